From an optimization exercise on the open Yosys and OpenROAD flow, aimed at small area; shortcuts taken in it are not production practice.
At most, simulation tests tie the RTL to the original design; equivalence was not proved.
The runs stand in the order in which they began. Some may have run side by side, so a run need not build on the results above it, and the first need not be the original design.
Some runs may be left out. An edit can pass the tests and still lose a function that they never use.
The RTL of runs 3, 5 to 8 and 10 was laid out without a check of its function.
Power and IR drop assume default switching activity.

File: config.mk
export PLATFORM = sky130hd
export DESIGN_NAME = Core
export DESIGN_NICKNAME = Core
export VERILOG_FILES = /design/flow/design.v
export SDC_FILE = /design/flow/constraint.sdc
export NUM_CORES = 8
export LEC_CHECK = 0
export CAP_MARGIN = 20
export CORE_MARGIN = 2
export CORE_UTILIZATION = 40
export SLEW_MARGIN = 20
File: constraint.sdc
create_clock -name core_clock -period 10.0 [get_ports {clk}]
set_input_delay 2.0000 -clock core_clock [delete_from_list [all_inputs] [get_ports {clk}]]
set_output_delay 2.0000 -clock core_clock [all_outputs]
set_load 0.01 [all_outputs]
File: run.sh
#!/bin/bash
# synth_recipe.tcl (not shown) runs the flow's synth.tcl, then flattens the netlist and writes it again
# the make line also repeats each setting of config.mk as NAME=value (left out here)
make -C /OpenROAD-flow-scripts/flow DESIGN_CONFIG=/design/flow/config.mk WORK_HOME=/design/flow/orfs CLKGATE_MAP_FILE= SYNTH_SCRIPT=/design/flow/synth_recipe.tcl finish
File: design.v
module config_cell(clk, config_en, config_reset, config_in, config_out, config_sig);
    parameter size = 1;
    input clk, config_en, config_reset, config_in;
    output config_out;
    output [size-1:0] config_sig;
    reg [size-1:0] temp;
    always @(posedge clk, posedge config_reset)
        if (config_reset)
            temp <= 0;
        else if (config_en)
            temp <= {config_in, temp} >> 1;
    assign config_sig = temp;
    assign config_out = temp[0];
endmodule
module FULLYCONN_1X1(clk, config_en, config_reset, config_in, config_out, in0, out0);
	parameter size = 16;
	input clk, config_en, config_reset, config_in;
	output config_out;
	input [size-1:0] in0;
	output reg [size-1:0] out0;
	wire mux_sel_0;
	config_cell #(1) config_cell_0(
		.clk(clk),
		.config_en(config_en),
		.config_reset(config_reset),
		.config_in(config_in),
		.config_out(config_out),
		.config_sig(mux_sel_0)
	);
	always @(*)
		case (mux_sel_0)
			0: out0 = in0;
			default: out0 = 0;
		endcase
endmodule
module FULLYCONN_2X1(clk, config_en, config_reset, config_in, config_out, in0, in1, out0);
	parameter size = 16;
	input clk, config_en, config_reset, config_in;
	output config_out;
	input [size-1:0] in0, in1;
	output reg [size-1:0] out0;
	wire mux_sel_0;
	config_cell #(1) config_cell_0(
		.clk(clk),
		.config_en(config_en),
		.config_reset(config_reset),
		.config_in(config_in),
		.config_out(config_out),
		.config_sig(mux_sel_0)
	);
	always @(*)
		case (mux_sel_0)
			0: out0 = in0;
			1: out0 = in1;
			default: out0 = 0;
		endcase
endmodule
module FULLYCONN_4X1(clk, config_en, config_reset, config_in, config_out, in0, in1, in2, in3, out0);
	parameter size = 16;
	input clk, config_en, config_reset, config_in;
	output config_out;
	input [size-1:0] in0, in1, in2, in3;
	output reg [size-1:0] out0;
	wire [1:0] mux_sel_0;
	config_cell #(2) config_cell_0(
		.clk(clk),
		.config_en(config_en),
		.config_reset(config_reset),
		.config_in(config_in),
		.config_out(config_out),
		.config_sig(mux_sel_0)
	);
	always @(*)
		case (mux_sel_0)
			0: out0 = in0;
			1: out0 = in1;
			2: out0 = in2;
			3: out0 = in3;
			default: out0 = 0;
		endcase
endmodule
module FULLYCONN_4X4(clk, config_en, config_reset, config_in, config_out, in0, in1, in2, in3, out0, out1, out2, out3);
	parameter size = 16;
	input clk, config_en, config_reset, config_in;
	output config_out;
	input [size-1:0] in0, in1, in2, in3;
	output reg [size-1:0] out0, out1, out2, out3;
	wire [1:0] mux_sel_0;
	wire [1:0] mux_sel_1;
	wire [1:0] mux_sel_2;
	wire [1:0] mux_sel_3;
	wire config_wire_1;
	wire config_wire_2;
	wire config_wire_3;
	config_cell #(2) config_cell_0(
		.clk(clk),
		.config_en(config_en),
		.config_reset(config_reset),
		.config_in(config_in),
		.config_out(config_wire_1),
		.config_sig(mux_sel_0)
	);
	config_cell #(2) config_cell_1(
		.clk(clk),
		.config_en(config_en),
		.config_reset(config_reset),
		.config_in(config_wire_1),
		.config_out(config_wire_2),
		.config_sig(mux_sel_1)
	);
	config_cell #(2) config_cell_2(
		.clk(clk),
		.config_en(config_en),
		.config_reset(config_reset),
		.config_in(config_wire_2),
		.config_out(config_wire_3),
		.config_sig(mux_sel_2)
	);
	config_cell #(2) config_cell_3(
		.clk(clk),
		.config_en(config_en),
		.config_reset(config_reset),
		.config_in(config_wire_3),
		.config_out(config_out),
		.config_sig(mux_sel_3)
	);
	always @(*)
		case (mux_sel_0)
			0: out0 = in0;
			1: out0 = in1;
			2: out0 = in2;
			3: out0 = in3;
			default: out0 = 0;
		endcase
	always @(*)
		case (mux_sel_1)
			0: out1 = in0;
			1: out1 = in1;
			2: out1 = in2;
			3: out1 = in3;
			default: out1 = 0;
		endcase
	always @(*)
		case (mux_sel_2)
			0: out2 = in0;
			1: out2 = in1;
			2: out2 = in2;
			3: out2 = in3;
			default: out2 = 0;
		endcase
	always @(*)
		case (mux_sel_3)
			0: out3 = in0;
			1: out3 = in1;
			2: out3 = in2;
			3: out3 = in3;
			default: out3 = 0;
		endcase
endmodule
module FULLYCONN_5X1(clk, config_en, config_reset, config_in, config_out, in0, in1, in2, in3, in4, out0);
	parameter size = 16;
	input clk, config_en, config_reset, config_in;
	output config_out;
	input [size-1:0] in0, in1, in2, in3, in4;
	output reg [size-1:0] out0;
	wire [2:0] mux_sel_0;
	config_cell #(3) config_cell_0(
		.clk(clk),
		.config_en(config_en),
		.config_reset(config_reset),
		.config_in(config_in),
		.config_out(config_out),
		.config_sig(mux_sel_0)
	);
	always @(*)
		case (mux_sel_0)
			0: out0 = in0;
			1: out0 = in1;
			2: out0 = in2;
			3: out0 = in3;
			4: out0 = in4;
			default: out0 = 0;
		endcase
endmodule
module FULLYCONN_6X1(clk, config_en, config_reset, config_in, config_out, in0, in1, in2, in3, in4, in5, out0);
	parameter size = 16;
	input clk, config_en, config_reset, config_in;
	output config_out;
	input [size-1:0] in0, in1, in2, in3, in4, in5;
	output reg [size-1:0] out0;
	wire [2:0] mux_sel_0;
	config_cell #(3) config_cell_0(
		.clk(clk),
		.config_en(config_en),
		.config_reset(config_reset),
		.config_in(config_in),
		.config_out(config_out),
		.config_sig(mux_sel_0)
	);
	always @(*)
		case (mux_sel_0)
			0: out0 = in0;
			1: out0 = in1;
			2: out0 = in2;
			3: out0 = in3;
			4: out0 = in4;
			5: out0 = in5;
			default: out0 = 0;
		endcase
endmodule
module MEM(clk, reset, config_sig, in0, in1, out0);
    parameter size = 16;
    input clk, reset, config_sig;
    input [size-1:0] in0, in1;
    output reg [size-1:0] out0;
    always @(posedge clk, posedge reset)
        if (reset == 1)
            out0 <= 0;
        else if (config_sig == 0)
            out0 <= in0;
        else
            out0 <= in1;
endmodule
module ALU(clk, reset, config_sig, in0, in1, out0);
    parameter size = 16;
    input clk, reset;
    input [size-1:0] in0;
    input [size-1:0] in1;
    output reg [size-1:0] out0;
    input [3:0] config_sig;
    wire [size-1:0] add_sel;
    wire [size-1:0] sub_sel;
    wire [size-1:0] mul_sel;
    wire [size-1:0] and_sel;
    wire [size-1:0] or_sel;
    wire [size-1:0] xor_sel;
    wire [size-1:0] shl_sel;
    wire [size-1:0] shr_sel;
    assign add_sel = in0 + in1;
    assign sub_sel = in0 - in1;
    assign mul_sel = in0 * in1;
    assign and_sel = in0 & in1;
    assign or_sel = in0 | in1;
    assign xor_sel = in0 ^ in1;
    assign shl_sel = in0 << in1;
    assign shr_sel = in0 >> in1;
    always @(posedge clk, posedge reset)
        if (reset == 1)
            out0 <= 0;
        else
        case (config_sig)
            0: out0 <= add_sel;
            1: out0 <= sub_sel;
            2: out0 <= mul_sel;
            3: out0 <= and_sel;
            4: out0 <= or_sel;
            5: out0 <= xor_sel;
            6: out0 <= shl_sel;
            7: out0 <= shr_sel;
            8: out0 <= in0;
            9: out0 <= in1;
            default: out0 <= 0;
        endcase
endmodule
module BlockIO(clk, reset, config_en, config_reset, config_in, config_out, in0, in1, out0);
    parameter size = 16;
    input clk, reset, config_en, config_reset, config_in;
    output config_out;
    input [size-1:0] in0, in1;
    output reg [size-1:0] out0;
    wire mux_sel;
    reg [size-1:0] in;
    config_cell #(1) config_cell_1(
        .clk(clk),
        .config_en(config_en), 
        .config_reset(config_reset), 
        .config_in(config_in), 
        .config_out(config_out), 
        .config_sig(mux_sel)
    );
    always @*
        case (mux_sel)
            0 : in = in0;
            1 : in = in1;
        endcase
    always @(posedge clk, posedge reset)
        if (reset == 1)
            out0 <= 0;
        else
            out0 <= in;
endmodule
module BlockMEM(config_en, config_reset, config_out, config_in, reset, clk, in0, in1, out0);
	parameter size = 16;
	input config_en, config_reset, config_in, reset, clk;
	output config_out;
	input [size-1:0] in0, in1;
	output [size-1:0] out0;
	wire config_sig_0;
	wire [size-1:0] in0;
	wire [size-1:0] in1;
	wire [size-1:0] MEM0_out0;
	config_cell #(1) config_cell_0(
		.clk(clk),
		.config_en(config_en),
		.config_reset(config_reset),
		.config_in(config_in),
		.config_out(config_out),
		.config_sig(config_sig_0)
	);
	MEM MEM0(
		.clk(clk),
		.reset(reset),
		.config_sig(config_sig_0),
		.in0(in0),
		.in1(in1),
		.out0(MEM0_out0)
	);
	assign out0 = MEM0_out0;
endmodule
module BlockPE(reset, config_en, config_reset, config_out, config_in, clk, in0, in1, out0);
	parameter size = 16;
	input reset, config_en, config_reset, config_in, clk;
	output config_out;
	input [size-1:0] in0, in1;
	output [size-1:0] out0;
	wire [3:0] config_sig_0;
	wire config_sig_1;
	wire config_wire_0;
	wire config_wire_1;
	wire config_wire_2;
	wire [size-1:0] SW_INPORT_FU_out2;
	wire [size-1:0] SW_INPORT_FU_out1;
	wire [size-1:0] in0;
	wire [size-1:0] ALU0_out0;
	wire [size-1:0] in1;
	wire [size-1:0] SW_INPORT_FU_out0;
	wire [size-1:0] SW_INPORT_FU_out3;
	wire [size-1:0] MEM0_out0;
	wire [size-1:0] SW_FU_OUTPORT_out0;
	config_cell #(4) config_cell_0(
		.clk(clk),
		.config_en(config_en),
		.config_reset(config_reset),
		.config_in(config_in),
		.config_out(config_wire_0),
		.config_sig(config_sig_0)
	);
	config_cell #(1) config_cell_1(
		.clk(clk),
		.config_en(config_en),
		.config_reset(config_reset),
		.config_in(config_wire_0),
		.config_out(config_wire_1),
		.config_sig(config_sig_1)
	);
	ALU ALU0(
		.clk(clk),
		.reset(reset),
		.config_sig(config_sig_0),
		.in0(SW_INPORT_FU_out0),
		.in1(SW_INPORT_FU_out1),
		.out0(ALU0_out0)
	);
	MEM MEM0(
		.clk(clk),
		.reset(reset),
		.config_sig(config_sig_1),
		.in0(SW_INPORT_FU_out2),
		.in1(SW_INPORT_FU_out3),
		.out0(MEM0_out0)
	);
	FULLYCONN_2X1 SW_FU_OUTPORT(
		.clk(clk),
		.config_en(config_en),
		.config_reset(config_reset),
		.config_in(config_wire_1),
		.config_out(config_wire_2),
		.in0(ALU0_out0),
		.in1(MEM0_out0),
		.out0(SW_FU_OUTPORT_out0)
	);
	FULLYCONN_4X4 SW_INPORT_FU(
		.clk(clk),
		.config_en(config_en),
		.config_reset(config_reset),
		.config_in(config_wire_2),
		.config_out(config_out),
		.in0(in0),
		.in1(in1),
		.in2(ALU0_out0),
		.in3(MEM0_out0),
		.out0(SW_INPORT_FU_out0),
		.out1(SW_INPORT_FU_out1),
		.out2(SW_INPORT_FU_out2),
		.out3(SW_INPORT_FU_out3)
	);
	assign out0 = SW_FU_OUTPORT_out0;
endmodule
module Core(clk, reset, config_en, config_in, config_out, in0, in1, in2, in3, in4, in5, in6, in7, out0, out1, out2, out3, out4, out5, out6, out7);
	parameter size = 16;
	input clk, reset, config_en, config_in;
	output config_out;
	input [size-1:0] in0, in1, in2, in3, in4, in5, in6, in7;
	output [size-1:0] out0, out1, out2, out3, out4, out5, out6, out7;
	wire config_reset;
	wire config_wire_0;
	wire config_wire_1;
	wire config_wire_2;
	wire config_wire_3;
	wire config_wire_4;
	wire config_wire_5;
	wire config_wire_6;
	wire config_wire_7;
	wire config_wire_8;
	wire config_wire_9;
	wire config_wire_10;
	wire config_wire_11;
	wire config_wire_12;
	wire config_wire_13;
	wire config_wire_14;
	wire config_wire_15;
	wire config_wire_16;
	wire config_wire_17;
	wire config_wire_18;
	wire config_wire_19;
	wire config_wire_20;
	wire config_wire_21;
	wire config_wire_22;
	wire config_wire_23;
	wire config_wire_24;
	wire config_wire_25;
	wire config_wire_26;
	wire config_wire_27;
	wire config_wire_28;
	wire config_wire_29;
	wire config_wire_30;
	wire config_wire_31;
	wire config_wire_32;
	wire config_wire_33;
	wire config_wire_34;
	wire config_wire_35;
	wire config_wire_36;
	wire config_wire_37;
	wire config_wire_38;
	wire config_wire_39;
	wire config_wire_40;
	wire config_wire_41;
	wire config_wire_42;
	wire config_wire_43;
	wire config_wire_44;
	wire config_wire_45;
	wire config_wire_46;
	wire config_wire_47;
	wire config_wire_48;
	wire config_wire_49;
	wire config_wire_50;
	wire config_wire_51;
	wire config_wire_52;
	wire config_wire_53;
	wire config_wire_54;
	wire config_wire_55;
	wire config_wire_56;
	wire config_wire_57;
	wire config_wire_58;
	wire config_wire_59;
	wire config_wire_60;
	wire config_wire_61;
	wire config_wire_62;
	wire config_wire_63;
	wire config_wire_64;
	wire config_wire_65;
	wire config_wire_66;
	wire config_wire_67;
	wire config_wire_68;
	wire config_wire_69;
	wire config_wire_70;
	wire config_wire_71;
	wire config_wire_72;
	wire config_wire_73;
	wire config_wire_74;
	wire config_wire_75;
	wire config_wire_76;
	wire config_wire_77;
	wire config_wire_78;
	wire config_wire_79;
	wire config_wire_80;
	wire config_wire_81;
	wire config_wire_82;
	wire config_wire_83;
	wire config_wire_84;
	wire config_wire_85;
	wire config_wire_86;
	wire config_wire_87;
	wire config_wire_88;
	wire config_wire_89;
	wire config_wire_90;
	wire config_wire_91;
	wire config_wire_92;
	wire config_wire_93;
	wire config_wire_94;
	wire config_wire_95;
	wire config_wire_96;
	wire config_wire_97;
	wire config_wire_98;
	wire config_wire_99;
	wire config_wire_100;
	wire config_wire_101;
	wire config_wire_102;
	wire [size-1:0] SW5X1_BlockPE7_in0_CONNECT_out0;
	wire [size-1:0] BlockMEM7_out0;
	wire [size-1:0] in3;
	wire [size-1:0] SW5X1_BlockPE14_in1_CONNECT_out0;
	wire [size-1:0] in4;
	wire [size-1:0] SW5X1_BlockPE4_in1_CONNECT_out0;
	wire [size-1:0] BlockMEM1_out0;
	wire [size-1:0] SW4X1_BlockPE10_in1_CONNECT_out0;
	wire [size-1:0] SW4X1_BlockPE6_in1_CONNECT_out0;
	wire [size-1:0] SW5X1_BlockPE2_in0_CONNECT_out0;
	wire [size-1:0] SW5X1_BlockPE4_in0_CONNECT_out0;
	wire [size-1:0] SW1X1_BlockMEM2_in1_CONNECT_out0;
	wire [size-1:0] BlockPE10_out0;
	wire [size-1:0] SW6X1_BlockPE12_in0_CONNECT_out0;
	wire [size-1:0] SW5X1_BlockPE8_in1_CONNECT_out0;
	wire [size-1:0] SW6X1_BlockPE3_in1_CONNECT_out0;
	wire [size-1:0] BlockMEM3_out0;
	wire [size-1:0] BlockMEM6_out0;
	wire [size-1:0] SW5X1_BlockPE13_in0_CONNECT_out0;
	wire [size-1:0] SW5X1_BlockPE11_in0_CONNECT_out0;
	wire [size-1:0] SW6X1_BlockPE15_in1_CONNECT_out0;
	wire [size-1:0] BlockMEM2_out0;
	wire [size-1:0] SW6X1_BlockPE12_in1_CONNECT_out0;
	wire [size-1:0] SW5X1_BlockPE14_in0_CONNECT_out0;
	wire [size-1:0] SW1X1_BlockIO3_in1_CONNECT_out0;
	wire [size-1:0] BlockMEM4_out0;
	wire [size-1:0] BlockPE5_out0;
	wire [size-1:0] SW5X1_BlockPE1_in1_CONNECT_out0;
	wire [size-1:0] BlockPE13_out0;
	wire [size-1:0] SW6X1_BlockPE0_in1_CONNECT_out0;
	wire [size-1:0] SW4X1_BlockPE6_in0_CONNECT_out0;
	wire [size-1:0] SW6X1_BlockPE3_in0_CONNECT_out0;
	wire [size-1:0] SW5X1_BlockPE13_in1_CONNECT_out0;
	wire [size-1:0] SW4X1_BlockPE5_in0_CONNECT_out0;
	wire [size-1:0] SW4X1_BlockPE5_in1_CONNECT_out0;
	wire [size-1:0] SW6X1_BlockPE0_in0_CONNECT_out0;
	wire [size-1:0] BlockIO4_out0;
	wire [size-1:0] in2;
	wire [size-1:0] SW1X1_out3_CONNECT_out0;
	wire [size-1:0] BlockPE1_out0;
	wire [size-1:0] BlockIO6_out0;
	wire [size-1:0] SW6X1_BlockPE15_in0_CONNECT_out0;
	wire [size-1:0] in7;
	wire [size-1:0] SW5X1_BlockPE2_in1_CONNECT_out0;
	wire [size-1:0] BlockIO7_out0;
	wire [size-1:0] BlockPE11_out0;
	wire [size-1:0] BlockPE3_out0;
	wire [size-1:0] SW1X1_BlockMEM0_in0_CONNECT_out0;
	wire [size-1:0] BlockPE6_out0;
	wire [size-1:0] BlockPE9_out0;
	wire [size-1:0] SW1X1_BlockMEM3_in1_CONNECT_out0;
	wire [size-1:0] SW1X1_BlockMEM4_in0_CONNECT_out0;
	wire [size-1:0] BlockPE0_out0;
	wire [size-1:0] in5;
	wire [size-1:0] SW1X1_BlockMEM4_in1_CONNECT_out0;
	wire [size-1:0] SW2X1_BlockIO6_in0_CONNECT_out0;
	wire [size-1:0] BlockPE4_out0;
	wire [size-1:0] SW1X1_BlockIO7_in1_CONNECT_out0;
	wire [size-1:0] SW1X1_out5_CONNECT_out0;
	wire [size-1:0] BlockIO3_out0;
	wire [size-1:0] SW1X1_out4_CONNECT_out0;
	wire [size-1:0] SW1X1_out2_CONNECT_out0;
	wire [size-1:0] SW4X1_BlockPE9_in0_CONNECT_out0;
	wire [size-1:0] SW1X1_BlockMEM5_in0_CONNECT_out0;
	wire [size-1:0] SW1X1_BlockMEM3_in0_CONNECT_out0;
	wire [size-1:0] SW1X1_BlockMEM6_in1_CONNECT_out0;
	wire [size-1:0] BlockPE7_out0;
	wire [size-1:0] SW4X1_BlockPE10_in0_CONNECT_out0;
	wire [size-1:0] in0;
	wire [size-1:0] SW1X1_BlockMEM1_in1_CONNECT_out0;
	wire [size-1:0] SW1X1_BlockIO6_in1_CONNECT_out0;
	wire [size-1:0] SW1X1_BlockIO4_in1_CONNECT_out0;
	wire [size-1:0] SW2X1_BlockIO4_in0_CONNECT_out0;
	wire [size-1:0] SW5X1_BlockPE1_in0_CONNECT_out0;
	wire [size-1:0] BlockIO5_out0;
	wire [size-1:0] SW5X1_BlockPE7_in1_CONNECT_out0;
	wire [size-1:0] SW1X1_BlockMEM7_in0_CONNECT_out0;
	wire [size-1:0] SW2X1_BlockIO2_in0_CONNECT_out0;
	wire [size-1:0] BlockMEM5_out0;
	wire [size-1:0] SW1X1_BlockMEM2_in0_CONNECT_out0;
	wire [size-1:0] BlockPE8_out0;
	wire [size-1:0] SW2X1_BlockIO1_in0_CONNECT_out0;
	wire [size-1:0] SW2X1_BlockIO7_in0_CONNECT_out0;
	wire [size-1:0] SW1X1_BlockMEM1_in0_CONNECT_out0;
	wire [size-1:0] SW1X1_out1_CONNECT_out0;
	wire [size-1:0] SW1X1_BlockIO1_in1_CONNECT_out0;
	wire [size-1:0] SW1X1_BlockMEM6_in0_CONNECT_out0;
	wire [size-1:0] SW1X1_BlockMEM7_in1_CONNECT_out0;
	wire [size-1:0] BlockPE14_out0;
	wire [size-1:0] BlockIO1_out0;
	wire [size-1:0] SW1X1_BlockIO0_in1_CONNECT_out0;
	wire [size-1:0] BlockPE2_out0;
	wire [size-1:0] BlockMEM0_out0;
	wire [size-1:0] in1;
	wire [size-1:0] BlockIO0_out0;
	wire [size-1:0] SW1X1_out7_CONNECT_out0;
	wire [size-1:0] BlockPE12_out0;
	wire [size-1:0] BlockPE15_out0;
	wire [size-1:0] SW1X1_BlockMEM5_in1_CONNECT_out0;
	wire [size-1:0] SW2X1_BlockIO3_in0_CONNECT_out0;
	wire [size-1:0] SW1X1_out0_CONNECT_out0;
	wire [size-1:0] BlockIO2_out0;
	wire [size-1:0] SW1X1_out6_CONNECT_out0;
	wire [size-1:0] in6;
	wire [size-1:0] SW5X1_BlockPE8_in0_CONNECT_out0;
	wire [size-1:0] SW4X1_BlockPE9_in1_CONNECT_out0;
	wire [size-1:0] SW1X1_BlockIO2_in1_CONNECT_out0;
	wire [size-1:0] SW1X1_BlockIO5_in1_CONNECT_out0;
	wire [size-1:0] SW2X1_BlockIO5_in0_CONNECT_out0;
	wire [size-1:0] SW5X1_BlockPE11_in1_CONNECT_out0;
	wire [size-1:0] SW1X1_BlockMEM0_in1_CONNECT_out0;
	wire [size-1:0] SW2X1_BlockIO0_in0_CONNECT_out0;
	BlockIO BlockIO0(
		.clk(clk),
		.reset(reset),
		.config_en(config_en),
		.config_reset(config_reset),
		.config_in(config_in),
		.config_out(config_wire_0),
		.in0(SW2X1_BlockIO0_in0_CONNECT_out0),
		.in1(SW1X1_BlockIO0_in1_CONNECT_out0),
		.out0(BlockIO0_out0)
	);
	BlockIO BlockIO1(
		.clk(clk),
		.reset(reset),
		.config_en(config_en),
		.config_reset(config_reset),
		.config_in(config_wire_0),
		.config_out(config_wire_1),
		.in0(SW2X1_BlockIO1_in0_CONNECT_out0),
		.in1(SW1X1_BlockIO1_in1_CONNECT_out0),
		.out0(BlockIO1_out0)
	);
	BlockIO BlockIO2(
		.clk(clk),
		.reset(reset),
		.config_en(config_en),
		.config_reset(config_reset),
		.config_in(config_wire_1),
		.config_out(config_wire_2),
		.in0(SW2X1_BlockIO2_in0_CONNECT_out0),
		.in1(SW1X1_BlockIO2_in1_CONNECT_out0),
		.out0(BlockIO2_out0)
	);
	BlockIO BlockIO3(
		.clk(clk),
		.reset(reset),
		.config_en(config_en),
		.config_reset(config_reset),
		.config_in(config_wire_2),
		.config_out(config_wire_3),
		.in0(SW2X1_BlockIO3_in0_CONNECT_out0),
		.in1(SW1X1_BlockIO3_in1_CONNECT_out0),
		.out0(BlockIO3_out0)
	);
	BlockIO BlockIO4(
		.clk(clk),
		.reset(reset),
		.config_en(config_en),
		.config_reset(config_reset),
		.config_in(config_wire_3),
		.config_out(config_wire_4),
		.in0(SW2X1_BlockIO4_in0_CONNECT_out0),
		.in1(SW1X1_BlockIO4_in1_CONNECT_out0),
		.out0(BlockIO4_out0)
	);
	BlockIO BlockIO5(
		.clk(clk),
		.reset(reset),
		.config_en(config_en),
		.config_reset(config_reset),
		.config_in(config_wire_4),
		.config_out(config_wire_5),
		.in0(SW2X1_BlockIO5_in0_CONNECT_out0),
		.in1(SW1X1_BlockIO5_in1_CONNECT_out0),
		.out0(BlockIO5_out0)
	);
	BlockIO BlockIO6(
		.clk(clk),
		.reset(reset),
		.config_en(config_en),
		.config_reset(config_reset),
		.config_in(config_wire_5),
		.config_out(config_wire_6),
		.in0(SW2X1_BlockIO6_in0_CONNECT_out0),
		.in1(SW1X1_BlockIO6_in1_CONNECT_out0),
		.out0(BlockIO6_out0)
	);
	BlockIO BlockIO7(
		.clk(clk),
		.reset(reset),
		.config_en(config_en),
		.config_reset(config_reset),
		.config_in(config_wire_6),
		.config_out(config_wire_7),
		.in0(SW2X1_BlockIO7_in0_CONNECT_out0),
		.in1(SW1X1_BlockIO7_in1_CONNECT_out0),
		.out0(BlockIO7_out0)
	);
	BlockMEM BlockMEM0(
		.config_en(config_en),
		.config_reset(config_reset),
		.config_out(config_wire_8),
		.config_in(config_wire_7),
		.reset(reset),
		.clk(clk),
		.in0(SW1X1_BlockMEM0_in0_CONNECT_out0),
		.in1(SW1X1_BlockMEM0_in1_CONNECT_out0),
		.out0(BlockMEM0_out0)
	);
	BlockMEM BlockMEM1(
		.config_en(config_en),
		.config_reset(config_reset),
		.config_out(config_wire_9),
		.config_in(config_wire_8),
		.reset(reset),
		.clk(clk),
		.in0(SW1X1_BlockMEM1_in0_CONNECT_out0),
		.in1(SW1X1_BlockMEM1_in1_CONNECT_out0),
		.out0(BlockMEM1_out0)
	);
	BlockMEM BlockMEM2(
		.config_en(config_en),
		.config_reset(config_reset),
		.config_out(config_wire_10),
		.config_in(config_wire_9),
		.reset(reset),
		.clk(clk),
		.in0(SW1X1_BlockMEM2_in0_CONNECT_out0),
		.in1(SW1X1_BlockMEM2_in1_CONNECT_out0),
		.out0(BlockMEM2_out0)
	);
	BlockMEM BlockMEM3(
		.config_en(config_en),
		.config_reset(config_reset),
		.config_out(config_wire_11),
		.config_in(config_wire_10),
		.reset(reset),
		.clk(clk),
		.in0(SW1X1_BlockMEM3_in0_CONNECT_out0),
		.in1(SW1X1_BlockMEM3_in1_CONNECT_out0),
		.out0(BlockMEM3_out0)
	);
	BlockMEM BlockMEM4(
		.config_en(config_en),
		.config_reset(config_reset),
		.config_out(config_wire_12),
		.config_in(config_wire_11),
		.reset(reset),
		.clk(clk),
		.in0(SW1X1_BlockMEM4_in0_CONNECT_out0),
		.in1(SW1X1_BlockMEM4_in1_CONNECT_out0),
		.out0(BlockMEM4_out0)
	);
	BlockMEM BlockMEM5(
		.config_en(config_en),
		.config_reset(config_reset),
		.config_out(config_wire_13),
		.config_in(config_wire_12),
		.reset(reset),
		.clk(clk),
		.in0(SW1X1_BlockMEM5_in0_CONNECT_out0),
		.in1(SW1X1_BlockMEM5_in1_CONNECT_out0),
		.out0(BlockMEM5_out0)
	);
	BlockMEM BlockMEM6(
		.config_en(config_en),
		.config_reset(config_reset),
		.config_out(config_wire_14),
		.config_in(config_wire_13),
		.reset(reset),
		.clk(clk),
		.in0(SW1X1_BlockMEM6_in0_CONNECT_out0),
		.in1(SW1X1_BlockMEM6_in1_CONNECT_out0),
		.out0(BlockMEM6_out0)
	);
	BlockMEM BlockMEM7(
		.config_en(config_en),
		.config_reset(config_reset),
		.config_out(config_wire_15),
		.config_in(config_wire_14),
		.reset(reset),
		.clk(clk),
		.in0(SW1X1_BlockMEM7_in0_CONNECT_out0),
		.in1(SW1X1_BlockMEM7_in1_CONNECT_out0),
		.out0(BlockMEM7_out0)
	);
	BlockPE BlockPE0(
		.reset(reset),
		.config_en(config_en),
		.config_reset(config_reset),
		.config_out(config_wire_16),
		.config_in(config_wire_15),
		.clk(clk),
		.in0(SW6X1_BlockPE0_in0_CONNECT_out0),
		.in1(SW6X1_BlockPE0_in1_CONNECT_out0),
		.out0(BlockPE0_out0)
	);
	BlockPE BlockPE1(
		.reset(reset),
		.config_en(config_en),
		.config_reset(config_reset),
		.config_out(config_wire_17),
		.config_in(config_wire_16),
		.clk(clk),
		.in0(SW5X1_BlockPE1_in0_CONNECT_out0),
		.in1(SW5X1_BlockPE1_in1_CONNECT_out0),
		.out0(BlockPE1_out0)
	);
	BlockPE BlockPE10(
		.reset(reset),
		.config_en(config_en),
		.config_reset(config_reset),
		.config_out(config_wire_18),
		.config_in(config_wire_17),
		.clk(clk),
		.in0(SW4X1_BlockPE10_in0_CONNECT_out0),
		.in1(SW4X1_BlockPE10_in1_CONNECT_out0),
		.out0(BlockPE10_out0)
	);
	BlockPE BlockPE11(
		.reset(reset),
		.config_en(config_en),
		.config_reset(config_reset),
		.config_out(config_wire_19),
		.config_in(config_wire_18),
		.clk(clk),
		.in0(SW5X1_BlockPE11_in0_CONNECT_out0),
		.in1(SW5X1_BlockPE11_in1_CONNECT_out0),
		.out0(BlockPE11_out0)
	);
	BlockPE BlockPE12(
		.reset(reset),
		.config_en(config_en),
		.config_reset(config_reset),
		.config_out(config_wire_20),
		.config_in(config_wire_19),
		.clk(clk),
		.in0(SW6X1_BlockPE12_in0_CONNECT_out0),
		.in1(SW6X1_BlockPE12_in1_CONNECT_out0),
		.out0(BlockPE12_out0)
	);
	BlockPE BlockPE13(
		.reset(reset),
		.config_en(config_en),
		.config_reset(config_reset),
		.config_out(config_wire_21),
		.config_in(config_wire_20),
		.clk(clk),
		.in0(SW5X1_BlockPE13_in0_CONNECT_out0),
		.in1(SW5X1_BlockPE13_in1_CONNECT_out0),
		.out0(BlockPE13_out0)
	);
	BlockPE BlockPE14(
		.reset(reset),
		.config_en(config_en),
		.config_reset(config_reset),
		.config_out(config_wire_22),
		.config_in(config_wire_21),
		.clk(clk),
		.in0(SW5X1_BlockPE14_in0_CONNECT_out0),
		.in1(SW5X1_BlockPE14_in1_CONNECT_out0),
		.out0(BlockPE14_out0)
	);
	BlockPE BlockPE15(
		.reset(reset),
		.config_en(config_en),
		.config_reset(config_reset),
		.config_out(config_wire_23),
		.config_in(config_wire_22),
		.clk(clk),
		.in0(SW6X1_BlockPE15_in0_CONNECT_out0),
		.in1(SW6X1_BlockPE15_in1_CONNECT_out0),
		.out0(BlockPE15_out0)
	);
	BlockPE BlockPE2(
		.reset(reset),
		.config_en(config_en),
		.config_reset(config_reset),
		.config_out(config_wire_24),
		.config_in(config_wire_23),
		.clk(clk),
		.in0(SW5X1_BlockPE2_in0_CONNECT_out0),
		.in1(SW5X1_BlockPE2_in1_CONNECT_out0),
		.out0(BlockPE2_out0)
	);
	BlockPE BlockPE3(
		.reset(reset),
		.config_en(config_en),
		.config_reset(config_reset),
		.config_out(config_wire_25),
		.config_in(config_wire_24),
		.clk(clk),
		.in0(SW6X1_BlockPE3_in0_CONNECT_out0),
		.in1(SW6X1_BlockPE3_in1_CONNECT_out0),
		.out0(BlockPE3_out0)
	);
	BlockPE BlockPE4(
		.reset(reset),
		.config_en(config_en),
		.config_reset(config_reset),
		.config_out(config_wire_26),
		.config_in(config_wire_25),
		.clk(clk),
		.in0(SW5X1_BlockPE4_in0_CONNECT_out0),
		.in1(SW5X1_BlockPE4_in1_CONNECT_out0),
		.out0(BlockPE4_out0)
	);
	BlockPE BlockPE5(
		.reset(reset),
		.config_en(config_en),
		.config_reset(config_reset),
		.config_out(config_wire_27),
		.config_in(config_wire_26),
		.clk(clk),
		.in0(SW4X1_BlockPE5_in0_CONNECT_out0),
		.in1(SW4X1_BlockPE5_in1_CONNECT_out0),
		.out0(BlockPE5_out0)
	);
	BlockPE BlockPE6(
		.reset(reset),
		.config_en(config_en),
		.config_reset(config_reset),
		.config_out(config_wire_28),
		.config_in(config_wire_27),
		.clk(clk),
		.in0(SW4X1_BlockPE6_in0_CONNECT_out0),
		.in1(SW4X1_BlockPE6_in1_CONNECT_out0),
		.out0(BlockPE6_out0)
	);
	BlockPE BlockPE7(
		.reset(reset),
		.config_en(config_en),
		.config_reset(config_reset),
		.config_out(config_wire_29),
		.config_in(config_wire_28),
		.clk(clk),
		.in0(SW5X1_BlockPE7_in0_CONNECT_out0),
		.in1(SW5X1_BlockPE7_in1_CONNECT_out0),
		.out0(BlockPE7_out0)
	);
	BlockPE BlockPE8(
		.reset(reset),
		.config_en(config_en),
		.config_reset(config_reset),
		.config_out(config_wire_30),
		.config_in(config_wire_29),
		.clk(clk),
		.in0(SW5X1_BlockPE8_in0_CONNECT_out0),
		.in1(SW5X1_BlockPE8_in1_CONNECT_out0),
		.out0(BlockPE8_out0)
	);
	BlockPE BlockPE9(
		.reset(reset),
		.config_en(config_en),
		.config_reset(config_reset),
		.config_out(config_wire_31),
		.config_in(config_wire_30),
		.clk(clk),
		.in0(SW4X1_BlockPE9_in0_CONNECT_out0),
		.in1(SW4X1_BlockPE9_in1_CONNECT_out0),
		.out0(BlockPE9_out0)
	);
	FULLYCONN_1X1 SW1X1_BlockIO0_in1_CONNECT(
		.clk(clk),
		.config_en(config_en),
		.config_reset(config_reset),
		.config_in(config_wire_31),
		.config_out(config_wire_32),
		.in0(BlockPE0_out0),
		.out0(SW1X1_BlockIO0_in1_CONNECT_out0)
	);
	FULLYCONN_1X1 SW1X1_BlockIO1_in1_CONNECT(
		.clk(clk),
		.config_en(config_en),
		.config_reset(config_reset),
		.config_in(config_wire_32),
		.config_out(config_wire_33),
		.in0(BlockPE1_out0),
		.out0(SW1X1_BlockIO1_in1_CONNECT_out0)
	);
	FULLYCONN_1X1 SW1X1_BlockIO2_in1_CONNECT(
		.clk(clk),
		.config_en(config_en),
		.config_reset(config_reset),
		.config_in(config_wire_33),
		.config_out(config_wire_34),
		.in0(BlockPE2_out0),
		.out0(SW1X1_BlockIO2_in1_CONNECT_out0)
	);
	FULLYCONN_1X1 SW1X1_BlockIO3_in1_CONNECT(
		.clk(clk),
		.config_en(config_en),
		.config_reset(config_reset),
		.config_in(config_wire_34),
		.config_out(config_wire_35),
		.in0(BlockPE3_out0),
		.out0(SW1X1_BlockIO3_in1_CONNECT_out0)
	);
	FULLYCONN_1X1 SW1X1_BlockIO4_in1_CONNECT(
		.clk(clk),
		.config_en(config_en),
		.config_reset(config_reset),
		.config_in(config_wire_35),
		.config_out(config_wire_36),
		.in0(BlockPE12_out0),
		.out0(SW1X1_BlockIO4_in1_CONNECT_out0)
	);
	FULLYCONN_1X1 SW1X1_BlockIO5_in1_CONNECT(
		.clk(clk),
		.config_en(config_en),
		.config_reset(config_reset),
		.config_in(config_wire_36),
		.config_out(config_wire_37),
		.in0(BlockPE13_out0),
		.out0(SW1X1_BlockIO5_in1_CONNECT_out0)
	);
	FULLYCONN_1X1 SW1X1_BlockIO6_in1_CONNECT(
		.clk(clk),
		.config_en(config_en),
		.config_reset(config_reset),
		.config_in(config_wire_37),
		.config_out(config_wire_38),
		.in0(BlockPE14_out0),
		.out0(SW1X1_BlockIO6_in1_CONNECT_out0)
	);
	FULLYCONN_1X1 SW1X1_BlockIO7_in1_CONNECT(
		.clk(clk),
		.config_en(config_en),
		.config_reset(config_reset),
		.config_in(config_wire_38),
		.config_out(config_wire_39),
		.in0(BlockPE15_out0),
		.out0(SW1X1_BlockIO7_in1_CONNECT_out0)
	);
	FULLYCONN_1X1 SW1X1_BlockMEM0_in0_CONNECT(
		.clk(clk),
		.config_en(config_en),
		.config_reset(config_reset),
		.config_in(config_wire_39),
		.config_out(config_wire_40),
		.in0(BlockPE0_out0),
		.out0(SW1X1_BlockMEM0_in0_CONNECT_out0)
	);
	FULLYCONN_1X1 SW1X1_BlockMEM0_in1_CONNECT(
		.clk(clk),
		.config_en(config_en),
		.config_reset(config_reset),
		.config_in(config_wire_40),
		.config_out(config_wire_41),
		.in0(BlockPE0_out0),
		.out0(SW1X1_BlockMEM0_in1_CONNECT_out0)
	);
	FULLYCONN_1X1 SW1X1_BlockMEM1_in0_CONNECT(
		.clk(clk),
		.config_en(config_en),
		.config_reset(config_reset),
		.config_in(config_wire_41),
		.config_out(config_wire_42),
		.in0(BlockPE4_out0),
		.out0(SW1X1_BlockMEM1_in0_CONNECT_out0)
	);
	FULLYCONN_1X1 SW1X1_BlockMEM1_in1_CONNECT(
		.clk(clk),
		.config_en(config_en),
		.config_reset(config_reset),
		.config_in(config_wire_42),
		.config_out(config_wire_43),
		.in0(BlockPE4_out0),
		.out0(SW1X1_BlockMEM1_in1_CONNECT_out0)
	);
	FULLYCONN_1X1 SW1X1_BlockMEM2_in0_CONNECT(
		.clk(clk),
		.config_en(config_en),
		.config_reset(config_reset),
		.config_in(config_wire_43),
		.config_out(config_wire_44),
		.in0(BlockPE8_out0),
		.out0(SW1X1_BlockMEM2_in0_CONNECT_out0)
	);
	FULLYCONN_1X1 SW1X1_BlockMEM2_in1_CONNECT(
		.clk(clk),
		.config_en(config_en),
		.config_reset(config_reset),
		.config_in(config_wire_44),
		.config_out(config_wire_45),
		.in0(BlockPE8_out0),
		.out0(SW1X1_BlockMEM2_in1_CONNECT_out0)
	);
	FULLYCONN_1X1 SW1X1_BlockMEM3_in0_CONNECT(
		.clk(clk),
		.config_en(config_en),
		.config_reset(config_reset),
		.config_in(config_wire_45),
		.config_out(config_wire_46),
		.in0(BlockPE12_out0),
		.out0(SW1X1_BlockMEM3_in0_CONNECT_out0)
	);
	FULLYCONN_1X1 SW1X1_BlockMEM3_in1_CONNECT(
		.clk(clk),
		.config_en(config_en),
		.config_reset(config_reset),
		.config_in(config_wire_46),
		.config_out(config_wire_47),
		.in0(BlockPE12_out0),
		.out0(SW1X1_BlockMEM3_in1_CONNECT_out0)
	);
	FULLYCONN_1X1 SW1X1_BlockMEM4_in0_CONNECT(
		.clk(clk),
		.config_en(config_en),
		.config_reset(config_reset),
		.config_in(config_wire_47),
		.config_out(config_wire_48),
		.in0(BlockPE3_out0),
		.out0(SW1X1_BlockMEM4_in0_CONNECT_out0)
	);
	FULLYCONN_1X1 SW1X1_BlockMEM4_in1_CONNECT(
		.clk(clk),
		.config_en(config_en),
		.config_reset(config_reset),
		.config_in(config_wire_48),
		.config_out(config_wire_49),
		.in0(BlockPE3_out0),
		.out0(SW1X1_BlockMEM4_in1_CONNECT_out0)
	);
	FULLYCONN_1X1 SW1X1_BlockMEM5_in0_CONNECT(
		.clk(clk),
		.config_en(config_en),
		.config_reset(config_reset),
		.config_in(config_wire_49),
		.config_out(config_wire_50),
		.in0(BlockPE7_out0),
		.out0(SW1X1_BlockMEM5_in0_CONNECT_out0)
	);
	FULLYCONN_1X1 SW1X1_BlockMEM5_in1_CONNECT(
		.clk(clk),
		.config_en(config_en),
		.config_reset(config_reset),
		.config_in(config_wire_50),
		.config_out(config_wire_51),
		.in0(BlockPE7_out0),
		.out0(SW1X1_BlockMEM5_in1_CONNECT_out0)
	);
	FULLYCONN_1X1 SW1X1_BlockMEM6_in0_CONNECT(
		.clk(clk),
		.config_en(config_en),
		.config_reset(config_reset),
		.config_in(config_wire_51),
		.config_out(config_wire_52),
		.in0(BlockPE11_out0),
		.out0(SW1X1_BlockMEM6_in0_CONNECT_out0)
	);
	FULLYCONN_1X1 SW1X1_BlockMEM6_in1_CONNECT(
		.clk(clk),
		.config_en(config_en),
		.config_reset(config_reset),
		.config_in(config_wire_52),
		.config_out(config_wire_53),
		.in0(BlockPE11_out0),
		.out0(SW1X1_BlockMEM6_in1_CONNECT_out0)
	);
	FULLYCONN_1X1 SW1X1_BlockMEM7_in0_CONNECT(
		.clk(clk),
		.config_en(config_en),
		.config_reset(config_reset),
		.config_in(config_wire_53),
		.config_out(config_wire_54),
		.in0(BlockPE15_out0),
		.out0(SW1X1_BlockMEM7_in0_CONNECT_out0)
	);
	FULLYCONN_1X1 SW1X1_BlockMEM7_in1_CONNECT(
		.clk(clk),
		.config_en(config_en),
		.config_reset(config_reset),
		.config_in(config_wire_54),
		.config_out(config_wire_55),
		.in0(BlockPE15_out0),
		.out0(SW1X1_BlockMEM7_in1_CONNECT_out0)
	);
	FULLYCONN_1X1 SW1X1_out0_CONNECT(
		.clk(clk),
		.config_en(config_en),
		.config_reset(config_reset),
		.config_in(config_wire_55),
		.config_out(config_wire_56),
		.in0(BlockIO0_out0),
		.out0(SW1X1_out0_CONNECT_out0)
	);
	FULLYCONN_1X1 SW1X1_out1_CONNECT(
		.clk(clk),
		.config_en(config_en),
		.config_reset(config_reset),
		.config_in(config_wire_56),
		.config_out(config_wire_57),
		.in0(BlockIO1_out0),
		.out0(SW1X1_out1_CONNECT_out0)
	);
	FULLYCONN_1X1 SW1X1_out2_CONNECT(
		.clk(clk),
		.config_en(config_en),
		.config_reset(config_reset),
		.config_in(config_wire_57),
		.config_out(config_wire_58),
		.in0(BlockIO2_out0),
		.out0(SW1X1_out2_CONNECT_out0)
	);
	FULLYCONN_1X1 SW1X1_out3_CONNECT(
		.clk(clk),
		.config_en(config_en),
		.config_reset(config_reset),
		.config_in(config_wire_58),
		.config_out(config_wire_59),
		.in0(BlockIO3_out0),
		.out0(SW1X1_out3_CONNECT_out0)
	);
	FULLYCONN_1X1 SW1X1_out4_CONNECT(
		.clk(clk),
		.config_en(config_en),
		.config_reset(config_reset),
		.config_in(config_wire_59),
		.config_out(config_wire_60),
		.in0(BlockIO4_out0),
		.out0(SW1X1_out4_CONNECT_out0)
	);
	FULLYCONN_1X1 SW1X1_out5_CONNECT(
		.clk(clk),
		.config_en(config_en),
		.config_reset(config_reset),
		.config_in(config_wire_60),
		.config_out(config_wire_61),
		.in0(BlockIO5_out0),
		.out0(SW1X1_out5_CONNECT_out0)
	);
	FULLYCONN_1X1 SW1X1_out6_CONNECT(
		.clk(clk),
		.config_en(config_en),
		.config_reset(config_reset),
		.config_in(config_wire_61),
		.config_out(config_wire_62),
		.in0(BlockIO6_out0),
		.out0(SW1X1_out6_CONNECT_out0)
	);
	FULLYCONN_1X1 SW1X1_out7_CONNECT(
		.clk(clk),
		.config_en(config_en),
		.config_reset(config_reset),
		.config_in(config_wire_62),
		.config_out(config_wire_63),
		.in0(BlockIO7_out0),
		.out0(SW1X1_out7_CONNECT_out0)
	);
	FULLYCONN_2X1 SW2X1_BlockIO0_in0_CONNECT(
		.clk(clk),
		.config_en(config_en),
		.config_reset(config_reset),
		.config_in(config_wire_63),
		.config_out(config_wire_64),
		.in0(BlockPE0_out0),
		.in1(in0),
		.out0(SW2X1_BlockIO0_in0_CONNECT_out0)
	);
	FULLYCONN_2X1 SW2X1_BlockIO1_in0_CONNECT(
		.clk(clk),
		.config_en(config_en),
		.config_reset(config_reset),
		.config_in(config_wire_64),
		.config_out(config_wire_65),
		.in0(BlockPE1_out0),
		.in1(in1),
		.out0(SW2X1_BlockIO1_in0_CONNECT_out0)
	);
	FULLYCONN_2X1 SW2X1_BlockIO2_in0_CONNECT(
		.clk(clk),
		.config_en(config_en),
		.config_reset(config_reset),
		.config_in(config_wire_65),
		.config_out(config_wire_66),
		.in0(BlockPE2_out0),
		.in1(in2),
		.out0(SW2X1_BlockIO2_in0_CONNECT_out0)
	);
	FULLYCONN_2X1 SW2X1_BlockIO3_in0_CONNECT(
		.clk(clk),
		.config_en(config_en),
		.config_reset(config_reset),
		.config_in(config_wire_66),
		.config_out(config_wire_67),
		.in0(BlockPE3_out0),
		.in1(in3),
		.out0(SW2X1_BlockIO3_in0_CONNECT_out0)
	);
	FULLYCONN_2X1 SW2X1_BlockIO4_in0_CONNECT(
		.clk(clk),
		.config_en(config_en),
		.config_reset(config_reset),
		.config_in(config_wire_67),
		.config_out(config_wire_68),
		.in0(BlockPE12_out0),
		.in1(in4),
		.out0(SW2X1_BlockIO4_in0_CONNECT_out0)
	);
	FULLYCONN_2X1 SW2X1_BlockIO5_in0_CONNECT(
		.clk(clk),
		.config_en(config_en),
		.config_reset(config_reset),
		.config_in(config_wire_68),
		.config_out(config_wire_69),
		.in0(BlockPE13_out0),
		.in1(in5),
		.out0(SW2X1_BlockIO5_in0_CONNECT_out0)
	);
	FULLYCONN_2X1 SW2X1_BlockIO6_in0_CONNECT(
		.clk(clk),
		.config_en(config_en),
		.config_reset(config_reset),
		.config_in(config_wire_69),
		.config_out(config_wire_70),
		.in0(BlockPE14_out0),
		.in1(in6),
		.out0(SW2X1_BlockIO6_in0_CONNECT_out0)
	);
	FULLYCONN_2X1 SW2X1_BlockIO7_in0_CONNECT(
		.clk(clk),
		.config_en(config_en),
		.config_reset(config_reset),
		.config_in(config_wire_70),
		.config_out(config_wire_71),
		.in0(BlockPE15_out0),
		.in1(in7),
		.out0(SW2X1_BlockIO7_in0_CONNECT_out0)
	);
	FULLYCONN_4X1 SW4X1_BlockPE10_in0_CONNECT(
		.clk(clk),
		.config_en(config_en),
		.config_reset(config_reset),
		.config_in(config_wire_71),
		.config_out(config_wire_72),
		.in0(BlockPE6_out0),
		.in1(BlockPE9_out0),
		.in2(BlockPE11_out0),
		.in3(BlockPE14_out0),
		.out0(SW4X1_BlockPE10_in0_CONNECT_out0)
	);
	FULLYCONN_4X1 SW4X1_BlockPE10_in1_CONNECT(
		.clk(clk),
		.config_en(config_en),
		.config_reset(config_reset),
		.config_in(config_wire_72),
		.config_out(config_wire_73),
		.in0(BlockPE6_out0),
		.in1(BlockPE9_out0),
		.in2(BlockPE11_out0),
		.in3(BlockPE14_out0),
		.out0(SW4X1_BlockPE10_in1_CONNECT_out0)
	);
	FULLYCONN_4X1 SW4X1_BlockPE5_in0_CONNECT(
		.clk(clk),
		.config_en(config_en),
		.config_reset(config_reset),
		.config_in(config_wire_73),
		.config_out(config_wire_74),
		.in0(BlockPE1_out0),
		.in1(BlockPE4_out0),
		.in2(BlockPE6_out0),
		.in3(BlockPE9_out0),
		.out0(SW4X1_BlockPE5_in0_CONNECT_out0)
	);
	FULLYCONN_4X1 SW4X1_BlockPE5_in1_CONNECT(
		.clk(clk),
		.config_en(config_en),
		.config_reset(config_reset),
		.config_in(config_wire_74),
		.config_out(config_wire_75),
		.in0(BlockPE1_out0),
		.in1(BlockPE4_out0),
		.in2(BlockPE6_out0),
		.in3(BlockPE9_out0),
		.out0(SW4X1_BlockPE5_in1_CONNECT_out0)
	);
	FULLYCONN_4X1 SW4X1_BlockPE6_in0_CONNECT(
		.clk(clk),
		.config_en(config_en),
		.config_reset(config_reset),
		.config_in(config_wire_75),
		.config_out(config_wire_76),
		.in0(BlockPE2_out0),
		.in1(BlockPE5_out0),
		.in2(BlockPE7_out0),
		.in3(BlockPE10_out0),
		.out0(SW4X1_BlockPE6_in0_CONNECT_out0)
	);
	FULLYCONN_4X1 SW4X1_BlockPE6_in1_CONNECT(
		.clk(clk),
		.config_en(config_en),
		.config_reset(config_reset),
		.config_in(config_wire_76),
		.config_out(config_wire_77),
		.in0(BlockPE2_out0),
		.in1(BlockPE5_out0),
		.in2(BlockPE7_out0),
		.in3(BlockPE10_out0),
		.out0(SW4X1_BlockPE6_in1_CONNECT_out0)
	);
	FULLYCONN_4X1 SW4X1_BlockPE9_in0_CONNECT(
		.clk(clk),
		.config_en(config_en),
		.config_reset(config_reset),
		.config_in(config_wire_77),
		.config_out(config_wire_78),
		.in0(BlockPE5_out0),
		.in1(BlockPE8_out0),
		.in2(BlockPE10_out0),
		.in3(BlockPE13_out0),
		.out0(SW4X1_BlockPE9_in0_CONNECT_out0)
	);
	FULLYCONN_4X1 SW4X1_BlockPE9_in1_CONNECT(
		.clk(clk),
		.config_en(config_en),
		.config_reset(config_reset),
		.config_in(config_wire_78),
		.config_out(config_wire_79),
		.in0(BlockPE5_out0),
		.in1(BlockPE8_out0),
		.in2(BlockPE10_out0),
		.in3(BlockPE13_out0),
		.out0(SW4X1_BlockPE9_in1_CONNECT_out0)
	);
	FULLYCONN_5X1 SW5X1_BlockPE11_in0_CONNECT(
		.clk(clk),
		.config_en(config_en),
		.config_reset(config_reset),
		.config_in(config_wire_79),
		.config_out(config_wire_80),
		.in0(BlockPE7_out0),
		.in1(BlockPE8_out0),
		.in2(BlockPE10_out0),
		.in3(BlockPE15_out0),
		.in4(BlockMEM6_out0),
		.out0(SW5X1_BlockPE11_in0_CONNECT_out0)
	);
	FULLYCONN_5X1 SW5X1_BlockPE11_in1_CONNECT(
		.clk(clk),
		.config_en(config_en),
		.config_reset(config_reset),
		.config_in(config_wire_80),
		.config_out(config_wire_81),
		.in0(BlockPE7_out0),
		.in1(BlockPE8_out0),
		.in2(BlockPE10_out0),
		.in3(BlockPE15_out0),
		.in4(BlockMEM6_out0),
		.out0(SW5X1_BlockPE11_in1_CONNECT_out0)
	);
	FULLYCONN_5X1 SW5X1_BlockPE13_in0_CONNECT(
		.clk(clk),
		.config_en(config_en),
		.config_reset(config_reset),
		.config_in(config_wire_81),
		.config_out(config_wire_82),
		.in0(BlockPE1_out0),
		.in1(BlockPE9_out0),
		.in2(BlockPE12_out0),
		.in3(BlockPE14_out0),
		.in4(BlockIO5_out0),
		.out0(SW5X1_BlockPE13_in0_CONNECT_out0)
	);
	FULLYCONN_5X1 SW5X1_BlockPE13_in1_CONNECT(
		.clk(clk),
		.config_en(config_en),
		.config_reset(config_reset),
		.config_in(config_wire_82),
		.config_out(config_wire_83),
		.in0(BlockPE1_out0),
		.in1(BlockPE9_out0),
		.in2(BlockPE12_out0),
		.in3(BlockPE14_out0),
		.in4(BlockIO5_out0),
		.out0(SW5X1_BlockPE13_in1_CONNECT_out0)
	);
	FULLYCONN_5X1 SW5X1_BlockPE14_in0_CONNECT(
		.clk(clk),
		.config_en(config_en),
		.config_reset(config_reset),
		.config_in(config_wire_83),
		.config_out(config_wire_84),
		.in0(BlockPE2_out0),
		.in1(BlockPE10_out0),
		.in2(BlockPE13_out0),
		.in3(BlockPE15_out0),
		.in4(BlockIO6_out0),
		.out0(SW5X1_BlockPE14_in0_CONNECT_out0)
	);
	FULLYCONN_5X1 SW5X1_BlockPE14_in1_CONNECT(
		.clk(clk),
		.config_en(config_en),
		.config_reset(config_reset),
		.config_in(config_wire_84),
		.config_out(config_wire_85),
		.in0(BlockPE2_out0),
		.in1(BlockPE10_out0),
		.in2(BlockPE13_out0),
		.in3(BlockPE15_out0),
		.in4(BlockIO6_out0),
		.out0(SW5X1_BlockPE14_in1_CONNECT_out0)
	);
	FULLYCONN_5X1 SW5X1_BlockPE1_in0_CONNECT(
		.clk(clk),
		.config_en(config_en),
		.config_reset(config_reset),
		.config_in(config_wire_85),
		.config_out(config_wire_86),
		.in0(BlockPE0_out0),
		.in1(BlockPE2_out0),
		.in2(BlockPE5_out0),
		.in3(BlockPE13_out0),
		.in4(BlockIO1_out0),
		.out0(SW5X1_BlockPE1_in0_CONNECT_out0)
	);
	FULLYCONN_5X1 SW5X1_BlockPE1_in1_CONNECT(
		.clk(clk),
		.config_en(config_en),
		.config_reset(config_reset),
		.config_in(config_wire_86),
		.config_out(config_wire_87),
		.in0(BlockPE0_out0),
		.in1(BlockPE2_out0),
		.in2(BlockPE5_out0),
		.in3(BlockPE13_out0),
		.in4(BlockIO1_out0),
		.out0(SW5X1_BlockPE1_in1_CONNECT_out0)
	);
	FULLYCONN_5X1 SW5X1_BlockPE2_in0_CONNECT(
		.clk(clk),
		.config_en(config_en),
		.config_reset(config_reset),
		.config_in(config_wire_87),
		.config_out(config_wire_88),
		.in0(BlockPE1_out0),
		.in1(BlockPE3_out0),
		.in2(BlockPE6_out0),
		.in3(BlockPE14_out0),
		.in4(BlockIO2_out0),
		.out0(SW5X1_BlockPE2_in0_CONNECT_out0)
	);
	FULLYCONN_5X1 SW5X1_BlockPE2_in1_CONNECT(
		.clk(clk),
		.config_en(config_en),
		.config_reset(config_reset),
		.config_in(config_wire_88),
		.config_out(config_wire_89),
		.in0(BlockPE1_out0),
		.in1(BlockPE3_out0),
		.in2(BlockPE6_out0),
		.in3(BlockPE14_out0),
		.in4(BlockIO2_out0),
		.out0(SW5X1_BlockPE2_in1_CONNECT_out0)
	);
	FULLYCONN_5X1 SW5X1_BlockPE4_in0_CONNECT(
		.clk(clk),
		.config_en(config_en),
		.config_reset(config_reset),
		.config_in(config_wire_89),
		.config_out(config_wire_90),
		.in0(BlockPE0_out0),
		.in1(BlockPE5_out0),
		.in2(BlockPE7_out0),
		.in3(BlockPE8_out0),
		.in4(BlockMEM1_out0),
		.out0(SW5X1_BlockPE4_in0_CONNECT_out0)
	);
	FULLYCONN_5X1 SW5X1_BlockPE4_in1_CONNECT(
		.clk(clk),
		.config_en(config_en),
		.config_reset(config_reset),
		.config_in(config_wire_90),
		.config_out(config_wire_91),
		.in0(BlockPE0_out0),
		.in1(BlockPE5_out0),
		.in2(BlockPE7_out0),
		.in3(BlockPE8_out0),
		.in4(BlockMEM1_out0),
		.out0(SW5X1_BlockPE4_in1_CONNECT_out0)
	);
	FULLYCONN_5X1 SW5X1_BlockPE7_in0_CONNECT(
		.clk(clk),
		.config_en(config_en),
		.config_reset(config_reset),
		.config_in(config_wire_91),
		.config_out(config_wire_92),
		.in0(BlockPE3_out0),
		.in1(BlockPE4_out0),
		.in2(BlockPE6_out0),
		.in3(BlockPE11_out0),
		.in4(BlockMEM5_out0),
		.out0(SW5X1_BlockPE7_in0_CONNECT_out0)
	);
	FULLYCONN_5X1 SW5X1_BlockPE7_in1_CONNECT(
		.clk(clk),
		.config_en(config_en),
		.config_reset(config_reset),
		.config_in(config_wire_92),
		.config_out(config_wire_93),
		.in0(BlockPE3_out0),
		.in1(BlockPE4_out0),
		.in2(BlockPE6_out0),
		.in3(BlockPE11_out0),
		.in4(BlockMEM5_out0),
		.out0(SW5X1_BlockPE7_in1_CONNECT_out0)
	);
	FULLYCONN_5X1 SW5X1_BlockPE8_in0_CONNECT(
		.clk(clk),
		.config_en(config_en),
		.config_reset(config_reset),
		.config_in(config_wire_93),
		.config_out(config_wire_94),
		.in0(BlockPE4_out0),
		.in1(BlockPE9_out0),
		.in2(BlockPE11_out0),
		.in3(BlockPE12_out0),
		.in4(BlockMEM2_out0),
		.out0(SW5X1_BlockPE8_in0_CONNECT_out0)
	);
	FULLYCONN_5X1 SW5X1_BlockPE8_in1_CONNECT(
		.clk(clk),
		.config_en(config_en),
		.config_reset(config_reset),
		.config_in(config_wire_94),
		.config_out(config_wire_95),
		.in0(BlockPE4_out0),
		.in1(BlockPE9_out0),
		.in2(BlockPE11_out0),
		.in3(BlockPE12_out0),
		.in4(BlockMEM2_out0),
		.out0(SW5X1_BlockPE8_in1_CONNECT_out0)
	);
	FULLYCONN_6X1 SW6X1_BlockPE0_in0_CONNECT(
		.clk(clk),
		.config_en(config_en),
		.config_reset(config_reset),
		.config_in(config_wire_95),
		.config_out(config_wire_96),
		.in0(BlockPE1_out0),
		.in1(BlockPE3_out0),
		.in2(BlockPE4_out0),
		.in3(BlockPE12_out0),
		.in4(BlockIO0_out0),
		.in5(BlockMEM0_out0),
		.out0(SW6X1_BlockPE0_in0_CONNECT_out0)
	);
	FULLYCONN_6X1 SW6X1_BlockPE0_in1_CONNECT(
		.clk(clk),
		.config_en(config_en),
		.config_reset(config_reset),
		.config_in(config_wire_96),
		.config_out(config_wire_97),
		.in0(BlockPE1_out0),
		.in1(BlockPE3_out0),
		.in2(BlockPE4_out0),
		.in3(BlockPE12_out0),
		.in4(BlockIO0_out0),
		.in5(BlockMEM0_out0),
		.out0(SW6X1_BlockPE0_in1_CONNECT_out0)
	);
	FULLYCONN_6X1 SW6X1_BlockPE12_in0_CONNECT(
		.clk(clk),
		.config_en(config_en),
		.config_reset(config_reset),
		.config_in(config_wire_97),
		.config_out(config_wire_98),
		.in0(BlockPE0_out0),
		.in1(BlockPE8_out0),
		.in2(BlockPE13_out0),
		.in3(BlockPE15_out0),
		.in4(BlockIO4_out0),
		.in5(BlockMEM3_out0),
		.out0(SW6X1_BlockPE12_in0_CONNECT_out0)
	);
	FULLYCONN_6X1 SW6X1_BlockPE12_in1_CONNECT(
		.clk(clk),
		.config_en(config_en),
		.config_reset(config_reset),
		.config_in(config_wire_98),
		.config_out(config_wire_99),
		.in0(BlockPE0_out0),
		.in1(BlockPE8_out0),
		.in2(BlockPE13_out0),
		.in3(BlockPE15_out0),
		.in4(BlockIO4_out0),
		.in5(BlockMEM3_out0),
		.out0(SW6X1_BlockPE12_in1_CONNECT_out0)
	);
	FULLYCONN_6X1 SW6X1_BlockPE15_in0_CONNECT(
		.clk(clk),
		.config_en(config_en),
		.config_reset(config_reset),
		.config_in(config_wire_99),
		.config_out(config_wire_100),
		.in0(BlockPE3_out0),
		.in1(BlockPE11_out0),
		.in2(BlockPE12_out0),
		.in3(BlockPE14_out0),
		.in4(BlockIO7_out0),
		.in5(BlockMEM7_out0),
		.out0(SW6X1_BlockPE15_in0_CONNECT_out0)
	);
	FULLYCONN_6X1 SW6X1_BlockPE15_in1_CONNECT(
		.clk(clk),
		.config_en(config_en),
		.config_reset(config_reset),
		.config_in(config_wire_100),
		.config_out(config_wire_101),
		.in0(BlockPE3_out0),
		.in1(BlockPE11_out0),
		.in2(BlockPE12_out0),
		.in3(BlockPE14_out0),
		.in4(BlockIO7_out0),
		.in5(BlockMEM7_out0),
		.out0(SW6X1_BlockPE15_in1_CONNECT_out0)
	);
	FULLYCONN_6X1 SW6X1_BlockPE3_in0_CONNECT(
		.clk(clk),
		.config_en(config_en),
		.config_reset(config_reset),
		.config_in(config_wire_101),
		.config_out(config_wire_102),
		.in0(BlockPE0_out0),
		.in1(BlockPE2_out0),
		.in2(BlockPE7_out0),
		.in3(BlockPE15_out0),
		.in4(BlockIO3_out0),
		.in5(BlockMEM4_out0),
		.out0(SW6X1_BlockPE3_in0_CONNECT_out0)
	);
	FULLYCONN_6X1 SW6X1_BlockPE3_in1_CONNECT(
		.clk(clk),
		.config_en(config_en),
		.config_reset(config_reset),
		.config_in(config_wire_102),
		.config_out(config_out),
		.in0(BlockPE0_out0),
		.in1(BlockPE2_out0),
		.in2(BlockPE7_out0),
		.in3(BlockPE15_out0),
		.in4(BlockIO3_out0),
		.in5(BlockMEM4_out0),
		.out0(SW6X1_BlockPE3_in1_CONNECT_out0)
	);
	assign config_reset = reset;
	assign out0 = SW1X1_out0_CONNECT_out0;
	assign out1 = SW1X1_out1_CONNECT_out0;
	assign out2 = SW1X1_out2_CONNECT_out0;
	assign out3 = SW1X1_out3_CONNECT_out0;
	assign out4 = SW1X1_out4_CONNECT_out0;
	assign out5 = SW1X1_out5_CONNECT_out0;
	assign out6 = SW1X1_out6_CONNECT_out0;
	assign out7 = SW1X1_out7_CONNECT_out0;
endmodule
==> results of run 1 <==
through the flow:
step | setup slack, ns | util, % | hold slack, ns | TNS, ns | cell area (um^2)
6_report | 0.385 | 43.6 | 0.512 | 0 | 217000
5_1_grt | 0.264 | 43.5 | 0.538 | 0 | 217000
4_1_cts | 0.622 | 43.5 | 0.509 | 0 | 217000
3_5_place_dp | 0.669 | 42.3 | 0.497 | 0 | 211000
3_3_place_gp | 0.745 | 42.3 | 0.494 | 0 | 211000
2_1_floorplan | -7.68 | - | 0.488 | -8725.09 | 200000
cell type report:
type | count | share of cell area [%]
antenna | 126 | 0.145
clock buffer | 224 | 2.17
clock inverter | 71 | 0.433
inverter | 2721 | 4.71
multi-input combinational | 19412 | 71.6
sequential | 1136 | 13.1
tap | 6655 | 3.84
timing repair buffer | 1067 | 4.05
logic make-up (layout without fill, tap and decap cells):
logic type,count (synthesis),count (layout),synth area share (%)
compound gates,6496,6496,22.0
xor+xnor,1017,1017,4.70
fa+ha+maj,2944,2944,23.2
buf+inv,4543,4083,8.64
flops,1136,1136,14.2
mux,1732,1732,11.4
other cells,0,126,0
simple gates,7223,7223,15.8
path summary, 6_finish.rpt:
path	startpoint	to	cells after the start
max in group asynchronous	reset	BlockPE11.ALU0.out0[11]	4
max reg2reg	BlockPE15.SW_FU_OUTPORT.config_cell_0.temp	BlockPE14.ALU0.out0[15]	25
max	BlockPE15.SW_FU_OUTPORT.config_cell_0.temp	BlockPE14.ALU0.out0[15]	25
min	BlockPE0.config_cell_1.temp	BlockPE0.config_cell_1.temp	1
min in group asynchronous	reset	BlockPE4.SW_INPORT_FU.config_cell_0.temp[1]	3
min reg2reg	BlockPE0.config_cell_1.temp	BlockPE0.config_cell_1.temp	1
layout by cell type, fill, tap and decap left out, types with 115 or more instances in the layout:
cell	instances
a21o_1	166
fa_1	1296
o21ai_0	1242
xnor2_1	784
nor2_1	2792
a22oi_1	603
inv_1	2576
clkdlybuf4s50_1	259
diode_2	126
a221oi_1	619
clkbuf_16	166
a31oi_1	173
nor2b_1	284
mux2i_1	679
nand2_1	2564
o211ai_1	285
o22ai_1	159
mux2_2	591
buf_4	791
a211oi_1	263
dfrtp_1	1134
ha_1	1643
a21oi_1	1580
and2_1	122
a211o_1	128
nand2b_1	141
nor3_1	274
mux4_2	386
clkinv_1	115
nand3_1	341
o221ai_1	181
xor2_1	196
layer usage:
| metal | vias to the layer above | GRT usage [%] | share of wire (%) |
|---|---|---|---|
| met5 | - | 0.462 | 0.072 |
| met1 | 103501 | 54.9 | 39 |
| met4 | 73 | 26.0 | 7.5 |
| met2 | 14822 | 59.8 | 41 |
| met3 | 3105 | 12.5 | 12 |
| li1 | 87274 | - | - |
worst max-delay path, cell delays in order, from the launching register on:
cell and delay (ns):
dfrtp_1 1.09, buf_4 0.34, mux2_2 0.63, a221oi_1 0.67, nand3b_1 0.16, a32oi_2 0.57, clkinv_1 0.48, nand2_1 0.22
fa_1 0.47, fa_1 0.52, inv_1 0.06, fa_1 0.52, fa_1 0.51, inv_1 0.05, fa_1 0.46, fa_1 0.40
xor2_1 0.17, xnor2_1 0.19, xnor2_1 0.16, xnor2_1 0.16, xnor2_1 0.15, xnor3_1 0.29, xnor3_1 0.39, xnor3_1 0.36
xnor2_1 0.19, o221ai_1 0.15
==> impl_metrics.tcl, run 1 <==
set metrics [dict create \
    status "timing/DRC/antenna clean" \
    finClkSkew_ns 0.0821 \
    multi_input_area_um2 155000 \
    cp-end-kind "register" \
    cts_setup_buffers 0 \
    fp.dieW_um 712 \
    grt_overflow 0 \
    synthTopCellsByArea "dfrtp_1 14%, fa_1 13%, ha_1 10%" \
    yosys.cell_types.count 111 \
    clock_path_buffers 4 \
    yosys.area.top_type "dfrtp_1" \
    hold_viol_final 0 \
    start_util_pct 40.2 \
    synth-main-ff-cell "dfrtp_1" \
    ios 261 \
    antenna_found_initial 160 \
    r2r_slack_ns 0.39 \
    core-area_um2 498000 \
    grt_max_degree 141 \
    cap_viol_max_count 0 \
    synth_enable_flop_cells 0 \
    grt_pass1_wl_mm 1540 \
    timing.final.crit_period_ns 9.61 \
    setup_viol 0 \
    syn_area_per_cell_um2 7.99 \
    worstPathArrival_ns 10.40 \
    syn_to_final_growth_pct 8.30 \
    num-fill-cells 50546 \
    yosysMostFrequentCell "nor2_1" \
    drive_gt1_share_pct 9.89 \
    cp.required_ns 10.79 \
    critical_path_class "register to register" \
    drt_iter0_markers 31649 \
    gp_routability_congestion 1.06 \
    drt-wirelength-per-cell_um 35.0 \
    cts_buffers 164 \
    fp.dieH_um 712 \
    relSlewSlack_pct 10.1 \
    synth_commonest_cells "2799 x nor2_1, 2577 x inv_1, 2564 x nand2_1" \
    hold_class "register to register" \
    track_usage_pct 41.8 \
    postCtsHoldBufs 0 \
    drv_slew 0 \
    max_freq_mhz 104 \
    route.detailed.drc 0 \
    clockRootBuffer "clkbuf_16" \
    async_flop_share_pct 100 \
    grt_pass1_vias 196876 \
    seq_area_um2 28400 \
    first_pass_iters 10 \
    cts_tree "done" \
    dpl.cell_count 30989 \
    critPathMaxFanout 19 \
    syn_area_um2 200000 \
    die_area_um2 507000 \
    h-tree-depth 4 \
    min_period_over_period_pct 96.1 \
    port_buffers 260 \
    clk_pin_slew_ns 0.07 \
    viasPerCell 6.65 \
    ant_nets 0 \
    cp-start-kind "register" \
    cts_resized 0 \
    vias 208775 \
    yosysTopAreaCellShare_pct 14.2 \
    drt-total-wl_mm 1100 \
    nNetsFinal 27578 \
    tightestPinTransition_ns 1.35 \
    syn-num-nets 28167 \
    finalNonFillerCells 31412 \
    clkSinkCount 1136 \
    rsz0062_at_grt "no" \
    place_hpwl_mm 852 \
    synth-warning-count 13 \
    synth_cells 25091 \
    clock_latency_ns 1.02 \
    synth_seq_cells 1136 \
    seq_area_frac_synth_pct 14.2 \
    rows 259 \
]
Power of run 1 is not shown: default switching activity piles up to over one toggle a cycle in this logic, so the estimate is an artifact.
==> inputs of run 2 (changes only) <==
==> design.v (replaced) <==
module FA(a, b, c, s, co);
	input a, b, c;
	output s, co;
	assign s = a ^ b ^ c;
	assign co = (a & b) | (a & c) | (b & c);
endmodule
module XNOR2(a, b, y);
	input a, b;
	output y;
	assign y = ~(a ^ b);
endmodule
module OR2(a, b, y);
	input a, b;
	output y;
	assign y = a | b;
endmodule
module ALU(op, a, b, y);
	input [3:0] op;
	input [15:0] a, b;
	output [15:0] y;
	wire o_add = (op == 4'd0);
	wire o_sub = (op == 4'd1);
	wire o_mul = (op == 4'd2);
	wire o_and = (op == 4'd3);
	wire o_or  = (op == 4'd4);
	wire o_xor = (op == 4'd5);
	wire o_shl = (op == 4'd6);
	wire o_shr = (op == 4'd7);
	wire o_pa  = (op == 4'd8);
	wire o_pb  = (op == 4'd9);
	wire o_sh = o_shl | o_shr;
	wire o_one = o_add | o_sub;
	wire big = |b[15:4];
	wire t0 = o_sub;                            
	wire t1 = o_add | o_or | o_xor | o_pb;      
	wire t2 = o_or | o_xor | o_pa | o_sub;      
	wire t3 = o_add | o_and | o_or | o_pb | o_pa;  
	wire [3:0] lo = {b[1:0] == 2'd3, b[1:0] == 2'd2, b[1:0] == 2'd1, b[1:0] == 2'd0};
	wire [3:0] hi = {4{o_sh & ~big}} & {b[3:2] == 2'd3, b[3:2] == 2'd2, b[3:2] == 2'd1, b[3:2] == 2'd0};
	wire cinn = ~o_sub;
	wire [15:0] x, yv, wn, r;
	genvar i;
	generate for (i = 0; i < 16; i = i + 1) begin : g
		assign x[i] = o_shr ? a[15 - i] : a[i];
		assign yv[i] = (o_mul & b[i]) | (lo[i % 4] & hi[i / 4]) | ((i == 0) & o_one);
		assign wn[i] = ~(a[i] ? (b[i] ? t3 : t2) : (b[i] ? t1 : t0));
		assign y[i] = o_shr ? r[15 - i] : r[i];
	end endgenerate
	wire [15:0] ppn0;
	wire [14:0] ppn1;
	wire [13:0] ppn2;
	wire [12:0] ppn3;
	wire [11:0] ppn4;
	wire [10:0] ppn5;
	wire [9:0] ppn6;
	wire [8:0] ppn7;
	wire [7:0] ppn8;
	wire [6:0] ppn9;
	wire [5:0] ppn10;
	wire [4:0] ppn11;
	wire [3:0] ppn12;
	wire [2:0] ppn13;
	wire [1:0] ppn14;
	wire [0:0] ppn15;
	assign ppn0[0] = ~(x[0] & yv[0]);
	assign ppn0[1] = ~(x[1] & yv[0]);
	assign ppn0[2] = ~(x[2] & yv[0]);
	assign ppn0[3] = ~(x[3] & yv[0]);
	assign ppn0[4] = ~(x[4] & yv[0]);
	assign ppn0[5] = ~(x[5] & yv[0]);
	assign ppn0[6] = ~(x[6] & yv[0]);
	assign ppn0[7] = ~(x[7] & yv[0]);
	assign ppn0[8] = ~(x[8] & yv[0]);
	assign ppn0[9] = ~(x[9] & yv[0]);
	assign ppn0[10] = ~(x[10] & yv[0]);
	assign ppn0[11] = ~(x[11] & yv[0]);
	assign ppn0[12] = ~(x[12] & yv[0]);
	assign ppn0[13] = ~(x[13] & yv[0]);
	assign ppn0[14] = ~(x[14] & yv[0]);
	assign ppn0[15] = ~(x[15] & yv[0]);
	assign ppn1[0] = ~((x[0] & yv[1]) | ~wn[1]);
	assign ppn1[1] = ~((x[1] & yv[1]) | ~wn[2]);
	assign ppn1[2] = ~((x[2] & yv[1]) | ~wn[3]);
	assign ppn1[3] = ~((x[3] & yv[1]) | ~wn[4]);
	assign ppn1[4] = ~((x[4] & yv[1]) | ~wn[5]);
	assign ppn1[5] = ~((x[5] & yv[1]) | ~wn[6]);
	assign ppn1[6] = ~((x[6] & yv[1]) | ~wn[7]);
	assign ppn1[7] = ~((x[7] & yv[1]) | ~wn[8]);
	assign ppn1[8] = ~((x[8] & yv[1]) | ~wn[9]);
	assign ppn1[9] = ~((x[9] & yv[1]) | ~wn[10]);
	assign ppn1[10] = ~((x[10] & yv[1]) | ~wn[11]);
	assign ppn1[11] = ~((x[11] & yv[1]) | ~wn[12]);
	assign ppn1[12] = ~((x[12] & yv[1]) | ~wn[13]);
	assign ppn1[13] = ~((x[13] & yv[1]) | ~wn[14]);
	assign ppn1[14] = ~((x[14] & yv[1]) | ~wn[15]);
	assign ppn2[0] = ~(x[0] & yv[2]);
	assign ppn2[1] = ~(x[1] & yv[2]);
	assign ppn2[2] = ~(x[2] & yv[2]);
	assign ppn2[3] = ~(x[3] & yv[2]);
	assign ppn2[4] = ~(x[4] & yv[2]);
	assign ppn2[5] = ~(x[5] & yv[2]);
	assign ppn2[6] = ~(x[6] & yv[2]);
	assign ppn2[7] = ~(x[7] & yv[2]);
	assign ppn2[8] = ~(x[8] & yv[2]);
	assign ppn2[9] = ~(x[9] & yv[2]);
	assign ppn2[10] = ~(x[10] & yv[2]);
	assign ppn2[11] = ~(x[11] & yv[2]);
	assign ppn2[12] = ~(x[12] & yv[2]);
	assign ppn2[13] = ~(x[13] & yv[2]);
	assign ppn3[0] = ~(x[0] & yv[3]);
	assign ppn3[1] = ~(x[1] & yv[3]);
	assign ppn3[2] = ~(x[2] & yv[3]);
	assign ppn3[3] = ~(x[3] & yv[3]);
	assign ppn3[4] = ~(x[4] & yv[3]);
	assign ppn3[5] = ~(x[5] & yv[3]);
	assign ppn3[6] = ~(x[6] & yv[3]);
	assign ppn3[7] = ~(x[7] & yv[3]);
	assign ppn3[8] = ~(x[8] & yv[3]);
	assign ppn3[9] = ~(x[9] & yv[3]);
	assign ppn3[10] = ~(x[10] & yv[3]);
	assign ppn3[11] = ~(x[11] & yv[3]);
	assign ppn3[12] = ~(x[12] & yv[3]);
	assign ppn4[0] = ~(x[0] & yv[4]);
	assign ppn4[1] = ~(x[1] & yv[4]);
	assign ppn4[2] = ~(x[2] & yv[4]);
	assign ppn4[3] = ~(x[3] & yv[4]);
	assign ppn4[4] = ~(x[4] & yv[4]);
	assign ppn4[5] = ~(x[5] & yv[4]);
	assign ppn4[6] = ~(x[6] & yv[4]);
	assign ppn4[7] = ~(x[7] & yv[4]);
	assign ppn4[8] = ~(x[8] & yv[4]);
	assign ppn4[9] = ~(x[9] & yv[4]);
	assign ppn4[10] = ~(x[10] & yv[4]);
	assign ppn4[11] = ~(x[11] & yv[4]);
	assign ppn5[0] = ~(x[0] & yv[5]);
	assign ppn5[1] = ~(x[1] & yv[5]);
	assign ppn5[2] = ~(x[2] & yv[5]);
	assign ppn5[3] = ~(x[3] & yv[5]);
	assign ppn5[4] = ~(x[4] & yv[5]);
	assign ppn5[5] = ~(x[5] & yv[5]);
	assign ppn5[6] = ~(x[6] & yv[5]);
	assign ppn5[7] = ~(x[7] & yv[5]);
	assign ppn5[8] = ~(x[8] & yv[5]);
	assign ppn5[9] = ~(x[9] & yv[5]);
	assign ppn5[10] = ~(x[10] & yv[5]);
	assign ppn6[0] = ~(x[0] & yv[6]);
	assign ppn6[1] = ~(x[1] & yv[6]);
	assign ppn6[2] = ~(x[2] & yv[6]);
	assign ppn6[3] = ~(x[3] & yv[6]);
	assign ppn6[4] = ~(x[4] & yv[6]);
	assign ppn6[5] = ~(x[5] & yv[6]);
	assign ppn6[6] = ~(x[6] & yv[6]);
	assign ppn6[7] = ~(x[7] & yv[6]);
	assign ppn6[8] = ~(x[8] & yv[6]);
	assign ppn6[9] = ~(x[9] & yv[6]);
	assign ppn7[0] = ~(x[0] & yv[7]);
	assign ppn7[1] = ~(x[1] & yv[7]);
	assign ppn7[2] = ~(x[2] & yv[7]);
	assign ppn7[3] = ~(x[3] & yv[7]);
	assign ppn7[4] = ~(x[4] & yv[7]);
	assign ppn7[5] = ~(x[5] & yv[7]);
	assign ppn7[6] = ~(x[6] & yv[7]);
	assign ppn7[7] = ~(x[7] & yv[7]);
	assign ppn7[8] = ~(x[8] & yv[7]);
	assign ppn8[0] = ~(x[0] & yv[8]);
	assign ppn8[1] = ~(x[1] & yv[8]);
	assign ppn8[2] = ~(x[2] & yv[8]);
	assign ppn8[3] = ~(x[3] & yv[8]);
	assign ppn8[4] = ~(x[4] & yv[8]);
	assign ppn8[5] = ~(x[5] & yv[8]);
	assign ppn8[6] = ~(x[6] & yv[8]);
	assign ppn8[7] = ~(x[7] & yv[8]);
	assign ppn9[0] = ~(x[0] & yv[9]);
	assign ppn9[1] = ~(x[1] & yv[9]);
	assign ppn9[2] = ~(x[2] & yv[9]);
	assign ppn9[3] = ~(x[3] & yv[9]);
	assign ppn9[4] = ~(x[4] & yv[9]);
	assign ppn9[5] = ~(x[5] & yv[9]);
	assign ppn9[6] = ~(x[6] & yv[9]);
	assign ppn10[0] = ~(x[0] & yv[10]);
	assign ppn10[1] = ~(x[1] & yv[10]);
	assign ppn10[2] = ~(x[2] & yv[10]);
	assign ppn10[3] = ~(x[3] & yv[10]);
	assign ppn10[4] = ~(x[4] & yv[10]);
	assign ppn10[5] = ~(x[5] & yv[10]);
	assign ppn11[0] = ~(x[0] & yv[11]);
	assign ppn11[1] = ~(x[1] & yv[11]);
	assign ppn11[2] = ~(x[2] & yv[11]);
	assign ppn11[3] = ~(x[3] & yv[11]);
	assign ppn11[4] = ~(x[4] & yv[11]);
	assign ppn12[0] = ~(x[0] & yv[12]);
	assign ppn12[1] = ~(x[1] & yv[12]);
	assign ppn12[2] = ~(x[2] & yv[12]);
	assign ppn12[3] = ~(x[3] & yv[12]);
	assign ppn13[0] = ~(x[0] & yv[13]);
	assign ppn13[1] = ~(x[1] & yv[13]);
	assign ppn13[2] = ~(x[2] & yv[13]);
	assign ppn14[0] = ~(x[0] & yv[14]);
	assign ppn14[1] = ~(x[1] & yv[14]);
	assign ppn15[0] = ~(x[0] & yv[15]);
	wire n1;
	wire n2;
	FA fa2(.a(wn[0]), .b(cinn), .c(ppn0[0]), .s(n1), .co(n2));
	wire n3;
	wire n4;
	FA fa4(.a(ppn0[1]), .b(ppn1[0]), .c(n2), .s(n3), .co(n4));
	wire n5;
	wire n6;
	FA fa6(.a(ppn0[2]), .b(ppn1[1]), .c(ppn2[0]), .s(n5), .co(n6));
	wire n7;
	wire n8;
	XNOR2 hx8(.a(n5), .b(n4), .y(n7));
	OR2 ho8(.a(n5), .b(n4), .y(n8));
	wire n9;
	wire n10;
	FA fa10(.a(ppn0[3]), .b(ppn1[2]), .c(ppn2[1]), .s(n9), .co(n10));
	wire n11;
	wire n12;
	FA fa12(.a(ppn3[0]), .b(n6), .c(n9), .s(n11), .co(n12));
	wire n13;
	wire n14;
	XNOR2 hx14(.a(n11), .b(n8), .y(n13));
	OR2 ho14(.a(n11), .b(n8), .y(n14));
	wire n15;
	wire n16;
	FA fa16(.a(ppn0[4]), .b(ppn1[3]), .c(ppn2[2]), .s(n15), .co(n16));
	wire n17;
	wire n18;
	FA fa18(.a(ppn3[1]), .b(ppn4[0]), .c(n10), .s(n17), .co(n18));
	wire n19;
	wire n20;
	FA fa20(.a(n15), .b(n12), .c(n17), .s(n19), .co(n20));
	wire n21;
	wire n22;
	XNOR2 hx22(.a(n14), .b(n19), .y(n21));
	OR2 ho22(.a(n14), .b(n19), .y(n22));
	wire n23;
	wire n24;
	FA fa24(.a(ppn0[5]), .b(ppn1[4]), .c(ppn2[3]), .s(n23), .co(n24));
	wire n25;
	wire n26;
	FA fa26(.a(ppn3[2]), .b(ppn4[1]), .c(ppn5[0]), .s(n25), .co(n26));
	wire n27;
	wire n28;
	FA fa28(.a(n16), .b(n23), .c(n25), .s(n27), .co(n28));
	wire n29;
	wire n30;
	FA fa30(.a(n18), .b(n27), .c(n20), .s(n29), .co(n30));
	wire n31;
	wire n32;
	XNOR2 hx32(.a(n22), .b(n29), .y(n31));
	OR2 ho32(.a(n22), .b(n29), .y(n32));
	wire n33;
	wire n34;
	FA fa34(.a(ppn0[6]), .b(ppn1[5]), .c(ppn2[4]), .s(n33), .co(n34));
	wire n35;
	wire n36;
	FA fa36(.a(ppn3[3]), .b(ppn4[2]), .c(ppn5[1]), .s(n35), .co(n36));
	wire n37;
	wire n38;
	FA fa38(.a(ppn6[0]), .b(n24), .c(n26), .s(n37), .co(n38));
	wire n39;
	wire n40;
	FA fa40(.a(n33), .b(n35), .c(n28), .s(n39), .co(n40));
	wire n41;
	wire n42;
	FA fa42(.a(n37), .b(n39), .c(n30), .s(n41), .co(n42));
	wire n43;
	wire n44;
	XNOR2 hx44(.a(n32), .b(n41), .y(n43));
	OR2 ho44(.a(n32), .b(n41), .y(n44));
	wire n45;
	wire n46;
	FA fa46(.a(ppn0[7]), .b(ppn1[6]), .c(ppn2[5]), .s(n45), .co(n46));
	wire n47;
	wire n48;
	FA fa48(.a(ppn3[4]), .b(ppn4[3]), .c(ppn5[2]), .s(n47), .co(n48));
	wire n49;
	wire n50;
	FA fa50(.a(ppn6[1]), .b(ppn7[0]), .c(n34), .s(n49), .co(n50));
	wire n51;
	wire n52;
	FA fa52(.a(n36), .b(n45), .c(n47), .s(n51), .co(n52));
	wire n53;
	wire n54;
	FA fa54(.a(n38), .b(n49), .c(n51), .s(n53), .co(n54));
	wire n55;
	wire n56;
	FA fa56(.a(n40), .b(n53), .c(n42), .s(n55), .co(n56));
	wire n57;
	wire n58;
	XNOR2 hx58(.a(n44), .b(n55), .y(n57));
	OR2 ho58(.a(n44), .b(n55), .y(n58));
	wire n59;
	wire n60;
	FA fa60(.a(ppn0[8]), .b(ppn1[7]), .c(ppn2[6]), .s(n59), .co(n60));
	wire n61;
	wire n62;
	FA fa62(.a(ppn3[5]), .b(ppn4[4]), .c(ppn5[3]), .s(n61), .co(n62));
	wire n63;
	wire n64;
	FA fa64(.a(ppn6[2]), .b(ppn7[1]), .c(ppn8[0]), .s(n63), .co(n64));
	wire n65;
	wire n66;
	FA fa66(.a(n46), .b(n48), .c(n59), .s(n65), .co(n66));
	wire n67;
	wire n68;
	FA fa68(.a(n61), .b(n63), .c(n50), .s(n67), .co(n68));
	wire n69;
	wire n70;
	FA fa70(.a(n52), .b(n65), .c(n54), .s(n69), .co(n70));
	wire n71;
	wire n72;
	FA fa72(.a(n67), .b(n69), .c(n56), .s(n71), .co(n72));
	wire n73;
	wire n74;
	XNOR2 hx74(.a(n58), .b(n71), .y(n73));
	OR2 ho74(.a(n58), .b(n71), .y(n74));
	wire n75;
	wire n76;
	FA fa76(.a(ppn0[9]), .b(ppn1[8]), .c(ppn2[7]), .s(n75), .co(n76));
	wire n77;
	wire n78;
	FA fa78(.a(ppn3[6]), .b(ppn4[5]), .c(ppn5[4]), .s(n77), .co(n78));
	wire n79;
	wire n80;
	FA fa80(.a(ppn6[3]), .b(ppn7[2]), .c(ppn8[1]), .s(n79), .co(n80));
	wire n81;
	wire n82;
	FA fa82(.a(ppn9[0]), .b(n60), .c(n62), .s(n81), .co(n82));
	wire n83;
	wire n84;
	FA fa84(.a(n64), .b(n75), .c(n77), .s(n83), .co(n84));
	wire n85;
	wire n86;
	FA fa86(.a(n79), .b(n66), .c(n81), .s(n85), .co(n86));
	wire n87;
	wire n88;
	FA fa88(.a(n83), .b(n68), .c(n85), .s(n87), .co(n88));
	wire n89;
	wire n90;
	FA fa90(.a(n70), .b(n87), .c(n72), .s(n89), .co(n90));
	wire n91;
	wire n92;
	XNOR2 hx92(.a(n74), .b(n89), .y(n91));
	OR2 ho92(.a(n74), .b(n89), .y(n92));
	wire n93;
	wire n94;
	FA fa94(.a(ppn0[10]), .b(ppn1[9]), .c(ppn2[8]), .s(n93), .co(n94));
	wire n95;
	wire n96;
	FA fa96(.a(ppn3[7]), .b(ppn4[6]), .c(ppn5[5]), .s(n95), .co(n96));
	wire n97;
	wire n98;
	FA fa98(.a(ppn6[4]), .b(ppn7[3]), .c(ppn8[2]), .s(n97), .co(n98));
	wire n99;
	wire n100;
	FA fa100(.a(ppn9[1]), .b(ppn10[0]), .c(n76), .s(n99), .co(n100));
	wire n101;
	wire n102;
	FA fa102(.a(n78), .b(n80), .c(n93), .s(n101), .co(n102));
	wire n103;
	wire n104;
	FA fa104(.a(n95), .b(n97), .c(n82), .s(n103), .co(n104));
	wire n105;
	wire n106;
	FA fa106(.a(n84), .b(n99), .c(n101), .s(n105), .co(n106));
	wire n107;
	wire n108;
	FA fa108(.a(n86), .b(n103), .c(n105), .s(n107), .co(n108));
	wire n109;
	wire n110;
	FA fa110(.a(n88), .b(n107), .c(n90), .s(n109), .co(n110));
	wire n111;
	wire n112;
	XNOR2 hx112(.a(n92), .b(n109), .y(n111));
	OR2 ho112(.a(n92), .b(n109), .y(n112));
	wire n113;
	wire n114;
	FA fa114(.a(ppn0[11]), .b(ppn1[10]), .c(ppn2[9]), .s(n113), .co(n114));
	wire n115;
	wire n116;
	FA fa116(.a(ppn3[8]), .b(ppn4[7]), .c(ppn5[6]), .s(n115), .co(n116));
	wire n117;
	wire n118;
	FA fa118(.a(ppn6[5]), .b(ppn7[4]), .c(ppn8[3]), .s(n117), .co(n118));
	wire n119;
	wire n120;
	FA fa120(.a(ppn9[2]), .b(ppn10[1]), .c(ppn11[0]), .s(n119), .co(n120));
	wire n121;
	wire n122;
	FA fa122(.a(n94), .b(n96), .c(n98), .s(n121), .co(n122));
	wire n123;
	wire n124;
	FA fa124(.a(n113), .b(n115), .c(n117), .s(n123), .co(n124));
	wire n125;
	wire n126;
	FA fa126(.a(n119), .b(n100), .c(n102), .s(n125), .co(n126));
	wire n127;
	wire n128;
	FA fa128(.a(n121), .b(n123), .c(n104), .s(n127), .co(n128));
	wire n129;
	wire n130;
	FA fa130(.a(n106), .b(n125), .c(n108), .s(n129), .co(n130));
	wire n131;
	wire n132;
	FA fa132(.a(n127), .b(n129), .c(n110), .s(n131), .co(n132));
	wire n133;
	wire n134;
	XNOR2 hx134(.a(n112), .b(n131), .y(n133));
	OR2 ho134(.a(n112), .b(n131), .y(n134));
	wire n135;
	wire n136;
	FA fa136(.a(ppn0[12]), .b(ppn1[11]), .c(ppn2[10]), .s(n135), .co(n136));
	wire n137;
	wire n138;
	FA fa138(.a(ppn3[9]), .b(ppn4[8]), .c(ppn5[7]), .s(n137), .co(n138));
	wire n139;
	wire n140;
	FA fa140(.a(ppn6[6]), .b(ppn7[5]), .c(ppn8[4]), .s(n139), .co(n140));
	wire n141;
	wire n142;
	FA fa142(.a(ppn9[3]), .b(ppn10[2]), .c(ppn11[1]), .s(n141), .co(n142));
	wire n143;
	wire n144;
	FA fa144(.a(ppn12[0]), .b(n114), .c(n116), .s(n143), .co(n144));
	wire n145;
	wire n146;
	FA fa146(.a(n118), .b(n120), .c(n135), .s(n145), .co(n146));
	wire n147;
	wire n148;
	FA fa148(.a(n137), .b(n139), .c(n141), .s(n147), .co(n148));
	wire n149;
	wire n150;
	FA fa150(.a(n122), .b(n124), .c(n143), .s(n149), .co(n150));
	wire n151;
	wire n152;
	FA fa152(.a(n145), .b(n147), .c(n126), .s(n151), .co(n152));
	wire n153;
	wire n154;
	FA fa154(.a(n149), .b(n128), .c(n151), .s(n153), .co(n154));
	wire n155;
	wire n156;
	FA fa156(.a(n130), .b(n153), .c(n132), .s(n155), .co(n156));
	wire n157;
	wire n158;
	XNOR2 hx158(.a(n134), .b(n155), .y(n157));
	OR2 ho158(.a(n134), .b(n155), .y(n158));
	wire n159;
	wire n160;
	FA fa160(.a(ppn0[13]), .b(ppn1[12]), .c(ppn2[11]), .s(n159), .co(n160));
	wire n161;
	wire n162;
	FA fa162(.a(ppn3[10]), .b(ppn4[9]), .c(ppn5[8]), .s(n161), .co(n162));
	wire n163;
	wire n164;
	FA fa164(.a(ppn6[7]), .b(ppn7[6]), .c(ppn8[5]), .s(n163), .co(n164));
	wire n165;
	wire n166;
	FA fa166(.a(ppn9[4]), .b(ppn10[3]), .c(ppn11[2]), .s(n165), .co(n166));
	wire n167;
	wire n168;
	FA fa168(.a(ppn12[1]), .b(ppn13[0]), .c(n136), .s(n167), .co(n168));
	wire n169;
	wire n170;
	FA fa170(.a(n138), .b(n140), .c(n142), .s(n169), .co(n170));
	wire n171;
	wire n172;
	FA fa172(.a(n159), .b(n161), .c(n163), .s(n171), .co(n172));
	wire n173;
	wire n174;
	FA fa174(.a(n165), .b(n144), .c(n146), .s(n173), .co(n174));
	wire n175;
	wire n176;
	FA fa176(.a(n148), .b(n167), .c(n169), .s(n175), .co(n176));
	wire n177;
	wire n178;
	FA fa178(.a(n171), .b(n150), .c(n173), .s(n177), .co(n178));
	wire n179;
	wire n180;
	FA fa180(.a(n175), .b(n152), .c(n177), .s(n179), .co(n180));
	wire n181;
	wire n182;
	FA fa182(.a(n154), .b(n179), .c(n156), .s(n181), .co(n182));
	wire n183;
	wire n184;
	XNOR2 hx184(.a(n158), .b(n181), .y(n183));
	OR2 ho184(.a(n158), .b(n181), .y(n184));
	wire n185;
	wire n186;
	FA fa186(.a(ppn0[14]), .b(ppn1[13]), .c(ppn2[12]), .s(n185), .co(n186));
	wire n187;
	wire n188;
	FA fa188(.a(ppn3[11]), .b(ppn4[10]), .c(ppn5[9]), .s(n187), .co(n188));
	wire n189;
	wire n190;
	FA fa190(.a(ppn6[8]), .b(ppn7[7]), .c(ppn8[6]), .s(n189), .co(n190));
	wire n191;
	wire n192;
	FA fa192(.a(ppn9[5]), .b(ppn10[4]), .c(ppn11[3]), .s(n191), .co(n192));
	wire n193;
	wire n194;
	FA fa194(.a(ppn12[2]), .b(ppn13[1]), .c(ppn14[0]), .s(n193), .co(n194));
	wire n195;
	wire n196;
	FA fa196(.a(n160), .b(n162), .c(n164), .s(n195), .co(n196));
	wire n197;
	wire n198;
	FA fa198(.a(n166), .b(n185), .c(n187), .s(n197), .co(n198));
	wire n199;
	wire n200;
	FA fa200(.a(n189), .b(n191), .c(n193), .s(n199), .co(n200));
	wire n201;
	wire n202;
	FA fa202(.a(n168), .b(n170), .c(n172), .s(n201), .co(n202));
	wire n203;
	wire n204;
	FA fa204(.a(n195), .b(n197), .c(n199), .s(n203), .co(n204));
	wire n205;
	wire n206;
	FA fa206(.a(n174), .b(n176), .c(n201), .s(n205), .co(n206));
	wire n207;
	wire n208;
	FA fa208(.a(n203), .b(n178), .c(n205), .s(n207), .co(n208));
	wire n209;
	wire n210;
	FA fa210(.a(n180), .b(n207), .c(n182), .s(n209), .co(n210));
	wire n211;
	wire n212;
	XNOR2 hx212(.a(n184), .b(n209), .y(n211));
	OR2 ho212(.a(n184), .b(n209), .y(n212));
	wire n213;
	assign n213 = ppn0[15] ^ ppn1[14];
	wire n214;
	assign n214 = ppn2[13] ^ ppn3[12];
	wire n215;
	assign n215 = ppn4[11] ^ ppn5[10];
	wire n216;
	assign n216 = ppn6[9] ^ ppn7[8];
	wire n217;
	assign n217 = ppn8[7] ^ ppn9[6];
	wire n218;
	assign n218 = ppn10[5] ^ ppn11[4];
	wire n219;
	assign n219 = ppn12[3] ^ ppn13[2];
	wire n220;
	assign n220 = ppn14[1] ^ ppn15[0];
	wire n221;
	assign n221 = n213 ^ n214;
	wire n222;
	assign n222 = n215 ^ n216;
	wire n223;
	assign n223 = n217 ^ n218;
	wire n224;
	assign n224 = n219 ^ n220;
	wire n225;
	assign n225 = n186 ^ n188;
	wire n226;
	assign n226 = n190 ^ n192;
	wire n227;
	assign n227 = n194 ^ n221;
	wire n228;
	assign n228 = n222 ^ n223;
	wire n229;
	assign n229 = n224 ^ n225;
	wire n230;
	assign n230 = n226 ^ n227;
	wire n231;
	assign n231 = n228 ^ n196;
	wire n232;
	assign n232 = n198 ^ n200;
	wire n233;
	assign n233 = n229 ^ n230;
	wire n234;
	assign n234 = n231 ^ n232;
	wire n235;
	assign n235 = n233 ^ n202;
	wire n236;
	assign n236 = n204 ^ n234;
	wire n237;
	assign n237 = n235 ^ n236;
	wire n238;
	assign n238 = n206 ^ n237;
	wire n239;
	assign n239 = n238 ^ n208;
	wire n240;
	assign n240 = n239 ^ n210;
	wire n241;
	assign n241 = n212 ^ n240;
	assign r[0] = ~n1;
	assign r[1] = ~n3;
	assign r[2] = ~n7;
	assign r[3] = ~n13;
	assign r[4] = ~n21;
	assign r[5] = ~n31;
	assign r[6] = ~n43;
	assign r[7] = ~n57;
	assign r[8] = ~n73;
	assign r[9] = ~n91;
	assign r[10] = ~n111;
	assign r[11] = ~n133;
	assign r[12] = ~n157;
	assign r[13] = ~n183;
	assign r[14] = ~n211;
	assign r[15] = n241;
endmodule
module Core(clk, reset, config_en, config_in, config_out, in0, in1, in2, in3, in4, in5, in6, in7, out0, out1, out2, out3, out4, out5, out6, out7);
	parameter size = 16;
	input clk, reset, config_en, config_in;
	output config_out;
	input [size-1:0] in0, in1, in2, in3, in4, in5, in6, in7;
	output [size-1:0] out0, out1, out2, out3, out4, out5, out6, out7;
	reg [367:0] cfg;
	always @(posedge clk, posedge reset)
		if (reset) cfg <= 0;
		else if (config_en) cfg <= {cfg[366:0], config_in};
	assign config_out = cfg[367];
	reg [size-1:0] io_q0, io_q1, io_q2, io_q3, io_q4, io_q5, io_q6, io_q7, bm_q0, bm_q1, bm_q2, bm_q3, bm_q4, bm_q5, bm_q6, bm_q7, alu_q0, mem_q0, alu_q1, mem_q1, alu_q10, mem_q10, alu_q11, mem_q11, alu_q12, mem_q12, alu_q13, mem_q13, alu_q14, mem_q14, alu_q15, mem_q15, alu_q2, mem_q2, alu_q3, mem_q3, alu_q4, mem_q4, alu_q5, mem_q5, alu_q6, mem_q6, alu_q7, mem_q7, alu_q8, mem_q8, alu_q9, mem_q9;
	wire [size-1:0] pe_out0, pe_out1, pe_out10, pe_out11, pe_out12, pe_out13, pe_out14, pe_out15, pe_out2, pe_out3, pe_out4, pe_out5, pe_out6, pe_out7, pe_out8, pe_out9, sw_SW1X1_BlockIO0_in1, sw_SW1X1_BlockIO1_in1, sw_SW1X1_BlockIO2_in1, sw_SW1X1_BlockIO3_in1, sw_SW1X1_BlockIO4_in1, sw_SW1X1_BlockIO5_in1, sw_SW1X1_BlockIO6_in1, sw_SW1X1_BlockIO7_in1, sw_SW1X1_BlockMEM0_in0, sw_SW1X1_BlockMEM0_in1, sw_SW1X1_BlockMEM1_in0, sw_SW1X1_BlockMEM1_in1, sw_SW1X1_BlockMEM2_in0, sw_SW1X1_BlockMEM2_in1, sw_SW1X1_BlockMEM3_in0, sw_SW1X1_BlockMEM3_in1, sw_SW1X1_BlockMEM4_in0, sw_SW1X1_BlockMEM4_in1, sw_SW1X1_BlockMEM5_in0, sw_SW1X1_BlockMEM5_in1, sw_SW1X1_BlockMEM6_in0, sw_SW1X1_BlockMEM6_in1, sw_SW1X1_BlockMEM7_in0, sw_SW1X1_BlockMEM7_in1, sw_SW1X1_out0, sw_SW1X1_out1, sw_SW1X1_out2, sw_SW1X1_out3, sw_SW1X1_out4, sw_SW1X1_out5, sw_SW1X1_out6, sw_SW1X1_out7, sw_SW2X1_BlockIO0_in0, sw_SW2X1_BlockIO1_in0, sw_SW2X1_BlockIO2_in0, sw_SW2X1_BlockIO3_in0, sw_SW2X1_BlockIO4_in0, sw_SW2X1_BlockIO5_in0, sw_SW2X1_BlockIO6_in0, sw_SW2X1_BlockIO7_in0, sw_SW4X1_BlockPE10_in0, sw_SW4X1_BlockPE10_in1, sw_SW4X1_BlockPE5_in0, sw_SW4X1_BlockPE5_in1, sw_SW4X1_BlockPE6_in0, sw_SW4X1_BlockPE6_in1, sw_SW4X1_BlockPE9_in0, sw_SW4X1_BlockPE9_in1, sw_SW5X1_BlockPE11_in0, sw_SW5X1_BlockPE11_in1, sw_SW5X1_BlockPE13_in0, sw_SW5X1_BlockPE13_in1, sw_SW5X1_BlockPE14_in0, sw_SW5X1_BlockPE14_in1, sw_SW5X1_BlockPE1_in0, sw_SW5X1_BlockPE1_in1, sw_SW5X1_BlockPE2_in0, sw_SW5X1_BlockPE2_in1, sw_SW5X1_BlockPE4_in0, sw_SW5X1_BlockPE4_in1, sw_SW5X1_BlockPE7_in0, sw_SW5X1_BlockPE7_in1, sw_SW5X1_BlockPE8_in0, sw_SW5X1_BlockPE8_in1, sw_SW6X1_BlockPE0_in0, sw_SW6X1_BlockPE0_in1, sw_SW6X1_BlockPE12_in0, sw_SW6X1_BlockPE12_in1, sw_SW6X1_BlockPE15_in0, sw_SW6X1_BlockPE15_in1, sw_SW6X1_BlockPE3_in0, sw_SW6X1_BlockPE3_in1;
	assign sw_SW1X1_BlockIO0_in1 = cfg[240] ? {size{1'b0}} : pe_out0;
	assign sw_SW1X1_BlockIO1_in1 = cfg[241] ? {size{1'b0}} : pe_out1;
	assign sw_SW1X1_BlockIO2_in1 = cfg[242] ? {size{1'b0}} : pe_out2;
	assign sw_SW1X1_BlockIO3_in1 = cfg[243] ? {size{1'b0}} : pe_out3;
	assign sw_SW1X1_BlockIO4_in1 = cfg[244] ? {size{1'b0}} : pe_out12;
	assign sw_SW1X1_BlockIO5_in1 = cfg[245] ? {size{1'b0}} : pe_out13;
	assign sw_SW1X1_BlockIO6_in1 = cfg[246] ? {size{1'b0}} : pe_out14;
	assign sw_SW1X1_BlockIO7_in1 = cfg[247] ? {size{1'b0}} : pe_out15;
	assign sw_SW1X1_BlockMEM0_in0 = cfg[248] ? {size{1'b0}} : pe_out0;
	assign sw_SW1X1_BlockMEM0_in1 = cfg[249] ? {size{1'b0}} : pe_out0;
	assign sw_SW1X1_BlockMEM1_in0 = cfg[250] ? {size{1'b0}} : pe_out4;
	assign sw_SW1X1_BlockMEM1_in1 = cfg[251] ? {size{1'b0}} : pe_out4;
	assign sw_SW1X1_BlockMEM2_in0 = cfg[252] ? {size{1'b0}} : pe_out8;
	assign sw_SW1X1_BlockMEM2_in1 = cfg[253] ? {size{1'b0}} : pe_out8;
	assign sw_SW1X1_BlockMEM3_in0 = cfg[254] ? {size{1'b0}} : pe_out12;
	assign sw_SW1X1_BlockMEM3_in1 = cfg[255] ? {size{1'b0}} : pe_out12;
	assign sw_SW1X1_BlockMEM4_in0 = cfg[256] ? {size{1'b0}} : pe_out3;
	assign sw_SW1X1_BlockMEM4_in1 = cfg[257] ? {size{1'b0}} : pe_out3;
	assign sw_SW1X1_BlockMEM5_in0 = cfg[258] ? {size{1'b0}} : pe_out7;
	assign sw_SW1X1_BlockMEM5_in1 = cfg[259] ? {size{1'b0}} : pe_out7;
	assign sw_SW1X1_BlockMEM6_in0 = cfg[260] ? {size{1'b0}} : pe_out11;
	assign sw_SW1X1_BlockMEM6_in1 = cfg[261] ? {size{1'b0}} : pe_out11;
	assign sw_SW1X1_BlockMEM7_in0 = cfg[262] ? {size{1'b0}} : pe_out15;
	assign sw_SW1X1_BlockMEM7_in1 = cfg[263] ? {size{1'b0}} : pe_out15;
	assign sw_SW1X1_out0 = cfg[264] ? {size{1'b0}} : io_q0;
	assign sw_SW1X1_out1 = cfg[265] ? {size{1'b0}} : io_q1;
	assign sw_SW1X1_out2 = cfg[266] ? {size{1'b0}} : io_q2;
	assign sw_SW1X1_out3 = cfg[267] ? {size{1'b0}} : io_q3;
	assign sw_SW1X1_out4 = cfg[268] ? {size{1'b0}} : io_q4;
	assign sw_SW1X1_out5 = cfg[269] ? {size{1'b0}} : io_q5;
	assign sw_SW1X1_out6 = cfg[270] ? {size{1'b0}} : io_q6;
	assign sw_SW1X1_out7 = cfg[271] ? {size{1'b0}} : io_q7;
	assign sw_SW2X1_BlockIO0_in0 = cfg[272] ? in0 : pe_out0;
	assign sw_SW2X1_BlockIO1_in0 = cfg[273] ? in1 : pe_out1;
	assign sw_SW2X1_BlockIO2_in0 = cfg[274] ? in2 : pe_out2;
	assign sw_SW2X1_BlockIO3_in0 = cfg[275] ? in3 : pe_out3;
	assign sw_SW2X1_BlockIO4_in0 = cfg[276] ? in4 : pe_out12;
	assign sw_SW2X1_BlockIO5_in0 = cfg[277] ? in5 : pe_out13;
	assign sw_SW2X1_BlockIO6_in0 = cfg[278] ? in6 : pe_out14;
	assign sw_SW2X1_BlockIO7_in0 = cfg[279] ? in7 : pe_out15;
	wire [1:0] sw_SW4X1_BlockPE10_in0_s = {cfg[280], cfg[281]};
	assign sw_SW4X1_BlockPE10_in0 = ({size{sw_SW4X1_BlockPE10_in0_s == 0}} & pe_out6) | ({size{sw_SW4X1_BlockPE10_in0_s == 1}} & pe_out9) | ({size{sw_SW4X1_BlockPE10_in0_s == 2}} & pe_out11) | ({size{sw_SW4X1_BlockPE10_in0_s == 3}} & pe_out14);
	wire [1:0] sw_SW4X1_BlockPE10_in1_s = {cfg[282], cfg[283]};
	assign sw_SW4X1_BlockPE10_in1 = ({size{sw_SW4X1_BlockPE10_in1_s == 0}} & pe_out6) | ({size{sw_SW4X1_BlockPE10_in1_s == 1}} & pe_out9) | ({size{sw_SW4X1_BlockPE10_in1_s == 2}} & pe_out11) | ({size{sw_SW4X1_BlockPE10_in1_s == 3}} & pe_out14);
	wire [1:0] sw_SW4X1_BlockPE5_in0_s = {cfg[284], cfg[285]};
	assign sw_SW4X1_BlockPE5_in0 = ({size{sw_SW4X1_BlockPE5_in0_s == 0}} & pe_out1) | ({size{sw_SW4X1_BlockPE5_in0_s == 1}} & pe_out4) | ({size{sw_SW4X1_BlockPE5_in0_s == 2}} & pe_out6) | ({size{sw_SW4X1_BlockPE5_in0_s == 3}} & pe_out9);
	wire [1:0] sw_SW4X1_BlockPE5_in1_s = {cfg[286], cfg[287]};
	assign sw_SW4X1_BlockPE5_in1 = ({size{sw_SW4X1_BlockPE5_in1_s == 0}} & pe_out1) | ({size{sw_SW4X1_BlockPE5_in1_s == 1}} & pe_out4) | ({size{sw_SW4X1_BlockPE5_in1_s == 2}} & pe_out6) | ({size{sw_SW4X1_BlockPE5_in1_s == 3}} & pe_out9);
	wire [1:0] sw_SW4X1_BlockPE6_in0_s = {cfg[288], cfg[289]};
	assign sw_SW4X1_BlockPE6_in0 = ({size{sw_SW4X1_BlockPE6_in0_s == 0}} & pe_out2) | ({size{sw_SW4X1_BlockPE6_in0_s == 1}} & pe_out5) | ({size{sw_SW4X1_BlockPE6_in0_s == 2}} & pe_out7) | ({size{sw_SW4X1_BlockPE6_in0_s == 3}} & pe_out10);
	wire [1:0] sw_SW4X1_BlockPE6_in1_s = {cfg[290], cfg[291]};
	assign sw_SW4X1_BlockPE6_in1 = ({size{sw_SW4X1_BlockPE6_in1_s == 0}} & pe_out2) | ({size{sw_SW4X1_BlockPE6_in1_s == 1}} & pe_out5) | ({size{sw_SW4X1_BlockPE6_in1_s == 2}} & pe_out7) | ({size{sw_SW4X1_BlockPE6_in1_s == 3}} & pe_out10);
	wire [1:0] sw_SW4X1_BlockPE9_in0_s = {cfg[292], cfg[293]};
	assign sw_SW4X1_BlockPE9_in0 = ({size{sw_SW4X1_BlockPE9_in0_s == 0}} & pe_out5) | ({size{sw_SW4X1_BlockPE9_in0_s == 1}} & pe_out8) | ({size{sw_SW4X1_BlockPE9_in0_s == 2}} & pe_out10) | ({size{sw_SW4X1_BlockPE9_in0_s == 3}} & pe_out13);
	wire [1:0] sw_SW4X1_BlockPE9_in1_s = {cfg[294], cfg[295]};
	assign sw_SW4X1_BlockPE9_in1 = ({size{sw_SW4X1_BlockPE9_in1_s == 0}} & pe_out5) | ({size{sw_SW4X1_BlockPE9_in1_s == 1}} & pe_out8) | ({size{sw_SW4X1_BlockPE9_in1_s == 2}} & pe_out10) | ({size{sw_SW4X1_BlockPE9_in1_s == 3}} & pe_out13);
	wire [2:0] sw_SW5X1_BlockPE11_in0_s = {cfg[296], cfg[297], cfg[298]};
	assign sw_SW5X1_BlockPE11_in0 = ({size{sw_SW5X1_BlockPE11_in0_s == 0}} & pe_out7) | ({size{sw_SW5X1_BlockPE11_in0_s == 1}} & pe_out8) | ({size{sw_SW5X1_BlockPE11_in0_s == 2}} & pe_out10) | ({size{sw_SW5X1_BlockPE11_in0_s == 3}} & pe_out15) | ({size{sw_SW5X1_BlockPE11_in0_s == 4}} & bm_q6);
	wire [2:0] sw_SW5X1_BlockPE11_in1_s = {cfg[299], cfg[300], cfg[301]};
	assign sw_SW5X1_BlockPE11_in1 = ({size{sw_SW5X1_BlockPE11_in1_s == 0}} & pe_out7) | ({size{sw_SW5X1_BlockPE11_in1_s == 1}} & pe_out8) | ({size{sw_SW5X1_BlockPE11_in1_s == 2}} & pe_out10) | ({size{sw_SW5X1_BlockPE11_in1_s == 3}} & pe_out15) | ({size{sw_SW5X1_BlockPE11_in1_s == 4}} & bm_q6);
	wire [2:0] sw_SW5X1_BlockPE13_in0_s = {cfg[302], cfg[303], cfg[304]};
	assign sw_SW5X1_BlockPE13_in0 = ({size{sw_SW5X1_BlockPE13_in0_s == 0}} & pe_out1) | ({size{sw_SW5X1_BlockPE13_in0_s == 1}} & pe_out9) | ({size{sw_SW5X1_BlockPE13_in0_s == 2}} & pe_out12) | ({size{sw_SW5X1_BlockPE13_in0_s == 3}} & pe_out14) | ({size{sw_SW5X1_BlockPE13_in0_s == 4}} & io_q5);
	wire [2:0] sw_SW5X1_BlockPE13_in1_s = {cfg[305], cfg[306], cfg[307]};
	assign sw_SW5X1_BlockPE13_in1 = ({size{sw_SW5X1_BlockPE13_in1_s == 0}} & pe_out1) | ({size{sw_SW5X1_BlockPE13_in1_s == 1}} & pe_out9) | ({size{sw_SW5X1_BlockPE13_in1_s == 2}} & pe_out12) | ({size{sw_SW5X1_BlockPE13_in1_s == 3}} & pe_out14) | ({size{sw_SW5X1_BlockPE13_in1_s == 4}} & io_q5);
	wire [2:0] sw_SW5X1_BlockPE14_in0_s = {cfg[308], cfg[309], cfg[310]};
	assign sw_SW5X1_BlockPE14_in0 = ({size{sw_SW5X1_BlockPE14_in0_s == 0}} & pe_out2) | ({size{sw_SW5X1_BlockPE14_in0_s == 1}} & pe_out10) | ({size{sw_SW5X1_BlockPE14_in0_s == 2}} & pe_out13) | ({size{sw_SW5X1_BlockPE14_in0_s == 3}} & pe_out15) | ({size{sw_SW5X1_BlockPE14_in0_s == 4}} & io_q6);
	wire [2:0] sw_SW5X1_BlockPE14_in1_s = {cfg[311], cfg[312], cfg[313]};
	assign sw_SW5X1_BlockPE14_in1 = ({size{sw_SW5X1_BlockPE14_in1_s == 0}} & pe_out2) | ({size{sw_SW5X1_BlockPE14_in1_s == 1}} & pe_out10) | ({size{sw_SW5X1_BlockPE14_in1_s == 2}} & pe_out13) | ({size{sw_SW5X1_BlockPE14_in1_s == 3}} & pe_out15) | ({size{sw_SW5X1_BlockPE14_in1_s == 4}} & io_q6);
	wire [2:0] sw_SW5X1_BlockPE1_in0_s = {cfg[314], cfg[315], cfg[316]};
	assign sw_SW5X1_BlockPE1_in0 = ({size{sw_SW5X1_BlockPE1_in0_s == 0}} & pe_out0) | ({size{sw_SW5X1_BlockPE1_in0_s == 1}} & pe_out2) | ({size{sw_SW5X1_BlockPE1_in0_s == 2}} & pe_out5) | ({size{sw_SW5X1_BlockPE1_in0_s == 3}} & pe_out13) | ({size{sw_SW5X1_BlockPE1_in0_s == 4}} & io_q1);
	wire [2:0] sw_SW5X1_BlockPE1_in1_s = {cfg[317], cfg[318], cfg[319]};
	assign sw_SW5X1_BlockPE1_in1 = ({size{sw_SW5X1_BlockPE1_in1_s == 0}} & pe_out0) | ({size{sw_SW5X1_BlockPE1_in1_s == 1}} & pe_out2) | ({size{sw_SW5X1_BlockPE1_in1_s == 2}} & pe_out5) | ({size{sw_SW5X1_BlockPE1_in1_s == 3}} & pe_out13) | ({size{sw_SW5X1_BlockPE1_in1_s == 4}} & io_q1);
	wire [2:0] sw_SW5X1_BlockPE2_in0_s = {cfg[320], cfg[321], cfg[322]};
	assign sw_SW5X1_BlockPE2_in0 = ({size{sw_SW5X1_BlockPE2_in0_s == 0}} & pe_out1) | ({size{sw_SW5X1_BlockPE2_in0_s == 1}} & pe_out3) | ({size{sw_SW5X1_BlockPE2_in0_s == 2}} & pe_out6) | ({size{sw_SW5X1_BlockPE2_in0_s == 3}} & pe_out14) | ({size{sw_SW5X1_BlockPE2_in0_s == 4}} & io_q2);
	wire [2:0] sw_SW5X1_BlockPE2_in1_s = {cfg[323], cfg[324], cfg[325]};
	assign sw_SW5X1_BlockPE2_in1 = ({size{sw_SW5X1_BlockPE2_in1_s == 0}} & pe_out1) | ({size{sw_SW5X1_BlockPE2_in1_s == 1}} & pe_out3) | ({size{sw_SW5X1_BlockPE2_in1_s == 2}} & pe_out6) | ({size{sw_SW5X1_BlockPE2_in1_s == 3}} & pe_out14) | ({size{sw_SW5X1_BlockPE2_in1_s == 4}} & io_q2);
	wire [2:0] sw_SW5X1_BlockPE4_in0_s = {cfg[326], cfg[327], cfg[328]};
	assign sw_SW5X1_BlockPE4_in0 = ({size{sw_SW5X1_BlockPE4_in0_s == 0}} & pe_out0) | ({size{sw_SW5X1_BlockPE4_in0_s == 1}} & pe_out5) | ({size{sw_SW5X1_BlockPE4_in0_s == 2}} & pe_out7) | ({size{sw_SW5X1_BlockPE4_in0_s == 3}} & pe_out8) | ({size{sw_SW5X1_BlockPE4_in0_s == 4}} & bm_q1);
	wire [2:0] sw_SW5X1_BlockPE4_in1_s = {cfg[329], cfg[330], cfg[331]};
	assign sw_SW5X1_BlockPE4_in1 = ({size{sw_SW5X1_BlockPE4_in1_s == 0}} & pe_out0) | ({size{sw_SW5X1_BlockPE4_in1_s == 1}} & pe_out5) | ({size{sw_SW5X1_BlockPE4_in1_s == 2}} & pe_out7) | ({size{sw_SW5X1_BlockPE4_in1_s == 3}} & pe_out8) | ({size{sw_SW5X1_BlockPE4_in1_s == 4}} & bm_q1);
	wire [2:0] sw_SW5X1_BlockPE7_in0_s = {cfg[332], cfg[333], cfg[334]};
	assign sw_SW5X1_BlockPE7_in0 = ({size{sw_SW5X1_BlockPE7_in0_s == 0}} & pe_out3) | ({size{sw_SW5X1_BlockPE7_in0_s == 1}} & pe_out4) | ({size{sw_SW5X1_BlockPE7_in0_s == 2}} & pe_out6) | ({size{sw_SW5X1_BlockPE7_in0_s == 3}} & pe_out11) | ({size{sw_SW5X1_BlockPE7_in0_s == 4}} & bm_q5);
	wire [2:0] sw_SW5X1_BlockPE7_in1_s = {cfg[335], cfg[336], cfg[337]};
	assign sw_SW5X1_BlockPE7_in1 = ({size{sw_SW5X1_BlockPE7_in1_s == 0}} & pe_out3) | ({size{sw_SW5X1_BlockPE7_in1_s == 1}} & pe_out4) | ({size{sw_SW5X1_BlockPE7_in1_s == 2}} & pe_out6) | ({size{sw_SW5X1_BlockPE7_in1_s == 3}} & pe_out11) | ({size{sw_SW5X1_BlockPE7_in1_s == 4}} & bm_q5);
	wire [2:0] sw_SW5X1_BlockPE8_in0_s = {cfg[338], cfg[339], cfg[340]};
	assign sw_SW5X1_BlockPE8_in0 = ({size{sw_SW5X1_BlockPE8_in0_s == 0}} & pe_out4) | ({size{sw_SW5X1_BlockPE8_in0_s == 1}} & pe_out9) | ({size{sw_SW5X1_BlockPE8_in0_s == 2}} & pe_out11) | ({size{sw_SW5X1_BlockPE8_in0_s == 3}} & pe_out12) | ({size{sw_SW5X1_BlockPE8_in0_s == 4}} & bm_q2);
	wire [2:0] sw_SW5X1_BlockPE8_in1_s = {cfg[341], cfg[342], cfg[343]};
	assign sw_SW5X1_BlockPE8_in1 = ({size{sw_SW5X1_BlockPE8_in1_s == 0}} & pe_out4) | ({size{sw_SW5X1_BlockPE8_in1_s == 1}} & pe_out9) | ({size{sw_SW5X1_BlockPE8_in1_s == 2}} & pe_out11) | ({size{sw_SW5X1_BlockPE8_in1_s == 3}} & pe_out12) | ({size{sw_SW5X1_BlockPE8_in1_s == 4}} & bm_q2);
	wire [2:0] sw_SW6X1_BlockPE0_in0_s = {cfg[344], cfg[345], cfg[346]};
	assign sw_SW6X1_BlockPE0_in0 = ({size{sw_SW6X1_BlockPE0_in0_s == 0}} & pe_out1) | ({size{sw_SW6X1_BlockPE0_in0_s == 1}} & pe_out3) | ({size{sw_SW6X1_BlockPE0_in0_s == 2}} & pe_out4) | ({size{sw_SW6X1_BlockPE0_in0_s == 3}} & pe_out12) | ({size{sw_SW6X1_BlockPE0_in0_s == 4}} & io_q0) | ({size{sw_SW6X1_BlockPE0_in0_s == 5}} & bm_q0);
	wire [2:0] sw_SW6X1_BlockPE0_in1_s = {cfg[347], cfg[348], cfg[349]};
	assign sw_SW6X1_BlockPE0_in1 = ({size{sw_SW6X1_BlockPE0_in1_s == 0}} & pe_out1) | ({size{sw_SW6X1_BlockPE0_in1_s == 1}} & pe_out3) | ({size{sw_SW6X1_BlockPE0_in1_s == 2}} & pe_out4) | ({size{sw_SW6X1_BlockPE0_in1_s == 3}} & pe_out12) | ({size{sw_SW6X1_BlockPE0_in1_s == 4}} & io_q0) | ({size{sw_SW6X1_BlockPE0_in1_s == 5}} & bm_q0);
	wire [2:0] sw_SW6X1_BlockPE12_in0_s = {cfg[350], cfg[351], cfg[352]};
	assign sw_SW6X1_BlockPE12_in0 = ({size{sw_SW6X1_BlockPE12_in0_s == 0}} & pe_out0) | ({size{sw_SW6X1_BlockPE12_in0_s == 1}} & pe_out8) | ({size{sw_SW6X1_BlockPE12_in0_s == 2}} & pe_out13) | ({size{sw_SW6X1_BlockPE12_in0_s == 3}} & pe_out15) | ({size{sw_SW6X1_BlockPE12_in0_s == 4}} & io_q4) | ({size{sw_SW6X1_BlockPE12_in0_s == 5}} & bm_q3);
	wire [2:0] sw_SW6X1_BlockPE12_in1_s = {cfg[353], cfg[354], cfg[355]};
	assign sw_SW6X1_BlockPE12_in1 = ({size{sw_SW6X1_BlockPE12_in1_s == 0}} & pe_out0) | ({size{sw_SW6X1_BlockPE12_in1_s == 1}} & pe_out8) | ({size{sw_SW6X1_BlockPE12_in1_s == 2}} & pe_out13) | ({size{sw_SW6X1_BlockPE12_in1_s == 3}} & pe_out15) | ({size{sw_SW6X1_BlockPE12_in1_s == 4}} & io_q4) | ({size{sw_SW6X1_BlockPE12_in1_s == 5}} & bm_q3);
	wire [2:0] sw_SW6X1_BlockPE15_in0_s = {cfg[356], cfg[357], cfg[358]};
	assign sw_SW6X1_BlockPE15_in0 = ({size{sw_SW6X1_BlockPE15_in0_s == 0}} & pe_out3) | ({size{sw_SW6X1_BlockPE15_in0_s == 1}} & pe_out11) | ({size{sw_SW6X1_BlockPE15_in0_s == 2}} & pe_out12) | ({size{sw_SW6X1_BlockPE15_in0_s == 3}} & pe_out14) | ({size{sw_SW6X1_BlockPE15_in0_s == 4}} & io_q7) | ({size{sw_SW6X1_BlockPE15_in0_s == 5}} & bm_q7);
	wire [2:0] sw_SW6X1_BlockPE15_in1_s = {cfg[359], cfg[360], cfg[361]};
	assign sw_SW6X1_BlockPE15_in1 = ({size{sw_SW6X1_BlockPE15_in1_s == 0}} & pe_out3) | ({size{sw_SW6X1_BlockPE15_in1_s == 1}} & pe_out11) | ({size{sw_SW6X1_BlockPE15_in1_s == 2}} & pe_out12) | ({size{sw_SW6X1_BlockPE15_in1_s == 3}} & pe_out14) | ({size{sw_SW6X1_BlockPE15_in1_s == 4}} & io_q7) | ({size{sw_SW6X1_BlockPE15_in1_s == 5}} & bm_q7);
	wire [2:0] sw_SW6X1_BlockPE3_in0_s = {cfg[362], cfg[363], cfg[364]};
	assign sw_SW6X1_BlockPE3_in0 = ({size{sw_SW6X1_BlockPE3_in0_s == 0}} & pe_out0) | ({size{sw_SW6X1_BlockPE3_in0_s == 1}} & pe_out2) | ({size{sw_SW6X1_BlockPE3_in0_s == 2}} & pe_out7) | ({size{sw_SW6X1_BlockPE3_in0_s == 3}} & pe_out15) | ({size{sw_SW6X1_BlockPE3_in0_s == 4}} & io_q3) | ({size{sw_SW6X1_BlockPE3_in0_s == 5}} & bm_q4);
	wire [2:0] sw_SW6X1_BlockPE3_in1_s = {cfg[365], cfg[366], cfg[367]};
	assign sw_SW6X1_BlockPE3_in1 = ({size{sw_SW6X1_BlockPE3_in1_s == 0}} & pe_out0) | ({size{sw_SW6X1_BlockPE3_in1_s == 1}} & pe_out2) | ({size{sw_SW6X1_BlockPE3_in1_s == 2}} & pe_out7) | ({size{sw_SW6X1_BlockPE3_in1_s == 3}} & pe_out15) | ({size{sw_SW6X1_BlockPE3_in1_s == 4}} & io_q3) | ({size{sw_SW6X1_BlockPE3_in1_s == 5}} & bm_q4);
	wire [size-1:0] io_d0 = cfg[0] ? sw_SW1X1_BlockIO0_in1 : sw_SW2X1_BlockIO0_in0;
	always @(posedge clk, posedge reset)
		if (reset) io_q0 <= 0;
		else io_q0 <= io_d0;
	wire [size-1:0] io_d1 = cfg[1] ? sw_SW1X1_BlockIO1_in1 : sw_SW2X1_BlockIO1_in0;
	always @(posedge clk, posedge reset)
		if (reset) io_q1 <= 0;
		else io_q1 <= io_d1;
	wire [size-1:0] io_d2 = cfg[2] ? sw_SW1X1_BlockIO2_in1 : sw_SW2X1_BlockIO2_in0;
	always @(posedge clk, posedge reset)
		if (reset) io_q2 <= 0;
		else io_q2 <= io_d2;
	wire [size-1:0] io_d3 = cfg[3] ? sw_SW1X1_BlockIO3_in1 : sw_SW2X1_BlockIO3_in0;
	always @(posedge clk, posedge reset)
		if (reset) io_q3 <= 0;
		else io_q3 <= io_d3;
	wire [size-1:0] io_d4 = cfg[4] ? sw_SW1X1_BlockIO4_in1 : sw_SW2X1_BlockIO4_in0;
	always @(posedge clk, posedge reset)
		if (reset) io_q4 <= 0;
		else io_q4 <= io_d4;
	wire [size-1:0] io_d5 = cfg[5] ? sw_SW1X1_BlockIO5_in1 : sw_SW2X1_BlockIO5_in0;
	always @(posedge clk, posedge reset)
		if (reset) io_q5 <= 0;
		else io_q5 <= io_d5;
	wire [size-1:0] io_d6 = cfg[6] ? sw_SW1X1_BlockIO6_in1 : sw_SW2X1_BlockIO6_in0;
	always @(posedge clk, posedge reset)
		if (reset) io_q6 <= 0;
		else io_q6 <= io_d6;
	wire [size-1:0] io_d7 = cfg[7] ? sw_SW1X1_BlockIO7_in1 : sw_SW2X1_BlockIO7_in0;
	always @(posedge clk, posedge reset)
		if (reset) io_q7 <= 0;
		else io_q7 <= io_d7;
	wire [size-1:0] bm_d0 = cfg[8] ? sw_SW1X1_BlockMEM0_in1 : sw_SW1X1_BlockMEM0_in0;
	always @(posedge clk, posedge reset)
		if (reset) bm_q0 <= 0;
		else bm_q0 <= bm_d0;
	wire [size-1:0] bm_d1 = cfg[9] ? sw_SW1X1_BlockMEM1_in1 : sw_SW1X1_BlockMEM1_in0;
	always @(posedge clk, posedge reset)
		if (reset) bm_q1 <= 0;
		else bm_q1 <= bm_d1;
	wire [size-1:0] bm_d2 = cfg[10] ? sw_SW1X1_BlockMEM2_in1 : sw_SW1X1_BlockMEM2_in0;
	always @(posedge clk, posedge reset)
		if (reset) bm_q2 <= 0;
		else bm_q2 <= bm_d2;
	wire [size-1:0] bm_d3 = cfg[11] ? sw_SW1X1_BlockMEM3_in1 : sw_SW1X1_BlockMEM3_in0;
	always @(posedge clk, posedge reset)
		if (reset) bm_q3 <= 0;
		else bm_q3 <= bm_d3;
	wire [size-1:0] bm_d4 = cfg[12] ? sw_SW1X1_BlockMEM4_in1 : sw_SW1X1_BlockMEM4_in0;
	always @(posedge clk, posedge reset)
		if (reset) bm_q4 <= 0;
		else bm_q4 <= bm_d4;
	wire [size-1:0] bm_d5 = cfg[13] ? sw_SW1X1_BlockMEM5_in1 : sw_SW1X1_BlockMEM5_in0;
	always @(posedge clk, posedge reset)
		if (reset) bm_q5 <= 0;
		else bm_q5 <= bm_d5;
	wire [size-1:0] bm_d6 = cfg[14] ? sw_SW1X1_BlockMEM6_in1 : sw_SW1X1_BlockMEM6_in0;
	always @(posedge clk, posedge reset)
		if (reset) bm_q6 <= 0;
		else bm_q6 <= bm_d6;
	wire [size-1:0] bm_d7 = cfg[15] ? sw_SW1X1_BlockMEM7_in1 : sw_SW1X1_BlockMEM7_in0;
	always @(posedge clk, posedge reset)
		if (reset) bm_q7 <= 0;
		else bm_q7 <= bm_d7;
	assign pe_out0 = cfg[21] ? mem_q0 : alu_q0;
	wire [1:0] pa0_s = {cfg[22], cfg[23]};
	wire [size-1:0] pa0 = ({size{pa0_s == 0}} & sw_SW6X1_BlockPE0_in0) | ({size{pa0_s == 1}} & sw_SW6X1_BlockPE0_in1) | ({size{pa0_s == 2}} & alu_q0) | ({size{pa0_s == 3}} & mem_q0);
	wire [1:0] pb0_s = {cfg[24], cfg[25]};
	wire [size-1:0] pb0 = ({size{pb0_s == 0}} & sw_SW6X1_BlockPE0_in0) | ({size{pb0_s == 1}} & sw_SW6X1_BlockPE0_in1) | ({size{pb0_s == 2}} & alu_q0) | ({size{pb0_s == 3}} & mem_q0);
	wire [1:0] ms0 = cfg[20] ? {cfg[28], cfg[29]} : {cfg[26], cfg[27]};
	wire [size-1:0] md0 = ({size{ms0 == 0}} & sw_SW6X1_BlockPE0_in0) | ({size{ms0 == 1}} & sw_SW6X1_BlockPE0_in1) | ({size{ms0 == 2}} & alu_q0) | ({size{ms0 == 3}} & mem_q0);
	wire [size-1:0] alu_d0;
	ALU ALU0(.op({cfg[16], cfg[17], cfg[18], cfg[19]}), .a(pa0), .b(pb0), .y(alu_d0));
	always @(posedge clk, posedge reset)
		if (reset) begin alu_q0 <= 0; mem_q0 <= 0; end
		else begin alu_q0 <= alu_d0; mem_q0 <= md0; end
	assign pe_out1 = cfg[35] ? mem_q1 : alu_q1;
	wire [1:0] pa1_s = {cfg[36], cfg[37]};
	wire [size-1:0] pa1 = ({size{pa1_s == 0}} & sw_SW5X1_BlockPE1_in0) | ({size{pa1_s == 1}} & sw_SW5X1_BlockPE1_in1) | ({size{pa1_s == 2}} & alu_q1) | ({size{pa1_s == 3}} & mem_q1);
	wire [1:0] pb1_s = {cfg[38], cfg[39]};
	wire [size-1:0] pb1 = ({size{pb1_s == 0}} & sw_SW5X1_BlockPE1_in0) | ({size{pb1_s == 1}} & sw_SW5X1_BlockPE1_in1) | ({size{pb1_s == 2}} & alu_q1) | ({size{pb1_s == 3}} & mem_q1);
	wire [1:0] ms1 = cfg[34] ? {cfg[42], cfg[43]} : {cfg[40], cfg[41]};
	wire [size-1:0] md1 = ({size{ms1 == 0}} & sw_SW5X1_BlockPE1_in0) | ({size{ms1 == 1}} & sw_SW5X1_BlockPE1_in1) | ({size{ms1 == 2}} & alu_q1) | ({size{ms1 == 3}} & mem_q1);
	wire [size-1:0] alu_d1;
	ALU ALU1(.op({cfg[30], cfg[31], cfg[32], cfg[33]}), .a(pa1), .b(pb1), .y(alu_d1));
	always @(posedge clk, posedge reset)
		if (reset) begin alu_q1 <= 0; mem_q1 <= 0; end
		else begin alu_q1 <= alu_d1; mem_q1 <= md1; end
	assign pe_out10 = cfg[49] ? mem_q10 : alu_q10;
	wire [1:0] pa10_s = {cfg[50], cfg[51]};
	wire [size-1:0] pa10 = ({size{pa10_s == 0}} & sw_SW4X1_BlockPE10_in0) | ({size{pa10_s == 1}} & sw_SW4X1_BlockPE10_in1) | ({size{pa10_s == 2}} & alu_q10) | ({size{pa10_s == 3}} & mem_q10);
	wire [1:0] pb10_s = {cfg[52], cfg[53]};
	wire [size-1:0] pb10 = ({size{pb10_s == 0}} & sw_SW4X1_BlockPE10_in0) | ({size{pb10_s == 1}} & sw_SW4X1_BlockPE10_in1) | ({size{pb10_s == 2}} & alu_q10) | ({size{pb10_s == 3}} & mem_q10);
	wire [1:0] ms10 = cfg[48] ? {cfg[56], cfg[57]} : {cfg[54], cfg[55]};
	wire [size-1:0] md10 = ({size{ms10 == 0}} & sw_SW4X1_BlockPE10_in0) | ({size{ms10 == 1}} & sw_SW4X1_BlockPE10_in1) | ({size{ms10 == 2}} & alu_q10) | ({size{ms10 == 3}} & mem_q10);
	wire [size-1:0] alu_d10;
	ALU ALU10(.op({cfg[44], cfg[45], cfg[46], cfg[47]}), .a(pa10), .b(pb10), .y(alu_d10));
	always @(posedge clk, posedge reset)
		if (reset) begin alu_q10 <= 0; mem_q10 <= 0; end
		else begin alu_q10 <= alu_d10; mem_q10 <= md10; end
	assign pe_out11 = cfg[63] ? mem_q11 : alu_q11;
	wire [1:0] pa11_s = {cfg[64], cfg[65]};
	wire [size-1:0] pa11 = ({size{pa11_s == 0}} & sw_SW5X1_BlockPE11_in0) | ({size{pa11_s == 1}} & sw_SW5X1_BlockPE11_in1) | ({size{pa11_s == 2}} & alu_q11) | ({size{pa11_s == 3}} & mem_q11);
	wire [1:0] pb11_s = {cfg[66], cfg[67]};
	wire [size-1:0] pb11 = ({size{pb11_s == 0}} & sw_SW5X1_BlockPE11_in0) | ({size{pb11_s == 1}} & sw_SW5X1_BlockPE11_in1) | ({size{pb11_s == 2}} & alu_q11) | ({size{pb11_s == 3}} & mem_q11);
	wire [1:0] ms11 = cfg[62] ? {cfg[70], cfg[71]} : {cfg[68], cfg[69]};
	wire [size-1:0] md11 = ({size{ms11 == 0}} & sw_SW5X1_BlockPE11_in0) | ({size{ms11 == 1}} & sw_SW5X1_BlockPE11_in1) | ({size{ms11 == 2}} & alu_q11) | ({size{ms11 == 3}} & mem_q11);
	wire [size-1:0] alu_d11;
	ALU ALU11(.op({cfg[58], cfg[59], cfg[60], cfg[61]}), .a(pa11), .b(pb11), .y(alu_d11));
	always @(posedge clk, posedge reset)
		if (reset) begin alu_q11 <= 0; mem_q11 <= 0; end
		else begin alu_q11 <= alu_d11; mem_q11 <= md11; end
	assign pe_out12 = cfg[77] ? mem_q12 : alu_q12;
	wire [1:0] pa12_s = {cfg[78], cfg[79]};
	wire [size-1:0] pa12 = ({size{pa12_s == 0}} & sw_SW6X1_BlockPE12_in0) | ({size{pa12_s == 1}} & sw_SW6X1_BlockPE12_in1) | ({size{pa12_s == 2}} & alu_q12) | ({size{pa12_s == 3}} & mem_q12);
	wire [1:0] pb12_s = {cfg[80], cfg[81]};
	wire [size-1:0] pb12 = ({size{pb12_s == 0}} & sw_SW6X1_BlockPE12_in0) | ({size{pb12_s == 1}} & sw_SW6X1_BlockPE12_in1) | ({size{pb12_s == 2}} & alu_q12) | ({size{pb12_s == 3}} & mem_q12);
	wire [1:0] ms12 = cfg[76] ? {cfg[84], cfg[85]} : {cfg[82], cfg[83]};
	wire [size-1:0] md12 = ({size{ms12 == 0}} & sw_SW6X1_BlockPE12_in0) | ({size{ms12 == 1}} & sw_SW6X1_BlockPE12_in1) | ({size{ms12 == 2}} & alu_q12) | ({size{ms12 == 3}} & mem_q12);
	wire [size-1:0] alu_d12;
	ALU ALU12(.op({cfg[72], cfg[73], cfg[74], cfg[75]}), .a(pa12), .b(pb12), .y(alu_d12));
	always @(posedge clk, posedge reset)
		if (reset) begin alu_q12 <= 0; mem_q12 <= 0; end
		else begin alu_q12 <= alu_d12; mem_q12 <= md12; end
	assign pe_out13 = cfg[91] ? mem_q13 : alu_q13;
	wire [1:0] pa13_s = {cfg[92], cfg[93]};
	wire [size-1:0] pa13 = ({size{pa13_s == 0}} & sw_SW5X1_BlockPE13_in0) | ({size{pa13_s == 1}} & sw_SW5X1_BlockPE13_in1) | ({size{pa13_s == 2}} & alu_q13) | ({size{pa13_s == 3}} & mem_q13);
	wire [1:0] pb13_s = {cfg[94], cfg[95]};
	wire [size-1:0] pb13 = ({size{pb13_s == 0}} & sw_SW5X1_BlockPE13_in0) | ({size{pb13_s == 1}} & sw_SW5X1_BlockPE13_in1) | ({size{pb13_s == 2}} & alu_q13) | ({size{pb13_s == 3}} & mem_q13);
	wire [1:0] ms13 = cfg[90] ? {cfg[98], cfg[99]} : {cfg[96], cfg[97]};
	wire [size-1:0] md13 = ({size{ms13 == 0}} & sw_SW5X1_BlockPE13_in0) | ({size{ms13 == 1}} & sw_SW5X1_BlockPE13_in1) | ({size{ms13 == 2}} & alu_q13) | ({size{ms13 == 3}} & mem_q13);
	wire [size-1:0] alu_d13;
	ALU ALU13(.op({cfg[86], cfg[87], cfg[88], cfg[89]}), .a(pa13), .b(pb13), .y(alu_d13));
	always @(posedge clk, posedge reset)
		if (reset) begin alu_q13 <= 0; mem_q13 <= 0; end
		else begin alu_q13 <= alu_d13; mem_q13 <= md13; end
	assign pe_out14 = cfg[105] ? mem_q14 : alu_q14;
	wire [1:0] pa14_s = {cfg[106], cfg[107]};
	wire [size-1:0] pa14 = ({size{pa14_s == 0}} & sw_SW5X1_BlockPE14_in0) | ({size{pa14_s == 1}} & sw_SW5X1_BlockPE14_in1) | ({size{pa14_s == 2}} & alu_q14) | ({size{pa14_s == 3}} & mem_q14);
	wire [1:0] pb14_s = {cfg[108], cfg[109]};
	wire [size-1:0] pb14 = ({size{pb14_s == 0}} & sw_SW5X1_BlockPE14_in0) | ({size{pb14_s == 1}} & sw_SW5X1_BlockPE14_in1) | ({size{pb14_s == 2}} & alu_q14) | ({size{pb14_s == 3}} & mem_q14);
	wire [1:0] ms14 = cfg[104] ? {cfg[112], cfg[113]} : {cfg[110], cfg[111]};
	wire [size-1:0] md14 = ({size{ms14 == 0}} & sw_SW5X1_BlockPE14_in0) | ({size{ms14 == 1}} & sw_SW5X1_BlockPE14_in1) | ({size{ms14 == 2}} & alu_q14) | ({size{ms14 == 3}} & mem_q14);
	wire [size-1:0] alu_d14;
	ALU ALU14(.op({cfg[100], cfg[101], cfg[102], cfg[103]}), .a(pa14), .b(pb14), .y(alu_d14));
	always @(posedge clk, posedge reset)
		if (reset) begin alu_q14 <= 0; mem_q14 <= 0; end
		else begin alu_q14 <= alu_d14; mem_q14 <= md14; end
	assign pe_out15 = cfg[119] ? mem_q15 : alu_q15;
	wire [1:0] pa15_s = {cfg[120], cfg[121]};
	wire [size-1:0] pa15 = ({size{pa15_s == 0}} & sw_SW6X1_BlockPE15_in0) | ({size{pa15_s == 1}} & sw_SW6X1_BlockPE15_in1) | ({size{pa15_s == 2}} & alu_q15) | ({size{pa15_s == 3}} & mem_q15);
	wire [1:0] pb15_s = {cfg[122], cfg[123]};
	wire [size-1:0] pb15 = ({size{pb15_s == 0}} & sw_SW6X1_BlockPE15_in0) | ({size{pb15_s == 1}} & sw_SW6X1_BlockPE15_in1) | ({size{pb15_s == 2}} & alu_q15) | ({size{pb15_s == 3}} & mem_q15);
	wire [1:0] ms15 = cfg[118] ? {cfg[126], cfg[127]} : {cfg[124], cfg[125]};
	wire [size-1:0] md15 = ({size{ms15 == 0}} & sw_SW6X1_BlockPE15_in0) | ({size{ms15 == 1}} & sw_SW6X1_BlockPE15_in1) | ({size{ms15 == 2}} & alu_q15) | ({size{ms15 == 3}} & mem_q15);
	wire [size-1:0] alu_d15;
	ALU ALU15(.op({cfg[114], cfg[115], cfg[116], cfg[117]}), .a(pa15), .b(pb15), .y(alu_d15));
	always @(posedge clk, posedge reset)
		if (reset) begin alu_q15 <= 0; mem_q15 <= 0; end
		else begin alu_q15 <= alu_d15; mem_q15 <= md15; end
	assign pe_out2 = cfg[133] ? mem_q2 : alu_q2;
	wire [1:0] pa2_s = {cfg[134], cfg[135]};
	wire [size-1:0] pa2 = ({size{pa2_s == 0}} & sw_SW5X1_BlockPE2_in0) | ({size{pa2_s == 1}} & sw_SW5X1_BlockPE2_in1) | ({size{pa2_s == 2}} & alu_q2) | ({size{pa2_s == 3}} & mem_q2);
	wire [1:0] pb2_s = {cfg[136], cfg[137]};
	wire [size-1:0] pb2 = ({size{pb2_s == 0}} & sw_SW5X1_BlockPE2_in0) | ({size{pb2_s == 1}} & sw_SW5X1_BlockPE2_in1) | ({size{pb2_s == 2}} & alu_q2) | ({size{pb2_s == 3}} & mem_q2);
	wire [1:0] ms2 = cfg[132] ? {cfg[140], cfg[141]} : {cfg[138], cfg[139]};
	wire [size-1:0] md2 = ({size{ms2 == 0}} & sw_SW5X1_BlockPE2_in0) | ({size{ms2 == 1}} & sw_SW5X1_BlockPE2_in1) | ({size{ms2 == 2}} & alu_q2) | ({size{ms2 == 3}} & mem_q2);
	wire [size-1:0] alu_d2;
	ALU ALU2(.op({cfg[128], cfg[129], cfg[130], cfg[131]}), .a(pa2), .b(pb2), .y(alu_d2));
	always @(posedge clk, posedge reset)
		if (reset) begin alu_q2 <= 0; mem_q2 <= 0; end
		else begin alu_q2 <= alu_d2; mem_q2 <= md2; end
	assign pe_out3 = cfg[147] ? mem_q3 : alu_q3;
	wire [1:0] pa3_s = {cfg[148], cfg[149]};
	wire [size-1:0] pa3 = ({size{pa3_s == 0}} & sw_SW6X1_BlockPE3_in0) | ({size{pa3_s == 1}} & sw_SW6X1_BlockPE3_in1) | ({size{pa3_s == 2}} & alu_q3) | ({size{pa3_s == 3}} & mem_q3);
	wire [1:0] pb3_s = {cfg[150], cfg[151]};
	wire [size-1:0] pb3 = ({size{pb3_s == 0}} & sw_SW6X1_BlockPE3_in0) | ({size{pb3_s == 1}} & sw_SW6X1_BlockPE3_in1) | ({size{pb3_s == 2}} & alu_q3) | ({size{pb3_s == 3}} & mem_q3);
	wire [1:0] ms3 = cfg[146] ? {cfg[154], cfg[155]} : {cfg[152], cfg[153]};
	wire [size-1:0] md3 = ({size{ms3 == 0}} & sw_SW6X1_BlockPE3_in0) | ({size{ms3 == 1}} & sw_SW6X1_BlockPE3_in1) | ({size{ms3 == 2}} & alu_q3) | ({size{ms3 == 3}} & mem_q3);
	wire [size-1:0] alu_d3;
	ALU ALU3(.op({cfg[142], cfg[143], cfg[144], cfg[145]}), .a(pa3), .b(pb3), .y(alu_d3));
	always @(posedge clk, posedge reset)
		if (reset) begin alu_q3 <= 0; mem_q3 <= 0; end
		else begin alu_q3 <= alu_d3; mem_q3 <= md3; end
	assign pe_out4 = cfg[161] ? mem_q4 : alu_q4;
	wire [1:0] pa4_s = {cfg[162], cfg[163]};
	wire [size-1:0] pa4 = ({size{pa4_s == 0}} & sw_SW5X1_BlockPE4_in0) | ({size{pa4_s == 1}} & sw_SW5X1_BlockPE4_in1) | ({size{pa4_s == 2}} & alu_q4) | ({size{pa4_s == 3}} & mem_q4);
	wire [1:0] pb4_s = {cfg[164], cfg[165]};
	wire [size-1:0] pb4 = ({size{pb4_s == 0}} & sw_SW5X1_BlockPE4_in0) | ({size{pb4_s == 1}} & sw_SW5X1_BlockPE4_in1) | ({size{pb4_s == 2}} & alu_q4) | ({size{pb4_s == 3}} & mem_q4);
	wire [1:0] ms4 = cfg[160] ? {cfg[168], cfg[169]} : {cfg[166], cfg[167]};
	wire [size-1:0] md4 = ({size{ms4 == 0}} & sw_SW5X1_BlockPE4_in0) | ({size{ms4 == 1}} & sw_SW5X1_BlockPE4_in1) | ({size{ms4 == 2}} & alu_q4) | ({size{ms4 == 3}} & mem_q4);
	wire [size-1:0] alu_d4;
	ALU ALU4(.op({cfg[156], cfg[157], cfg[158], cfg[159]}), .a(pa4), .b(pb4), .y(alu_d4));
	always @(posedge clk, posedge reset)
		if (reset) begin alu_q4 <= 0; mem_q4 <= 0; end
		else begin alu_q4 <= alu_d4; mem_q4 <= md4; end
	assign pe_out5 = cfg[175] ? mem_q5 : alu_q5;
	wire [1:0] pa5_s = {cfg[176], cfg[177]};
	wire [size-1:0] pa5 = ({size{pa5_s == 0}} & sw_SW4X1_BlockPE5_in0) | ({size{pa5_s == 1}} & sw_SW4X1_BlockPE5_in1) | ({size{pa5_s == 2}} & alu_q5) | ({size{pa5_s == 3}} & mem_q5);
	wire [1:0] pb5_s = {cfg[178], cfg[179]};
	wire [size-1:0] pb5 = ({size{pb5_s == 0}} & sw_SW4X1_BlockPE5_in0) | ({size{pb5_s == 1}} & sw_SW4X1_BlockPE5_in1) | ({size{pb5_s == 2}} & alu_q5) | ({size{pb5_s == 3}} & mem_q5);
	wire [1:0] ms5 = cfg[174] ? {cfg[182], cfg[183]} : {cfg[180], cfg[181]};
	wire [size-1:0] md5 = ({size{ms5 == 0}} & sw_SW4X1_BlockPE5_in0) | ({size{ms5 == 1}} & sw_SW4X1_BlockPE5_in1) | ({size{ms5 == 2}} & alu_q5) | ({size{ms5 == 3}} & mem_q5);
	wire [size-1:0] alu_d5;
	ALU ALU5(.op({cfg[170], cfg[171], cfg[172], cfg[173]}), .a(pa5), .b(pb5), .y(alu_d5));
	always @(posedge clk, posedge reset)
		if (reset) begin alu_q5 <= 0; mem_q5 <= 0; end
		else begin alu_q5 <= alu_d5; mem_q5 <= md5; end
	assign pe_out6 = cfg[189] ? mem_q6 : alu_q6;
	wire [1:0] pa6_s = {cfg[190], cfg[191]};
	wire [size-1:0] pa6 = ({size{pa6_s == 0}} & sw_SW4X1_BlockPE6_in0) | ({size{pa6_s == 1}} & sw_SW4X1_BlockPE6_in1) | ({size{pa6_s == 2}} & alu_q6) | ({size{pa6_s == 3}} & mem_q6);
	wire [1:0] pb6_s = {cfg[192], cfg[193]};
	wire [size-1:0] pb6 = ({size{pb6_s == 0}} & sw_SW4X1_BlockPE6_in0) | ({size{pb6_s == 1}} & sw_SW4X1_BlockPE6_in1) | ({size{pb6_s == 2}} & alu_q6) | ({size{pb6_s == 3}} & mem_q6);
	wire [1:0] ms6 = cfg[188] ? {cfg[196], cfg[197]} : {cfg[194], cfg[195]};
	wire [size-1:0] md6 = ({size{ms6 == 0}} & sw_SW4X1_BlockPE6_in0) | ({size{ms6 == 1}} & sw_SW4X1_BlockPE6_in1) | ({size{ms6 == 2}} & alu_q6) | ({size{ms6 == 3}} & mem_q6);
	wire [size-1:0] alu_d6;
	ALU ALU6(.op({cfg[184], cfg[185], cfg[186], cfg[187]}), .a(pa6), .b(pb6), .y(alu_d6));
	always @(posedge clk, posedge reset)
		if (reset) begin alu_q6 <= 0; mem_q6 <= 0; end
		else begin alu_q6 <= alu_d6; mem_q6 <= md6; end
	assign pe_out7 = cfg[203] ? mem_q7 : alu_q7;
	wire [1:0] pa7_s = {cfg[204], cfg[205]};
	wire [size-1:0] pa7 = ({size{pa7_s == 0}} & sw_SW5X1_BlockPE7_in0) | ({size{pa7_s == 1}} & sw_SW5X1_BlockPE7_in1) | ({size{pa7_s == 2}} & alu_q7) | ({size{pa7_s == 3}} & mem_q7);
	wire [1:0] pb7_s = {cfg[206], cfg[207]};
	wire [size-1:0] pb7 = ({size{pb7_s == 0}} & sw_SW5X1_BlockPE7_in0) | ({size{pb7_s == 1}} & sw_SW5X1_BlockPE7_in1) | ({size{pb7_s == 2}} & alu_q7) | ({size{pb7_s == 3}} & mem_q7);
	wire [1:0] ms7 = cfg[202] ? {cfg[210], cfg[211]} : {cfg[208], cfg[209]};
	wire [size-1:0] md7 = ({size{ms7 == 0}} & sw_SW5X1_BlockPE7_in0) | ({size{ms7 == 1}} & sw_SW5X1_BlockPE7_in1) | ({size{ms7 == 2}} & alu_q7) | ({size{ms7 == 3}} & mem_q7);
	wire [size-1:0] alu_d7;
	ALU ALU7(.op({cfg[198], cfg[199], cfg[200], cfg[201]}), .a(pa7), .b(pb7), .y(alu_d7));
	always @(posedge clk, posedge reset)
		if (reset) begin alu_q7 <= 0; mem_q7 <= 0; end
		else begin alu_q7 <= alu_d7; mem_q7 <= md7; end
	assign pe_out8 = cfg[217] ? mem_q8 : alu_q8;
	wire [1:0] pa8_s = {cfg[218], cfg[219]};
	wire [size-1:0] pa8 = ({size{pa8_s == 0}} & sw_SW5X1_BlockPE8_in0) | ({size{pa8_s == 1}} & sw_SW5X1_BlockPE8_in1) | ({size{pa8_s == 2}} & alu_q8) | ({size{pa8_s == 3}} & mem_q8);
	wire [1:0] pb8_s = {cfg[220], cfg[221]};
	wire [size-1:0] pb8 = ({size{pb8_s == 0}} & sw_SW5X1_BlockPE8_in0) | ({size{pb8_s == 1}} & sw_SW5X1_BlockPE8_in1) | ({size{pb8_s == 2}} & alu_q8) | ({size{pb8_s == 3}} & mem_q8);
	wire [1:0] ms8 = cfg[216] ? {cfg[224], cfg[225]} : {cfg[222], cfg[223]};
	wire [size-1:0] md8 = ({size{ms8 == 0}} & sw_SW5X1_BlockPE8_in0) | ({size{ms8 == 1}} & sw_SW5X1_BlockPE8_in1) | ({size{ms8 == 2}} & alu_q8) | ({size{ms8 == 3}} & mem_q8);
	wire [size-1:0] alu_d8;
	ALU ALU8(.op({cfg[212], cfg[213], cfg[214], cfg[215]}), .a(pa8), .b(pb8), .y(alu_d8));
	always @(posedge clk, posedge reset)
		if (reset) begin alu_q8 <= 0; mem_q8 <= 0; end
		else begin alu_q8 <= alu_d8; mem_q8 <= md8; end
	assign pe_out9 = cfg[231] ? mem_q9 : alu_q9;
	wire [1:0] pa9_s = {cfg[232], cfg[233]};
	wire [size-1:0] pa9 = ({size{pa9_s == 0}} & sw_SW4X1_BlockPE9_in0) | ({size{pa9_s == 1}} & sw_SW4X1_BlockPE9_in1) | ({size{pa9_s == 2}} & alu_q9) | ({size{pa9_s == 3}} & mem_q9);
	wire [1:0] pb9_s = {cfg[234], cfg[235]};
	wire [size-1:0] pb9 = ({size{pb9_s == 0}} & sw_SW4X1_BlockPE9_in0) | ({size{pb9_s == 1}} & sw_SW4X1_BlockPE9_in1) | ({size{pb9_s == 2}} & alu_q9) | ({size{pb9_s == 3}} & mem_q9);
	wire [1:0] ms9 = cfg[230] ? {cfg[238], cfg[239]} : {cfg[236], cfg[237]};
	wire [size-1:0] md9 = ({size{ms9 == 0}} & sw_SW4X1_BlockPE9_in0) | ({size{ms9 == 1}} & sw_SW4X1_BlockPE9_in1) | ({size{ms9 == 2}} & alu_q9) | ({size{ms9 == 3}} & mem_q9);
	wire [size-1:0] alu_d9;
	ALU ALU9(.op({cfg[226], cfg[227], cfg[228], cfg[229]}), .a(pa9), .b(pb9), .y(alu_d9));
	always @(posedge clk, posedge reset)
		if (reset) begin alu_q9 <= 0; mem_q9 <= 0; end
		else begin alu_q9 <= alu_d9; mem_q9 <= md9; end
	assign out0 = sw_SW1X1_out0;
	assign out1 = sw_SW1X1_out1;
	assign out2 = sw_SW1X1_out2;
	assign out3 = sw_SW1X1_out3;
	assign out4 = sw_SW1X1_out4;
	assign out5 = sw_SW1X1_out5;
	assign out6 = sw_SW1X1_out6;
	assign out7 = sw_SW1X1_out7;
endmodule
--- a/config.mk
+++ b/config.mk
@@ -9,3 +9,4 @@
 export CORE_MARGIN = 2
 export CORE_UTILIZATION = 40
 export SLEW_MARGIN = 20
+export SYNTH_HIERARCHICAL = 1
==> run 2 against run 1 <==
  * The layout now fails its checks (setup timing)
  * Non-clock buffer count up 3580
  * Synthesized cell count fell by 35%
  * Sequential cell count did not move
  * Final cell count fell by 20%
  * Critical path type unchanged
  * Largest cell class unchanged
  * Highest routed layer unchanged
==> impl_metrics.tcl, run 2 <==
set metrics [dict create \
    ant_nets 0 \
    dpl.cell_count 24227 \
    rows 231 \
    cp-start-kind "register" \
    finClkSkew_ns 0.0504 \
    max_freq_mhz 94.9 \
    clock_path_buffers 4 \
    grt_overflow 0 \
    drv_slew 0 \
    seq_area_frac_synth_pct 17.9 \
    yosysMostFrequentCell "nand2_1" \
    place_hpwl_mm 660 \
    async_flop_share_pct 100 \
    cp-end-kind "register" \
    yosys.cell_types.count 84 \
    worstPathArrival_ns 11.35 \
    hold_viol_final 0 \
    grt_pass1_wl_mm 1160 \
    drt-wirelength-per-cell_um 33.2 \
    clockRootBuffer "clkbuf_16" \
    port_buffers 260 \
    fp.dieH_um 633 \
    top_register "cfg" \
    cap_viol_max_count 0 \
    cts_tree "done" \
    yosysTopAreaCellShare_pct 18.8 \
    timing.final.crit_period_ns 10.54 \
    route.detailed.drc 0 \
    syn_area_per_cell_um2 9.71 \
    synthTopCellsByArea "fa_1 19%, dfrtp_1 18%, mux4_2 6.6%" \
    nNetsFinal 21150 \
    drive_gt1_share_pct 36.1 \
    relSlewSlack_pct 14.1 \
    min_period_over_period_pct 105 \
    fin_ws_ns -0.540 \
    hold_class "register to register" \
    cp.required_ns 10.81 \
    track_usage_pct 40.3 \
    drt_iter0_markers 22669 \
    critical_path_class "register to register" \
    drt-total-wl_mm 830 \
    cp_slowest_cell "mux4_2" \
    dpl_cell_area_um2 194000 \
    critPathMaxStageDelay_ns 0.59 \
    core-area_um2 395000 \
    grt_max_degree 160 \
    first_pass_iters 14 \
    critPathMaxFanout 10 \
    yosys.area.top_type "fa_1" \
    syn_area_um2 158000 \
    ios 261 \
    synth_seq_cells 1136 \
    grt_pass1_vias 154175 \
    syn-num-nets 17938 \
    final_cell_mix "3872 x buf_4, 2564 x nand2_1, 1254 x fa_1" \
    tightestPinTransition_ns 1.29 \
    cts_buffers 161 \
    clock_latency_ns 0.93 \
    setup_viol 31 \
    crit_top_cell "fa_2" \
    violations "setup timing" \
    fp.dieW_um 633 \
    rsz0062_at_grt "yes" \
    die_area_um2 401000 \
    clk_pin_slew_ns 0.06 \
    syn_to_final_growth_pct 30.0 \
    antenna_found_initial 102 \
    synth_cells 16318 \
    status "finished with violations" \
    finalNonFillerCells 24973 \
    postLayoutCellArea_um2 206000 \
    synth_commonest_cells "2594 x nand2_1, 1488 x fa_1, 1136 x dfrtp_1" \
    largest_reg_flops 368 \
    synth-warning-count 7 \
    whs_ns 0.529 \
    vias 159901 \
    gp_routability_congestion 1.09 \
    start_util_pct 40.1 \
    synth_enable_flop_cells 0 \
    final_common_cell "buf_4" \
    viasPerCell 6.40 \
    synth-main-ff-cell "dfrtp_1" \
    h-tree-depth 4 \
    clkSinkCount 1136 \
]
==> run 2: cell count changes in the layout (fill, tap and decap cells not counted), sizes merged, moves of 272 or more <==
cell | previous run | this run
a21oi | 1587 | 311
a221oi | 631 | 52
buf | 806 | 4386
ha | 1648 | 0
inv | 2618 | 309
mux2 | 600 | 920
nor2 | 2807 | 635
o21ai | 1254 | 333
o22ai | 159 | 613
xnor2 | 784 | 512
==> run 2: area by class of cell <==
class | count | area (um^2)
Inverter | 295 | 1110
Tap cell | 5242 | 6560
Antenna cell | 74 | 185
Sequential cell | 1136 | 28500
Multi-Input combinational cell | 13289 | 123000
Fill cell | 35942 | 189000
Timing Repair Buffer | 4647 | 40900
Clock buffer | 207 | 4370
Clock inverter | 83 | 1110
==> run 2: kinds of logic (layout without fill, tap and decap cells) <==
kind of cell	after synthesis	in the layout	synth area share, %
simple gates	5196	5196	16.7
compound gates	3737	3737	17.5
mux	2259	2260	18.8
buf+inv	1894	5232	6.18
fa+ha+maj	1488	1488	18.8
flops	1136	1136	17.9
xor+xnor	608	608	4.01
other cells	0	74	0
==> run 2: path summary, 6_finish.rpt <==
check                      slack [ns]   endpoint  cells past startpoint      from
max                             -0.54  alu_q0[0]                     38   cfg[77]
min                              0.53   cfg[261]                      1  cfg[260]
max reg2reg                     -0.54  alu_q0[0]                     38   cfg[77]
min reg2reg                      0.53   cfg[261]                      1  cfg[260]
max in group asynchronous        6.29    cfg[19]                      4     reset
min in group asynchronous        1.54  alu_q9[6]                      2     reset
==> run 2: metrics by stage <==
stage | TNS, ns | setup WS, ns | utilization, %
2_1_floorplan | -8738.30 | -7.68 | -
3_3_place_gp | -27.25 | -1.02 | 49.0
3_5_place_dp | -28.62 | -1.07 | 49.0
4_1_cts | -8.81 | -0.632 | 51.4
5_1_grt | -15.92 | -0.723 | 52.1
6_report | -7.59 | -0.540 | 52.1
==> run 2: worst max-delay path, delay by kind of cell, from the launching register on <==
family | cells | cell delay (ns)
AND/OR/NAND/NOR | 6 | 1.36
multiplexers | 3 | 1.00
buffers and inverters | 7 | 1.03
flip-flops | 1 | 0.42
XOR/XNOR | 7 | 1.36
AO/OA/AOI/OAI | 2 | 0.39
adder cells (fa/ha/maj) | 13 | 4.84
==> run 2: routing by layer <==
metal | wire, um | vias up | track usage, %
li1 | - | 66348 | -
met1 | 317000 | 81240 | 51.9
met2 | 346000 | 10061 | 58.1
met3 | 95800 | 2212 | 11.8
met4 | 71500 | 40 | 27.8
met5 | 275 | - | 0
==> run 2: per-module statistics from Yosys, one instance, submodules excluded <==
module | cells inside | copies in the design | flip-flops and latches | cell area [um^2]
ALU | 458 | 16 | 0 | 3000
OR2 | 1 | 208 | 0 | 6.26
Core | 7086 | 1 | 1136 | 77500
FA | 1 | 1488 | 0 | 20.0
XNOR2 | 1 | 208 | 0 | 8.76
==> run 2: what timing repair did <==
item,in CTS,in global routing
buffers inserted,245,138
pin swaps,281,274
resized for setup,563,289
hold buffers,0,0
hold endpoints to repair,0,0
endpoints found under the setup margin,32,32
gates cloned,1,3
Power of run 2 is not shown: the default activity estimate is doubtful for this run.
==> inputs of run 3 (changes only) <==
--- a/design.v
+++ b/design.v
@@ -9,14 +9,34 @@
 	output y;
 	assign y = ~(a ^ b);
 endmodule
+module XOR2(a, b, y);
+	input a, b;
+	output y;
+	assign y = a ^ b;
+endmodule
+module INV(a, y);
+	input a;
+	output y;
+	assign y = ~a;
+endmodule
+module GI(gh, th, gl, y);
+	input gh, th, gl;
+	output y;
+	assign y = ~(gh | (th & gl));
+endmodule
+module GP(gh, th, gl, y);
+	input gh, th, gl;
+	output y;
+	assign y = ~(gh & (th | gl));
+endmodule
 module OR2(a, b, y);
 	input a, b;
 	output y;
 	assign y = a | b;
 endmodule
-module ALU(op, a, b, y);
+module ALU(op, an, bn, y);
 	input [3:0] op;
-	input [15:0] a, b;
+	input [15:0] an, bn;
 	output [15:0] y;
 	wire o_add = (op == 4'd0);
 	wire o_sub = (op == 4'd1);
@@ -30,22 +50,23 @@
 	wire o_pb  = (op == 4'd9);
 	wire o_sh = o_shl | o_shr;
 	wire o_one = o_add | o_sub;
-	wire big = |b[15:4];
-	wire t0 = o_sub;                            
-	wire t1 = o_add | o_or | o_xor | o_pb;      
-	wire t2 = o_or | o_xor | o_pa | o_sub;      
-	wire t3 = o_add | o_and | o_or | o_pb | o_pa;  
-	wire [3:0] lo = {b[1:0] == 2'd3, b[1:0] == 2'd2, b[1:0] == 2'd1, b[1:0] == 2'd0};
-	wire [3:0] hi = {4{o_sh & ~big}} & {b[3:2] == 2'd3, b[3:2] == 2'd2, b[3:2] == 2'd1, b[3:2] == 2'd0};
+	wire big = ~&bn[15:4];
+	wire t00 = o_sub;                               
+	wire t01 = o_add | o_or | o_xor | o_pb;         
+	wire t10 = o_or | o_xor | o_pa | o_sub;         
+	wire t11 = o_add | o_and | o_or | o_pb | o_pa;  
+	wire [3:0] lo = {bn[1:0] == 2'd0, bn[1:0] == 2'd1, bn[1:0] == 2'd2, bn[1:0] == 2'd3};
+	wire [3:0] hi = {4{o_sh & ~big}} & {bn[3:2] == 2'd0, bn[3:2] == 2'd1, bn[3:2] == 2'd2, bn[3:2] == 2'd3};
 	wire cinn = ~o_sub;
-	wire [15:0] x, yv, wn, r;
+	wire [15:0] x, yv, w, rn;
 	genvar i;
 	generate for (i = 0; i < 16; i = i + 1) begin : g
-		assign x[i] = o_shr ? a[15 - i] : a[i];
-		assign yv[i] = (o_mul & b[i]) | (lo[i % 4] & hi[i / 4]) | ((i == 0) & o_one);
-		assign wn[i] = ~(a[i] ? (b[i] ? t3 : t2) : (b[i] ? t1 : t0));
-		assign y[i] = o_shr ? r[15 - i] : r[i];
+		assign x[i] = o_shr ? ~an[15 - i] : ~an[i];
+		assign yv[i] = (o_mul & ~bn[i]) | (lo[i % 4] & hi[i / 4]) | ((i == 0) & o_one);
+		assign w[i] = an[i] ? (bn[i] ? t00 : t01) : (bn[i] ? t10 : t11);
+		assign y[i] = o_shr ? ~rn[15 - i] : ~rn[i];
 	end endgenerate
+	wire wn0 = ~w[0];
 	wire [15:0] ppn0;
 	wire [14:0] ppn1;
 	wire [13:0] ppn2;
@@ -78,21 +99,21 @@
 	assign ppn0[13] = ~(x[13] & yv[0]);
 	assign ppn0[14] = ~(x[14] & yv[0]);
 	assign ppn0[15] = ~(x[15] & yv[0]);
-	assign ppn1[0] = ~((x[0] & yv[1]) | ~wn[1]);
-	assign ppn1[1] = ~((x[1] & yv[1]) | ~wn[2]);
-	assign ppn1[2] = ~((x[2] & yv[1]) | ~wn[3]);
-	assign ppn1[3] = ~((x[3] & yv[1]) | ~wn[4]);
-	assign ppn1[4] = ~((x[4] & yv[1]) | ~wn[5]);
-	assign ppn1[5] = ~((x[5] & yv[1]) | ~wn[6]);
-	assign ppn1[6] = ~((x[6] & yv[1]) | ~wn[7]);
-	assign ppn1[7] = ~((x[7] & yv[1]) | ~wn[8]);
-	assign ppn1[8] = ~((x[8] & yv[1]) | ~wn[9]);
-	assign ppn1[9] = ~((x[9] & yv[1]) | ~wn[10]);
-	assign ppn1[10] = ~((x[10] & yv[1]) | ~wn[11]);
-	assign ppn1[11] = ~((x[11] & yv[1]) | ~wn[12]);
-	assign ppn1[12] = ~((x[12] & yv[1]) | ~wn[13]);
-	assign ppn1[13] = ~((x[13] & yv[1]) | ~wn[14]);
-	assign ppn1[14] = ~((x[14] & yv[1]) | ~wn[15]);
+	assign ppn1[0] = ~((x[0] & yv[1]) | w[1]);
+	assign ppn1[1] = ~((x[1] & yv[1]) | w[2]);
+	assign ppn1[2] = ~((x[2] & yv[1]) | w[3]);
+	assign ppn1[3] = ~((x[3] & yv[1]) | w[4]);
+	assign ppn1[4] = ~((x[4] & yv[1]) | w[5]);
+	assign ppn1[5] = ~((x[5] & yv[1]) | w[6]);
+	assign ppn1[6] = ~((x[6] & yv[1]) | w[7]);
+	assign ppn1[7] = ~((x[7] & yv[1]) | w[8]);
+	assign ppn1[8] = ~((x[8] & yv[1]) | w[9]);
+	assign ppn1[9] = ~((x[9] & yv[1]) | w[10]);
+	assign ppn1[10] = ~((x[10] & yv[1]) | w[11]);
+	assign ppn1[11] = ~((x[11] & yv[1]) | w[12]);
+	assign ppn1[12] = ~((x[12] & yv[1]) | w[13]);
+	assign ppn1[13] = ~((x[13] & yv[1]) | w[14]);
+	assign ppn1[14] = ~((x[14] & yv[1]) | w[15]);
 	assign ppn2[0] = ~(x[0] & yv[2]);
 	assign ppn2[1] = ~(x[1] & yv[2]);
 	assign ppn2[2] = ~(x[2] & yv[2]);
@@ -200,409 +221,469 @@
 	assign ppn15[0] = ~(x[0] & yv[15]);
 	wire n1;
 	wire n2;
-	FA fa2(.a(wn[0]), .b(cinn), .c(ppn0[0]), .s(n1), .co(n2));
+	XNOR2 hx2(.a(ppn0[13]), .b(ppn10[3]), .y(n1));
+	OR2 ho2(.a(ppn0[13]), .b(ppn10[3]), .y(n2));
 	wire n3;
 	wire n4;
-	FA fa4(.a(ppn0[1]), .b(ppn1[0]), .c(n2), .s(n3), .co(n4));
+	FA fa4(.a(ppn0[14]), .b(ppn10[4]), .c(ppn11[3]), .s(n3), .co(n4));
 	wire n5;
 	wire n6;
-	FA fa6(.a(ppn0[2]), .b(ppn1[1]), .c(ppn2[0]), .s(n5), .co(n6));
+	XNOR2 hx6(.a(ppn12[2]), .b(ppn13[1]), .y(n5));
+	OR2 ho6(.a(ppn12[2]), .b(ppn13[1]), .y(n6));
 	wire n7;
 	wire n8;
-	XNOR2 hx8(.a(n5), .b(n4), .y(n7));
-	OR2 ho8(.a(n5), .b(n4), .y(n8));
+	XNOR2 hx8(.a(ppn0[9]), .b(ppn2[7]), .y(n7));
+	OR2 ho8(.a(ppn0[9]), .b(ppn2[7]), .y(n8));
 	wire n9;
 	wire n10;
-	FA fa10(.a(ppn0[3]), .b(ppn1[2]), .c(ppn2[1]), .s(n9), .co(n10));
+	FA fa10(.a(ppn0[10]), .b(ppn10[0]), .c(ppn2[8]), .s(n9), .co(n10));
 	wire n11;
 	wire n12;
-	FA fa12(.a(ppn3[0]), .b(n6), .c(n9), .s(n11), .co(n12));
+	XNOR2 hx12(.a(ppn3[7]), .b(ppn4[6]), .y(n11));
+	OR2 ho12(.a(ppn3[7]), .b(ppn4[6]), .y(n12));
 	wire n13;
 	wire n14;
-	XNOR2 hx14(.a(n11), .b(n8), .y(n13));
-	OR2 ho14(.a(n11), .b(n8), .y(n14));
+	FA fa14(.a(ppn0[11]), .b(ppn10[1]), .c(ppn11[0]), .s(n13), .co(n14));
 	wire n15;
 	wire n16;
-	FA fa16(.a(ppn0[4]), .b(ppn1[3]), .c(ppn2[2]), .s(n15), .co(n16));
+	FA fa16(.a(ppn2[9]), .b(ppn3[8]), .c(ppn4[7]), .s(n15), .co(n16));
 	wire n17;
 	wire n18;
-	FA fa18(.a(ppn3[1]), .b(ppn4[0]), .c(n10), .s(n17), .co(n18));
+	XNOR2 hx18(.a(ppn5[6]), .b(ppn6[5]), .y(n17));
+	OR2 ho18(.a(ppn5[6]), .b(ppn6[5]), .y(n18));
 	wire n19;
 	wire n20;
-	FA fa20(.a(n15), .b(n12), .c(n17), .s(n19), .co(n20));
+	FA fa20(.a(ppn0[12]), .b(ppn10[2]), .c(ppn11[1]), .s(n19), .co(n20));
 	wire n21;
 	wire n22;
-	XNOR2 hx22(.a(n14), .b(n19), .y(n21));
-	OR2 ho22(.a(n14), .b(n19), .y(n22));
+	FA fa22(.a(ppn12[0]), .b(ppn2[10]), .c(ppn3[9]), .s(n21), .co(n22));
 	wire n23;
 	wire n24;
-	FA fa24(.a(ppn0[5]), .b(ppn1[4]), .c(ppn2[3]), .s(n23), .co(n24));
+	FA fa24(.a(ppn4[8]), .b(ppn5[7]), .c(ppn6[6]), .s(n23), .co(n24));
 	wire n25;
 	wire n26;
-	FA fa26(.a(ppn3[2]), .b(ppn4[1]), .c(ppn5[0]), .s(n25), .co(n26));
+	XNOR2 hx26(.a(ppn7[5]), .b(ppn8[4]), .y(n25));
+	OR2 ho26(.a(ppn7[5]), .b(ppn8[4]), .y(n26));
 	wire n27;
 	wire n28;
-	FA fa28(.a(n16), .b(n23), .c(n25), .s(n27), .co(n28));
+	FA fa28(.a(ppn11[2]), .b(ppn12[1]), .c(ppn13[0]), .s(n27), .co(n28));
 	wire n29;
 	wire n30;
-	FA fa30(.a(n18), .b(n27), .c(n20), .s(n29), .co(n30));
+	FA fa30(.a(ppn2[11]), .b(ppn3[10]), .c(ppn4[9]), .s(n29), .co(n30));
 	wire n31;
 	wire n32;
-	XNOR2 hx32(.a(n22), .b(n29), .y(n31));
-	OR2 ho32(.a(n22), .b(n29), .y(n32));
+	FA fa32(.a(ppn5[8]), .b(ppn6[7]), .c(ppn7[6]), .s(n31), .co(n32));
 	wire n33;
 	wire n34;
-	FA fa34(.a(ppn0[6]), .b(ppn1[5]), .c(ppn2[4]), .s(n33), .co(n34));
+	FA fa34(.a(ppn8[5]), .b(ppn9[4]), .c(ppn1[12]), .s(n33), .co(n34));
 	wire n35;
 	wire n36;
-	FA fa36(.a(ppn3[3]), .b(ppn4[2]), .c(ppn5[1]), .s(n35), .co(n36));
+	FA fa36(.a(ppn14[0]), .b(ppn2[12]), .c(ppn3[11]), .s(n35), .co(n36));
 	wire n37;
 	wire n38;
-	FA fa38(.a(ppn6[0]), .b(n24), .c(n26), .s(n37), .co(n38));
+	FA fa38(.a(ppn4[10]), .b(ppn5[9]), .c(ppn6[8]), .s(n37), .co(n38));
 	wire n39;
 	wire n40;
-	FA fa40(.a(n33), .b(n35), .c(n28), .s(n39), .co(n40));
+	FA fa40(.a(ppn7[7]), .b(ppn8[6]), .c(ppn9[5]), .s(n39), .co(n40));
 	wire n41;
 	wire n42;
-	FA fa42(.a(n37), .b(n39), .c(n30), .s(n41), .co(n42));
+	FA fa42(.a(ppn1[13]), .b(n2), .c(n5), .s(n41), .co(n42));
 	wire n43;
 	wire n44;
-	XNOR2 hx44(.a(n32), .b(n41), .y(n43));
-	OR2 ho44(.a(n32), .b(n41), .y(n44));
+	XNOR2 hx44(.a(ppn0[6]), .b(ppn2[4]), .y(n43));
+	OR2 ho44(.a(ppn0[6]), .b(ppn2[4]), .y(n44));
 	wire n45;
 	wire n46;
-	FA fa46(.a(ppn0[7]), .b(ppn1[6]), .c(ppn2[5]), .s(n45), .co(n46));
+	FA fa46(.a(ppn0[7]), .b(ppn2[5]), .c(ppn3[4]), .s(n45), .co(n46));
 	wire n47;
 	wire n48;
-	FA fa48(.a(ppn3[4]), .b(ppn4[3]), .c(ppn5[2]), .s(n47), .co(n48));
+	XNOR2 hx48(.a(ppn4[3]), .b(ppn5[2]), .y(n47));
+	OR2 ho48(.a(ppn4[3]), .b(ppn5[2]), .y(n48));
 	wire n49;
 	wire n50;
-	FA fa50(.a(ppn6[1]), .b(ppn7[0]), .c(n34), .s(n49), .co(n50));
+	FA fa50(.a(ppn0[8]), .b(ppn2[6]), .c(ppn3[5]), .s(n49), .co(n50));
 	wire n51;
 	wire n52;
-	FA fa52(.a(n36), .b(n45), .c(n47), .s(n51), .co(n52));
+	FA fa52(.a(ppn4[4]), .b(ppn5[3]), .c(ppn6[2]), .s(n51), .co(n52));
 	wire n53;
 	wire n54;
-	FA fa54(.a(n38), .b(n49), .c(n51), .s(n53), .co(n54));
+	XNOR2 hx54(.a(ppn7[1]), .b(ppn8[0]), .y(n53));
+	OR2 ho54(.a(ppn7[1]), .b(ppn8[0]), .y(n54));
 	wire n55;
 	wire n56;
-	FA fa56(.a(n40), .b(n53), .c(n42), .s(n55), .co(n56));
+	FA fa56(.a(ppn3[6]), .b(ppn4[5]), .c(ppn5[4]), .s(n55), .co(n56));
 	wire n57;
 	wire n58;
-	XNOR2 hx58(.a(n44), .b(n55), .y(n57));
-	OR2 ho58(.a(n44), .b(n55), .y(n58));
+	FA fa58(.a(ppn6[3]), .b(ppn7[2]), .c(ppn8[1]), .s(n57), .co(n58));
 	wire n59;
 	wire n60;
-	FA fa60(.a(ppn0[8]), .b(ppn1[7]), .c(ppn2[6]), .s(n59), .co(n60));
+	FA fa60(.a(ppn9[0]), .b(ppn1[8]), .c(n7), .s(n59), .co(n60));
 	wire n61;
 	wire n62;
-	FA fa62(.a(ppn3[5]), .b(ppn4[4]), .c(ppn5[3]), .s(n61), .co(n62));
+	FA fa62(.a(ppn5[5]), .b(ppn6[4]), .c(ppn7[3]), .s(n61), .co(n62));
 	wire n63;
 	wire n64;
-	FA fa64(.a(ppn6[2]), .b(ppn7[1]), .c(ppn8[0]), .s(n63), .co(n64));
+	FA fa64(.a(ppn8[2]), .b(ppn9[1]), .c(ppn1[9]), .s(n63), .co(n64));
 	wire n65;
 	wire n66;
-	FA fa66(.a(n46), .b(n48), .c(n59), .s(n65), .co(n66));
+	FA fa66(.a(n8), .b(n11), .c(n9), .s(n65), .co(n66));
 	wire n67;
 	wire n68;
-	FA fa68(.a(n61), .b(n63), .c(n50), .s(n67), .co(n68));
+	FA fa68(.a(ppn7[4]), .b(ppn8[3]), .c(ppn9[2]), .s(n67), .co(n68));
 	wire n69;
 	wire n70;
-	FA fa70(.a(n52), .b(n65), .c(n54), .s(n69), .co(n70));
+	FA fa70(.a(ppn1[10]), .b(n12), .c(n17), .s(n69), .co(n70));
 	wire n71;
 	wire n72;
-	FA fa72(.a(n67), .b(n69), .c(n56), .s(n71), .co(n72));
+	FA fa72(.a(n10), .b(n13), .c(n15), .s(n71), .co(n72));
 	wire n73;
 	wire n74;
-	XNOR2 hx74(.a(n58), .b(n71), .y(n73));
-	OR2 ho74(.a(n58), .b(n71), .y(n74));
+	FA fa74(.a(ppn9[3]), .b(ppn1[11]), .c(n18), .s(n73), .co(n74));
 	wire n75;
 	wire n76;
-	FA fa76(.a(ppn0[9]), .b(ppn1[8]), .c(ppn2[7]), .s(n75), .co(n76));
+	FA fa76(.a(n25), .b(n14), .c(n16), .s(n75), .co(n76));
 	wire n77;
 	wire n78;
-	FA fa78(.a(ppn3[6]), .b(ppn4[5]), .c(ppn5[4]), .s(n77), .co(n78));
+	FA fa78(.a(n19), .b(n21), .c(n23), .s(n77), .co(n78));
 	wire n79;
 	wire n80;
-	FA fa80(.a(ppn6[3]), .b(ppn7[2]), .c(ppn8[1]), .s(n79), .co(n80));
+	FA fa80(.a(n26), .b(n1), .c(n20), .s(n79), .co(n80));
 	wire n81;
 	wire n82;
-	FA fa82(.a(ppn9[0]), .b(n60), .c(n62), .s(n81), .co(n82));
+	FA fa82(.a(n22), .b(n24), .c(n27), .s(n81), .co(n82));
 	wire n83;
 	wire n84;
-	FA fa84(.a(n64), .b(n75), .c(n77), .s(n83), .co(n84));
+	FA fa84(.a(n29), .b(n31), .c(n33), .s(n83), .co(n84));
 	wire n85;
 	wire n86;
-	FA fa86(.a(n79), .b(n66), .c(n81), .s(n85), .co(n86));
+	FA fa86(.a(n28), .b(n30), .c(n32), .s(n85), .co(n86));
 	wire n87;
 	wire n88;
-	FA fa88(.a(n83), .b(n68), .c(n85), .s(n87), .co(n88));
+	FA fa88(.a(n3), .b(n35), .c(n37), .s(n87), .co(n88));
 	wire n89;
 	wire n90;
-	FA fa90(.a(n70), .b(n87), .c(n72), .s(n89), .co(n90));
+	FA fa90(.a(n39), .b(n34), .c(n41), .s(n89), .co(n90));
 	wire n91;
 	wire n92;
-	XNOR2 hx92(.a(n74), .b(n89), .y(n91));
-	OR2 ho92(.a(n74), .b(n89), .y(n92));
+	XNOR2 hx92(.a(ppn0[4]), .b(ppn2[2]), .y(n91));
+	OR2 ho92(.a(ppn0[4]), .b(ppn2[2]), .y(n92));
 	wire n93;
 	wire n94;
-	FA fa94(.a(ppn0[10]), .b(ppn1[9]), .c(ppn2[8]), .s(n93), .co(n94));
+	FA fa94(.a(ppn0[5]), .b(ppn2[3]), .c(ppn3[2]), .s(n93), .co(n94));
 	wire n95;
 	wire n96;
-	FA fa96(.a(ppn3[7]), .b(ppn4[6]), .c(ppn5[5]), .s(n95), .co(n96));
+	XNOR2 hx96(.a(ppn4[1]), .b(ppn5[0]), .y(n95));
+	OR2 ho96(.a(ppn4[1]), .b(ppn5[0]), .y(n96));
 	wire n97;
 	wire n98;
-	FA fa98(.a(ppn6[4]), .b(ppn7[3]), .c(ppn8[2]), .s(n97), .co(n98));
+	FA fa98(.a(ppn3[3]), .b(ppn4[2]), .c(ppn5[1]), .s(n97), .co(n98));
 	wire n99;
 	wire n100;
-	FA fa100(.a(ppn9[1]), .b(ppn10[0]), .c(n76), .s(n99), .co(n100));
+	FA fa100(.a(ppn6[0]), .b(ppn1[5]), .c(n43), .s(n99), .co(n100));
 	wire n101;
 	wire n102;
-	FA fa102(.a(n78), .b(n80), .c(n93), .s(n101), .co(n102));
+	FA fa102(.a(ppn6[1]), .b(ppn7[0]), .c(ppn1[6]), .s(n101), .co(n102));
 	wire n103;
 	wire n104;
-	FA fa104(.a(n95), .b(n97), .c(n82), .s(n103), .co(n104));
+	FA fa104(.a(n44), .b(n47), .c(n45), .s(n103), .co(n104));
 	wire n105;
 	wire n106;
-	FA fa106(.a(n84), .b(n99), .c(n101), .s(n105), .co(n106));
+	FA fa106(.a(ppn1[7]), .b(n48), .c(n53), .s(n105), .co(n106));
 	wire n107;
 	wire n108;
-	FA fa108(.a(n86), .b(n103), .c(n105), .s(n107), .co(n108));
+	FA fa108(.a(n46), .b(n49), .c(n51), .s(n107), .co(n108));
 	wire n109;
 	wire n110;
-	FA fa110(.a(n88), .b(n107), .c(n90), .s(n109), .co(n110));
+	FA fa110(.a(n54), .b(n50), .c(n52), .s(n109), .co(n110));
 	wire n111;
 	wire n112;
-	XNOR2 hx112(.a(n92), .b(n109), .y(n111));
-	OR2 ho112(.a(n92), .b(n109), .y(n112));
+	FA fa112(.a(n55), .b(n57), .c(n59), .s(n111), .co(n112));
 	wire n113;
 	wire n114;
-	FA fa114(.a(ppn0[11]), .b(ppn1[10]), .c(ppn2[9]), .s(n113), .co(n114));
+	FA fa114(.a(n56), .b(n58), .c(n61), .s(n113), .co(n114));
 	wire n115;
 	wire n116;
-	FA fa116(.a(ppn3[8]), .b(ppn4[7]), .c(ppn5[6]), .s(n115), .co(n116));
+	FA fa116(.a(n63), .b(n60), .c(n65), .s(n115), .co(n116));
 	wire n117;
 	wire n118;
-	FA fa118(.a(ppn6[5]), .b(ppn7[4]), .c(ppn8[3]), .s(n117), .co(n118));
+	FA fa118(.a(n62), .b(n67), .c(n64), .s(n117), .co(n118));
 	wire n119;
 	wire n120;
-	FA fa120(.a(ppn9[2]), .b(ppn10[1]), .c(ppn11[0]), .s(n119), .co(n120));
+	FA fa120(.a(n69), .b(n66), .c(n71), .s(n119), .co(n120));
 	wire n121;
 	wire n122;
-	FA fa122(.a(n94), .b(n96), .c(n98), .s(n121), .co(n122));
+	FA fa122(.a(n68), .b(n70), .c(n73), .s(n121), .co(n122));
 	wire n123;
 	wire n124;
-	FA fa124(.a(n113), .b(n115), .c(n117), .s(n123), .co(n124));
+	FA fa124(.a(n72), .b(n75), .c(n77), .s(n123), .co(n124));
 	wire n125;
 	wire n126;
-	FA fa126(.a(n119), .b(n100), .c(n102), .s(n125), .co(n126));
+	FA fa126(.a(n74), .b(n76), .c(n78), .s(n125), .co(n126));
 	wire n127;
 	wire n128;
-	FA fa128(.a(n121), .b(n123), .c(n104), .s(n127), .co(n128));
+	FA fa128(.a(n79), .b(n81), .c(n83), .s(n127), .co(n128));
 	wire n129;
 	wire n130;
-	FA fa130(.a(n106), .b(n125), .c(n108), .s(n129), .co(n130));
+	FA fa130(.a(n80), .b(n82), .c(n85), .s(n129), .co(n130));
 	wire n131;
 	wire n132;
-	FA fa132(.a(n127), .b(n129), .c(n110), .s(n131), .co(n132));
+	FA fa132(.a(n84), .b(n87), .c(n89), .s(n131), .co(n132));
 	wire n133;
 	wire n134;
-	XNOR2 hx134(.a(n112), .b(n131), .y(n133));
-	OR2 ho134(.a(n112), .b(n131), .y(n134));
+	XNOR2 hx134(.a(ppn0[3]), .b(ppn2[1]), .y(n133));
+	OR2 ho134(.a(ppn0[3]), .b(ppn2[1]), .y(n134));
 	wire n135;
 	wire n136;
-	FA fa136(.a(ppn0[12]), .b(ppn1[11]), .c(ppn2[10]), .s(n135), .co(n136));
+	FA fa136(.a(ppn3[1]), .b(ppn4[0]), .c(ppn1[3]), .s(n135), .co(n136));
 	wire n137;
 	wire n138;
-	FA fa138(.a(ppn3[9]), .b(ppn4[8]), .c(ppn5[7]), .s(n137), .co(n138));
+	FA fa138(.a(ppn1[4]), .b(n92), .c(n95), .s(n137), .co(n138));
 	wire n139;
 	wire n140;
-	FA fa140(.a(ppn6[6]), .b(ppn7[5]), .c(ppn8[4]), .s(n139), .co(n140));
+	FA fa140(.a(n96), .b(n94), .c(n97), .s(n139), .co(n140));
 	wire n141;
 	wire n142;
-	FA fa142(.a(ppn9[3]), .b(ppn10[2]), .c(ppn11[1]), .s(n141), .co(n142));
+	FA fa142(.a(n98), .b(n101), .c(n100), .s(n141), .co(n142));
 	wire n143;
 	wire n144;
-	FA fa144(.a(ppn12[0]), .b(n114), .c(n116), .s(n143), .co(n144));
+	FA fa144(.a(n102), .b(n105), .c(n104), .s(n143), .co(n144));
 	wire n145;
 	wire n146;
-	FA fa146(.a(n118), .b(n120), .c(n135), .s(n145), .co(n146));
+	FA fa146(.a(n106), .b(n108), .c(n109), .s(n145), .co(n146));
 	wire n147;
 	wire n148;
-	FA fa148(.a(n137), .b(n139), .c(n141), .s(n147), .co(n148));
+	FA fa148(.a(n110), .b(n113), .c(n112), .s(n147), .co(n148));
 	wire n149;
 	wire n150;
-	FA fa150(.a(n122), .b(n124), .c(n143), .s(n149), .co(n150));
+	FA fa150(.a(n114), .b(n117), .c(n116), .s(n149), .co(n150));
 	wire n151;
 	wire n152;
-	FA fa152(.a(n145), .b(n147), .c(n126), .s(n151), .co(n152));
+	FA fa152(.a(n118), .b(n121), .c(n120), .s(n151), .co(n152));
 	wire n153;
 	wire n154;
-	FA fa154(.a(n149), .b(n128), .c(n151), .s(n153), .co(n154));
+	FA fa154(.a(n122), .b(n124), .c(n125), .s(n153), .co(n154));
 	wire n155;
 	wire n156;
-	FA fa156(.a(n130), .b(n153), .c(n132), .s(n155), .co(n156));
+	FA fa156(.a(n126), .b(n129), .c(n128), .s(n155), .co(n156));
 	wire n157;
 	wire n158;
-	XNOR2 hx158(.a(n134), .b(n155), .y(n157));
-	OR2 ho158(.a(n134), .b(n155), .y(n158));
+	XNOR2 hx158(.a(cinn), .b(ppn0[0]), .y(n157));
+	OR2 ho158(.a(cinn), .b(ppn0[0]), .y(n158));
 	wire n159;
 	wire n160;
-	FA fa160(.a(ppn0[13]), .b(ppn1[12]), .c(ppn2[11]), .s(n159), .co(n160));
+	XNOR2 hx160(.a(ppn0[1]), .b(ppn1[0]), .y(n159));
+	OR2 ho160(.a(ppn0[1]), .b(ppn1[0]), .y(n160));
 	wire n161;
 	wire n162;
-	FA fa162(.a(ppn3[10]), .b(ppn4[9]), .c(ppn5[8]), .s(n161), .co(n162));
+	FA fa162(.a(ppn0[2]), .b(ppn2[0]), .c(ppn1[1]), .s(n161), .co(n162));
 	wire n163;
 	wire n164;
-	FA fa164(.a(ppn6[7]), .b(ppn7[6]), .c(ppn8[5]), .s(n163), .co(n164));
+	FA fa164(.a(ppn3[0]), .b(ppn1[2]), .c(n133), .s(n163), .co(n164));
 	wire n165;
 	wire n166;
-	FA fa166(.a(ppn9[4]), .b(ppn10[3]), .c(ppn11[2]), .s(n165), .co(n166));
+	FA fa166(.a(n134), .b(n91), .c(n135), .s(n165), .co(n166));
 	wire n167;
 	wire n168;
-	FA fa168(.a(ppn12[1]), .b(ppn13[0]), .c(n136), .s(n167), .co(n168));
+	FA fa168(.a(n93), .b(n136), .c(n137), .s(n167), .co(n168));
 	wire n169;
 	wire n170;
-	FA fa170(.a(n138), .b(n140), .c(n142), .s(n169), .co(n170));
+	FA fa170(.a(n138), .b(n99), .c(n139), .s(n169), .co(n170));
 	wire n171;
 	wire n172;
-	FA fa172(.a(n159), .b(n161), .c(n163), .s(n171), .co(n172));
+	FA fa172(.a(n140), .b(n103), .c(n141), .s(n171), .co(n172));
 	wire n173;
 	wire n174;
-	FA fa174(.a(n165), .b(n144), .c(n146), .s(n173), .co(n174));
+	FA fa174(.a(n107), .b(n142), .c(n143), .s(n173), .co(n174));
 	wire n175;
 	wire n176;
-	FA fa176(.a(n148), .b(n167), .c(n169), .s(n175), .co(n176));
+	FA fa176(.a(n111), .b(n144), .c(n145), .s(n175), .co(n176));
 	wire n177;
 	wire n178;
-	FA fa178(.a(n171), .b(n150), .c(n173), .s(n177), .co(n178));
+	FA fa178(.a(n146), .b(n115), .c(n147), .s(n177), .co(n178));
 	wire n179;
 	wire n180;
-	FA fa180(.a(n175), .b(n152), .c(n177), .s(n179), .co(n180));
+	FA fa180(.a(n119), .b(n148), .c(n149), .s(n179), .co(n180));
 	wire n181;
 	wire n182;
-	FA fa182(.a(n154), .b(n179), .c(n156), .s(n181), .co(n182));
+	FA fa182(.a(n123), .b(n150), .c(n151), .s(n181), .co(n182));
 	wire n183;
 	wire n184;
-	XNOR2 hx184(.a(n158), .b(n181), .y(n183));
-	OR2 ho184(.a(n158), .b(n181), .y(n184));
+	FA fa184(.a(n127), .b(n152), .c(n153), .s(n183), .co(n184));
 	wire n185;
 	wire n186;
-	FA fa186(.a(ppn0[14]), .b(ppn1[13]), .c(ppn2[12]), .s(n185), .co(n186));
+	FA fa186(.a(n131), .b(n154), .c(n155), .s(n185), .co(n186));
 	wire n187;
 	wire n188;
-	FA fa188(.a(ppn3[11]), .b(ppn4[10]), .c(ppn5[9]), .s(n187), .co(n188));
+	XNOR2 hx188(.a(wn0), .b(n157), .y(n187));
+	OR2 ho188(.a(wn0), .b(n157), .y(n188));
 	wire n189;
 	wire n190;
-	FA fa190(.a(ppn6[8]), .b(ppn7[7]), .c(ppn8[6]), .s(n189), .co(n190));
+	FA fa190(.a(n158), .b(n159), .c(n188), .s(n189), .co(n190));
 	wire n191;
 	wire n192;
-	FA fa192(.a(ppn9[5]), .b(ppn10[4]), .c(ppn11[3]), .s(n191), .co(n192));
+	FA fa192(.a(n160), .b(n161), .c(n190), .s(n191), .co(n192));
 	wire n193;
 	wire n194;
-	FA fa194(.a(ppn12[2]), .b(ppn13[1]), .c(ppn14[0]), .s(n193), .co(n194));
+	FA fa194(.a(n162), .b(n163), .c(n192), .s(n193), .co(n194));
 	wire n195;
 	wire n196;
-	FA fa196(.a(n160), .b(n162), .c(n164), .s(n195), .co(n196));
+	FA fa196(.a(n164), .b(n165), .c(n194), .s(n195), .co(n196));
 	wire n197;
 	wire n198;
-	FA fa198(.a(n166), .b(n185), .c(n187), .s(n197), .co(n198));
+	FA fa198(.a(n166), .b(n167), .c(n196), .s(n197), .co(n198));
+	wire g6 = ~(n168 | n169);
+	wire tp6 = ~(n168 & n169);
+	wire h6 = n168 ^ n169;
+	wire g7 = ~(n170 | n171);
+	wire tp7 = ~(n170 & n171);
+	wire h7 = n170 ^ n171;
+	wire g8 = ~(n172 | n173);
+	wire tp8 = ~(n172 & n173);
+	wire h8 = n172 ^ n173;
+	wire g9 = ~(n174 | n175);
+	wire tp9 = ~(n174 & n175);
+	wire h9 = n174 ^ n175;
+	wire g10 = ~(n176 | n177);
+	wire tp10 = ~(n176 & n177);
+	wire h10 = n176 ^ n177;
+	wire g11 = ~(n178 | n179);
+	wire tp11 = ~(n178 & n179);
+	wire h11 = n178 ^ n179;
+	wire g12 = ~(n180 | n181);
+	wire tp12 = ~(n180 & n181);
+	wire h12 = n180 ^ n181;
+	wire g13 = ~(n182 | n183);
+	wire tp13 = ~(n182 & n183);
+	wire h13 = n182 ^ n183;
+	wire g14 = ~(n184 | n185);
+	wire tp14 = ~(n184 & n185);
+	wire h14 = n184 ^ n185;
 	wire n199;
+	INV iv199(.a(n198), .y(n199));
 	wire n200;
-	FA fa200(.a(n189), .b(n191), .c(n193), .s(n199), .co(n200));
+	GI gi200(.gh(g6), .th(tp6), .gl(n199), .y(n200));
 	wire n201;
+	GI gi201(.gh(g8), .th(tp8), .gl(g7), .y(n201));
 	wire n202;
-	FA fa202(.a(n168), .b(n170), .c(n172), .s(n201), .co(n202));
+	assign n202 = ~(tp8 & tp7);
 	wire n203;
+	GI gi203(.gh(g10), .th(tp10), .gl(g9), .y(n203));
 	wire n204;
-	FA fa204(.a(n195), .b(n197), .c(n199), .s(n203), .co(n204));
+	assign n204 = ~(tp10 & tp9);
 	wire n205;
+	GI gi205(.gh(g12), .th(tp12), .gl(g11), .y(n205));
 	wire n206;
-	FA fa206(.a(n174), .b(n176), .c(n201), .s(n205), .co(n206));
+	assign n206 = ~(tp12 & tp11);
 	wire n207;
+	GI gi207(.gh(g14), .th(tp14), .gl(g13), .y(n207));
 	wire n208;
-	FA fa208(.a(n203), .b(n178), .c(n205), .s(n207), .co(n208));
+	assign n208 = ~(tp14 & tp13);
 	wire n209;
+	INV iv209(.a(n200), .y(n209));
 	wire n210;
-	FA fa210(.a(n180), .b(n207), .c(n182), .s(n209), .co(n210));
+	GI gi210(.gh(g7), .th(tp7), .gl(n209), .y(n210));
 	wire n211;
+	GP gp211(.gh(n201), .th(n202), .gl(n200), .y(n211));
 	wire n212;
-	XNOR2 hx212(.a(n184), .b(n209), .y(n211));
-	OR2 ho212(.a(n184), .b(n209), .y(n212));
+	INV iv212(.a(n203), .y(n212));
 	wire n213;
-	assign n213 = ppn0[15] ^ ppn1[14];
+	INV iv213(.a(n204), .y(n213));
 	wire n214;
-	assign n214 = ppn2[13] ^ ppn3[12];
+	GI gi214(.gh(g11), .th(tp11), .gl(n212), .y(n214));
 	wire n215;
-	assign n215 = ppn4[11] ^ ppn5[10];
+	assign n215 = ~(tp11 & n213);
 	wire n216;
-	assign n216 = ppn6[9] ^ ppn7[8];
+	GP gp216(.gh(n205), .th(n206), .gl(n203), .y(n216));
 	wire n217;
-	assign n217 = ppn8[7] ^ ppn9[6];
+	assign n217 = ~(n206 | n204);
 	wire n218;
-	assign n218 = ppn10[5] ^ ppn11[4];
+	GI gi218(.gh(g9), .th(tp9), .gl(n211), .y(n218));
 	wire n219;
-	assign n219 = ppn12[3] ^ ppn13[2];
+	INV iv219(.a(n211), .y(n219));
 	wire n220;
-	assign n220 = ppn14[1] ^ ppn15[0];
+	GP gp220(.gh(n203), .th(n204), .gl(n219), .y(n220));
 	wire n221;
-	assign n221 = n213 ^ n214;
+	GP gp221(.gh(n214), .th(n215), .gl(n219), .y(n221));
 	wire n222;
-	assign n222 = n215 ^ n216;
+	GI gi222(.gh(n216), .th(n217), .gl(n211), .y(n222));
 	wire n223;
-	assign n223 = n217 ^ n218;
+	INV iv223(.a(n222), .y(n223));
 	wire n224;
-	assign n224 = n219 ^ n220;
+	GI gi224(.gh(g13), .th(tp13), .gl(n223), .y(n224));
 	wire n225;
-	assign n225 = n186 ^ n188;
+	GP gp225(.gh(n207), .th(n208), .gl(n222), .y(n225));
 	wire n226;
-	assign n226 = n190 ^ n192;
+	XOR2 xo226(.a(ppn0[15]), .b(ppn10[5]), .y(n226));
 	wire n227;
-	assign n227 = n194 ^ n221;
+	XOR2 xo227(.a(ppn11[4]), .b(ppn12[3]), .y(n227));
 	wire n228;
-	assign n228 = n222 ^ n223;
+	XOR2 xo228(.a(ppn13[2]), .b(ppn14[1]), .y(n228));
 	wire n229;
-	assign n229 = n224 ^ n225;
+	XOR2 xo229(.a(ppn15[0]), .b(ppn2[13]), .y(n229));
 	wire n230;
-	assign n230 = n226 ^ n227;
+	XOR2 xo230(.a(ppn3[12]), .b(ppn4[11]), .y(n230));
 	wire n231;
-	assign n231 = n228 ^ n196;
+	XOR2 xo231(.a(ppn5[10]), .b(ppn6[9]), .y(n231));
 	wire n232;
-	assign n232 = n198 ^ n200;
+	XOR2 xo232(.a(ppn7[8]), .b(ppn8[7]), .y(n232));
 	wire n233;
-	assign n233 = n229 ^ n230;
+	XOR2 xo233(.a(ppn9[6]), .b(ppn1[14]), .y(n233));
 	wire n234;
-	assign n234 = n231 ^ n232;
+	XOR2 xo234(.a(n226), .b(n227), .y(n234));
 	wire n235;
-	assign n235 = n233 ^ n202;
+	XOR2 xo235(.a(n228), .b(n229), .y(n235));
 	wire n236;
-	assign n236 = n204 ^ n234;
+	XOR2 xo236(.a(n230), .b(n231), .y(n236));
 	wire n237;
-	assign n237 = n235 ^ n236;
+	XOR2 xo237(.a(n232), .b(n6), .y(n237));
 	wire n238;
-	assign n238 = n206 ^ n237;
+	XOR2 xo238(.a(n233), .b(n234), .y(n238));
 	wire n239;
-	assign n239 = n238 ^ n208;
+	XOR2 xo239(.a(n235), .b(n236), .y(n239));
 	wire n240;
-	assign n240 = n239 ^ n210;
+	XOR2 xo240(.a(n237), .b(n36), .y(n240));
 	wire n241;
-	assign n241 = n212 ^ n240;
-	assign r[0] = ~n1;
-	assign r[1] = ~n3;
-	assign r[2] = ~n7;
-	assign r[3] = ~n13;
-	assign r[4] = ~n21;
-	assign r[5] = ~n31;
-	assign r[6] = ~n43;
-	assign r[7] = ~n57;
-	assign r[8] = ~n73;
-	assign r[9] = ~n91;
-	assign r[10] = ~n111;
-	assign r[11] = ~n133;
-	assign r[12] = ~n157;
-	assign r[13] = ~n183;
-	assign r[14] = ~n211;
-	assign r[15] = n241;
+	XOR2 xo241(.a(n38), .b(n4), .y(n241));
+	wire n242;
+	XOR2 xo242(.a(n40), .b(n238), .y(n242));
+	wire n243;
+	XOR2 xo243(.a(n239), .b(n240), .y(n243));
+	wire n244;
+	XOR2 xo244(.a(n241), .b(n42), .y(n244));
+	wire n245;
+	XOR2 xo245(.a(n242), .b(n243), .y(n245));
+	wire n246;
+	XOR2 xo246(.a(n86), .b(n244), .y(n246));
+	wire n247;
+	XOR2 xo247(.a(n88), .b(n245), .y(n247));
+	wire n248;
+	XOR2 xo248(.a(n246), .b(n90), .y(n248));
+	wire n249;
+	XOR2 xo249(.a(n247), .b(n130), .y(n249));
+	wire n250;
+	XOR2 xo250(.a(n248), .b(n249), .y(n250));
+	wire n251;
+	XOR2 xo251(.a(n132), .b(n250), .y(n251));
+	wire n252;
+	XOR2 xo252(.a(n251), .b(n156), .y(n252));
+	wire n253;
+	XOR2 xo253(.a(n252), .b(n186), .y(n253));
+	assign rn[0] = n187;
+	assign rn[1] = n189;
+	assign rn[2] = n191;
+	assign rn[3] = n193;
+	assign rn[4] = n195;
+	assign rn[5] = n197;
+	assign rn[6] = (h6 ^ n198);
+	assign rn[7] = (h7 ^ n200);
+	assign rn[8] = (h8 ^ n210);
+	assign rn[9] = ~(h9 ^ n211);
+	assign rn[10] = (h10 ^ n218);
+	assign rn[11] = ~(h11 ^ n220);
+	assign rn[12] = ~(h12 ^ n221);
+	assign rn[13] = (h13 ^ n222);
+	assign rn[14] = (h14 ^ n224);
+	assign rn[15] = (n253 ^ n225);
 endmodule
 module Core(clk, reset, config_en, config_in, config_out, in0, in1, in2, in3, in4, in5, in6, in7, out0, out1, out2, out3, out4, out5, out6, out7);
 	parameter size = 16;
@@ -793,7 +874,7 @@
 	wire [1:0] ms0 = cfg[20] ? {cfg[28], cfg[29]} : {cfg[26], cfg[27]};
 	wire [size-1:0] md0 = ({size{ms0 == 0}} & sw_SW6X1_BlockPE0_in0) | ({size{ms0 == 1}} & sw_SW6X1_BlockPE0_in1) | ({size{ms0 == 2}} & alu_q0) | ({size{ms0 == 3}} & mem_q0);
 	wire [size-1:0] alu_d0;
-	ALU ALU0(.op({cfg[16], cfg[17], cfg[18], cfg[19]}), .a(pa0), .b(pb0), .y(alu_d0));
+	ALU ALU0(.op({cfg[16], cfg[17], cfg[18], cfg[19]}), .an(~pa0), .bn(~pb0), .y(alu_d0));
 	always @(posedge clk, posedge reset)
 		if (reset) begin alu_q0 <= 0; mem_q0 <= 0; end
 		else begin alu_q0 <= alu_d0; mem_q0 <= md0; end
@@ -805,7 +886,7 @@
 	wire [1:0] ms1 = cfg[34] ? {cfg[42], cfg[43]} : {cfg[40], cfg[41]};
 	wire [size-1:0] md1 = ({size{ms1 == 0}} & sw_SW5X1_BlockPE1_in0) | ({size{ms1 == 1}} & sw_SW5X1_BlockPE1_in1) | ({size{ms1 == 2}} & alu_q1) | ({size{ms1 == 3}} & mem_q1);
 	wire [size-1:0] alu_d1;
-	ALU ALU1(.op({cfg[30], cfg[31], cfg[32], cfg[33]}), .a(pa1), .b(pb1), .y(alu_d1));
+	ALU ALU1(.op({cfg[30], cfg[31], cfg[32], cfg[33]}), .an(~pa1), .bn(~pb1), .y(alu_d1));
 	always @(posedge clk, posedge reset)
 		if (reset) begin alu_q1 <= 0; mem_q1 <= 0; end
 		else begin alu_q1 <= alu_d1; mem_q1 <= md1; end
@@ -817,7 +898,7 @@
 	wire [1:0] ms10 = cfg[48] ? {cfg[56], cfg[57]} : {cfg[54], cfg[55]};
 	wire [size-1:0] md10 = ({size{ms10 == 0}} & sw_SW4X1_BlockPE10_in0) | ({size{ms10 == 1}} & sw_SW4X1_BlockPE10_in1) | ({size{ms10 == 2}} & alu_q10) | ({size{ms10 == 3}} & mem_q10);
 	wire [size-1:0] alu_d10;
-	ALU ALU10(.op({cfg[44], cfg[45], cfg[46], cfg[47]}), .a(pa10), .b(pb10), .y(alu_d10));
+	ALU ALU10(.op({cfg[44], cfg[45], cfg[46], cfg[47]}), .an(~pa10), .bn(~pb10), .y(alu_d10));
 	always @(posedge clk, posedge reset)
 		if (reset) begin alu_q10 <= 0; mem_q10 <= 0; end
 		else begin alu_q10 <= alu_d10; mem_q10 <= md10; end
@@ -829,7 +910,7 @@
 	wire [1:0] ms11 = cfg[62] ? {cfg[70], cfg[71]} : {cfg[68], cfg[69]};
 	wire [size-1:0] md11 = ({size{ms11 == 0}} & sw_SW5X1_BlockPE11_in0) | ({size{ms11 == 1}} & sw_SW5X1_BlockPE11_in1) | ({size{ms11 == 2}} & alu_q11) | ({size{ms11 == 3}} & mem_q11);
 	wire [size-1:0] alu_d11;
-	ALU ALU11(.op({cfg[58], cfg[59], cfg[60], cfg[61]}), .a(pa11), .b(pb11), .y(alu_d11));
+	ALU ALU11(.op({cfg[58], cfg[59], cfg[60], cfg[61]}), .an(~pa11), .bn(~pb11), .y(alu_d11));
 	always @(posedge clk, posedge reset)
 		if (reset) begin alu_q11 <= 0; mem_q11 <= 0; end
 		else begin alu_q11 <= alu_d11; mem_q11 <= md11; end
@@ -841,7 +922,7 @@
 	wire [1:0] ms12 = cfg[76] ? {cfg[84], cfg[85]} : {cfg[82], cfg[83]};
 	wire [size-1:0] md12 = ({size{ms12 == 0}} & sw_SW6X1_BlockPE12_in0) | ({size{ms12 == 1}} & sw_SW6X1_BlockPE12_in1) | ({size{ms12 == 2}} & alu_q12) | ({size{ms12 == 3}} & mem_q12);
 	wire [size-1:0] alu_d12;
-	ALU ALU12(.op({cfg[72], cfg[73], cfg[74], cfg[75]}), .a(pa12), .b(pb12), .y(alu_d12));
+	ALU ALU12(.op({cfg[72], cfg[73], cfg[74], cfg[75]}), .an(~pa12), .bn(~pb12), .y(alu_d12));
 	always @(posedge clk, posedge reset)
 		if (reset) begin alu_q12 <= 0; mem_q12 <= 0; end
 		else begin alu_q12 <= alu_d12; mem_q12 <= md12; end
@@ -853,7 +934,7 @@
 	wire [1:0] ms13 = cfg[90] ? {cfg[98], cfg[99]} : {cfg[96], cfg[97]};
 	wire [size-1:0] md13 = ({size{ms13 == 0}} & sw_SW5X1_BlockPE13_in0) | ({size{ms13 == 1}} & sw_SW5X1_BlockPE13_in1) | ({size{ms13 == 2}} & alu_q13) | ({size{ms13 == 3}} & mem_q13);
 	wire [size-1:0] alu_d13;
-	ALU ALU13(.op({cfg[86], cfg[87], cfg[88], cfg[89]}), .a(pa13), .b(pb13), .y(alu_d13));
+	ALU ALU13(.op({cfg[86], cfg[87], cfg[88], cfg[89]}), .an(~pa13), .bn(~pb13), .y(alu_d13));
 	always @(posedge clk, posedge reset)
 		if (reset) begin alu_q13 <= 0; mem_q13 <= 0; end
 		else begin alu_q13 <= alu_d13; mem_q13 <= md13; end
@@ -865,7 +946,7 @@
 	wire [1:0] ms14 = cfg[104] ? {cfg[112], cfg[113]} : {cfg[110], cfg[111]};
 	wire [size-1:0] md14 = ({size{ms14 == 0}} & sw_SW5X1_BlockPE14_in0) | ({size{ms14 == 1}} & sw_SW5X1_BlockPE14_in1) | ({size{ms14 == 2}} & alu_q14) | ({size{ms14 == 3}} & mem_q14);
 	wire [size-1:0] alu_d14;
-	ALU ALU14(.op({cfg[100], cfg[101], cfg[102], cfg[103]}), .a(pa14), .b(pb14), .y(alu_d14));
+	ALU ALU14(.op({cfg[100], cfg[101], cfg[102], cfg[103]}), .an(~pa14), .bn(~pb14), .y(alu_d14));
 	always @(posedge clk, posedge reset)
 		if (reset) begin alu_q14 <= 0; mem_q14 <= 0; end
 		else begin alu_q14 <= alu_d14; mem_q14 <= md14; end
@@ -877,7 +958,7 @@
 	wire [1:0] ms15 = cfg[118] ? {cfg[126], cfg[127]} : {cfg[124], cfg[125]};
 	wire [size-1:0] md15 = ({size{ms15 == 0}} & sw_SW6X1_BlockPE15_in0) | ({size{ms15 == 1}} & sw_SW6X1_BlockPE15_in1) | ({size{ms15 == 2}} & alu_q15) | ({size{ms15 == 3}} & mem_q15);
 	wire [size-1:0] alu_d15;
-	ALU ALU15(.op({cfg[114], cfg[115], cfg[116], cfg[117]}), .a(pa15), .b(pb15), .y(alu_d15));
+	ALU ALU15(.op({cfg[114], cfg[115], cfg[116], cfg[117]}), .an(~pa15), .bn(~pb15), .y(alu_d15));
 	always @(posedge clk, posedge reset)
 		if (reset) begin alu_q15 <= 0; mem_q15 <= 0; end
 		else begin alu_q15 <= alu_d15; mem_q15 <= md15; end
@@ -889,7 +970,7 @@
 	wire [1:0] ms2 = cfg[132] ? {cfg[140], cfg[141]} : {cfg[138], cfg[139]};
 	wire [size-1:0] md2 = ({size{ms2 == 0}} & sw_SW5X1_BlockPE2_in0) | ({size{ms2 == 1}} & sw_SW5X1_BlockPE2_in1) | ({size{ms2 == 2}} & alu_q2) | ({size{ms2 == 3}} & mem_q2);
 	wire [size-1:0] alu_d2;
-	ALU ALU2(.op({cfg[128], cfg[129], cfg[130], cfg[131]}), .a(pa2), .b(pb2), .y(alu_d2));
+	ALU ALU2(.op({cfg[128], cfg[129], cfg[130], cfg[131]}), .an(~pa2), .bn(~pb2), .y(alu_d2));
 	always @(posedge clk, posedge reset)
 		if (reset) begin alu_q2 <= 0; mem_q2 <= 0; end
 		else begin alu_q2 <= alu_d2; mem_q2 <= md2; end
@@ -901,7 +982,7 @@
 	wire [1:0] ms3 = cfg[146] ? {cfg[154], cfg[155]} : {cfg[152], cfg[153]};
 	wire [size-1:0] md3 = ({size{ms3 == 0}} & sw_SW6X1_BlockPE3_in0) | ({size{ms3 == 1}} & sw_SW6X1_BlockPE3_in1) | ({size{ms3 == 2}} & alu_q3) | ({size{ms3 == 3}} & mem_q3);
 	wire [size-1:0] alu_d3;
-	ALU ALU3(.op({cfg[142], cfg[143], cfg[144], cfg[145]}), .a(pa3), .b(pb3), .y(alu_d3));
+	ALU ALU3(.op({cfg[142], cfg[143], cfg[144], cfg[145]}), .an(~pa3), .bn(~pb3), .y(alu_d3));
 	always @(posedge clk, posedge reset)
 		if (reset) begin alu_q3 <= 0; mem_q3 <= 0; end
 		else begin alu_q3 <= alu_d3; mem_q3 <= md3; end
@@ -913,7 +994,7 @@
 	wire [1:0] ms4 = cfg[160] ? {cfg[168], cfg[169]} : {cfg[166], cfg[167]};
 	wire [size-1:0] md4 = ({size{ms4 == 0}} & sw_SW5X1_BlockPE4_in0) | ({size{ms4 == 1}} & sw_SW5X1_BlockPE4_in1) | ({size{ms4 == 2}} & alu_q4) | ({size{ms4 == 3}} & mem_q4);
 	wire [size-1:0] alu_d4;
-	ALU ALU4(.op({cfg[156], cfg[157], cfg[158], cfg[159]}), .a(pa4), .b(pb4), .y(alu_d4));
+	ALU ALU4(.op({cfg[156], cfg[157], cfg[158], cfg[159]}), .an(~pa4), .bn(~pb4), .y(alu_d4));
 	always @(posedge clk, posedge reset)
 		if (reset) begin alu_q4 <= 0; mem_q4 <= 0; end
 		else begin alu_q4 <= alu_d4; mem_q4 <= md4; end
@@ -925,7 +1006,7 @@
 	wire [1:0] ms5 = cfg[174] ? {cfg[182], cfg[183]} : {cfg[180], cfg[181]};
 	wire [size-1:0] md5 = ({size{ms5 == 0}} & sw_SW4X1_BlockPE5_in0) | ({size{ms5 == 1}} & sw_SW4X1_BlockPE5_in1) | ({size{ms5 == 2}} & alu_q5) | ({size{ms5 == 3}} & mem_q5);
 	wire [size-1:0] alu_d5;
-	ALU ALU5(.op({cfg[170], cfg[171], cfg[172], cfg[173]}), .a(pa5), .b(pb5), .y(alu_d5));
+	ALU ALU5(.op({cfg[170], cfg[171], cfg[172], cfg[173]}), .an(~pa5), .bn(~pb5), .y(alu_d5));
 	always @(posedge clk, posedge reset)
 		if (reset) begin alu_q5 <= 0; mem_q5 <= 0; end
 		else begin alu_q5 <= alu_d5; mem_q5 <= md5; end
@@ -937,7 +1018,7 @@
 	wire [1:0] ms6 = cfg[188] ? {cfg[196], cfg[197]} : {cfg[194], cfg[195]};
 	wire [size-1:0] md6 = ({size{ms6 == 0}} & sw_SW4X1_BlockPE6_in0) | ({size{ms6 == 1}} & sw_SW4X1_BlockPE6_in1) | ({size{ms6 == 2}} & alu_q6) | ({size{ms6 == 3}} & mem_q6);
 	wire [size-1:0] alu_d6;
-	ALU ALU6(.op({cfg[184], cfg[185], cfg[186], cfg[187]}), .a(pa6), .b(pb6), .y(alu_d6));
+	ALU ALU6(.op({cfg[184], cfg[185], cfg[186], cfg[187]}), .an(~pa6), .bn(~pb6), .y(alu_d6));
 	always @(posedge clk, posedge reset)
 		if (reset) begin alu_q6 <= 0; mem_q6 <= 0; end
 		else begin alu_q6 <= alu_d6; mem_q6 <= md6; end
@@ -949,7 +1030,7 @@
 	wire [1:0] ms7 = cfg[202] ? {cfg[210], cfg[211]} : {cfg[208], cfg[209]};
 	wire [size-1:0] md7 = ({size{ms7 == 0}} & sw_SW5X1_BlockPE7_in0) | ({size{ms7 == 1}} & sw_SW5X1_BlockPE7_in1) | ({size{ms7 == 2}} & alu_q7) | ({size{ms7 == 3}} & mem_q7);
 	wire [size-1:0] alu_d7;
-	ALU ALU7(.op({cfg[198], cfg[199], cfg[200], cfg[201]}), .a(pa7), .b(pb7), .y(alu_d7));
+	ALU ALU7(.op({cfg[198], cfg[199], cfg[200], cfg[201]}), .an(~pa7), .bn(~pb7), .y(alu_d7));
 	always @(posedge clk, posedge reset)
 		if (reset) begin alu_q7 <= 0; mem_q7 <= 0; end
 		else begin alu_q7 <= alu_d7; mem_q7 <= md7; end
@@ -961,7 +1042,7 @@
 	wire [1:0] ms8 = cfg[216] ? {cfg[224], cfg[225]} : {cfg[222], cfg[223]};
 	wire [size-1:0] md8 = ({size{ms8 == 0}} & sw_SW5X1_BlockPE8_in0) | ({size{ms8 == 1}} & sw_SW5X1_BlockPE8_in1) | ({size{ms8 == 2}} & alu_q8) | ({size{ms8 == 3}} & mem_q8);
 	wire [size-1:0] alu_d8;
-	ALU ALU8(.op({cfg[212], cfg[213], cfg[214], cfg[215]}), .a(pa8), .b(pb8), .y(alu_d8));
+	ALU ALU8(.op({cfg[212], cfg[213], cfg[214], cfg[215]}), .an(~pa8), .bn(~pb8), .y(alu_d8));
 	always @(posedge clk, posedge reset)
 		if (reset) begin alu_q8 <= 0; mem_q8 <= 0; end
 		else begin alu_q8 <= alu_d8; mem_q8 <= md8; end
@@ -973,7 +1054,7 @@
 	wire [1:0] ms9 = cfg[230] ? {cfg[238], cfg[239]} : {cfg[236], cfg[237]};
 	wire [size-1:0] md9 = ({size{ms9 == 0}} & sw_SW4X1_BlockPE9_in0) | ({size{ms9 == 1}} & sw_SW4X1_BlockPE9_in1) | ({size{ms9 == 2}} & alu_q9) | ({size{ms9 == 3}} & mem_q9);
 	wire [size-1:0] alu_d9;
-	ALU ALU9(.op({cfg[226], cfg[227], cfg[228], cfg[229]}), .a(pa9), .b(pb9), .y(alu_d9));
+	ALU ALU9(.op({cfg[226], cfg[227], cfg[228], cfg[229]}), .an(~pa9), .bn(~pb9), .y(alu_d9));
 	always @(posedge clk, posedge reset)
 		if (reset) begin alu_q9 <= 0; mem_q9 <= 0; end
 		else begin alu_q9 <= alu_d9; mem_q9 <= md9; end
==> flow/run.sh (new file) <==
#!/bin/bash
# Own layout flow: the standard ORFS flow, except that synthesis maps the
# combinational logic with an area-oriented ABC script (flow/abc_area.script)
# instead of ORFS's delay-oriented one. Everything else (yosys passes, register
# mapping, flattening and renaming, floorplan, placement, CTS, routing) is the
# standard flow, run through a copy of standard.sh.
set -euo pipefail
HERE=$(pwd)
FLOWDIR=$HERE/flow
mkdir -p $HERE/custom
# ORFS synth.tcl with the final technology-mapping abc call using our script
sed 's#^\(\s*\)log_cmd abc {\*}\$abc_args$#\1log_cmd abc {*}[lreplace $abc_args 1 1 '"$FLOWDIR"'/abc_area.script]#' \
    $FLOW_HOME/scripts/synth.tcl > $HERE/custom/synth.tcl
grep -q "abc_area.script\]" $HERE/custom/synth.tcl
# The standard flow's synthesis wrapper, sourcing the patched synth.tcl
sed 's#source \$::env(SCRIPTS_DIR)/synth.tcl#source '"$HERE"'/custom/synth.tcl#' synth_recipe.tcl > $HERE/custom/synth_recipe.tcl
grep -q "custom/synth.tcl" $HERE/custom/synth_recipe.tcl
# standard.sh with our synthesis script
sed 's#SYNTH_SCRIPT=[^ ]*synth_recipe.tcl#SYNTH_SCRIPT='"$HERE"'/custom/synth_recipe.tcl#' standard.sh > $HERE/custom/standard.sh
grep -q "custom/synth_recipe.tcl" $HERE/custom/standard.sh
bash $HERE/custom/standard.sh finish > $HERE/flow.log 2>&1
==> flow/abc_area.script (new file) <==
&get -n
&st
&dch
&nf -p -R 1000
&put
==> standard.sh (new file) <==
#!/bin/bash
# synth_recipe.tcl (not shown) runs the flow's synth.tcl, then flattens the netlist and writes it again
# the make line also repeats each setting of config.mk as NAME=value (left out here)
make -C /OpenROAD-flow-scripts/flow DESIGN_CONFIG=/design/flow/config.mk WORK_HOME=/design/flow/orfs CLKGATE_MAP_FILE= SYNTH_SCRIPT=/design/flow/synth_recipe.tcl "${@:-finish}"
removed: run.sh
==> run 3 against run 2 <==
  * Cell area down 25%
  * Now clean on timing, DRC and antenna
  * Worst setup slack improved by 1.1 ns
  * Core utilization decreased by 5.3 points
  * Clock skew is 0.030 ns higher
==> impl_metrics.tcl, run 3 <==
set metrics [dict create \
    rsz0062_at_grt "no" \
    setup_viol 0 \
    gp_routability_congestion 1.05 \
    synth_commonest_cells "2641 x nand2_1, 1344 x fa_1, 1170 x o22ai_1" \
    final_common_cell "nand2_1" \
    ios 261 \
    synth-warning-count 7 \
    synth-main-ff-cell "dfrtp_1" \
    cp.required_ns 10.79 \
    top_register "cfg" \
    drive_gt1_share_pct 10.5 \
    seq_area_frac_synth_pct 21.5 \
    port_buffers 260 \
    yosysTopAreaCellShare_pct 21.5 \
    status "timing/DRC/antenna clean" \
    synth_cells 14111 \
    syn_area_um2 132000 \
    critPathMaxStageDelay_ns 1.09 \
    min_period_over_period_pct 94.5 \
    start_util_pct 40.3 \
    clock_path_buffers 4 \
    place_hpwl_mm 484 \
    largest_reg_flops 368 \
    tightestPinTransition_ns 1.35 \
    hold_viol_final 0 \
    relSlewSlack_pct 7.94 \
    yosys.area.top_type "dfrtp_1" \
    track_usage_pct 37.3 \
    finClkSkew_ns 0.0805 \
    cap_viol_max_count 0 \
    die_area_um2 335000 \
    nNetsFinal 17233 \
    grt_pass1_wl_mm 913 \
    cts_tree "done" \
    route.detailed.drc 0 \
    fp.dieW_um 579 \
    ant_nets 0 \
    num-fill-cells 31323 \
    clk_pin_slew_ns 0.06 \
    drt_iter0_markers 19419 \
    yosysMostFrequentCell "nand2_1" \
    yosys.cell_types.count 41 \
    clock_latency_ns 0.91 \
    grt_pass1_vias 126924 \
    rows 210 \
    cp-start-kind "register" \
    drt-wirelength-per-cell_um 31.9 \
    first_pass_iters 14 \
    critical_path_class "register to register" \
    clockRootBuffer "clkbuf_16" \
    fin_setup_tns_ns 0 \
    clkSinkCount 1136 \
    worstPathArrival_ns 10.24 \
    synthTopCellsByArea "dfrtp_1 22%, fa_1 20%, nand2_1 7.5%" \
    synth_seq_cells 1136 \
    syn-num-nets 15875 \
    fp.dieH_um 579 \
    async_flop_share_pct 100 \
    antenna_found_initial 45 \
    grt_overflow 0 \
    syn_to_final_growth_pct 16.2 \
    cp-end-kind "register" \
    viasPerCell 6.67 \
    max_freq_mhz 106 \
    postCtsHoldBufs 0 \
    hold_class "register to register" \
    r2r_slack_ns 0.55 \
    drv_slew 0 \
    drt-total-wl_mm 638 \
    critPathMaxFanout 17 \
    timing.final.crit_period_ns 9.45 \
    h-tree-depth 4 \
    vias 133317 \
    cp_slowest_cell "dfrtp_1" \
    synth_enable_flop_cells 0 \
    grt_max_degree 187 \
    core-area_um2 328000 \
    syn_area_per_cell_um2 9.36 \
    final_cell_mix "2641 x nand2_1, 1344 x fa_1, 1170 x o22ai_1" \
    cts_buffers 147 \
]
## run 3: cell types whose count changed in the layout (fill, tap and decap cells not counted), sizes merged, moves of 474 or more
| cell | previous run | this run |
|---|---|---|
| a21oi | 311 | 1114 |
| mux2 | 920 | 446 |
| xor2 | 48 | 528 |
| buf | 4386 | 949 |
| clkinv | 33 | 619 |
| a22oi | 753 | 5 |
| o22ai | 613 | 1170 |
## run 3: layout make-up
type / instances / area (um^2) / share of cell area (%)
multi-input combinational: 12388 / 102000 / 66.7
timing repair buffer: 1209 / 9980 / 6.51
tap: 4346 / 5440 / 3.54
sequential: 1136 / 28400 / 18.5
clock inverter: 62 / 793 / 0.517
clock buffer: 197 / 4090 / 2.66
inverter: 587 / 2230 / 1.45
antenna: 63 / 158 / 0.103
## run 3: routing by layer
metal | up-vias | GRT usage, % | routed length (um)
met5 | - | 1.18 | 711
met4 | 32 | 25.1 | 54300
met3 | 2259 | 14.1 | 82200
met2 | 9307 | 53.9 | 266000
met1 | 66410 | 46.0 | 234000
li1 | 55309 | - | -
## run 3: path summary, 6_finish.rpt
check / cells after the start / from / to
min: 1 / cfg[68] / cfg[69]
max: 29 / cfg[161] / alu_q7[0]
max reg2reg: 29 / cfg[161] / alu_q7[0]
min reg2reg: 1 / cfg[68] / cfg[69]
min in group asynchronous: 2 / reset / alu_q12[8]
max in group asynchronous: 4 / reset / cfg[184]
## run 3: modules after synthesis, one instance, submodules excluded
module	flip-flops and latches	cell area, um^2	times used	cells inside
Core	1136	65100	1	6559
ALU	0	1940	16	309
FA	0	20.0	1344	1
XNOR2	0	8.76	240	1
XOR2	0	8.76	448	1
OR2	0	6.26	240	1
GI	0	5.00	160	1
GP	0	5.00	80	1
INV	0	3.75	96	1
## run 3: through the flow
step	instance area, um^2	utilization (%)	cells	worst slack [ns]	hold slack, ns
after floorplan	132000	-	14111	0.858	0.468
after global placement	148000	45.2	19656	0.725	0.489
final	153000	46.8	19988	0.546	0.504
after detailed placement	148000	45.2	19658	0.624	0.495
after CTS	153000	46.7	19917	0.599	0.509
after global routing	153000	46.8	19925	0.0450	0.522
## run 3: critical path: cells and delay by family (launching register included)
kind,cells,cell delay (ns)
fa+ha+maj,6,2.60
compound gates,11,2.37
flops,1,1.09
simple gates,6,1.09
mux,1,0.97
buf+inv,4,0.95
xor+xnor,1,0.28
## run 3: what timing repair did
action	4_1_cts	5_1_grt
setup buffers	0	0
gates resized for setup	0	1
endpoints found under the setup margin	0	2
hold endpoints to repair	0	0
## run 3: cell families (layout without fill, tap and decap cells)
kind of cell / Yosys count / count (layout) / synth area share, %
AO/OA/AOI/OAI: 4107 / 4107 / 20.5
XOR/XNOR: 848 / 848 / 5.62
adder cells (fa/ha/maj): 1632 / 1632 / 23.1
buffers and inverters: 587 / 2055 / 1.67
flip-flops: 1136 / 1136 / 21.5
multiplexers: 1305 / 1305 / 12.7
other: 0 / 63 / 0
AND/OR/NAND/NOR: 4496 / 4496 / 14.9
Power of run 3 is not shown: the default activity estimate is doubtful for this run.
==> inputs of run 4 (changes only) <==
--- a/design.v
+++ b/design.v
@@ -14,6 +14,26 @@
 	output y;
 	assign y = a ^ b;
 endmodule
+module O22AI(a1, a2, b1, b2, y);
+	input a1, a2, b1, b2;
+	output y;
+	assign y = ~((a1 | a2) & (b1 | b2));
+endmodule
+module O21AI(a1, a2, b1, y);
+	input a1, a2, b1;
+	output y;
+	assign y = ~((a1 | a2) & b1);
+endmodule
+module O211AI(a1, a2, b1, c1, y);
+	input a1, a2, b1, c1;
+	output y;
+	assign y = ~((a1 | a2) & b1 & c1);
+endmodule
+module NAND2(a, b, y);
+	input a, b;
+	output y;
+	assign y = ~(a & b);
+endmodule
 module INV(a, y);
 	input a;
 	output y;
@@ -58,13 +78,21 @@
 	wire [3:0] lo = {bn[1:0] == 2'd0, bn[1:0] == 2'd1, bn[1:0] == 2'd2, bn[1:0] == 2'd3};
 	wire [3:0] hi = {4{o_sh & ~big}} & {bn[3:2] == 2'd0, bn[3:2] == 2'd1, bn[3:2] == 2'd2, bn[3:2] == 2'd3};
 	wire cinn = ~o_sub;
-	wire [15:0] x, yv, w, rn;
+	wire [15:0] x, yv, w, rn, decn;
+	wire shrn = ~o_shr;
+	wire muln = ~o_mul;
+	wire onen = ~o_one;
 	genvar i;
 	generate for (i = 0; i < 16; i = i + 1) begin : g
-		assign x[i] = o_shr ? ~an[15 - i] : ~an[i];
-		assign yv[i] = (o_mul & ~bn[i]) | (lo[i % 4] & hi[i / 4]) | ((i == 0) & o_one);
+		O22AI xm(.a1(o_shr), .a2(an[i]), .b1(shrn), .b2(an[15 - i]), .y(x[i]));
+		O22AI ym(.a1(o_shr), .a2(rn[i]), .b1(shrn), .b2(rn[15 - i]), .y(y[i]));
+		NAND2 dn(.a(lo[i % 4]), .b(hi[i / 4]), .y(decn[i]));
+		if (i == 0) begin : y0
+			O211AI yg(.a1(muln), .a2(bn[i]), .b1(decn[i]), .c1(onen), .y(yv[i]));
+		end else begin : yi
+			O21AI yg(.a1(muln), .a2(bn[i]), .b1(decn[i]), .y(yv[i]));
+		end
 		assign w[i] = an[i] ? (bn[i] ? t00 : t01) : (bn[i] ? t10 : t11);
-		assign y[i] = o_shr ? ~rn[15 - i] : ~rn[i];
 	end endgenerate
 	wire wn0 = ~w[0];
 	wire [15:0] ppn0;
==> run 4 against run 3 <==
  * Die area is 0.83% lower
  * Count of clock-buffer cells in the layout is 11 lower
  * Core utilization is 0.36 points higher
  * First-iteration DRC count up 10%
  * Still clean on timing, DRC and antenna
  * Wire length is 4.6% higher
  * Final cell count rose by 4.8%
  * Highest routed layer unchanged
  * Hold slack gained 0.0041 ns
==> impl_metrics.tcl, run 4 <==
set metrics [dict create \
    status "timing/DRC/antenna clean" \
    ant_nets 0 \
    start_util_pct 40.1 \
    h-tree-depth 4 \
    track_usage_pct 39.1 \
    viasPerCell 6.66 \
    fp.dieH_um 576 \
    yosysMostFrequentCell "nand2_1" \
    top_register "cfg" \
    async_flop_share_pct 100 \
    synthTopCellsByArea "dfrtp_1 22%, fa_1 21%, nand2_1 8.3%" \
    yosys.area_share.xor_xnor_pct 5.67 \
    critical_path_class "register to register" \
    worstPathArrival_ns 10.20 \
    cts_buffers 146 \
    cts_setup_buffers 0 \
    cp_slowest_cell "a221oi_1" \
    cp-start-kind "register" \
    clock_path_buffers 3 \
    grt_max_degree 148 \
    gp_routability_congestion 1.07 \
    die_area_um2 332000 \
    drt-wirelength-per-cell_um 31.8 \
    vias 139512 \
    yosys.area.top_type "dfrtp_1" \
    crit_top_cell "fa_1" \
    timing.final.crit_period_ns 9.49 \
    synth_compound_area_share_pct 25.9 \
    yosys.area_share.adder_pct 23.3 \
    syn-num-nets 16684 \
    hold_viol_final 0 \
    cap_viol_max_count 0 \
    core-area_um2 327000 \
    hold_class "register to register" \
    route.detailed.drc 0 \
    first_pass_iters 11 \
    critPathMaxStageDelay_ns 0.98 \
    grt_overflow 0 \
    setup_viol 0 \
    drt-total-wl_mm 667 \
    cts_resized 0 \
    clk_pin_slew_ns 0.06 \
    drt_iter0_markers 21368 \
    fp.dieW_um 576 \
    final_common_cell "nand2_1" \
    drive_gt1_share_pct 9.29 \
    rsz0062_at_grt "no" \
    syn_to_final_growth_pct 17.6 \
    synth-main-ff-cell "dfrtp_1" \
    num-fill-cells 31721 \
    grt_pass1_vias 129496 \
    syn_area_per_cell_um2 8.78 \
    place_hpwl_mm 510 \
    port_buffers 260 \
    path_buf_inv 3 \
    synth_top_family_by_area "compound AO/OA/AOI/OAI gates" \
    synth-warning-count 7 \
    antenna_found_initial 73 \
    critPathMaxFanout 17 \
    yosys.cell_types.count 42 \
    grt_pass1_wl_mm 949 \
    fin_setup_tns_ns 0 \
    finClkSkew_ns 0.0599 \
    cts_tree "done" \
    seq_area_um2 28400 \
    crit_family "compound AO/OA/AOI/OAI gates" \
    synth_mux_area_share_pct 5.97 \
    multi_input_area_um2 102000 \
    clkSinkCount 1136 \
    synth_cells 14920 \
    tightestPinTransition_ns 1.35 \
    yosys.area_share.simple_pct 15.8 \
    syn_area_um2 131000 \
    ios 261 \
    min_period_over_period_pct 94.9 \
    cp.required_ns 10.70 \
    final_cell_mix "2913 x nand2_1, 1426 x o22ai_1, 1344 x fa_1" \
    postCtsHoldBufs 0 \
    clockRootBuffer "clkbuf_16" \
    synth_seq_cells 1136 \
    largest_reg_flops 368 \
    yosysTopAreaCellShare_pct 21.7 \
    clock_latency_ns 0.88 \
    relSlewSlack_pct 8.41 \
    synth_enable_flop_cells 0 \
    cp-end-kind "register" \
    rows 210 \
    synth_commonest_cells "2913 x nand2_1, 1430 x o22ai_1, 1344 x fa_1" \
    nNetsFinal 18180 \
    drv_slew 0 \
    seq_area_frac_synth_pct 21.7 \
    max_freq_mhz 105 \
]
-- run 4: changes by cell type after synthesis, moves of 34 or more --
cell      before   now
o22ai_1     1170  1430
o211ai_1      12    75
a21oi_1     1114  1080
nor2b_1      208   265
mux4_2       256     0
o21ai_0      536   918
nand4_1       96    32
nand2_1     2641  2913
nor2_1       772   907
a211oi_1       5   389
mux2i_1      603   284
-- run 4: worst paths after layout --
| check | startpoint | to | slack (ns) | cells after the start |
|---|---|---|---|---|
| worst min-delay path | cfg[250] | cfg[251] | 0.51 | 1 |
| worst max register to register | cfg[147] | alu_q15[14] | 0.51 | 27 |
| worst min register to register | cfg[250] | cfg[251] | 0.51 | 1 |
| min in group asynchronous | reset | alu_q12[7] | 1.65 | 2 |
| max in group asynchronous | reset | io_q6[0] | 6.18 | 4 |
| worst max-delay path | cfg[147] | alu_q15[14] | 0.51 | 27 |
-- run 4: per-stage QoR --
step / instance area [um^2] / instances / hold WS [ns] / utilization (%) / worst slack [ns]
3_3_place_gp: 148000 / 20611 / 0.484 / 45.4 / 1.00
3_5_place_dp: 148000 / 20612 / 0.495 / 45.4 / 0.987
6_report: 154000 / 20947 / 0.509 / 47.2 / 0.507
2_1_floorplan: 131000 / 14920 / 0.468 / - / 0.858
4_1_cts: 154000 / 20881 / 0.503 / 47.1 / 0.864
5_1_grt: 154000 / 20888 / 0.529 / 47.1 / 0.214
-- run 4: per-module statistics from Yosys (local to each module, per instance), excerpt --
| module | copies in the design | area (um^2) | cells |
|---|---|---|---|
| XNOR2 | 240 | 8.76 | 1 |
| FA | 1344 | 20.0 | 1 |
| INV | 96 | 3.75 | 1 |
| XOR2 | 448 | 8.76 | 1 |
| GP | 80 | 5.00 | 1 |
| GI | 160 | 5.00 | 1 |
| O22AI | 512 | 6.26 | 1 |
| Core | 1 | 65100 | 6536 |
-- run 4: per-layer routing --
layer / global-route usage, % / up-vias / wire length (um)
li1: - / 58653 / -
met1: 50.7 / 69163 / 257000
met2: 55.1 / 9504 / 272000
met3: 13.6 / 2138 / 84000
met4: 25.1 / 54 / 52100
met5: 1.38 / - / 1150
-- run 4: cells by family after synthesis --
logic type      after synthesis
compound gates             5189
xor+xnor                    848
fa+ha+maj                  1632
buf+inv                     560
flops                      1136
mux                         726
simple gates               4829
-- run 4: final cells by class --
| cell class | instances | area share (%) |
|---|---|---|
| Tap cell | 4346 | 3.53 |
| Sequential cell | 1136 | 18.5 |
| Timing Repair Buffer | 1348 | 7.11 |
| Clock buffer | 186 | 2.61 |
| Inverter | 560 | 1.38 |
| Clock inverter | 83 | 0.907 |
| Multi-Input combinational cell | 13224 | 65.9 |
| Antenna cell | 64 | 0.104 |
Power of run 4 is not shown: the default activity estimate is doubtful for this run.
## Run 5: large edit since run 4, in outline
design.v: 1097 -> 1220 lines; modules unchanged: 11
  A22OI: new, 5 lines
  NOR2: new, 5 lines
  NOR3B: new, 5 lines
  NOR2B: new, 5 lines
  NAND2B: new, 5 lines
  O2BB2AI: new, 5 lines
  MUX2: new, 5 lines
  MUX2V: new, 10 lines
  NOR2V: new, 8 lines
  ANDNV: new, 8 lines
  PEOUT: new, 10 lines
  IOSEL: new, 9 lines
  SW4N: new, 12 lines
  SW5N: new, 13 lines
  SW6N: new, 13 lines
  XBN: new, 12 lines
  XBP: new, 12 lines
  ALU: edited, 659 -> 662 lines
  Core: edited, 382 -> 360 lines, shown in part
==> module A22OI as of run 5 <==
module A22OI(a1, a2, b1, b2, y);
	input a1, a2, b1, b2;
	output y;
	assign y = ~((a1 & a2) | (b1 & b2));
endmodule
==> module NOR2 as of run 5 <==
module NOR2(a, b, y);
	input a, b;
	output y;
	assign y = ~(a | b);
endmodule
==> module NOR3B as of run 5 <==
module NOR3B(a, b, cn, y);
	input a, b, cn;
	output y;
	assign y = ~a & ~b & cn;
endmodule
==> module NOR2B as of run 5 <==
module NOR2B(a, bn, y);
	input a, bn;
	output y;
	assign y = ~a & bn;
endmodule
==> module NAND2B as of run 5 <==
module NAND2B(an, b, y);
	input an, b;
	output y;
	assign y = an | ~b;
endmodule
==> module O2BB2AI as of run 5 <==
module O2BB2AI(a1n, a2n, b1, b2, y);
	input a1n, a2n, b1, b2;
	output y;
	assign y = (a1n & a2n) | ~(b1 | b2);
endmodule
==> module MUX2 as of run 5 <==
module MUX2(s, a0, a1, y);
	input s, a0, a1;
	output y;
	assign y = s ? a1 : a0;
endmodule
==> module MUX2V as of run 5 <==
module MUX2V(s, a0, a1, y);
	parameter n = 16;
	input s;
	input [n-1:0] a0, a1;
	output [n-1:0] y;
	genvar i;
	generate for (i = 0; i < n; i = i + 1) begin : b
		MUX2 m(.s(s), .a0(a0[i]), .a1(a1[i]), .y(y[i]));
	end endgenerate
endmodule
==> module NOR2V as of run 5 <==
module NOR2V(a, b, y);
	input [15:0] a, b;
	output [15:0] y;
	genvar i;
	generate for (i = 0; i < 16; i = i + 1) begin : b_
		NOR2 g(.a(a[i]), .b(b[i]), .y(y[i]));
	end endgenerate
endmodule
==> module ANDNV as of run 5 <==
module ANDNV(a, bn, y);
	input [15:0] a, bn;
	output [15:0] y;
	genvar i;
	generate for (i = 0; i < 16; i = i + 1) begin : b_
		NOR2B g(.a(bn[i]), .bn(a[i]), .y(y[i]));
	end endgenerate
endmodule
==> module PEOUT as of run 5 <==
module PEOUT(s, alu, mem, yn);
	input s;
	input [15:0] alu, mem;
	output [15:0] yn;
	wire sn = ~s;
	genvar i;
	generate for (i = 0; i < 16; i = i + 1) begin : b_
		O22AI g(.a1(s), .a2(alu[i]), .b1(sn), .b2(mem[i]), .y(yn[i]));
	end endgenerate
endmodule
==> module IOSEL as of run 5 <==
module IOSEL(pen, d, usepen, used, y);
	input [15:0] pen, d;
	input usepen, used;
	output [15:0] y;
	genvar i;
	generate for (i = 0; i < 16; i = i + 1) begin : b_
		O2BB2AI g(.a1n(d[i]), .a2n(used), .b1(pen[i]), .b2(usepen), .y(y[i]));
	end endgenerate
endmodule
==> module SW4N as of run 5 <==
module SW4N(d0, d1, d2, d3, e0, e1, e2, e3, yn);
	input [15:0] d0, d1, d2, d3;
	input e0, e1, e2, e3;
	output [15:0] yn;
	genvar i;
	generate for (i = 0; i < 16; i = i + 1) begin : b_
		wire p01, p23;
		O22AI g0(.a1(d0[i]), .a2(e0), .b1(d1[i]), .b2(e1), .y(p01));
		O22AI g1(.a1(d2[i]), .a2(e2), .b1(d3[i]), .b2(e3), .y(p23));
		NOR2 g2(.a(p01), .b(p23), .y(yn[i]));
	end endgenerate
endmodule
==> module SW5N as of run 5 <==
module SW5N(d0, d1, d2, d3, d4, e0, e1, e2, e3, e4, yn);
	input [15:0] d0, d1, d2, d3, d4;
	input e0, e1, e2, e3, e4;
	output [15:0] yn;
	genvar i;
	generate for (i = 0; i < 16; i = i + 1) begin : b_
		wire p01, p23, n4;
		O22AI g0(.a1(d0[i]), .a2(e0), .b1(d1[i]), .b2(e1), .y(p01));
		O22AI g1(.a1(d2[i]), .a2(e2), .b1(d3[i]), .b2(e3), .y(p23));
		NAND2 g2(.a(d4[i]), .b(e4), .y(n4));
		NOR3B g3(.a(p01), .b(p23), .cn(n4), .y(yn[i]));
	end endgenerate
endmodule
==> module SW6N as of run 5 <==
module SW6N(d0, d1, d2, d3, d4, d5, e0, e1, e2, e3, e4, e5, yn);
	input [15:0] d0, d1, d2, d3, d4, d5;
	input e0, e1, e2, e3, e4, e5;
	output [15:0] yn;
	genvar i;
	generate for (i = 0; i < 16; i = i + 1) begin : b_
		wire p01, p23, n45;
		O22AI g0(.a1(d0[i]), .a2(e0), .b1(d1[i]), .b2(e1), .y(p01));
		O22AI g1(.a1(d2[i]), .a2(e2), .b1(d3[i]), .b2(e3), .y(p23));
		A22OI g2(.a1(d4[i]), .a2(e4), .b1(d5[i]), .b2(e5), .y(n45));
		NOR3B g3(.a(p01), .b(p23), .cn(n45), .y(yn[i]));
	end endgenerate
endmodule
==> module XBN as of run 5 <==
module XBN(sw0n, sw1n, alu, mem, e0n, e1n, e2, e3, y);
	input [15:0] sw0n, sw1n, alu, mem;
	input e0n, e1n, e2, e3;
	output [15:0] y;
	genvar i;
	generate for (i = 0; i < 16; i = i + 1) begin : b_
		wire p01, n23;
		O22AI g0(.a1(sw0n[i]), .a2(e0n), .b1(sw1n[i]), .b2(e1n), .y(p01));
		A22OI g1(.a1(alu[i]), .a2(e2), .b1(mem[i]), .b2(e3), .y(n23));
		NOR2B g2(.a(p01), .bn(n23), .y(y[i]));
	end endgenerate
endmodule
==> module XBP as of run 5 <==
module XBP(sw0n, sw1n, alu, mem, e0n, e1n, e2, e3, y);
	input [15:0] sw0n, sw1n, alu, mem;
	input e0n, e1n, e2, e3;
	output [15:0] y;
	genvar i;
	generate for (i = 0; i < 16; i = i + 1) begin : b_
		wire p01, n23;
		O22AI g0(.a1(sw0n[i]), .a2(e0n), .b1(sw1n[i]), .b2(e1n), .y(p01));
		A22OI g1(.a1(alu[i]), .a2(e2), .b1(mem[i]), .b2(e3), .y(n23));
		NAND2B g2(.an(p01), .b(n23), .y(y[i]));
	end endgenerate
endmodule
==> module ALU, changes in run 5 <==
@@ -20,7 +20,10 @@
 	wire t10 = o_or | o_xor | o_pa | o_sub;         
 	wire t11 = o_add | o_and | o_or | o_pb | o_pa;  
 	wire [3:0] lo = {bn[1:0] == 2'd0, bn[1:0] == 2'd1, bn[1:0] == 2'd2, bn[1:0] == 2'd3};
-	wire [3:0] hi = {4{o_sh & ~big}} & {bn[3:2] == 2'd0, bn[3:2] == 2'd1, bn[3:2] == 2'd2, bn[3:2] == 2'd3};
+	wire [3:0] hi = {4{o_sh}} & {bn[3:2] == 2'd0, bn[3:2] == 2'd1, bn[3:2] == 2'd2, bn[3:2] == 2'd3};
+	wire kill = o_sh & big;
+	wire so1 = o_shr | kill;
+	wire so2 = ~o_shr | kill;
 	wire cinn = ~o_sub;
 	wire [15:0] x, yv, w, rn, decn;
 	wire shrn = ~o_shr;
@@ -29,7 +32,7 @@
 	genvar i;
 	generate for (i = 0; i < 16; i = i + 1) begin : g
 		O22AI xm(.a1(o_shr), .a2(an[i]), .b1(shrn), .b2(an[15 - i]), .y(x[i]));
-		O22AI ym(.a1(o_shr), .a2(rn[i]), .b1(shrn), .b2(rn[15 - i]), .y(y[i]));
+		O22AI ym(.a1(so1), .a2(rn[i]), .b1(so2), .b2(rn[15 - i]), .y(y[i]));
 		NAND2 dn(.a(lo[i % 4]), .b(hi[i / 4]), .y(decn[i]));
 		if (i == 0) begin : y0
 			O211AI yg(.a1(muln), .a2(bn[i]), .b1(decn[i]), .c1(onen), .y(yv[i]));
==> module Core as of run 5, first 24 of 360 lines <==
module Core(clk, reset, config_en, config_in, config_out, in0, in1, in2, in3, in4, in5, in6, in7, out0, out1, out2, out3, out4, out5, out6, out7);
	parameter size = 16;
	input clk, reset, config_en, config_in;
	output config_out;
	input [size-1:0] in0, in1, in2, in3, in4, in5, in6, in7;
	output [size-1:0] out0, out1, out2, out3, out4, out5, out6, out7;
	reg [367:0] cfg;
	wire [367:0] cfg_d;
	MUX2V #(368) cfg_mux(.s(config_en), .a0(cfg), .a1({cfg[366:0], config_in}), .y(cfg_d));
	always @(posedge clk, posedge reset)
		if (reset) cfg <= 0;
		else cfg <= cfg_d;
	assign config_out = cfg[367];
	reg [size-1:0] io_q0, io_q1, io_q2, io_q3, io_q4, io_q5, io_q6, io_q7, bm_q0, bm_q1, bm_q2, bm_q3, bm_q4, bm_q5, bm_q6, bm_q7, alu_q0, alu_q1, alu_q10, alu_q11, alu_q12, alu_q13, alu_q14, alu_q15, alu_q2, alu_q3, alu_q4, alu_q5, alu_q6, alu_q7, alu_q8, alu_q9, mem_q0, mem_q1, mem_q10, mem_q11, mem_q12, mem_q13, mem_q14, mem_q15, mem_q2, mem_q3, mem_q4, mem_q5, mem_q6, mem_q7, mem_q8, mem_q9;
	wire [size-1:0] pe_n0, pe_n1, pe_n10, pe_n11, pe_n12, pe_n13, pe_n14, pe_n15, pe_n2, pe_n3, pe_n4, pe_n5, pe_n6, pe_n7, pe_n8, pe_n9;
	PEOUT pe_o0(.s(cfg[21]), .alu(alu_q0), .mem(mem_q0), .yn(pe_n0));
	PEOUT pe_o1(.s(cfg[35]), .alu(alu_q1), .mem(mem_q1), .yn(pe_n1));
	PEOUT pe_o10(.s(cfg[49]), .alu(alu_q10), .mem(mem_q10), .yn(pe_n10));
	PEOUT pe_o11(.s(cfg[63]), .alu(alu_q11), .mem(mem_q11), .yn(pe_n11));
	PEOUT pe_o12(.s(cfg[77]), .alu(alu_q12), .mem(mem_q12), .yn(pe_n12));
	PEOUT pe_o13(.s(cfg[91]), .alu(alu_q13), .mem(mem_q13), .yn(pe_n13));
	PEOUT pe_o14(.s(cfg[105]), .alu(alu_q14), .mem(mem_q14), .yn(pe_n14));
	PEOUT pe_o15(.s(cfg[119]), .alu(alu_q15), .mem(mem_q15), .yn(pe_n15));
	PEOUT pe_o2(.s(cfg[133]), .alu(alu_q2), .mem(mem_q2), .yn(pe_n2));
==> flow/abc_area.script (replaced) <==
&get -n
&st
&dch
&nf -p -R 1000 -F 8 -A 4 -C 32
&put
==> run 5 against run 4 <==
  * Worst setup slack improved by 0.54 ns
  * Still clean
  * Die area up 1.3%
  * Synthesized area up 1.3%
  * Final cell count up 1.0%
==> impl_metrics.tcl, run 5 <==
set metrics [dict create \
    status "timing/DRC/antenna clean" \
    largest_reg_flops 368 \
    clock_path_buffers 4 \
    synth_commonest_cells "2976 x nand2_1, 2560 x o22ai_1, 1344 x fa_1" \
    nNetsFinal 18406 \
    setup_viol 0 \
    syn_to_final_growth_pct 15.8 \
    yosysTopAreaCellShare_pct 21.4 \
    grt_overflow 0 \
    cts_setup_buffers 0 \
    gp_routability_congestion 1.06 \
    track_usage_pct 36.9 \
    synth-main-ff-cell "dfrtp_1" \
    synth_seq_cells 1136 \
    worstPathArrival_ns 9.70 \
    drv_slew 0 \
    postCtsHoldBufs 0 \
    antenna_found_initial 35 \
    synth_enable_flop_cells 0 \
    cap_viol_max_count 0 \
    start_util_pct 40.2 \
    yosys.area.top_type "dfrtp_1" \
    clock_latency_ns 0.91 \
    crit_top_cell "fa_1" \
    timing.final.crit_period_ns 8.95 \
    final_common_cell "nand2_1" \
    clockRootBuffer "clkbuf_16" \
    critPathMaxStageDelay_ns 1.06 \
    cts_resized 0 \
    async_flop_share_pct 100 \
    hold_viol_final 0 \
    h-tree-depth 4 \
    synthTopCellsByArea "dfrtp_1 21%, fa_1 20%, o22ai_1 12%" \
    cp-start-kind "register" \
    cp-end-kind "register" \
    worstSetupStartpoint "cfg[217]" \
    final_cell_mix "2976 x nand2_1, 2392 x o22ai_1, 1344 x fa_1" \
    core-area_um2 330000 \
    cp_slowest_cell "o22ai_2" \
    hold_class "register to register" \
    crit_end "alu_q11[15]" \
    port_buffers 260 \
    clkSinkCount 1136 \
    cts_tree "done" \
    drt-total-wl_mm 641 \
    seq_area_frac_synth_pct 21.4 \
    yosysMostFrequentCell "nand2_1" \
    grt_pass1_wl_mm 925 \
    fp.dieH_um 580 \
    critPathMaxFanout 19 \
    rows 211 \
    place_hpwl_mm 484 \
    top_register "cfg" \
    tightestPinTransition_ns 1.42 \
    finClkSkew_ns 0.0618 \
    max_freq_mhz 112 \
    first_pass_iters 11 \
    syn_area_um2 133000 \
    r2r_slack_ns 1.05 \
    cts_buffers 150 \
    ant_nets 0 \
    r2r_start "cfg[217]" \
    drt_iter0_markers 21050 \
    cp.required_ns 10.74 \
    synth-warning-count 7 \
    ios 261 \
    fp.dieW_um 580 \
    min_period_over_period_pct 89.5 \
    viasPerCell 6.58 \
    vias 139317 \
    die_area_um2 336000 \
    critical_path_class "register to register" \
    drive_gt1_share_pct 7.46 \
    yosys.cell_types.count 31 \
    clk_pin_slew_ns 0.06 \
    ff2ff_path_depth 24 \
    route.detailed.drc 0 \
    drt-wirelength-per-cell_um 30.3 \
    relSlewSlack_pct 5.62 \
    grt_max_degree 137 \
    rsz0062_at_grt "no" \
    syn_area_per_cell_um2 8.60 \
    synth_cells 15425 \
    fin_setup_tns_ns 0 \
    syn-num-nets 17189 \
    timing.rr.end "alu_q11[15]" \
    path_cells "clkinv_1, o22ai_2, o22ai_1, nor3b_1, o22ai_1, nor2b_1, and3_1, nand2_1, o21ai_0, buf_4, a21oi_1, xnor2_1, fa_1, fa_1, fa_1, fa_1, fa_1, clkinv_1, a21oi_1, o21ai_0, a21oi_1, o21ai_0, xor2_1, o22ai_1" \
    grt_pass1_vias 130132 \
]
run 5: cell types whose count changed in the layout (fill, tap and decap cells not counted), sizes merged, moves of 234 or more:
cell | previous run | this run
a21oi | 1080 | 464
nand2b | 102 | 336
o221ai | 432 | 0
a22oi | 5 | 896
buf | 1088 | 805
o22ai | 1430 | 2560
nor2 | 907 | 600
nor3b | 35 | 408
mux2i | 284 | 32
nor2b | 265 | 712
a221oi | 455 | 0
run 5: worst min path at each step:
stage             start       end  slack (ns)  depth (start not counted)
2_1_floorplan  cfg[272]  cfg[272]        0.47                          1
3_3_place_gp   cfg[250]  cfg[250]        0.48                          1
3_5_place_dp   cfg[256]  cfg[256]        0.49                          1
4_1_cts        cfg[256]  cfg[256]        0.50                          1
5_1_grt         cfg[12]   cfg[13]        0.51                          1
6_report        cfg[12]   cfg[13]        0.50                          1
run 5: per-layer routing:
layer / share of wire (%) / GRT usage, %
met1: 38 / 47.4
met2: 41 / 52.1
met3: 13 / 12.4
met4: 8.7 / 25.8
met5: 0.037 / 0.156
run 5: metrics by stage:
stage | util (%) | hold WS, ns | std cells | area, um^2 | setup WS [ns]
6_report | 46.5 | 0.502 | 21166 | 154000 | 1.05
5_1_grt | 46.5 | 0.513 | 21123 | 154000 | 0.634
4_1_cts | 46.4 | 0.504 | 21117 | 153000 | 1.38
3_5_place_dp | 44.9 | 0.491 | 20851 | 148000 | 1.45
3_3_place_gp | 44.8 | 0.482 | 20851 | 148000 | 1.49
2_1_floorplan | - | 0.469 | 15425 | 133000 | 0.858
run 5: area by class of cell:
| class | count | area (um^2) |
|---|---|---|
| flip-flops and latches | 1136 | 28400 |
| multi-input cells | 13712 | 104000 |
| repair buffers | 1065 | 8790 |
| clock buffers | 194 | 4190 |
| well taps | 4366 | 5460 |
| diodes | 44 | 110 |
| inverters | 577 | 2190 |
| clock inverters | 72 | 915 |
| fillers | 32073 | 177000 |
run 5: cells by family after synthesis:
| group | share of synthesized area, % |
|---|---|
| buffers and inverters | 1.63 |
| adders and majority gates | 23.0 |
| muxes | 3.57 |
| xor gates and xnor gates | 5.71 |
| AOI/OAI and AO/OA | 24.5 |
| DFF | 21.4 |
| and+or+nand+nor | 20.2 |
run 5: Yosys stat by module, one instance, submodules excluded, excerpt:
module,cells,flops+latches
A22OI,1,0
ALU,302,0
Core,1585,1136
FA,1,0
GI,1,0
GP,1,0
INV,1,0
MUX2,1,0
NAND2,1,0
O21AI,1,0
O22AI,1,0
O2BB2AI,2,0
OR2,1,0
PEOUT,1,0
XNOR2,1,0
XOR2,1,0
run 5: worst max-delay path: cells and delay by family, from the launching register on:
| family | cells | cell delay, ns |
|---|---|---|
| buf+inv | 3 | 0.79 |
| xor+xnor | 2 | 0.46 |
| fa+ha+maj | 5 | 2.07 |
| compound gates | 10 | 3.03 |
| flops | 1 | 0.93 |
| simple gates | 4 | 1.50 |
Power of run 5 is not shown: the default activity estimate is doubtful for this run.
==> inputs of run 6 (changes only) <==
--- a/flow/run.sh
+++ b/flow/run.sh
@@ -1,9 +1,13 @@
 #!/bin/bash
-# Own layout flow: the standard ORFS flow, except that synthesis maps the
-# combinational logic with an area-oriented ABC script (flow/abc_area.script)
-# instead of ORFS's delay-oriented one. Everything else (yosys passes, register
-# mapping, flattening and renaming, floorplan, placement, CTS, routing) is the
-# standard flow, run through a copy of standard.sh.
+# Own layout flow: the standard ORFS flow, except that
+#  * synthesis maps the combinational logic with an area-oriented ABC script
+#    (flow/abc_area.script) instead of ORFS's delay-oriented one; every other
+#    synthesis pass (register mapping, flattening, renaming) is the standard flow's own;
+#  * the ORFS variables listed in flow/extra_args (one NAME=value per line) are
+#    passed to make on top of the standard flow's settings.
+# The rest (floorplan, placement, CTS, routing, final) is the standard flow,
+# run through a copy of standard.sh. Each tool writes its full log under
+# orfs/logs/ as usual; make's own output goes to flow.log.
 set -euo pipefail
 HERE=$(pwd)
 FLOWDIR=$HERE/flow
@@ -18,4 +22,11 @@
 # standard.sh with our synthesis script
 sed 's#SYNTH_SCRIPT=[^ ]*synth_recipe.tcl#SYNTH_SCRIPT='"$HERE"'/custom/synth_recipe.tcl#' standard.sh > $HERE/custom/standard.sh
 grep -q "custom/synth_recipe.tcl" $HERE/custom/standard.sh
-bash $HERE/custom/standard.sh finish > $HERE/flow.log 2>&1
+EXTRA=()
+if [[ -f $FLOWDIR/extra_args ]]; then
+  while IFS= read -r line; do
+    [[ -z "$line" || "$line" == \#* ]] && continue
+    EXTRA+=("$line")
+  done < $FLOWDIR/extra_args
+fi
+bash $HERE/custom/standard.sh "${EXTRA[@]}" finish > $HERE/flow.log 2>&1
==> flow/extra_args (new file) <==
RECOVER_POWER=100
CTS_ARGS=-sink_clustering_enable -repair_clock_nets -dont_use_dummy_load
==> run 6 against run 5 <==
  * Now fails the layout checks on capacitance limit, slew limit
  * Synthesized area did not move
  * Core utilization fell by 0.78 points
  * Die area did not move
  * Final cell count fell by 0.54%
  * Sequential share of layout area rose by 0.32 points
  * Synthesized cell count did not move
  * Worst setup slack got worse by 0.73 ns
  * Sequential cell count did not move
  * Wire length fell by 0.34%
  * Fmax fell by 7.6%
  * Global-route usage barely moved
  * Via count fell by 0.54%
  * Critical path type unchanged
  * Highest routed layer unchanged
==> impl_metrics.tcl, run 6 <==
set metrics [dict create \
    status "finished with violations" \
    violations "capacitance limit, slew limit" \
    synth_cells 15425 \
    r2r_slack_ns 0.31 \
    synth_seq_cells 1136 \
    cap_viol_max_count 72 \
    ant_nets 0 \
    synthTopCellsByArea "dfrtp_1 21%, fa_1 20%, o22ai_1 12%" \
    first_pass_iters 12 \
    relSlewSlack_pct -285 \
    gp_routability_congestion 1.06 \
    synth-main-ff-cell "dfrtp_1" \
    yosys.cell_types.count 31 \
    core-area_um2 330000 \
    port_buffers 260 \
    cts_resized 0 \
    final_cell_mix "2976 x nand2_1, 2473 x o22ai_1, 1344 x fa_1" \
    rsz0062_at_grt "no" \
    async_flop_share_pct 100 \
    drv_slew 1379 \
    syn_area_per_cell_um2 8.60 \
    top_register "cfg" \
    syn_area_um2 133000 \
    final_common_cell "nand2_1" \
    clock_path_buffers 4 \
    worstPathArrival_ns 10.40 \
    max_freq_mhz 103 \
    ios 261 \
    finClkSkew_ns 0.0992 \
    fin_setup_tns_ns 0 \
    grt_pass1_wl_mm 924 \
    synth_enable_flop_cells 0 \
    start_util_pct 40.2 \
    timing.final.crit_period_ns 9.69 \
    cp-start-kind "register" \
    cp-end-kind "register" \
    min_period_over_period_pct 96.9 \
    rows 211 \
    critPathMaxStageDelay_ns 1.58 \
    critPathMaxFanout 19 \
    synth-warning-count 7 \
    syn_to_final_growth_pct 13.9 \
    grt_max_degree 137 \
    path_cells "buf_4, clkinv_1, clkbuf_1, o22ai_1, clkbuf_1, o22ai_1, nor3b_1, o22ai_1, nor2b_1, o22ai_1, buf_4, a211oi_1, fa_1, fa_1, fa_1, fa_1, fa_1, clkinv_1, a21oi_1, o21ai_0, a21oi_1, o21ai_0, xor2_1, o22ai_1" \
    clock_latency_ns 0.90 \
    place_hpwl_mm 484 \
    track_usage_pct 36.9 \
    route.detailed.drc 0 \
    tightestPinTransition_ns 5.78 \
    nNetsFinal 18405 \
    final_core_util_pct 45.7 \
    cp.required_ns 10.72 \
    yosysMostFrequentCell "nand2_1" \
    clkSinkCount 1136 \
    syn-num-nets 17189 \
    drt-total-wl_mm 639 \
    drt_iter0_markers 21343 \
    seq_area_frac_synth_pct 21.4 \
    grt_pass1_vias 129793 \
    h-tree-depth 4 \
    viasPerCell 6.58 \
    clk_pin_slew_ns 0.06 \
    vias 138570 \
    drive_gt1_share_pct 5.51 \
    setup_viol 0 \
    cp_slowest_cell "o22ai_1" \
    antenna_found_initial 44 \
    hold_viol_final 0 \
    fp.dieW_um 580 \
    grt_overflow 0 \
    hold_class "register to register" \
    postCtsHoldBufs 0 \
    largest_reg_flops 368 \
    clockRootBuffer "clkbuf_16" \
    cts_tree "done" \
    drt-wirelength-per-cell_um 30.4 \
    critical_path_class "register to register" \
    yosysTopAreaCellShare_pct 21.4 \
    holdPathStages 1 \
    ff2ff_path_depth 24 \
    fp.dieH_um 580 \
    die_area_um2 336000 \
    synth_commonest_cells "2976 x nand2_1, 2560 x o22ai_1, 1344 x fa_1" \
    cts_buffers 150 \
    yosys.area.top_type "dfrtp_1" \
    cts_setup_buffers 0 \
]
## run 6: layout make-up
| type | instances | area [um^2] |
|---|---|---|
| clock buffers | 150 | 3750 |
| multi-input cells | 13712 | 103000 |
| diodes | 47 | 118 |
| repair buffers | 1064 | 8160 |
| well taps | 4366 | 5460 |
| flip-flops and latches | 1136 | 28400 |
| fillers | 32423 | 179000 |
| inverters | 577 | 2170 |
## run 6: critical path, delay by kind of cell, from the launching register on
family,cells,cell delay (ns)
AO/OA/AOI/OAI,10,3.88
buffers and inverters,6,1.96
XOR/XNOR,1,0.22
flip-flops,1,0.32
adder cells (fa/ha/maj),5,2.22
AND/OR/NAND/NOR,2,0.98
## run 6: path summary, 6_finish.rpt
kind / start / to
worst max-delay path: cfg[21] / alu_q12[15]
worst min-delay path: cfg[251] / cfg[252]
worst max register to register: cfg[21] / alu_q12[15]
worst min register to register: cfg[251] / cfg[252]
max in group asynchronous: reset / bm_q5[15]
min in group asynchronous: reset / cfg[115]
## run 6: cells by family (layout without fill, tap and decap cells)
| family | Yosys count | in the layout | share of synthesized area [%] |
|---|---|---|---|
| and+or+nand+nor | 5632 | 5632 | 20.2 |
| AOI/OAI and AO/OA | 5160 | 5160 | 24.5 |
| adders and majority gates | 1632 | 1632 | 23.0 |
| DFF | 1136 | 1136 | 21.4 |
| xor gates and xnor gates | 864 | 864 | 5.71 |
| buffers and inverters | 577 | 1791 | 1.63 |
| muxes | 424 | 424 | 3.57 |
| other | 0 | 47 | 0 |
## run 6: Yosys stat by module, one instance, submodules excluded, excerpt
| module | cells inside | cell area [um^2] | flip-flops and latches |
|---|---|---|---|
| NOR2 | 1 | 3.75 | 0 |
| NOR3B | 1 | 7.51 | 0 |
| O21AI | 1 | 5.00 | 0 |
| O2BB2AI | 2 | 8.76 | 0 |
| PEOUT | 1 | 3.75 | 0 |
| NOR2B | 1 | 6.26 | 0 |
| Core | 1585 | 31300 | 1136 |
| MUX2 | 1 | 11.3 | 0 |
| XOR2 | 1 | 8.76 | 0 |
| NAND2 | 1 | 3.75 | 0 |
| GI | 1 | 5.00 | 0 |
| ALU | 302 | 1540 | 0 |
| A22OI | 1 | 7.51 | 0 |
| O211AI | 1 | 7.51 | 0 |
## run 6: per-layer routing
metal	track usage, %	wire, um
met2	52.0	259000
met5	0.283	239
met3	12.4	83100
met4	25.7	55800
met1	47.3	241000
## run 6: metrics by stage
step	cells	area (um^2)	hold WS (ns)	setup WS [ns]
floorplan	15425	133000	0.469	0.858
CTS	21001	152000	0.493	1.41
detailed placement	20851	148000	0.491	1.45
global route	21009	151000	0.511	0.314
global placement	20851	148000	0.482	1.49
finish	21052	151000	0.497	0.313
Power of run 6 is not shown: the default activity estimate is doubtful for this run.
==> inputs of run 7 (changes only) <==
--- a/config.mk
+++ b/config.mk
@@ -5,8 +5,8 @@
 export SDC_FILE = /design/flow/constraint.sdc
 export NUM_CORES = 8
 export LEC_CHECK = 0
-export CAP_MARGIN = 20
+export CAP_MARGIN = 10
 export CORE_MARGIN = 2
 export CORE_UTILIZATION = 40
-export SLEW_MARGIN = 20
+export SLEW_MARGIN = 10
 export SYNTH_HIERARCHICAL = 1
==> run 7 against run 6 <==
  * The layout still fails its checks (capacitance limit, slew limit)
  * Highest routed layer unchanged
  * Critical endpoint is now alu_q10[15]
  * Critical path type unchanged
  * Clock skew is 0.020 ns higher
  * Count of clock-buffer cells in the layout is 2 lower
  * Synthesized area stayed put
==> impl_metrics.tcl, run 7 <==
set metrics [dict create \
    status "finished with violations" \
    violations "capacitance limit, slew limit" \
    core-area_um2 330000 \
    cp.required_ns 10.74 \
    fin_setup_tns_ns 0 \
    viasPerCell 6.59 \
    seq_area_frac_synth_pct 21.4 \
    port_buffers 260 \
    start_util_pct 40.2 \
    critPathMaxFanout 15 \
    grtUsageMet3_pct 12.4 \
    gp_routability_congestion 1.06 \
    clockRootBuffer "clkbuf_16" \
    cts_resized 0 \
    h-tree-depth 4 \
    syn_area_per_cell_um2 8.60 \
    clock_path_buffers 4 \
    max_freq_mhz 105 \
    hold_class "register to register" \
    cp_slowest_cell "o22ai_1" \
    synth_seq_cells 1136 \
    grt_max_degree 137 \
    nNetsFinal 18401 \
    rows 211 \
    ios 261 \
    cts_setup_buffers 0 \
    grt_pass1_vias 130298 \
    first_pass_iters 13 \
    route.detailed.drc 0 \
    syn_to_final_growth_pct 13.6 \
    synth_commonest_cells "2976 x nand2_1, 2560 x o22ai_1, 1344 x fa_1" \
    place_hpwl_mm 484 \
    fp.dieW_um 580 \
    fp.dieH_um 580 \
    yosysTopAreaCellShare_pct 21.4 \
    worstPathArrival_ns 10.27 \
    final_cell_mix "2976 x nand2_1, 2481 x o22ai_1, 1344 x fa_1" \
    yosysMostFrequentCell "nand2_1" \
    cp-start-kind "register" \
    async_flop_share_pct 100 \
    timing.final.crit_period_ns 9.53 \
    antenna_found_initial 52 \
    largest_reg_flops 368 \
    relSlewSlack_pct -290 \
    hold_viol_final 0 \
    grt_busiest_layer "met2" \
    grt_pass1_wl_mm 924 \
    drt_iter0_markers 21014 \
    finClkSkew_ns 0.120 \
    drt-total-wl_mm 640 \
    yosys.cell_types.count 31 \
    synth-main-ff-cell "dfrtp_1" \
    tightestPinTransition_ns 5.85 \
    clock_latency_ns 0.92 \
    cap_viol_max_count 73 \
    synthTopCellsByArea "dfrtp_1 21%, fa_1 20%, o22ai_1 12%" \
    drv_slew 1407 \
    critical_path_class "register to register" \
    cp-end-kind "register" \
    postCtsHoldBufs 0 \
    critPathMaxStageDelay_ns 1.62 \
    dpl.cell_count 20851 \
    yosys.area.top_type "dfrtp_1" \
    die_area_um2 336000 \
    drt-wirelength-per-cell_um 30.4 \
    synth_cells 15425 \
    drive_gt1_share_pct 5.33 \
    grt_overflow 0 \
    min_period_over_period_pct 95.3 \
    clk_pin_slew_ns 0.05 \
    final_common_cell "nand2_1" \
    synth_enable_flop_cells 0 \
    vias 138636 \
    finalNonFillerCells 21036 \
    num-fill-cells 32620 \
    ant_nets 0 \
    top_register "cfg" \
    setup_viol 0 \
    syn_area_um2 133000 \
    syn-num-nets 17189 \
    grt_use_met1_pct 47.2 \
    path_cells "clkinv_1, buf_4, o22ai_1, clkbuf_1, o22ai_1, nor2_1, o22ai_1, nor2b_1, o22ai_1, a211oi_1, fa_1, fa_1, fa_1, fa_1, fa_1, clkinv_1, a21oi_1, o21ai_0, a21oi_1, o21ai_0, xor2_1, o22ai_1" \
    track_usage_pct 36.9 \
    cts_buffers 148 \
    clkSinkCount 1136 \
    grtUsageMet2_pct 52.1 \
    rsz0062_at_grt "no" \
    cts_tree "done" \
    synth-warning-count 7 \
]
-- run 7: cell counts after synthesis --
No cell type changed its count.
-- run 7: area by class of cell --
cell class	count	area, um^2	share of cell area, %
diodes	35	87.6	0.0581
clock buffers	148	3700	2.46
inverters	577	2170	1.44
multi-input cells	13712	103000	68.2
flip-flops and latches	1136	28400	18.9
well taps	4366	5460	3.62
repair buffers	1062	8100	5.37
-- run 7: Yosys stat by module (local to each module, per instance), a selection --
module | flip-flops and latches | cell area (um^2) | times used | cells inside
A22OI | 0 | 7.51 | 896 | 1
GP | 0 | 5.00 | 80 | 1
INV | 0 | 3.75 | 96 | 1
NAND2 | 0 | 3.75 | 512 | 1
NOR2 | 0 | 3.75 | 256 | 1
NOR2B | 0 | 6.26 | 640 | 1
O211AI | 0 | 7.51 | 16 | 1
O2BB2AI | 0 | 8.76 | 128 | 2
PEOUT | 0 | 3.75 | 16 | 1
XOR2 | 0 | 8.76 | 448 | 1
-- run 7: path summary, 6_finish.rpt --
| check | endpoint | cells past startpoint | slack (ns) | startpoint |
|---|---|---|---|---|
| max | alu_q10[15] | 22 | 0.47 | cfg[105] |
| min reg2reg | cfg[251] | 1 | 0.48 | cfg[250] |
| min in group asynchronous | cfg[115] | 2 | 3.30 | reset |
| max reg2reg | alu_q10[15] | 22 | 0.47 | cfg[105] |
| max in group asynchronous | mem_q7[9] | 4 | 1.58 | reset |
| min | cfg[251] | 1 | 0.48 | cfg[250] |
-- run 7: stage by stage --
stage	area (um^2)	hold slack, ns	setup WS [ns]	utilization (%)
floorplan	133000	0.469	0.858	-
global placement	148000	0.482	1.49	44.8
detailed placement	148000	0.491	1.42	44.8
CTS	152000	0.471	1.37	46.0
global route	151000	0.492	0.337	45.6
finish	151000	0.478	0.466	45.6
-- run 7: per-layer routing --
layer | share of wire (%) | vias to the layer above
li1 | - | 59120
met1 | 38 | 68041
met2 | 40 | 9213
met3 | 13 | 2206
met4 | 8.8 | 56
met5 | 0.14 | -
-- run 7: critical path: cells and delay by family, from the launching register on --
family                     cells  cell delay, ns
buffers and inverters          4            1.41
xor gates and xnor gates       1            0.32
AOI/OAI and AO/OA             10            4.28
adders and majority gates      5            2.15
DFF                            1            0.34
and+or+nand+nor                2            0.87
-- run 7: logic make-up (layout without fill, tap and decap cells) --
family          count (synthesis)  after routing  share of synthesized area [%]
simple gates                 5632           5632                           20.2
compound gates               5160           5160                           24.5
fa+ha+maj                    1632           1632                           23.0
flops                        1136           1136                           21.4
xor+xnor                      864            864                           5.71
buf+inv                       577           1787                           1.63
mux                           424            424                           3.57
other cells                     0             35                              0
Power of run 7 is not shown: the default activity estimate is doubtful for this run.
==> inputs of run 8 (changes only) <==
--- a/design.v
+++ b/design.v
@@ -38,19 +38,40 @@
 	output y;
 	assign y = (a1n & a2n) | ~(b1 | b2);
 endmodule
-module MUX2(s, a0, a1, y);
-	input s, a0, a1;
+module A22O(a1, a2, b1, b2, y);
+	input a1, a2, b1, b2;
 	output y;
-	assign y = s ? a1 : a0;
+	assign y = (a1 & a2) | (b1 & b2);
 endmodule
-module MUX2V(s, a0, a1, y);
+module O22A(a1, a2, b1, b2, y);
+	input a1, a2, b1, b2;
+	output y;
+	assign y = (a1 | a2) & (b1 | b2);
+endmodule
+module A21OI(a1, a2, b1, y);
+	input a1, a2, b1;
+	output y;
+	assign y = ~((a1 & a2) | b1);
+endmodule
+module A221OI(a1, a2, b1, b2, c1, y);
+	input a1, a2, b1, b2, c1;
+	output y;
+	assign y = ~((a1 & a2) | (b1 & b2) | c1);
+endmodule
+module O221AI(a1, a2, b1, b2, c1, y);
+	input a1, a2, b1, b2, c1;
+	output y;
+	assign y = ~((a1 | a2) & (b1 | b2) & c1);
+endmodule
+module CFGV(en, q, prev, y);
 	parameter n = 16;
-	input s;
-	input [n-1:0] a0, a1;
+	input en;
+	input [n-1:0] q, prev;
 	output [n-1:0] y;
+	wire enn = ~en;
 	genvar i;
 	generate for (i = 0; i < n; i = i + 1) begin : b
-		MUX2 m(.s(s), .a0(a0[i]), .a1(a1[i]), .y(y[i]));
+		A22O m(.a1(en), .a2(prev[i]), .b1(enn), .b2(q[i]), .y(y[i]));
 	end endgenerate
 endmodule
 module NOR2V(a, b, y);
@@ -88,66 +109,62 @@
 		O2BB2AI g(.a1n(d[i]), .a2n(used), .b1(pen[i]), .b2(usepen), .y(y[i]));
 	end endgenerate
 endmodule
-module SW4N(d0, d1, d2, d3, e0, e1, e2, e3, yn);
+module SW4(d0, d1, d2, d3, e0, e1, e2, e3, y);
 	input [15:0] d0, d1, d2, d3;
 	input e0, e1, e2, e3;
-	output [15:0] yn;
+	output [15:0] y;
 	genvar i;
 	generate for (i = 0; i < 16; i = i + 1) begin : b_
-		wire p01, p23;
-		O22AI g0(.a1(d0[i]), .a2(e0), .b1(d1[i]), .b2(e1), .y(p01));
-		O22AI g1(.a1(d2[i]), .a2(e2), .b1(d3[i]), .b2(e3), .y(p23));
-		NOR2 g2(.a(p01), .b(p23), .y(yn[i]));
+		wire q;
+		O22A g0(.a1(d0[i]), .a2(e0), .b1(d1[i]), .b2(e1), .y(q));
+		O221AI g1(.a1(d2[i]), .a2(e2), .b1(d3[i]), .b2(e3), .c1(q), .y(y[i]));
 	end endgenerate
 endmodule
-module SW5N(d0, d1, d2, d3, d4, e0, e1, e2, e3, e4, yn);
+module SW5(d0, d1, d2, d3, d4, e0, e1, e2, e3, e4, y);
 	input [15:0] d0, d1, d2, d3, d4;
 	input e0, e1, e2, e3, e4;
-	output [15:0] yn;
+	output [15:0] y;
 	genvar i;
 	generate for (i = 0; i < 16; i = i + 1) begin : b_
-		wire p01, p23, n4;
+		wire p01, q;
 		O22AI g0(.a1(d0[i]), .a2(e0), .b1(d1[i]), .b2(e1), .y(p01));
-		O22AI g1(.a1(d2[i]), .a2(e2), .b1(d3[i]), .b2(e3), .y(p23));
-		NAND2 g2(.a(d4[i]), .b(e4), .y(n4));
-		NOR3B g3(.a(p01), .b(p23), .cn(n4), .y(yn[i]));
+		A21OI g1(.a1(d4[i]), .a2(e4), .b1(p01), .y(q));
+		O221AI g2(.a1(d2[i]), .a2(e2), .b1(d3[i]), .b2(e3), .c1(q), .y(y[i]));
 	end endgenerate
 endmodule
-module SW6N(d0, d1, d2, d3, d4, d5, e0, e1, e2, e3, e4, e5, yn);
+module SW6(d0, d1, d2, d3, d4, d5, e0, e1, e2, e3, e4, e5, y);
 	input [15:0] d0, d1, d2, d3, d4, d5;
 	input e0, e1, e2, e3, e4, e5;
-	output [15:0] yn;
+	output [15:0] y;
 	genvar i;
 	generate for (i = 0; i < 16; i = i + 1) begin : b_
-		wire p01, p23, n45;
+		wire p01, q;
 		O22AI g0(.a1(d0[i]), .a2(e0), .b1(d1[i]), .b2(e1), .y(p01));
-		O22AI g1(.a1(d2[i]), .a2(e2), .b1(d3[i]), .b2(e3), .y(p23));
-		A22OI g2(.a1(d4[i]), .a2(e4), .b1(d5[i]), .b2(e5), .y(n45));
-		NOR3B g3(.a(p01), .b(p23), .cn(n45), .y(yn[i]));
+		A221OI g1(.a1(d4[i]), .a2(e4), .b1(d5[i]), .b2(e5), .c1(p01), .y(q));
+		O221AI g2(.a1(d2[i]), .a2(e2), .b1(d3[i]), .b2(e3), .c1(q), .y(y[i]));
 	end endgenerate
 endmodule
-module XBN(sw0n, sw1n, alu, mem, e0n, e1n, e2, e3, y);
-	input [15:0] sw0n, sw1n, alu, mem;
-	input e0n, e1n, e2, e3;
+module XBN(sw0, sw1, alu, mem, e0, e1, e2, e3, y);
+	input [15:0] sw0, sw1, alu, mem;
+	input e0, e1, e2, e3;
 	output [15:0] y;
 	genvar i;
 	generate for (i = 0; i < 16; i = i + 1) begin : b_
-		wire p01, n23;
-		O22AI g0(.a1(sw0n[i]), .a2(e0n), .b1(sw1n[i]), .b2(e1n), .y(p01));
-		A22OI g1(.a1(alu[i]), .a2(e2), .b1(mem[i]), .b2(e3), .y(n23));
-		NOR2B g2(.a(p01), .bn(n23), .y(y[i]));
+		wire t23;
+		A22O g0(.a1(alu[i]), .a2(e2), .b1(mem[i]), .b2(e3), .y(t23));
+		A221OI g1(.a1(sw0[i]), .a2(e0), .b1(sw1[i]), .b2(e1), .c1(t23), .y(y[i]));
 	end endgenerate
 endmodule
-module XBP(sw0n, sw1n, alu, mem, e0n, e1n, e2, e3, y);
-	input [15:0] sw0n, sw1n, alu, mem;
-	input e0n, e1n, e2, e3;
+module XBP(sw0, sw1, alu, mem, e0, e1, e2, e3, y);
+	input [15:0] sw0, sw1, alu, mem;
+	input e0, e1, e2, e3;
 	output [15:0] y;
 	genvar i;
 	generate for (i = 0; i < 16; i = i + 1) begin : b_
-		wire p01, n23;
-		O22AI g0(.a1(sw0n[i]), .a2(e0n), .b1(sw1n[i]), .b2(e1n), .y(p01));
+		wire n01, n23;
+		A22OI g0(.a1(sw0[i]), .a2(e0), .b1(sw1[i]), .b2(e1), .y(n01));
 		A22OI g1(.a1(alu[i]), .a2(e2), .b1(mem[i]), .b2(e3), .y(n23));
-		NAND2B g2(.an(p01), .b(n23), .y(y[i]));
+		NAND2 g2(.a(n01), .b(n23), .y(y[i]));
 	end endgenerate
 endmodule
 module FA(a, b, c, s, co);
@@ -866,7 +883,7 @@
 	output [size-1:0] out0, out1, out2, out3, out4, out5, out6, out7;
 	reg [367:0] cfg;
 	wire [367:0] cfg_d;
-	MUX2V #(368) cfg_mux(.s(config_en), .a0(cfg), .a1({cfg[366:0], config_in}), .y(cfg_d));
+	CFGV #(368) cfg_mux(.en(config_en), .q(cfg), .prev({cfg[366:0], config_in}), .y(cfg_d));
 	always @(posedge clk, posedge reset)
 		if (reset) cfg <= 0;
 		else cfg <= cfg_d;
@@ -889,241 +906,241 @@
 	PEOUT pe_o7(.s(cfg[203]), .alu(alu_q7), .mem(mem_q7), .yn(pe_n7));
 	PEOUT pe_o8(.s(cfg[217]), .alu(alu_q8), .mem(mem_q8), .yn(pe_n8));
 	PEOUT pe_o9(.s(cfg[231]), .alu(alu_q9), .mem(mem_q9), .yn(pe_n9));
-	wire [size-1:0] swn0_0;
-	SW6N swn0_0_m(.d0(pe_n1), .d1(pe_n3), .d2(pe_n4), .d3(pe_n12), .d4(io_q0), .d5(bm_q0), .e0(~(~cfg[344] & ~cfg[345] & ~cfg[346])), .e1(~(~cfg[344] & ~cfg[345] & cfg[346])), .e2(~(~cfg[344] & cfg[345] & ~cfg[346])), .e3(~(~cfg[344] & cfg[345] & cfg[346])), .e4((cfg[344] & ~cfg[345] & ~cfg[346])), .e5((cfg[344] & ~cfg[345] & cfg[346])), .yn(swn0_0));
-	wire [size-1:0] swn0_1;
-	SW6N swn0_1_m(.d0(pe_n1), .d1(pe_n3), .d2(pe_n4), .d3(pe_n12), .d4(io_q0), .d5(bm_q0), .e0(~(~cfg[347] & ~cfg[348] & ~cfg[349])), .e1(~(~cfg[347] & ~cfg[348] & cfg[349])), .e2(~(~cfg[347] & cfg[348] & ~cfg[349])), .e3(~(~cfg[347] & cfg[348] & cfg[349])), .e4((cfg[347] & ~cfg[348] & ~cfg[349])), .e5((cfg[347] & ~cfg[348] & cfg[349])), .yn(swn0_1));
+	wire [size-1:0] sw0_0;
+	SW6 sw0_0_m(.d0(pe_n1), .d1(pe_n3), .d2(pe_n4), .d3(pe_n12), .d4(io_q0), .d5(bm_q0), .e0(~(~cfg[344] & ~cfg[345] & ~cfg[346])), .e1(~(~cfg[344] & ~cfg[345] & cfg[346])), .e2(~(~cfg[344] & cfg[345] & ~cfg[346])), .e3(~(~cfg[344] & cfg[345] & cfg[346])), .e4((cfg[344] & ~cfg[345] & ~cfg[346])), .e5((cfg[344] & ~cfg[345] & cfg[346])), .y(sw0_0));
+	wire [size-1:0] sw0_1;
+	SW6 sw0_1_m(.d0(pe_n1), .d1(pe_n3), .d2(pe_n4), .d3(pe_n12), .d4(io_q0), .d5(bm_q0), .e0(~(~cfg[347] & ~cfg[348] & ~cfg[349])), .e1(~(~cfg[347] & ~cfg[348] & cfg[349])), .e2(~(~cfg[347] & cfg[348] & ~cfg[349])), .e3(~(~cfg[347] & cfg[348] & cfg[349])), .e4((cfg[347] & ~cfg[348] & ~cfg[349])), .e5((cfg[347] & ~cfg[348] & cfg[349])), .y(sw0_1));
 	wire [size-1:0] an0;
-	XBN an0_m(.sw0n(swn0_0), .sw1n(swn0_1), .alu(alu_q0), .mem(mem_q0), .e0n(~(~cfg[22] & ~cfg[23])), .e1n(~(~cfg[22] & cfg[23])), .e2((cfg[22] & ~cfg[23])), .e3((cfg[22] & cfg[23])), .y(an0));
+	XBN an0_m(.sw0(sw0_0), .sw1(sw0_1), .alu(alu_q0), .mem(mem_q0), .e0((~cfg[22] & ~cfg[23])), .e1((~cfg[22] & cfg[23])), .e2((cfg[22] & ~cfg[23])), .e3((cfg[22] & cfg[23])), .y(an0));
 	wire [size-1:0] bn0;
-	XBN bn0_m(.sw0n(swn0_0), .sw1n(swn0_1), .alu(alu_q0), .mem(mem_q0), .e0n(~(~cfg[24] & ~cfg[25])), .e1n(~(~cfg[24] & cfg[25])), .e2((cfg[24] & ~cfg[25])), .e3((cfg[24] & cfg[25])), .y(bn0));
+	XBN bn0_m(.sw0(sw0_0), .sw1(sw0_1), .alu(alu_q0), .mem(mem_q0), .e0((~cfg[24] & ~cfg[25])), .e1((~cfg[24] & cfg[25])), .e2((cfg[24] & ~cfg[25])), .e3((cfg[24] & cfg[25])), .y(bn0));
 	wire [size-1:0] md0;
-	XBP md0_m(.sw0n(swn0_0), .sw1n(swn0_1), .alu(alu_q0), .mem(mem_q0), .e0n(~(~(cfg[20] ? cfg[28] : cfg[26]) & ~(cfg[20] ? cfg[29] : cfg[27]))), .e1n(~(~(cfg[20] ? cfg[28] : cfg[26]) & (cfg[20] ? cfg[29] : cfg[27]))), .e2(((cfg[20] ? cfg[28] : cfg[26]) & ~(cfg[20] ? cfg[29] : cfg[27]))), .e3(((cfg[20] ? cfg[28] : cfg[26]) & (cfg[20] ? cfg[29] : cfg[27]))), .y(md0));
+	XBP md0_m(.sw0(sw0_0), .sw1(sw0_1), .alu(alu_q0), .mem(mem_q0), .e0((~(cfg[20] ? cfg[28] : cfg[26]) & ~(cfg[20] ? cfg[29] : cfg[27]))), .e1((~(cfg[20] ? cfg[28] : cfg[26]) & (cfg[20] ? cfg[29] : cfg[27]))), .e2(((cfg[20] ? cfg[28] : cfg[26]) & ~(cfg[20] ? cfg[29] : cfg[27]))), .e3(((cfg[20] ? cfg[28] : cfg[26]) & (cfg[20] ? cfg[29] : cfg[27]))), .y(md0));
 	wire [size-1:0] alu_d0;
 	ALU ALU0(.op({cfg[16], cfg[17], cfg[18], cfg[19]}), .an(an0), .bn(bn0), .y(alu_d0));
 	always @(posedge clk, posedge reset)
 		if (reset) begin alu_q0 <= 0; mem_q0 <= 0; end
 		else begin alu_q0 <= alu_d0; mem_q0 <= md0; end
-	wire [size-1:0] swn1_0;
-	SW5N swn1_0_m(.d0(pe_n0), .d1(pe_n2), .d2(pe_n5), .d3(pe_n13), .d4(io_q1), .e0(~(~cfg[314] & ~cfg[315] & ~cfg[316])), .e1(~(~cfg[314] & ~cfg[315] & cfg[316])), .e2(~(~cfg[314] & cfg[315] & ~cfg[316])), .e3(~(~cfg[314] & cfg[315] & cfg[316])), .e4((cfg[314] & ~cfg[315] & ~cfg[316])), .yn(swn1_0));
-	wire [size-1:0] swn1_1;
-	SW5N swn1_1_m(.d0(pe_n0), .d1(pe_n2), .d2(pe_n5), .d3(pe_n13), .d4(io_q1), .e0(~(~cfg[317] & ~cfg[318] & ~cfg[319])), .e1(~(~cfg[317] & ~cfg[318] & cfg[319])), .e2(~(~cfg[317] & cfg[318] & ~cfg[319])), .e3(~(~cfg[317] & cfg[318] & cfg[319])), .e4((cfg[317] & ~cfg[318] & ~cfg[319])), .yn(swn1_1));
+	wire [size-1:0] sw1_0;
+	SW5 sw1_0_m(.d0(pe_n0), .d1(pe_n2), .d2(pe_n5), .d3(pe_n13), .d4(io_q1), .e0(~(~cfg[314] & ~cfg[315] & ~cfg[316])), .e1(~(~cfg[314] & ~cfg[315] & cfg[316])), .e2(~(~cfg[314] & cfg[315] & ~cfg[316])), .e3(~(~cfg[314] & cfg[315] & cfg[316])), .e4((cfg[314] & ~cfg[315] & ~cfg[316])), .y(sw1_0));
+	wire [size-1:0] sw1_1;
+	SW5 sw1_1_m(.d0(pe_n0), .d1(pe_n2), .d2(pe_n5), .d3(pe_n13), .d4(io_q1), .e0(~(~cfg[317] & ~cfg[318] & ~cfg[319])), .e1(~(~cfg[317] & ~cfg[318] & cfg[319])), .e2(~(~cfg[317] & cfg[318] & ~cfg[319])), .e3(~(~cfg[317] & cfg[318] & cfg[319])), .e4((cfg[317] & ~cfg[318] & ~cfg[319])), .y(sw1_1));
 	wire [size-1:0] an1;
-	XBN an1_m(.sw0n(swn1_0), .sw1n(swn1_1), .alu(alu_q1), .mem(mem_q1), .e0n(~(~cfg[36] & ~cfg[37])), .e1n(~(~cfg[36] & cfg[37])), .e2((cfg[36] & ~cfg[37])), .e3((cfg[36] & cfg[37])), .y(an1));
+	XBN an1_m(.sw0(sw1_0), .sw1(sw1_1), .alu(alu_q1), .mem(mem_q1), .e0((~cfg[36] & ~cfg[37])), .e1((~cfg[36] & cfg[37])), .e2((cfg[36] & ~cfg[37])), .e3((cfg[36] & cfg[37])), .y(an1));
 	wire [size-1:0] bn1;
-	XBN bn1_m(.sw0n(swn1_0), .sw1n(swn1_1), .alu(alu_q1), .mem(mem_q1), .e0n(~(~cfg[38] & ~cfg[39])), .e1n(~(~cfg[38] & cfg[39])), .e2((cfg[38] & ~cfg[39])), .e3((cfg[38] & cfg[39])), .y(bn1));
+	XBN bn1_m(.sw0(sw1_0), .sw1(sw1_1), .alu(alu_q1), .mem(mem_q1), .e0((~cfg[38] & ~cfg[39])), .e1((~cfg[38] & cfg[39])), .e2((cfg[38] & ~cfg[39])), .e3((cfg[38] & cfg[39])), .y(bn1));
 	wire [size-1:0] md1;
-	XBP md1_m(.sw0n(swn1_0), .sw1n(swn1_1), .alu(alu_q1), .mem(mem_q1), .e0n(~(~(cfg[34] ? cfg[42] : cfg[40]) & ~(cfg[34] ? cfg[43] : cfg[41]))), .e1n(~(~(cfg[34] ? cfg[42] : cfg[40]) & (cfg[34] ? cfg[43] : cfg[41]))), .e2(((cfg[34] ? cfg[42] : cfg[40]) & ~(cfg[34] ? cfg[43] : cfg[41]))), .e3(((cfg[34] ? cfg[42] : cfg[40]) & (cfg[34] ? cfg[43] : cfg[41]))), .y(md1));
+	XBP md1_m(.sw0(sw1_0), .sw1(sw1_1), .alu(alu_q1), .mem(mem_q1), .e0((~(cfg[34] ? cfg[42] : cfg[40]) & ~(cfg[34] ? cfg[43] : cfg[41]))), .e1((~(cfg[34] ? cfg[42] : cfg[40]) & (cfg[34] ? cfg[43] : cfg[41]))), .e2(((cfg[34] ? cfg[42] : cfg[40]) & ~(cfg[34] ? cfg[43] : cfg[41]))), .e3(((cfg[34] ? cfg[42] : cfg[40]) & (cfg[34] ? cfg[43] : cfg[41]))), .y(md1));
 	wire [size-1:0] alu_d1;
 	ALU ALU1(.op({cfg[30], cfg[31], cfg[32], cfg[33]}), .an(an1), .bn(bn1), .y(alu_d1));
 	always @(posedge clk, posedge reset)
 		if (reset) begin alu_q1 <= 0; mem_q1 <= 0; end
 		else begin alu_q1 <= alu_d1; mem_q1 <= md1; end
-	wire [size-1:0] swn10_0;
-	SW4N swn10_0_m(.d0(pe_n6), .d1(pe_n9), .d2(pe_n11), .d3(pe_n14), .e0(~(~cfg[280] & ~cfg[281])), .e1(~(~cfg[280] & cfg[281])), .e2(~(cfg[280] & ~cfg[281])), .e3(~(cfg[280] & cfg[281])), .yn(swn10_0));
-	wire [size-1:0] swn10_1;
-	SW4N swn10_1_m(.d0(pe_n6), .d1(pe_n9), .d2(pe_n11), .d3(pe_n14), .e0(~(~cfg[282] & ~cfg[283])), .e1(~(~cfg[282] & cfg[283])), .e2(~(cfg[282] & ~cfg[283])), .e3(~(cfg[282] & cfg[283])), .yn(swn10_1));
+	wire [size-1:0] sw10_0;
+	SW4 sw10_0_m(.d0(pe_n6), .d1(pe_n9), .d2(pe_n11), .d3(pe_n14), .e0(~(~cfg[280] & ~cfg[281])), .e1(~(~cfg[280] & cfg[281])), .e2(~(cfg[280] & ~cfg[281])), .e3(~(cfg[280] & cfg[281])), .y(sw10_0));
+	wire [size-1:0] sw10_1;
+	SW4 sw10_1_m(.d0(pe_n6), .d1(pe_n9), .d2(pe_n11), .d3(pe_n14), .e0(~(~cfg[282] & ~cfg[283])), .e1(~(~cfg[282] & cfg[283])), .e2(~(cfg[282] & ~cfg[283])), .e3(~(cfg[282] & cfg[283])), .y(sw10_1));
 	wire [size-1:0] an10;
-	XBN an10_m(.sw0n(swn10_0), .sw1n(swn10_1), .alu(alu_q10), .mem(mem_q10), .e0n(~(~cfg[50] & ~cfg[51])), .e1n(~(~cfg[50] & cfg[51])), .e2((cfg[50] & ~cfg[51])), .e3((cfg[50] & cfg[51])), .y(an10));
+	XBN an10_m(.sw0(sw10_0), .sw1(sw10_1), .alu(alu_q10), .mem(mem_q10), .e0((~cfg[50] & ~cfg[51])), .e1((~cfg[50] & cfg[51])), .e2((cfg[50] & ~cfg[51])), .e3((cfg[50] & cfg[51])), .y(an10));
 	wire [size-1:0] bn10;
-	XBN bn10_m(.sw0n(swn10_0), .sw1n(swn10_1), .alu(alu_q10), .mem(mem_q10), .e0n(~(~cfg[52] & ~cfg[53])), .e1n(~(~cfg[52] & cfg[53])), .e2((cfg[52] & ~cfg[53])), .e3((cfg[52] & cfg[53])), .y(bn10));
+	XBN bn10_m(.sw0(sw10_0), .sw1(sw10_1), .alu(alu_q10), .mem(mem_q10), .e0((~cfg[52] & ~cfg[53])), .e1((~cfg[52] & cfg[53])), .e2((cfg[52] & ~cfg[53])), .e3((cfg[52] & cfg[53])), .y(bn10));
 	wire [size-1:0] md10;
-	XBP md10_m(.sw0n(swn10_0), .sw1n(swn10_1), .alu(alu_q10), .mem(mem_q10), .e0n(~(~(cfg[48] ? cfg[56] : cfg[54]) & ~(cfg[48] ? cfg[57] : cfg[55]))), .e1n(~(~(cfg[48] ? cfg[56] : cfg[54]) & (cfg[48] ? cfg[57] : cfg[55]))), .e2(((cfg[48] ? cfg[56] : cfg[54]) & ~(cfg[48] ? cfg[57] : cfg[55]))), .e3(((cfg[48] ? cfg[56] : cfg[54]) & (cfg[48] ? cfg[57] : cfg[55]))), .y(md10));
+	XBP md10_m(.sw0(sw10_0), .sw1(sw10_1), .alu(alu_q10), .mem(mem_q10), .e0((~(cfg[48] ? cfg[56] : cfg[54]) & ~(cfg[48] ? cfg[57] : cfg[55]))), .e1((~(cfg[48] ? cfg[56] : cfg[54]) & (cfg[48] ? cfg[57] : cfg[55]))), .e2(((cfg[48] ? cfg[56] : cfg[54]) & ~(cfg[48] ? cfg[57] : cfg[55]))), .e3(((cfg[48] ? cfg[56] : cfg[54]) & (cfg[48] ? cfg[57] : cfg[55]))), .y(md10));
 	wire [size-1:0] alu_d10;
 	ALU ALU10(.op({cfg[44], cfg[45], cfg[46], cfg[47]}), .an(an10), .bn(bn10), .y(alu_d10));
 	always @(posedge clk, posedge reset)
 		if (reset) begin alu_q10 <= 0; mem_q10 <= 0; end
 		else begin alu_q10 <= alu_d10; mem_q10 <= md10; end
-	wire [size-1:0] swn11_0;
-	SW5N swn11_0_m(.d0(pe_n7), .d1(pe_n8), .d2(pe_n10), .d3(pe_n15), .d4(bm_q6), .e0(~(~cfg[296] & ~cfg[297] & ~cfg[298])), .e1(~(~cfg[296] & ~cfg[297] & cfg[298])), .e2(~(~cfg[296] & cfg[297] & ~cfg[298])), .e3(~(~cfg[296] & cfg[297] & cfg[298])), .e4((cfg[296] & ~cfg[297] & ~cfg[298])), .yn(swn11_0));
-	wire [size-1:0] swn11_1;
-	SW5N swn11_1_m(.d0(pe_n7), .d1(pe_n8), .d2(pe_n10), .d3(pe_n15), .d4(bm_q6), .e0(~(~cfg[299] & ~cfg[300] & ~cfg[301])), .e1(~(~cfg[299] & ~cfg[300] & cfg[301])), .e2(~(~cfg[299] & cfg[300] & ~cfg[301])), .e3(~(~cfg[299] & cfg[300] & cfg[301])), .e4((cfg[299] & ~cfg[300] & ~cfg[301])), .yn(swn11_1));
+	wire [size-1:0] sw11_0;
+	SW5 sw11_0_m(.d0(pe_n7), .d1(pe_n8), .d2(pe_n10), .d3(pe_n15), .d4(bm_q6), .e0(~(~cfg[296] & ~cfg[297] & ~cfg[298])), .e1(~(~cfg[296] & ~cfg[297] & cfg[298])), .e2(~(~cfg[296] & cfg[297] & ~cfg[298])), .e3(~(~cfg[296] & cfg[297] & cfg[298])), .e4((cfg[296] & ~cfg[297] & ~cfg[298])), .y(sw11_0));
+	wire [size-1:0] sw11_1;
+	SW5 sw11_1_m(.d0(pe_n7), .d1(pe_n8), .d2(pe_n10), .d3(pe_n15), .d4(bm_q6), .e0(~(~cfg[299] & ~cfg[300] & ~cfg[301])), .e1(~(~cfg[299] & ~cfg[300] & cfg[301])), .e2(~(~cfg[299] & cfg[300] & ~cfg[301])), .e3(~(~cfg[299] & cfg[300] & cfg[301])), .e4((cfg[299] & ~cfg[300] & ~cfg[301])), .y(sw11_1));
 	wire [size-1:0] an11;
-	XBN an11_m(.sw0n(swn11_0), .sw1n(swn11_1), .alu(alu_q11), .mem(mem_q11), .e0n(~(~cfg[64] & ~cfg[65])), .e1n(~(~cfg[64] & cfg[65])), .e2((cfg[64] & ~cfg[65])), .e3((cfg[64] & cfg[65])), .y(an11));
+	XBN an11_m(.sw0(sw11_0), .sw1(sw11_1), .alu(alu_q11), .mem(mem_q11), .e0((~cfg[64] & ~cfg[65])), .e1((~cfg[64] & cfg[65])), .e2((cfg[64] & ~cfg[65])), .e3((cfg[64] & cfg[65])), .y(an11));
 	wire [size-1:0] bn11;
-	XBN bn11_m(.sw0n(swn11_0), .sw1n(swn11_1), .alu(alu_q11), .mem(mem_q11), .e0n(~(~cfg[66] & ~cfg[67])), .e1n(~(~cfg[66] & cfg[67])), .e2((cfg[66] & ~cfg[67])), .e3((cfg[66] & cfg[67])), .y(bn11));
+	XBN bn11_m(.sw0(sw11_0), .sw1(sw11_1), .alu(alu_q11), .mem(mem_q11), .e0((~cfg[66] & ~cfg[67])), .e1((~cfg[66] & cfg[67])), .e2((cfg[66] & ~cfg[67])), .e3((cfg[66] & cfg[67])), .y(bn11));
 	wire [size-1:0] md11;
-	XBP md11_m(.sw0n(swn11_0), .sw1n(swn11_1), .alu(alu_q11), .mem(mem_q11), .e0n(~(~(cfg[62] ? cfg[70] : cfg[68]) & ~(cfg[62] ? cfg[71] : cfg[69]))), .e1n(~(~(cfg[62] ? cfg[70] : cfg[68]) & (cfg[62] ? cfg[71] : cfg[69]))), .e2(((cfg[62] ? cfg[70] : cfg[68]) & ~(cfg[62] ? cfg[71] : cfg[69]))), .e3(((cfg[62] ? cfg[70] : cfg[68]) & (cfg[62] ? cfg[71] : cfg[69]))), .y(md11));
+	XBP md11_m(.sw0(sw11_0), .sw1(sw11_1), .alu(alu_q11), .mem(mem_q11), .e0((~(cfg[62] ? cfg[70] : cfg[68]) & ~(cfg[62] ? cfg[71] : cfg[69]))), .e1((~(cfg[62] ? cfg[70] : cfg[68]) & (cfg[62] ? cfg[71] : cfg[69]))), .e2(((cfg[62] ? cfg[70] : cfg[68]) & ~(cfg[62] ? cfg[71] : cfg[69]))), .e3(((cfg[62] ? cfg[70] : cfg[68]) & (cfg[62] ? cfg[71] : cfg[69]))), .y(md11));
 	wire [size-1:0] alu_d11;
 	ALU ALU11(.op({cfg[58], cfg[59], cfg[60], cfg[61]}), .an(an11), .bn(bn11), .y(alu_d11));
 	always @(posedge clk, posedge reset)
 		if (reset) begin alu_q11 <= 0; mem_q11 <= 0; end
 		else begin alu_q11 <= alu_d11; mem_q11 <= md11; end
-	wire [size-1:0] swn12_0;
-	SW6N swn12_0_m(.d0(pe_n0), .d1(pe_n8), .d2(pe_n13), .d3(pe_n15), .d4(io_q4), .d5(bm_q3), .e0(~(~cfg[350] & ~cfg[351] & ~cfg[352])), .e1(~(~cfg[350] & ~cfg[351] & cfg[352])), .e2(~(~cfg[350] & cfg[351] & ~cfg[352])), .e3(~(~cfg[350] & cfg[351] & cfg[352])), .e4((cfg[350] & ~cfg[351] & ~cfg[352])), .e5((cfg[350] & ~cfg[351] & cfg[352])), .yn(swn12_0));
-	wire [size-1:0] swn12_1;
-	SW6N swn12_1_m(.d0(pe_n0), .d1(pe_n8), .d2(pe_n13), .d3(pe_n15), .d4(io_q4), .d5(bm_q3), .e0(~(~cfg[353] & ~cfg[354] & ~cfg[355])), .e1(~(~cfg[353] & ~cfg[354] & cfg[355])), .e2(~(~cfg[353] & cfg[354] & ~cfg[355])), .e3(~(~cfg[353] & cfg[354] & cfg[355])), .e4((cfg[353] & ~cfg[354] & ~cfg[355])), .e5((cfg[353] & ~cfg[354] & cfg[355])), .yn(swn12_1));
+	wire [size-1:0] sw12_0;
+	SW6 sw12_0_m(.d0(pe_n0), .d1(pe_n8), .d2(pe_n13), .d3(pe_n15), .d4(io_q4), .d5(bm_q3), .e0(~(~cfg[350] & ~cfg[351] & ~cfg[352])), .e1(~(~cfg[350] & ~cfg[351] & cfg[352])), .e2(~(~cfg[350] & cfg[351] & ~cfg[352])), .e3(~(~cfg[350] & cfg[351] & cfg[352])), .e4((cfg[350] & ~cfg[351] & ~cfg[352])), .e5((cfg[350] & ~cfg[351] & cfg[352])), .y(sw12_0));
+	wire [size-1:0] sw12_1;
+	SW6 sw12_1_m(.d0(pe_n0), .d1(pe_n8), .d2(pe_n13), .d3(pe_n15), .d4(io_q4), .d5(bm_q3), .e0(~(~cfg[353] & ~cfg[354] & ~cfg[355])), .e1(~(~cfg[353] & ~cfg[354] & cfg[355])), .e2(~(~cfg[353] & cfg[354] & ~cfg[355])), .e3(~(~cfg[353] & cfg[354] & cfg[355])), .e4((cfg[353] & ~cfg[354] & ~cfg[355])), .e5((cfg[353] & ~cfg[354] & cfg[355])), .y(sw12_1));
 	wire [size-1:0] an12;
-	XBN an12_m(.sw0n(swn12_0), .sw1n(swn12_1), .alu(alu_q12), .mem(mem_q12), .e0n(~(~cfg[78] & ~cfg[79])), .e1n(~(~cfg[78] & cfg[79])), .e2((cfg[78] & ~cfg[79])), .e3((cfg[78] & cfg[79])), .y(an12));
+	XBN an12_m(.sw0(sw12_0), .sw1(sw12_1), .alu(alu_q12), .mem(mem_q12), .e0((~cfg[78] & ~cfg[79])), .e1((~cfg[78] & cfg[79])), .e2((cfg[78] & ~cfg[79])), .e3((cfg[78] & cfg[79])), .y(an12));
 	wire [size-1:0] bn12;
-	XBN bn12_m(.sw0n(swn12_0), .sw1n(swn12_1), .alu(alu_q12), .mem(mem_q12), .e0n(~(~cfg[80] & ~cfg[81])), .e1n(~(~cfg[80] & cfg[81])), .e2((cfg[80] & ~cfg[81])), .e3((cfg[80] & cfg[81])), .y(bn12));
+	XBN bn12_m(.sw0(sw12_0), .sw1(sw12_1), .alu(alu_q12), .mem(mem_q12), .e0((~cfg[80] & ~cfg[81])), .e1((~cfg[80] & cfg[81])), .e2((cfg[80] & ~cfg[81])), .e3((cfg[80] & cfg[81])), .y(bn12));
 	wire [size-1:0] md12;
-	XBP md12_m(.sw0n(swn12_0), .sw1n(swn12_1), .alu(alu_q12), .mem(mem_q12), .e0n(~(~(cfg[76] ? cfg[84] : cfg[82]) & ~(cfg[76] ? cfg[85] : cfg[83]))), .e1n(~(~(cfg[76] ? cfg[84] : cfg[82]) & (cfg[76] ? cfg[85] : cfg[83]))), .e2(((cfg[76] ? cfg[84] : cfg[82]) & ~(cfg[76] ? cfg[85] : cfg[83]))), .e3(((cfg[76] ? cfg[84] : cfg[82]) & (cfg[76] ? cfg[85] : cfg[83]))), .y(md12));
+	XBP md12_m(.sw0(sw12_0), .sw1(sw12_1), .alu(alu_q12), .mem(mem_q12), .e0((~(cfg[76] ? cfg[84] : cfg[82]) & ~(cfg[76] ? cfg[85] : cfg[83]))), .e1((~(cfg[76] ? cfg[84] : cfg[82]) & (cfg[76] ? cfg[85] : cfg[83]))), .e2(((cfg[76] ? cfg[84] : cfg[82]) & ~(cfg[76] ? cfg[85] : cfg[83]))), .e3(((cfg[76] ? cfg[84] : cfg[82]) & (cfg[76] ? cfg[85] : cfg[83]))), .y(md12));
 	wire [size-1:0] alu_d12;
 	ALU ALU12(.op({cfg[72], cfg[73], cfg[74], cfg[75]}), .an(an12), .bn(bn12), .y(alu_d12));
 	always @(posedge clk, posedge reset)
 		if (reset) begin alu_q12 <= 0; mem_q12 <= 0; end
 		else begin alu_q12 <= alu_d12; mem_q12 <= md12; end
-	wire [size-1:0] swn13_0;
-	SW5N swn13_0_m(.d0(pe_n1), .d1(pe_n9), .d2(pe_n12), .d3(pe_n14), .d4(io_q5), .e0(~(~cfg[302] & ~cfg[303] & ~cfg[304])), .e1(~(~cfg[302] & ~cfg[303] & cfg[304])), .e2(~(~cfg[302] & cfg[303] & ~cfg[304])), .e3(~(~cfg[302] & cfg[303] & cfg[304])), .e4((cfg[302] & ~cfg[303] & ~cfg[304])), .yn(swn13_0));
-	wire [size-1:0] swn13_1;
-	SW5N swn13_1_m(.d0(pe_n1), .d1(pe_n9), .d2(pe_n12), .d3(pe_n14), .d4(io_q5), .e0(~(~cfg[305] & ~cfg[306] & ~cfg[307])), .e1(~(~cfg[305] & ~cfg[306] & cfg[307])), .e2(~(~cfg[305] & cfg[306] & ~cfg[307])), .e3(~(~cfg[305] & cfg[306] & cfg[307])), .e4((cfg[305] & ~cfg[306] & ~cfg[307])), .yn(swn13_1));
+	wire [size-1:0] sw13_0;
+	SW5 sw13_0_m(.d0(pe_n1), .d1(pe_n9), .d2(pe_n12), .d3(pe_n14), .d4(io_q5), .e0(~(~cfg[302] & ~cfg[303] & ~cfg[304])), .e1(~(~cfg[302] & ~cfg[303] & cfg[304])), .e2(~(~cfg[302] & cfg[303] & ~cfg[304])), .e3(~(~cfg[302] & cfg[303] & cfg[304])), .e4((cfg[302] & ~cfg[303] & ~cfg[304])), .y(sw13_0));
+	wire [size-1:0] sw13_1;
+	SW5 sw13_1_m(.d0(pe_n1), .d1(pe_n9), .d2(pe_n12), .d3(pe_n14), .d4(io_q5), .e0(~(~cfg[305] & ~cfg[306] & ~cfg[307])), .e1(~(~cfg[305] & ~cfg[306] & cfg[307])), .e2(~(~cfg[305] & cfg[306] & ~cfg[307])), .e3(~(~cfg[305] & cfg[306] & cfg[307])), .e4((cfg[305] & ~cfg[306] & ~cfg[307])), .y(sw13_1));
 	wire [size-1:0] an13;
-	XBN an13_m(.sw0n(swn13_0), .sw1n(swn13_1), .alu(alu_q13), .mem(mem_q13), .e0n(~(~cfg[92] & ~cfg[93])), .e1n(~(~cfg[92] & cfg[93])), .e2((cfg[92] & ~cfg[93])), .e3((cfg[92] & cfg[93])), .y(an13));
+	XBN an13_m(.sw0(sw13_0), .sw1(sw13_1), .alu(alu_q13), .mem(mem_q13), .e0((~cfg[92] & ~cfg[93])), .e1((~cfg[92] & cfg[93])), .e2((cfg[92] & ~cfg[93])), .e3((cfg[92] & cfg[93])), .y(an13));
 	wire [size-1:0] bn13;
-	XBN bn13_m(.sw0n(swn13_0), .sw1n(swn13_1), .alu(alu_q13), .mem(mem_q13), .e0n(~(~cfg[94] & ~cfg[95])), .e1n(~(~cfg[94] & cfg[95])), .e2((cfg[94] & ~cfg[95])), .e3((cfg[94] & cfg[95])), .y(bn13));
+	XBN bn13_m(.sw0(sw13_0), .sw1(sw13_1), .alu(alu_q13), .mem(mem_q13), .e0((~cfg[94] & ~cfg[95])), .e1((~cfg[94] & cfg[95])), .e2((cfg[94] & ~cfg[95])), .e3((cfg[94] & cfg[95])), .y(bn13));
 	wire [size-1:0] md13;
-	XBP md13_m(.sw0n(swn13_0), .sw1n(swn13_1), .alu(alu_q13), .mem(mem_q13), .e0n(~(~(cfg[90] ? cfg[98] : cfg[96]) & ~(cfg[90] ? cfg[99] : cfg[97]))), .e1n(~(~(cfg[90] ? cfg[98] : cfg[96]) & (cfg[90] ? cfg[99] : cfg[97]))), .e2(((cfg[90] ? cfg[98] : cfg[96]) & ~(cfg[90] ? cfg[99] : cfg[97]))), .e3(((cfg[90] ? cfg[98] : cfg[96]) & (cfg[90] ? cfg[99] : cfg[97]))), .y(md13));
+	XBP md13_m(.sw0(sw13_0), .sw1(sw13_1), .alu(alu_q13), .mem(mem_q13), .e0((~(cfg[90] ? cfg[98] : cfg[96]) & ~(cfg[90] ? cfg[99] : cfg[97]))), .e1((~(cfg[90] ? cfg[98] : cfg[96]) & (cfg[90] ? cfg[99] : cfg[97]))), .e2(((cfg[90] ? cfg[98] : cfg[96]) & ~(cfg[90] ? cfg[99] : cfg[97]))), .e3(((cfg[90] ? cfg[98] : cfg[96]) & (cfg[90] ? cfg[99] : cfg[97]))), .y(md13));
 	wire [size-1:0] alu_d13;
 	ALU ALU13(.op({cfg[86], cfg[87], cfg[88], cfg[89]}), .an(an13), .bn(bn13), .y(alu_d13));
 	always @(posedge clk, posedge reset)
 		if (reset) begin alu_q13 <= 0; mem_q13 <= 0; end
 		else begin alu_q13 <= alu_d13; mem_q13 <= md13; end
-	wire [size-1:0] swn14_0;
-	SW5N swn14_0_m(.d0(pe_n2), .d1(pe_n10), .d2(pe_n13), .d3(pe_n15), .d4(io_q6), .e0(~(~cfg[308] & ~cfg[309] & ~cfg[310])), .e1(~(~cfg[308] & ~cfg[309] & cfg[310])), .e2(~(~cfg[308] & cfg[309] & ~cfg[310])), .e3(~(~cfg[308] & cfg[309] & cfg[310])), .e4((cfg[308] & ~cfg[309] & ~cfg[310])), .yn(swn14_0));
-	wire [size-1:0] swn14_1;
-	SW5N swn14_1_m(.d0(pe_n2), .d1(pe_n10), .d2(pe_n13), .d3(pe_n15), .d4(io_q6), .e0(~(~cfg[311] & ~cfg[312] & ~cfg[313])), .e1(~(~cfg[311] & ~cfg[312] & cfg[313])), .e2(~(~cfg[311] & cfg[312] & ~cfg[313])), .e3(~(~cfg[311] & cfg[312] & cfg[313])), .e4((cfg[311] & ~cfg[312] & ~cfg[313])), .yn(swn14_1));
+	wire [size-1:0] sw14_0;
+	SW5 sw14_0_m(.d0(pe_n2), .d1(pe_n10), .d2(pe_n13), .d3(pe_n15), .d4(io_q6), .e0(~(~cfg[308] & ~cfg[309] & ~cfg[310])), .e1(~(~cfg[308] & ~cfg[309] & cfg[310])), .e2(~(~cfg[308] & cfg[309] & ~cfg[310])), .e3(~(~cfg[308] & cfg[309] & cfg[310])), .e4((cfg[308] & ~cfg[309] & ~cfg[310])), .y(sw14_0));
+	wire [size-1:0] sw14_1;
+	SW5 sw14_1_m(.d0(pe_n2), .d1(pe_n10), .d2(pe_n13), .d3(pe_n15), .d4(io_q6), .e0(~(~cfg[311] & ~cfg[312] & ~cfg[313])), .e1(~(~cfg[311] & ~cfg[312] & cfg[313])), .e2(~(~cfg[311] & cfg[312] & ~cfg[313])), .e3(~(~cfg[311] & cfg[312] & cfg[313])), .e4((cfg[311] & ~cfg[312] & ~cfg[313])), .y(sw14_1));
 	wire [size-1:0] an14;
-	XBN an14_m(.sw0n(swn14_0), .sw1n(swn14_1), .alu(alu_q14), .mem(mem_q14), .e0n(~(~cfg[106] & ~cfg[107])), .e1n(~(~cfg[106] & cfg[107])), .e2((cfg[106] & ~cfg[107])), .e3((cfg[106] & cfg[107])), .y(an14));
+	XBN an14_m(.sw0(sw14_0), .sw1(sw14_1), .alu(alu_q14), .mem(mem_q14), .e0((~cfg[106] & ~cfg[107])), .e1((~cfg[106] & cfg[107])), .e2((cfg[106] & ~cfg[107])), .e3((cfg[106] & cfg[107])), .y(an14));
 	wire [size-1:0] bn14;
-	XBN bn14_m(.sw0n(swn14_0), .sw1n(swn14_1), .alu(alu_q14), .mem(mem_q14), .e0n(~(~cfg[108] & ~cfg[109])), .e1n(~(~cfg[108] & cfg[109])), .e2((cfg[108] & ~cfg[109])), .e3((cfg[108] & cfg[109])), .y(bn14));
+	XBN bn14_m(.sw0(sw14_0), .sw1(sw14_1), .alu(alu_q14), .mem(mem_q14), .e0((~cfg[108] & ~cfg[109])), .e1((~cfg[108] & cfg[109])), .e2((cfg[108] & ~cfg[109])), .e3((cfg[108] & cfg[109])), .y(bn14));
 	wire [size-1:0] md14;
-	XBP md14_m(.sw0n(swn14_0), .sw1n(swn14_1), .alu(alu_q14), .mem(mem_q14), .e0n(~(~(cfg[104] ? cfg[112] : cfg[110]) & ~(cfg[104] ? cfg[113] : cfg[111]))), .e1n(~(~(cfg[104] ? cfg[112] : cfg[110]) & (cfg[104] ? cfg[113] : cfg[111]))), .e2(((cfg[104] ? cfg[112] : cfg[110]) & ~(cfg[104] ? cfg[113] : cfg[111]))), .e3(((cfg[104] ? cfg[112] : cfg[110]) & (cfg[104] ? cfg[113] : cfg[111]))), .y(md14));
+	XBP md14_m(.sw0(sw14_0), .sw1(sw14_1), .alu(alu_q14), .mem(mem_q14), .e0((~(cfg[104] ? cfg[112] : cfg[110]) & ~(cfg[104] ? cfg[113] : cfg[111]))), .e1((~(cfg[104] ? cfg[112] : cfg[110]) & (cfg[104] ? cfg[113] : cfg[111]))), .e2(((cfg[104] ? cfg[112] : cfg[110]) & ~(cfg[104] ? cfg[113] : cfg[111]))), .e3(((cfg[104] ? cfg[112] : cfg[110]) & (cfg[104] ? cfg[113] : cfg[111]))), .y(md14));
 	wire [size-1:0] alu_d14;
 	ALU ALU14(.op({cfg[100], cfg[101], cfg[102], cfg[103]}), .an(an14), .bn(bn14), .y(alu_d14));
 	always @(posedge clk, posedge reset)
 		if (reset) begin alu_q14 <= 0; mem_q14 <= 0; end
 		else begin alu_q14 <= alu_d14; mem_q14 <= md14; end
-	wire [size-1:0] swn15_0;
-	SW6N swn15_0_m(.d0(pe_n3), .d1(pe_n11), .d2(pe_n12), .d3(pe_n14), .d4(io_q7), .d5(bm_q7), .e0(~(~cfg[356] & ~cfg[357] & ~cfg[358])), .e1(~(~cfg[356] & ~cfg[357] & cfg[358])), .e2(~(~cfg[356] & cfg[357] & ~cfg[358])), .e3(~(~cfg[356] & cfg[357] & cfg[358])), .e4((cfg[356] & ~cfg[357] & ~cfg[358])), .e5((cfg[356] & ~cfg[357] & cfg[358])), .yn(swn15_0));
-	wire [size-1:0] swn15_1;
-	SW6N swn15_1_m(.d0(pe_n3), .d1(pe_n11), .d2(pe_n12), .d3(pe_n14), .d4(io_q7), .d5(bm_q7), .e0(~(~cfg[359] & ~cfg[360] & ~cfg[361])), .e1(~(~cfg[359] & ~cfg[360] & cfg[361])), .e2(~(~cfg[359] & cfg[360] & ~cfg[361])), .e3(~(~cfg[359] & cfg[360] & cfg[361])), .e4((cfg[359] & ~cfg[360] & ~cfg[361])), .e5((cfg[359] & ~cfg[360] & cfg[361])), .yn(swn15_1));
+	wire [size-1:0] sw15_0;
+	SW6 sw15_0_m(.d0(pe_n3), .d1(pe_n11), .d2(pe_n12), .d3(pe_n14), .d4(io_q7), .d5(bm_q7), .e0(~(~cfg[356] & ~cfg[357] & ~cfg[358])), .e1(~(~cfg[356] & ~cfg[357] & cfg[358])), .e2(~(~cfg[356] & cfg[357] & ~cfg[358])), .e3(~(~cfg[356] & cfg[357] & cfg[358])), .e4((cfg[356] & ~cfg[357] & ~cfg[358])), .e5((cfg[356] & ~cfg[357] & cfg[358])), .y(sw15_0));
+	wire [size-1:0] sw15_1;
+	SW6 sw15_1_m(.d0(pe_n3), .d1(pe_n11), .d2(pe_n12), .d3(pe_n14), .d4(io_q7), .d5(bm_q7), .e0(~(~cfg[359] & ~cfg[360] & ~cfg[361])), .e1(~(~cfg[359] & ~cfg[360] & cfg[361])), .e2(~(~cfg[359] & cfg[360] & ~cfg[361])), .e3(~(~cfg[359] & cfg[360] & cfg[361])), .e4((cfg[359] & ~cfg[360] & ~cfg[361])), .e5((cfg[359] & ~cfg[360] & cfg[361])), .y(sw15_1));
 	wire [size-1:0] an15;
-	XBN an15_m(.sw0n(swn15_0), .sw1n(swn15_1), .alu(alu_q15), .mem(mem_q15), .e0n(~(~cfg[120] & ~cfg[121])), .e1n(~(~cfg[120] & cfg[121])), .e2((cfg[120] & ~cfg[121])), .e3((cfg[120] & cfg[121])), .y(an15));
+	XBN an15_m(.sw0(sw15_0), .sw1(sw15_1), .alu(alu_q15), .mem(mem_q15), .e0((~cfg[120] & ~cfg[121])), .e1((~cfg[120] & cfg[121])), .e2((cfg[120] & ~cfg[121])), .e3((cfg[120] & cfg[121])), .y(an15));
 	wire [size-1:0] bn15;
-	XBN bn15_m(.sw0n(swn15_0), .sw1n(swn15_1), .alu(alu_q15), .mem(mem_q15), .e0n(~(~cfg[122] & ~cfg[123])), .e1n(~(~cfg[122] & cfg[123])), .e2((cfg[122] & ~cfg[123])), .e3((cfg[122] & cfg[123])), .y(bn15));
+	XBN bn15_m(.sw0(sw15_0), .sw1(sw15_1), .alu(alu_q15), .mem(mem_q15), .e0((~cfg[122] & ~cfg[123])), .e1((~cfg[122] & cfg[123])), .e2((cfg[122] & ~cfg[123])), .e3((cfg[122] & cfg[123])), .y(bn15));
 	wire [size-1:0] md15;
-	XBP md15_m(.sw0n(swn15_0), .sw1n(swn15_1), .alu(alu_q15), .mem(mem_q15), .e0n(~(~(cfg[118] ? cfg[126] : cfg[124]) & ~(cfg[118] ? cfg[127] : cfg[125]))), .e1n(~(~(cfg[118] ? cfg[126] : cfg[124]) & (cfg[118] ? cfg[127] : cfg[125]))), .e2(((cfg[118] ? cfg[126] : cfg[124]) & ~(cfg[118] ? cfg[127] : cfg[125]))), .e3(((cfg[118] ? cfg[126] : cfg[124]) & (cfg[118] ? cfg[127] : cfg[125]))), .y(md15));
+	XBP md15_m(.sw0(sw15_0), .sw1(sw15_1), .alu(alu_q15), .mem(mem_q15), .e0((~(cfg[118] ? cfg[126] : cfg[124]) & ~(cfg[118] ? cfg[127] : cfg[125]))), .e1((~(cfg[118] ? cfg[126] : cfg[124]) & (cfg[118] ? cfg[127] : cfg[125]))), .e2(((cfg[118] ? cfg[126] : cfg[124]) & ~(cfg[118] ? cfg[127] : cfg[125]))), .e3(((cfg[118] ? cfg[126] : cfg[124]) & (cfg[118] ? cfg[127] : cfg[125]))), .y(md15));
 	wire [size-1:0] alu_d15;
 	ALU ALU15(.op({cfg[114], cfg[115], cfg[116], cfg[117]}), .an(an15), .bn(bn15), .y(alu_d15));
 	always @(posedge clk, posedge reset)
 		if (reset) begin alu_q15 <= 0; mem_q15 <= 0; end
 		else begin alu_q15 <= alu_d15; mem_q15 <= md15; end
-	wire [size-1:0] swn2_0;
-	SW5N swn2_0_m(.d0(pe_n1), .d1(pe_n3), .d2(pe_n6), .d3(pe_n14), .d4(io_q2), .e0(~(~cfg[320] & ~cfg[321] & ~cfg[322])), .e1(~(~cfg[320] & ~cfg[321] & cfg[322])), .e2(~(~cfg[320] & cfg[321] & ~cfg[322])), .e3(~(~cfg[320] & cfg[321] & cfg[322])), .e4((cfg[320] & ~cfg[321] & ~cfg[322])), .yn(swn2_0));
-	wire [size-1:0] swn2_1;
-	SW5N swn2_1_m(.d0(pe_n1), .d1(pe_n3), .d2(pe_n6), .d3(pe_n14), .d4(io_q2), .e0(~(~cfg[323] & ~cfg[324] & ~cfg[325])), .e1(~(~cfg[323] & ~cfg[324] & cfg[325])), .e2(~(~cfg[323] & cfg[324] & ~cfg[325])), .e3(~(~cfg[323] & cfg[324] & cfg[325])), .e4((cfg[323] & ~cfg[324] & ~cfg[325])), .yn(swn2_1));
+	wire [size-1:0] sw2_0;
+	SW5 sw2_0_m(.d0(pe_n1), .d1(pe_n3), .d2(pe_n6), .d3(pe_n14), .d4(io_q2), .e0(~(~cfg[320] & ~cfg[321] & ~cfg[322])), .e1(~(~cfg[320] & ~cfg[321] & cfg[322])), .e2(~(~cfg[320] & cfg[321] & ~cfg[322])), .e3(~(~cfg[320] & cfg[321] & cfg[322])), .e4((cfg[320] & ~cfg[321] & ~cfg[322])), .y(sw2_0));
+	wire [size-1:0] sw2_1;
+	SW5 sw2_1_m(.d0(pe_n1), .d1(pe_n3), .d2(pe_n6), .d3(pe_n14), .d4(io_q2), .e0(~(~cfg[323] & ~cfg[324] & ~cfg[325])), .e1(~(~cfg[323] & ~cfg[324] & cfg[325])), .e2(~(~cfg[323] & cfg[324] & ~cfg[325])), .e3(~(~cfg[323] & cfg[324] & cfg[325])), .e4((cfg[323] & ~cfg[324] & ~cfg[325])), .y(sw2_1));
 	wire [size-1:0] an2;
-	XBN an2_m(.sw0n(swn2_0), .sw1n(swn2_1), .alu(alu_q2), .mem(mem_q2), .e0n(~(~cfg[134] & ~cfg[135])), .e1n(~(~cfg[134] & cfg[135])), .e2((cfg[134] & ~cfg[135])), .e3((cfg[134] & cfg[135])), .y(an2));
+	XBN an2_m(.sw0(sw2_0), .sw1(sw2_1), .alu(alu_q2), .mem(mem_q2), .e0((~cfg[134] & ~cfg[135])), .e1((~cfg[134] & cfg[135])), .e2((cfg[134] & ~cfg[135])), .e3((cfg[134] & cfg[135])), .y(an2));
 	wire [size-1:0] bn2;
-	XBN bn2_m(.sw0n(swn2_0), .sw1n(swn2_1), .alu(alu_q2), .mem(mem_q2), .e0n(~(~cfg[136] & ~cfg[137])), .e1n(~(~cfg[136] & cfg[137])), .e2((cfg[136] & ~cfg[137])), .e3((cfg[136] & cfg[137])), .y(bn2));
+	XBN bn2_m(.sw0(sw2_0), .sw1(sw2_1), .alu(alu_q2), .mem(mem_q2), .e0((~cfg[136] & ~cfg[137])), .e1((~cfg[136] & cfg[137])), .e2((cfg[136] & ~cfg[137])), .e3((cfg[136] & cfg[137])), .y(bn2));
 	wire [size-1:0] md2;
-	XBP md2_m(.sw0n(swn2_0), .sw1n(swn2_1), .alu(alu_q2), .mem(mem_q2), .e0n(~(~(cfg[132] ? cfg[140] : cfg[138]) & ~(cfg[132] ? cfg[141] : cfg[139]))), .e1n(~(~(cfg[132] ? cfg[140] : cfg[138]) & (cfg[132] ? cfg[141] : cfg[139]))), .e2(((cfg[132] ? cfg[140] : cfg[138]) & ~(cfg[132] ? cfg[141] : cfg[139]))), .e3(((cfg[132] ? cfg[140] : cfg[138]) & (cfg[132] ? cfg[141] : cfg[139]))), .y(md2));
+	XBP md2_m(.sw0(sw2_0), .sw1(sw2_1), .alu(alu_q2), .mem(mem_q2), .e0((~(cfg[132] ? cfg[140] : cfg[138]) & ~(cfg[132] ? cfg[141] : cfg[139]))), .e1((~(cfg[132] ? cfg[140] : cfg[138]) & (cfg[132] ? cfg[141] : cfg[139]))), .e2(((cfg[132] ? cfg[140] : cfg[138]) & ~(cfg[132] ? cfg[141] : cfg[139]))), .e3(((cfg[132] ? cfg[140] : cfg[138]) & (cfg[132] ? cfg[141] : cfg[139]))), .y(md2));
 	wire [size-1:0] alu_d2;
 	ALU ALU2(.op({cfg[128], cfg[129], cfg[130], cfg[131]}), .an(an2), .bn(bn2), .y(alu_d2));
 	always @(posedge clk, posedge reset)
 		if (reset) begin alu_q2 <= 0; mem_q2 <= 0; end
 		else begin alu_q2 <= alu_d2; mem_q2 <= md2; end
-	wire [size-1:0] swn3_0;
-	SW6N swn3_0_m(.d0(pe_n0), .d1(pe_n2), .d2(pe_n7), .d3(pe_n15), .d4(io_q3), .d5(bm_q4), .e0(~(~cfg[362] & ~cfg[363] & ~cfg[364])), .e1(~(~cfg[362] & ~cfg[363] & cfg[364])), .e2(~(~cfg[362] & cfg[363] & ~cfg[364])), .e3(~(~cfg[362] & cfg[363] & cfg[364])), .e4((cfg[362] & ~cfg[363] & ~cfg[364])), .e5((cfg[362] & ~cfg[363] & cfg[364])), .yn(swn3_0));
-	wire [size-1:0] swn3_1;
-	SW6N swn3_1_m(.d0(pe_n0), .d1(pe_n2), .d2(pe_n7), .d3(pe_n15), .d4(io_q3), .d5(bm_q4), .e0(~(~cfg[365] & ~cfg[366] & ~cfg[367])), .e1(~(~cfg[365] & ~cfg[366] & cfg[367])), .e2(~(~cfg[365] & cfg[366] & ~cfg[367])), .e3(~(~cfg[365] & cfg[366] & cfg[367])), .e4((cfg[365] & ~cfg[366] & ~cfg[367])), .e5((cfg[365] & ~cfg[366] & cfg[367])), .yn(swn3_1));
+	wire [size-1:0] sw3_0;
+	SW6 sw3_0_m(.d0(pe_n0), .d1(pe_n2), .d2(pe_n7), .d3(pe_n15), .d4(io_q3), .d5(bm_q4), .e0(~(~cfg[362] & ~cfg[363] & ~cfg[364])), .e1(~(~cfg[362] & ~cfg[363] & cfg[364])), .e2(~(~cfg[362] & cfg[363] & ~cfg[364])), .e3(~(~cfg[362] & cfg[363] & cfg[364])), .e4((cfg[362] & ~cfg[363] & ~cfg[364])), .e5((cfg[362] & ~cfg[363] & cfg[364])), .y(sw3_0));
+	wire [size-1:0] sw3_1;
+	SW6 sw3_1_m(.d0(pe_n0), .d1(pe_n2), .d2(pe_n7), .d3(pe_n15), .d4(io_q3), .d5(bm_q4), .e0(~(~cfg[365] & ~cfg[366] & ~cfg[367])), .e1(~(~cfg[365] & ~cfg[366] & cfg[367])), .e2(~(~cfg[365] & cfg[366] & ~cfg[367])), .e3(~(~cfg[365] & cfg[366] & cfg[367])), .e4((cfg[365] & ~cfg[366] & ~cfg[367])), .e5((cfg[365] & ~cfg[366] & cfg[367])), .y(sw3_1));
 	wire [size-1:0] an3;
-	XBN an3_m(.sw0n(swn3_0), .sw1n(swn3_1), .alu(alu_q3), .mem(mem_q3), .e0n(~(~cfg[148] & ~cfg[149])), .e1n(~(~cfg[148] & cfg[149])), .e2((cfg[148] & ~cfg[149])), .e3((cfg[148] & cfg[149])), .y(an3));
+	XBN an3_m(.sw0(sw3_0), .sw1(sw3_1), .alu(alu_q3), .mem(mem_q3), .e0((~cfg[148] & ~cfg[149])), .e1((~cfg[148] & cfg[149])), .e2((cfg[148] & ~cfg[149])), .e3((cfg[148] & cfg[149])), .y(an3));
 	wire [size-1:0] bn3;
-	XBN bn3_m(.sw0n(swn3_0), .sw1n(swn3_1), .alu(alu_q3), .mem(mem_q3), .e0n(~(~cfg[150] & ~cfg[151])), .e1n(~(~cfg[150] & cfg[151])), .e2((cfg[150] & ~cfg[151])), .e3((cfg[150] & cfg[151])), .y(bn3));
+	XBN bn3_m(.sw0(sw3_0), .sw1(sw3_1), .alu(alu_q3), .mem(mem_q3), .e0((~cfg[150] & ~cfg[151])), .e1((~cfg[150] & cfg[151])), .e2((cfg[150] & ~cfg[151])), .e3((cfg[150] & cfg[151])), .y(bn3));
 	wire [size-1:0] md3;
-	XBP md3_m(.sw0n(swn3_0), .sw1n(swn3_1), .alu(alu_q3), .mem(mem_q3), .e0n(~(~(cfg[146] ? cfg[154] : cfg[152]) & ~(cfg[146] ? cfg[155] : cfg[153]))), .e1n(~(~(cfg[146] ? cfg[154] : cfg[152]) & (cfg[146] ? cfg[155] : cfg[153]))), .e2(((cfg[146] ? cfg[154] : cfg[152]) & ~(cfg[146] ? cfg[155] : cfg[153]))), .e3(((cfg[146] ? cfg[154] : cfg[152]) & (cfg[146] ? cfg[155] : cfg[153]))), .y(md3));
+	XBP md3_m(.sw0(sw3_0), .sw1(sw3_1), .alu(alu_q3), .mem(mem_q3), .e0((~(cfg[146] ? cfg[154] : cfg[152]) & ~(cfg[146] ? cfg[155] : cfg[153]))), .e1((~(cfg[146] ? cfg[154] : cfg[152]) & (cfg[146] ? cfg[155] : cfg[153]))), .e2(((cfg[146] ? cfg[154] : cfg[152]) & ~(cfg[146] ? cfg[155] : cfg[153]))), .e3(((cfg[146] ? cfg[154] : cfg[152]) & (cfg[146] ? cfg[155] : cfg[153]))), .y(md3));
 	wire [size-1:0] alu_d3;
 	ALU ALU3(.op({cfg[142], cfg[143], cfg[144], cfg[145]}), .an(an3), .bn(bn3), .y(alu_d3));
 	always @(posedge clk, posedge reset)
 		if (reset) begin alu_q3 <= 0; mem_q3 <= 0; end
 		else begin alu_q3 <= alu_d3; mem_q3 <= md3; end
-	wire [size-1:0] swn4_0;
-	SW5N swn4_0_m(.d0(pe_n0), .d1(pe_n5), .d2(pe_n7), .d3(pe_n8), .d4(bm_q1), .e0(~(~cfg[326] & ~cfg[327] & ~cfg[328])), .e1(~(~cfg[326] & ~cfg[327] & cfg[328])), .e2(~(~cfg[326] & cfg[327] & ~cfg[328])), .e3(~(~cfg[326] & cfg[327] & cfg[328])), .e4((cfg[326] & ~cfg[327] & ~cfg[328])), .yn(swn4_0));
-	wire [size-1:0] swn4_1;
-	SW5N swn4_1_m(.d0(pe_n0), .d1(pe_n5), .d2(pe_n7), .d3(pe_n8), .d4(bm_q1), .e0(~(~cfg[329] & ~cfg[330] & ~cfg[331])), .e1(~(~cfg[329] & ~cfg[330] & cfg[331])), .e2(~(~cfg[329] & cfg[330] & ~cfg[331])), .e3(~(~cfg[329] & cfg[330] & cfg[331])), .e4((cfg[329] & ~cfg[330] & ~cfg[331])), .yn(swn4_1));
+	wire [size-1:0] sw4_0;
+	SW5 sw4_0_m(.d0(pe_n0), .d1(pe_n5), .d2(pe_n7), .d3(pe_n8), .d4(bm_q1), .e0(~(~cfg[326] & ~cfg[327] & ~cfg[328])), .e1(~(~cfg[326] & ~cfg[327] & cfg[328])), .e2(~(~cfg[326] & cfg[327] & ~cfg[328])), .e3(~(~cfg[326] & cfg[327] & cfg[328])), .e4((cfg[326] & ~cfg[327] & ~cfg[328])), .y(sw4_0));
+	wire [size-1:0] sw4_1;
+	SW5 sw4_1_m(.d0(pe_n0), .d1(pe_n5), .d2(pe_n7), .d3(pe_n8), .d4(bm_q1), .e0(~(~cfg[329] & ~cfg[330] & ~cfg[331])), .e1(~(~cfg[329] & ~cfg[330] & cfg[331])), .e2(~(~cfg[329] & cfg[330] & ~cfg[331])), .e3(~(~cfg[329] & cfg[330] & cfg[331])), .e4((cfg[329] & ~cfg[330] & ~cfg[331])), .y(sw4_1));
 	wire [size-1:0] an4;
-	XBN an4_m(.sw0n(swn4_0), .sw1n(swn4_1), .alu(alu_q4), .mem(mem_q4), .e0n(~(~cfg[162] & ~cfg[163])), .e1n(~(~cfg[162] & cfg[163])), .e2((cfg[162] & ~cfg[163])), .e3((cfg[162] & cfg[163])), .y(an4));
+	XBN an4_m(.sw0(sw4_0), .sw1(sw4_1), .alu(alu_q4), .mem(mem_q4), .e0((~cfg[162] & ~cfg[163])), .e1((~cfg[162] & cfg[163])), .e2((cfg[162] & ~cfg[163])), .e3((cfg[162] & cfg[163])), .y(an4));
 	wire [size-1:0] bn4;
-	XBN bn4_m(.sw0n(swn4_0), .sw1n(swn4_1), .alu(alu_q4), .mem(mem_q4), .e0n(~(~cfg[164] & ~cfg[165])), .e1n(~(~cfg[164] & cfg[165])), .e2((cfg[164] & ~cfg[165])), .e3((cfg[164] & cfg[165])), .y(bn4));
+	XBN bn4_m(.sw0(sw4_0), .sw1(sw4_1), .alu(alu_q4), .mem(mem_q4), .e0((~cfg[164] & ~cfg[165])), .e1((~cfg[164] & cfg[165])), .e2((cfg[164] & ~cfg[165])), .e3((cfg[164] & cfg[165])), .y(bn4));
 	wire [size-1:0] md4;
-	XBP md4_m(.sw0n(swn4_0), .sw1n(swn4_1), .alu(alu_q4), .mem(mem_q4), .e0n(~(~(cfg[160] ? cfg[168] : cfg[166]) & ~(cfg[160] ? cfg[169] : cfg[167]))), .e1n(~(~(cfg[160] ? cfg[168] : cfg[166]) & (cfg[160] ? cfg[169] : cfg[167]))), .e2(((cfg[160] ? cfg[168] : cfg[166]) & ~(cfg[160] ? cfg[169] : cfg[167]))), .e3(((cfg[160] ? cfg[168] : cfg[166]) & (cfg[160] ? cfg[169] : cfg[167]))), .y(md4));
+	XBP md4_m(.sw0(sw4_0), .sw1(sw4_1), .alu(alu_q4), .mem(mem_q4), .e0((~(cfg[160] ? cfg[168] : cfg[166]) & ~(cfg[160] ? cfg[169] : cfg[167]))), .e1((~(cfg[160] ? cfg[168] : cfg[166]) & (cfg[160] ? cfg[169] : cfg[167]))), .e2(((cfg[160] ? cfg[168] : cfg[166]) & ~(cfg[160] ? cfg[169] : cfg[167]))), .e3(((cfg[160] ? cfg[168] : cfg[166]) & (cfg[160] ? cfg[169] : cfg[167]))), .y(md4));
 	wire [size-1:0] alu_d4;
 	ALU ALU4(.op({cfg[156], cfg[157], cfg[158], cfg[159]}), .an(an4), .bn(bn4), .y(alu_d4));
 	always @(posedge clk, posedge reset)
 		if (reset) begin alu_q4 <= 0; mem_q4 <= 0; end
 		else begin alu_q4 <= alu_d4; mem_q4 <= md4; end
-	wire [size-1:0] swn5_0;
-	SW4N swn5_0_m(.d0(pe_n1), .d1(pe_n4), .d2(pe_n6), .d3(pe_n9), .e0(~(~cfg[284] & ~cfg[285])), .e1(~(~cfg[284] & cfg[285])), .e2(~(cfg[284] & ~cfg[285])), .e3(~(cfg[284] & cfg[285])), .yn(swn5_0));
-	wire [size-1:0] swn5_1;
-	SW4N swn5_1_m(.d0(pe_n1), .d1(pe_n4), .d2(pe_n6), .d3(pe_n9), .e0(~(~cfg[286] & ~cfg[287])), .e1(~(~cfg[286] & cfg[287])), .e2(~(cfg[286] & ~cfg[287])), .e3(~(cfg[286] & cfg[287])), .yn(swn5_1));
+	wire [size-1:0] sw5_0;
+	SW4 sw5_0_m(.d0(pe_n1), .d1(pe_n4), .d2(pe_n6), .d3(pe_n9), .e0(~(~cfg[284] & ~cfg[285])), .e1(~(~cfg[284] & cfg[285])), .e2(~(cfg[284] & ~cfg[285])), .e3(~(cfg[284] & cfg[285])), .y(sw5_0));
+	wire [size-1:0] sw5_1;
+	SW4 sw5_1_m(.d0(pe_n1), .d1(pe_n4), .d2(pe_n6), .d3(pe_n9), .e0(~(~cfg[286] & ~cfg[287])), .e1(~(~cfg[286] & cfg[287])), .e2(~(cfg[286] & ~cfg[287])), .e3(~(cfg[286] & cfg[287])), .y(sw5_1));
 	wire [size-1:0] an5;
-	XBN an5_m(.sw0n(swn5_0), .sw1n(swn5_1), .alu(alu_q5), .mem(mem_q5), .e0n(~(~cfg[176] & ~cfg[177])), .e1n(~(~cfg[176] & cfg[177])), .e2((cfg[176] & ~cfg[177])), .e3((cfg[176] & cfg[177])), .y(an5));
+	XBN an5_m(.sw0(sw5_0), .sw1(sw5_1), .alu(alu_q5), .mem(mem_q5), .e0((~cfg[176] & ~cfg[177])), .e1((~cfg[176] & cfg[177])), .e2((cfg[176] & ~cfg[177])), .e3((cfg[176] & cfg[177])), .y(an5));
 	wire [size-1:0] bn5;
-	XBN bn5_m(.sw0n(swn5_0), .sw1n(swn5_1), .alu(alu_q5), .mem(mem_q5), .e0n(~(~cfg[178] & ~cfg[179])), .e1n(~(~cfg[178] & cfg[179])), .e2((cfg[178] & ~cfg[179])), .e3((cfg[178] & cfg[179])), .y(bn5));
+	XBN bn5_m(.sw0(sw5_0), .sw1(sw5_1), .alu(alu_q5), .mem(mem_q5), .e0((~cfg[178] & ~cfg[179])), .e1((~cfg[178] & cfg[179])), .e2((cfg[178] & ~cfg[179])), .e3((cfg[178] & cfg[179])), .y(bn5));
 	wire [size-1:0] md5;
-	XBP md5_m(.sw0n(swn5_0), .sw1n(swn5_1), .alu(alu_q5), .mem(mem_q5), .e0n(~(~(cfg[174] ? cfg[182] : cfg[180]) & ~(cfg[174] ? cfg[183] : cfg[181]))), .e1n(~(~(cfg[174] ? cfg[182] : cfg[180]) & (cfg[174] ? cfg[183] : cfg[181]))), .e2(((cfg[174] ? cfg[182] : cfg[180]) & ~(cfg[174] ? cfg[183] : cfg[181]))), .e3(((cfg[174] ? cfg[182] : cfg[180]) & (cfg[174] ? cfg[183] : cfg[181]))), .y(md5));
+	XBP md5_m(.sw0(sw5_0), .sw1(sw5_1), .alu(alu_q5), .mem(mem_q5), .e0((~(cfg[174] ? cfg[182] : cfg[180]) & ~(cfg[174] ? cfg[183] : cfg[181]))), .e1((~(cfg[174] ? cfg[182] : cfg[180]) & (cfg[174] ? cfg[183] : cfg[181]))), .e2(((cfg[174] ? cfg[182] : cfg[180]) & ~(cfg[174] ? cfg[183] : cfg[181]))), .e3(((cfg[174] ? cfg[182] : cfg[180]) & (cfg[174] ? cfg[183] : cfg[181]))), .y(md5));
 	wire [size-1:0] alu_d5;
 	ALU ALU5(.op({cfg[170], cfg[171], cfg[172], cfg[173]}), .an(an5), .bn(bn5), .y(alu_d5));
 	always @(posedge clk, posedge reset)
 		if (reset) begin alu_q5 <= 0; mem_q5 <= 0; end
 		else begin alu_q5 <= alu_d5; mem_q5 <= md5; end
-	wire [size-1:0] swn6_0;
-	SW4N swn6_0_m(.d0(pe_n2), .d1(pe_n5), .d2(pe_n7), .d3(pe_n10), .e0(~(~cfg[288] & ~cfg[289])), .e1(~(~cfg[288] & cfg[289])), .e2(~(cfg[288] & ~cfg[289])), .e3(~(cfg[288] & cfg[289])), .yn(swn6_0));
-	wire [size-1:0] swn6_1;
-	SW4N swn6_1_m(.d0(pe_n2), .d1(pe_n5), .d2(pe_n7), .d3(pe_n10), .e0(~(~cfg[290] & ~cfg[291])), .e1(~(~cfg[290] & cfg[291])), .e2(~(cfg[290] & ~cfg[291])), .e3(~(cfg[290] & cfg[291])), .yn(swn6_1));
+	wire [size-1:0] sw6_0;
+	SW4 sw6_0_m(.d0(pe_n2), .d1(pe_n5), .d2(pe_n7), .d3(pe_n10), .e0(~(~cfg[288] & ~cfg[289])), .e1(~(~cfg[288] & cfg[289])), .e2(~(cfg[288] & ~cfg[289])), .e3(~(cfg[288] & cfg[289])), .y(sw6_0));
+	wire [size-1:0] sw6_1;
+	SW4 sw6_1_m(.d0(pe_n2), .d1(pe_n5), .d2(pe_n7), .d3(pe_n10), .e0(~(~cfg[290] & ~cfg[291])), .e1(~(~cfg[290] & cfg[291])), .e2(~(cfg[290] & ~cfg[291])), .e3(~(cfg[290] & cfg[291])), .y(sw6_1));
 	wire [size-1:0] an6;
-	XBN an6_m(.sw0n(swn6_0), .sw1n(swn6_1), .alu(alu_q6), .mem(mem_q6), .e0n(~(~cfg[190] & ~cfg[191])), .e1n(~(~cfg[190] & cfg[191])), .e2((cfg[190] & ~cfg[191])), .e3((cfg[190] & cfg[191])), .y(an6));
+	XBN an6_m(.sw0(sw6_0), .sw1(sw6_1), .alu(alu_q6), .mem(mem_q6), .e0((~cfg[190] & ~cfg[191])), .e1((~cfg[190] & cfg[191])), .e2((cfg[190] & ~cfg[191])), .e3((cfg[190] & cfg[191])), .y(an6));
 	wire [size-1:0] bn6;
-	XBN bn6_m(.sw0n(swn6_0), .sw1n(swn6_1), .alu(alu_q6), .mem(mem_q6), .e0n(~(~cfg[192] & ~cfg[193])), .e1n(~(~cfg[192] & cfg[193])), .e2((cfg[192] & ~cfg[193])), .e3((cfg[192] & cfg[193])), .y(bn6));
+	XBN bn6_m(.sw0(sw6_0), .sw1(sw6_1), .alu(alu_q6), .mem(mem_q6), .e0((~cfg[192] & ~cfg[193])), .e1((~cfg[192] & cfg[193])), .e2((cfg[192] & ~cfg[193])), .e3((cfg[192] & cfg[193])), .y(bn6));
 	wire [size-1:0] md6;
-	XBP md6_m(.sw0n(swn6_0), .sw1n(swn6_1), .alu(alu_q6), .mem(mem_q6), .e0n(~(~(cfg[188] ? cfg[196] : cfg[194]) & ~(cfg[188] ? cfg[197] : cfg[195]))), .e1n(~(~(cfg[188] ? cfg[196] : cfg[194]) & (cfg[188] ? cfg[197] : cfg[195]))), .e2(((cfg[188] ? cfg[196] : cfg[194]) & ~(cfg[188] ? cfg[197] : cfg[195]))), .e3(((cfg[188] ? cfg[196] : cfg[194]) & (cfg[188] ? cfg[197] : cfg[195]))), .y(md6));
+	XBP md6_m(.sw0(sw6_0), .sw1(sw6_1), .alu(alu_q6), .mem(mem_q6), .e0((~(cfg[188] ? cfg[196] : cfg[194]) & ~(cfg[188] ? cfg[197] : cfg[195]))), .e1((~(cfg[188] ? cfg[196] : cfg[194]) & (cfg[188] ? cfg[197] : cfg[195]))), .e2(((cfg[188] ? cfg[196] : cfg[194]) & ~(cfg[188] ? cfg[197] : cfg[195]))), .e3(((cfg[188] ? cfg[196] : cfg[194]) & (cfg[188] ? cfg[197] : cfg[195]))), .y(md6));
 	wire [size-1:0] alu_d6;
 	ALU ALU6(.op({cfg[184], cfg[185], cfg[186], cfg[187]}), .an(an6), .bn(bn6), .y(alu_d6));
 	always @(posedge clk, posedge reset)
 		if (reset) begin alu_q6 <= 0; mem_q6 <= 0; end
 		else begin alu_q6 <= alu_d6; mem_q6 <= md6; end
-	wire [size-1:0] swn7_0;
-	SW5N swn7_0_m(.d0(pe_n3), .d1(pe_n4), .d2(pe_n6), .d3(pe_n11), .d4(bm_q5), .e0(~(~cfg[332] & ~cfg[333] & ~cfg[334])), .e1(~(~cfg[332] & ~cfg[333] & cfg[334])), .e2(~(~cfg[332] & cfg[333] & ~cfg[334])), .e3(~(~cfg[332] & cfg[333] & cfg[334])), .e4((cfg[332] & ~cfg[333] & ~cfg[334])), .yn(swn7_0));
-	wire [size-1:0] swn7_1;
-	SW5N swn7_1_m(.d0(pe_n3), .d1(pe_n4), .d2(pe_n6), .d3(pe_n11), .d4(bm_q5), .e0(~(~cfg[335] & ~cfg[336] & ~cfg[337])), .e1(~(~cfg[335] & ~cfg[336] & cfg[337])), .e2(~(~cfg[335] & cfg[336] & ~cfg[337])), .e3(~(~cfg[335] & cfg[336] & cfg[337])), .e4((cfg[335] & ~cfg[336] & ~cfg[337])), .yn(swn7_1));
+	wire [size-1:0] sw7_0;
+	SW5 sw7_0_m(.d0(pe_n3), .d1(pe_n4), .d2(pe_n6), .d3(pe_n11), .d4(bm_q5), .e0(~(~cfg[332] & ~cfg[333] & ~cfg[334])), .e1(~(~cfg[332] & ~cfg[333] & cfg[334])), .e2(~(~cfg[332] & cfg[333] & ~cfg[334])), .e3(~(~cfg[332] & cfg[333] & cfg[334])), .e4((cfg[332] & ~cfg[333] & ~cfg[334])), .y(sw7_0));
+	wire [size-1:0] sw7_1;
+	SW5 sw7_1_m(.d0(pe_n3), .d1(pe_n4), .d2(pe_n6), .d3(pe_n11), .d4(bm_q5), .e0(~(~cfg[335] & ~cfg[336] & ~cfg[337])), .e1(~(~cfg[335] & ~cfg[336] & cfg[337])), .e2(~(~cfg[335] & cfg[336] & ~cfg[337])), .e3(~(~cfg[335] & cfg[336] & cfg[337])), .e4((cfg[335] & ~cfg[336] & ~cfg[337])), .y(sw7_1));
 	wire [size-1:0] an7;
-	XBN an7_m(.sw0n(swn7_0), .sw1n(swn7_1), .alu(alu_q7), .mem(mem_q7), .e0n(~(~cfg[204] & ~cfg[205])), .e1n(~(~cfg[204] & cfg[205])), .e2((cfg[204] & ~cfg[205])), .e3((cfg[204] & cfg[205])), .y(an7));
+	XBN an7_m(.sw0(sw7_0), .sw1(sw7_1), .alu(alu_q7), .mem(mem_q7), .e0((~cfg[204] & ~cfg[205])), .e1((~cfg[204] & cfg[205])), .e2((cfg[204] & ~cfg[205])), .e3((cfg[204] & cfg[205])), .y(an7));
 	wire [size-1:0] bn7;
-	XBN bn7_m(.sw0n(swn7_0), .sw1n(swn7_1), .alu(alu_q7), .mem(mem_q7), .e0n(~(~cfg[206] & ~cfg[207])), .e1n(~(~cfg[206] & cfg[207])), .e2((cfg[206] & ~cfg[207])), .e3((cfg[206] & cfg[207])), .y(bn7));
+	XBN bn7_m(.sw0(sw7_0), .sw1(sw7_1), .alu(alu_q7), .mem(mem_q7), .e0((~cfg[206] & ~cfg[207])), .e1((~cfg[206] & cfg[207])), .e2((cfg[206] & ~cfg[207])), .e3((cfg[206] & cfg[207])), .y(bn7));
 	wire [size-1:0] md7;
-	XBP md7_m(.sw0n(swn7_0), .sw1n(swn7_1), .alu(alu_q7), .mem(mem_q7), .e0n(~(~(cfg[202] ? cfg[210] : cfg[208]) & ~(cfg[202] ? cfg[211] : cfg[209]))), .e1n(~(~(cfg[202] ? cfg[210] : cfg[208]) & (cfg[202] ? cfg[211] : cfg[209]))), .e2(((cfg[202] ? cfg[210] : cfg[208]) & ~(cfg[202] ? cfg[211] : cfg[209]))), .e3(((cfg[202] ? cfg[210] : cfg[208]) & (cfg[202] ? cfg[211] : cfg[209]))), .y(md7));
+	XBP md7_m(.sw0(sw7_0), .sw1(sw7_1), .alu(alu_q7), .mem(mem_q7), .e0((~(cfg[202] ? cfg[210] : cfg[208]) & ~(cfg[202] ? cfg[211] : cfg[209]))), .e1((~(cfg[202] ? cfg[210] : cfg[208]) & (cfg[202] ? cfg[211] : cfg[209]))), .e2(((cfg[202] ? cfg[210] : cfg[208]) & ~(cfg[202] ? cfg[211] : cfg[209]))), .e3(((cfg[202] ? cfg[210] : cfg[208]) & (cfg[202] ? cfg[211] : cfg[209]))), .y(md7));
 	wire [size-1:0] alu_d7;
 	ALU ALU7(.op({cfg[198], cfg[199], cfg[200], cfg[201]}), .an(an7), .bn(bn7), .y(alu_d7));
 	always @(posedge clk, posedge reset)
 		if (reset) begin alu_q7 <= 0; mem_q7 <= 0; end
 		else begin alu_q7 <= alu_d7; mem_q7 <= md7; end
-	wire [size-1:0] swn8_0;
-	SW5N swn8_0_m(.d0(pe_n4), .d1(pe_n9), .d2(pe_n11), .d3(pe_n12), .d4(bm_q2), .e0(~(~cfg[338] & ~cfg[339] & ~cfg[340])), .e1(~(~cfg[338] & ~cfg[339] & cfg[340])), .e2(~(~cfg[338] & cfg[339] & ~cfg[340])), .e3(~(~cfg[338] & cfg[339] & cfg[340])), .e4((cfg[338] & ~cfg[339] & ~cfg[340])), .yn(swn8_0));
-	wire [size-1:0] swn8_1;
-	SW5N swn8_1_m(.d0(pe_n4), .d1(pe_n9), .d2(pe_n11), .d3(pe_n12), .d4(bm_q2), .e0(~(~cfg[341] & ~cfg[342] & ~cfg[343])), .e1(~(~cfg[341] & ~cfg[342] & cfg[343])), .e2(~(~cfg[341] & cfg[342] & ~cfg[343])), .e3(~(~cfg[341] & cfg[342] & cfg[343])), .e4((cfg[341] & ~cfg[342] & ~cfg[343])), .yn(swn8_1));
+	wire [size-1:0] sw8_0;
+	SW5 sw8_0_m(.d0(pe_n4), .d1(pe_n9), .d2(pe_n11), .d3(pe_n12), .d4(bm_q2), .e0(~(~cfg[338] & ~cfg[339] & ~cfg[340])), .e1(~(~cfg[338] & ~cfg[339] & cfg[340])), .e2(~(~cfg[338] & cfg[339] & ~cfg[340])), .e3(~(~cfg[338] & cfg[339] & cfg[340])), .e4((cfg[338] & ~cfg[339] & ~cfg[340])), .y(sw8_0));
+	wire [size-1:0] sw8_1;
+	SW5 sw8_1_m(.d0(pe_n4), .d1(pe_n9), .d2(pe_n11), .d3(pe_n12), .d4(bm_q2), .e0(~(~cfg[341] & ~cfg[342] & ~cfg[343])), .e1(~(~cfg[341] & ~cfg[342] & cfg[343])), .e2(~(~cfg[341] & cfg[342] & ~cfg[343])), .e3(~(~cfg[341] & cfg[342] & cfg[343])), .e4((cfg[341] & ~cfg[342] & ~cfg[343])), .y(sw8_1));
 	wire [size-1:0] an8;
-	XBN an8_m(.sw0n(swn8_0), .sw1n(swn8_1), .alu(alu_q8), .mem(mem_q8), .e0n(~(~cfg[218] & ~cfg[219])), .e1n(~(~cfg[218] & cfg[219])), .e2((cfg[218] & ~cfg[219])), .e3((cfg[218] & cfg[219])), .y(an8));
+	XBN an8_m(.sw0(sw8_0), .sw1(sw8_1), .alu(alu_q8), .mem(mem_q8), .e0((~cfg[218] & ~cfg[219])), .e1((~cfg[218] & cfg[219])), .e2((cfg[218] & ~cfg[219])), .e3((cfg[218] & cfg[219])), .y(an8));
 	wire [size-1:0] bn8;
-	XBN bn8_m(.sw0n(swn8_0), .sw1n(swn8_1), .alu(alu_q8), .mem(mem_q8), .e0n(~(~cfg[220] & ~cfg[221])), .e1n(~(~cfg[220] & cfg[221])), .e2((cfg[220] & ~cfg[221])), .e3((cfg[220] & cfg[221])), .y(bn8));
+	XBN bn8_m(.sw0(sw8_0), .sw1(sw8_1), .alu(alu_q8), .mem(mem_q8), .e0((~cfg[220] & ~cfg[221])), .e1((~cfg[220] & cfg[221])), .e2((cfg[220] & ~cfg[221])), .e3((cfg[220] & cfg[221])), .y(bn8));
 	wire [size-1:0] md8;
-	XBP md8_m(.sw0n(swn8_0), .sw1n(swn8_1), .alu(alu_q8), .mem(mem_q8), .e0n(~(~(cfg[216] ? cfg[224] : cfg[222]) & ~(cfg[216] ? cfg[225] : cfg[223]))), .e1n(~(~(cfg[216] ? cfg[224] : cfg[222]) & (cfg[216] ? cfg[225] : cfg[223]))), .e2(((cfg[216] ? cfg[224] : cfg[222]) & ~(cfg[216] ? cfg[225] : cfg[223]))), .e3(((cfg[216] ? cfg[224] : cfg[222]) & (cfg[216] ? cfg[225] : cfg[223]))), .y(md8));
+	XBP md8_m(.sw0(sw8_0), .sw1(sw8_1), .alu(alu_q8), .mem(mem_q8), .e0((~(cfg[216] ? cfg[224] : cfg[222]) & ~(cfg[216] ? cfg[225] : cfg[223]))), .e1((~(cfg[216] ? cfg[224] : cfg[222]) & (cfg[216] ? cfg[225] : cfg[223]))), .e2(((cfg[216] ? cfg[224] : cfg[222]) & ~(cfg[216] ? cfg[225] : cfg[223]))), .e3(((cfg[216] ? cfg[224] : cfg[222]) & (cfg[216] ? cfg[225] : cfg[223]))), .y(md8));
 	wire [size-1:0] alu_d8;
 	ALU ALU8(.op({cfg[212], cfg[213], cfg[214], cfg[215]}), .an(an8), .bn(bn8), .y(alu_d8));
 	always @(posedge clk, posedge reset)
 		if (reset) begin alu_q8 <= 0; mem_q8 <= 0; end
 		else begin alu_q8 <= alu_d8; mem_q8 <= md8; end
-	wire [size-1:0] swn9_0;
-	SW4N swn9_0_m(.d0(pe_n5), .d1(pe_n8), .d2(pe_n10), .d3(pe_n13), .e0(~(~cfg[292] & ~cfg[293])), .e1(~(~cfg[292] & cfg[293])), .e2(~(cfg[292] & ~cfg[293])), .e3(~(cfg[292] & cfg[293])), .yn(swn9_0));
-	wire [size-1:0] swn9_1;
-	SW4N swn9_1_m(.d0(pe_n5), .d1(pe_n8), .d2(pe_n10), .d3(pe_n13), .e0(~(~cfg[294] & ~cfg[295])), .e1(~(~cfg[294] & cfg[295])), .e2(~(cfg[294] & ~cfg[295])), .e3(~(cfg[294] & cfg[295])), .yn(swn9_1));
+	wire [size-1:0] sw9_0;
+	SW4 sw9_0_m(.d0(pe_n5), .d1(pe_n8), .d2(pe_n10), .d3(pe_n13), .e0(~(~cfg[292] & ~cfg[293])), .e1(~(~cfg[292] & cfg[293])), .e2(~(cfg[292] & ~cfg[293])), .e3(~(cfg[292] & cfg[293])), .y(sw9_0));
+	wire [size-1:0] sw9_1;
+	SW4 sw9_1_m(.d0(pe_n5), .d1(pe_n8), .d2(pe_n10), .d3(pe_n13), .e0(~(~cfg[294] & ~cfg[295])), .e1(~(~cfg[294] & cfg[295])), .e2(~(cfg[294] & ~cfg[295])), .e3(~(cfg[294] & cfg[295])), .y(sw9_1));
 	wire [size-1:0] an9;
-	XBN an9_m(.sw0n(swn9_0), .sw1n(swn9_1), .alu(alu_q9), .mem(mem_q9), .e0n(~(~cfg[232] & ~cfg[233])), .e1n(~(~cfg[232] & cfg[233])), .e2((cfg[232] & ~cfg[233])), .e3((cfg[232] & cfg[233])), .y(an9));
+	XBN an9_m(.sw0(sw9_0), .sw1(sw9_1), .alu(alu_q9), .mem(mem_q9), .e0((~cfg[232] & ~cfg[233])), .e1((~cfg[232] & cfg[233])), .e2((cfg[232] & ~cfg[233])), .e3((cfg[232] & cfg[233])), .y(an9));
 	wire [size-1:0] bn9;
-	XBN bn9_m(.sw0n(swn9_0), .sw1n(swn9_1), .alu(alu_q9), .mem(mem_q9), .e0n(~(~cfg[234] & ~cfg[235])), .e1n(~(~cfg[234] & cfg[235])), .e2((cfg[234] & ~cfg[235])), .e3((cfg[234] & cfg[235])), .y(bn9));
+	XBN bn9_m(.sw0(sw9_0), .sw1(sw9_1), .alu(alu_q9), .mem(mem_q9), .e0((~cfg[234] & ~cfg[235])), .e1((~cfg[234] & cfg[235])), .e2((cfg[234] & ~cfg[235])), .e3((cfg[234] & cfg[235])), .y(bn9));
 	wire [size-1:0] md9;
-	XBP md9_m(.sw0n(swn9_0), .sw1n(swn9_1), .alu(alu_q9), .mem(mem_q9), .e0n(~(~(cfg[230] ? cfg[238] : cfg[236]) & ~(cfg[230] ? cfg[239] : cfg[237]))), .e1n(~(~(cfg[230] ? cfg[238] : cfg[236]) & (cfg[230] ? cfg[239] : cfg[237]))), .e2(((cfg[230] ? cfg[238] : cfg[236]) & ~(cfg[230] ? cfg[239] : cfg[237]))), .e3(((cfg[230] ? cfg[238] : cfg[236]) & (cfg[230] ? cfg[239] : cfg[237]))), .y(md9));
+	XBP md9_m(.sw0(sw9_0), .sw1(sw9_1), .alu(alu_q9), .mem(mem_q9), .e0((~(cfg[230] ? cfg[238] : cfg[236]) & ~(cfg[230] ? cfg[239] : cfg[237]))), .e1((~(cfg[230] ? cfg[238] : cfg[236]) & (cfg[230] ? cfg[239] : cfg[237]))), .e2(((cfg[230] ? cfg[238] : cfg[236]) & ~(cfg[230] ? cfg[239] : cfg[237]))), .e3(((cfg[230] ? cfg[238] : cfg[236]) & (cfg[230] ? cfg[239] : cfg[237]))), .y(md9));
 	wire [size-1:0] alu_d9;
 	ALU ALU9(.op({cfg[226], cfg[227], cfg[228], cfg[229]}), .an(an9), .bn(bn9), .y(alu_d9));
 	always @(posedge clk, posedge reset)
--- a/config.mk
+++ b/config.mk
@@ -5,8 +5,8 @@
 export SDC_FILE = /design/flow/constraint.sdc
 export NUM_CORES = 8
 export LEC_CHECK = 0
-export CAP_MARGIN = 10
+export CAP_MARGIN = 20
 export CORE_MARGIN = 2
 export CORE_UTILIZATION = 40
-export SLEW_MARGIN = 10
+export SLEW_MARGIN = 20
 export SYNTH_HIERARCHICAL = 1
removed: flow/extra_args
==> run 8 against run 7 <==
  * Now clean on timing, DRC and antenna
  * Core utilization up 1.8 points
  * Non-clock buffer count increased by 299
  * Worst setup slack improved by 0.65 ns
  * Final cell count is 3.0% lower
  * Hold slack gained 0.021 ns
  * Via count is 0.28% higher
  * Die area fell by 2.8%
  * Sequential share of layout area down 0.17 points
  * Fmax up 7.3%
  * Cell area rose by 0.92%
  * Critical endpoint is now alu_q10[14]
  * Highest routed layer unchanged
==> impl_metrics.tcl, run 8 <==
set metrics [dict create \
    final_common_cell "nand2_1" \
    cts_tree "done" \
    synth_cells 14418 \
    top_layer "met5" \
    antenna_found_initial 52 \
    syn_to_final_growth_pct 18.0 \
    worstPathArrival_ns 9.61 \
    fp.dieW_um 572 \
    min_period_over_period_pct 88.8 \
    fp.dieH_um 572 \
    timing.rr.end "alu_q10[14]" \
    finClkSkew_ns 0.101 \
    cp-end-kind "register" \
    cts_buffers 147 \
    cp.required_ns 10.73 \
    critical_path_class "register to register" \
    seq_area_frac_synth_pct 22.0 \
    met2_length_mm 256 \
    rows 208 \
    first_pass_iters 12 \
    synth_top_family_by_area "compound AO/OA/AOI/OAI gates" \
    fin_setup_tns_ns 0 \
    clock_path_buffers 4 \
    drt-total-wl_mm 649 \
    track_usage_pct 38.6 \
    synth-main-ff-cell "dfrtp_1" \
    syn_area_um2 129000 \
    yosys.area_share.xor_xnor_pct 5.87 \
    h-tree-depth 4 \
    clockRootBuffer "clkbuf_16" \
    cap_viol_max_count 0 \
    synth_enable_flop_cells 0 \
    synth_commonest_cells "2944 x nand2_1, 1344 x fa_1, 1152 x o22ai_1" \
    max_freq_mhz 113 \
    clk_pin_slew_ns 0.06 \
    whs_ns 0.500 \
    final_cell_mix "2944 x nand2_1, 1344 x fa_1, 1136 x dfrtp_1" \
    port_buffers 260 \
    synth-warning-count 7 \
    postCtsHoldBufs 0 \
    critPathMaxStageDelay_ns 1.21 \
    yosys.area_share.simple_pct 14.4 \
    tightestPinTransition_ns 1.32 \
    gp_routability_congestion 1.07 \
    syn-num-nets 16182 \
    largest_reg_flops 368 \
    relSlewSlack_pct 11.9 \
    yosys.area_share.adder_pct 23.7 \
    core-area_um2 321000 \
    synth_mux_area_share_pct 0.598 \
    worstHoldStart "cfg[254]" \
    viasPerCell 6.82 \
    r2r_slack_ns 1.12 \
    vias 139026 \
    holdPathEnd "cfg[255]" \
    synth_seq_cells 1136 \
    path_buf_inv 5 \
    r2r_start "cfg[63]" \
    timing.final.crit_period_ns 8.88 \
    yosysMostFrequentCell "nand2_1" \
    drt-wirelength-per-cell_um 31.8 \
    dr_wl_met3_mm 91.2 \
    drv_slew 0 \
    yosys.cell_types.count 35 \
    grt_max_degree 189 \
    drt_iter0_markers 23576 \
    synthTopCellsByArea "dfrtp_1 22%, fa_1 21%, nand2_1 8.6%" \
    ios 261 \
    cp-start-kind "register" \
    wl_met1_mm 241 \
    drive_gt1_share_pct 9.95 \
    place_hpwl_mm 485 \
    rsz0062_at_grt "no" \
    yosys.area.top_type "dfrtp_1" \
    syn_area_per_cell_um2 8.94 \
    crit_family "compound AO/OA/AOI/OAI gates" \
    async_flop_share_pct 100 \
    grt_pass1_vias 128852 \
    route.detailed.drc 0 \
    die_area_um2 327000 \
    grt_overflow 0 \
    hold_viol_final 0 \
    hold_class "register to register" \
    synth_compound_area_share_pct 31.8 \
    crit_top_cell "fa_1" \
    path_cells "buf_4, clkinv_1, o22ai_2, o221ai_1, a221oi_1, and2_0, nand2_1, o211ai_1, buf_4, nand2_1, fa_1, fa_1, fa_1, fa_1, fa_1, clkinv_1, ha_1, a21oi_1, o21ai_0, a21oi_1, clkinv_1, a21oi_1, xor2_1, o22ai_1" \
    cts_setup_buffers 0 \
    clock_latency_ns 0.90 \
    yosysTopAreaCellShare_pct 22.0 \
    setup_viol 0 \
    cts_resized 0 \
    finalNonFillerCells 20397 \
    holdPathStages 1 \
    start_util_pct 40.2 \
    nNetsFinal 17692 \
    ant_nets 0 \
    status "timing/DRC/antenna clean" \
    num-fill-cells 31020 \
    ff2ff_path_depth 24 \
    dpl.cell_count 20072 \
    critPathMaxFanout 19 \
    top_register "cfg" \
    grt_pass1_wl_mm 929 \
    cp_slowest_cell "o22ai_2" \
    clkSinkCount 1136 \
]
## run 8: cell types whose count changed in the layout (fill, tap and decap cells not counted), sizes merged, moves of 256 or more
cell and delta:
o221ai +512, a21oi +256, nor2b -480, nor3b -384, mux2 -352, a22oi -384
a221oi +640, a22o +880, o22ai -1408, nand2b -288, buf +459
## run 8: worst reg2reg max path: cells and delay by family (launching register included)
family,cells,cell delay (ns)
buf+inv,5,1.42
flops,1,0.32
simple gates,3,0.49
compound gates,9,3.59
xor+xnor,1,0.29
fa+ha+maj,6,2.59
## run 8: how the worst max path moves through the flow
stage	start	end	slack [ns]	cells past startpoint
2_1_floorplan	reset	alu_q0[0]	0.86	1
3_3_place_gp	cfg[63]	alu_q15[14]	1.51	26
3_5_place_dp	cfg[63]	alu_q10[14]	1.48	24
4_1_cts	cfg[63]	alu_q10[14]	1.45	24
5_1_grt	cfg[63]	alu_q15[14]	0.84	26
6_report	cfg[63]	alu_q10[14]	1.12	24
## run 8: area by class of cell
type / instances / area [um^2] / share of cell area, %
multi-input cells: 12704 / 100000 / 65.7
flip-flops and latches: 1136 / 28400 / 18.7
repair buffers: 1361 / 11000 / 7.23
well taps: 4305 / 5390 / 3.54
clock buffers: 180 / 4060 / 2.67
inverters: 578 / 2200 / 1.45
clock inverters: 80 / 963 / 0.633
diodes: 53 / 133 / 0.0872
## run 8: layer usage
layer | GRT usage [%] | up-vias
met3 | 15.5 | 2513
met1 | 48.7 | 68275
met5 | 0.955 | -
li1 | - | 58126
met4 | 28.6 | 44
met2 | 52.6 | 10068
## run 8: stage by stage
step                setup slack, ns  cell area [um^2]  utilization (%)
floorplan                     0.858            129000                -
global placement               1.51            147000             45.7
detailed placement             1.48            147000             45.7
CTS                            1.45            152000             47.3
global route                  0.845            152000             47.4
finish                         1.12            152000             47.4
## run 8: kinds of logic after synthesis
logic type      count (synthesis)
compound gates               5784
xor+xnor                      864
fa+ha+maj                    1632
buf+inv                       578
flops                        1136
mux                            72
simple gates                 4352
## run 8: modules after synthesis, one instance, submodules excluded, a selection
module	flops+latches	cells	cell area (um^2)	copies in the design
Core	1136	1601	31400	1
O211AI	0	1	7.51	16
A22OI	0	1	7.51	512
GP	0	1	5.00	80
O22AI	0	1	6.26	1152
A21OI	0	1	5.00	256
NOR2	0	1	3.75	128
NOR2B	0	1	6.26	128
O21AI	0	1	5.00	240
XOR2	0	1	8.76	448
INV	0	1	3.75	96
OR2	0	1	6.26	240
Power of run 8 is not shown: the default activity estimate is doubtful for this run.
==> inputs of run 9 (changes only) <==
--- a/design.v
+++ b/design.v
@@ -721,12 +721,12 @@
 	wire n197;
 	wire n198;
 	FA fa198(.a(n166), .b(n167), .c(n196), .s(n197), .co(n198));
-	wire g6 = ~(n168 | n169);
-	wire tp6 = ~(n168 & n169);
-	wire h6 = n168 ^ n169;
-	wire g7 = ~(n170 | n171);
-	wire tp7 = ~(n170 & n171);
-	wire h7 = n170 ^ n171;
+	wire n199;
+	wire n200;
+	FA fa200(.a(n168), .b(n169), .c(n198), .s(n199), .co(n200));
+	wire n201;
+	wire n202;
+	FA fa202(.a(n170), .b(n171), .c(n200), .s(n201), .co(n202));
 	wire g8 = ~(n172 | n173);
 	wire tp8 = ~(n172 & n173);
 	wire h8 = n172 ^ n173;
@@ -748,132 +748,122 @@
 	wire g14 = ~(n184 | n185);
 	wire tp14 = ~(n184 & n185);
 	wire h14 = n184 ^ n185;
-	wire n199;
-	INV iv199(.a(n198), .y(n199));
-	wire n200;
-	GI gi200(.gh(g6), .th(tp6), .gl(n199), .y(n200));
-	wire n201;
-	GI gi201(.gh(g8), .th(tp8), .gl(g7), .y(n201));
-	wire n202;
-	assign n202 = ~(tp8 & tp7);
 	wire n203;
-	GI gi203(.gh(g10), .th(tp10), .gl(g9), .y(n203));
+	INV iv203(.a(n202), .y(n203));
 	wire n204;
-	assign n204 = ~(tp10 & tp9);
+	GI gi204(.gh(g8), .th(tp8), .gl(n203), .y(n204));
 	wire n205;
-	GI gi205(.gh(g12), .th(tp12), .gl(g11), .y(n205));
+	GI gi205(.gh(g10), .th(tp10), .gl(g9), .y(n205));
 	wire n206;
-	assign n206 = ~(tp12 & tp11);
+	assign n206 = ~(tp10 & tp9);
 	wire n207;
-	GI gi207(.gh(g14), .th(tp14), .gl(g13), .y(n207));
+	GI gi207(.gh(g12), .th(tp12), .gl(g11), .y(n207));
 	wire n208;
-	assign n208 = ~(tp14 & tp13);
+	assign n208 = ~(tp12 & tp11);
 	wire n209;
-	INV iv209(.a(n200), .y(n209));
+	GI gi209(.gh(g14), .th(tp14), .gl(g13), .y(n209));
 	wire n210;
-	GI gi210(.gh(g7), .th(tp7), .gl(n209), .y(n210));
+	assign n210 = ~(tp14 & tp13);
 	wire n211;
-	GP gp211(.gh(n201), .th(n202), .gl(n200), .y(n211));
+	INV iv211(.a(n204), .y(n211));
 	wire n212;
-	INV iv212(.a(n203), .y(n212));
+	GI gi212(.gh(g9), .th(tp9), .gl(n211), .y(n212));
 	wire n213;
-	INV iv213(.a(n204), .y(n213));
+	GP gp213(.gh(n205), .th(n206), .gl(n204), .y(n213));
 	wire n214;
-	GI gi214(.gh(g11), .th(tp11), .gl(n212), .y(n214));
+	INV iv214(.a(n207), .y(n214));
 	wire n215;
-	assign n215 = ~(tp11 & n213);
+	INV iv215(.a(n208), .y(n215));
 	wire n216;
-	GP gp216(.gh(n205), .th(n206), .gl(n203), .y(n216));
+	GI gi216(.gh(g13), .th(tp13), .gl(n214), .y(n216));
 	wire n217;
-	assign n217 = ~(n206 | n204);
+	assign n217 = ~(tp13 & n215);
 	wire n218;
-	GI gi218(.gh(g9), .th(tp9), .gl(n211), .y(n218));
+	GP gp218(.gh(n209), .th(n210), .gl(n207), .y(n218));
 	wire n219;
-	INV iv219(.a(n211), .y(n219));
+	assign n219 = ~(n210 | n208);
 	wire n220;
-	GP gp220(.gh(n203), .th(n204), .gl(n219), .y(n220));
+	GI gi220(.gh(g11), .th(tp11), .gl(n213), .y(n220));
 	wire n221;
-	GP gp221(.gh(n214), .th(n215), .gl(n219), .y(n221));
+	INV iv221(.a(n213), .y(n221));
 	wire n222;
-	GI gi222(.gh(n216), .th(n217), .gl(n211), .y(n222));
+	GP gp222(.gh(n207), .th(n208), .gl(n221), .y(n222));
 	wire n223;
-	INV iv223(.a(n222), .y(n223));
+	GP gp223(.gh(n216), .th(n217), .gl(n221), .y(n223));
 	wire n224;
-	GI gi224(.gh(g13), .th(tp13), .gl(n223), .y(n224));
+	GI gi224(.gh(n218), .th(n219), .gl(n213), .y(n224));
 	wire n225;
-	GP gp225(.gh(n207), .th(n208), .gl(n222), .y(n225));
+	XOR2 xo225(.a(ppn0[15]), .b(ppn10[5]), .y(n225));
 	wire n226;
-	XOR2 xo226(.a(ppn0[15]), .b(ppn10[5]), .y(n226));
+	XOR2 xo226(.a(ppn11[4]), .b(ppn12[3]), .y(n226));
 	wire n227;
-	XOR2 xo227(.a(ppn11[4]), .b(ppn12[3]), .y(n227));
+	XOR2 xo227(.a(ppn13[2]), .b(ppn14[1]), .y(n227));
 	wire n228;
-	XOR2 xo228(.a(ppn13[2]), .b(ppn14[1]), .y(n228));
+	XOR2 xo228(.a(ppn15[0]), .b(ppn2[13]), .y(n228));
 	wire n229;
-	XOR2 xo229(.a(ppn15[0]), .b(ppn2[13]), .y(n229));
+	XOR2 xo229(.a(ppn3[12]), .b(ppn4[11]), .y(n229));
 	wire n230;
-	XOR2 xo230(.a(ppn3[12]), .b(ppn4[11]), .y(n230));
+	XOR2 xo230(.a(ppn5[10]), .b(ppn6[9]), .y(n230));
 	wire n231;
-	XOR2 xo231(.a(ppn5[10]), .b(ppn6[9]), .y(n231));
+	XOR2 xo231(.a(ppn7[8]), .b(ppn8[7]), .y(n231));
 	wire n232;
-	XOR2 xo232(.a(ppn7[8]), .b(ppn8[7]), .y(n232));
+	XOR2 xo232(.a(ppn9[6]), .b(ppn1[14]), .y(n232));
 	wire n233;
-	XOR2 xo233(.a(ppn9[6]), .b(ppn1[14]), .y(n233));
+	XOR2 xo233(.a(n225), .b(n226), .y(n233));
 	wire n234;
-	XOR2 xo234(.a(n226), .b(n227), .y(n234));
+	XOR2 xo234(.a(n227), .b(n228), .y(n234));
 	wire n235;
-	XOR2 xo235(.a(n228), .b(n229), .y(n235));
+	XOR2 xo235(.a(n229), .b(n230), .y(n235));
 	wire n236;
-	XOR2 xo236(.a(n230), .b(n231), .y(n236));
+	XOR2 xo236(.a(n231), .b(n6), .y(n236));
 	wire n237;
-	XOR2 xo237(.a(n232), .b(n6), .y(n237));
+	XOR2 xo237(.a(n232), .b(n233), .y(n237));
 	wire n238;
-	XOR2 xo238(.a(n233), .b(n234), .y(n238));
+	XOR2 xo238(.a(n234), .b(n235), .y(n238));
 	wire n239;
-	XOR2 xo239(.a(n235), .b(n236), .y(n239));
+	XOR2 xo239(.a(n236), .b(n36), .y(n239));
 	wire n240;
-	XOR2 xo240(.a(n237), .b(n36), .y(n240));
+	XOR2 xo240(.a(n38), .b(n4), .y(n240));
 	wire n241;
-	XOR2 xo241(.a(n38), .b(n4), .y(n241));
+	XOR2 xo241(.a(n40), .b(n237), .y(n241));
 	wire n242;
-	XOR2 xo242(.a(n40), .b(n238), .y(n242));
+	XOR2 xo242(.a(n238), .b(n239), .y(n242));
 	wire n243;
-	XOR2 xo243(.a(n239), .b(n240), .y(n243));
+	XOR2 xo243(.a(n240), .b(n42), .y(n243));
 	wire n244;
-	XOR2 xo244(.a(n241), .b(n42), .y(n244));
+	XOR2 xo244(.a(n241), .b(n242), .y(n244));
 	wire n245;
-	XOR2 xo245(.a(n242), .b(n243), .y(n245));
+	XOR2 xo245(.a(n86), .b(n243), .y(n245));
 	wire n246;
-	XOR2 xo246(.a(n86), .b(n244), .y(n246));
+	XOR2 xo246(.a(n88), .b(n244), .y(n246));
 	wire n247;
-	XOR2 xo247(.a(n88), .b(n245), .y(n247));
+	XOR2 xo247(.a(n245), .b(n90), .y(n247));
 	wire n248;
-	XOR2 xo248(.a(n246), .b(n90), .y(n248));
+	XOR2 xo248(.a(n246), .b(n130), .y(n248));
 	wire n249;
-	XOR2 xo249(.a(n247), .b(n130), .y(n249));
+	XOR2 xo249(.a(n247), .b(n248), .y(n249));
 	wire n250;
-	XOR2 xo250(.a(n248), .b(n249), .y(n250));
+	XOR2 xo250(.a(n132), .b(n249), .y(n250));
 	wire n251;
-	XOR2 xo251(.a(n132), .b(n250), .y(n251));
+	XOR2 xo251(.a(n250), .b(n156), .y(n251));
 	wire n252;
-	XOR2 xo252(.a(n251), .b(n156), .y(n252));
-	wire n253;
-	XOR2 xo253(.a(n252), .b(n186), .y(n253));
+	XOR2 xo252(.a(n251), .b(n186), .y(n252));
 	assign rn[0] = n187;
 	assign rn[1] = n189;
 	assign rn[2] = n191;
 	assign rn[3] = n193;
 	assign rn[4] = n195;
 	assign rn[5] = n197;
-	assign rn[6] = (h6 ^ n198);
-	assign rn[7] = (h7 ^ n200);
-	assign rn[8] = (h8 ^ n210);
-	assign rn[9] = ~(h9 ^ n211);
-	assign rn[10] = (h10 ^ n218);
-	assign rn[11] = ~(h11 ^ n220);
-	assign rn[12] = ~(h12 ^ n221);
-	assign rn[13] = (h13 ^ n222);
-	assign rn[14] = (h14 ^ n224);
-	assign rn[15] = (n253 ^ n225);
+	assign rn[6] = n199;
+	assign rn[7] = n201;
+	assign rn[8] = (h8 ^ n202);
+	assign rn[9] = (h9 ^ n204);
+	assign rn[10] = (h10 ^ n212);
+	assign rn[11] = ~(h11 ^ n213);
+	assign rn[12] = (h12 ^ n220);
+	assign rn[13] = ~(h13 ^ n222);
+	assign rn[14] = ~(h14 ^ n223);
+	assign rn[15] = (n252 ^ ~n224);
 endmodule
 module Core(clk, reset, config_en, config_in, config_out, in0, in1, in2, in3, in4, in5, in6, in7, out0, out1, out2, out3, out4, out5, out6, out7);
 	parameter size = 16;
--- a/flow/run.sh
+++ b/flow/run.sh
@@ -4,7 +4,8 @@
 #    (flow/abc_area.script) instead of ORFS's delay-oriented one; every other
 #    synthesis pass (register mapping, flattening, renaming) is the standard flow's own;
 #  * the ORFS variables listed in flow/extra_args (one NAME=value per line) are
-#    passed to make on top of the standard flow's settings.
+#    passed to make on top of the standard flow's settings; a line DONT_USE_ADD=cells adds
+#    cells to the platform's DONT_USE_CELLS list.
 # The rest (floorplan, placement, CTS, routing, final) is the standard flow,
 # run through a copy of standard.sh. Each tool writes its full log under
 # orfs/logs/ as usual; make's own output goes to flow.log.
@@ -26,7 +27,14 @@
 if [[ -f $FLOWDIR/extra_args ]]; then
   while IFS= read -r line; do
     [[ -z "$line" || "$line" == \#* ]] && continue
-    EXTRA+=("$line")
+    if [[ "$line" == DONT_USE_ADD=* ]]; then
+      base=$(make --no-print-directory -C $FLOW_HOME DESIGN_CONFIG=$FLOW_CONFIG WORK_HOME=$HERE/orfs print-DONT_USE_CELLS 2>/dev/null | sed -n 's/^DONT_USE_CELLS: //p')
+      [[ -n "$base" ]]
+      EXTRA+=("DONT_USE_CELLS=$base ${line#DONT_USE_ADD=}")
+    else
+      EXTRA+=("$line")
+    fi
   done < $FLOWDIR/extra_args
 fi
+printf '%s\n' "${EXTRA[@]}" > $HERE/custom/extra_args.used
 bash $HERE/custom/standard.sh "${EXTRA[@]}" finish > $HERE/flow.log 2>&1
==> flow/extra_args (new file) <==
CTS_ARGS=-sink_clustering_enable -repair_clock_nets -dont_use_dummy_load -sink_clustering_size 20 -sink_clustering_max_diameter 60
DONT_USE_ADD=sky130_fd_sc_hd__o21ai_0 sky130_fd_sc_hd__and2_0 sky130_fd_sc_hd__or2_0 sky130_fd_sc_hd__a21boi_0 sky130_fd_sc_hd__o311ai_0 sky130_fd_sc_hd__a2111oi_0 sky130_fd_sc_hd__a21bo_1 sky130_fd_sc_hd__a31o_1 sky130_fd_sc_hd__and4bb_1 sky130_fd_sc_hd__inv_1 sky130_fd_sc_hd__mux2_1 sky130_fd_sc_hd__mux4_1 sky130_fd_sc_hd__o211a_1 sky130_fd_sc_hd__o21ba_1 sky130_fd_sc_hd__o221a_1 sky130_fd_sc_hd__or2_1 sky130_fd_sc_hd__or3b_1 sky130_fd_sc_hd__or4b_1
BUFFER_PORTS_ARGS=-buffer_cell sky130_fd_sc_hd__buf_2
--- a/config.mk
+++ b/config.mk
@@ -8,5 +8,6 @@
 export CAP_MARGIN = 20
 export CORE_MARGIN = 2
 export CORE_UTILIZATION = 40
+export PLACE_DENSITY = 0.8
 export SLEW_MARGIN = 20
 export SYNTH_HIERARCHICAL = 1
==> run 9 against run 8 <==
  * Global-route usage decreased by 0.44 points
  * Clock skew increased by 0.041 ns
  * Via count decreased by 0.59%
  * Final cell count decreased by 4.0%
  * Die area decreased by 0.96%
==> impl_metrics.tcl, run 9 <==
set metrics [dict create \
    port_buffers 260 \
    place_hpwl_mm 477 \
    nNetsFinal 17101 \
    yosys.area_share.xor_xnor_pct 5.71 \
    cts_resized 0 \
    drt_iter0_markers 26232 \
    yosys.area_share.adder_pct 23.8 \
    postCtsHoldBufs 0 \
    clock_latency_ns 0.84 \
    synth-main-ff-cell "dfrtp_1" \
    cp_slowest_cell "a221oi_1" \
    drt-wirelength-per-cell_um 32.7 \
    ant_nets 0 \
    cp.required_ns 10.65 \
    yosys.area_share.simple_pct 14.3 \
    timing.final.crit_period_ns 9.08 \
    ff2ff_path_depth 26 \
    dpl_cell_area_um2 142000 \
    synth_enable_flop_cells 0 \
    syn_area_um2 128000 \
    yosysTopAreaCellShare_pct 22.3 \
    synth_compound_area_share_pct 32.0 \
    clock_path_buffers 3 \
    r2r_start "cfg[231]" \
    synthTopCellsByArea "dfrtp_1 22%, fa_1 22%, nand2_1 8.5%" \
    worstSetupStartpoint "cfg[231]" \
    holdPathStages 1 \
    drt-total-wl_mm 640 \
    antenna_found_initial 36 \
    synth_seq_cells 1136 \
    critical_path_class "register to register" \
    grt_pass1_wl_mm 915 \
    max_freq_mhz 110 \
    grt_max_degree 208 \
    cts_tree "done" \
    clk_pin_slew_ns 0.08 \
    track_usage_pct 38.2 \
    route.detailed.drc 0 \
    clockRootBuffer "clkbuf_16" \
    cts_buffers 109 \
    cp-start-kind "register" \
    ios 261 \
    syn-num-nets 15846 \
    cts_setup_buffers 0 \
    synth_top_family_by_area "compound AO/OA/AOI/OAI gates" \
    syn_to_final_growth_pct 13.6 \
    fin_setup_tns_ns 0 \
    yosys.cell_types.count 35 \
    synth-warning-count 7 \
    finClkSkew_ns 0.142 \
    drive_gt1_share_pct 11.5 \
    r2r_slack_ns 0.92 \
    worstPathArrival_ns 9.73 \
    fp.dieH_um 569 \
    cap_viol_max_count 0 \
    num-fill-cells 30381 \
    setup_viol 0 \
    synth_cells 14114 \
    yosysMostFrequentCell "nand2_1" \
    final_core_util_pct 45.7 \
    first_pass_iters 17 \
    worstHoldStart "cfg[84]" \
    cp-end-kind "register" \
    async_flop_share_pct 100 \
    postLayoutCellArea_um2 145000 \
    yosys.area.top_type "dfrtp_1" \
    tightestPinTransition_ns 1.40 \
    critPathMaxStageDelay_ns 0.78 \
    grt_overflow 0 \
    seq_area_frac_synth_pct 22.3 \
    top_register "cfg" \
    start_util_pct 40.2 \
    crit_top_cell "fa_1" \
    rows 207 \
    status "timing/DRC/antenna clean" \
    vias 138212 \
    final_common_cell "nand2_1" \
    whs_ns 0.500 \
    relSlewSlack_pct 6.92 \
    h-tree-depth 3 \
    synth_mux_area_share_pct 0.604 \
    largest_reg_flops 368 \
    synth_commonest_cells "2880 x nand2_1, 1376 x fa_1, 1152 x o22ai_1" \
    final_cell_mix "2880 x nand2_1, 1376 x fa_1, 1136 x dfrtp_1" \
    clkSinkCount 1136 \
    hold_viol_final 0 \
    fp.dieW_um 569 \
    viasPerCell 7.06 \
    grt_pass1_vias 128515 \
    gp_routability_congestion 1.09 \
    core-area_um2 318000 \
    syn_area_per_cell_um2 9.05 \
    die_area_um2 324000 \
    drv_slew 0 \
    min_period_over_period_pct 90.8 \
    rsz0062_at_grt "no" \
    critPathMaxFanout 16 \
    hold_class "register to register" \
]
-- run 9: area by class of cell --
type	count	area (um^2)	area share [%]
multi-input combinational	12512	98800	68.1
sequential	1136	28400	19.6
timing repair buffer	1144	8060	5.56
tap	4180	5230	3.60
clock buffer	109	2730	1.88
inverter	466	1780	1.23
antenna	36	90.1	0.0621
-- run 9: per-module statistics from Yosys, one instance, submodules excluded, a selection --
module / area [um^2] / flops+latches / cells inside / times used
A22O: 8.76 / 0 / 1 / 880
O22AI: 6.26 / 0 / 1 / 1152
XOR2: 8.76 / 0 / 1 / 448
A21OI: 5.00 / 0 / 1 / 256
INV: 3.75 / 0 / 1 / 80
GP: 5.00 / 0 / 1 / 64
GI: 5.00 / 0 / 1 / 128
O21AI: 5.00 / 0 / 1 / 240
ALU: 1440 / 0 / 285 / 16
PEOUT: 3.75 / 0 / 1 / 16
Core: 31400 / 1136 / 1601 / 1
O211AI: 7.51 / 0 / 1 / 16
O221AI: 8.76 / 0 / 1 / 512
O2BB2AI: 8.76 / 0 / 2 / 128
NOR2B: 6.26 / 0 / 1 / 128
A22OI: 7.51 / 0 / 1 / 512
-- run 9: metal layers --
| layer | global-route usage, % | part of all wire [%] | up-vias |
|---|---|---|---|
| met5 | 0.892 | 0.096 | - |
| met4 | 27.8 | 9.4 | 35 |
| met3 | 16.3 | 15 | 2593 |
| met2 | 51.5 | 39 | 11339 |
| met1 | 48.2 | 36 | 67689 |
| li1 | - | - | 56556 |
-- run 9: cell families (layout without fill, tap and decap cells) --
kind of cell / Yosys count / after routing
other cells: 0 / 36
mux: 72 / 72
compound gates: 5736 / 5736
flops: 1136 / 1136
xor+xnor: 832 / 832
buf+inv: 466 / 1719
simple gates: 4272 / 4272
fa+ha+maj: 1600 / 1600
-- run 9: critical path: cells and delay by family (launching register included) --
kind,cells,cell delay [ns]
DFF,1,0.35
and+or+nand+nor,2,0.44
buffers and inverters,5,1.44
adders and majority gates,7,2.82
xor gates and xnor gates,2,0.36
AOI/OAI and AO/OA,10,3.46
-- run 9: path summary, 6_finish.rpt --
| kind | end |
|---|---|
| worst max-delay path | alu_q13[2] |
| worst min-delay path | cfg[85] |
| worst max register to register | alu_q13[2] |
| worst min register to register | cfg[85] |
| max in group asynchronous | alu_q1[12] |
| min in group asynchronous | alu_q15[14] |
-- run 9: metrics by stage --
stage               cells  setup WS (ns)
global placement    19399           1.58
finish              19583          0.924
CTS                 19518           1.38
global route        19554          0.718
floorplan           14114          0.858
detailed placement  19409           1.45
Power of run 9 is not shown: the default activity estimate is doubtful for this run.
==> inputs of run 10 (changes only) <==
--- a/design.v
+++ b/design.v
@@ -727,12 +727,12 @@
 	wire n201;
 	wire n202;
 	FA fa202(.a(n170), .b(n171), .c(n200), .s(n201), .co(n202));
-	wire g8 = ~(n172 | n173);
-	wire tp8 = ~(n172 & n173);
-	wire h8 = n172 ^ n173;
-	wire g9 = ~(n174 | n175);
-	wire tp9 = ~(n174 & n175);
-	wire h9 = n174 ^ n175;
+	wire n203;
+	wire n204;
+	FA fa204(.a(n172), .b(n173), .c(n202), .s(n203), .co(n204));
+	wire n205;
+	wire n206;
+	FA fa206(.a(n174), .b(n175), .c(n204), .s(n205), .co(n206));
 	wire g10 = ~(n176 | n177);
 	wire tp10 = ~(n176 & n177);
 	wire h10 = n176 ^ n177;
@@ -748,106 +748,86 @@
 	wire g14 = ~(n184 | n185);
 	wire tp14 = ~(n184 & n185);
 	wire h14 = n184 ^ n185;
-	wire n203;
-	INV iv203(.a(n202), .y(n203));
-	wire n204;
-	GI gi204(.gh(g8), .th(tp8), .gl(n203), .y(n204));
-	wire n205;
-	GI gi205(.gh(g10), .th(tp10), .gl(g9), .y(n205));
-	wire n206;
-	assign n206 = ~(tp10 & tp9);
 	wire n207;
-	GI gi207(.gh(g12), .th(tp12), .gl(g11), .y(n207));
+	INV iv207(.a(n206), .y(n207));
 	wire n208;
-	assign n208 = ~(tp12 & tp11);
+	GI gi208(.gh(g10), .th(tp10), .gl(n207), .y(n208));
 	wire n209;
-	GI gi209(.gh(g14), .th(tp14), .gl(g13), .y(n209));
+	GI gi209(.gh(g12), .th(tp12), .gl(g11), .y(n209));
 	wire n210;
-	assign n210 = ~(tp14 & tp13);
+	assign n210 = ~(tp12 & tp11);
 	wire n211;
-	INV iv211(.a(n204), .y(n211));
+	GI gi211(.gh(g14), .th(tp14), .gl(g13), .y(n211));
 	wire n212;
-	GI gi212(.gh(g9), .th(tp9), .gl(n211), .y(n212));
+	assign n212 = ~(tp14 & tp13);
 	wire n213;
-	GP gp213(.gh(n205), .th(n206), .gl(n204), .y(n213));
+	INV iv213(.a(n208), .y(n213));
 	wire n214;
-	INV iv214(.a(n207), .y(n214));
+	GI gi214(.gh(g11), .th(tp11), .gl(n213), .y(n214));
 	wire n215;
-	INV iv215(.a(n208), .y(n215));
+	GP gp215(.gh(n209), .th(n210), .gl(n208), .y(n215));
 	wire n216;
-	GI gi216(.gh(g13), .th(tp13), .gl(n214), .y(n216));
+	GI gi216(.gh(g13), .th(tp13), .gl(n215), .y(n216));
 	wire n217;
-	assign n217 = ~(tp13 & n215);
+	INV iv217(.a(n215), .y(n217));
 	wire n218;
-	GP gp218(.gh(n209), .th(n210), .gl(n207), .y(n218));
+	GP gp218(.gh(n211), .th(n212), .gl(n217), .y(n218));
 	wire n219;
-	assign n219 = ~(n210 | n208);
+	XOR2 xo219(.a(ppn0[15]), .b(ppn10[5]), .y(n219));
 	wire n220;
-	GI gi220(.gh(g11), .th(tp11), .gl(n213), .y(n220));
+	XOR2 xo220(.a(ppn11[4]), .b(ppn12[3]), .y(n220));
 	wire n221;
-	INV iv221(.a(n213), .y(n221));
+	XOR2 xo221(.a(ppn13[2]), .b(ppn14[1]), .y(n221));
 	wire n222;
-	GP gp222(.gh(n207), .th(n208), .gl(n221), .y(n222));
+	XOR2 xo222(.a(ppn15[0]), .b(ppn2[13]), .y(n222));
 	wire n223;
-	GP gp223(.gh(n216), .th(n217), .gl(n221), .y(n223));
+	XOR2 xo223(.a(ppn3[12]), .b(ppn4[11]), .y(n223));
 	wire n224;
-	GI gi224(.gh(n218), .th(n219), .gl(n213), .y(n224));
+	XOR2 xo224(.a(ppn5[10]), .b(ppn6[9]), .y(n224));
 	wire n225;
-	XOR2 xo225(.a(ppn0[15]), .b(ppn10[5]), .y(n225));
+	XOR2 xo225(.a(ppn7[8]), .b(ppn8[7]), .y(n225));
 	wire n226;
-	XOR2 xo226(.a(ppn11[4]), .b(ppn12[3]), .y(n226));
+	XOR2 xo226(.a(ppn9[6]), .b(ppn1[14]), .y(n226));
 	wire n227;
-	XOR2 xo227(.a(ppn13[2]), .b(ppn14[1]), .y(n227));
+	XOR2 xo227(.a(n219), .b(n220), .y(n227));
 	wire n228;
-	XOR2 xo228(.a(ppn15[0]), .b(ppn2[13]), .y(n228));
+	XOR2 xo228(.a(n221), .b(n222), .y(n228));
 	wire n229;
-	XOR2 xo229(.a(ppn3[12]), .b(ppn4[11]), .y(n229));
+	XOR2 xo229(.a(n223), .b(n224), .y(n229));
 	wire n230;
-	XOR2 xo230(.a(ppn5[10]), .b(ppn6[9]), .y(n230));
+	XOR2 xo230(.a(n225), .b(n6), .y(n230));
 	wire n231;
-	XOR2 xo231(.a(ppn7[8]), .b(ppn8[7]), .y(n231));
+	XOR2 xo231(.a(n226), .b(n227), .y(n231));
 	wire n232;
-	XOR2 xo232(.a(ppn9[6]), .b(ppn1[14]), .y(n232));
+	XOR2 xo232(.a(n228), .b(n229), .y(n232));
 	wire n233;
-	XOR2 xo233(.a(n225), .b(n226), .y(n233));
+	XOR2 xo233(.a(n230), .b(n36), .y(n233));
 	wire n234;
-	XOR2 xo234(.a(n227), .b(n228), .y(n234));
+	XOR2 xo234(.a(n38), .b(n4), .y(n234));
 	wire n235;
-	XOR2 xo235(.a(n229), .b(n230), .y(n235));
+	XOR2 xo235(.a(n40), .b(n231), .y(n235));
 	wire n236;
-	XOR2 xo236(.a(n231), .b(n6), .y(n236));
+	XOR2 xo236(.a(n232), .b(n233), .y(n236));
 	wire n237;
-	XOR2 xo237(.a(n232), .b(n233), .y(n237));
+	XOR2 xo237(.a(n234), .b(n42), .y(n237));
 	wire n238;
-	XOR2 xo238(.a(n234), .b(n235), .y(n238));
+	XOR2 xo238(.a(n235), .b(n236), .y(n238));
 	wire n239;
-	XOR2 xo239(.a(n236), .b(n36), .y(n239));
+	XOR2 xo239(.a(n86), .b(n237), .y(n239));
 	wire n240;
-	XOR2 xo240(.a(n38), .b(n4), .y(n240));
+	XOR2 xo240(.a(n88), .b(n238), .y(n240));
 	wire n241;
-	XOR2 xo241(.a(n40), .b(n237), .y(n241));
+	XOR2 xo241(.a(n239), .b(n90), .y(n241));
 	wire n242;
-	XOR2 xo242(.a(n238), .b(n239), .y(n242));
+	XOR2 xo242(.a(n240), .b(n130), .y(n242));
 	wire n243;
-	XOR2 xo243(.a(n240), .b(n42), .y(n243));
+	XOR2 xo243(.a(n241), .b(n242), .y(n243));
 	wire n244;
-	XOR2 xo244(.a(n241), .b(n242), .y(n244));
+	XOR2 xo244(.a(n132), .b(n243), .y(n244));
 	wire n245;
-	XOR2 xo245(.a(n86), .b(n243), .y(n245));
+	XOR2 xo245(.a(n244), .b(n156), .y(n245));
 	wire n246;
-	XOR2 xo246(.a(n88), .b(n244), .y(n246));
-	wire n247;
-	XOR2 xo247(.a(n245), .b(n90), .y(n247));
-	wire n248;
-	XOR2 xo248(.a(n246), .b(n130), .y(n248));
-	wire n249;
-	XOR2 xo249(.a(n247), .b(n248), .y(n249));
-	wire n250;
-	XOR2 xo250(.a(n132), .b(n249), .y(n250));
-	wire n251;
-	XOR2 xo251(.a(n250), .b(n156), .y(n251));
-	wire n252;
-	XOR2 xo252(.a(n251), .b(n186), .y(n252));
+	XOR2 xo246(.a(n245), .b(n186), .y(n246));
 	assign rn[0] = n187;
 	assign rn[1] = n189;
 	assign rn[2] = n191;
@@ -856,14 +836,14 @@
 	assign rn[5] = n197;
 	assign rn[6] = n199;
 	assign rn[7] = n201;
-	assign rn[8] = (h8 ^ n202);
-	assign rn[9] = (h9 ^ n204);
-	assign rn[10] = (h10 ^ n212);
-	assign rn[11] = ~(h11 ^ n213);
-	assign rn[12] = (h12 ^ n220);
-	assign rn[13] = ~(h13 ^ n222);
-	assign rn[14] = ~(h14 ^ n223);
-	assign rn[15] = (n252 ^ ~n224);
+	assign rn[8] = n203;
+	assign rn[9] = n205;
+	assign rn[10] = (h10 ^ n206);
+	assign rn[11] = (h11 ^ n208);
+	assign rn[12] = (h12 ^ n214);
+	assign rn[13] = ~(h13 ^ n215);
+	assign rn[14] = (h14 ^ n216);
+	assign rn[15] = (n246 ^ n218);
 endmodule
 module Core(clk, reset, config_en, config_in, config_out, in0, in1, in2, in3, in4, in5, in6, in7, out0, out1, out2, out3, out4, out5, out6, out7);
 	parameter size = 16;
==> flow/extra_args (replaced) <==
CTS_ARGS=-sink_clustering_enable -repair_clock_nets -dont_use_dummy_load -sink_clustering_size 20 -sink_clustering_max_diameter 60
DONT_USE_ADD=sky130_fd_sc_hd__o21ai_0 sky130_fd_sc_hd__and2_0 sky130_fd_sc_hd__or2_0 sky130_fd_sc_hd__a21boi_0 sky130_fd_sc_hd__o311ai_0 sky130_fd_sc_hd__a2111oi_0 sky130_fd_sc_hd__a21bo_1 sky130_fd_sc_hd__a31o_1 sky130_fd_sc_hd__and4bb_1 sky130_fd_sc_hd__inv_1 sky130_fd_sc_hd__mux2_1 sky130_fd_sc_hd__mux4_1 sky130_fd_sc_hd__o211a_1 sky130_fd_sc_hd__o21ba_1 sky130_fd_sc_hd__o221a_1 sky130_fd_sc_hd__or2_1 sky130_fd_sc_hd__or3b_1 sky130_fd_sc_hd__or4b_1
BUFFER_PORTS_ARGS=-buffer_cell sky130_fd_sc_hd__buf_1
==> run 10 against run 9 <==
  * Critical endpoint is now alu_q3[15]
  * Hold slack better by 0.019 ns
  * Sequential share of layout area is 0.13 points higher
  * Critical path depth is 4 higher
  * Still clean on timing, DRC and antenna
  * Fmax is 6.3% lower
  * First-iteration DRC count is 0.48% lower
  * Wire length is 0.22% lower
==> impl_metrics.tcl, run 10 <==
set metrics [dict create \
    status "timing/DRC/antenna clean" \
    grt_max_degree 177 \
    finClkSkew_ns 0.154 \
    fp.dieH_um 566 \
    port_buffers 260 \
    max_freq_mhz 103 \
    yosys.area.top_type "dfrtp_1" \
    synth_cells 13858 \
    start_util_pct 40.2 \
    hold_viol_final 0 \
    cp-end-kind "register" \
    synth_commonest_cells "2944 x nand2_1, 1408 x fa_1, 1152 x o22ai_1" \
    min_period_over_period_pct 96.9 \
    r2r_slack_ns 0.31 \
    crit_family "adder cells" \
    final_common_cell "nand2_1" \
    synth_enable_flop_cells 0 \
    synth_seq_cells 1136 \
    viasPerCell 7.14 \
    holdPathStages 1 \
    hold_class "register to register" \
    seq_area_frac_synth_pct 22.5 \
    timing.rr.end "alu_q3[15]" \
    rows 206 \
    ff2ff_path_depth 30 \
    grt_pass1_vias 129306 \
    yosysMostFrequentCell "nand2_1" \
    vias 138459 \
    yosys.cell_types.count 36 \
    clock_path_buffers 3 \
    rsz0062_at_grt "no" \
    cts_setup_buffers 0 \
    crit_top_cell "fa_1" \
    crit_end "alu_q3[15]" \
    drt-total-wl_mm 638 \
    drive_gt1_share_pct 10.3 \
    cap_viol_max_count 0 \
    clockRootBuffer "clkbuf_16" \
    path_depth 30 \
    first_pass_iters 20 \
    path_buf_inv 5 \
    route.detailed.drc 0 \
    nNetsFinal 16842 \
    whs_ns 0.518 \
    place_hpwl_mm 469 \
    drt_iter0_markers 26105 \
    num-fill-cells 29981 \
    largest_reg_flops 368 \
    drv_slew 0 \
    seq_area_um2 28400 \
    h-tree-depth 3 \
    async_flop_share_pct 100 \
    tightestPinTransition_ns 1.43 \
    clock_latency_ns 0.89 \
    cts_tree "done" \
    grt_overflow 0 \
    final_cell_mix "2944 x nand2_1, 1408 x fa_1, 1134 x dfrtp_1" \
    track_usage_pct 38.6 \
    critPathMaxStageDelay_ns 0.97 \
    top_register "cfg" \
    fin_setup_tns_ns 0 \
    synth-warning-count 7 \
    multi_input_area_um2 98000 \
    clkSinkCount 1136 \
    critical_path_class "register to register" \
    core-area_um2 314000 \
    synthTopCellsByArea "dfrtp_1 23%, fa_1 22%, nand2_1 8.7%" \
    setup_viol 0 \
    grt_pass1_wl_mm 917 \
    cp-start-kind "register" \
    syn_area_um2 126000 \
    fp.dieW_um 566 \
    antenna_found_initial 65 \
    r2r_start "cfg[21]" \
    syn_area_per_cell_um2 9.11 \
    dpl.cell_count 19159 \
    clk_pin_slew_ns 0.07 \
    ant_nets 0 \
    syn-num-nets 15558 \
    finalNonFillerCells 19386 \
    final_core_util_pct 45.8 \
    cp_slowest_cell "a221oi_1" \
    die_area_um2 320000 \
    cts_buffers 120 \
    synth-main-ff-cell "dfrtp_1" \
    gp_routability_congestion 1.11 \
    yosysTopAreaCellShare_pct 22.5 \
    worstSetupStartpoint "cfg[21]" \
    ios 261 \
    drt-wirelength-per-cell_um 32.9 \
    syn_to_final_growth_pct 14.1 \
    cp.required_ns 10.71 \
    critPathMaxFanout 16 \
    timing.final.crit_period_ns 9.69 \
    worstPathArrival_ns 10.39 \
    relSlewSlack_pct 4.81 \
]
[run 10: changes by cell type after synthesis, sizes merged, moves of 32 or more]
cell / previous run / this run
fa: 1376 / 1408
nor2: 536 / 504
xnor2: 304 / 256
ha: 224 / 160
nand2: 2880 / 2944
clkinv: 466 / 338
o211ai: 64 / 96
a211oi: 384 / 320
o21ai: 736 / 704
[run 10: timing repair]
item / 4_1_cts / 5_1_grt
endpoints found under the setup margin: 0 / 2
endpoints found under the hold margin: 0 / 0
resized for setup: 0 / 1
hold buffers: 0 / 0
[run 10: metrics by stage]
stage / setup slack [ns] / instance area, um^2
2_1_floorplan: 0.858 / 126000
3_3_place_gp: 0.659 / 140000
3_5_place_dp: 0.556 / 140000
4_1_cts: 0.512 / 143000
5_1_grt: 0.0254 / 144000
6_report: 0.314 / 144000
[run 10: worst min-delay path by stage]
stage / startpoint / to / slack (ns)
after global routing: cfg[274] / cfg[274] / 0.53
final: cfg[254] / cfg[255] / 0.52
after detailed placement: cfg[277] / cfg[277] / 0.50
after CTS: cfg[254] / cfg[255] / 0.51
after global placement: cfg[255] / cfg[255] / 0.50
after floorplan: cfg[272] / cfg[272] / 0.48
[run 10: layout make-up]
type	count	area share, %
antenna	86	0.149
clock buffer	120	2.08
inverter	338	0.906
multi-input combinational	12384	68.0
sequential	1136	19.7
tap	4160	3.61
timing repair buffer	1162	5.53
[run 10: cells by family after synthesis]
family / count (synthesis) / share of synthesized area (%)
adder cells (fa/ha/maj): 1568 / 23.9
flip-flops: 1136 / 22.5
buffers and inverters: 338 / 1.00
XOR/XNOR: 800 / 5.55
multiplexers: 72 / 0.610
AND/OR/NAND/NOR: 4288 / 14.5
AO/OA/AOI/OAI: 5656 / 31.9
[run 10: per-module statistics from Yosys (local to each module, per instance), excerpt]
module | times used | cells inside | flops+latches
XOR2 | 448 | 1 | 0
O22A | 128 | 1 | 0
GP | 32 | 1 | 0
PEOUT | 16 | 1 | 0
A22OI | 512 | 1 | 0
GI | 80 | 1 | 0
O211AI | 16 | 1 | 0
FA | 1408 | 1 | 0
ALU | 16 | 274 | 0
A221OI | 640 | 1 | 0
[run 10: routing by layer]
layer / track usage, % / part of all wire, %
met3: 17.1 / 15
met4: 33.0 / 11
met5: 1.80 / 0.11
met1: 45.2 / 34
met2: 53.4 / 40
[run 10: worst reg2reg max path: cells and delay by family (launching register included)]
kind / cells / cell delay [ns]
AOI/OAI and AO/OA: 10 / 2.77
and+or+nand+nor: 4 / 0.87
DFF: 1 / 0.61
buffers and inverters: 5 / 1.29
xor gates and xnor gates: 2 / 0.42
adders and majority gates: 9 / 3.64
Power of run 10 is not shown: the default activity estimate is doubtful for this run.
==> inputs of run 11 (changes only) <==
==> design.v: back to that of run 9 <==
--- a/config.mk
+++ b/config.mk
@@ -8,6 +8,5 @@
 export CAP_MARGIN = 20
 export CORE_MARGIN = 2
 export CORE_UTILIZATION = 40
-export PLACE_DENSITY = 0.8
 export SLEW_MARGIN = 20
 export SYNTH_HIERARCHICAL = 1
==> run 11 against run 10 <==
  * Sequential cell count is the same
  * Sequential share of layout area shrank 0.30 points
  * First-iteration DRC count shrank 16%
  * Global-route usage is essentially flat
  * Via count shrank 1.8%
  * Wire length grew 0.71%
  * Count of clock-buffer cells in the layout grew 25
  * Final cell count grew 1.2%
  * The layout now fails its checks (capacitance limit, slew limit)
  * Synthesized area grew 1.1%
==> impl_metrics.tcl, run 11 <==
set metrics [dict create \
    status "finished with violations" \
    violations "capacitance limit, slew limit" \
    cap_viol_max_count 1 \
    core-area_um2 318000 \
    relSlewSlack_pct -0.799 \
    cts_tree "done" \
    critPathMaxFanout 19 \
    yosys.area.top_type "dfrtp_1" \
    yosys.area_share.simple_pct 14.3 \
    drt_iter0_markers 21825 \
    drt-total-wl_mm 643 \
    timing.final.crit_period_ns 9.53 \
    max_freq_mhz 105 \
    port_buffers 260 \
    yosys.area_share.adder_pct 23.8 \
    min_period_over_period_pct 95.3 \
    drt-wirelength-per-cell_um 32.8 \
    tightestPinTransition_ns 1.51 \
    syn_area_um2 128000 \
    viasPerCell 6.93 \
    clkSinkCount 1136 \
    fp.dieW_um 569 \
    synth_top_family_by_area "compound AO/OA/AOI/OAI gates" \
    cp-start-kind "register" \
    hold_viol_final 0 \
    ios 261 \
    syn_area_per_cell_um2 9.05 \
    die_area_um2 324000 \
    cts_setup_buffers 0 \
    route.detailed.drc 0 \
    whs_ns 0.448 \
    fp.dieH_um 569 \
    antenna_found_initial 37 \
    synthTopCellsByArea "dfrtp_1 22%, fa_1 22%, nand2_1 8.5%" \
    clock_path_buffers 4 \
    critPathMaxStageDelay_ns 1.00 \
    grt_max_degree 194 \
    first_pass_iters 13 \
    synth_cells 14114 \
    postCtsHoldBufs 0 \
    hold_class "register to register" \
    seq_area_frac_synth_pct 22.3 \
    drive_gt1_share_pct 10.4 \
    critical_path_class "register to register" \
    synth-warning-count 7 \
    rows 207 \
    largest_reg_flops 368 \
    yosysMostFrequentCell "nand2_1" \
    cts_resized 0 \
    synth_compound_area_share_pct 32.0 \
    cp.required_ns 10.76 \
    top_register "cfg" \
    synth_mux_area_share_pct 0.604 \
    r2r_slack_ns 0.47 \
    synth_commonest_cells "2880 x nand2_1, 1376 x fa_1, 1152 x o22ai_1" \
    drv_slew 5 \
    final_common_cell "nand2_1" \
    place_hpwl_mm 476 \
    synth_seq_cells 1136 \
    nNetsFinal 17113 \
    gp_routability_congestion 1.04 \
    grt_pass1_wl_mm 919 \
    fin_setup_tns_ns 0 \
    yosys.cell_types.count 35 \
    vias 135926 \
    worstPathArrival_ns 10.29 \
    dpl.cell_count 19393 \
    crit_top_cell "fa_1" \
    clk_pin_slew_ns 0.08 \
    track_usage_pct 38.5 \
    grt_pass1_vias 126163 \
    clockRootBuffer "clkbuf_16" \
    cp_slowest_cell "dfrtp_1" \
    ant_nets 0 \
    start_util_pct 40.2 \
    synth_enable_flop_cells 0 \
    h-tree-depth 4 \
    async_flop_share_pct 100 \
    finClkSkew_ns 0.154 \
    cp-end-kind "register" \
    clock_latency_ns 0.93 \
    yosys.area_share.xor_xnor_pct 5.71 \
    grt_overflow 0 \
    finalNonFillerCells 19619 \
    yosysTopAreaCellShare_pct 22.3 \
    rsz0062_at_grt "no" \
    syn-num-nets 15846 \
    setup_viol 0 \
    final_cell_mix "2880 x nand2_1, 1376 x fa_1, 1136 x dfrtp_1" \
    synth-main-ff-cell "dfrtp_1" \
    syn_to_final_growth_pct 14.6 \
    cts_buffers 145 \
]
## run 11: cell types whose count changed in the layout (fill, tap and decap cells not counted), moves of 35 or more
cell,delta
ha_1,+64
buf_4,-37
o22ai_2,+46
nor2_1,+45
a211oi_1,+64
o22ai_1,-71
nand2_1,-64
clkinv_1,+129
o21ai_1,+35
xnor2_1,+48
## run 11: cells by family after synthesis
family,count (synthesis)
muxes,72
buffers and inverters,466
xor gates and xnor gates,832
adders and majority gates,1600
AOI/OAI and AO/OA,5736
DFF,1136
and+or+nand+nor,4272
## run 11: through the flow
stage | util, % | cell area (um^2) | setup slack (ns)
after floorplan | - | 128000 | 0.858
after detailed placement | 44.7 | 142000 | 0.780
after CTS | 45.9 | 146000 | 0.822
after global placement | 44.6 | 142000 | 1.06
final | 46.1 | 146000 | 0.470
after global routing | 46.0 | 146000 | 0.193
## run 11: area by class of cell
cell class                      count  area, um^2
Timing Repair Buffer             1120        7650
Sequential cell                  1136       28400
Clock buffer                      145        3630
Antenna cell                       60         150
Multi-Input combinational cell  12512       99500
Inverter                          466        1780
Fill cell                       30833      171000
Tap cell                         4180        5230
## run 11: critical path: cells and delay by family, from the launching register on
kind	cells	cell delay (ns)
DFF	1	1.00
xor gates and xnor gates	2	0.33
AOI/OAI and AO/OA	11	3.32
adders and majority gates	7	2.92
buffers and inverters	5	1.83
## run 11: final timing paths
path	startpoint	end	cells past startpoint
hold reg to reg	cfg[250]	cfg[251]	1
max in group asynchronous	reset	io_q1[5]	4
setup / recovery	cfg[203]	alu_q11[2]	25
hold / removal	cfg[250]	cfg[251]	1
setup reg to reg	cfg[203]	alu_q11[2]	25
min in group asynchronous	reset	io_q4[7]	2
## run 11: routing by layer
layer	global-route usage, %	part of all wire [%]
met5	1.25	0.078
met2	53.1	40
met4	28.9	9.1
met3	14.4	13
met1	48.7	37
## run 11: Yosys stat by module, one instance, submodules excluded, a selection
| module | cells | flops+latches | copies in the design |
|---|---|---|---|
| ALU | 285 | 0 | 16 |
| FA | 1 | 0 | 1376 |
| XOR2 | 1 | 0 | 448 |
| O211AI | 1 | 0 | 16 |
| A22OI | 1 | 0 | 512 |
| NOR2B | 1 | 0 | 128 |
| OR2 | 1 | 0 | 240 |
| A21OI | 1 | 0 | 256 |
| O21AI | 1 | 0 | 240 |
| GP | 1 | 0 | 64 |
| GI | 1 | 0 | 128 |
| INV | 1 | 0 | 80 |
| PEOUT | 1 | 0 | 16 |
Power of run 11 is not shown: the default activity estimate is doubtful for this run.
==> inputs of run 12 (changes only) <==
--- a/design.v
+++ b/design.v
@@ -729,25 +729,32 @@
 	FA fa202(.a(n170), .b(n171), .c(n200), .s(n201), .co(n202));
 	wire g8 = ~(n172 | n173);
 	wire tp8 = ~(n172 & n173);
-	wire h8 = n172 ^ n173;
+	wire h8;
+	XOR2 px8(.a(n172), .b(n173), .y(h8));
 	wire g9 = ~(n174 | n175);
 	wire tp9 = ~(n174 & n175);
-	wire h9 = n174 ^ n175;
+	wire h9;
+	XOR2 px9(.a(n174), .b(n175), .y(h9));
 	wire g10 = ~(n176 | n177);
 	wire tp10 = ~(n176 & n177);
-	wire h10 = n176 ^ n177;
+	wire h10;
+	XOR2 px10(.a(n176), .b(n177), .y(h10));
 	wire g11 = ~(n178 | n179);
 	wire tp11 = ~(n178 & n179);
-	wire h11 = n178 ^ n179;
+	wire h11;
+	XOR2 px11(.a(n178), .b(n179), .y(h11));
 	wire g12 = ~(n180 | n181);
 	wire tp12 = ~(n180 & n181);
-	wire h12 = n180 ^ n181;
+	wire h12;
+	XOR2 px12(.a(n180), .b(n181), .y(h12));
 	wire g13 = ~(n182 | n183);
 	wire tp13 = ~(n182 & n183);
-	wire h13 = n182 ^ n183;
+	wire h13;
+	XOR2 px13(.a(n182), .b(n183), .y(h13));
 	wire g14 = ~(n184 | n185);
 	wire tp14 = ~(n184 & n185);
-	wire h14 = n184 ^ n185;
+	wire h14;
+	XOR2 px14(.a(n184), .b(n185), .y(h14));
 	wire n203;
 	INV iv203(.a(n202), .y(n203));
 	wire n204;
==> run 12 against run 11 <==
  * The run now finishes clean
  * Fmax up 2.3%
  * Die area down 1.7%
  * Count of clock-buffer cells in the layout up 8
==> impl_metrics.tcl, run 12 <==
set metrics [dict create \
    clock_path_buffers 4 \
    rsz0062_at_grt "no" \
    gp_routability_congestion 1.07 \
    cts_setup_buffers 0 \
    worstSetupStartpoint "cfg[231]" \
    yosys.area.top_type "dfrtp_1" \
    ios 261 \
    grtUsageMet3_pct 16.6 \
    die_area_um2 318000 \
    final_common_cell "nand2_1" \
    drt_iter0_markers 24129 \
    r2r_slack_ns 0.69 \
    synthTopCellsByArea "dfrtp_1 23%, fa_1 22%, nand2_1 9.0%" \
    grtUsageMet2_pct 55.2 \
    clock_latency_ns 0.99 \
    drv_slew 0 \
    critical_path_class "register to register" \
    grt_pass1_wl_mm 934 \
    grt_pass1_vias 127014 \
    syn_area_um2 126000 \
    synth_enable_flop_cells 0 \
    finalNonFillerCells 19428 \
    place_hpwl_mm 485 \
    h-tree-depth 4 \
    grt_busiest_layer "met2" \
    ant_nets 0 \
    grt_use_met1_pct 49.9 \
    setup_viol 0 \
    start_util_pct 40.2 \
    fp.dieH_um 564 \
    yosysTopAreaCellShare_pct 22.6 \
    cts_tree "done" \
    drive_gt1_share_pct 10.8 \
    port_buffers 260 \
    vias 136655 \
    worstPathArrival_ns 10.04 \
    nNetsFinal 16756 \
    cts_buffers 153 \
    hold_viol_final 0 \
    cp_slowest_cell "o22ai_2" \
    whs_ns 0.456 \
    status "timing/DRC/antenna clean" \
    timing.final.crit_period_ns 9.31 \
    cp.required_ns 10.73 \
    max_freq_mhz 107 \
    route.detailed.drc 0 \
    antenna_found_initial 48 \
    drt-wirelength-per-cell_um 33.8 \
    yosys.cell_types.count 34 \
    fp.dieW_um 564 \
    rows 205 \
    syn_area_per_cell_um2 9.01 \
    seq_area_frac_synth_pct 22.6 \
    syn_to_final_growth_pct 15.0 \
    grt_overflow 0 \
    yosysMostFrequentCell "nand2_1" \
    postCtsHoldBufs 0 \
    cp-end-kind "register" \
    final_core_util_pct 46.2 \
    crit_top_cell "fa_1" \
    clockRootBuffer "clkbuf_16" \
    final_cell_mix "3008 x nand2_1, 1376 x fa_1, 1135 x dfrtp_1" \
    grt_max_degree 165 \
    worstHoldStart "cfg[252]" \
    core-area_um2 312000 \
    synth_seq_cells 1136 \
    cp-start-kind "register" \
    min_period_over_period_pct 93.1 \
    num-fill-cells 30290 \
    critPathMaxStageDelay_ns 1.01 \
    tightestPinTransition_ns 1.42 \
    dpl.cell_count 19212 \
    first_pass_iters 10 \
    largest_reg_flops 368 \
    synth-main-ff-cell "dfrtp_1" \
    fin_setup_tns_ns 0 \
    track_usage_pct 40.1 \
    r2r_start "cfg[231]" \
    multi_input_area_um2 98500 \
    synth_commonest_cells "3008 x nand2_1, 1376 x fa_1, 1152 x o22ai_1" \
    drt-total-wl_mm 657 \
    viasPerCell 7.03 \
    cts_resized 0 \
    seq_area_um2 28400 \
    syn-num-nets 15446 \
    clkSinkCount 1136 \
    cap_viol_max_count 0 \
    hold_class "register to register" \
    async_flop_share_pct 100 \
    critPathMaxFanout 19 \
    clk_pin_slew_ns 0.09 \
    relSlewSlack_pct 5.14 \
    synth-warning-count 7 \
    top_register "cfg" \
    synth_cells 13938 \
    finClkSkew_ns 0.173 \
]
[run 12: changes by cell type in the layout (fill, tap and decap cells not counted), sizes merged, moves of 48 or more]
cell    change
nor3b      -48
nand2     +128
nor2      +128
ha        -224
xor2       +96
clkinv    -336
[run 12: kinds of logic (layout without fill, tap and decap cells)]
logic type      after synthesis  in the layout  synth area share, %
compound gates             5736           5736                 32.5
flops                      1136           1136                 22.6
other cells                   0             42                    0
fa+ha+maj                  1376           1376                 21.9
xor+xnor                    944            944                 6.59
buf+inv                     130           1438                0.389
mux                          72             72                0.614
simple gates               4544           4544                 15.4
[run 12: worst paths after layout]
kind | to | cells past startpoint
min | cfg[253] | 1
min reg2reg | cfg[253] | 1
max in group asynchronous | mem_q6[6] | 4
min in group asynchronous | alu_q12[9] | 2
max reg2reg | alu_q13[13] | 29
max | alu_q13[13] | 29
[run 12: area by class of cell]
class | count | area share, %
multi-input cells | 12672 | 68.2
flip-flops and latches | 1136 | 19.7
inverters | 130 | 0.361
diodes | 42 | 0.0728
repair buffers | 1155 | 5.40
well taps | 4140 | 3.59
clock buffers | 153 | 2.65
[run 12: through the flow]
stage,area (um^2),setup slack (ns)
floorplan,126000,0.858
global placement,140000,1.16
detailed placement,140000,0.980
CTS,144000,0.866
global route,144000,0.436
finish,144000,0.688
[run 12: worst max-delay path, delay by kind of cell (launching register included)]
family | cells | cell delay (ns)
xor gates and xnor gates | 2 | 0.32
AOI/OAI and AO/OA | 10 | 2.88
buffers and inverters | 6 | 1.36
DFF | 1 | 0.95
and+or+nand+nor | 4 | 0.77
adders and majority gates | 7 | 2.90
[run 12: Yosys stat by module, one instance, submodules excluded, excerpt]
module  cells inside  times used  flops+latches  area [um^2]
A22O               1         880              0         8.76
NOR2B              1         128              0         6.26
A21OI              1         256              0         5.00
A22OI              1         512              0         7.51
GP                 1          64              0         5.00
OR2                1         240              0         6.26
INV                1          80              0         3.75
O211AI             1          16              0         7.51
Core            1601           1           1136        31400
XNOR2              1         240              0         8.76
NOR2               1         128              0         3.75
ALU              267          16              0         1240
FA                 1        1376              0         20.0
[run 12: routing by layer]
layer | part of all wire [%] | vias to the layer above
met5 | 0.13 | -
met4 | 9.4 | 63
met3 | 14 | 2579
met2 | 40 | 10489
met1 | 36 | 67096
li1 | - | 56428
Power of run 12 is not shown: the default activity estimate is doubtful for this run.
==> inputs of run 13 (changes only) <==
--- a/config.mk
+++ b/config.mk
@@ -5,8 +5,8 @@
 export SDC_FILE = /design/flow/constraint.sdc
 export NUM_CORES = 8
 export LEC_CHECK = 0
-export CAP_MARGIN = 20
+export CAP_MARGIN = 30
 export CORE_MARGIN = 2
 export CORE_UTILIZATION = 40
-export SLEW_MARGIN = 20
+export SLEW_MARGIN = 30
 export SYNTH_HIERARCHICAL = 1
==> run 13 against run 12 <==
  * First-iteration DRC count shrank 0.46%
  * Critical path type unchanged
  * Sequential cell count is the same
  * Worst setup slack gained 0.15 ns
  * Cell area rose by 0.65%
  * Critical path depth decreased by 3
  * Critical endpoint is now alu_q12[13]
==> impl_metrics.tcl, run 13 <==
set metrics [dict create \
    status "timing/DRC/antenna clean" \
    synth-warning-count 7 \
    yosys.area_share.adder_pct 21.9 \
    crit_family "compound AO/OA/AOI/OAI gates" \
    syn_area_um2 126000 \
    gp_routability_congestion 1.07 \
    cp_slowest_cell "dfrtp_1" \
    nNetsFinal 16807 \
    r2r_start "cfg[21]" \
    crit_end "alu_q12[13]" \
    first_pass_iters 12 \
    core-area_um2 312000 \
    drt-wirelength-per-cell_um 33.8 \
    path_depth 26 \
    clkSinkCount 1136 \
    hold_class "register to register" \
    worstSetupStartpoint "cfg[21]" \
    setup_viol 0 \
    critPathMaxStageDelay_ns 0.98 \
    cts_setup_buffers 0 \
    viasPerCell 7.02 \
    postLayoutCellArea_um2 145000 \
    track_usage_pct 40.2 \
    drv_slew 0 \
    max_freq_mhz 109 \
    path_buf_inv 5 \
    ant_nets 0 \
    h-tree-depth 4 \
    yosysMostFrequentCell "nand2_1" \
    clock_latency_ns 0.99 \
    fin_setup_tns_ns 0 \
    fp.dieW_um 564 \
    yosys.area.top_type "dfrtp_1" \
    synth_commonest_cells "3008 x nand2_1, 1376 x fa_1, 1152 x o22ai_1" \
    grt_overflow 0 \
    min_period_over_period_pct 91.6 \
    synthTopCellsByArea "dfrtp_1 23%, fa_1 22%, nand2_1 9.0%" \
    drt-total-wl_mm 658 \
    yosys.cell_types.count 34 \
    largest_reg_flops 368 \
    synth_mux_area_share_pct 0.614 \
    top_register "cfg" \
    rows 205 \
    cap_viol_max_count 0 \
    syn_to_final_growth_pct 15.7 \
    die_area_um2 318000 \
    place_ws_ns 1.17 \
    relSlewSlack_pct 19.1 \
    num-fill-cells 30251 \
    route.detailed.drc 0 \
    cp-end-kind "register" \
    synth_compound_area_share_pct 32.5 \
    seq_area_frac_synth_pct 22.6 \
    antenna_found_initial 44 \
    syn_area_per_cell_um2 9.01 \
    cp.required_ns 10.73 \
    cts_resized 0 \
    postCtsHoldBufs 0 \
    final_common_cell "nand2_1" \
    clk_pin_slew_ns 0.08 \
    critical_path_class "register to register" \
    port_buffers 260 \
    rsz0062_at_grt "no" \
    syn-num-nets 15446 \
    clock_path_buffers 4 \
    yosysTopAreaCellShare_pct 22.6 \
    ff2ff_path_depth 26 \
    cts_buffers 158 \
    yosys.area_share.simple_pct 15.4 \
    synth_seq_cells 1136 \
    async_flop_share_pct 100 \
    grt_max_degree 165 \
    worstPathArrival_ns 9.89 \
    yosys.area_share.xor_xnor_pct 6.59 \
    timing.rr.end "alu_q12[13]" \
    dpl_cell_area_um2 141000 \
    hold_viol_final 0 \
    vias 136719 \
    grt_pass1_vias 127216 \
    place_hpwl_mm 485 \
    synth-main-ff-cell "dfrtp_1" \
    synth_top_family_by_area "compound AO/OA/AOI/OAI gates" \
    synth_enable_flop_cells 0 \
    critPathMaxFanout 19 \
    clockRootBuffer "clkbuf_16" \
    synth_cells 13938 \
    grt_pass1_wl_mm 935 \
    crit_top_cell "fa_1" \
    final_cell_mix "3008 x nand2_1, 1376 x fa_1, 1135 x dfrtp_1" \
    cts_tree "done" \
    ios 261 \
    drive_gt1_share_pct 11.5 \
    fin_ws_ns 0.839 \
    r2r_slack_ns 0.84 \
    start_util_pct 40.2 \
    cp-start-kind "register" \
    drt_iter0_markers 24019 \
    timing.final.crit_period_ns 9.16 \
    fp.dieH_um 564 \
    finClkSkew_ns 0.181 \
    tightestPinTransition_ns 1.21 \
]
-- run 13: cell counts after synthesis --
No cell type changed its count.
-- run 13: how the worst min path moves through the flow --
stage / from / to / slack, ns / cells after the start
after floorplan: cfg[272] / cfg[272] / 0.48 / 1
after global placement: cfg[251] / cfg[251] / 0.50 / 1
after detailed placement: cfg[252] / cfg[252] / 0.51 / 1
after CTS: cfg[261] / cfg[262] / 0.47 / 1
after global routing: cfg[261] / cfg[262] / 0.47 / 1
final: cfg[261] / cfg[262] / 0.46 / 1
-- run 13: cells by family after synthesis --
logic type               after synthesis
AND/OR/NAND/NOR                     4544
buffers and inverters                130
multiplexers                          72
XOR/XNOR                             944
flip-flops                          1136
adder cells (fa/ha/maj)             1376
AO/OA/AOI/OAI                       5736
-- run 13: per-layer routing --
layer	share of wire (%)	routed length, um	track usage, %	vias to the layer above
li1	-	-	-	56527
met1	37	241000	49.9	67236
met2	40	261000	55.2	10385
met3	14	94400	17.0	2527
met4	9.3	60900	29.6	44
met5	0.14	925	1.10	-
-- run 13: cell type report --
type	count	area, um^2	area share [%]
tap	4140	5180	3.57
clock buffer	158	3950	2.72
multi-input combinational	12672	99000	68.1
inverter	130	522	0.359
sequential	1136	28400	19.6
timing repair buffer	1201	8090	5.57
antenna	46	115	0.0792
-- run 13: Yosys stat by module (local to each module, per instance), a selection --
| module | cell area, um^2 | cells inside |
|---|---|---|
| NOR2B | 6.26 | 1 |
| O22AI | 6.26 | 1 |
| INV | 3.75 | 1 |
| A22O | 8.76 | 1 |
| A21OI | 5.00 | 1 |
| GI | 5.00 | 1 |
| O2BB2AI | 8.76 | 2 |
| PEOUT | 3.75 | 1 |
| NAND2 | 3.75 | 1 |
| O21AI | 5.00 | 1 |
| NOR2 | 3.75 | 1 |
| O211AI | 7.51 | 1 |
| XOR2 | 8.76 | 1 |
| O221AI | 8.76 | 1 |
-- run 13: metrics by stage --
stage	hold WS, ns	std cells	util [%]
floorplan	0.478	13938	-
global placement	0.499	19202	44.8
detailed placement	0.507	19229	45.1
CTS	0.471	19387	46.3
global route	0.472	19443	46.5
finish	0.458	19483	46.5
Power of run 13 is not shown: the default activity estimate is doubtful for this run.
==> inputs of run 14 (changes only) <==
--- a/design.v
+++ b/design.v
@@ -727,14 +727,12 @@
 	wire n201;
 	wire n202;
 	FA fa202(.a(n170), .b(n171), .c(n200), .s(n201), .co(n202));
-	wire g8 = ~(n172 | n173);
-	wire tp8 = ~(n172 & n173);
-	wire h8;
-	XOR2 px8(.a(n172), .b(n173), .y(h8));
-	wire g9 = ~(n174 | n175);
-	wire tp9 = ~(n174 & n175);
-	wire h9;
-	XOR2 px9(.a(n174), .b(n175), .y(h9));
+	wire n203;
+	wire n204;
+	FA fa204(.a(n172), .b(n173), .c(n202), .s(n203), .co(n204));
+	wire n205;
+	wire n206;
+	FA fa206(.a(n174), .b(n175), .c(n204), .s(n205), .co(n206));
 	wire g10 = ~(n176 | n177);
 	wire tp10 = ~(n176 & n177);
 	wire h10;
@@ -755,106 +753,86 @@
 	wire tp14 = ~(n184 & n185);
 	wire h14;
 	XOR2 px14(.a(n184), .b(n185), .y(h14));
-	wire n203;
-	INV iv203(.a(n202), .y(n203));
-	wire n204;
-	GI gi204(.gh(g8), .th(tp8), .gl(n203), .y(n204));
-	wire n205;
-	GI gi205(.gh(g10), .th(tp10), .gl(g9), .y(n205));
-	wire n206;
-	assign n206 = ~(tp10 & tp9);
 	wire n207;
-	GI gi207(.gh(g12), .th(tp12), .gl(g11), .y(n207));
+	INV iv207(.a(n206), .y(n207));
 	wire n208;
-	assign n208 = ~(tp12 & tp11);
+	GI gi208(.gh(g10), .th(tp10), .gl(n207), .y(n208));
 	wire n209;
-	GI gi209(.gh(g14), .th(tp14), .gl(g13), .y(n209));
+	GI gi209(.gh(g12), .th(tp12), .gl(g11), .y(n209));
 	wire n210;
-	assign n210 = ~(tp14 & tp13);
+	assign n210 = ~(tp12 & tp11);
 	wire n211;
-	INV iv211(.a(n204), .y(n211));
+	GI gi211(.gh(g14), .th(tp14), .gl(g13), .y(n211));
 	wire n212;
-	GI gi212(.gh(g9), .th(tp9), .gl(n211), .y(n212));
+	assign n212 = ~(tp14 & tp13);
 	wire n213;
-	GP gp213(.gh(n205), .th(n206), .gl(n204), .y(n213));
+	INV iv213(.a(n208), .y(n213));
 	wire n214;
-	INV iv214(.a(n207), .y(n214));
+	GI gi214(.gh(g11), .th(tp11), .gl(n213), .y(n214));
 	wire n215;
-	INV iv215(.a(n208), .y(n215));
+	GP gp215(.gh(n209), .th(n210), .gl(n208), .y(n215));
 	wire n216;
-	GI gi216(.gh(g13), .th(tp13), .gl(n214), .y(n216));
+	GI gi216(.gh(g13), .th(tp13), .gl(n215), .y(n216));
 	wire n217;
-	assign n217 = ~(tp13 & n215);
+	INV iv217(.a(n215), .y(n217));
 	wire n218;
-	GP gp218(.gh(n209), .th(n210), .gl(n207), .y(n218));
+	GP gp218(.gh(n211), .th(n212), .gl(n217), .y(n218));
 	wire n219;
-	assign n219 = ~(n210 | n208);
+	XOR2 xo219(.a(ppn0[15]), .b(ppn10[5]), .y(n219));
 	wire n220;
-	GI gi220(.gh(g11), .th(tp11), .gl(n213), .y(n220));
+	XOR2 xo220(.a(ppn11[4]), .b(ppn12[3]), .y(n220));
 	wire n221;
-	INV iv221(.a(n213), .y(n221));
+	XOR2 xo221(.a(ppn13[2]), .b(ppn14[1]), .y(n221));
 	wire n222;
-	GP gp222(.gh(n207), .th(n208), .gl(n221), .y(n222));
+	XOR2 xo222(.a(ppn15[0]), .b(ppn2[13]), .y(n222));
 	wire n223;
-	GP gp223(.gh(n216), .th(n217), .gl(n221), .y(n223));
+	XOR2 xo223(.a(ppn3[12]), .b(ppn4[11]), .y(n223));
 	wire n224;
-	GI gi224(.gh(n218), .th(n219), .gl(n213), .y(n224));
+	XOR2 xo224(.a(ppn5[10]), .b(ppn6[9]), .y(n224));
 	wire n225;
-	XOR2 xo225(.a(ppn0[15]), .b(ppn10[5]), .y(n225));
+	XOR2 xo225(.a(ppn7[8]), .b(ppn8[7]), .y(n225));
 	wire n226;
-	XOR2 xo226(.a(ppn11[4]), .b(ppn12[3]), .y(n226));
+	XOR2 xo226(.a(ppn9[6]), .b(ppn1[14]), .y(n226));
 	wire n227;
-	XOR2 xo227(.a(ppn13[2]), .b(ppn14[1]), .y(n227));
+	XOR2 xo227(.a(n219), .b(n220), .y(n227));
 	wire n228;
-	XOR2 xo228(.a(ppn15[0]), .b(ppn2[13]), .y(n228));
+	XOR2 xo228(.a(n221), .b(n222), .y(n228));
 	wire n229;
-	XOR2 xo229(.a(ppn3[12]), .b(ppn4[11]), .y(n229));
+	XOR2 xo229(.a(n223), .b(n224), .y(n229));
 	wire n230;
-	XOR2 xo230(.a(ppn5[10]), .b(ppn6[9]), .y(n230));
+	XOR2 xo230(.a(n225), .b(n6), .y(n230));
 	wire n231;
-	XOR2 xo231(.a(ppn7[8]), .b(ppn8[7]), .y(n231));
+	XOR2 xo231(.a(n226), .b(n227), .y(n231));
 	wire n232;
-	XOR2 xo232(.a(ppn9[6]), .b(ppn1[14]), .y(n232));
+	XOR2 xo232(.a(n228), .b(n229), .y(n232));
 	wire n233;
-	XOR2 xo233(.a(n225), .b(n226), .y(n233));
+	XOR2 xo233(.a(n230), .b(n36), .y(n233));
 	wire n234;
-	XOR2 xo234(.a(n227), .b(n228), .y(n234));
+	XOR2 xo234(.a(n38), .b(n4), .y(n234));
 	wire n235;
-	XOR2 xo235(.a(n229), .b(n230), .y(n235));
+	XOR2 xo235(.a(n40), .b(n231), .y(n235));
 	wire n236;
-	XOR2 xo236(.a(n231), .b(n6), .y(n236));
+	XOR2 xo236(.a(n232), .b(n233), .y(n236));
 	wire n237;
-	XOR2 xo237(.a(n232), .b(n233), .y(n237));
+	XOR2 xo237(.a(n234), .b(n42), .y(n237));
 	wire n238;
-	XOR2 xo238(.a(n234), .b(n235), .y(n238));
+	XOR2 xo238(.a(n235), .b(n236), .y(n238));
 	wire n239;
-	XOR2 xo239(.a(n236), .b(n36), .y(n239));
+	XOR2 xo239(.a(n86), .b(n237), .y(n239));
 	wire n240;
-	XOR2 xo240(.a(n38), .b(n4), .y(n240));
+	XOR2 xo240(.a(n88), .b(n238), .y(n240));
 	wire n241;
-	XOR2 xo241(.a(n40), .b(n237), .y(n241));
+	XOR2 xo241(.a(n239), .b(n90), .y(n241));
 	wire n242;
-	XOR2 xo242(.a(n238), .b(n239), .y(n242));
+	XOR2 xo242(.a(n240), .b(n130), .y(n242));
 	wire n243;
-	XOR2 xo243(.a(n240), .b(n42), .y(n243));
+	XOR2 xo243(.a(n241), .b(n242), .y(n243));
 	wire n244;
-	XOR2 xo244(.a(n241), .b(n242), .y(n244));
+	XOR2 xo244(.a(n132), .b(n243), .y(n244));
 	wire n245;
-	XOR2 xo245(.a(n86), .b(n243), .y(n245));
+	XOR2 xo245(.a(n244), .b(n156), .y(n245));
 	wire n246;
-	XOR2 xo246(.a(n88), .b(n244), .y(n246));
-	wire n247;
-	XOR2 xo247(.a(n245), .b(n90), .y(n247));
-	wire n248;
-	XOR2 xo248(.a(n246), .b(n130), .y(n248));
-	wire n249;
-	XOR2 xo249(.a(n247), .b(n248), .y(n249));
-	wire n250;
-	XOR2 xo250(.a(n132), .b(n249), .y(n250));
-	wire n251;
-	XOR2 xo251(.a(n250), .b(n156), .y(n251));
-	wire n252;
-	XOR2 xo252(.a(n251), .b(n186), .y(n252));
+	XOR2 xo246(.a(n245), .b(n186), .y(n246));
 	assign rn[0] = n187;
 	assign rn[1] = n189;
 	assign rn[2] = n191;
@@ -863,14 +841,14 @@
 	assign rn[5] = n197;
 	assign rn[6] = n199;
 	assign rn[7] = n201;
-	assign rn[8] = (h8 ^ n202);
-	assign rn[9] = (h9 ^ n204);
-	assign rn[10] = (h10 ^ n212);
-	assign rn[11] = ~(h11 ^ n213);
-	assign rn[12] = (h12 ^ n220);
-	assign rn[13] = ~(h13 ^ n222);
-	assign rn[14] = ~(h14 ^ n223);
-	assign rn[15] = (n252 ^ ~n224);
+	assign rn[8] = n203;
+	assign rn[9] = n205;
+	assign rn[10] = (h10 ^ n206);
+	assign rn[11] = (h11 ^ n208);
+	assign rn[12] = (h12 ^ n214);
+	assign rn[13] = ~(h13 ^ n215);
+	assign rn[14] = (h14 ^ n216);
+	assign rn[15] = (n246 ^ n218);
 endmodule
 module Core(clk, reset, config_en, config_in, config_out, in0, in1, in2, in3, in4, in5, in6, in7, out0, out1, out2, out3, out4, out5, out6, out7);
 	parameter size = 16;
--- a/config.mk
+++ b/config.mk
@@ -5,8 +5,8 @@
 export SDC_FILE = /design/flow/constraint.sdc
 export NUM_CORES = 8
 export LEC_CHECK = 0
-export CAP_MARGIN = 30
+export CAP_MARGIN = 20
 export CORE_MARGIN = 2
 export CORE_UTILIZATION = 40
-export SLEW_MARGIN = 30
+export SLEW_MARGIN = 20
 export SYNTH_HIERARCHICAL = 1
==> run 14 against run 13 <==
  * Still clean
  * Die area is 0.63% lower
  * Final cell count is 1.2% lower
  * Count of clock-buffer cells in the layout is 15 lower
  * Clock skew is 0.022 ns lower
  * Sequential share of layout area is 0.25 points higher
  * Highest routed layer unchanged
==> impl_metrics.tcl, run 14 <==
set metrics [dict create \
    port_buffers 260 \
    finClkSkew_ns 0.159 \
    worstHoldStart "cfg[274]" \
    holdPathStages 1 \
    timing.rr.end "alu_q4[15]" \
    rows 205 \
    tightestPinTransition_ns 1.41 \
    r2r_slack_ns 0.35 \
    top_register "cfg" \
    holdPathEnd "cfg[275]" \
    multi_input_area_um2 97700 \
    worstPathArrival_ns 10.27 \
    yosys.cell_types.count 35 \
    route.detailed.drc 0 \
    drv_slew 0 \
    timing.final.crit_period_ns 9.65 \
    synth_commonest_cells "3056 x nand2_1, 1408 x fa_1, 1152 x o22ai_1" \
    grt_pass1_vias 125158 \
    crit_top_cell "fa_1" \
    clk_pin_slew_ns 0.09 \
    synth_enable_flop_cells 0 \
    cts_setup_buffers 0 \
    vias 134985 \
    syn_area_um2 125000 \
    clock_path_buffers 4 \
    clock_latency_ns 0.94 \
    ir_drop_mv 0.279 \
    relSlewSlack_pct 6.23 \
    antenna_found_initial 54 \
    track_usage_pct 39.6 \
    hold_viol_final 0 \
    max_freq_mhz 104 \
    drive_gt1_share_pct 11.1 \
    fp.dieW_um 562 \
    synth-main-ff-cell "dfrtp_1" \
    num-fill-cells 30326 \
    first_pass_iters 12 \
    synth_seq_cells 1136 \
    cp-start-kind "register" \
    ff2ff_path_depth 31 \
    yosysMostFrequentCell "nand2_1" \
    status "timing/DRC/antenna clean" \
    largest_reg_flops 368 \
    final_core_util_pct 46.1 \
    start_util_pct 40.1 \
    ant_nets 0 \
    grt_max_degree 173 \
    async_flop_share_pct 100 \
    core-area_um2 311000 \
    drt-wirelength-per-cell_um 33.5 \
    ios 261 \
    grt_pass1_wl_mm 919 \
    power.density_nw_per_um2 386 \
    final_cell_mix "3056 x nand2_1, 1408 x fa_1, 1136 x dfrtp_1" \
    viasPerCell 7.01 \
    grt_overflow 0 \
    cp.required_ns 10.61 \
    final_common_cell "nand2_1" \
    syn_area_per_cell_um2 9.09 \
    min_period_over_period_pct 96.5 \
    yosysTopAreaCellShare_pct 22.8 \
    yosys.area.top_type "dfrtp_1" \
    r2r_start "cfg[175]" \
    cp_slowest_cell "o22ai_1" \
    seq_area_um2 28400 \
    drt_iter0_markers 21097 \
    clockRootBuffer "clkbuf_16" \
    place_hpwl_mm 481 \
    fp.dieH_um 562 \
    postCtsHoldBufs 0 \
    critical_path_class "register to register" \
    nNetsFinal 16577 \
    p_leak_nw 47.2 \
    syn-num-nets 15254 \
    critPathMaxFanout 19 \
    rsz0062_at_grt "no" \
    clkSinkCount 1136 \
    h-tree-depth 4 \
    cp-end-kind "register" \
    drt-total-wl_mm 645 \
    cts_tree "done" \
    hold_class "register to register" \
    die_area_um2 316000 \
    gp_routability_congestion 1.08 \
    seq_area_frac_synth_pct 22.8 \
    critPathMaxStageDelay_ns 1.04 \
    synthTopCellsByArea "dfrtp_1 23%, fa_1 23%, nand2_1 9.2%" \
    setup_viol 0 \
    cts_buffers 143 \
    fin_setup_tns_ns 0 \
    cap_viol_max_count 0 \
    syn_to_final_growth_pct 15.0 \
    synth_cells 13714 \
    synth-warning-count 7 \
    cts_resized 0 \
]
-- run 14: cell types whose count changed in the layout (fill, tap and decap cells not counted), sizes merged, moves of 32 or more --
cell / delta
a211oi: -96
a21oi: -32
nor3b: +32
nor2: -96
fa: +32
or3: -32
clkbuf: -33
clkinv: -32
o211ai: +48
nand2: +48
xnor2: -64
nand2b: -32
-- run 14: metrics by stage --
step           hold WS [ns]  setup slack [ns]  cell area, um^2  instances  total power, mW
5_1_grt               0.528             0.204           143000      19184             57.8
6_report              0.497             0.348           143000      19245             55.4
3_3_place_gp          0.481             0.722           139000      18997             48.5
2_1_floorplan         0.478             0.858           125000      13714             31.9
3_5_place_dp          0.499             0.809           139000      19008             48.8
4_1_cts               0.494             0.708           143000      19151             53.5
-- run 14: logic make-up (layout without fill, tap and decap cells) --
| family | Yosys count | count (layout) | synth area share (%) |
|---|---|---|---|
| buf+inv | 98 | 1419 | 0.295 |
| other cells | 0 | 70 | 0 |
| mux | 72 | 72 | 0.618 |
| xor+xnor | 880 | 880 | 6.18 |
| compound gates | 5656 | 5656 | 32.3 |
| fa+ha+maj | 1408 | 1408 | 22.6 |
| flops | 1136 | 1136 | 22.8 |
| simple gates | 4464 | 4464 | 15.2 |
-- run 14: layout make-up --
class | instances | share of cell area [%]
clock buffers | 143 | 2.49
well taps | 4140 | 3.61
multi-input cells | 12480 | 68.1
repair buffers | 1178 | 5.57
diodes | 70 | 0.122
inverters | 98 | 0.280
flip-flops and latches | 1136 | 19.8
-- run 14: worst max path at each step --
| stage | to | cells past startpoint | start |
|---|---|---|---|
| after global placement | alu_q2[0] | 29 | cfg[105] |
| after CTS | alu_q4[15] | 25 | cfg[21] |
| after global routing | alu_q6[15] | 30 | cfg[175] |
| after detailed placement | alu_q4[15] | 25 | cfg[21] |
| final | alu_q4[15] | 31 | cfg[175] |
| after floorplan | alu_q0[0] | 1 | reset |
-- run 14: per-layer routing --
metal / vias up / global-route usage, % / share of wire [%]
met3: 2370 / 15.4 / 14
met5: - / 2.30 / 0.16
met1: 66930 / 50.3 / 37
li1: 55684 / - / -
met2: 9959 / 54.5 / 40
met4: 42 / 27.8 / 8.7
-- run 14: critical path: cells and delay by family, from the launching register on --
family | cells | cell delay (ns)
buf+inv | 6 | 1.36
compound gates | 10 | 2.85
flops | 1 | 0.34
xor+xnor | 2 | 0.43
fa+ha+maj | 9 | 3.63
simple gates | 4 | 0.74
-- run 14: modules after synthesis (local to each module, per instance), a selection --
module / copies in the design / cells / cell area [um^2]
NAND2: 512 / 1 / 3.75
INV: 48 / 1 / 3.75
FA: 1408 / 1 / 20.0
O22AI: 1152 / 1 / 6.26
O22A: 128 / 1 / 8.76
O221AI: 512 / 1 / 8.76
-- run 14: report_power, final --
group | internal [mW] | switching, mW | leakage (nW) | total, mW
combinational | 14.9 | 26.6 | 31.3 | 41.4
sequential | 6.58 | 2.75 | 14.1 | 9.33
clock | 2.50 | 2.11 | 1.76 | 4.61
total | 24.0 | 31.4 | 47.2 | 55.4
==> inputs of run 15 (changes only) <==
--- a/config.mk
+++ b/config.mk
@@ -8,5 +8,6 @@
 export CAP_MARGIN = 20
 export CORE_MARGIN = 2
 export CORE_UTILIZATION = 40
+export PLACE_DENSITY = 0.7
 export SLEW_MARGIN = 20
 export SYNTH_HIERARCHICAL = 1
==> run 15 against run 14 <==
  * Wire length decreased by 1.2%
  * Cell area decreased by 0.71%
  * Still clean on timing, DRC and antenna
  * Sequential cell count is the same
  * Non-clock buffer count down 56
  * Combinational power hardly changed
  * Largest cell class unchanged
  * Sequential share of layout area up 0.14 points
  * Die area unchanged
  * Critical path type unchanged
  * Largest power group unchanged
  * Register-to-register slack improved by 0.06 ns
  * Hold slack improved by 0.019 ns
==> impl_metrics.tcl, run 15 <==
set metrics [dict create \
    yosysMostFrequentCell "nand2_1" \
    synth-main-ff-cell "dfrtp_1" \
    tightestPinTransition_ns 1.41 \
    relSlewSlack_pct 5.74 \
    num-fill-cells 29952 \
    clock_latency_ns 0.90 \
    track_usage_pct 39.3 \
    clockRootBuffer "clkbuf_16" \
    synth_commonest_cells "3056 x nand2_1, 1408 x fa_1, 1152 x o22ai_1" \
    cts_resized 0 \
    port_buffers 260 \
    top_register "cfg" \
    worstHoldStart "cfg[277]" \
    drt_iter0_markers 24426 \
    nNetsFinal 16512 \
    worstPathArrival_ns 10.30 \
    drive_gt1_share_pct 10.2 \
    grt_pass1_wl_mm 914 \
    clock_path_buffers 4 \
    synth-warning-count 7 \
    multi_input_area_um2 97300 \
    viasPerCell 7.10 \
    ant_nets 0 \
    p_leak_nw 46.7 \
    syn_area_um2 125000 \
    synth_enable_flop_cells 0 \
    grt_pass1_vias 126432 \
    cts_tree "done" \
    cp-start-kind "register" \
    report.power.total_mw 54.9 \
    cp_slowest_cell "a221oi_1" \
    place_ws_ns 0.571 \
    h-tree-depth 4 \
    power.density_nw_per_um2 385 \
    holdPathStages 1 \
    synth_seq_cells 1136 \
    ir_drop_mv 0.260 \
    cap_viol_max_count 0 \
    min_period_over_period_pct 96.0 \
    final_core_util_pct 45.8 \
    yosys.cell_types.count 35 \
    fin_setup_tns_ns 0 \
    rows 205 \
    postCtsHoldBufs 0 \
    hold_viol_final 0 \
    syn_area_per_cell_um2 9.09 \
    status "timing/DRC/antenna clean" \
    critPathMaxFanout 13 \
    r2r_slack_ns 0.40 \
    largest_reg_flops 368 \
    yosysTopAreaCellShare_pct 22.8 \
    first_pass_iters 15 \
    max_freq_mhz 104 \
    setup_viol 0 \
    cts_setup_buffers 0 \
    critical_path_class "register to register" \
    timing.final.crit_period_ns 9.60 \
    fp.dieW_um 562 \
    rsz0062_at_grt "no" \
    ff2ff_path_depth 28 \
    drt-wirelength-per-cell_um 33.2 \
    antenna_found_initial 57 \
    clkSinkCount 1136 \
    critPathMaxStageDelay_ns 0.91 \
    die_area_um2 316000 \
    core-area_um2 311000 \
    fin_ws_ns 0.405 \
    cp.required_ns 10.70 \
    finClkSkew_ns 0.0992 \
    final_common_cell "nand2_1" \
    place_hpwl_mm 466 \
    start_util_pct 40.1 \
    grt_overflow 0 \
    async_flop_share_pct 100 \
    seq_area_um2 28400 \
    crit_top_cell "fa_1" \
    r2r_start "cfg[21]" \
    ios 261 \
    final_cell_mix "3056 x nand2_1, 1408 x fa_1, 1135 x dfrtp_1" \
    fp.dieH_um 562 \
    yosys.area.top_type "dfrtp_1" \
    grt_max_degree 166 \
    hold_class "register to register" \
    drt-total-wl_mm 638 \
    seq_area_frac_synth_pct 22.8 \
    synthTopCellsByArea "dfrtp_1 23%, fa_1 23%, nand2_1 9.2%" \
    syn_to_final_growth_pct 14.2 \
    synth_cells 13714 \
    clk_pin_slew_ns 0.08 \
    worstSetupStartpoint "cfg[21]" \
    gp_routability_congestion 1.08 \
    drv_slew 0 \
    vias 136241 \
    cp-end-kind "register" \
    cts_buffers 134 \
    syn-num-nets 15254 \
    route.detailed.drc 0 \
]
run 15: layout make-up:
cell class	count	area share, %
diodes	91	0.160
clock buffers	134	2.35
inverters	98	0.282
multi-input cells	12480	68.3
flip-flops and latches	1136	20.0
well taps	4140	3.64
repair buffers	1122	5.31
run 15: final timing paths:
path | end
min in group asynchronous | alu_q12[7]
max in group asynchronous | cfg[268]
max reg2reg | alu_q1[15]
max | alu_q1[15]
min reg2reg | cfg[278]
min | cfg[278]
run 15: per-stage QoR:
step / hold WS (ns) / std cells / area, um^2
after global routing: 0.523 / 19146 / 142000
after CTS: 0.505 / 19093 / 142000
final: 0.516 / 19201 / 142000
after floorplan: 0.478 / 13714 / 125000
after global placement: 0.497 / 18955 / 138000
after detailed placement: 0.506 / 18959 / 138000
run 15: worst max-delay path: cells and delay by family, from the launching register on:
kind	cells	cell delay (ns)
flops	1	0.62
xor+xnor	2	0.31
simple gates	2	0.45
fa+ha+maj	9	3.51
compound gates	10	3.29
buf+inv	5	1.20
run 15: layer usage:
| metal | routed length (um) | vias to the layer above | global-route usage, % |
|---|---|---|---|
| met5 | 937 | - | 1.96 |
| met2 | 251000 | 10898 | 52.9 |
| met1 | 223000 | 66727 | 47.5 |
| li1 | - | 55620 | - |
| met4 | 69100 | 42 | 33.4 |
| met3 | 93500 | 2954 | 17.5 |
run 15: cells by family after synthesis:
family | synth area share [%]
simple gates | 15.2
xor+xnor | 6.18
buf+inv | 0.295
fa+ha+maj | 22.6
flops | 22.8
mux | 0.618
compound gates | 32.3
run 15: power by group:
| part | switching [mW] | internal, mW | leakage, nW | total [mW] |
|---|---|---|---|---|
| Clock | 2.08 | 2.35 | 1.65 | 4.43 |
| Sequential | 2.72 | 6.58 | 14.1 | 9.30 |
| Combinational | 26.3 | 14.9 | 30.9 | 41.2 |
run 15: modules after synthesis, one instance, submodules excluded, excerpt:
module | flops+latches | cells inside
O2BB2AI | 0 | 2
O22A | 0 | 1
NOR2B | 0 | 1
XOR2 | 0 | 1
A22OI | 0 | 1
O221AI | 0 | 1
A21OI | 0 | 1
A22O | 0 | 1
O211AI | 0 | 1
GI | 0 | 1
O22AI | 0 | 1
GP | 0 | 1
==> inputs of run 16 (changes only) <==
==> flow/extra_args (replaced) <==
CTS_ARGS=-sink_clustering_enable -repair_clock_nets -dont_use_dummy_load -sink_clustering_size 22 -sink_clustering_max_diameter 80
DONT_USE_ADD=sky130_fd_sc_hd__o21ai_0 sky130_fd_sc_hd__and2_0 sky130_fd_sc_hd__or2_0 sky130_fd_sc_hd__a21boi_0 sky130_fd_sc_hd__o311ai_0 sky130_fd_sc_hd__a2111oi_0 sky130_fd_sc_hd__a21bo_1 sky130_fd_sc_hd__a31o_1 sky130_fd_sc_hd__and4bb_1 sky130_fd_sc_hd__inv_1 sky130_fd_sc_hd__mux2_1 sky130_fd_sc_hd__mux4_1 sky130_fd_sc_hd__o211a_1 sky130_fd_sc_hd__o21ba_1 sky130_fd_sc_hd__o221a_1 sky130_fd_sc_hd__or2_1 sky130_fd_sc_hd__or3b_1 sky130_fd_sc_hd__or4b_1
BUFFER_PORTS_ARGS=-buffer_cell sky130_fd_sc_hd__buf_1
==> config.mk (replaced) <==
export PLATFORM = sky130hd
export DESIGN_NAME = Core
export DESIGN_NICKNAME = Core
export VERILOG_FILES = /design/flow/design.v
export SDC_FILE = /design/flow/constraint.sdc
export NUM_CORES = 8
export LEC_CHECK = 0
export CAP_MARGIN = 25
export CORE_MARGIN = 2
export CORE_UTILIZATION = 40
export SLEW_MARGIN = 25
export SYNTH_HIERARCHICAL = 1
==> run 16 against run 15 <==
  * Fmax up 0.30%
  * Global-route usage up 0.23 points
  * Die area unchanged
  * Cell area grew 0.20%
  * Sequential power up 0.4%
  * Synthesized cell count did not move
  * Sequential share of layout area about the same
  * Non-clock buffer count rose by 77
  * Critical path type unchanged
  * Critical endpoint is now alu_q4[15]
  * Largest power group unchanged
==> impl_metrics.tcl, run 16 <==
set metrics [dict create \
    grt_pass1_vias 125082 \
    fin_setup_tns_ns 0 \
    synthTopCellsByArea "dfrtp_1 23%, fa_1 23%, nand2_1 9.2%" \
    worstPathArrival_ns 10.21 \
    crit_top_cell "fa_1" \
    rsz0062_at_grt "no" \
    relSlewSlack_pct 10.9 \
    r2r_slack_ns 0.43 \
    yosysMostFrequentCell "nand2_1" \
    ios 261 \
    synth_commonest_cells "3056 x nand2_1, 1408 x fa_1, 1152 x o22ai_1" \
    port_buffers 260 \
    yosys.area.top_type "dfrtp_1" \
    grt_pass1_wl_mm 918 \
    cp_slowest_cell "a221oi_1" \
    synth_enable_flop_cells 0 \
    clkSinkCount 1136 \
    drt-wirelength-per-cell_um 33.5 \
    cp.required_ns 10.64 \
    clock_latency_ns 0.97 \
    ir_drop_mv 0.261 \
    status "timing/DRC/antenna clean" \
    critical_path_class "register to register" \
    nNetsFinal 16557 \
    hold_class "register to register" \
    syn-num-nets 15254 \
    timing.final.crit_period_ns 9.57 \
    drt-total-wl_mm 644 \
    drive_gt1_share_pct 11.1 \
    clockRootBuffer "clkbuf_16" \
    viasPerCell 7.00 \
    power.density_nw_per_um2 382 \
    fp.dieW_um 562 \
    largest_reg_flops 368 \
    setup_viol 0 \
    crit_family "adder cells" \
    syn_to_final_growth_pct 14.5 \
    syn_area_um2 125000 \
    cts_setup_buffers 0 \
    final_cell_mix "3056 x nand2_1, 1408 x fa_1, 1136 x dfrtp_1" \
    top_register "cfg" \
    seq_area_frac_synth_pct 22.8 \
    first_pass_iters 11 \
    hold_viol_final 0 \
    cp-end-kind "register" \
    cp-start-kind "register" \
    clock_path_buffers 4 \
    finClkSkew_ns 0.172 \
    yosysTopAreaCellShare_pct 22.8 \
    yosys.cell_types.count 35 \
    synth-main-ff-cell "dfrtp_1" \
    core-area_um2 311000 \
    vias 134484 \
    syn_area_per_cell_um2 9.09 \
    synth_cells 13714 \
    max_freq_mhz 105 \
    cts_buffers 102 \
    cts_resized 0 \
    place_hpwl_mm 481 \
    die_area_um2 316000 \
    ant_nets 0 \
    track_usage_pct 39.6 \
    path_buf_inv 6 \
    h-tree-depth 3 \
    drt_iter0_markers 21847 \
    async_flop_share_pct 100 \
    tightestPinTransition_ns 1.34 \
    cts_tree "done" \
    synth_seq_cells 1136 \
    clk_pin_slew_ns 0.09 \
    route.detailed.drc 0 \
    rows 205 \
    final_common_cell "nand2_1" \
    grt_max_degree 173 \
    drv_slew 0 \
    critPathMaxStageDelay_ns 0.90 \
    cap_viol_max_count 0 \
    p_leak_nw 46.8 \
    min_period_over_period_pct 95.7 \
    grt_overflow 0 \
    final_core_util_pct 45.9 \
    start_util_pct 40.1 \
    gp_routability_congestion 1.08 \
    fp.dieH_um 562 \
    antenna_found_initial 46 \
    postCtsHoldBufs 0 \
    synth-warning-count 7 \
    critPathMaxFanout 16 \
]
[run 16: cell counts after synthesis]
No cell type changed its count.
[run 16: Yosys stat by module, one instance, submodules excluded, a selection]
module / cells / flip-flops and latches / copies in the design / area, um^2
GI: 1 / 0 / 80 / 5.00
O211AI: 1 / 0 / 16 / 7.51
NAND2: 1 / 0 / 512 / 3.75
A21OI: 1 / 0 / 256 / 5.00
INV: 1 / 0 / 48 / 3.75
NOR2: 1 / 0 / 128 / 3.75
O22A: 1 / 0 / 128 / 8.76
A22O: 1 / 0 / 880 / 8.76
XNOR2: 1 / 0 / 240 / 8.76
PEOUT: 1 / 0 / 16 / 3.75
NOR2B: 1 / 0 / 128 / 6.26
O22AI: 1 / 0 / 1152 / 6.26
GP: 1 / 0 / 32 / 5.00
A221OI: 1 / 0 / 640 / 8.76
[run 16: worst reg2reg max path, delay by kind of cell (launching register included)]
family	cells	cell delay, ns
compound gates	8	2.62
xor+xnor	2	0.43
fa+ha+maj	9	3.61
buf+inv	6	1.41
flops	1	0.35
simple gates	4	0.83
[run 16: final cells by class]
type	instances	area (um^2)
fill	30405	168000
multi-input combinational	12480	97900
sequential	1136	28400
timing repair buffer	1199	8120
tap	4140	5180
clock buffer	102	2550
inverter	98	402
antenna	64	160
[run 16: layer usage]
layer | share of wire [%] | up-vias | wire length [um] | GRT usage [%]
li1 | - | 55674 | - | -
met2 | 40 | 9876 | 257000 | 54.3
met1 | 37 | 66600 | 241000 | 50.8
met4 | 8.9 | 43 | 57400 | 28.3
met5 | 0.16 | - | 1030 | 1.31
met3 | 13 | 2291 | 86800 | 14.7
[run 16: path summary, 6_finish.rpt]
kind                           from         end  cells after the start
max                        cfg[217]  alu_q4[15]                     29
min                        cfg[224]    cfg[225]                      1
max reg2reg                cfg[217]  alu_q4[15]                     29
min reg2reg                cfg[224]    cfg[225]                      1
max in group asynchronous     reset  mem_q5[12]                      5
min in group asynchronous     reset     cfg[80]                      2
[run 16: where the power goes]
| group | internal (mW) | switching, mW |
|---|---|---|
| Sequential | 6.58 | 2.76 |
| Clock | 1.78 | 1.91 |
| Combinational | 15.0 | 26.6 |
[run 16: cells by family (layout without fill, tap and decap cells)]
group / count (synthesis) / in the layout / synth area share (%)
adders and majority gates: 1408 / 1408 / 22.6
DFF: 1136 / 1136 / 22.8
other: 0 / 64 / 0
xor gates and xnor gates: 880 / 880 / 6.18
buffers and inverters: 98 / 1399 / 0.295
AOI/OAI and AO/OA: 5656 / 5656 / 32.3
and+or+nand+nor: 4464 / 4464 / 15.2
muxes: 72 / 72 / 0.618
[run 16: per-stage QoR]
step	power, mW	std cells	instance area (um^2)	hold slack [ns]	worst slack, ns
global placement	48.5	18997	139000	0.481	0.722
CTS	52.7	19123	142000	0.438	0.700
finish	54.6	19219	143000	0.435	0.433
global route	57.0	19159	143000	0.459	0.155
floorplan	31.9	13714	125000	0.478	0.858
detailed placement	48.8	19021	140000	0.497	0.900
==> inputs of run 17 (changes only) <==
--- a/config.mk
+++ b/config.mk
@@ -8,5 +8,6 @@
 export CAP_MARGIN = 25
 export CORE_MARGIN = 2
 export CORE_UTILIZATION = 40
+export PLACE_DENSITY = 0.7
 export SLEW_MARGIN = 25
 export SYNTH_HIERARCHICAL = 1
==> run 17 against run 16 <==
  * Sequential cell count did not move
  * Via count grew 0.97%
  * Still clean on timing, DRC and antenna
  * Core utilization fell by 0.33 points
==> impl_metrics.tcl, run 17 <==
set metrics [dict create \
    status "timing/DRC/antenna clean" \
    clk_pin_slew_ns 0.10 \
    grt_overflow 0 \
    antenna_found_initial 42 \
    route.detailed.drc 0 \
    critPathMaxFanout 16 \
    ff2ff_path_depth 31 \
    rsz0062_at_grt "no" \
    cp-start-kind "register" \
    drt_iter0_markers 24564 \
    hold_class "register to register" \
    port_buffers 260 \
    grt_max_degree 166 \
    postCtsHoldBufs 0 \
    fin_setup_tns_ns 0 \
    cap_viol_max_count 0 \
    clockRootBuffer "clkbuf_16" \
    clkSinkCount 1136 \
    die_area_um2 316000 \
    finClkSkew_ns 0.105 \
    cp-end-kind "register" \
    rows 205 \
    yosys.area.top_type "dfrtp_1" \
    timing.final.crit_period_ns 9.57 \
    vias 135795 \
    grt_busiest_layer "met2" \
    synth_cells 13714 \
    top_register "cfg" \
    drt-wirelength-per-cell_um 33.2 \
    cts_resized 0 \
    setup_viol 0 \
    h-tree-depth 3 \
    yosysTopAreaCellShare_pct 22.8 \
    yosys.cell_types.count 35 \
    whs_ns 0.519 \
    grt_pass1_wl_mm 910 \
    crit_top_cell "fa_1" \
    drv_slew 0 \
    seq_area_frac_synth_pct 22.8 \
    hold_viol_final 0 \
    p_leak_nw 46.3 \
    cts_setup_buffers 0 \
    final_common_cell "nand2_1" \
    dpl_cell_area_um2 139000 \
    gp_routability_congestion 1.08 \
    ant_nets 0 \
    synth_commonest_cells "3056 x nand2_1, 1408 x fa_1, 1152 x o22ai_1" \
    final_core_util_pct 45.6 \
    ios 261 \
    first_pass_iters 14 \
    synth_seq_cells 1136 \
    core-area_um2 311000 \
    viasPerCell 7.08 \
    nNetsFinal 16492 \
    fp.dieW_um 562 \
    place_hpwl_mm 466 \
    worstSetupStartpoint "cfg[21]" \
    start_util_pct 40.1 \
    grt_pass1_vias 126076 \
    worstPathArrival_ns 10.31 \
    ir_drop_mv 0.251 \
    drive_gt1_share_pct 10.2 \
    final_cell_mix "3056 x nand2_1, 1408 x fa_1, 1135 x dfrtp_1" \
    cp.required_ns 10.74 \
    syn-num-nets 15254 \
    timing.rr.end "alu_q3[15]" \
    syn_area_um2 125000 \
    relSlewSlack_pct 12.1 \
    clock_latency_ns 0.93 \
    synthTopCellsByArea "dfrtp_1 23%, fa_1 23%, nand2_1 9.2%" \
    syn_to_final_growth_pct 13.6 \
    min_period_over_period_pct 95.7 \
    finalNonFillerCells 19168 \
    cts_buffers 95 \
    synth-warning-count 7 \
    postLayoutCellArea_um2 142000 \
    clock_path_buffers 4 \
    dpl.cell_count 18966 \
    fp.dieH_um 562 \
    syn_area_per_cell_um2 9.09 \
    grtUsageMet3_pct 16.7 \
    critical_path_class "register to register" \
    async_flop_share_pct 100 \
    drt-total-wl_mm 636 \
    crit_end "alu_q3[15]" \
    r2r_start "cfg[21]" \
    synth-main-ff-cell "dfrtp_1" \
    grt_use_met1_pct 47.5 \
    r2r_slack_ns 0.43 \
    cp_slowest_cell "o22ai_4" \
    track_usage_pct 39.1 \
    max_freq_mhz 104 \
    yosysMostFrequentCell "nand2_1" \
    synth_enable_flop_cells 0 \
    largest_reg_flops 368 \
    cts_tree "done" \
    critPathMaxStageDelay_ns 0.91 \
    tightestPinTransition_ns 1.32 \
    power.density_nw_per_um2 382 \
    grtUsageMet2_pct 53.0 \
]
==> run 17: cell count changes in the layout (fill, tap and decap cells not counted), sizes merged <==
cell	change
buf	-47
clkdlybuf4s18	-4
clkbuf	-13
clkdlybuf4s15	-1
diode	+14
==> run 17: report_power, final <==
group          switching, mW  internal (mW)
clock                   1.87           1.67
combinational           26.3           14.9
sequential              2.73           6.57
total                   30.9           23.2
==> run 17: how the worst min path moves through the flow <==
stage	start	to	slack, ns	cells after the start
2_1_floorplan	cfg[272]	cfg[272]	0.48	1
6_report	cfg[277]	cfg[278]	0.52	1
3_5_place_dp	cfg[250]	cfg[250]	0.51	1
3_3_place_gp	cfg[277]	cfg[277]	0.50	1
4_1_cts	cfg[277]	cfg[278]	0.51	1
5_1_grt	cfg[277]	cfg[278]	0.53	1
==> run 17: stage by stage <==
step	setup slack (ns)	total power, mW
floorplan	0.858	31.9
global placement	0.658	47.4
detailed placement	0.574	48.0
CTS	0.546	51.7
global route	0.0534	56.3
finish	0.426	54.1
==> run 17: cell families after synthesis <==
family	count (synthesis)	share of synthesized area (%)
compound gates	5656	32.3
flops	1136	22.8
mux	72	0.618
fa+ha+maj	1408	22.6
xor+xnor	880	6.18
buf+inv	98	0.295
simple gates	4464	15.2
==> run 17: layout make-up <==
cell class | instances | area, um^2
fill | 30083 | 169000
multi-input combinational | 12480 | 97400
sequential | 1136 | 28400
timing repair buffer | 1141 | 7720
tap | 4140 | 5180
clock buffer | 95 | 2380
inverter | 98 | 402
antenna | 78 | 195
==> run 17: Yosys stat by module (local to each module, per instance), excerpt <==
| module | area, um^2 | flip-flops and latches | copies in the design |
|---|---|---|---|
| NOR2 | 3.75 | 0 | 128 |
| O22AI | 6.26 | 0 | 1152 |
| O221AI | 8.76 | 0 | 512 |
| XOR2 | 8.76 | 0 | 528 |
| NAND2 | 3.75 | 0 | 512 |
| OR2 | 6.26 | 0 | 240 |
| GI | 5.00 | 0 | 80 |
| GP | 5.00 | 0 | 32 |
| O22A | 8.76 | 0 | 128 |
| PEOUT | 3.75 | 0 | 16 |
| A21OI | 5.00 | 0 | 256 |
| A22OI | 7.51 | 0 | 512 |
| O2BB2AI | 8.76 | 0 | 128 |
| FA | 20.0 | 0 | 1408 |
==> run 17: worst max-delay path: cells and delay by family (launching register included) <==
kind            cells  cell delay (ns)
fa+ha+maj           9             3.63
xor+xnor            2             0.39
buf+inv             6             1.34
compound gates     10             2.73
flops               1             0.63
simple gates        4             0.72
==> run 17: layer usage <==
metal / part of all wire [%] / vias up
li1: - / 55577
met3: 14 / 2810
met5: 0.18 / -
met2: 39 / 10870
met4: 11 / 36
met1: 35 / 66502
==> inputs of run 18 (changes only) <==
--- a/design.v
+++ b/design.v
@@ -733,14 +733,12 @@
 	wire n205;
 	wire n206;
 	FA fa206(.a(n174), .b(n175), .c(n204), .s(n205), .co(n206));
-	wire g10 = ~(n176 | n177);
-	wire tp10 = ~(n176 & n177);
-	wire h10;
-	XOR2 px10(.a(n176), .b(n177), .y(h10));
-	wire g11 = ~(n178 | n179);
-	wire tp11 = ~(n178 & n179);
-	wire h11;
-	XOR2 px11(.a(n178), .b(n179), .y(h11));
+	wire n207;
+	wire n208;
+	FA fa208(.a(n176), .b(n177), .c(n206), .s(n207), .co(n208));
+	wire n209;
+	wire n210;
+	FA fa210(.a(n178), .b(n179), .c(n208), .s(n209), .co(n210));
 	wire g12 = ~(n180 | n181);
 	wire tp12 = ~(n180 & n181);
 	wire h12;
@@ -753,86 +751,76 @@
 	wire tp14 = ~(n184 & n185);
 	wire h14;
 	XOR2 px14(.a(n184), .b(n185), .y(h14));
-	wire n207;
-	INV iv207(.a(n206), .y(n207));
-	wire n208;
-	GI gi208(.gh(g10), .th(tp10), .gl(n207), .y(n208));
-	wire n209;
-	GI gi209(.gh(g12), .th(tp12), .gl(g11), .y(n209));
-	wire n210;
-	assign n210 = ~(tp12 & tp11);
 	wire n211;
-	GI gi211(.gh(g14), .th(tp14), .gl(g13), .y(n211));
+	INV iv211(.a(n210), .y(n211));
 	wire n212;
-	assign n212 = ~(tp14 & tp13);
+	GI gi212(.gh(g12), .th(tp12), .gl(n211), .y(n212));
 	wire n213;
-	INV iv213(.a(n208), .y(n213));
+	GI gi213(.gh(g14), .th(tp14), .gl(g13), .y(n213));
 	wire n214;
-	GI gi214(.gh(g11), .th(tp11), .gl(n213), .y(n214));
+	assign n214 = ~(tp14 & tp13);
 	wire n215;
-	GP gp215(.gh(n209), .th(n210), .gl(n208), .y(n215));
+	INV iv215(.a(n212), .y(n215));
 	wire n216;
 	GI gi216(.gh(g13), .th(tp13), .gl(n215), .y(n216));
 	wire n217;
-	INV iv217(.a(n215), .y(n217));
+	GP gp217(.gh(n213), .th(n214), .gl(n212), .y(n217));
 	wire n218;
-	GP gp218(.gh(n211), .th(n212), .gl(n217), .y(n218));
+	XOR2 xo218(.a(ppn0[15]), .b(ppn10[5]), .y(n218));
 	wire n219;
-	XOR2 xo219(.a(ppn0[15]), .b(ppn10[5]), .y(n219));
+	XOR2 xo219(.a(ppn11[4]), .b(ppn12[3]), .y(n219));
 	wire n220;
-	XOR2 xo220(.a(ppn11[4]), .b(ppn12[3]), .y(n220));
+	XOR2 xo220(.a(ppn13[2]), .b(ppn14[1]), .y(n220));
 	wire n221;
-	XOR2 xo221(.a(ppn13[2]), .b(ppn14[1]), .y(n221));
+	XOR2 xo221(.a(ppn15[0]), .b(ppn2[13]), .y(n221));
 	wire n222;
-	XOR2 xo222(.a(ppn15[0]), .b(ppn2[13]), .y(n222));
+	XOR2 xo222(.a(ppn3[12]), .b(ppn4[11]), .y(n222));
 	wire n223;
-	XOR2 xo223(.a(ppn3[12]), .b(ppn4[11]), .y(n223));
+	XOR2 xo223(.a(ppn5[10]), .b(ppn6[9]), .y(n223));
 	wire n224;
-	XOR2 xo224(.a(ppn5[10]), .b(ppn6[9]), .y(n224));
+	XOR2 xo224(.a(ppn7[8]), .b(ppn8[7]), .y(n224));
 	wire n225;
-	XOR2 xo225(.a(ppn7[8]), .b(ppn8[7]), .y(n225));
+	XOR2 xo225(.a(ppn9[6]), .b(ppn1[14]), .y(n225));
 	wire n226;
-	XOR2 xo226(.a(ppn9[6]), .b(ppn1[14]), .y(n226));
+	XOR2 xo226(.a(n218), .b(n219), .y(n226));
 	wire n227;
-	XOR2 xo227(.a(n219), .b(n220), .y(n227));
+	XOR2 xo227(.a(n220), .b(n221), .y(n227));
 	wire n228;
-	XOR2 xo228(.a(n221), .b(n222), .y(n228));
+	XOR2 xo228(.a(n222), .b(n223), .y(n228));
 	wire n229;
-	XOR2 xo229(.a(n223), .b(n224), .y(n229));
+	XOR2 xo229(.a(n224), .b(n6), .y(n229));
 	wire n230;
-	XOR2 xo230(.a(n225), .b(n6), .y(n230));
+	XOR2 xo230(.a(n225), .b(n226), .y(n230));
 	wire n231;
-	XOR2 xo231(.a(n226), .b(n227), .y(n231));
+	XOR2 xo231(.a(n227), .b(n228), .y(n231));
 	wire n232;
-	XOR2 xo232(.a(n228), .b(n229), .y(n232));
+	XOR2 xo232(.a(n229), .b(n36), .y(n232));
 	wire n233;
-	XOR2 xo233(.a(n230), .b(n36), .y(n233));
+	XOR2 xo233(.a(n38), .b(n4), .y(n233));
 	wire n234;
-	XOR2 xo234(.a(n38), .b(n4), .y(n234));
+	XOR2 xo234(.a(n40), .b(n230), .y(n234));
 	wire n235;
-	XOR2 xo235(.a(n40), .b(n231), .y(n235));
+	XOR2 xo235(.a(n231), .b(n232), .y(n235));
 	wire n236;
-	XOR2 xo236(.a(n232), .b(n233), .y(n236));
+	XOR2 xo236(.a(n233), .b(n42), .y(n236));
 	wire n237;
-	XOR2 xo237(.a(n234), .b(n42), .y(n237));
+	XOR2 xo237(.a(n234), .b(n235), .y(n237));
 	wire n238;
-	XOR2 xo238(.a(n235), .b(n236), .y(n238));
+	XOR2 xo238(.a(n86), .b(n236), .y(n238));
 	wire n239;
-	XOR2 xo239(.a(n86), .b(n237), .y(n239));
+	XOR2 xo239(.a(n88), .b(n237), .y(n239));
 	wire n240;
-	XOR2 xo240(.a(n88), .b(n238), .y(n240));
+	XOR2 xo240(.a(n238), .b(n90), .y(n240));
 	wire n241;
-	XOR2 xo241(.a(n239), .b(n90), .y(n241));
+	XOR2 xo241(.a(n239), .b(n130), .y(n241));
 	wire n242;
-	XOR2 xo242(.a(n240), .b(n130), .y(n242));
+	XOR2 xo242(.a(n240), .b(n241), .y(n242));
 	wire n243;
-	XOR2 xo243(.a(n241), .b(n242), .y(n243));
+	XOR2 xo243(.a(n132), .b(n242), .y(n243));
 	wire n244;
-	XOR2 xo244(.a(n132), .b(n243), .y(n244));
+	XOR2 xo244(.a(n243), .b(n156), .y(n244));
 	wire n245;
-	XOR2 xo245(.a(n244), .b(n156), .y(n245));
-	wire n246;
-	XOR2 xo246(.a(n245), .b(n186), .y(n246));
+	XOR2 xo245(.a(n244), .b(n186), .y(n245));
 	assign rn[0] = n187;
 	assign rn[1] = n189;
 	assign rn[2] = n191;
@@ -843,12 +831,12 @@
 	assign rn[7] = n201;
 	assign rn[8] = n203;
 	assign rn[9] = n205;
-	assign rn[10] = (h10 ^ n206);
-	assign rn[11] = (h11 ^ n208);
-	assign rn[12] = (h12 ^ n214);
-	assign rn[13] = ~(h13 ^ n215);
+	assign rn[10] = n207;
+	assign rn[11] = n209;
+	assign rn[12] = (h12 ^ n210);
+	assign rn[13] = (h13 ^ n212);
 	assign rn[14] = (h14 ^ n216);
-	assign rn[15] = (n246 ^ n218);
+	assign rn[15] = (n245 ^ n217);
 endmodule
 module Core(clk, reset, config_en, config_in, config_out, in0, in1, in2, in3, in4, in5, in6, in7, out0, out1, out2, out3, out4, out5, out6, out7);
 	parameter size = 16;
==> run 18 against run 17 <==
  * Cell area is essentially flat
  * Clock skew shrank 0.022 ns
  * Global-route usage grew 0.46 points
  * Critical path type unchanged
  * Largest cell class unchanged
  * Largest power group unchanged
==> impl_metrics.tcl, run 18 <==
set metrics [dict create \
    h-tree-depth 3 \
    hold_viol_final 0 \
    setup_viol 0 \
    syn_area_per_cell_um2 9.19 \
    synth_commonest_cells "2944 x nand2_1, 1440 x fa_1, 1152 x o22ai_1" \
    cp.required_ns 10.60 \
    async_flop_share_pct 100 \
    report.power.total_mw 53.4 \
    drt_iter0_markers 24050 \
    nNetsFinal 16402 \
    grt_overflow 0 \
    yosysTopAreaCellShare_pct 23.2 \
    start_util_pct 40.2 \
    fin_setup_tns_ns 0 \
    clk_pin_slew_ns 0.08 \
    vias 134251 \
    critical_path_class "register to register" \
    p_leak_nw 46.2 \
    cp-end-kind "register" \
    antenna_found_initial 47 \
    cts_tree "done" \
    die_area_um2 315000 \
    route.detailed.drc 0 \
    syn_area_um2 124000 \
    synth-main-ff-cell "dfrtp_1" \
    yosys.cell_types.count 35 \
    synthTopCellsByArea "fa_1 23%, dfrtp_1 23%, nand2_1 8.9%" \
    clock_latency_ns 0.80 \
    critPathMaxFanout 10 \
    drv_slew 0 \
    ir_drop_mv 0.213 \
    grt_pass1_wl_mm 916 \
    largest_reg_flops 368 \
    relSlewSlack_pct 12.6 \
    clkSinkCount 1136 \
    drt-total-wl_mm 643 \
    synth_seq_cells 1136 \
    place_hpwl_mm 478 \
    rows 204 \
    cap_viol_max_count 0 \
    timing.final.crit_period_ns 9.75 \
    worstPathArrival_ns 10.35 \
    first_pass_iters 14 \
    fp.dieW_um 561 \
    seq_area_frac_synth_pct 22.9 \
    cts_buffers 95 \
    status "timing/DRC/antenna clean" \
    power.density_nw_per_um2 377 \
    fp.dieH_um 561 \
    grt_pass1_vias 126459 \
    viasPerCell 7.07 \
    hold_class "register to register" \
    syn_to_final_growth_pct 14.1 \
    ios 261 \
    clock_path_buffers 3 \
    yosys.area.top_type "fa_1" \
    finClkSkew_ns 0.0834 \
    clockRootBuffer "clkbuf_16" \
    cp-start-kind "register" \
    core-area_um2 309000 \
    rsz0062_at_grt "no" \
    top_register "cfg" \
    grt_max_degree 184 \
    ant_nets 0 \
    drt-wirelength-per-cell_um 33.9 \
    tightestPinTransition_ns 1.31 \
    synth-warning-count 7 \
    syn-num-nets 15078 \
    synth_cells 13506 \
    yosysMostFrequentCell "nand2_1" \
    min_period_over_period_pct 97.5 \
    final_common_cell "nand2_1" \
    synth_enable_flop_cells 0 \
    gp_routability_congestion 1.07 \
    final_cell_mix "2944 x nand2_1, 1440 x fa_1, 1134 x dfrtp_1" \
    drive_gt1_share_pct 10.9 \
    max_freq_mhz 103 \
    port_buffers 260 \
    track_usage_pct 39.6 \
]
[run 18: kinds of logic (layout without fill, tap and decap cells)]
| group | after synthesis | count (layout) | share of synthesized area, % |
|---|---|---|---|
| mux | 72 | 72 | 0.621 |
| fa+ha+maj | 1440 | 1440 | 23.2 |
| compound gates | 5608 | 5608 | 32.3 |
| other cells | 0 | 30 | 0 |
| xor+xnor | 816 | 816 | 5.76 |
| flops | 1136 | 1136 | 22.9 |
| buf+inv | 82 | 1404 | 0.248 |
| simple gates | 4352 | 4352 | 14.9 |
[run 18: final cells by class]
class | instances | area, um^2
fillers | 30044 | 167000
multi-input cells | 12288 | 96900
flip-flops and latches | 1136 | 28400
repair buffers | 1227 | 8340
well taps | 4120 | 5150
clock buffers | 95 | 2380
inverters | 82 | 342
diodes | 30 | 75.1
[run 18: path summary, 6_finish.rpt]
path / startpoint / endpoint / slack, ns / cells after the start
worst max-delay path: cfg[63] / alu_q10[0] / 0.25 / 26
worst min-delay path: cfg[274] / cfg[274] / 0.52 / 1
worst max register to register: cfg[63] / alu_q10[0] / 0.25 / 26
worst min register to register: cfg[274] / cfg[274] / 0.52 / 1
max in group asynchronous: reset / cfg[35] / 6.50 / 4
min in group asynchronous: reset / alu_q12[10] / 1.37 / 2
[run 18: routing by layer]
| metal | global-route usage [%] | routed length (um) |
|---|---|---|
| met1 | 48.3 | 228000 |
| met2 | 55.9 | 262000 |
| met3 | 14.7 | 87100 |
| met4 | 31.6 | 65300 |
| met5 | 0.979 | 960 |
[run 18: repair_timing]
item	4_1_cts	5_1_grt
hold buffers	0	0
setup buffers	0	3
gates resized for setup	0	5
endpoints found under the setup margin	0	18
hold endpoints to repair	0	0
[run 18: critical path, stage by stage, from the launching register on]
cell and delay (ns):
dfrtp_1 0.32, buf_4 0.20, clkinv_1 0.33, o22ai_2 1.06, buf_4 0.26, o221ai_1 0.24, a221oi_1 0.78, o22ai_1 0.26
nand2_1 0.16, xnor2_1 0.10, or2_2 0.34, fa_1 0.39, fa_1 0.44, fa_1 0.41, fa_1 0.43, fa_1 0.42
fa_1 0.40, fa_1 0.40, fa_1 0.41, fa_1 0.39, fa_1 0.40, fa_1 0.42, clkinv_1 0.06, a21oi_1 0.11
o21ai_1 0.18, xor2_1 0.43, o22ai_1 0.18
[run 18: power by group]
group          internal [mW]  switching [mW]  total [mW]
Clock                   1.66            1.87        3.54
Combinational           14.8            26.1        40.9
Sequential              6.58            2.45        9.03
[run 18: modules after synthesis, one instance, submodules excluded, a selection]
module | cells inside | cell area (um^2) | flip-flops and latches
Core | 1601 | 31400 | 1136
ALU | 251 | 1160 | 0
FA | 1 | 20.0 | 0
XOR2 | 1 | 8.76 | 0
XNOR2 | 1 | 8.76 | 0
O221AI | 1 | 8.76 | 0
A221OI | 1 | 8.76 | 0
O211AI | 1 | 7.51 | 0
OR2 | 1 | 6.26 | 0
NOR2B | 1 | 6.26 | 0
GI | 1 | 5.00 | 0
A21OI | 1 | 5.00 | 0
O21AI | 1 | 5.00 | 0
GP | 1 | 5.00 | 0
NOR2 | 1 | 3.75 | 0
[run 18: stage by stage]
stage | utilization (%) | worst slack (ns) | cell area (um^2) | hold slack, ns | cells
after CTS | 45.7 | 0.270 | 141000 | 0.523 | 18912
after global routing | 45.8 | 0.0233 | 142000 | 0.537 | 18953
after global placement | 44.8 | 0.537 | 138000 | 0.498 | 18802
after floorplan | - | 0.858 | 124000 | 0.478 | 13506
final | 45.9 | 0.249 | 142000 | 0.523 | 18978
after detailed placement | 44.9 | 0.307 | 139000 | 0.505 | 18817

-- what the ideal ports hide --
The results above use ideal ports. As a check the final layouts listed here were re-extracted and re-timed, cells and wires unchanged.
Step 1 sets driving cells, clkbuf_16 on the clock port and buf_2 on the other inputs (assumed; they add their load-dependent delay and slew).
Step 2 times the ports against the registers' clock, not the clock port: input delays grow and output delays shrink by t, the midpoint of the rising clock arrivals with the driver on.
Three values: no drivers, after step 1, after step 2; two values: the first two.
run | t, ns | slack for setup (ns) | worst setup path at the end
run 1 | 1.103 | 0.385 / 0.385 / 0.385 | register to register
run 2 | 1.027 | -0.540 / -0.540 / -0.540 | register to register
run 3 | 0.986 | 0.546 / 0.546 / 0.546 | register to register
run 4 | 0.961 | 0.507 / 0.507 / 0.507 | register to register
run 5 | 0.994 | 1.047 / 1.047 / 1.047 | register to register
run 6 | 0.971 | 0.313 / 0.313 / 0.031 | input to register
run 7 | 0.978 | 0.466 / 0.466 / 0.022 | input to register
run 8 | 0.961 | 1.118 / 1.118 / 1.118 | register to register
run 9 | 0.871 | 0.924 / 0.924 / 0.924 | register to register
run 10 | 0.913 | 0.314 / 0.314 / 0.314 | register to register
run 11 | 0.973 | 0.470 / 0.470 / 0.470 | register to register
run 12 | 1.008 | 0.688 / 0.688 / 0.688 | register to register
run 13 | 1.008 | 0.839 / 0.839 / 0.839 | register to register
run 14 | 0.973 | 0.348 / 0.348 / 0.348 | register to register
run 15 | 0.961 | 0.405 / 0.405 / 0.405 | register to register
run 16 | 1.009 | 0.433 / 0.433 / 0.433 | register to register
run 17 | 0.980 | 0.426 / 0.426 / 0.426 | register to register
run 18 | 0.857 | 0.249 / 0.249 / 0.249 | register to register
The setup slack of run 7, which loses most, moves by 0.000 ns with the drivers and by -0.444 ns with both steps.
